Context: an optimization exercise on an open-source flow, tuned for small area and a short achievable clock period. The choices shown serve that exercise and are no tape-out recipe. Where RTL was checked, it was by simulation tests only, not by an equivalence proof against the original. The runs stand in the order in which they began. Some may have run side by side, so a run need not build on the results above it, and the first need not be the original design. The series may have gaps, and a smaller design here may also do less where the tests do not look. Function not checked in runs 2, 5, 6, 8, 10, 12, 16, 17, 20, 21, 23 to 31 and 38: the RTL went through the layout flow alone. Power is estimated from default activity; no workload was simulated.

File: design/flow/run.sh
#!/bin/bash
# synth_recipe.tcl (not shown) runs the flow's synth.tcl, then flattens the netlist and writes it again
# the make line also repeats each setting of config.mk as NAME=value (left out here)
make -C /OpenROAD-flow-scripts/flow DESIGN_CONFIG=/design/flow/config.mk WORK_HOME=/design/flow/orfs CLKGATE_MAP_FILE= SYNTH_SCRIPT=/design/flow/synth_recipe.tcl finish
File: design/flow/config.mk
export PLATFORM = sky130hd
export DESIGN_NAME = CS
export DESIGN_NICKNAME = CS
export VERILOG_FILES = /design/flow/design.v
export SDC_FILE = /design/flow/constraint.sdc
export NUM_CORES = 4
export LEC_CHECK = 0
export CAP_MARGIN = 20
export CORE_MARGIN = 2
export CORE_UTILIZATION = 40
export SLEW_MARGIN = 20
File: design/flow/constraint.sdc
create_clock -name core_clock -period 23.0 [get_ports {clk}]
set_input_delay 4.6000 -clock core_clock [delete_from_list [all_inputs] [get_ports {clk}]]
set_output_delay 4.6000 -clock core_clock [all_outputs]
set_load 0.01 [all_outputs]
File: design/flow/design.v
`timescale 1ns/10ps
module CS(Y, X, reset, clk);
input clk, reset; 
input [7:0] X;
output reg [9:0] Y;
reg [3:0]count;
reg [7:0]buffer[8:0];
wire [10:0]avg;
wire [7:0]smaller0, smaller1, smaller2, smaller3, smaller4, smaller5, smaller6, smaller7, smaller8, 
          com01, com23, com45, com67, 
          com03, com47,
          com07, com8;        
integer i;
assign avg = (buffer[0] + buffer[1] + buffer[2] + buffer[3] + buffer[4] + buffer[5] + buffer[6] + buffer[7] + buffer[8])/9; 
assign smaller0 = (buffer[0] <= avg)?buffer[0]:8'd0;
assign smaller1 = (buffer[1] <= avg)?buffer[1]:8'd0;
assign smaller2 = (buffer[2] <= avg)?buffer[2]:8'd0;
assign smaller3 = (buffer[3] <= avg)?buffer[3]:8'd0;
assign smaller4 = (buffer[4] <= avg)?buffer[4]:8'd0;
assign smaller5 = (buffer[5] <= avg)?buffer[5]:8'd0;
assign smaller6 = (buffer[6] <= avg)?buffer[6]:8'd0;
assign smaller7 = (buffer[7] <= avg)?buffer[7]:8'd0;
assign smaller8 = (buffer[8] <= avg)?buffer[8]:8'd0;
assign com01 = (smaller0 > smaller1)?smaller0:smaller1;
assign com23 = (smaller2 > smaller3)?smaller2:smaller3;
assign com45 = (smaller4 > smaller5)?smaller4:smaller5;
assign com67 = (smaller6 > smaller7)?smaller6:smaller7;
assign com03 = (com01 > com23)?com01:com23;
assign com47 = (com45 > com67)?com45:com67;
assign com07 = (com03 > com47)?com03:com47;
assign com8 = (com07 > smaller8)?com07:smaller8;
always@(posedge clk)
begin
  if(reset)
    begin
      for(i = 0; i < 9; i = i + 1)
        buffer[i] <= 8'd0;    
  end  
  else
    begin
      for(i = 0; i < 8; i = i + 1)
          buffer[i+1] <= buffer[i]; 
      buffer[0] <= X;
  end
end
always@(posedge clk)
begin
  if(reset)
    begin
      count <= 4'd0; 
      Y <= 10'd0; 
  end  
  else
    begin
      if(count != 4'd9)
        begin     
          Y <= 10'd0;  
          count <= count + 4'd1;  
      end
      else
        begin
          count <= count;
                Y <= (buffer[0] + buffer[1] + buffer[2] + buffer[3] + buffer[4] + buffer[5] + buffer[6] + buffer[7] + buffer[8] + (com8 * 9)) >> 3;
      end
  end
end
endmodule
==> results of run 1 <==
[power by group through the flow]
stage	registers (W)	clock network, W	logic (W)
finish	0.000155	0.000162	0.000992
global route	0.000156	0.000170	0.00111
CTS	0.000155	0.000165	0.000953
detailed placement	0.000159	0	0.000943
global placement	0.000159	0	0.000941
floorplan	0.000157	0	0.000735
[cells in the final DEF (no fill, tap or decap), drive strengths merged, types with 6 or more instances in the layout]
cell and count:
a211oi 16, a21o 28, a21oi 60, a31oi 8
and2 9, and3 11, buf 32, clkbuf 9
clkdlybuf4s50 18, dfxtp 86, fa 59, ha 171
inv 163, maj3 6, mux2i 24, nand2 117
nand2b 24, nand3 48, nand4 21, nor2 88
nor2b 70, nor3 19, o211ai 10, o21a 43
o21ai 67, o221ai 8, o31ai 15, or2 8
or3 8, xnor2 22, xor2 6
[metrics by stage]
step                util [%]  setup TNS (ps)
finish                 44.71               0
global route           44.71          -72.07
CTS                    44.13               0
detailed placement     42.97               0
global placement       42.97               0
floorplan                  -               0
[per-layer routing]
layer	wire (um)	part of all wire, %
met1	14910	49
met2	13630	45
met3	1368	4.5
met4	600	2.0
met5	0	0
[area by class of cell]
| cell class | instances | area [um^2] |
|---|---|---|
| Inverter | 159 | 601.8 |
| Sequential cell | 86 | 1722 |
| Clock inverter | 7 | 85.08 |
| Timing Repair Buffer | 50 | 421.7 |
| Fill cell | 2621 | 14780 |
| Multi-Input combinational cell | 1043 | 8466 |
| Tap cell | 341 | 426.7 |
| Clock buffer | 9 | 225.2 |
[worst max path at each step]
stage,from,end
final,buffer[0][5],Y[8]
after CTS,buffer[0][2],Y[8]
after global placement,buffer[0][2],Y[8]
after global routing,buffer[0][2],Y[8]
after detailed placement,buffer[0][2],Y[8]
after floorplan,buffer[0][2],Y[8]
[cells by family (layout without fill, tap and decap cells)]
kind of cell             Yosys count  in the layout  share of synthesized area [%]
XOR/XNOR                          28             28                          2.345
AO/OA/AOI/OAI                    314            314                          20.65
flip-flops                        86             86                          15.97
adder cells (fa/ha/maj)          236            236                          31.40
buffers and inverters            189            225                          6.709
AND/OR/NAND/NOR                  437            437                          20.28
multiplexers                      28             28                          2.647
[critical path: cells and delay by family, from the launching register on]
family,cells,cell delay (ps)
AND/OR/NAND/NOR,23,3820
XOR/XNOR,1,210
buffers and inverters,14,1730
AO/OA/AOI/OAI,43,8240
adder cells (fa/ha/maj),17,6050
flip-flops,1,480
multiplexers,3,930
[flip-flops by register name (all words and copies together) (netlist names)]
signal,cells
count,4
Y,10
buffer,72
[repair_timing]
item	CTS	global route
buffers inserted	0	3
gates resized for setup	0	30
setup endpoints to repair	0	9
==> qor.csv, run 1 <==
metric;value;unit
status;finished clean;
worst_r2r_path_depth;101;
tightest_slew;778.6;ps
stdcell_area;0.01195;mm^2
synth_cell_types;91;
cpMaxStageDelayCell;fa_1;
pwr-share-seq;11.9;%
path_clk_slew;70;ps
dpl_cell_area;0.01148;mm^2
finalNetCount;1589;
crit_required;23250;ps
total_power;0.001309;W
htree_num_levels;3;
max_slew_margin;48.09;%
yosysMostFrequentCell;ha_1;
netlist.area_leader.share;19.85;%
finalSetupViolCount;0;
drt-initial-drc-count;785;
period_needed;21660;ps
antenna_cells;0;
p_sw;0.0006561;W
async_flop_share;0;%
place_ws;111.0;ps
holdCritStartpoint;count[2];
regToRegEndpoint;Y[8];
synth_seq_area_share;15.97;%
slew_violations;0;
yosysWarnings;2;
grt_pass1_wl;49140;um
hold_depth;2;
syn_inst;1318;
internal-power;0.0006529;W
critPathArrivalTime;21910;ps
ir_drop;0.08048;mV
numCtsBuffers;9;
clock_tree.buffer_depth;2;
p_clk_share;12.4;%
power_density;109.6;mW/mm^2
grt_overflow;0;
antenna_found_initial;0;
cellLeakagePower;5.757;nW
cts_tree;done;
end_kind;flop;
hold_end;count[2];
rows;60;
max_stage_delay;560;ps
fin_cells;1695;
hold_path.class;flop to flop;
ios;20;
track_usage;22.17;%
io_buffers;19;
synth_top_flop_cell;dfxtp_1;
dieWidth;168.2;um
p_comb_share;75.8;%
drcViolationCount;0;
swShare;50.12;%
hold_viol_final;0;
reg2reg_slack;1340;ps
routed_wl;30510;um
syn-cell-area;0.01078;mm^2
ys_seq_elements;86;
die_h;168.2;um
setup.worst_path.start_class;flop;
use_met3;2.821;%
fin_crit_sh;94.17;%
maxCapViolations;0;
ctsHoldBuffers;0;
grt_pass1_vias;9211;
critPathKind;flop to flop;
core-area;0.02673;mm^2
grt_start_max_net_pins;53;
holdWs;506.8;ps
fin_ws;1342;ps
synthTopCellsByCount;ha_1, inv_1, nand2_1;
clock-sinks;86;
synthTopCellsByArea;ha_1, dfxtp_1, fa_1;
cts_root_buf;clkbuf_16;
clock-skew-final;11.00;ps
fmax;46.17;MHz
die_area;0.02828;mm^2
drtPass1Iterations;5;
synth_edf_count;0;
drive_gt1_share;8.124;%
path_max_fanout;18;
num_vias;9442;
viasPerCell;5.571;
wl_per_cell;18.00;um
syn_to_final_growth;10.84;%
syn_area_per_cell;8.178;um^2
start_util;40.33;%
ant_nets;0;
gp_congestion;0.8885;
yosysTopAreaCell;ha_1;
place_inst;1676;
met2_usage;35.47;%
rr_startpoint;buffer[0][5];
use_met1;31.69;%
clock_latency;360;ps
hpwlAfterDp;24510;um
grt-busiest-layer;met2;
==> inputs of run 2 (changes only) <==
==> design/flow/design.v (replaced) <==
`timescale 1ns/10ps
module CS(Y, X, reset, clk);
input clk, reset;
input [7:0] X;
output reg [9:0] Y;
reg [3:0] count;
reg [7:0] w [0:8];
reg [7:0] q;       
reg [3:0] r;       
integer i, k;
wire full = (count == 4'd9);
always @(posedge clk) begin
  w[0] <= X;
  for (i = 1; i < 9; i = i + 1) w[i] <= w[i-1];
end
always @(posedge clk) begin
  if (reset) count <= 4'd0;
  else if (!full) count <= count + 4'd1;
end
wire [9:0] u = {2'b00, X} - {2'b00, (full ? w[8] : 8'd0)};
wire signed [5:0] s = $signed({2'b00, r}) + $signed({3'b000, u[2:0]}) + $signed({3'b000, u[8:6]})
                    + $signed({5'b00000, u[9]}) - $signed({3'b000, u[5:3]});    
wire signed [5:0] s1 = s < 0 ? s + 6'sd9 : (s >= 18 ? s - 6'sd18 : (s >= 9 ? s - 6'sd9 : s));
wire [3:0] rn = s1[3:0];
wire [7:0] v = {4'd0, r} + u[7:0] - {4'd0, rn};
wire [7:0] qn = q + (v << 6) - (v << 3) + v;
always @(posedge clk) begin
  if (reset) begin q <= 8'd0; r <= 4'd0; end
  else begin q <= qn; r <= rn; end
end
function gt8;
  input [7:0] a; input [7:0] b;
  reg [7:0] g, l; reg [3:0] g1, l1; reg [1:0] g2, l2;
  integer k;
  begin
    g = a & ~b; l = ~a & b;
    for (k = 0; k < 4; k = k + 1) begin
      g1[k] = g[2*k+1] | (~l[2*k+1] & g[2*k]);
      l1[k] = l[2*k+1] | (~g[2*k+1] & l[2*k]);
    end
    for (k = 0; k < 2; k = k + 1) begin
      g2[k] = g1[2*k+1] | (~l1[2*k+1] & g1[2*k]);
      l2[k] = l1[2*k+1] | (~g1[2*k+1] & l1[2*k]);
    end
    gt8 = g2[1] | (~l2[1] & g2[0]);
  end
endfunction
reg [8:0] c;
reg [7:0] xa;
reg any;
always @(*) begin
  for (i = 0; i < 9; i = i + 1) c[i] = !gt8(w[i], q);
  for (k = 7; k >= 0; k = k - 1) begin
    any = 1'b0;
    for (i = 0; i < 9; i = i + 1) any = any | (c[i] & w[i][k]);
    xa[k] = any;
    for (i = 0; i < 9; i = i + 1) c[i] = c[i] & (w[i][k] | !any);
  end
end
wire [8:0] T = q + xa;
wire [12:0] tot = {T, 3'b000} + T + r;
always @(posedge clk) begin
  if (reset || !full) Y <= 10'd0;
  else Y <= tot[12:3];
end
endmodule
==> run 2 against run 1 <==
Still clean. Register-to-register slack better by 11000 ps. Highest routed layer unchanged. Final cell count decreased by 28%. Critical endpoint is now q[7]. Non-clock buffer count down 27.
==> qor.csv, run 2 <==
metric;value;unit
status;finished clean;
critPathKind;input pin to flop;
gp_congestion;0.9578;
use_met1;32.84;%
drcViolationCount;0;
syn_inst;945;
largest_reg_flops;72;
mostFrequentLayoutCells;dfxtp_1, inv_1, ha_1;
end_kind;flop;
tightest_slew;734.7;ps
hpwlAfterDp;19460;um
grt_pass1_vias;7003;
ys_seq_elements;98;
clock_latency;360;ps
finalNetCount;1042;
ios;20;
netlist.area_leader.share;24.47;%
drt-initial-drc-count;785;
path_max_fanout;8;
hold_path.class;flop to flop;
ctsHoldBuffers;0;
io_buffers;19;
synthTopCellsByCount;dfxtp_1, inv_1, ha_1;
syn-cell-area;0.008018;mm^2
core-area;0.01959;mm^2
die_area;0.02119;mm^2
grt_start_max_net_pins;19;
synth_seq_area_share;24.47;%
setup_tns;0;ps
antenna_cells;0;
period_needed;13290;ps
routed_wl;25280;um
yosysTopAreaCell;dfxtp_1;
crit_required;23230;ps
clock_tree.buffer_depth;2;
top_register;w;
num_vias;7478;
cts_tree;done;
reg2reg_slack;11970;ps
grt-busiest-layer;met2;
grt_overflow;0;
max_slew_margin;49.76;%
critPathArrivalTime;13520;ps
path_clk_slew;70;ps
yosysWarnings;2;
synth_edf_count;0;
rows;51;
post_cts_buffers;0;
cts_resized;0;
track_usage;23.78;%
setup.worst_path.start_class;input pin;
start_util;40.93;%
cpMaxStageDelayCell;fa_1;
async_flop_share;0;%
use_met3;4.326;%
crit_buf_inv;5;
htree_num_levels;3;
numCtsBuffers;9;
crit_top_cell;ha_1;
rsz0062_at_grt;no;
cts_root_buf;clkbuf_16;
clock-skew-final;8.294;ps
hold_viol_final;0;
maxCapViolations;0;
slew_violations;0;
layout_commonest_cell;dfxtp_1;
syn_area_per_cell;8.484;um^2
synthTopCellsByArea;dfxtp_1, ha_1, fa_1;
max_stage_delay;650;ps
crit_family;adder cells;
grt_pass1_wl;39770;um
die_h;145.6;um
finalSetupViolCount;0;
drive_gt1_share;5.579;%
drtPass1Iterations;6;
viasPerCell;6.155;
antenna_found_initial;0;
met2_usage;37.56;%
syn_to_final_growth;8.833;%
synth_top_flop_cell;dfxtp_1;
yosysMostFrequentCell;dfxtp_1;
clock-sinks;98;
reg_top3;w: 72 flops, Y: 10 flops, q: 8 flops;
synth_cell_types;88;
dieWidth;145.6;um
ant_nets;0;
fmax;75.22;MHz
fin_crit_sh;57.80;%
wl_per_cell;20.81;um
## run 2: changes by cell type in the layout (fill, tap and decap cells not counted), sizes merged, moves of 28 or more
cell | before | now
ha | 171 | 68
nand2 | 117 | 44
inv | 163 | 91
nor2 | 88 | 46
fa | 59 | 19
nor2b | 70 | 39
buf | 32 | 4
## run 2: worst paths after layout
check | from | end | cells past startpoint
setup / recovery | X[0] | q[7] | 41
hold / removal | w[1][0] | w[2][0] | 0
setup reg to reg | q[3] | Y[8] | 41
hold reg to reg | w[1][0] | w[2][0] | 0
## run 2: cell families (layout without fill, tap and decap cells)
group	after synthesis	count (layout)	synth area share, %
buffers and inverters	123	128	6.149
adder cells (fa/ha/maj)	101	101	17.13
XOR/XNOR	42	42	4.588
AND/OR/NAND/NOR	266	266	18.31
flip-flops	98	98	24.47
AO/OA/AOI/OAI	315	315	29.35
## run 2: final cells by class
class / instances / area (um^2)
Timing Repair Buffer: 23 / 220.2
Clock buffer: 10 / 239.0
Fill cell: 1954 / 10860
Multi-Input combinational cell: 724 / 5563
Tap cell: 265 / 331.6
Inverter: 89 / 336.6
Clock inverter: 6 / 73.82
Sequential cell: 98 / 1962
## run 2: stage by stage
step	instance area (um^2)	instances	hold slack (ps)	setup slack, ps	utilization, %
floorplan	8018	945	325.8	10450	-
global placement	8413	1199	338.5	9550	42.95
detailed placement	8413	1199	345.0	9357	42.95
CTS	8726	1215	357.9	9738	44.54
global route	8726	1215	366.6	9027	44.54
finish	8726	1215	358.7	9705	44.54
## run 2: routing by layer
layer  share of wire, %  wire (um)  vias to the layer above
li1                   -          -                     3515
met1                 45      11340                     3528
met2                 44      11200                      389
met3                8.6       2163                       46
met4                2.3        575                        0
met5                  0          0                        -
Power of run 2 is not shown: default switching activity piles up to over one toggle a cycle in this logic, so the estimate is an artifact.
==> inputs of run 3 (changes only) <==
==> design/flow/design.v (replaced) <==
`timescale 1ns/10ps
module cs_fa(input a, input b, input c, output s, output co);
  assign s = a ^ b ^ c;
  assign co = (a & b) | (a & c) | (b & c);
endmodule
module cs_ha(input a, input b, output s, output co);
  assign s = a ^ b;
  assign co = a & b;
endmodule
module cs_hb(input a, input b, output s, output co);
  assign s = ~(a ^ b);
  assign co = a | b;
endmodule
module cs_xor(input a, input b, output y);
  assign y = a ^ b;
endmodule
module cs_xnor(input a, input b, output y);
  assign y = ~(a ^ b);
endmodule
module cs_maj(input a, input b, input c, output y);
  assign y = (a & b) | (a & c) | (b & c);
endmodule
module cs_and(input a, input b, output y);
  assign y = a & b;
endmodule
module cs_or(input a, input b, output y);
  assign y = a | b;
endmodule
module cs_inv(input a, output y);
  assign y = ~a;
endmodule
module cs_nand(input a, input b, output y);
  assign y = ~(a & b);
endmodule
module cs_orn(input a, input b, output y);
  assign y = a | ~b;
endmodule
module cs_o21a(input a, input b, input c, output y);
  assign y = (a | b) & c;
endmodule
module cs_nand3(input a, input b, input c, output y);
  assign y = ~(a & b & c);
endmodule
module cs_nor3(input a, input b, input c, output y);
  assign y = ~(a | b | c);
endmodule
module cs_or3(input a, input b, input c, output y);
  assign y = a | b | c;
endmodule
module cs_and9(input [8:0] a, output y, output ny);
  assign y = &a;
  assign ny = ~(&a);
endmodule
module cs_mux(input s, input a, input b, output y);
  assign y = s ? b : a;
endmodule
module cs_ge(input [4:0] h, output g1, output g2);
  assign g1 = h[4] | (h[3] & (h[2] | h[1] | h[0]));
  assign g2 = h[4] & (h[3] | h[2] | h[1]);
endmodule
module CS(Y, X, reset, clk);
input clk, reset;
input [7:0] X;
output reg [9:0] Y;
reg [3:0] count;                  
reg [7:0] w0, w1, w2, w3, w4, w5, w6, w7, w8;    
reg [7:0] q;                      
reg [3:0] r;                      
wire full = (count == 4'd9);
wire en = full & ~reset;
wire [7:0] qn;
wire [3:0] rn;
wire [9:0] Yd;
always @(posedge clk) begin
  w0 <= X; w1 <= w0; w2 <= w1; w3 <= w2; w4 <= w3;
  w5 <= w4; w6 <= w5; w7 <= w6; w8 <= w7;
end
always @(posedge clk) begin
  if (reset) count <= 4'd0;
  else if (!full) count <= count + 4'd1;
end
always @(posedge clk) begin
  if (reset) begin q <= 8'd0; r <= 4'd0; end
  else begin q <= qn; r <= rn; end
end
always @(posedge clk) Y <= Yd;
wire n1, n2, n3, n4, n5, n6, n7, n8, n9, n10, n11, n12, n13, n14, n15, n16, n17, n18, n19, n20, n21, n22, n23, n24, n25, n26, n27, n28, n29, n30, n31, n32, n33, n34, n35, n36, n37, n38, n39, n40, n41, n42, n43, n44, n45, n46, n47, n48, n49, n50, n51, n52, n53, n54, n55, n56, n57, n58, n59, n60, n61, n62, n63, n64, n65, n66, n67, n68, n69, n70, n71, n72, n73, n74, n75, n76, n77, n78, n79, n80, n81, n82, n83, n84, n85, n86, n87, n88, n89, n90, n91, n92, n93, n94, n95, n96, n97, n98, n99, n100, n101, n102, n103, n104, n105, n106, n107, n108, n109, n110, n111, n112, n113, n114, n115, n116, n117, n118, n119, n120, n121, n122, n123, n124, n125, n126, n127, n128, n129, n130, n131, n132, n133, n134, n135, n136, n137, n138, n139, n140, n141, n142, n143, n144, n145, n146, n147, n148, n149, n150, n151, n152, n153, n154, n155, n156, n157, n158, n159, n160, n161, n162, n163, n164, n165, n166, n167, n168, n169, n170, n171, n172, n173, n174, n175, n176, n177, n178, n179, n180, n181, n182, n183, n184, n185, n186, n187, n188, n189, n190, n191, n192, n193, n194, n195, n196, n197, n198, n199, n200, n201, n202, n203, n204, n205, n206, n207, n208, n209, n210, n211, n212, n213, n214, n215, n216, n217, n218, n219, n220, n221, n222, n223, n224, n225, n226, n227, n228, n229, n230, n231, n232, n233, n234, n235, n236, n237, n238, n239, n240, n241, n242, n243, n244, n245, n246, n247, n248, n249, n250, n251, n252, n253, n254, n255, n256, n257, n258, n259, n260, n261, n262, n263, n264, n265, n266, n267, n268, n269, n270, n271, n272, n273, n274, n275, n276, n277, n278, n279, n280, n281, n282, n283, n284, n285, n286, n287, n288, n289, n290, n291, n292, n293, n294, n295, n296, n297, n298, n299, n300, n301, n302, n303, n304, n305, n306, n307, n308, n309, n310, n311, n312, n313, n314, n315, n316, n317, n318, n319, n320, n321, n322, n323, n324, n325, n326, n327, n328, n329, n330, n331, n332, n333, n334, n335, n336, n337, n338, n339, n340, n341, n342, n343, n344, n345, n346, n347, n348, n349, n350, n351, n352, n353, n354, n355, n356, n357, n358, n359, n360, n361, n362, n363, n364, n365, n366, n367, n368, n369, n370, n371, n372, n373, n374, n375, n376, n377, n378, n379, n380, n381, n382, n383, n384, n385, n386, n387, n388, n389, n390, n391, n392, n393, n394, n395, n396, n397, n398, n399, n400, n401, n402, n403, n404, n405, n406, n407, n408, n409, n410, n411, n412, n413, n414, n415, n416, n417, n418, n419, n420, n421, n422, n423, n424, n425, n426, n427, n428, n429, n430, n431, n432, n433, n434, n435, n436, n437, n438, n439, n440, n441, n442, n443, n444, n445, n446, n447, n448, n449, n450, n451, n452, n453, n454, n455, n456, n457, n458, n459, n460, n461, n462, n463, n464, n465, n466, n467, n468, n469, n470, n471, n472, n473, n474, n475, n476, n477, n478, n479, n480, n481, n482, n483, n484, n485, n486, n487, n488, n489, n490, n491, n492, n493, n494, n495, n496, n497, n498, n499, n500;
cs_and u0 (.a(w8[0]), .b(full), .y(n1));
cs_and u1 (.a(w8[1]), .b(full), .y(n2));
cs_and u2 (.a(w8[2]), .b(full), .y(n3));
cs_and u3 (.a(w8[3]), .b(full), .y(n4));
cs_and u4 (.a(w8[4]), .b(full), .y(n5));
cs_and u5 (.a(w8[5]), .b(full), .y(n6));
cs_and u6 (.a(w8[6]), .b(full), .y(n7));
cs_and u7 (.a(w8[7]), .b(full), .y(n8));
cs_inv u8 (.a(n1), .y(n9));
cs_inv u9 (.a(n2), .y(n10));
cs_inv u10 (.a(n3), .y(n11));
cs_inv u11 (.a(n7), .y(n12));
cs_inv u12 (.a(n8), .y(n13));
cs_inv u13 (.a(r[0]), .y(n14));
cs_fa u14 (.a(n14), .b(n4), .c(n9), .s(n15), .co(n16));
cs_fa u15 (.a(r[1]), .b(r[0]), .c(n5), .s(n17), .co(n18));
cs_fa u16 (.a(n10), .b(n13), .c(n17), .s(n19), .co(n20));
cs_fa u17 (.a(r[2]), .b(n6), .c(n11), .s(n21), .co(n22));
cs_fa u18 (.a(n18), .b(n21), .c(n20), .s(n23), .co(n24));
cs_fa u19 (.a(r[3]), .b(n22), .c(n24), .s(n25), .co(n26));
cs_ha u20 (.a(n12), .b(n15), .s(n27), .co(n28));
cs_fa u21 (.a(n16), .b(n19), .c(n28), .s(n29), .co(n30));
cs_ha u22 (.a(n23), .b(n30), .s(n31), .co(n32));
cs_ha u23 (.a(n25), .b(n32), .s(n33), .co(n34));
cs_xor u24 (.a(n26), .b(n34), .y(n35));
cs_ge u25 (.h({n35, n33, n31, n29, n27}), .g1(n36), .g2(n37));
cs_fa u26 (.a(n27), .b(n36), .c(n37), .s(n38), .co(n39));
cs_fa u27 (.a(n29), .b(n36), .c(n37), .s(n40), .co(n41));
cs_fa u28 (.a(n31), .b(n36), .c(n37), .s(n42), .co(n43));
cs_ha u29 (.a(n39), .b(n40), .s(n44), .co(n45));
cs_fa u30 (.a(n41), .b(n42), .c(n45), .s(n46), .co(n47));
cs_fa u31 (.a(n33), .b(n43), .c(n47), .s(n48), .co(n49));
cs_inv u32 (.a(X[3]), .y(n50));
cs_inv u33 (.a(X[4]), .y(n51));
cs_inv u34 (.a(X[5]), .y(n52));
cs_fa u35 (.a(n38), .b(X[0]), .c(X[6]), .s(n53), .co(n54));
cs_fa u36 (.a(X[1]), .b(X[7]), .c(n51), .s(n55), .co(n56));
cs_fa u37 (.a(n44), .b(n54), .c(n55), .s(n57), .co(n58));
cs_fa u38 (.a(X[2]), .b(n52), .c(n56), .s(n59), .co(n60));
cs_fa u39 (.a(n46), .b(n58), .c(n59), .s(n61), .co(n62));
cs_fa u40 (.a(n60), .b(n48), .c(n62), .s(n63), .co(n64));
cs_ha u41 (.a(n50), .b(n53), .s(n65), .co(n66));
cs_ha u42 (.a(n57), .b(n66), .s(n67), .co(n68));
cs_ha u43 (.a(n61), .b(n68), .s(n69), .co(n70));
cs_ha u44 (.a(n63), .b(n70), .s(n71), .co(n72));
cs_xor u45 (.a(n64), .b(n72), .y(n73));
cs_ge u46 (.h({n73, n71, n69, n67, n65}), .g1(n74), .g2(n75));
cs_fa u47 (.a(n65), .b(n74), .c(n75), .s(n76), .co(n77));
cs_fa u48 (.a(n67), .b(n74), .c(n75), .s(n78), .co(n79));
cs_fa u49 (.a(n69), .b(n74), .c(n75), .s(n80), .co(n81));
cs_ha u50 (.a(n77), .b(n78), .s(n82), .co(n83));
cs_fa u51 (.a(n79), .b(n80), .c(n83), .s(n84), .co(n85));
cs_fa u52 (.a(n71), .b(n81), .c(n85), .s(n86), .co(n87));
cs_inv u53 (.a(n4), .y(n88));
cs_inv u54 (.a(n5), .y(n89));
cs_inv u55 (.a(n6), .y(n90));
cs_inv u56 (.a(q[1]), .y(n91));
cs_inv u57 (.a(q[5]), .y(n92));
cs_inv u58 (.a(q[6]), .y(n93));
cs_inv u59 (.a(q[7]), .y(n94));
cs_fa u60 (.a(q[0]), .b(n88), .c(n12), .s(n95), .co(n96));
cs_fa u61 (.a(n95), .b(n36), .c(n37), .s(n97), .co(n98));
cs_fa u62 (.a(n97), .b(X[3]), .c(X[6]), .s(n99), .co(n100));
cs_fa u63 (.a(n99), .b(n74), .c(n75), .s(n101), .co(n102));
cs_fa u64 (.a(n91), .b(n89), .c(n12), .s(n103), .co(n104));
cs_fa u65 (.a(n13), .b(n96), .c(n103), .s(n105), .co(n106));
cs_fa u66 (.a(n105), .b(n98), .c(X[4]), .s(n107), .co(n108));
cs_fa u67 (.a(X[6]), .b(X[7]), .c(n100), .s(n109), .co(n110));
cs_fa u68 (.a(n107), .b(n109), .c(n102), .s(n111), .co(n112));
cs_fa u69 (.a(q[2]), .b(q[1]), .c(n90), .s(n113), .co(n114));
cs_fa u70 (.a(n12), .b(n13), .c(n104), .s(n115), .co(n116));
cs_fa u71 (.a(n113), .b(n106), .c(n115), .s(n117), .co(n118));
cs_fa u72 (.a(n117), .b(X[5]), .c(X[6]), .s(n119), .co(n120));
cs_fa u73 (.a(X[7]), .b(n108), .c(n119), .s(n121), .co(n122));
cs_fa u74 (.a(n110), .b(n121), .c(n112), .s(n123), .co(n124));
cs_fa u75 (.a(q[3]), .b(n13), .c(n114), .s(n125), .co(n126));
cs_fa u76 (.a(n116), .b(n125), .c(n118), .s(n127), .co(n128));
cs_fa u77 (.a(n127), .b(X[7]), .c(n120), .s(n129), .co(n130));
cs_fa u78 (.a(n122), .b(n129), .c(n124), .s(n131), .co(n132));
cs_fa u79 (.a(q[4]), .b(n126), .c(n128), .s(n133), .co(n134));
cs_fa u80 (.a(n133), .b(n130), .c(n132), .s(n135), .co(n136));
cs_fa u81 (.a(n92), .b(n134), .c(n136), .s(n137), .co(n138));
cs_fa u82 (.a(q[5]), .b(n93), .c(n138), .s(n139), .co(n140));
cs_fa u83 (.a(q[6]), .b(n94), .c(n140), .s(n141), .co(n142));
cs_inv u84 (.a(q[0]), .y(n143));
cs_inv u85 (.a(q[2]), .y(n144));
cs_inv u86 (.a(q[3]), .y(n145));
cs_inv u87 (.a(q[4]), .y(n146));
cs_and u88 (.a(w0[0]), .b(n143), .y(n147));
cs_maj u89 (.a(w0[1]), .b(n91), .c(n147), .y(n148));
cs_maj u90 (.a(w0[2]), .b(n144), .c(n148), .y(n149));
cs_maj u91 (.a(w0[3]), .b(n145), .c(n149), .y(n150));
cs_maj u92 (.a(w0[4]), .b(n146), .c(n150), .y(n151));
cs_maj u93 (.a(w0[5]), .b(n92), .c(n151), .y(n152));
cs_maj u94 (.a(w0[6]), .b(n93), .c(n152), .y(n153));
cs_maj u95 (.a(w0[7]), .b(n94), .c(n153), .y(n154));
cs_and u96 (.a(w1[0]), .b(n143), .y(n155));
cs_maj u97 (.a(w1[1]), .b(n91), .c(n155), .y(n156));
cs_maj u98 (.a(w1[2]), .b(n144), .c(n156), .y(n157));
cs_maj u99 (.a(w1[3]), .b(n145), .c(n157), .y(n158));
cs_maj u100 (.a(w1[4]), .b(n146), .c(n158), .y(n159));
cs_maj u101 (.a(w1[5]), .b(n92), .c(n159), .y(n160));
cs_maj u102 (.a(w1[6]), .b(n93), .c(n160), .y(n161));
cs_maj u103 (.a(w1[7]), .b(n94), .c(n161), .y(n162));
cs_and u104 (.a(w2[0]), .b(n143), .y(n163));
cs_maj u105 (.a(w2[1]), .b(n91), .c(n163), .y(n164));
cs_maj u106 (.a(w2[2]), .b(n144), .c(n164), .y(n165));
cs_maj u107 (.a(w2[3]), .b(n145), .c(n165), .y(n166));
cs_maj u108 (.a(w2[4]), .b(n146), .c(n166), .y(n167));
cs_maj u109 (.a(w2[5]), .b(n92), .c(n167), .y(n168));
cs_maj u110 (.a(w2[6]), .b(n93), .c(n168), .y(n169));
cs_maj u111 (.a(w2[7]), .b(n94), .c(n169), .y(n170));
cs_and u112 (.a(w3[0]), .b(n143), .y(n171));
cs_maj u113 (.a(w3[1]), .b(n91), .c(n171), .y(n172));
cs_maj u114 (.a(w3[2]), .b(n144), .c(n172), .y(n173));
cs_maj u115 (.a(w3[3]), .b(n145), .c(n173), .y(n174));
cs_maj u116 (.a(w3[4]), .b(n146), .c(n174), .y(n175));
cs_maj u117 (.a(w3[5]), .b(n92), .c(n175), .y(n176));
cs_maj u118 (.a(w3[6]), .b(n93), .c(n176), .y(n177));
cs_maj u119 (.a(w3[7]), .b(n94), .c(n177), .y(n178));
cs_and u120 (.a(w4[0]), .b(n143), .y(n179));
cs_maj u121 (.a(w4[1]), .b(n91), .c(n179), .y(n180));
cs_maj u122 (.a(w4[2]), .b(n144), .c(n180), .y(n181));
cs_maj u123 (.a(w4[3]), .b(n145), .c(n181), .y(n182));
cs_maj u124 (.a(w4[4]), .b(n146), .c(n182), .y(n183));
cs_maj u125 (.a(w4[5]), .b(n92), .c(n183), .y(n184));
cs_maj u126 (.a(w4[6]), .b(n93), .c(n184), .y(n185));
cs_maj u127 (.a(w4[7]), .b(n94), .c(n185), .y(n186));
cs_and u128 (.a(w5[0]), .b(n143), .y(n187));
cs_maj u129 (.a(w5[1]), .b(n91), .c(n187), .y(n188));
cs_maj u130 (.a(w5[2]), .b(n144), .c(n188), .y(n189));
cs_maj u131 (.a(w5[3]), .b(n145), .c(n189), .y(n190));
cs_maj u132 (.a(w5[4]), .b(n146), .c(n190), .y(n191));
cs_maj u133 (.a(w5[5]), .b(n92), .c(n191), .y(n192));
cs_maj u134 (.a(w5[6]), .b(n93), .c(n192), .y(n193));
cs_maj u135 (.a(w5[7]), .b(n94), .c(n193), .y(n194));
cs_and u136 (.a(w6[0]), .b(n143), .y(n195));
cs_maj u137 (.a(w6[1]), .b(n91), .c(n195), .y(n196));
cs_maj u138 (.a(w6[2]), .b(n144), .c(n196), .y(n197));
cs_maj u139 (.a(w6[3]), .b(n145), .c(n197), .y(n198));
cs_maj u140 (.a(w6[4]), .b(n146), .c(n198), .y(n199));
cs_maj u141 (.a(w6[5]), .b(n92), .c(n199), .y(n200));
cs_maj u142 (.a(w6[6]), .b(n93), .c(n200), .y(n201));
cs_maj u143 (.a(w6[7]), .b(n94), .c(n201), .y(n202));
cs_and u144 (.a(w7[0]), .b(n143), .y(n203));
cs_maj u145 (.a(w7[1]), .b(n91), .c(n203), .y(n204));
cs_maj u146 (.a(w7[2]), .b(n144), .c(n204), .y(n205));
cs_maj u147 (.a(w7[3]), .b(n145), .c(n205), .y(n206));
cs_maj u148 (.a(w7[4]), .b(n146), .c(n206), .y(n207));
cs_maj u149 (.a(w7[5]), .b(n92), .c(n207), .y(n208));
cs_maj u150 (.a(w7[6]), .b(n93), .c(n208), .y(n209));
cs_maj u151 (.a(w7[7]), .b(n94), .c(n209), .y(n210));
cs_and u152 (.a(w8[0]), .b(n143), .y(n211));
cs_maj u153 (.a(w8[1]), .b(n91), .c(n211), .y(n212));
cs_maj u154 (.a(w8[2]), .b(n144), .c(n212), .y(n213));
cs_maj u155 (.a(w8[3]), .b(n145), .c(n213), .y(n214));
cs_maj u156 (.a(w8[4]), .b(n146), .c(n214), .y(n215));
cs_maj u157 (.a(w8[5]), .b(n92), .c(n215), .y(n216));
cs_maj u158 (.a(w8[6]), .b(n93), .c(n216), .y(n217));
cs_maj u159 (.a(w8[7]), .b(n94), .c(n217), .y(n218));
cs_orn u160 (.a(n154), .b(w0[7]), .y(n219));
cs_orn u161 (.a(n162), .b(w1[7]), .y(n220));
cs_orn u162 (.a(n170), .b(w2[7]), .y(n221));
cs_orn u163 (.a(n178), .b(w3[7]), .y(n222));
cs_orn u164 (.a(n186), .b(w4[7]), .y(n223));
cs_orn u165 (.a(n194), .b(w5[7]), .y(n224));
cs_orn u166 (.a(n202), .b(w6[7]), .y(n225));
cs_orn u167 (.a(n210), .b(w7[7]), .y(n226));
cs_orn u168 (.a(n218), .b(w8[7]), .y(n227));
cs_nand3 u169 (.a(n219), .b(n220), .c(n221), .y(n228));
cs_nand3 u170 (.a(n222), .b(n223), .c(n224), .y(n229));
cs_nand3 u171 (.a(n225), .b(n226), .c(n227), .y(n230));
cs_nor3 u172 (.a(n228), .b(n229), .c(n230), .y(n231));
cs_or3 u173 (.a(n228), .b(n229), .c(n230), .y(n232));
cs_inv u174 (.a(n154), .y(n233));
cs_o21a u175 (.a(w0[7]), .b(n231), .c(n233), .y(n234));
cs_inv u176 (.a(n162), .y(n235));
cs_o21a u177 (.a(w1[7]), .b(n231), .c(n235), .y(n236));
cs_inv u178 (.a(n170), .y(n237));
cs_o21a u179 (.a(w2[7]), .b(n231), .c(n237), .y(n238));
cs_inv u180 (.a(n178), .y(n239));
cs_o21a u181 (.a(w3[7]), .b(n231), .c(n239), .y(n240));
cs_inv u182 (.a(n186), .y(n241));
cs_o21a u183 (.a(w4[7]), .b(n231), .c(n241), .y(n242));
cs_inv u184 (.a(n194), .y(n243));
cs_o21a u185 (.a(w5[7]), .b(n231), .c(n243), .y(n244));
cs_inv u186 (.a(n202), .y(n245));
cs_o21a u187 (.a(w6[7]), .b(n231), .c(n245), .y(n246));
cs_inv u188 (.a(n210), .y(n247));
cs_o21a u189 (.a(w7[7]), .b(n231), .c(n247), .y(n248));
cs_inv u190 (.a(n218), .y(n249));
cs_o21a u191 (.a(w8[7]), .b(n231), .c(n249), .y(n250));
cs_nand u192 (.a(n234), .b(w0[6]), .y(n251));
cs_nand u193 (.a(n236), .b(w1[6]), .y(n252));
cs_nand u194 (.a(n238), .b(w2[6]), .y(n253));
cs_nand u195 (.a(n240), .b(w3[6]), .y(n254));
cs_nand u196 (.a(n242), .b(w4[6]), .y(n255));
cs_nand u197 (.a(n244), .b(w5[6]), .y(n256));
cs_nand u198 (.a(n246), .b(w6[6]), .y(n257));
cs_nand u199 (.a(n248), .b(w7[6]), .y(n258));
cs_nand u200 (.a(n250), .b(w8[6]), .y(n259));
cs_nand3 u201 (.a(n251), .b(n252), .c(n253), .y(n260));
cs_nand3 u202 (.a(n254), .b(n255), .c(n256), .y(n261));
cs_nand3 u203 (.a(n257), .b(n258), .c(n259), .y(n262));
cs_nor3 u204 (.a(n260), .b(n261), .c(n262), .y(n263));
cs_or3 u205 (.a(n260), .b(n261), .c(n262), .y(n264));
cs_o21a u206 (.a(w0[6]), .b(n263), .c(n234), .y(n265));
cs_o21a u207 (.a(w1[6]), .b(n263), .c(n236), .y(n266));
cs_o21a u208 (.a(w2[6]), .b(n263), .c(n238), .y(n267));
cs_o21a u209 (.a(w3[6]), .b(n263), .c(n240), .y(n268));
cs_o21a u210 (.a(w4[6]), .b(n263), .c(n242), .y(n269));
cs_o21a u211 (.a(w5[6]), .b(n263), .c(n244), .y(n270));
cs_o21a u212 (.a(w6[6]), .b(n263), .c(n246), .y(n271));
cs_o21a u213 (.a(w7[6]), .b(n263), .c(n248), .y(n272));
cs_o21a u214 (.a(w8[6]), .b(n263), .c(n250), .y(n273));
cs_nand u215 (.a(n265), .b(w0[5]), .y(n274));
cs_nand u216 (.a(n266), .b(w1[5]), .y(n275));
cs_nand u217 (.a(n267), .b(w2[5]), .y(n276));
cs_nand u218 (.a(n268), .b(w3[5]), .y(n277));
cs_nand u219 (.a(n269), .b(w4[5]), .y(n278));
cs_nand u220 (.a(n270), .b(w5[5]), .y(n279));
cs_nand u221 (.a(n271), .b(w6[5]), .y(n280));
cs_nand u222 (.a(n272), .b(w7[5]), .y(n281));
cs_nand u223 (.a(n273), .b(w8[5]), .y(n282));
cs_nand3 u224 (.a(n274), .b(n275), .c(n276), .y(n283));
cs_nand3 u225 (.a(n277), .b(n278), .c(n279), .y(n284));
cs_nand3 u226 (.a(n280), .b(n281), .c(n282), .y(n285));
cs_nor3 u227 (.a(n283), .b(n284), .c(n285), .y(n286));
cs_or3 u228 (.a(n283), .b(n284), .c(n285), .y(n287));
cs_o21a u229 (.a(w0[5]), .b(n286), .c(n265), .y(n288));
cs_o21a u230 (.a(w1[5]), .b(n286), .c(n266), .y(n289));
cs_o21a u231 (.a(w2[5]), .b(n286), .c(n267), .y(n290));
cs_o21a u232 (.a(w3[5]), .b(n286), .c(n268), .y(n291));
cs_o21a u233 (.a(w4[5]), .b(n286), .c(n269), .y(n292));
cs_o21a u234 (.a(w5[5]), .b(n286), .c(n270), .y(n293));
cs_o21a u235 (.a(w6[5]), .b(n286), .c(n271), .y(n294));
cs_o21a u236 (.a(w7[5]), .b(n286), .c(n272), .y(n295));
cs_o21a u237 (.a(w8[5]), .b(n286), .c(n273), .y(n296));
cs_nand u238 (.a(n288), .b(w0[4]), .y(n297));
cs_nand u239 (.a(n289), .b(w1[4]), .y(n298));
cs_nand u240 (.a(n290), .b(w2[4]), .y(n299));
cs_nand u241 (.a(n291), .b(w3[4]), .y(n300));
cs_nand u242 (.a(n292), .b(w4[4]), .y(n301));
cs_nand u243 (.a(n293), .b(w5[4]), .y(n302));
cs_nand u244 (.a(n294), .b(w6[4]), .y(n303));
cs_nand u245 (.a(n295), .b(w7[4]), .y(n304));
cs_nand u246 (.a(n296), .b(w8[4]), .y(n305));
cs_nand3 u247 (.a(n297), .b(n298), .c(n299), .y(n306));
cs_nand3 u248 (.a(n300), .b(n301), .c(n302), .y(n307));
cs_nand3 u249 (.a(n303), .b(n304), .c(n305), .y(n308));
cs_nor3 u250 (.a(n306), .b(n307), .c(n308), .y(n309));
cs_or3 u251 (.a(n306), .b(n307), .c(n308), .y(n310));
cs_o21a u252 (.a(w0[4]), .b(n309), .c(n288), .y(n311));
cs_o21a u253 (.a(w1[4]), .b(n309), .c(n289), .y(n312));
cs_o21a u254 (.a(w2[4]), .b(n309), .c(n290), .y(n313));
cs_o21a u255 (.a(w3[4]), .b(n309), .c(n291), .y(n314));
cs_o21a u256 (.a(w4[4]), .b(n309), .c(n292), .y(n315));
cs_o21a u257 (.a(w5[4]), .b(n309), .c(n293), .y(n316));
cs_o21a u258 (.a(w6[4]), .b(n309), .c(n294), .y(n317));
cs_o21a u259 (.a(w7[4]), .b(n309), .c(n295), .y(n318));
cs_o21a u260 (.a(w8[4]), .b(n309), .c(n296), .y(n319));
cs_nand u261 (.a(n311), .b(w0[3]), .y(n320));
cs_nand u262 (.a(n312), .b(w1[3]), .y(n321));
cs_nand u263 (.a(n313), .b(w2[3]), .y(n322));
cs_nand u264 (.a(n314), .b(w3[3]), .y(n323));
cs_nand u265 (.a(n315), .b(w4[3]), .y(n324));
cs_nand u266 (.a(n316), .b(w5[3]), .y(n325));
cs_nand u267 (.a(n317), .b(w6[3]), .y(n326));
cs_nand u268 (.a(n318), .b(w7[3]), .y(n327));
cs_nand u269 (.a(n319), .b(w8[3]), .y(n328));
cs_nand3 u270 (.a(n320), .b(n321), .c(n322), .y(n329));
cs_nand3 u271 (.a(n323), .b(n324), .c(n325), .y(n330));
cs_nand3 u272 (.a(n326), .b(n327), .c(n328), .y(n331));
cs_nor3 u273 (.a(n329), .b(n330), .c(n331), .y(n332));
cs_or3 u274 (.a(n329), .b(n330), .c(n331), .y(n333));
cs_o21a u275 (.a(w0[3]), .b(n332), .c(n311), .y(n334));
cs_o21a u276 (.a(w1[3]), .b(n332), .c(n312), .y(n335));
cs_o21a u277 (.a(w2[3]), .b(n332), .c(n313), .y(n336));
cs_o21a u278 (.a(w3[3]), .b(n332), .c(n314), .y(n337));
cs_o21a u279 (.a(w4[3]), .b(n332), .c(n315), .y(n338));
cs_o21a u280 (.a(w5[3]), .b(n332), .c(n316), .y(n339));
cs_o21a u281 (.a(w6[3]), .b(n332), .c(n317), .y(n340));
cs_o21a u282 (.a(w7[3]), .b(n332), .c(n318), .y(n341));
cs_o21a u283 (.a(w8[3]), .b(n332), .c(n319), .y(n342));
cs_nand u284 (.a(n334), .b(w0[2]), .y(n343));
cs_nand u285 (.a(n335), .b(w1[2]), .y(n344));
cs_nand u286 (.a(n336), .b(w2[2]), .y(n345));
cs_nand u287 (.a(n337), .b(w3[2]), .y(n346));
cs_nand u288 (.a(n338), .b(w4[2]), .y(n347));
cs_nand u289 (.a(n339), .b(w5[2]), .y(n348));
cs_nand u290 (.a(n340), .b(w6[2]), .y(n349));
cs_nand u291 (.a(n341), .b(w7[2]), .y(n350));
cs_nand u292 (.a(n342), .b(w8[2]), .y(n351));
cs_nand3 u293 (.a(n343), .b(n344), .c(n345), .y(n352));
cs_nand3 u294 (.a(n346), .b(n347), .c(n348), .y(n353));
cs_nand3 u295 (.a(n349), .b(n350), .c(n351), .y(n354));
cs_nor3 u296 (.a(n352), .b(n353), .c(n354), .y(n355));
cs_or3 u297 (.a(n352), .b(n353), .c(n354), .y(n356));
cs_o21a u298 (.a(w0[2]), .b(n355), .c(n334), .y(n357));
cs_o21a u299 (.a(w1[2]), .b(n355), .c(n335), .y(n358));
cs_o21a u300 (.a(w2[2]), .b(n355), .c(n336), .y(n359));
cs_o21a u301 (.a(w3[2]), .b(n355), .c(n337), .y(n360));
cs_o21a u302 (.a(w4[2]), .b(n355), .c(n338), .y(n361));
cs_o21a u303 (.a(w5[2]), .b(n355), .c(n339), .y(n362));
cs_o21a u304 (.a(w6[2]), .b(n355), .c(n340), .y(n363));
cs_o21a u305 (.a(w7[2]), .b(n355), .c(n341), .y(n364));
cs_o21a u306 (.a(w8[2]), .b(n355), .c(n342), .y(n365));
cs_nand u307 (.a(n357), .b(w0[1]), .y(n366));
cs_nand u308 (.a(n358), .b(w1[1]), .y(n367));
cs_nand u309 (.a(n359), .b(w2[1]), .y(n368));
cs_nand u310 (.a(n360), .b(w3[1]), .y(n369));
cs_nand u311 (.a(n361), .b(w4[1]), .y(n370));
cs_nand u312 (.a(n362), .b(w5[1]), .y(n371));
cs_nand u313 (.a(n363), .b(w6[1]), .y(n372));
cs_nand u314 (.a(n364), .b(w7[1]), .y(n373));
cs_nand u315 (.a(n365), .b(w8[1]), .y(n374));
cs_nand3 u316 (.a(n366), .b(n367), .c(n368), .y(n375));
cs_nand3 u317 (.a(n369), .b(n370), .c(n371), .y(n376));
cs_nand3 u318 (.a(n372), .b(n373), .c(n374), .y(n377));
cs_nor3 u319 (.a(n375), .b(n376), .c(n377), .y(n378));
cs_or3 u320 (.a(n375), .b(n376), .c(n377), .y(n379));
cs_o21a u321 (.a(w0[1]), .b(n378), .c(n357), .y(n380));
cs_o21a u322 (.a(w1[1]), .b(n378), .c(n358), .y(n381));
cs_o21a u323 (.a(w2[1]), .b(n378), .c(n359), .y(n382));
cs_o21a u324 (.a(w3[1]), .b(n378), .c(n360), .y(n383));
cs_o21a u325 (.a(w4[1]), .b(n378), .c(n361), .y(n384));
cs_o21a u326 (.a(w5[1]), .b(n378), .c(n362), .y(n385));
cs_o21a u327 (.a(w6[1]), .b(n378), .c(n363), .y(n386));
cs_o21a u328 (.a(w7[1]), .b(n378), .c(n364), .y(n387));
cs_o21a u329 (.a(w8[1]), .b(n378), .c(n365), .y(n388));
cs_nand u330 (.a(n380), .b(w0[0]), .y(n389));
cs_nand u331 (.a(n381), .b(w1[0]), .y(n390));
cs_nand u332 (.a(n382), .b(w2[0]), .y(n391));
cs_nand u333 (.a(n383), .b(w3[0]), .y(n392));
cs_nand u334 (.a(n384), .b(w4[0]), .y(n393));
cs_nand u335 (.a(n385), .b(w5[0]), .y(n394));
cs_nand u336 (.a(n386), .b(w6[0]), .y(n395));
cs_nand u337 (.a(n387), .b(w7[0]), .y(n396));
cs_nand u338 (.a(n388), .b(w8[0]), .y(n397));
cs_nand3 u339 (.a(n389), .b(n390), .c(n391), .y(n398));
cs_nand3 u340 (.a(n392), .b(n393), .c(n394), .y(n399));
cs_nand3 u341 (.a(n395), .b(n396), .c(n397), .y(n400));
cs_nor3 u342 (.a(n398), .b(n399), .c(n400), .y(n401));
cs_or3 u343 (.a(n398), .b(n399), .c(n400), .y(n402));
cs_fa u344 (.a(q[0]), .b(q[3]), .c(r[3]), .s(n403), .co(n404));
cs_fa u345 (.a(q[1]), .b(q[4]), .c(n404), .s(n405), .co(n406));
cs_fa u346 (.a(q[2]), .b(q[5]), .c(n406), .s(n407), .co(n408));
cs_fa u347 (.a(q[3]), .b(q[6]), .c(n408), .s(n409), .co(n410));
cs_fa u348 (.a(q[4]), .b(q[7]), .c(n410), .s(n411), .co(n412));
cs_ha u349 (.a(q[0]), .b(r[0]), .s(n413), .co(n414));
cs_fa u350 (.a(q[1]), .b(r[1]), .c(n414), .s(n415), .co(n416));
cs_fa u351 (.a(q[2]), .b(r[2]), .c(n416), .s(n417), .co(n418));
cs_ha u352 (.a(n403), .b(n418), .s(n419), .co(n420));
cs_ha u353 (.a(n405), .b(n420), .s(n421), .co(n422));
cs_ha u354 (.a(n407), .b(n422), .s(n423), .co(n424));
cs_ha u355 (.a(n409), .b(n424), .s(n425), .co(n426));
cs_ha u356 (.a(n411), .b(n426), .s(n427), .co(n428));
cs_fa u357 (.a(q[5]), .b(n412), .c(n428), .s(n429), .co(n430));
cs_ha u358 (.a(q[6]), .b(n430), .s(n431), .co(n432));
cs_ha u359 (.a(q[7]), .b(n432), .s(n433), .co(n434));
cs_fa u360 (.a(n419), .b(n333), .c(n402), .s(n435), .co(n436));
cs_fa u361 (.a(n421), .b(n310), .c(n379), .s(n437), .co(n438));
cs_fa u362 (.a(n423), .b(n287), .c(n356), .s(n439), .co(n440));
cs_fa u363 (.a(n425), .b(n264), .c(n333), .s(n441), .co(n442));
cs_fa u364 (.a(n427), .b(n232), .c(n310), .s(n443), .co(n444));
cs_fa u365 (.a(n429), .b(n287), .c(n444), .s(n445), .co(n446));
cs_fa u366 (.a(n431), .b(n264), .c(n446), .s(n447), .co(n448));
cs_fa u367 (.a(n232), .b(n433), .c(n448), .s(n449), .co(n450));
cs_ha u368 (.a(n413), .b(n402), .s(n451), .co(n452));
cs_fa u369 (.a(n415), .b(n379), .c(n452), .s(n453), .co(n454));
cs_fa u370 (.a(n417), .b(n356), .c(n454), .s(n455), .co(n456));
cs_ha u371 (.a(n435), .b(n456), .s(n457), .co(n458));
cs_fa u372 (.a(n437), .b(n436), .c(n458), .s(n459), .co(n460));
cs_fa u373 (.a(n439), .b(n438), .c(n460), .s(n461), .co(n462));
cs_fa u374 (.a(n441), .b(n440), .c(n462), .s(n463), .co(n464));
cs_ha u375 (.a(n443), .b(n442), .s(n465), .co(n466));
cs_ha u376 (.a(n445), .b(n466), .s(n467), .co(n468));
cs_ha u377 (.a(n447), .b(n468), .s(n469), .co(n470));
cs_ha u378 (.a(n449), .b(n470), .s(n471), .co(n472));
cs_fa u379 (.a(n434), .b(n450), .c(n472), .s(n473), .co(n474));
cs_hb u380 (.a(n443), .b(n442), .s(n475), .co(n476));
cs_ha u381 (.a(n445), .b(n476), .s(n477), .co(n478));
cs_ha u382 (.a(n447), .b(n478), .s(n479), .co(n480));
cs_ha u383 (.a(n449), .b(n480), .s(n481), .co(n482));
cs_fa u384 (.a(n434), .b(n450), .c(n482), .s(n483), .co(n484));
cs_mux u385 (.s(n464), .a(n465), .b(n475), .y(n485));
cs_mux u386 (.s(n464), .a(n467), .b(n477), .y(n486));
cs_mux u387 (.s(n464), .a(n469), .b(n479), .y(n487));
cs_mux u388 (.s(n464), .a(n471), .b(n481), .y(n488));
cs_mux u389 (.s(n464), .a(n473), .b(n483), .y(n489));
cs_mux u390 (.s(n464), .a(n474), .b(n484), .y(n490));
cs_and u391 (.a(n457), .b(en), .y(n491));
cs_and u392 (.a(n459), .b(en), .y(n492));
cs_and u393 (.a(n461), .b(en), .y(n493));
cs_and u394 (.a(n463), .b(en), .y(n494));
cs_and u395 (.a(n485), .b(en), .y(n495));
cs_and u396 (.a(n486), .b(en), .y(n496));
cs_and u397 (.a(n487), .b(en), .y(n497));
cs_and u398 (.a(n488), .b(en), .y(n498));
cs_and u399 (.a(n489), .b(en), .y(n499));
cs_and u400 (.a(n490), .b(en), .y(n500));
assign qn[0] = n101;
assign qn[1] = n111;
assign qn[2] = n123;
assign qn[3] = n131;
assign qn[4] = n135;
assign qn[5] = n137;
assign qn[6] = n139;
assign qn[7] = n141;
assign rn[0] = n76;
assign rn[1] = n82;
assign rn[2] = n84;
assign rn[3] = n86;
assign Yd[0] = n491;
assign Yd[1] = n492;
assign Yd[2] = n493;
assign Yd[3] = n494;
assign Yd[4] = n495;
assign Yd[5] = n496;
assign Yd[6] = n497;
assign Yd[7] = n498;
assign Yd[8] = n499;
assign Yd[9] = n500;
endmodule
--- a/design/flow/config.mk
+++ b/design/flow/config.mk
@@ -9,3 +9,5 @@
 export CORE_MARGIN = 2
 export CORE_UTILIZATION = 40
 export SLEW_MARGIN = 20
+export SYNTH_HIERARCHICAL = 1
+export SYNTH_MINIMUM_KEEP_SIZE = 0
==> run 3 against run 2 <==
Final cell count fell by 37%. Critical path depth rose by 7. Wire length fell by 51%. First-iteration DRC count fell by 84%. Register-to-register slack got worse by 600 ps. Area after synthesis fell by 24%. Count of clock-buffer cells in the layout fell by 1. Worst hold slack improved by 9.4 ps. Fmax rose by 14%. Sequential cell count did not move. Worst setup slack improved by 1700 ps.
==> qor.csv, run 3 <==
metric;value;unit
grt_overflow;0;
yosysWarnings;7;
clock_latency;360;ps
post_cts_buffers;0;
clock_tree.buffer_depth;2;
core-area;0.01503;mm^2
final_core_util;45.09;%
num_vias;3782;
largest_reg_flops;10;
drtPass1Iterations;4;
synth_cell_types;25;
critPathArrivalTime;11880;ps
rsz0062_at_grt;no;
ctsHoldBuffers;0;
ant_nets;0;
dieWidth;127.2;um
period_needed;11630;ps
rows;45;
ios;20;
mostFrequentLayoutCells;dfxtp_1, fa_1, nand2_1;
status;finished clean;
place_ws;11410;ps
cpMaxStageDelayCell;fa_1;
syn-cell-area;0.006075;mm^2
start_util;40.41;%
critPathKind;flop to flop;
fmax;86.01;MHz
hold_viol_final;0;
crit_family;adder cells;
crit_buf_inv;1;
top_register;Y;
track_usage;16.46;%
cts_tree;done;
yosysTopAreaCell;dfxtp_1;
drt-initial-drc-count;128;
yosysMostFrequentCell;dfxtp_1;
antenna_cells;0;
crit_required;23250;ps
tightest_slew;617.4;ps
layout_commonest_cell;dfxtp_1;
grt_pass1_wl;20840;um
die_area;0.01619;mm^2
path_max_fanout;10;
setup_tns;0;ps
hold_path.class;flop to flop;
routed_wl;12280;um
die_h;127.2;um
antenna_found_initial;0;
setup.worst_path.start_class;flop;
synthTopCellsByCount;dfxtp_1, fa_1, nand2_1;
fin_ws;11370;ps
slew_violations;0;
synth_edf_count;0;
fin_crit_sh;50.55;%
finalNetCount;676;
syn_area_per_cell;11.29;um^2
cts_resized;0;
synth_top_flop_cell;dfxtp_1;
gp_congestion;0.8209;
cts_root_buf;clkbuf_16;
grt_pass1_vias;4113;
io_buffers;19;
htree_num_levels;3;
viasPerCell;4.976;
crit_top_cell;nand3_1;
end_kind;flop;
clock-sinks;98;
wl_per_cell;16.16;um
path_clk_slew;70;ps
drcViolationCount;0;
netlist.area_leader.share;32.30;%
syn_inst;538;
hpwlAfterDp;10240;um
syn_to_final_growth;11.58;%
synthTopCellsByArea;dfxtp_1, fa_1, maj3_2;
drive_gt1_share;16.96;%
ys_seq_elements;98;
max_slew_margin;58.71;%
maxCapViolations;0;
async_flop_share;0;%
clock-skew-final;8.081;ps
grt_start_max_net_pins;19;
max_stage_delay;570;ps
numCtsBuffers;9;
finalSetupViolCount;0;
synth_seq_area_share;32.30;%
-- run 3: changes by cell type after synthesis, moves of 23 or more --
cell      delta
o211ai_1    -23
xnor2_1     -28
inv_1       -45
nor2_1      -38
a21oi_1     -51
nor2b_1     -27
fa_1        +51
o21ai_0     -37
ha_1        -39
o21a_1      +46
maj3_2      +61
-- run 3: worst reg2reg max path, delay by kind of cell, from the launching register on --
family | cells | cell delay [ps]
compound gates | 7 | 1590
flops | 1 | 490
fa+ha+maj | 14 | 4870
simple gates | 25 | 3900
buf+inv | 1 | 300
mux | 1 | 360
-- run 3: per-module statistics from Yosys, one instance, submodules excluded, a selection --
| module | flip-flops and latches | copies in the design | cells inside | cell area, um^2 |
|---|---|---|---|---|
| cs_and | 0 | 27 | 1 | 6.256 |
| cs_fa | 0 | 70 | 1 | 20.02 |
| cs_hb | 0 | 1 | 5 | 27.53 |
| cs_maj | 0 | 63 | 1 | 11.26 |
| cs_mux | 0 | 6 | 1 | 15.01 |
| cs_nand3 | 0 | 24 | 1 | 5.005 |
| cs_or3 | 0 | 8 | 1 | 6.256 |
| cs_orn | 0 | 9 | 1 | 6.256 |
-- run 3: path summary, 6_finish.rpt --
kind	start	to	slack [ps]	depth (start not counted)
min	w0[0]	w1[0]	370	0
max	q[1]	Y[4]	11370	48
min reg2reg	w0[0]	w1[0]	370	0
max reg2reg	q[1]	Y[4]	11370	48
-- run 3: routing by layer --
layer  vias up  share of wire (%)  global-route usage (%)
li1       1864                  -                       -
met1      1850                 47                   21.43
met2        52                 48                   27.20
met3        16                3.0                   2.889
met4         0                1.6                   6.981
met5         -                  0                       0
-- run 3: cell families (layout without fill, tap and decap cells) --
family	Yosys count	in the layout	synth area share, %
DFF	98	98	32.30
buffers and inverters	36	70	2.286
muxes	6	6	1.483
and+or+nand+nor	165	165	14.23
AOI/OAI and AO/OA	67	67	8.404
adders and majority gates	162	162	40.72
xor gates and xnor gates	4	4	0.5768
-- run 3: area by class of cell --
| type | count | area [um^2] |
|---|---|---|
| multi-input cells | 404 | 3974 |
| repair buffers | 19 | 190.2 |
| well taps | 188 | 235.2 |
| clock buffers | 9 | 225.2 |
| clock inverters | 7 | 60.06 |
| flip-flops and latches | 98 | 1962 |
| fillers | 1391 | 8255 |
| inverters | 35 | 131.4 |
-- run 3: stage by stage --
stage          cells  hold WS [ps]  instance area, um^2
4_1_cts          760         367.3                 6778
3_5_place_dp     744         357.9                 6492
3_3_place_gp     744         365.7                 6492
6_report         760         368.1                 6778
5_1_grt          760         372.3                 6778
2_1_floorplan    538         343.8                 6075
Power of run 3 is left out for the same reason.
==> inputs of run 4 (changes only) <==
==> design/flow/design.v (replaced) <==
`timescale 1ns/10ps
module cs_fa(input a, input b, input c, output s, output co);
  assign s = a ^ b ^ c;
  assign co = (a & b) | (a & c) | (b & c);
endmodule
module cs_ha(input a, input b, output s, output co);
  assign s = a ^ b;
  assign co = a & b;
endmodule
module cs_hb(input a, input b, output s, output co);
  assign s = ~(a ^ b);
  assign co = a | b;
endmodule
module cs_xor(input a, input b, output y);
  assign y = a ^ b;
endmodule
module cs_xnor(input a, input b, output y);
  assign y = ~(a ^ b);
endmodule
module cs_maj(input a, input b, input c, output y);
  assign y = (a & b) | (a & c) | (b & c);
endmodule
module cs_and(input a, input b, output y);
  assign y = a & b;
endmodule
module cs_or(input a, input b, output y);
  assign y = a | b;
endmodule
module cs_inv(input a, output y);
  assign y = ~a;
endmodule
module cs_nand(input a, input b, output y);
  assign y = ~(a & b);
endmodule
module cs_orn(input a, input b, output y);
  assign y = a | ~b;
endmodule
module cs_o21a(input a, input b, input c, output y);
  assign y = (a | b) & c;
endmodule
module cs_nand3(input a, input b, input c, output y);
  assign y = ~(a & b & c);
endmodule
module cs_nor3(input a, input b, input c, output y);
  assign y = ~(a | b | c);
endmodule
module cs_or3(input a, input b, input c, output y);
  assign y = a | b | c;
endmodule
module cs_and9(input [8:0] a, output y, output ny);
  assign y = &a;
  assign ny = ~(&a);
endmodule
module cs_mux(input s, input a, input b, output y);
  assign y = s ? b : a;
endmodule
module cs_ge(input [4:0] h, output g1, output g2);
  assign g1 = h[4] | (h[3] & (h[2] | h[1] | h[0]));
  assign g2 = h[4] & (h[3] | h[2] | h[1]);
endmodule
module cs_add8(input [7:0] a, input [7:0] b, output [7:0] s);
  assign s = a + b;
endmodule
module cs_add13(input [12:0] a, input [12:0] b, output [12:0] s);
  assign s = a + b;
endmodule
module CS(Y, X, reset, clk);
input clk, reset;
input [7:0] X;
output reg [9:0] Y;
reg [3:0] count;                  
reg [7:0] w0, w1, w2, w3, w4, w5, w6, w7, w8;    
reg [7:0] q;                      
reg [3:0] r;                      
wire full = (count == 4'd9);
wire en = full & ~reset;
wire [7:0] qn;
wire [3:0] rn;
wire [9:0] Yd;
always @(posedge clk) begin
  w0 <= X; w1 <= w0; w2 <= w1; w3 <= w2; w4 <= w3;
  w5 <= w4; w6 <= w5; w7 <= w6; w8 <= w7;
end
always @(posedge clk) begin
  if (reset) count <= 4'd0;
  else if (!full) count <= count + 4'd1;
end
always @(posedge clk) begin
  if (reset) begin q <= 8'd0; r <= 4'd0; end
  else begin q <= qn; r <= rn; end
end
always @(posedge clk) Y <= Yd;
wire n1, n2, n3, n4, n5, n6, n7, n8, n9, n10, n11, n12, n13, n14, n15, n16, n17, n18, n19, n20, n21, n22, n23, n24, n25, n26, n27, n28, n29, n30, n31, n32, n33, n34, n35, n36, n37, n38, n39, n40, n41, n42, n43, n44, n45, n46, n47, n48, n49, n50, n51, n52, n53, n54, n55, n56, n57, n58, n59, n60, n61, n62, n63, n64, n65, n66, n67, n68, n69, n70, n71, n72, n73, n74, n75, n76, n77, n78, n79, n80, n81, n82, n83, n84, n85, n86, n87, n88, n89, n90, n91, n92, n93, n94, n95, n96, n97, n98, n99, n100, n101, n102, n103, n104, n105, n106, n107, n108, n109, n110, n111, n112, n113, n114, n115, n116, n117, n118, n119, n120, n121, n122, n123, n124, n125, n126, n127, n128, n129, n130, n131, n132, n133, n134, n135, n136, n137, n138, n139, n140, n141, n142, n143, n144, n145, n146, n147, n148, n149, n150, n151, n152, n153, n154, n155, n156, n157, n158, n159, n160, n161, n162, n163, n164, n165, n166, n167, n168, n169, n170, n171, n172, n173, n174, n175, n176, n177, n178, n179, n180, n181, n182, n183, n184, n185, n186, n187, n188, n189, n190, n191, n192, n193, n194, n195, n196, n197, n198, n199, n200, n201, n202, n203, n204, n205, n206, n207, n208, n209, n210, n211, n212, n213, n214, n215, n216, n217, n218, n219, n220, n221, n222, n223, n224, n225, n226, n227, n228, n229, n230, n231, n232, n233, n234, n235, n236, n237, n238, n239, n240, n241, n242, n243, n244, n245, n246, n247, n248, n249, n250, n251, n252, n253, n254, n255, n256, n257, n258, n259, n260, n261, n262, n263, n264, n265, n266, n267, n268, n269, n270, n271, n272, n273, n274, n275, n276, n277, n278, n279, n280, n281, n282, n283, n284, n285, n286, n287, n288, n289, n290, n291, n292, n293, n294, n295, n296, n297, n298, n299, n300, n301, n302, n303, n304, n305, n306, n307, n308, n309, n310, n311, n312, n313, n314, n315, n316, n317, n318, n319, n320, n321, n322, n323, n324, n325, n326, n327, n328, n329, n330, n331, n332, n333, n334, n335, n336, n337, n338, n339, n340, n341, n342, n343, n344, n345, n346, n347, n348, n349, n350, n351, n352, n353, n354, n355, n356, n357, n358, n359, n360, n361, n362, n363, n364, n365, n366, n367, n368, n369, n370, n371, n372, n373, n374, n375, n376, n377, n378, n379, n380, n381, n382, n383, n384, n385, n386, n387, n388, n389, n390, n391, n392, n393, n394, n395, n396, n397, n398, n399, n400, n401, n402, n403, n404, n405, n406, n407, n408, n409, n410, n411, n412, n413, n414, n415, n416, n417, n418, n419, n420, n421, n422, n423, n424, n425, n426, n427, n428, n429, n430, n431, n432, n433, n434, n435, n436, n437, n438, n439, n440, n441, n442, n443, n444, n445, n446, n447, n448, n449, n450, n451, n452, n453, n454, n455, n456, n457, n458, n459, n460, n461, n462, n463, n464, n465, n466, n467, n468, n469, n470, n471, n472, n473, n474, n475, n476, n477, n478, n479, n480, n481, n482, n483, n484, n485;
cs_and u0 (.a(w8[0]), .b(full), .y(n1));
cs_and u1 (.a(w8[1]), .b(full), .y(n2));
cs_and u2 (.a(w8[2]), .b(full), .y(n3));
cs_and u3 (.a(w8[3]), .b(full), .y(n4));
cs_and u4 (.a(w8[4]), .b(full), .y(n5));
cs_and u5 (.a(w8[5]), .b(full), .y(n6));
cs_and u6 (.a(w8[6]), .b(full), .y(n7));
cs_and u7 (.a(w8[7]), .b(full), .y(n8));
cs_inv u8 (.a(n1), .y(n9));
cs_inv u9 (.a(n2), .y(n10));
cs_inv u10 (.a(n3), .y(n11));
cs_inv u11 (.a(n7), .y(n12));
cs_inv u12 (.a(n8), .y(n13));
cs_inv u13 (.a(r[0]), .y(n14));
cs_fa u14 (.a(n14), .b(n4), .c(n9), .s(n15), .co(n16));
cs_fa u15 (.a(r[1]), .b(r[0]), .c(n5), .s(n17), .co(n18));
cs_fa u16 (.a(n10), .b(n13), .c(n17), .s(n19), .co(n20));
cs_fa u17 (.a(r[2]), .b(n6), .c(n11), .s(n21), .co(n22));
cs_fa u18 (.a(n18), .b(n21), .c(n20), .s(n23), .co(n24));
cs_fa u19 (.a(r[3]), .b(n22), .c(n24), .s(n25), .co(n26));
cs_ha u20 (.a(n12), .b(n15), .s(n27), .co(n28));
cs_fa u21 (.a(n16), .b(n19), .c(n28), .s(n29), .co(n30));
cs_ha u22 (.a(n23), .b(n30), .s(n31), .co(n32));
cs_ha u23 (.a(n25), .b(n32), .s(n33), .co(n34));
cs_xor u24 (.a(n26), .b(n34), .y(n35));
cs_ge u25 (.h({n35, n33, n31, n29, n27}), .g1(n36), .g2(n37));
cs_fa u26 (.a(n27), .b(n36), .c(n37), .s(n38), .co(n39));
cs_fa u27 (.a(n29), .b(n36), .c(n37), .s(n40), .co(n41));
cs_fa u28 (.a(n31), .b(n36), .c(n37), .s(n42), .co(n43));
cs_ha u29 (.a(n39), .b(n40), .s(n44), .co(n45));
cs_fa u30 (.a(n41), .b(n42), .c(n45), .s(n46), .co(n47));
cs_fa u31 (.a(n33), .b(n43), .c(n47), .s(n48), .co(n49));
cs_inv u32 (.a(X[3]), .y(n50));
cs_inv u33 (.a(X[4]), .y(n51));
cs_inv u34 (.a(X[5]), .y(n52));
cs_fa u35 (.a(n38), .b(X[0]), .c(X[6]), .s(n53), .co(n54));
cs_fa u36 (.a(X[1]), .b(X[7]), .c(n51), .s(n55), .co(n56));
cs_fa u37 (.a(n44), .b(n54), .c(n55), .s(n57), .co(n58));
cs_fa u38 (.a(X[2]), .b(n52), .c(n56), .s(n59), .co(n60));
cs_fa u39 (.a(n46), .b(n58), .c(n59), .s(n61), .co(n62));
cs_fa u40 (.a(n60), .b(n48), .c(n62), .s(n63), .co(n64));
cs_ha u41 (.a(n50), .b(n53), .s(n65), .co(n66));
cs_ha u42 (.a(n57), .b(n66), .s(n67), .co(n68));
cs_ha u43 (.a(n61), .b(n68), .s(n69), .co(n70));
cs_ha u44 (.a(n63), .b(n70), .s(n71), .co(n72));
cs_xor u45 (.a(n64), .b(n72), .y(n73));
cs_ge u46 (.h({n73, n71, n69, n67, n65}), .g1(n74), .g2(n75));
cs_fa u47 (.a(n65), .b(n74), .c(n75), .s(n76), .co(n77));
cs_fa u48 (.a(n67), .b(n74), .c(n75), .s(n78), .co(n79));
cs_fa u49 (.a(n69), .b(n74), .c(n75), .s(n80), .co(n81));
cs_ha u50 (.a(n77), .b(n78), .s(n82), .co(n83));
cs_fa u51 (.a(n79), .b(n80), .c(n83), .s(n84), .co(n85));
cs_fa u52 (.a(n71), .b(n81), .c(n85), .s(n86), .co(n87));
cs_inv u53 (.a(n4), .y(n88));
cs_inv u54 (.a(n5), .y(n89));
cs_inv u55 (.a(n6), .y(n90));
cs_inv u56 (.a(q[1]), .y(n91));
cs_inv u57 (.a(q[5]), .y(n92));
cs_inv u58 (.a(q[6]), .y(n93));
cs_inv u59 (.a(q[7]), .y(n94));
cs_fa u60 (.a(q[0]), .b(n88), .c(n12), .s(n95), .co(n96));
cs_ha u61 (.a(n36), .b(n37), .s(n97), .co(n98));
cs_fa u62 (.a(n91), .b(n89), .c(n12), .s(n99), .co(n100));
cs_ha u63 (.a(n13), .b(X[4]), .s(n101), .co(n102));
cs_fa u64 (.a(q[2]), .b(q[1]), .c(n90), .s(n103), .co(n104));
cs_fa u65 (.a(n12), .b(n13), .c(X[5]), .s(n105), .co(n106));
cs_fa u66 (.a(n95), .b(n97), .c(X[3]), .s(n107), .co(n108));
cs_fa u67 (.a(n99), .b(n96), .c(n98), .s(n109), .co(n110));
cs_ha u68 (.a(X[6]), .b(X[7]), .s(n111), .co(n112));
cs_fa u69 (.a(n103), .b(n100), .c(X[6]), .s(n113), .co(n114));
cs_fa u70 (.a(X[7]), .b(n102), .c(n105), .s(n115), .co(n116));
cs_fa u71 (.a(q[3]), .b(n13), .c(n104), .s(n117), .co(n118));
cs_ha u72 (.a(X[7]), .b(n106), .s(n119), .co(n120));
cs_ha u73 (.a(X[6]), .b(n107), .s(n121), .co(n122));
cs_fa u74 (.a(n109), .b(n101), .c(n111), .s(n123), .co(n124));
cs_fa u75 (.a(n110), .b(n112), .c(n113), .s(n125), .co(n126));
cs_fa u76 (.a(n117), .b(n114), .c(n119), .s(n127), .co(n128));
cs_ha u77 (.a(q[4]), .b(n118), .s(n129), .co(n130));
cs_ha u78 (.a(n121), .b(n74), .s(n131), .co(n132));
cs_fa u79 (.a(n108), .b(n123), .c(n122), .s(n133), .co(n134));
cs_fa u80 (.a(n124), .b(n115), .c(n125), .s(n135), .co(n136));
cs_fa u81 (.a(n116), .b(n126), .c(n127), .s(n137), .co(n138));
cs_fa u82 (.a(n129), .b(n120), .c(n128), .s(n139), .co(n140));
cs_ha u83 (.a(n92), .b(n130), .s(n141), .co(n142));
cs_ha u84 (.a(q[5]), .b(n93), .s(n143), .co(n144));
cs_ha u85 (.a(q[6]), .b(n94), .s(n145), .co(n146));
cs_add8 u86 (.a({n145, n143, n141, n139, n137, n135, n133, n75}), .b({n144, n142, n140, n138, n136, n134, n132, n131}), .s({n154, n153, n152, n151, n150, n149, n148, n147}));
cs_inv u87 (.a(q[0]), .y(n155));
cs_inv u88 (.a(q[2]), .y(n156));
cs_inv u89 (.a(q[3]), .y(n157));
cs_inv u90 (.a(q[4]), .y(n158));
cs_and u91 (.a(w0[0]), .b(n155), .y(n159));
cs_maj u92 (.a(w0[1]), .b(n91), .c(n159), .y(n160));
cs_maj u93 (.a(w0[2]), .b(n156), .c(n160), .y(n161));
cs_maj u94 (.a(w0[3]), .b(n157), .c(n161), .y(n162));
cs_maj u95 (.a(w0[4]), .b(n158), .c(n162), .y(n163));
cs_maj u96 (.a(w0[5]), .b(n92), .c(n163), .y(n164));
cs_maj u97 (.a(w0[6]), .b(n93), .c(n164), .y(n165));
cs_maj u98 (.a(w0[7]), .b(n94), .c(n165), .y(n166));
cs_and u99 (.a(w1[0]), .b(n155), .y(n167));
cs_maj u100 (.a(w1[1]), .b(n91), .c(n167), .y(n168));
cs_maj u101 (.a(w1[2]), .b(n156), .c(n168), .y(n169));
cs_maj u102 (.a(w1[3]), .b(n157), .c(n169), .y(n170));
cs_maj u103 (.a(w1[4]), .b(n158), .c(n170), .y(n171));
cs_maj u104 (.a(w1[5]), .b(n92), .c(n171), .y(n172));
cs_maj u105 (.a(w1[6]), .b(n93), .c(n172), .y(n173));
cs_maj u106 (.a(w1[7]), .b(n94), .c(n173), .y(n174));
cs_and u107 (.a(w2[0]), .b(n155), .y(n175));
cs_maj u108 (.a(w2[1]), .b(n91), .c(n175), .y(n176));
cs_maj u109 (.a(w2[2]), .b(n156), .c(n176), .y(n177));
cs_maj u110 (.a(w2[3]), .b(n157), .c(n177), .y(n178));
cs_maj u111 (.a(w2[4]), .b(n158), .c(n178), .y(n179));
cs_maj u112 (.a(w2[5]), .b(n92), .c(n179), .y(n180));
cs_maj u113 (.a(w2[6]), .b(n93), .c(n180), .y(n181));
cs_maj u114 (.a(w2[7]), .b(n94), .c(n181), .y(n182));
cs_and u115 (.a(w3[0]), .b(n155), .y(n183));
cs_maj u116 (.a(w3[1]), .b(n91), .c(n183), .y(n184));
cs_maj u117 (.a(w3[2]), .b(n156), .c(n184), .y(n185));
cs_maj u118 (.a(w3[3]), .b(n157), .c(n185), .y(n186));
cs_maj u119 (.a(w3[4]), .b(n158), .c(n186), .y(n187));
cs_maj u120 (.a(w3[5]), .b(n92), .c(n187), .y(n188));
cs_maj u121 (.a(w3[6]), .b(n93), .c(n188), .y(n189));
cs_maj u122 (.a(w3[7]), .b(n94), .c(n189), .y(n190));
cs_and u123 (.a(w4[0]), .b(n155), .y(n191));
cs_maj u124 (.a(w4[1]), .b(n91), .c(n191), .y(n192));
cs_maj u125 (.a(w4[2]), .b(n156), .c(n192), .y(n193));
cs_maj u126 (.a(w4[3]), .b(n157), .c(n193), .y(n194));
cs_maj u127 (.a(w4[4]), .b(n158), .c(n194), .y(n195));
cs_maj u128 (.a(w4[5]), .b(n92), .c(n195), .y(n196));
cs_maj u129 (.a(w4[6]), .b(n93), .c(n196), .y(n197));
cs_maj u130 (.a(w4[7]), .b(n94), .c(n197), .y(n198));
cs_and u131 (.a(w5[0]), .b(n155), .y(n199));
cs_maj u132 (.a(w5[1]), .b(n91), .c(n199), .y(n200));
cs_maj u133 (.a(w5[2]), .b(n156), .c(n200), .y(n201));
cs_maj u134 (.a(w5[3]), .b(n157), .c(n201), .y(n202));
cs_maj u135 (.a(w5[4]), .b(n158), .c(n202), .y(n203));
cs_maj u136 (.a(w5[5]), .b(n92), .c(n203), .y(n204));
cs_maj u137 (.a(w5[6]), .b(n93), .c(n204), .y(n205));
cs_maj u138 (.a(w5[7]), .b(n94), .c(n205), .y(n206));
cs_and u139 (.a(w6[0]), .b(n155), .y(n207));
cs_maj u140 (.a(w6[1]), .b(n91), .c(n207), .y(n208));
cs_maj u141 (.a(w6[2]), .b(n156), .c(n208), .y(n209));
cs_maj u142 (.a(w6[3]), .b(n157), .c(n209), .y(n210));
cs_maj u143 (.a(w6[4]), .b(n158), .c(n210), .y(n211));
cs_maj u144 (.a(w6[5]), .b(n92), .c(n211), .y(n212));
cs_maj u145 (.a(w6[6]), .b(n93), .c(n212), .y(n213));
cs_maj u146 (.a(w6[7]), .b(n94), .c(n213), .y(n214));
cs_and u147 (.a(w7[0]), .b(n155), .y(n215));
cs_maj u148 (.a(w7[1]), .b(n91), .c(n215), .y(n216));
cs_maj u149 (.a(w7[2]), .b(n156), .c(n216), .y(n217));
cs_maj u150 (.a(w7[3]), .b(n157), .c(n217), .y(n218));
cs_maj u151 (.a(w7[4]), .b(n158), .c(n218), .y(n219));
cs_maj u152 (.a(w7[5]), .b(n92), .c(n219), .y(n220));
cs_maj u153 (.a(w7[6]), .b(n93), .c(n220), .y(n221));
cs_maj u154 (.a(w7[7]), .b(n94), .c(n221), .y(n222));
cs_and u155 (.a(w8[0]), .b(n155), .y(n223));
cs_maj u156 (.a(w8[1]), .b(n91), .c(n223), .y(n224));
cs_maj u157 (.a(w8[2]), .b(n156), .c(n224), .y(n225));
cs_maj u158 (.a(w8[3]), .b(n157), .c(n225), .y(n226));
cs_maj u159 (.a(w8[4]), .b(n158), .c(n226), .y(n227));
cs_maj u160 (.a(w8[5]), .b(n92), .c(n227), .y(n228));
cs_maj u161 (.a(w8[6]), .b(n93), .c(n228), .y(n229));
cs_maj u162 (.a(w8[7]), .b(n94), .c(n229), .y(n230));
cs_orn u163 (.a(n166), .b(w0[7]), .y(n231));
cs_orn u164 (.a(n174), .b(w1[7]), .y(n232));
cs_orn u165 (.a(n182), .b(w2[7]), .y(n233));
cs_orn u166 (.a(n190), .b(w3[7]), .y(n234));
cs_orn u167 (.a(n198), .b(w4[7]), .y(n235));
cs_orn u168 (.a(n206), .b(w5[7]), .y(n236));
cs_orn u169 (.a(n214), .b(w6[7]), .y(n237));
cs_orn u170 (.a(n222), .b(w7[7]), .y(n238));
cs_orn u171 (.a(n230), .b(w8[7]), .y(n239));
cs_nand3 u172 (.a(n231), .b(n232), .c(n233), .y(n240));
cs_nand3 u173 (.a(n234), .b(n235), .c(n236), .y(n241));
cs_nand3 u174 (.a(n237), .b(n238), .c(n239), .y(n242));
cs_nor3 u175 (.a(n240), .b(n241), .c(n242), .y(n243));
cs_or3 u176 (.a(n240), .b(n241), .c(n242), .y(n244));
cs_inv u177 (.a(n166), .y(n245));
cs_o21a u178 (.a(w0[7]), .b(n243), .c(n245), .y(n246));
cs_inv u179 (.a(n174), .y(n247));
cs_o21a u180 (.a(w1[7]), .b(n243), .c(n247), .y(n248));
cs_inv u181 (.a(n182), .y(n249));
cs_o21a u182 (.a(w2[7]), .b(n243), .c(n249), .y(n250));
cs_inv u183 (.a(n190), .y(n251));
cs_o21a u184 (.a(w3[7]), .b(n243), .c(n251), .y(n252));
cs_inv u185 (.a(n198), .y(n253));
cs_o21a u186 (.a(w4[7]), .b(n243), .c(n253), .y(n254));
cs_inv u187 (.a(n206), .y(n255));
cs_o21a u188 (.a(w5[7]), .b(n243), .c(n255), .y(n256));
cs_inv u189 (.a(n214), .y(n257));
cs_o21a u190 (.a(w6[7]), .b(n243), .c(n257), .y(n258));
cs_inv u191 (.a(n222), .y(n259));
cs_o21a u192 (.a(w7[7]), .b(n243), .c(n259), .y(n260));
cs_inv u193 (.a(n230), .y(n261));
cs_o21a u194 (.a(w8[7]), .b(n243), .c(n261), .y(n262));
cs_nand u195 (.a(n246), .b(w0[6]), .y(n263));
cs_nand u196 (.a(n248), .b(w1[6]), .y(n264));
cs_nand u197 (.a(n250), .b(w2[6]), .y(n265));
cs_nand u198 (.a(n252), .b(w3[6]), .y(n266));
cs_nand u199 (.a(n254), .b(w4[6]), .y(n267));
cs_nand u200 (.a(n256), .b(w5[6]), .y(n268));
cs_nand u201 (.a(n258), .b(w6[6]), .y(n269));
cs_nand u202 (.a(n260), .b(w7[6]), .y(n270));
cs_nand u203 (.a(n262), .b(w8[6]), .y(n271));
cs_nand3 u204 (.a(n263), .b(n264), .c(n265), .y(n272));
cs_nand3 u205 (.a(n266), .b(n267), .c(n268), .y(n273));
cs_nand3 u206 (.a(n269), .b(n270), .c(n271), .y(n274));
cs_nor3 u207 (.a(n272), .b(n273), .c(n274), .y(n275));
cs_or3 u208 (.a(n272), .b(n273), .c(n274), .y(n276));
cs_o21a u209 (.a(w0[6]), .b(n275), .c(n246), .y(n277));
cs_o21a u210 (.a(w1[6]), .b(n275), .c(n248), .y(n278));
cs_o21a u211 (.a(w2[6]), .b(n275), .c(n250), .y(n279));
cs_o21a u212 (.a(w3[6]), .b(n275), .c(n252), .y(n280));
cs_o21a u213 (.a(w4[6]), .b(n275), .c(n254), .y(n281));
cs_o21a u214 (.a(w5[6]), .b(n275), .c(n256), .y(n282));
cs_o21a u215 (.a(w6[6]), .b(n275), .c(n258), .y(n283));
cs_o21a u216 (.a(w7[6]), .b(n275), .c(n260), .y(n284));
cs_o21a u217 (.a(w8[6]), .b(n275), .c(n262), .y(n285));
cs_nand u218 (.a(n277), .b(w0[5]), .y(n286));
cs_nand u219 (.a(n278), .b(w1[5]), .y(n287));
cs_nand u220 (.a(n279), .b(w2[5]), .y(n288));
cs_nand u221 (.a(n280), .b(w3[5]), .y(n289));
cs_nand u222 (.a(n281), .b(w4[5]), .y(n290));
cs_nand u223 (.a(n282), .b(w5[5]), .y(n291));
cs_nand u224 (.a(n283), .b(w6[5]), .y(n292));
cs_nand u225 (.a(n284), .b(w7[5]), .y(n293));
cs_nand u226 (.a(n285), .b(w8[5]), .y(n294));
cs_nand3 u227 (.a(n286), .b(n287), .c(n288), .y(n295));
cs_nand3 u228 (.a(n289), .b(n290), .c(n291), .y(n296));
cs_nand3 u229 (.a(n292), .b(n293), .c(n294), .y(n297));
cs_nor3 u230 (.a(n295), .b(n296), .c(n297), .y(n298));
cs_or3 u231 (.a(n295), .b(n296), .c(n297), .y(n299));
cs_o21a u232 (.a(w0[5]), .b(n298), .c(n277), .y(n300));
cs_o21a u233 (.a(w1[5]), .b(n298), .c(n278), .y(n301));
cs_o21a u234 (.a(w2[5]), .b(n298), .c(n279), .y(n302));
cs_o21a u235 (.a(w3[5]), .b(n298), .c(n280), .y(n303));
cs_o21a u236 (.a(w4[5]), .b(n298), .c(n281), .y(n304));
cs_o21a u237 (.a(w5[5]), .b(n298), .c(n282), .y(n305));
cs_o21a u238 (.a(w6[5]), .b(n298), .c(n283), .y(n306));
cs_o21a u239 (.a(w7[5]), .b(n298), .c(n284), .y(n307));
cs_o21a u240 (.a(w8[5]), .b(n298), .c(n285), .y(n308));
cs_nand u241 (.a(n300), .b(w0[4]), .y(n309));
cs_nand u242 (.a(n301), .b(w1[4]), .y(n310));
cs_nand u243 (.a(n302), .b(w2[4]), .y(n311));
cs_nand u244 (.a(n303), .b(w3[4]), .y(n312));
cs_nand u245 (.a(n304), .b(w4[4]), .y(n313));
cs_nand u246 (.a(n305), .b(w5[4]), .y(n314));
cs_nand u247 (.a(n306), .b(w6[4]), .y(n315));
cs_nand u248 (.a(n307), .b(w7[4]), .y(n316));
cs_nand u249 (.a(n308), .b(w8[4]), .y(n317));
cs_nand3 u250 (.a(n309), .b(n310), .c(n311), .y(n318));
cs_nand3 u251 (.a(n312), .b(n313), .c(n314), .y(n319));
cs_nand3 u252 (.a(n315), .b(n316), .c(n317), .y(n320));
cs_nor3 u253 (.a(n318), .b(n319), .c(n320), .y(n321));
cs_or3 u254 (.a(n318), .b(n319), .c(n320), .y(n322));
cs_o21a u255 (.a(w0[4]), .b(n321), .c(n300), .y(n323));
cs_o21a u256 (.a(w1[4]), .b(n321), .c(n301), .y(n324));
cs_o21a u257 (.a(w2[4]), .b(n321), .c(n302), .y(n325));
cs_o21a u258 (.a(w3[4]), .b(n321), .c(n303), .y(n326));
cs_o21a u259 (.a(w4[4]), .b(n321), .c(n304), .y(n327));
cs_o21a u260 (.a(w5[4]), .b(n321), .c(n305), .y(n328));
cs_o21a u261 (.a(w6[4]), .b(n321), .c(n306), .y(n329));
cs_o21a u262 (.a(w7[4]), .b(n321), .c(n307), .y(n330));
cs_o21a u263 (.a(w8[4]), .b(n321), .c(n308), .y(n331));
cs_nand u264 (.a(n323), .b(w0[3]), .y(n332));
cs_nand u265 (.a(n324), .b(w1[3]), .y(n333));
cs_nand u266 (.a(n325), .b(w2[3]), .y(n334));
cs_nand u267 (.a(n326), .b(w3[3]), .y(n335));
cs_nand u268 (.a(n327), .b(w4[3]), .y(n336));
cs_nand u269 (.a(n328), .b(w5[3]), .y(n337));
cs_nand u270 (.a(n329), .b(w6[3]), .y(n338));
cs_nand u271 (.a(n330), .b(w7[3]), .y(n339));
cs_nand u272 (.a(n331), .b(w8[3]), .y(n340));
cs_nand3 u273 (.a(n332), .b(n333), .c(n334), .y(n341));
cs_nand3 u274 (.a(n335), .b(n336), .c(n337), .y(n342));
cs_nand3 u275 (.a(n338), .b(n339), .c(n340), .y(n343));
cs_nor3 u276 (.a(n341), .b(n342), .c(n343), .y(n344));
cs_or3 u277 (.a(n341), .b(n342), .c(n343), .y(n345));
cs_o21a u278 (.a(w0[3]), .b(n344), .c(n323), .y(n346));
cs_o21a u279 (.a(w1[3]), .b(n344), .c(n324), .y(n347));
cs_o21a u280 (.a(w2[3]), .b(n344), .c(n325), .y(n348));
cs_o21a u281 (.a(w3[3]), .b(n344), .c(n326), .y(n349));
cs_o21a u282 (.a(w4[3]), .b(n344), .c(n327), .y(n350));
cs_o21a u283 (.a(w5[3]), .b(n344), .c(n328), .y(n351));
cs_o21a u284 (.a(w6[3]), .b(n344), .c(n329), .y(n352));
cs_o21a u285 (.a(w7[3]), .b(n344), .c(n330), .y(n353));
cs_o21a u286 (.a(w8[3]), .b(n344), .c(n331), .y(n354));
cs_nand u287 (.a(n346), .b(w0[2]), .y(n355));
cs_nand u288 (.a(n347), .b(w1[2]), .y(n356));
cs_nand u289 (.a(n348), .b(w2[2]), .y(n357));
cs_nand u290 (.a(n349), .b(w3[2]), .y(n358));
cs_nand u291 (.a(n350), .b(w4[2]), .y(n359));
cs_nand u292 (.a(n351), .b(w5[2]), .y(n360));
cs_nand u293 (.a(n352), .b(w6[2]), .y(n361));
cs_nand u294 (.a(n353), .b(w7[2]), .y(n362));
cs_nand u295 (.a(n354), .b(w8[2]), .y(n363));
cs_nand3 u296 (.a(n355), .b(n356), .c(n357), .y(n364));
cs_nand3 u297 (.a(n358), .b(n359), .c(n360), .y(n365));
cs_nand3 u298 (.a(n361), .b(n362), .c(n363), .y(n366));
cs_nor3 u299 (.a(n364), .b(n365), .c(n366), .y(n367));
cs_or3 u300 (.a(n364), .b(n365), .c(n366), .y(n368));
cs_o21a u301 (.a(w0[2]), .b(n367), .c(n346), .y(n369));
cs_o21a u302 (.a(w1[2]), .b(n367), .c(n347), .y(n370));
cs_o21a u303 (.a(w2[2]), .b(n367), .c(n348), .y(n371));
cs_o21a u304 (.a(w3[2]), .b(n367), .c(n349), .y(n372));
cs_o21a u305 (.a(w4[2]), .b(n367), .c(n350), .y(n373));
cs_o21a u306 (.a(w5[2]), .b(n367), .c(n351), .y(n374));
cs_o21a u307 (.a(w6[2]), .b(n367), .c(n352), .y(n375));
cs_o21a u308 (.a(w7[2]), .b(n367), .c(n353), .y(n376));
cs_o21a u309 (.a(w8[2]), .b(n367), .c(n354), .y(n377));
cs_nand u310 (.a(n369), .b(w0[1]), .y(n378));
cs_nand u311 (.a(n370), .b(w1[1]), .y(n379));
cs_nand u312 (.a(n371), .b(w2[1]), .y(n380));
cs_nand u313 (.a(n372), .b(w3[1]), .y(n381));
cs_nand u314 (.a(n373), .b(w4[1]), .y(n382));
cs_nand u315 (.a(n374), .b(w5[1]), .y(n383));
cs_nand u316 (.a(n375), .b(w6[1]), .y(n384));
cs_nand u317 (.a(n376), .b(w7[1]), .y(n385));
cs_nand u318 (.a(n377), .b(w8[1]), .y(n386));
cs_nand3 u319 (.a(n378), .b(n379), .c(n380), .y(n387));
cs_nand3 u320 (.a(n381), .b(n382), .c(n383), .y(n388));
cs_nand3 u321 (.a(n384), .b(n385), .c(n386), .y(n389));
cs_nor3 u322 (.a(n387), .b(n388), .c(n389), .y(n390));
cs_or3 u323 (.a(n387), .b(n388), .c(n389), .y(n391));
cs_o21a u324 (.a(w0[1]), .b(n390), .c(n369), .y(n392));
cs_o21a u325 (.a(w1[1]), .b(n390), .c(n370), .y(n393));
cs_o21a u326 (.a(w2[1]), .b(n390), .c(n371), .y(n394));
cs_o21a u327 (.a(w3[1]), .b(n390), .c(n372), .y(n395));
cs_o21a u328 (.a(w4[1]), .b(n390), .c(n373), .y(n396));
cs_o21a u329 (.a(w5[1]), .b(n390), .c(n374), .y(n397));
cs_o21a u330 (.a(w6[1]), .b(n390), .c(n375), .y(n398));
cs_o21a u331 (.a(w7[1]), .b(n390), .c(n376), .y(n399));
cs_o21a u332 (.a(w8[1]), .b(n390), .c(n377), .y(n400));
cs_nand u333 (.a(n392), .b(w0[0]), .y(n401));
cs_nand u334 (.a(n393), .b(w1[0]), .y(n402));
cs_nand u335 (.a(n394), .b(w2[0]), .y(n403));
cs_nand u336 (.a(n395), .b(w3[0]), .y(n404));
cs_nand u337 (.a(n396), .b(w4[0]), .y(n405));
cs_nand u338 (.a(n397), .b(w5[0]), .y(n406));
cs_nand u339 (.a(n398), .b(w6[0]), .y(n407));
cs_nand u340 (.a(n399), .b(w7[0]), .y(n408));
cs_nand u341 (.a(n400), .b(w8[0]), .y(n409));
cs_nand3 u342 (.a(n401), .b(n402), .c(n403), .y(n410));
cs_nand3 u343 (.a(n404), .b(n405), .c(n406), .y(n411));
cs_nand3 u344 (.a(n407), .b(n408), .c(n409), .y(n412));
cs_nor3 u345 (.a(n410), .b(n411), .c(n412), .y(n413));
cs_or3 u346 (.a(n410), .b(n411), .c(n412), .y(n414));
cs_fa u347 (.a(q[0]), .b(q[3]), .c(r[3]), .s(n415), .co(n416));
cs_fa u348 (.a(q[1]), .b(q[4]), .c(n416), .s(n417), .co(n418));
cs_fa u349 (.a(q[2]), .b(q[5]), .c(n418), .s(n419), .co(n420));
cs_fa u350 (.a(q[3]), .b(q[6]), .c(n420), .s(n421), .co(n422));
cs_fa u351 (.a(q[4]), .b(q[7]), .c(n422), .s(n423), .co(n424));
cs_ha u352 (.a(q[0]), .b(r[0]), .s(n425), .co(n426));
cs_fa u353 (.a(q[1]), .b(r[1]), .c(n426), .s(n427), .co(n428));
cs_fa u354 (.a(q[2]), .b(r[2]), .c(n428), .s(n429), .co(n430));
cs_ha u355 (.a(n415), .b(n430), .s(n431), .co(n432));
cs_ha u356 (.a(n417), .b(n432), .s(n433), .co(n434));
cs_ha u357 (.a(n419), .b(n434), .s(n435), .co(n436));
cs_ha u358 (.a(n421), .b(n436), .s(n437), .co(n438));
cs_ha u359 (.a(n423), .b(n438), .s(n439), .co(n440));
cs_fa u360 (.a(q[5]), .b(n424), .c(n440), .s(n441), .co(n442));
cs_ha u361 (.a(q[6]), .b(n442), .s(n443), .co(n444));
cs_ha u362 (.a(q[7]), .b(n444), .s(n445), .co(n446));
cs_ha u363 (.a(n431), .b(n345), .s(n447), .co(n448));
cs_fa u364 (.a(n433), .b(n322), .c(n391), .s(n449), .co(n450));
cs_fa u365 (.a(n435), .b(n299), .c(n368), .s(n451), .co(n452));
cs_fa u366 (.a(n437), .b(n276), .c(n345), .s(n453), .co(n454));
cs_fa u367 (.a(n439), .b(n244), .c(n322), .s(n455), .co(n456));
cs_ha u368 (.a(n441), .b(n299), .s(n457), .co(n458));
cs_ha u369 (.a(n443), .b(n276), .s(n459), .co(n460));
cs_ha u370 (.a(n244), .b(n445), .s(n461), .co(n462));
cs_add13 u371 (.a({1'b0, n446, n461, n459, n457, n455, n453, n451, n449, n414, n429, n427, n425}), .b({1'b0, n462, n460, n458, n456, n454, n452, n450, n448, n447, n368, n391, n414}), .s({n475, n474, n473, n472, n471, n470, n469, n468, n467, n466, n465, n464, n463}));
cs_and u372 (.a(n466), .b(en), .y(n476));
cs_and u373 (.a(n467), .b(en), .y(n477));
cs_and u374 (.a(n468), .b(en), .y(n478));
cs_and u375 (.a(n469), .b(en), .y(n479));
cs_and u376 (.a(n470), .b(en), .y(n480));
cs_and u377 (.a(n471), .b(en), .y(n481));
cs_and u378 (.a(n472), .b(en), .y(n482));
cs_and u379 (.a(n473), .b(en), .y(n483));
cs_and u380 (.a(n474), .b(en), .y(n484));
cs_and u381 (.a(n475), .b(en), .y(n485));
assign qn[0] = n147;
assign qn[1] = n148;
assign qn[2] = n149;
assign qn[3] = n150;
assign qn[4] = n151;
assign qn[5] = n152;
assign qn[6] = n153;
assign qn[7] = n154;
assign rn[0] = n76;
assign rn[1] = n82;
assign rn[2] = n84;
assign rn[3] = n86;
assign Yd[0] = n476;
assign Yd[1] = n477;
assign Yd[2] = n478;
assign Yd[3] = n479;
assign Yd[4] = n480;
assign Yd[5] = n481;
assign Yd[6] = n482;
assign Yd[7] = n483;
assign Yd[8] = n484;
assign Yd[9] = n485;
endmodule
==> run 4 against run 3 <==
Via count up 21%. Non-clock buffer count is the same. Final cell count grew 15%. Area after synthesis grew 7.4%. Core utilization is 0.66 points higher. Cell area is 7.2% higher.
==> qor.csv, run 4 <==
metric;value;unit
setup.worst_path.start_class;flop;
path_max_fanout;9;
yosysWarnings;7;
numCtsBuffers;9;
fin_crit_sh;45.21;%
slew_violations;0;
hold_viol_final;0;
holdCritStartpoint;w7[0];
viasPerCell;5.210;
rsz0062_at_grt;no;
cpMaxStageDelayCell;nor3_2;
place_ws;12690;ps
end_kind;flop;
ant_nets;0;
crit_top_cell;nand3_1;
cts_root_buf;clkbuf_16;
dpl_cell_area;0.006980;mm^2
reg2reg_slack;12600;ps
hold_depth;0;
worst_r2r_path_depth;47;
die_h;131.7;um
fin_ws;12600;ps
status;finished clean;
syn-cell-area;0.006524;mm^2
clock-skew-final;10.13;ps
start_util;41.07;%
dieWidth;131.7;um
rr_startpoint;q[0];
fmax;96.17;MHz
regToRegEndpoint;Y[8];
crit_buf_inv;1;
holdWs;379.0;ps
rows;46;
max_slew_margin;57.61;%
max_stage_delay;490;ps
finalNetCount;771;
drcViolationCount;0;
ctsHoldBuffers;0;
grt_pass1_vias;4656;
die_area;0.01735;mm^2
gp_congestion;0.9330;
post_cts_buffers;0;
syn_to_final_growth;11.39;%
hold_path.class;flop to flop;
layout_commonest_cell;dfxtp_1;
clock_latency;360;ps
largest_reg_flops;10;
grt_overflow;0;
num_vias;4569;
drtPass1Iterations;4;
syn_area_per_cell;10.42;um^2
seq_area;0.001962;mm^2
routed_wl;14130;um
stdcell_area;0.007267;mm^2
setup_tns;0;ps
track_usage;17.21;%
finalSetupViolCount;0;
fillers;1526;
critPathArrivalTime;10650;ps
drt-initial-drc-count;231;
hpwlAfterDp;11910;um
clock_tree.buffer_depth;2;
antenna_cells;0;
grt_pass1_wl;23800;um
mostFrequentLayoutCells;dfxtp_1, nand2_1, o21a_1;
antenna_found_initial;0;
maxCapViolations;0;
cts_tree;done;
syn_inst;626;
hold_end;w8[0];
core-area;0.01589;mm^2
crit_family;simple AND/OR/NAND/NOR gates;
grt_start_max_net_pins;18;
period_needed;10400;ps
top_register;Y;
crit_required;23250;ps
multi_input_area;0.004419;mm^2
io_buffers;19;
wl_per_cell;16.11;um
htree_num_levels;3;
clock-sinks;98;
path_clk_slew;70;ps
drive_gt1_share;14.67;%
ios;20;
tightest_slew;633.9;ps
cts_resized;0;
critPathKind;flop to flop;
==> run 4: routing by layer <==
layer  global-route usage (%)  vias to the layer above  part of all wire, %
li1                         -                     2246                    -
met1                    22.80                     2207                   47
met2                    27.49                       88                   47
met3                    2.392                       28                  3.1
met4                    8.877                        0                  3.0
met5                        0                        -                    0
==> run 4: layout make-up <==
class                           instances  share of cell area, %
Inverter                               37                  1.911
Sequential cell                        98                  27.00
Tap cell                              216                  3.719
Clock buffer                           10                  3.289
Timing Repair Buffer                   19                  2.617
Multi-Input combinational cell        491                  60.81
Clock inverter                          6                 0.6543
==> run 4: metrics by stage <==
step	cells	utilization, %
final	877	45.75
after global routing	877	45.75
after CTS	877	45.75
after detailed placement	861	43.94
after global placement	861	43.94
after floorplan	627	-
==> run 4: how the worst max path moves through the flow <==
stage                     start  endpoint  slack [ps]  cells past startpoint
after global placement     q[1]      Y[8]       12870                     46
after global routing       q[1]      Y[8]       11710                     46
after floorplan            q[1]      Y[9]       14010                     47
final                      q[0]      Y[8]       12600                     47
after CTS                  q[1]      Y[8]       12680                     46
after detailed placement   q[1]      Y[9]       12690                     47
==> run 4: worst register-to-register path, delay by kind of cell, from the launching register on <==
kind / cells / cell delay (ps)
compound gates: 11 / 2690
fa+ha+maj: 8 / 2660
buf+inv: 1 / 160
flops: 1 / 460
simple gates: 27 / 4340
Power of run 4 is left out for the same reason.
## Run 5: large edit since run 4, in outline
design/flow/design.v: 498 -> 524 lines; modules unchanged: 20
  CS: edited, 432 -> 458 lines, shown in part
==> module CS as of run 5, first 26 of 458 lines <==
module CS(Y, X, reset, clk);
input clk, reset;
input [7:0] X;
output reg [9:0] Y;
reg [3:0] count;                  
reg [7:0] w0, w1, w2, w3, w4, w5, w6, w7, w8;    
reg [7:0] q;                      
reg [3:0] r;                      
wire full = (count == 4'd9);
wire en = full & ~reset;
wire [7:0] qn;
wire [3:0] rn;
wire [9:0] Yd;
always @(posedge clk) begin
  w0 <= X; w1 <= w0; w2 <= w1; w3 <= w2; w4 <= w3;
  w5 <= w4; w6 <= w5; w7 <= w6; w8 <= w7;
end
always @(posedge clk) begin
  if (reset) count <= 4'd0;
  else if (!full) count <= count + 4'd1;
end
always @(posedge clk) begin
  if (reset) begin q <= 8'd0; r <= 4'd0; end
  else begin q <= qn; r <= rn; end
end
always @(posedge clk) Y <= Yd;
==> run 5 against run 4 <==
Worst hold slack worse by 13 ps. Global-route usage decreased by 0.52 points. Die area rose by 1.9%. Still clean.
==> qor.csv, run 5 <==
metric;value;unit
regToRegEndpoint;Y[8];
die_h;133.0;um
cts_tree;done;
gp_congestion;0.8498;
track_usage;16.69;%
tightest_slew;667.1;ps
syn_inst;651;
grt_start_max_net_pins;19;
drt-initial-drc-count;280;
setup_tns;0;ps
numCtsBuffers;9;
layout_commonest_cell;dfxtp_1;
viasPerCell;5.007;
ant_nets;0;
slew_violations;0;
place_inst;891;
hold_viol_final;0;
yosysWarnings;7;
grt_overflow;0;
cpMaxStageDelayCell;dfxtp_1;
start_util;40.54;%
cts_resized;0;
drtPass1Iterations;4;
clock_tree.buffer_depth;2;
syn-cell-area;0.006651;mm^2
holdCritStartpoint;w7[0];
dieWidth;133.0;um
finalSetupViolCount;0;
path_clk_slew;70;ps
mostFrequentLayoutCells;dfxtp_1, nand2_1, o21a_1;
drcViolationCount;0;
clock_latency;360;ps
stdcell_area;0.007423;mm^2
critical_path.startpoint;q[0];
use_met1;21.89;%
worst_r2r_path_depth;48;
hold_path.class;flop to flop;
max_stage_delay;550;ps
fin_crit_sh;45.69;%
dpl_cell_area;0.007117;mm^2
htree_num_levels;3;
crit_required;23250;ps
wl_per_cell;15.38;um
grt_pass1_vias;4626;
hold_depth;0;
fin_ws;12490;ps
io_buffers;19;
maxCapViolations;0;
critPathKind;flop to flop;
syn_area_per_cell;10.22;um^2
path_max_fanout;7;
end_kind;flop;
num_vias;4541;
max_slew_margin;55.38;%
grt-busiest-layer;met2;
ctsHoldBuffers;0;
use_met3;4.368;%
rsz0062_at_grt;no;
reg2reg_slack;12490;ps
drive_gt1_share;15.14;%
hpwlAfterDp;11420;um
antenna_cells;0;
crit_top_cell;nand3_1;
grt_pass1_wl;23290;um
top_register;Y;
setup.worst_path.start_class;flop;
status;finished clean;
core-area;0.01641;mm^2
met2_usage;27.55;%
fin_cells;907;
finalNetCount;795;
routed_wl;13950;um
critPathArrivalTime;10760;ps
hold_end;w8[0];
place_ws;12500;ps
die_area;0.01768;mm^2
largest_reg_flops;10;
ios;20;
antenna_found_initial;0;
post_cts_buffers;0;
clock-skew-final;7.765;ps
period_needed;10510;ps
cts_root_buf;clkbuf_16;
rows;47;
clock-sinks;98;
syn_to_final_growth;11.61;%
fmax;95.16;MHz
rr_startpoint;q[0];
==> run 5: worst max-delay path, delay by kind of cell, from the launching register on <==
family          cells  cell delay (ps)
buf+inv             1              110
simple gates       27             4330
compound gates     11             2360
fa+ha+maj           9             3070
flops               1              550
==> run 5: per-layer routing <==
layer,vias to the layer above,wire [um]
met5,-,0
met4,0,200
met3,15,481
met2,67,6542
met1,2167,6727
li1,2292,-
==> run 5: worst max path at each step <==
| stage | end | slack, ps | cells after the start |
|---|---|---|---|
| global route | Y[8] | 11680 | 48 |
| finish | Y[8] | 12490 | 48 |
| floorplan | Y[8] | 13890 | 48 |
| global placement | Y[8] | 12610 | 48 |
| detailed placement | Y[8] | 12500 | 48 |
| CTS | Y[8] | 12470 | 48 |
==> run 5: stage by stage <==
step	hold slack [ps]	util, %
6_report	366.1	45.25
5_1_grt	378.7	45.25
4_1_cts	368.1	45.25
3_5_place_dp	358.2	43.38
3_3_place_gp	363.9	43.38
2_1_floorplan	343.8	-
==> run 5: final cells by class <==
type,count,area (um^2)
Timing Repair Buffer,19,190.2
Fill cell,1554,8984
Multi-Input combinational cell,497,4476
Clock buffer,9,225.2
Tap cell,220,275.3
Inverter,57,214.0
Sequential cell,98,1962
Clock inverter,7,81.33
Power of run 5 is left out for the same reason.
==> inputs of run 6 (changes only) <==
--- a/design/flow/config.mk
+++ b/design/flow/config.mk
@@ -7,7 +7,9 @@
 export LEC_CHECK = 0
 export CAP_MARGIN = 20
 export CORE_MARGIN = 2
-export CORE_UTILIZATION = 40
+export CORE_UTILIZATION = 65
+export CTS_BUF_LIST = sky130_fd_sc_hd__clkbuf_4 sky130_fd_sc_hd__clkbuf_8
+export PLACE_DENSITY = 0.75
 export SLEW_MARGIN = 20
 export SYNTH_HIERARCHICAL = 1
 export SYNTH_MINIMUM_KEEP_SIZE = 0
==> run 6 against run 5 <==
Cell area down 2.3%. Via count grew 2.7%. Fmax decreased by 0.95%. Sequential cell count unchanged. Final cell count decreased by 9.5%. Synthesized cell count unchanged. Critical path type unchanged. Die area fell by 37%. Highest routed layer unchanged. Critical path depth unchanged. Still clean. Count of clock-buffer cells in the layout rose by 1. Clock skew increased by 4.9 ps.
==> qor.csv, run 6 <==
metric;value;unit
drcViolationCount;0;
syn_inst;651;
cts_resized;0;
maxCapViolations;0;
routed_wl;14020;um
clock-sinks;98;
max_slew_margin;66.36;%
cts_tree;done;
hold_end;w8[0];
rr_startpoint;q[0];
finalSetupViolCount;0;
grt_pass1_wl;24020;um
crit_required;23280;ps
finalNetCount;796;
path_max_fanout;7;
track_usage;27.59;%
antenna_cells;0;
largest_reg_flops;10;
drt-initial-drc-count;198;
period_needed;10610;ps
syn-cell-area;0.006651;mm^2
status;finished clean;
hold_path.class;flop to flop;
layout_commonest_cell;dfxtp_1;
clock-skew-final;12.71;ps
ctsHoldBuffers;0;
crit_top_cell;nand3_1;
hold_viol_final;0;
ios;20;
regToRegEndpoint;Y[8];
max_stage_delay;590;ps
die_area;0.01106;mm^2
yosysWarnings;7;
fmax;94.26;MHz
slew_violations;0;
syn_to_final_growth;8.992;%
setup.worst_path.start_class;flop;
clock_tree.buffer_depth;2;
ant_nets;0;
crit_family;simple AND/OR/NAND/NOR gates;
viasPerCell;5.681;
setup_tns;0;ps
post_cts_buffers;0;
rows;36;
worst_r2r_path_depth;48;
end_kind;flop;
path_clk_slew;90;ps
holdCritStartpoint;w7[0];
cpMaxStageDelayCell;dfxtp_1;
fin_crit_sh;46.13;%
grt_pass1_vias;4882;
antenna_found_initial;0;
multi_input_area;0.004476;mm^2
num_vias;4664;
drive_gt1_share;15.26;%
reg2reg_slack;12390;ps
grt_overflow;0;
tightest_slew;502.8;ps
seq_area;0.001962;mm^2
rsz0062_at_grt;no;
die_h;105.2;um
hpwlAfterDp;11410;um
grt_start_max_net_pins;18;
dieWidth;105.2;um
top_register;Y;
start_util;67.43;%
cts_root_buf;clkbuf_8;
syn_area_per_cell;10.22;um^2
numCtsBuffers;9;
clock_latency;390;ps
wl_per_cell;17.07;um
gp_congestion;0.8981;
crit_buf_inv;1;
io_buffers;19;
mostFrequentLayoutCells;dfxtp_1, nand2_1, o21a_1;
hold_depth;0;
drtPass1Iterations;4;
core-area;0.009864;mm^2
htree_num_levels;3;
critPathKind;flop to flop;
critPathArrivalTime;10890;ps
fillers;712;
[run 6: per-layer routing]
layer  share of wire [%]  track usage (%)  vias to the layer above
met1                  44            34.66                     2232
met2                  50            46.75                      113
met4                 1.5            8.000                        0
met5                   0                0                        -
li1                    -                -                     2298
met3                 4.8            7.299                       21
[run 6: stage by stage]
step / instance area [um^2] / util [%] / setup WS (ps) / std cells / hold WS (ps)
CTS: 7249 / 73.49 / 12440 / 821 / 375.1
global placement: 7015 / 71.12 / 12780 / 805 / 359.6
detailed placement: 7015 / 71.12 / 12580 / 805 / 361.1
finish: 7249 / 73.49 / 12390 / 821 / 374.0
floorplan: 6659 / - / 13890 / 653 / 343.8
global route: 7249 / 73.49 / 11720 / 821 / 383.2
[run 6: how the worst max path moves through the flow]
stage	from	end	slack, ps	cells after the start
after global placement	q[0]	Y[8]	12780	48
final	q[0]	Y[8]	12390	48
after CTS	q[0]	Y[8]	12440	48
after floorplan	q[0]	Y[8]	13890	48
after detailed placement	q[0]	Y[8]	12580	48
after global routing	q[0]	Y[8]	11720	48
[run 6: cell type report]
type,count,share of cell area (%)
multi-input cells,497,61.74
flip-flops and latches,98,27.06
inverters,57,2.951
repair buffers,20,2.727
well taps,133,2.295
clock buffers,10,1.899
clock inverters,6,1.329
Power of run 6 is left out for the same reason.
==> inputs of run 7 (changes only) <==
==> design/flow/design.v (replaced) <==
`timescale 1ns/10ps
module cs_fa(input a, input b, input c, output s, output co);
  assign s = a ^ b ^ c;
  assign co = (a & b) | (a & c) | (b & c);
endmodule
module cs_ha(input a, input b, output s, output co);
  assign s = a ^ b;
  assign co = a & b;
endmodule
module cs_hb(input a, input b, output s, output co);
  assign s = ~(a ^ b);
  assign co = a | b;
endmodule
module cs_xor(input a, input b, output y);
  assign y = a ^ b;
endmodule
module cs_xnor(input a, input b, output y);
  assign y = ~(a ^ b);
endmodule
module cs_maj(input a, input b, input c, output y);
  assign y = (a & b) | (a & c) | (b & c);
endmodule
module cs_and(input a, input b, output y);
  assign y = a & b;
endmodule
module cs_or(input a, input b, output y);
  assign y = a | b;
endmodule
module cs_inv(input a, output y);
  assign y = ~a;
endmodule
module cs_nand(input a, input b, output y);
  assign y = ~(a & b);
endmodule
module cs_orn(input a, input b, output y);
  assign y = a | ~b;
endmodule
module cs_o21a(input a, input b, input c, output y);
  assign y = (a | b) & c;
endmodule
module cs_nand3(input a, input b, input c, output y);
  assign y = ~(a & b & c);
endmodule
module cs_nor3(input a, input b, input c, output y);
  assign y = ~(a | b | c);
endmodule
module cs_or3(input a, input b, input c, output y);
  assign y = a | b | c;
endmodule
module cs_and9(input [8:0] a, output y, output ny);
  assign y = &a;
  assign ny = ~(&a);
endmodule
module cs_ao222i(input a0, input b0, input a1, input b1, input a2, input b2, output y);
  assign y = ~((a0 & b0) | (a1 & b1) | (a2 & b2));
endmodule
module cs_and3(input a, input b, input c, output y);
  assign y = a & b & c;
endmodule
module cs_mux(input s, input a, input b, output y);
  assign y = s ? b : a;
endmodule
module cs_ge(input [4:0] h, output g1, output g2);
  assign g1 = h[4] | (h[3] & (h[2] | h[1] | h[0]));
  assign g2 = h[4] & (h[3] | h[2] | h[1]);
endmodule
module cs_add8(input [7:0] a, input [7:0] b, output [7:0] s);
  assign s = a + b;
endmodule
module cs_add13(input [12:0] a, input [12:0] b, output [12:0] s);
  assign s = a + b;
endmodule
module CS(Y, X, reset, clk);
input clk, reset;
input [7:0] X;
output reg [9:0] Y;
reg [3:0] count;                  
reg [7:0] w0, w1, w2, w3, w4, w5, w6, w7, w8;    
reg [7:0] q;                      
reg [3:0] r;                      
wire full = (count == 4'd9);
wire en = full & ~reset;
wire [7:0] qn;
wire [3:0] rn;
wire [9:0] Yd;
always @(posedge clk) begin
  w0 <= X; w1 <= w0; w2 <= w1; w3 <= w2; w4 <= w3;
  w5 <= w4; w6 <= w5; w7 <= w6; w8 <= w7;
end
always @(posedge clk) begin
  if (reset) count <= 4'd0;
  else if (!full) count <= count + 4'd1;
end
always @(posedge clk) begin
  if (reset) begin q <= 8'd0; r <= 4'd0; end
  else begin q <= qn; r <= rn; end
end
always @(posedge clk) Y <= Yd;
wire n1, n2, n3, n4, n5, n6, n7, n8, n9, n10, n11, n12, n13, n14, n15, n16, n17, n18, n19, n20, n21, n22, n23, n24, n25, n26, n27, n28, n29, n30, n31, n32, n33, n34, n35, n36, n37, n38, n39, n40, n41, n42, n43, n44, n45, n46, n47, n48, n49, n50, n51, n52, n53, n54, n55, n56, n57, n58, n59, n60, n61, n62, n63, n64, n65, n66, n67, n68, n69, n70, n71, n72, n73, n74, n75, n76, n77, n78, n79, n80, n81, n82, n83, n84, n85, n86, n87, n88, n89, n90, n91, n92, n93, n94, n95, n96, n97, n98, n99, n100, n101, n102, n103, n104, n105, n106, n107, n108, n109, n110, n111, n112, n113, n114, n115, n116, n117, n118, n119, n120, n121, n122, n123, n124, n125, n126, n127, n128, n129, n130, n131, n132, n133, n134, n135, n136, n137, n138, n139, n140, n141, n142, n143, n144, n145, n146, n147, n148, n149, n150, n151, n152, n153, n154, n155, n156, n157, n158, n159, n160, n161, n162, n163, n164, n165, n166, n167, n168, n169, n170, n171, n172, n173, n174, n175, n176, n177, n178, n179, n180, n181, n182, n183, n184, n185, n186, n187, n188, n189, n190, n191, n192, n193, n194, n195, n196, n197, n198, n199, n200, n201, n202, n203, n204, n205, n206, n207, n208, n209, n210, n211, n212, n213, n214, n215, n216, n217, n218, n219, n220, n221, n222, n223, n224, n225, n226, n227, n228, n229, n230, n231, n232, n233, n234, n235, n236, n237, n238, n239, n240, n241, n242, n243, n244, n245, n246, n247, n248, n249, n250, n251, n252, n253, n254, n255, n256, n257, n258, n259, n260, n261, n262, n263, n264, n265, n266, n267, n268, n269, n270, n271, n272, n273, n274, n275, n276, n277, n278, n279, n280, n281, n282, n283, n284, n285, n286, n287, n288, n289, n290, n291, n292, n293, n294, n295, n296, n297, n298, n299, n300, n301, n302, n303, n304, n305, n306, n307, n308, n309, n310, n311, n312, n313, n314, n315, n316, n317, n318, n319, n320, n321, n322, n323, n324, n325, n326, n327, n328, n329, n330, n331, n332, n333, n334, n335, n336, n337, n338, n339, n340, n341, n342, n343, n344, n345, n346, n347, n348, n349, n350, n351, n352, n353, n354, n355, n356, n357, n358, n359, n360, n361, n362, n363, n364, n365, n366, n367, n368, n369, n370, n371, n372, n373, n374, n375, n376, n377, n378, n379, n380, n381, n382, n383, n384, n385, n386, n387, n388, n389, n390, n391, n392, n393, n394, n395, n396, n397, n398, n399, n400, n401, n402, n403, n404, n405, n406, n407, n408, n409, n410, n411, n412, n413, n414, n415, n416, n417, n418, n419, n420, n421, n422, n423, n424, n425, n426, n427, n428, n429, n430, n431, n432, n433, n434, n435, n436, n437;
cs_and u0 (.a(w8[0]), .b(full), .y(n1));
cs_and u1 (.a(w8[1]), .b(full), .y(n2));
cs_and u2 (.a(w8[2]), .b(full), .y(n3));
cs_and u3 (.a(w8[3]), .b(full), .y(n4));
cs_and u4 (.a(w8[4]), .b(full), .y(n5));
cs_and u5 (.a(w8[5]), .b(full), .y(n6));
cs_and u6 (.a(w8[6]), .b(full), .y(n7));
cs_and u7 (.a(w8[7]), .b(full), .y(n8));
cs_inv u8 (.a(n1), .y(n9));
cs_inv u9 (.a(n2), .y(n10));
cs_inv u10 (.a(n3), .y(n11));
cs_inv u11 (.a(n7), .y(n12));
cs_inv u12 (.a(n8), .y(n13));
cs_inv u13 (.a(r[0]), .y(n14));
cs_fa u14 (.a(n14), .b(n4), .c(n9), .s(n15), .co(n16));
cs_fa u15 (.a(r[1]), .b(r[0]), .c(n5), .s(n17), .co(n18));
cs_fa u16 (.a(n10), .b(n13), .c(n17), .s(n19), .co(n20));
cs_fa u17 (.a(r[2]), .b(n6), .c(n11), .s(n21), .co(n22));
cs_fa u18 (.a(n18), .b(n21), .c(n20), .s(n23), .co(n24));
cs_fa u19 (.a(r[3]), .b(n22), .c(n24), .s(n25), .co(n26));
cs_ha u20 (.a(n12), .b(n15), .s(n27), .co(n28));
cs_fa u21 (.a(n16), .b(n19), .c(n28), .s(n29), .co(n30));
cs_ha u22 (.a(n23), .b(n30), .s(n31), .co(n32));
cs_ha u23 (.a(n25), .b(n32), .s(n33), .co(n34));
cs_xor u24 (.a(n26), .b(n34), .y(n35));
cs_ge u25 (.h({n35, n33, n31, n29, n27}), .g1(n36), .g2(n37));
cs_fa u26 (.a(n27), .b(n36), .c(n37), .s(n38), .co(n39));
cs_fa u27 (.a(n29), .b(n36), .c(n37), .s(n40), .co(n41));
cs_fa u28 (.a(n31), .b(n36), .c(n37), .s(n42), .co(n43));
cs_ha u29 (.a(n39), .b(n40), .s(n44), .co(n45));
cs_fa u30 (.a(n41), .b(n42), .c(n45), .s(n46), .co(n47));
cs_fa u31 (.a(n33), .b(n43), .c(n47), .s(n48), .co(n49));
cs_inv u32 (.a(X[3]), .y(n50));
cs_inv u33 (.a(X[4]), .y(n51));
cs_inv u34 (.a(X[5]), .y(n52));
cs_fa u35 (.a(n38), .b(X[0]), .c(X[6]), .s(n53), .co(n54));
cs_fa u36 (.a(X[1]), .b(X[7]), .c(n51), .s(n55), .co(n56));
cs_fa u37 (.a(n44), .b(n54), .c(n55), .s(n57), .co(n58));
cs_fa u38 (.a(X[2]), .b(n52), .c(n56), .s(n59), .co(n60));
cs_fa u39 (.a(n46), .b(n58), .c(n59), .s(n61), .co(n62));
cs_fa u40 (.a(n60), .b(n48), .c(n62), .s(n63), .co(n64));
cs_ha u41 (.a(n50), .b(n53), .s(n65), .co(n66));
cs_ha u42 (.a(n57), .b(n66), .s(n67), .co(n68));
cs_ha u43 (.a(n61), .b(n68), .s(n69), .co(n70));
cs_ha u44 (.a(n63), .b(n70), .s(n71), .co(n72));
cs_xor u45 (.a(n64), .b(n72), .y(n73));
cs_ge u46 (.h({n73, n71, n69, n67, n65}), .g1(n74), .g2(n75));
cs_fa u47 (.a(n65), .b(n74), .c(n75), .s(n76), .co(n77));
cs_fa u48 (.a(n67), .b(n74), .c(n75), .s(n78), .co(n79));
cs_fa u49 (.a(n69), .b(n74), .c(n75), .s(n80), .co(n81));
cs_ha u50 (.a(n77), .b(n78), .s(n82), .co(n83));
cs_fa u51 (.a(n79), .b(n80), .c(n83), .s(n84), .co(n85));
cs_fa u52 (.a(n71), .b(n81), .c(n85), .s(n86), .co(n87));
cs_inv u53 (.a(n4), .y(n88));
cs_inv u54 (.a(n5), .y(n89));
cs_inv u55 (.a(n6), .y(n90));
cs_inv u56 (.a(q[1]), .y(n91));
cs_inv u57 (.a(q[5]), .y(n92));
cs_inv u58 (.a(q[6]), .y(n93));
cs_inv u59 (.a(q[7]), .y(n94));
cs_fa u60 (.a(q[0]), .b(n88), .c(n12), .s(n95), .co(n96));
cs_ha u61 (.a(n36), .b(n37), .s(n97), .co(n98));
cs_fa u62 (.a(n91), .b(n89), .c(n12), .s(n99), .co(n100));
cs_ha u63 (.a(n13), .b(X[4]), .s(n101), .co(n102));
cs_fa u64 (.a(q[2]), .b(q[1]), .c(n90), .s(n103), .co(n104));
cs_fa u65 (.a(n12), .b(n13), .c(X[5]), .s(n105), .co(n106));
cs_fa u66 (.a(n95), .b(n97), .c(X[3]), .s(n107), .co(n108));
cs_fa u67 (.a(n99), .b(n96), .c(n98), .s(n109), .co(n110));
cs_ha u68 (.a(X[6]), .b(X[7]), .s(n111), .co(n112));
cs_fa u69 (.a(n103), .b(n100), .c(X[6]), .s(n113), .co(n114));
cs_fa u70 (.a(X[7]), .b(n102), .c(n105), .s(n115), .co(n116));
cs_fa u71 (.a(q[3]), .b(n13), .c(n104), .s(n117), .co(n118));
cs_ha u72 (.a(X[7]), .b(n106), .s(n119), .co(n120));
cs_ha u73 (.a(X[6]), .b(n107), .s(n121), .co(n122));
cs_fa u74 (.a(n109), .b(n101), .c(n111), .s(n123), .co(n124));
cs_fa u75 (.a(n110), .b(n112), .c(n113), .s(n125), .co(n126));
cs_fa u76 (.a(n117), .b(n114), .c(n119), .s(n127), .co(n128));
cs_ha u77 (.a(q[4]), .b(n118), .s(n129), .co(n130));
cs_ha u78 (.a(n121), .b(n74), .s(n131), .co(n132));
cs_fa u79 (.a(n108), .b(n123), .c(n122), .s(n133), .co(n134));
cs_fa u80 (.a(n124), .b(n115), .c(n125), .s(n135), .co(n136));
cs_fa u81 (.a(n116), .b(n126), .c(n127), .s(n137), .co(n138));
cs_fa u82 (.a(n129), .b(n120), .c(n128), .s(n139), .co(n140));
cs_ha u83 (.a(n92), .b(n130), .s(n141), .co(n142));
cs_ha u84 (.a(q[5]), .b(n93), .s(n143), .co(n144));
cs_ha u85 (.a(q[6]), .b(n94), .s(n145), .co(n146));
cs_add8 u86 (.a({n145, n143, n141, n139, n137, n135, n133, n75}), .b({n144, n142, n140, n138, n136, n134, n132, n131}), .s({n154, n153, n152, n151, n150, n149, n148, n147}));
cs_inv u87 (.a(q[0]), .y(n155));
cs_inv u88 (.a(q[1]), .y(n156));
cs_inv u89 (.a(q[2]), .y(n157));
cs_inv u90 (.a(q[3]), .y(n158));
cs_inv u91 (.a(q[4]), .y(n159));
cs_inv u92 (.a(q[5]), .y(n160));
cs_inv u93 (.a(q[6]), .y(n161));
cs_inv u94 (.a(q[7]), .y(n162));
cs_inv u95 (.a(q[0]), .y(n163));
cs_inv u96 (.a(q[1]), .y(n164));
cs_inv u97 (.a(q[2]), .y(n165));
cs_inv u98 (.a(q[3]), .y(n166));
cs_inv u99 (.a(q[4]), .y(n167));
cs_inv u100 (.a(q[5]), .y(n168));
cs_inv u101 (.a(q[6]), .y(n169));
cs_inv u102 (.a(q[7]), .y(n170));
cs_inv u103 (.a(q[0]), .y(n171));
cs_inv u104 (.a(q[1]), .y(n172));
cs_inv u105 (.a(q[2]), .y(n173));
cs_inv u106 (.a(q[3]), .y(n174));
cs_inv u107 (.a(q[4]), .y(n175));
cs_inv u108 (.a(q[5]), .y(n176));
cs_inv u109 (.a(q[6]), .y(n177));
cs_inv u110 (.a(q[7]), .y(n178));
cs_and u111 (.a(w0[0]), .b(n155), .y(n179));
cs_maj u112 (.a(w0[1]), .b(n156), .c(n179), .y(n180));
cs_maj u113 (.a(w0[2]), .b(n157), .c(n180), .y(n181));
cs_maj u114 (.a(w0[3]), .b(n158), .c(n181), .y(n182));
cs_maj u115 (.a(w0[4]), .b(n159), .c(n182), .y(n183));
cs_maj u116 (.a(w0[5]), .b(n160), .c(n183), .y(n184));
cs_maj u117 (.a(w0[6]), .b(n161), .c(n184), .y(n185));
cs_maj u118 (.a(w0[7]), .b(n162), .c(n185), .y(n186));
cs_and u119 (.a(w1[0]), .b(n155), .y(n187));
cs_maj u120 (.a(w1[1]), .b(n156), .c(n187), .y(n188));
cs_maj u121 (.a(w1[2]), .b(n157), .c(n188), .y(n189));
cs_maj u122 (.a(w1[3]), .b(n158), .c(n189), .y(n190));
cs_maj u123 (.a(w1[4]), .b(n159), .c(n190), .y(n191));
cs_maj u124 (.a(w1[5]), .b(n160), .c(n191), .y(n192));
cs_maj u125 (.a(w1[6]), .b(n161), .c(n192), .y(n193));
cs_maj u126 (.a(w1[7]), .b(n162), .c(n193), .y(n194));
cs_and u127 (.a(w2[0]), .b(n155), .y(n195));
cs_maj u128 (.a(w2[1]), .b(n156), .c(n195), .y(n196));
cs_maj u129 (.a(w2[2]), .b(n157), .c(n196), .y(n197));
cs_maj u130 (.a(w2[3]), .b(n158), .c(n197), .y(n198));
cs_maj u131 (.a(w2[4]), .b(n159), .c(n198), .y(n199));
cs_maj u132 (.a(w2[5]), .b(n160), .c(n199), .y(n200));
cs_maj u133 (.a(w2[6]), .b(n161), .c(n200), .y(n201));
cs_maj u134 (.a(w2[7]), .b(n162), .c(n201), .y(n202));
cs_and u135 (.a(w3[0]), .b(n163), .y(n203));
cs_maj u136 (.a(w3[1]), .b(n164), .c(n203), .y(n204));
cs_maj u137 (.a(w3[2]), .b(n165), .c(n204), .y(n205));
cs_maj u138 (.a(w3[3]), .b(n166), .c(n205), .y(n206));
cs_maj u139 (.a(w3[4]), .b(n167), .c(n206), .y(n207));
cs_maj u140 (.a(w3[5]), .b(n168), .c(n207), .y(n208));
cs_maj u141 (.a(w3[6]), .b(n169), .c(n208), .y(n209));
cs_maj u142 (.a(w3[7]), .b(n170), .c(n209), .y(n210));
cs_and u143 (.a(w4[0]), .b(n163), .y(n211));
cs_maj u144 (.a(w4[1]), .b(n164), .c(n211), .y(n212));
cs_maj u145 (.a(w4[2]), .b(n165), .c(n212), .y(n213));
cs_maj u146 (.a(w4[3]), .b(n166), .c(n213), .y(n214));
cs_maj u147 (.a(w4[4]), .b(n167), .c(n214), .y(n215));
cs_maj u148 (.a(w4[5]), .b(n168), .c(n215), .y(n216));
cs_maj u149 (.a(w4[6]), .b(n169), .c(n216), .y(n217));
cs_maj u150 (.a(w4[7]), .b(n170), .c(n217), .y(n218));
cs_and u151 (.a(w5[0]), .b(n163), .y(n219));
cs_maj u152 (.a(w5[1]), .b(n164), .c(n219), .y(n220));
cs_maj u153 (.a(w5[2]), .b(n165), .c(n220), .y(n221));
cs_maj u154 (.a(w5[3]), .b(n166), .c(n221), .y(n222));
cs_maj u155 (.a(w5[4]), .b(n167), .c(n222), .y(n223));
cs_maj u156 (.a(w5[5]), .b(n168), .c(n223), .y(n224));
cs_maj u157 (.a(w5[6]), .b(n169), .c(n224), .y(n225));
cs_maj u158 (.a(w5[7]), .b(n170), .c(n225), .y(n226));
cs_and u159 (.a(w6[0]), .b(n171), .y(n227));
cs_maj u160 (.a(w6[1]), .b(n172), .c(n227), .y(n228));
cs_maj u161 (.a(w6[2]), .b(n173), .c(n228), .y(n229));
cs_maj u162 (.a(w6[3]), .b(n174), .c(n229), .y(n230));
cs_maj u163 (.a(w6[4]), .b(n175), .c(n230), .y(n231));
cs_maj u164 (.a(w6[5]), .b(n176), .c(n231), .y(n232));
cs_maj u165 (.a(w6[6]), .b(n177), .c(n232), .y(n233));
cs_maj u166 (.a(w6[7]), .b(n178), .c(n233), .y(n234));
cs_and u167 (.a(w7[0]), .b(n171), .y(n235));
cs_maj u168 (.a(w7[1]), .b(n172), .c(n235), .y(n236));
cs_maj u169 (.a(w7[2]), .b(n173), .c(n236), .y(n237));
cs_maj u170 (.a(w7[3]), .b(n174), .c(n237), .y(n238));
cs_maj u171 (.a(w7[4]), .b(n175), .c(n238), .y(n239));
cs_maj u172 (.a(w7[5]), .b(n176), .c(n239), .y(n240));
cs_maj u173 (.a(w7[6]), .b(n177), .c(n240), .y(n241));
cs_maj u174 (.a(w7[7]), .b(n178), .c(n241), .y(n242));
cs_and u175 (.a(w8[0]), .b(n171), .y(n243));
cs_maj u176 (.a(w8[1]), .b(n172), .c(n243), .y(n244));
cs_maj u177 (.a(w8[2]), .b(n173), .c(n244), .y(n245));
cs_maj u178 (.a(w8[3]), .b(n174), .c(n245), .y(n246));
cs_maj u179 (.a(w8[4]), .b(n175), .c(n246), .y(n247));
cs_maj u180 (.a(w8[5]), .b(n176), .c(n247), .y(n248));
cs_maj u181 (.a(w8[6]), .b(n177), .c(n248), .y(n249));
cs_maj u182 (.a(w8[7]), .b(n178), .c(n249), .y(n250));
cs_inv u183 (.a(n186), .y(n251));
cs_inv u184 (.a(n194), .y(n252));
cs_inv u185 (.a(n202), .y(n253));
cs_inv u186 (.a(n210), .y(n254));
cs_inv u187 (.a(n218), .y(n255));
cs_inv u188 (.a(n226), .y(n256));
cs_inv u189 (.a(n234), .y(n257));
cs_inv u190 (.a(n242), .y(n258));
cs_inv u191 (.a(n250), .y(n259));
cs_ao222i u192 (.a0(n251), .b0(w0[7]), .a1(n252), .b1(w1[7]), .a2(n253), .b2(w2[7]), .y(n260));
cs_ao222i u193 (.a0(n254), .b0(w3[7]), .a1(n255), .b1(w4[7]), .a2(n256), .b2(w5[7]), .y(n261));
cs_ao222i u194 (.a0(n257), .b0(w6[7]), .a1(n258), .b1(w7[7]), .a2(n259), .b2(w8[7]), .y(n262));
cs_and3 u195 (.a(n260), .b(n261), .c(n262), .y(n263));
cs_and3 u196 (.a(n260), .b(n261), .c(n262), .y(n264));
cs_nand3 u197 (.a(n260), .b(n261), .c(n262), .y(n265));
cs_o21a u198 (.a(w0[7]), .b(n263), .c(n251), .y(n266));
cs_o21a u199 (.a(w1[7]), .b(n263), .c(n252), .y(n267));
cs_o21a u200 (.a(w2[7]), .b(n263), .c(n253), .y(n268));
cs_o21a u201 (.a(w3[7]), .b(n263), .c(n254), .y(n269));
cs_o21a u202 (.a(w4[7]), .b(n263), .c(n255), .y(n270));
cs_o21a u203 (.a(w5[7]), .b(n264), .c(n256), .y(n271));
cs_o21a u204 (.a(w6[7]), .b(n264), .c(n257), .y(n272));
cs_o21a u205 (.a(w7[7]), .b(n264), .c(n258), .y(n273));
cs_o21a u206 (.a(w8[7]), .b(n264), .c(n259), .y(n274));
cs_ao222i u207 (.a0(n266), .b0(w0[6]), .a1(n267), .b1(w1[6]), .a2(n268), .b2(w2[6]), .y(n275));
cs_ao222i u208 (.a0(n269), .b0(w3[6]), .a1(n270), .b1(w4[6]), .a2(n271), .b2(w5[6]), .y(n276));
cs_ao222i u209 (.a0(n272), .b0(w6[6]), .a1(n273), .b1(w7[6]), .a2(n274), .b2(w8[6]), .y(n277));
cs_and3 u210 (.a(n275), .b(n276), .c(n277), .y(n278));
cs_and3 u211 (.a(n275), .b(n276), .c(n277), .y(n279));
cs_nand3 u212 (.a(n275), .b(n276), .c(n277), .y(n280));
cs_o21a u213 (.a(w0[6]), .b(n278), .c(n266), .y(n281));
cs_o21a u214 (.a(w1[6]), .b(n278), .c(n267), .y(n282));
cs_o21a u215 (.a(w2[6]), .b(n278), .c(n268), .y(n283));
cs_o21a u216 (.a(w3[6]), .b(n278), .c(n269), .y(n284));
cs_o21a u217 (.a(w4[6]), .b(n278), .c(n270), .y(n285));
cs_o21a u218 (.a(w5[6]), .b(n279), .c(n271), .y(n286));
cs_o21a u219 (.a(w6[6]), .b(n279), .c(n272), .y(n287));
cs_o21a u220 (.a(w7[6]), .b(n279), .c(n273), .y(n288));
cs_o21a u221 (.a(w8[6]), .b(n279), .c(n274), .y(n289));
cs_ao222i u222 (.a0(n281), .b0(w0[5]), .a1(n282), .b1(w1[5]), .a2(n283), .b2(w2[5]), .y(n290));
cs_ao222i u223 (.a0(n284), .b0(w3[5]), .a1(n285), .b1(w4[5]), .a2(n286), .b2(w5[5]), .y(n291));
cs_ao222i u224 (.a0(n287), .b0(w6[5]), .a1(n288), .b1(w7[5]), .a2(n289), .b2(w8[5]), .y(n292));
cs_and3 u225 (.a(n290), .b(n291), .c(n292), .y(n293));
cs_and3 u226 (.a(n290), .b(n291), .c(n292), .y(n294));
cs_nand3 u227 (.a(n290), .b(n291), .c(n292), .y(n295));
cs_o21a u228 (.a(w0[5]), .b(n293), .c(n281), .y(n296));
cs_o21a u229 (.a(w1[5]), .b(n293), .c(n282), .y(n297));
cs_o21a u230 (.a(w2[5]), .b(n293), .c(n283), .y(n298));
cs_o21a u231 (.a(w3[5]), .b(n293), .c(n284), .y(n299));
cs_o21a u232 (.a(w4[5]), .b(n293), .c(n285), .y(n300));
cs_o21a u233 (.a(w5[5]), .b(n294), .c(n286), .y(n301));
cs_o21a u234 (.a(w6[5]), .b(n294), .c(n287), .y(n302));
cs_o21a u235 (.a(w7[5]), .b(n294), .c(n288), .y(n303));
cs_o21a u236 (.a(w8[5]), .b(n294), .c(n289), .y(n304));
cs_ao222i u237 (.a0(n296), .b0(w0[4]), .a1(n297), .b1(w1[4]), .a2(n298), .b2(w2[4]), .y(n305));
cs_ao222i u238 (.a0(n299), .b0(w3[4]), .a1(n300), .b1(w4[4]), .a2(n301), .b2(w5[4]), .y(n306));
cs_ao222i u239 (.a0(n302), .b0(w6[4]), .a1(n303), .b1(w7[4]), .a2(n304), .b2(w8[4]), .y(n307));
cs_and3 u240 (.a(n305), .b(n306), .c(n307), .y(n308));
cs_and3 u241 (.a(n305), .b(n306), .c(n307), .y(n309));
cs_nand3 u242 (.a(n305), .b(n306), .c(n307), .y(n310));
cs_o21a u243 (.a(w0[4]), .b(n308), .c(n296), .y(n311));
cs_o21a u244 (.a(w1[4]), .b(n308), .c(n297), .y(n312));
cs_o21a u245 (.a(w2[4]), .b(n308), .c(n298), .y(n313));
cs_o21a u246 (.a(w3[4]), .b(n308), .c(n299), .y(n314));
cs_o21a u247 (.a(w4[4]), .b(n308), .c(n300), .y(n315));
cs_o21a u248 (.a(w5[4]), .b(n309), .c(n301), .y(n316));
cs_o21a u249 (.a(w6[4]), .b(n309), .c(n302), .y(n317));
cs_o21a u250 (.a(w7[4]), .b(n309), .c(n303), .y(n318));
cs_o21a u251 (.a(w8[4]), .b(n309), .c(n304), .y(n319));
cs_ao222i u252 (.a0(n311), .b0(w0[3]), .a1(n312), .b1(w1[3]), .a2(n313), .b2(w2[3]), .y(n320));
cs_ao222i u253 (.a0(n314), .b0(w3[3]), .a1(n315), .b1(w4[3]), .a2(n316), .b2(w5[3]), .y(n321));
cs_ao222i u254 (.a0(n317), .b0(w6[3]), .a1(n318), .b1(w7[3]), .a2(n319), .b2(w8[3]), .y(n322));
cs_and3 u255 (.a(n320), .b(n321), .c(n322), .y(n323));
cs_and3 u256 (.a(n320), .b(n321), .c(n322), .y(n324));
cs_nand3 u257 (.a(n320), .b(n321), .c(n322), .y(n325));
cs_o21a u258 (.a(w0[3]), .b(n323), .c(n311), .y(n326));
cs_o21a u259 (.a(w1[3]), .b(n323), .c(n312), .y(n327));
cs_o21a u260 (.a(w2[3]), .b(n323), .c(n313), .y(n328));
cs_o21a u261 (.a(w3[3]), .b(n323), .c(n314), .y(n329));
cs_o21a u262 (.a(w4[3]), .b(n323), .c(n315), .y(n330));
cs_o21a u263 (.a(w5[3]), .b(n324), .c(n316), .y(n331));
cs_o21a u264 (.a(w6[3]), .b(n324), .c(n317), .y(n332));
cs_o21a u265 (.a(w7[3]), .b(n324), .c(n318), .y(n333));
cs_o21a u266 (.a(w8[3]), .b(n324), .c(n319), .y(n334));
cs_ao222i u267 (.a0(n326), .b0(w0[2]), .a1(n327), .b1(w1[2]), .a2(n328), .b2(w2[2]), .y(n335));
cs_ao222i u268 (.a0(n329), .b0(w3[2]), .a1(n330), .b1(w4[2]), .a2(n331), .b2(w5[2]), .y(n336));
cs_ao222i u269 (.a0(n332), .b0(w6[2]), .a1(n333), .b1(w7[2]), .a2(n334), .b2(w8[2]), .y(n337));
cs_and3 u270 (.a(n335), .b(n336), .c(n337), .y(n338));
cs_and3 u271 (.a(n335), .b(n336), .c(n337), .y(n339));
cs_nand3 u272 (.a(n335), .b(n336), .c(n337), .y(n340));
cs_o21a u273 (.a(w0[2]), .b(n338), .c(n326), .y(n341));
cs_o21a u274 (.a(w1[2]), .b(n338), .c(n327), .y(n342));
cs_o21a u275 (.a(w2[2]), .b(n338), .c(n328), .y(n343));
cs_o21a u276 (.a(w3[2]), .b(n338), .c(n329), .y(n344));
cs_o21a u277 (.a(w4[2]), .b(n338), .c(n330), .y(n345));
cs_o21a u278 (.a(w5[2]), .b(n339), .c(n331), .y(n346));
cs_o21a u279 (.a(w6[2]), .b(n339), .c(n332), .y(n347));
cs_o21a u280 (.a(w7[2]), .b(n339), .c(n333), .y(n348));
cs_o21a u281 (.a(w8[2]), .b(n339), .c(n334), .y(n349));
cs_ao222i u282 (.a0(n341), .b0(w0[1]), .a1(n342), .b1(w1[1]), .a2(n343), .b2(w2[1]), .y(n350));
cs_ao222i u283 (.a0(n344), .b0(w3[1]), .a1(n345), .b1(w4[1]), .a2(n346), .b2(w5[1]), .y(n351));
cs_ao222i u284 (.a0(n347), .b0(w6[1]), .a1(n348), .b1(w7[1]), .a2(n349), .b2(w8[1]), .y(n352));
cs_and3 u285 (.a(n350), .b(n351), .c(n352), .y(n353));
cs_and3 u286 (.a(n350), .b(n351), .c(n352), .y(n354));
cs_nand3 u287 (.a(n350), .b(n351), .c(n352), .y(n355));
cs_o21a u288 (.a(w0[1]), .b(n353), .c(n341), .y(n356));
cs_o21a u289 (.a(w1[1]), .b(n353), .c(n342), .y(n357));
cs_o21a u290 (.a(w2[1]), .b(n353), .c(n343), .y(n358));
cs_o21a u291 (.a(w3[1]), .b(n353), .c(n344), .y(n359));
cs_o21a u292 (.a(w4[1]), .b(n353), .c(n345), .y(n360));
cs_o21a u293 (.a(w5[1]), .b(n354), .c(n346), .y(n361));
cs_o21a u294 (.a(w6[1]), .b(n354), .c(n347), .y(n362));
cs_o21a u295 (.a(w7[1]), .b(n354), .c(n348), .y(n363));
cs_o21a u296 (.a(w8[1]), .b(n354), .c(n349), .y(n364));
cs_ao222i u297 (.a0(n356), .b0(w0[0]), .a1(n357), .b1(w1[0]), .a2(n358), .b2(w2[0]), .y(n365));
cs_ao222i u298 (.a0(n359), .b0(w3[0]), .a1(n360), .b1(w4[0]), .a2(n361), .b2(w5[0]), .y(n366));
cs_ao222i u299 (.a0(n362), .b0(w6[0]), .a1(n363), .b1(w7[0]), .a2(n364), .b2(w8[0]), .y(n367));
cs_and3 u300 (.a(n365), .b(n366), .c(n367), .y(n368));
cs_and3 u301 (.a(n365), .b(n366), .c(n367), .y(n369));
cs_nand3 u302 (.a(n365), .b(n366), .c(n367), .y(n370));
cs_ha u303 (.a(q[0]), .b(q[3]), .s(n371), .co(n372));
cs_ha u304 (.a(q[1]), .b(q[4]), .s(n373), .co(n374));
cs_ha u305 (.a(q[2]), .b(q[5]), .s(n375), .co(n376));
cs_ha u306 (.a(q[3]), .b(q[6]), .s(n377), .co(n378));
cs_ha u307 (.a(q[4]), .b(q[7]), .s(n379), .co(n380));
cs_ha u308 (.a(r[3]), .b(n371), .s(n381), .co(n382));
cs_fa u309 (.a(n373), .b(n372), .c(n310), .s(n383), .co(n384));
cs_fa u310 (.a(n375), .b(n374), .c(n295), .s(n385), .co(n386));
cs_fa u311 (.a(n377), .b(n376), .c(n280), .s(n387), .co(n388));
cs_fa u312 (.a(n379), .b(n378), .c(n265), .s(n389), .co(n390));
cs_ha u313 (.a(q[5]), .b(n380), .s(n391), .co(n392));
cs_ha u314 (.a(q[0]), .b(r[0]), .s(n393), .co(n394));
cs_fa u315 (.a(q[1]), .b(r[1]), .c(n355), .s(n395), .co(n396));
cs_fa u316 (.a(q[2]), .b(r[2]), .c(n340), .s(n397), .co(n398));
cs_fa u317 (.a(n381), .b(n325), .c(n370), .s(n399), .co(n400));
cs_fa u318 (.a(n382), .b(n383), .c(n355), .s(n401), .co(n402));
cs_fa u319 (.a(n385), .b(n384), .c(n340), .s(n403), .co(n404));
cs_fa u320 (.a(n387), .b(n386), .c(n325), .s(n405), .co(n406));
cs_fa u321 (.a(n389), .b(n388), .c(n310), .s(n407), .co(n408));
cs_fa u322 (.a(n391), .b(n390), .c(n295), .s(n409), .co(n410));
cs_fa u323 (.a(q[6]), .b(n392), .c(n280), .s(n411), .co(n412));
cs_ha u324 (.a(q[7]), .b(n265), .s(n413), .co(n414));
cs_add13 u325 (.a({1'b0, n414, n413, n411, n409, n407, n405, n403, n401, n399, n397, n395, n370}), .b({1'b0, 1'b0, n412, n410, n408, n406, n404, n402, n400, n398, n396, n394, n393}), .s({n427, n426, n425, n424, n423, n422, n421, n420, n419, n418, n417, n416, n415}));
cs_and u326 (.a(n418), .b(en), .y(n428));
cs_and u327 (.a(n419), .b(en), .y(n429));
cs_and u328 (.a(n420), .b(en), .y(n430));
cs_and u329 (.a(n421), .b(en), .y(n431));
cs_and u330 (.a(n422), .b(en), .y(n432));
cs_and u331 (.a(n423), .b(en), .y(n433));
cs_and u332 (.a(n424), .b(en), .y(n434));
cs_and u333 (.a(n425), .b(en), .y(n435));
cs_and u334 (.a(n426), .b(en), .y(n436));
cs_and u335 (.a(n427), .b(en), .y(n437));
assign qn[0] = n147;
assign qn[1] = n148;
assign qn[2] = n149;
assign qn[3] = n150;
assign qn[4] = n151;
assign qn[5] = n152;
assign qn[6] = n153;
assign qn[7] = n154;
assign rn[0] = n76;
assign rn[1] = n82;
assign rn[2] = n84;
assign rn[3] = n86;
assign Yd[0] = n428;
assign Yd[1] = n429;
assign Yd[2] = n430;
assign Yd[3] = n431;
assign Yd[4] = n432;
assign Yd[5] = n433;
assign Yd[6] = n434;
assign Yd[7] = n435;
assign Yd[8] = n436;
assign Yd[9] = n437;
endmodule
==> design/flow/config.mk (replaced) <==
export PLATFORM = sky130hd
export DESIGN_NAME = CS
export DESIGN_NICKNAME = CS
export VERILOG_FILES = /design/flow/design.v
export SDC_FILE = /design/flow/constraint.sdc
export NUM_CORES = 4
export LEC_CHECK = 0
export CAP_MARGIN = 20
export CORE_MARGIN = 2
export CORE_UTILIZATION = 40
export SLEW_MARGIN = 20
export SYNTH_HIERARCHICAL = 1
export SYNTH_MINIMUM_KEEP_SIZE = 0
==> run 7 against run 6 <==
Core utilization is 28 points lower. Final cell count up 1.3%. Clock skew down 6.0 ps. Area after synthesis decreased by 3.5%. Via count down 4.9%. Critical path type unchanged. Largest cell class unchanged. Highest routed layer unchanged.
==> qor.csv, run 7 <==
metric;value;unit
path_clk_slew;70;ps
io_buffers;19;
hpwlAfterDp;11160;um
drtPass1Iterations;5;
fin_crit_sh;50.72;%
layout_commonest_cell;dfxtp_1;
num_vias;4437;
critPathArrivalTime;11920;ps
syn_area_per_cell;11.08;um^2
drcViolationCount;0;
gp_congestion;0.8000;
mostFrequentLayoutCells;dfxtp_1, o21a_1, maj3_2;
ctsHoldBuffers;0;
max_slew_margin;65.44;%
syn_to_final_growth;11.76;%
end_kind;flop;
cts_root_buf;clkbuf_16;
place_inst;816;
regToRegEndpoint;Y[8];
hold_depth;0;
place_ws;11340;ps
worst_r2r_path_depth;41;
cpMaxStageDelayCell;a222oi_1;
numCtsBuffers;9;
grt_pass1_vias;4632;
setup.worst_path.start_class;flop;
htree_num_levels;3;
hold_end;w8[0];
slew_violations;0;
routed_wl;13310;um
die_area;0.01707;mm^2
ios;20;
cts_resized;0;
reg2reg_slack;11330;ps
crit_buf_inv;2;
grt_overflow;0;
setup_tns;0;ps
multi_input_area;0.004240;mm^2
fmax;85.72;MHz
start_util;40.69;%
crit_required;23250;ps
clock-skew-final;6.697;ps
track_usage;17.01;%
antenna_cells;0;
dieWidth;130.7;um
drive_gt1_share;14.77;%
core-area;0.01577;mm^2
critPathKind;flop to flop;
cts_tree;done;
hold_viol_final;0;
rows;46;
path_max_fanout;7;
fillers;1485;
top_register;Y;
clock_tree.buffer_depth;2;
holdCritStartpoint;w7[0];
critical_path.startpoint;q[0];
rr_startpoint;q[0];
fin_ws;11330;ps
clock_latency;350;ps
status;finished clean;
max_stage_delay;530;ps
die_h;130.7;um
syn-cell-area;0.006416;mm^2
fin_cells;832;
finalSetupViolCount;0;
grt_start_max_net_pins;18;
hold_path.class;flop to flop;
largest_reg_flops;10;
tightest_slew;518.4;ps
period_needed;11670;ps
ant_nets;0;
post_cts_buffers;0;
yosysWarnings;7;
rsz0062_at_grt;no;
viasPerCell;5.333;
drt-initial-drc-count;268;
syn_inst;579;
seq_area;0.001962;mm^2
clock-sinks;98;
wl_per_cell;16.00;um
finalNetCount;724;
maxCapViolations;0;
grt_pass1_wl;22340;um
crit_family;compound AO/OA/AOI/OAI gates;
antenna_found_initial;0;
[run 7: cell types whose count changed in the layout (fill, tap and decap cells not counted), sizes merged, moves of 8 or more]
cell    change
nand3      -16
or3         -8
and3       +14
nor3       -14
nand2b      -9
a222oi     +24
nand2      -63
[run 7: worst max path at each step]
stage / end / cells after the start
final: Y[8] / 41
after global routing: Y[8] / 41
after CTS: Y[8] / 41
after detailed placement: Y[8] / 41
after global placement: Y[8] / 41
after floorplan: Y[8] / 41
[run 7: cell type report]
type	count	area share, %
multi-input cells	425	59.13
well taps	216	3.769
inverters	57	2.984
flip-flops and latches	98	27.36
clock inverters	6	0.6631
clock buffers	10	3.333
repair buffers	20	2.757
[run 7: routing by layer]
layer	global-route usage (%)	vias to the layer above	wire length [um]
li1	-	2152	-
met1	20.54	2194	5843
met2	29.66	69	6752
met3	3.054	22	370
met4	7.697	0	345
met5	0	-	0
[run 7: per-stage QoR]
stage | instance area (um^2) | util, % | hold slack, ps
CTS | 7171 | 45.47 | 376.6
floorplan | 6424 | - | 342.9
finish | 7171 | 45.47 | 369.7
detailed placement | 6884 | 43.65 | 359.7
global route | 7171 | 45.47 | 383.5
global placement | 6884 | 43.65 | 362.0
Power of run 7 is left out for the same reason.
## Run 8: large edit since run 7, in outline
design/flow/design.v: 458 -> 481 lines; modules unchanged: 22
  cs_o221a: new, 3 lines
  CS: edited, 386 -> 406 lines, shown in part
==> module cs_o221a as of run 8 <==
module cs_o221a(input a1, input a2, input b1, input b2, input c, output y);
  assign y = (a1 | a2) & (b1 | b2) & c;
endmodule
==> module CS as of run 8, first 23 of 406 lines <==
module CS(Y, X, reset, clk);
input clk, reset;
input [7:0] X;
output reg [9:0] Y;
reg [3:0] count;                  
reg [7:0] w0, w1, w2, w3, w4, w5, w6, w7, w8;    
reg [7:0] q;                      
reg [3:0] r;                      
wire full = (count == 4'd9);
wire en = full & ~reset;
wire [7:0] qn;
wire [3:0] rn;
wire [9:0] Yd;
always @(posedge clk) begin
  w0 <= X; w1 <= w0; w2 <= w1; w3 <= w2; w4 <= w3;
  w5 <= w4; w6 <= w5; w7 <= w6; w8 <= w7;
end
always @(posedge clk) begin
  if (reset) count <= 4'd0;
  else if (!full) count <= count + 4'd1;
end
always @(posedge clk) begin
  if (reset) begin q <= 8'd0; r <= 4'd0; end
==> run 8 against run 7 <==
Worst hold slack gained 17 ps. Core utilization rose by 0.64 points. Die area rose by 2.8%. Via count is 7.1% higher. Synthesized cell count is 2.2% higher. Worst setup slack gained 1000 ps.
==> qor.csv, run 8 <==
metric;value;unit
yosysWarnings;7;
crit_top_cell;maj3_2;
clock-sinks;98;
hold_viol_final;0;
holdCritStartpoint;w1[0];
seq_area;0.001962;mm^2
critPathArrivalTime;10880;ps
dpl_cell_area;0.007059;mm^2
ios;20;
hold_end;w2[0];
fin_crit_sh;46.20;%
setup.worst_path.start_class;flop;
cts_tree;done;
track_usage;18.42;%
layout_commonest_cell;dfxtp_1;
regToRegEndpoint;Y[8];
syn_to_final_growth;11.79;%
gp_congestion;0.8689;
dieWidth;132.4;um
syn-cell-area;0.006599;mm^2
top_register;Y;
mostFrequentLayoutCells;dfxtp_1, and2_1, maj3_2;
stdcell_area;0.007377;mm^2
grt_pass1_vias;4872;
die_area;0.01754;mm^2
clock_tree.buffer_depth;2;
fillers;1514;
drive_gt1_share;14.17;%
max_stage_delay;600;ps
syn_inst;592;
finalSetupViolCount;0;
rows;46;
numCtsBuffers;9;
cpMaxStageDelayCell;dfxtp_1;
hpwlAfterDp;12020;um
htree_num_levels;3;
grt_start_max_net_pins;18;
start_util;41.24;%
routed_wl;15260;um
slew_violations;0;
path_clk_slew;70;ps
hold_depth;0;
cts_resized;0;
setup_tns;0;ps
viasPerCell;5.628;
grt_overflow;0;
max_slew_margin;56.03;%
finalNetCount;736;
drt-initial-drc-count;621;
drcViolationCount;0;
die_h;132.4;um
antenna_found_initial;0;
critPathKind;flop to flop;
wl_per_cell;18.07;um
fmax;94.12;MHz
post_cts_buffers;0;
clock_latency;360;ps
num_vias;4750;
reg2reg_slack;12380;ps
rr_startpoint;q[0];
hold_path.class;flop to flop;
rsz0062_at_grt;no;
maxCapViolations;0;
ant_nets;0;
clock-skew-final;5.824;ps
io_buffers;19;
cts_root_buf;clkbuf_16;
syn_area_per_cell;11.15;um^2
drtPass1Iterations;6;
status;finished clean;
largest_reg_flops;10;
multi_input_area;0.004408;mm^2
path_max_fanout;10;
end_kind;flop;
crit_required;23250;ps
tightest_slew;657.5;ps
grt_pass1_wl;25300;um
period_needed;10630;ps
antenna_cells;0;
worst_r2r_path_depth;34;
core-area;0.01600;mm^2
ctsHoldBuffers;0;
## run 8: worst max path at each step
stage          start  endpoint  slack (ps)  depth (start not counted)
2_1_floorplan   X[1]      r[3]       14160                         13
3_3_place_gp    q[1]      Y[8]       12810                         33
3_5_place_dp    q[0]      Y[8]       12590                         34
4_1_cts         q[0]      Y[8]       12530                         34
5_1_grt         q[0]      Y[8]       11840                         34
6_report        q[0]      Y[8]       12380                         34
## run 8: worst max-delay path: cells and delay by family, from the launching register on
| kind | cells | cell delay [ps] |
|---|---|---|
| DFF | 1 | 600 |
| adders and majority gates | 9 | 3020 |
| AOI/OAI and AO/OA | 15 | 4830 |
| and+or+nand+nor | 7 | 1740 |
| buffers and inverters | 3 | 330 |
## run 8: per-layer routing
metal / up-vias / global-route usage, % / wire, um
li1: 2246 / - / -
met1: 2324 / 25.30 / 6857
met2: 158 / 28.87 / 7084
met3: 22 / 2.107 / 838
met4: 0 / 9.080 / 473
met5: - / 0 / 0
## run 8: area by class of cell
class,count,share of cell area [%]
Clock inverter,6,1.204
Inverter,61,3.104
Timing Repair Buffer,19,2.578
Multi-Input combinational cell,434,59.75
Clock buffer,10,3.104
Tap cell,216,3.663
Sequential cell,98,26.59
## run 8: through the flow
stage | hold WS (ps) | setup WS, ps | std cells | util [%]
3_3_place_gp | 375.9 | 12810 | 828 | 44.12
6_report | 386.7 | 12380 | 844 | 46.11
2_1_floorplan | 354.1 | 14160 | 594 | -
3_5_place_dp | 373.7 | 12590 | 828 | 44.12
4_1_cts | 382.1 | 12530 | 844 | 46.11
5_1_grt | 394.7 | 11840 | 844 | 46.11
Power of run 8 is left out for the same reason.
==> run 9: too many edits to list; what changed since run 8 <==
design/flow/design.v: 481 -> 481 lines; modules unchanged: 23
  cs_add5: new, 3 lines
  CS: edited, 406 -> 403 lines, shown in part
==> module cs_add5 as of run 9 <==
module cs_add5(input [4:0] a, input [4:0] b, output [4:0] s);
  assign s = a + b;
endmodule
==> module CS as of run 9, first 24 of 403 lines <==
module CS(Y, X, reset, clk);
input clk, reset;
input [7:0] X;
output reg [9:0] Y;
reg [3:0] count;                  
reg [7:0] w0, w1, w2, w3, w4, w5, w6, w7, w8;    
reg [7:0] q;                      
reg [3:0] r;                      
wire full = (count == 4'd9);
wire en = full & ~reset;
wire [7:0] qn;
wire [3:0] rn;
wire [9:0] Yd;
always @(posedge clk) begin
  w0 <= X; w1 <= w0; w2 <= w1; w3 <= w2; w4 <= w3;
  w5 <= w4; w6 <= w5; w7 <= w6; w8 <= w7;
end
always @(posedge clk) begin
  if (reset) count <= 4'd0;
  else if (!full) count <= count + 4'd1;
end
always @(posedge clk) begin
  if (reset) begin q <= 8'd0; r <= 4'd0; end
  else begin q <= qn; r <= rn; end
==> run 9 against run 8 <==
Non-clock buffer count unchanged. Global-route usage decreased by 0.26 points. Critical path depth decreased by 2. Synthesized cell count increased by 1.0%. Final cell count increased by 1.3%. Register-to-register slack improved by 400 ps. Worst setup slack improved by 400 ps. Cell area increased by 0.66%. Sequential share of layout area decreased by 0.17 points. Largest cell class unchanged. Highest routed layer unchanged.
==> qor.csv, run 9 <==
metric;value;unit
status;finished clean;
finalSetupViolCount;0;
hold_path.class;flop to flop;
rows;47;
grt_pass1_vias;4926;
critPathArrivalTime;10470;ps
path_clk_slew;70;ps
maxCapViolations;0;
seq_area;0.001962;mm^2
grt_start_max_net_pins;18;
slew_violations;0;
wl_per_cell;17.83;um
dieWidth;133.2;um
hold_viol_final;0;
antenna_cells;0;
period_needed;10230;ps
grt_pass1_wl;25070;um
drcViolationCount;0;
ctsHoldBuffers;0;
dpl_cell_area;0.007143;mm^2
routed_wl;15240;um
crit_required;23250;ps
track_usage;18.16;%
yosysWarnings;7;
mostFrequentLayoutCells;dfxtp_1, inv_1, and2_1;
core-area;0.01647;mm^2
crit_top_cell;maj3_2;
cpMaxStageDelayCell;dfxtp_1;
stdcell_area;0.007426;mm^2
multi_input_area;0.004476;mm^2
setup.worst_path.start_class;flop;
crit_family;compound AO/OA/AOI/OAI gates;
rsz0062_at_grt;no;
drtPass1Iterations;6;
clock_tree.buffer_depth;2;
fillers;1581;
fmax;97.79;MHz
fin_crit_sh;44.46;%
cts_resized;0;
clock-sinks;98;
drt-initial-drc-count;465;
setup_tns;0;ps
hpwlAfterDp;12130;um
syn-cell-area;0.006674;mm^2
grt_overflow;0;
start_util;40.53;%
antenna_found_initial;0;
die_area;0.01773;mm^2
max_stage_delay;570;ps
ant_nets;0;
end_kind;flop;
gp_congestion;0.8377;
cts_root_buf;clkbuf_16;
drive_gt1_share;14.33;%
numCtsBuffers;9;
syn_to_final_growth;11.27;%
largest_reg_flops;10;
viasPerCell;5.604;
layout_commonest_cell;dfxtp_1;
path_max_fanout;10;
finalNetCount;745;
syn_area_per_cell;11.16;um^2
post_cts_buffers;0;
htree_num_levels;3;
num_vias;4791;
syn_inst;598;
io_buffers;19;
top_register;Y;
cts_tree;done;
die_h;133.2;um
max_slew_margin;57.20;%
reg2reg_slack;12770;ps
ios;20;
critPathKind;flop to flop;
clock_latency;360;ps
crit_buf_inv;2;
tightest_slew;640.0;ps
clock-skew-final;9.288;ps
## run 9: cell type report
| cell class | instances | area share [%] |
|---|---|---|
| Timing Repair Buffer | 19 | 2.561 |
| Tap cell | 220 | 3.707 |
| Clock inverter | 3 | 0.3033 |
| Multi-Input combinational cell | 438 | 60.27 |
| Clock buffer | 13 | 3.505 |
| Sequential cell | 98 | 26.42 |
| Inverter | 64 | 3.235 |
## run 9: per-stage QoR
stage               utilization (%)  hold slack [ps]  cells  worst slack, ps
global placement              43.38            372.8    839            12930
floorplan                         -            354.1    601            14360
CTS                           45.10            371.6    855            12860
global route                  45.10            393.9    855            12270
detailed placement            43.38            364.4    839            12900
finish                        45.10            371.1    855            12770
## run 9: worst paths after layout
check | start | cells after the start | to
worst max-delay path | q[0] | 32 | Y[7]
worst min register to register | w7[0] | 0 | w8[0]
worst min-delay path | w7[0] | 0 | w8[0]
worst max register to register | q[0] | 32 | Y[7]
## run 9: per-layer routing
metal  wire length [um]  track usage [%]  share of wire (%)  vias to the layer above
met5                  0                0                  0                        -
met4                435            8.156                2.9                        0
met3                583            2.435                3.8                       25
met2               7287            29.82                 48                      120
met1               6936            23.99                 46                     2400
li1                   -                -                  -                     2246
## run 9: worst register-to-register path: cells and delay by family, from the launching register on
family	cells	cell delay, ps
AOI/OAI and AO/OA	14	4530
adders and majority gates	9	3200
and+or+nand+nor	6	1430
DFF	1	570
buffers and inverters	2	230
xor gates and xnor gates	1	140
Power of run 9 is left out for the same reason.
==> inputs of run 10 (changes only) <==
==> design/flow/design.v (replaced) <==
`timescale 1ns/10ps
module cs_fa(input a, input b, input c, output s, output co);
  assign s = a ^ b ^ c;
  assign co = (a & b) | (a & c) | (b & c);
endmodule
module cs_ha(input a, input b, output s, output co);
  assign s = a ^ b;
  assign co = a & b;
endmodule
module cs_hb(input a, input b, output s, output co);
  assign s = ~(a ^ b);
  assign co = a | b;
endmodule
module cs_xor(input a, input b, output y);
  assign y = a ^ b;
endmodule
module cs_xnor(input a, input b, output y);
  assign y = ~(a ^ b);
endmodule
module cs_maj(input a, input b, input c, output y);
  assign y = (a & b) | (a & c) | (b & c);
endmodule
module cs_and(input a, input b, output y);
  assign y = a & b;
endmodule
module cs_or(input a, input b, output y);
  assign y = a | b;
endmodule
module cs_inv(input a, output y);
  assign y = ~a;
endmodule
module cs_nand(input a, input b, output y);
  assign y = ~(a & b);
endmodule
module cs_orn(input a, input b, output y);
  assign y = a | ~b;
endmodule
module cs_o21a(input a, input b, input c, output y);
  assign y = (a | b) & c;
endmodule
module cs_nand3(input a, input b, input c, output y);
  assign y = ~(a & b & c);
endmodule
module cs_nor3(input a, input b, input c, output y);
  assign y = ~(a | b | c);
endmodule
module cs_or3(input a, input b, input c, output y);
  assign y = a | b | c;
endmodule
module cs_and9(input [8:0] a, output y, output ny);
  assign y = &a;
  assign ny = ~(&a);
endmodule
module cs_ao222i(input a0, input b0, input a1, input b1, input a2, input b2, output y);
  assign y = ~((a0 & b0) | (a1 & b1) | (a2 & b2));
endmodule
module cs_and3(input a, input b, input c, output y);
  assign y = a & b & c;
endmodule
module cs_o221a(input a1, input a2, input b1, input b2, input c, output y);
  assign y = (a1 | a2) & (b1 | b2) & c;
endmodule
module cs_mux(input s, input a, input b, output y);
  assign y = s ? b : a;
endmodule
module cs_ge(input [4:0] h, output g1, output g2);
  assign g1 = h[4] | (h[3] & (h[2] | h[1] | h[0]));
  assign g2 = h[4] & (h[3] | h[2] | h[1]);
endmodule
module cs_add8(input [7:0] a, input [7:0] b, output [7:0] s);
  assign s = a + b;
endmodule
module cs_add13(input [12:0] a, input [12:0] b, output [12:0] s);
  assign s = a + b;
endmodule
module CS(Y, X, reset, clk);
input clk, reset;
input [7:0] X;
output reg [9:0] Y;
reg [3:0] count;                  
reg [7:0] w0, w1, w2, w3, w4, w5, w6, w7, w8;    
reg [7:0] q;                      
reg [3:0] r;                      
wire full = (count == 4'd9);
wire en = full & ~reset;
wire [7:0] qn;
wire [3:0] rn;
wire [9:0] Yd;
always @(posedge clk) begin
  w0 <= X; w1 <= w0; w2 <= w1; w3 <= w2; w4 <= w3;
  w5 <= w4; w6 <= w5; w7 <= w6; w8 <= w7;
end
always @(posedge clk) begin
  if (reset) count <= 4'd0;
  else if (!full) count <= count + 4'd1;
end
always @(posedge clk) begin
  if (reset) begin q <= 8'd0; r <= 4'd0; end
  else begin q <= qn; r <= rn; end
end
always @(posedge clk) Y <= Yd;
wire n1, n2, n3, n4, n5, n6, n7, n8, n9, n10, n11, n12, n13, n14, n15, n16, n17, n18, n19, n20, n21, n22, n23, n24, n25, n26, n27, n28, n29, n30, n31, n32, n33, n34, n35, n36, n37, n38, n39, n40, n41, n42, n43, n44, n45, n46, n47, n48, n49, n50, n51, n52, n53, n54, n55, n56, n57, n58, n59, n60, n61, n62, n63, n64, n65, n66, n67, n68, n69, n70, n71, n72, n73, n74, n75, n76, n77, n78, n79, n80, n81, n82, n83, n84, n85, n86, n87, n88, n89, n90, n91, n92, n93, n94, n95, n96, n97, n98, n99, n100, n101, n102, n103, n104, n105, n106, n107, n108, n109, n110, n111, n112, n113, n114, n115, n116, n117, n118, n119, n120, n121, n122, n123, n124, n125, n126, n127, n128, n129, n130, n131, n132, n133, n134, n135, n136, n137, n138, n139, n140, n141, n142, n143, n144, n145, n146, n147, n148, n149, n150, n151, n152, n153, n154, n155, n156, n157, n158, n159, n160, n161, n162, n163, n164, n165, n166, n167, n168, n169, n170, n171, n172, n173, n174, n175, n176, n177, n178, n179, n180, n181, n182, n183, n184, n185, n186, n187, n188, n189, n190, n191, n192, n193, n194, n195, n196, n197, n198, n199, n200, n201, n202, n203, n204, n205, n206, n207, n208, n209, n210, n211, n212, n213, n214, n215, n216, n217, n218, n219, n220, n221, n222, n223, n224, n225, n226, n227, n228, n229, n230, n231, n232, n233, n234, n235, n236, n237, n238, n239, n240, n241, n242, n243, n244, n245, n246, n247, n248, n249, n250, n251, n252, n253, n254, n255, n256, n257, n258, n259, n260, n261, n262, n263, n264, n265, n266, n267, n268, n269, n270, n271, n272, n273, n274, n275, n276, n277, n278, n279, n280, n281, n282, n283, n284, n285, n286, n287, n288, n289, n290, n291, n292, n293, n294, n295, n296, n297, n298, n299, n300, n301, n302, n303, n304, n305, n306, n307, n308, n309, n310, n311, n312, n313, n314, n315, n316, n317, n318, n319, n320, n321, n322, n323, n324, n325, n326, n327, n328, n329, n330, n331, n332, n333, n334, n335, n336, n337, n338, n339, n340, n341, n342, n343, n344, n345, n346, n347, n348, n349, n350, n351, n352, n353, n354, n355, n356, n357, n358, n359, n360, n361, n362, n363, n364, n365, n366, n367, n368, n369, n370, n371, n372, n373, n374, n375, n376, n377, n378, n379, n380, n381, n382, n383, n384, n385, n386, n387, n388, n389, n390, n391, n392, n393, n394, n395, n396, n397, n398, n399, n400, n401, n402, n403, n404, n405, n406, n407, n408, n409, n410, n411, n412, n413, n414, n415, n416, n417, n418, n419, n420, n421, n422, n423, n424, n425, n426, n427, n428, n429;
cs_and u0 (.a(w8[0]), .b(full), .y(n1));
cs_and u1 (.a(w8[1]), .b(full), .y(n2));
cs_and u2 (.a(w8[2]), .b(full), .y(n3));
cs_and u3 (.a(w8[3]), .b(full), .y(n4));
cs_and u4 (.a(w8[4]), .b(full), .y(n5));
cs_and u5 (.a(w8[5]), .b(full), .y(n6));
cs_and u6 (.a(w8[6]), .b(full), .y(n7));
cs_and u7 (.a(w8[7]), .b(full), .y(n8));
cs_inv u8 (.a(n1), .y(n9));
cs_inv u9 (.a(n2), .y(n10));
cs_inv u10 (.a(n3), .y(n11));
cs_inv u11 (.a(n7), .y(n12));
cs_inv u12 (.a(n8), .y(n13));
cs_inv u13 (.a(r[0]), .y(n14));
cs_fa u14 (.a(n14), .b(n4), .c(n9), .s(n15), .co(n16));
cs_fa u15 (.a(r[1]), .b(r[0]), .c(n5), .s(n17), .co(n18));
cs_fa u16 (.a(n10), .b(n13), .c(n17), .s(n19), .co(n20));
cs_fa u17 (.a(r[2]), .b(n6), .c(n11), .s(n21), .co(n22));
cs_fa u18 (.a(n18), .b(n21), .c(n20), .s(n23), .co(n24));
cs_fa u19 (.a(r[3]), .b(n22), .c(n24), .s(n25), .co(n26));
cs_ha u20 (.a(n12), .b(n15), .s(n27), .co(n28));
cs_fa u21 (.a(n16), .b(n19), .c(n28), .s(n29), .co(n30));
cs_ha u22 (.a(n23), .b(n30), .s(n31), .co(n32));
cs_ha u23 (.a(n25), .b(n32), .s(n33), .co(n34));
cs_xor u24 (.a(n26), .b(n34), .y(n35));
cs_ge u25 (.h({n35, n33, n31, n29, n27}), .g1(n36), .g2(n37));
cs_fa u26 (.a(n27), .b(n36), .c(n37), .s(n38), .co(n39));
cs_fa u27 (.a(n29), .b(n36), .c(n37), .s(n40), .co(n41));
cs_fa u28 (.a(n31), .b(n36), .c(n37), .s(n42), .co(n43));
cs_ha u29 (.a(n39), .b(n40), .s(n44), .co(n45));
cs_fa u30 (.a(n41), .b(n42), .c(n45), .s(n46), .co(n47));
cs_fa u31 (.a(n33), .b(n43), .c(n47), .s(n48), .co(n49));
cs_inv u32 (.a(X[3]), .y(n50));
cs_inv u33 (.a(X[4]), .y(n51));
cs_inv u34 (.a(X[5]), .y(n52));
cs_fa u35 (.a(n38), .b(X[0]), .c(X[6]), .s(n53), .co(n54));
cs_fa u36 (.a(X[1]), .b(X[7]), .c(n51), .s(n55), .co(n56));
cs_fa u37 (.a(n44), .b(n54), .c(n55), .s(n57), .co(n58));
cs_fa u38 (.a(X[2]), .b(n52), .c(n56), .s(n59), .co(n60));
cs_fa u39 (.a(n46), .b(n58), .c(n59), .s(n61), .co(n62));
cs_fa u40 (.a(n60), .b(n48), .c(n62), .s(n63), .co(n64));
cs_ha u41 (.a(n50), .b(n53), .s(n65), .co(n66));
cs_ha u42 (.a(n57), .b(n66), .s(n67), .co(n68));
cs_ha u43 (.a(n61), .b(n68), .s(n69), .co(n70));
cs_ha u44 (.a(n63), .b(n70), .s(n71), .co(n72));
cs_xor u45 (.a(n64), .b(n72), .y(n73));
cs_ge u46 (.h({n73, n71, n69, n67, n65}), .g1(n74), .g2(n75));
cs_fa u47 (.a(n65), .b(n74), .c(n75), .s(n76), .co(n77));
cs_fa u48 (.a(n67), .b(n74), .c(n75), .s(n78), .co(n79));
cs_fa u49 (.a(n69), .b(n74), .c(n75), .s(n80), .co(n81));
cs_ha u50 (.a(n77), .b(n78), .s(n82), .co(n83));
cs_fa u51 (.a(n79), .b(n80), .c(n83), .s(n84), .co(n85));
cs_fa u52 (.a(n71), .b(n81), .c(n85), .s(n86), .co(n87));
cs_inv u53 (.a(n4), .y(n88));
cs_inv u54 (.a(n5), .y(n89));
cs_inv u55 (.a(n6), .y(n90));
cs_inv u56 (.a(q[1]), .y(n91));
cs_inv u57 (.a(q[5]), .y(n92));
cs_inv u58 (.a(q[6]), .y(n93));
cs_inv u59 (.a(q[7]), .y(n94));
cs_fa u60 (.a(q[0]), .b(n88), .c(n12), .s(n95), .co(n96));
cs_ha u61 (.a(n36), .b(n37), .s(n97), .co(n98));
cs_fa u62 (.a(n91), .b(n89), .c(n12), .s(n99), .co(n100));
cs_ha u63 (.a(n13), .b(X[4]), .s(n101), .co(n102));
cs_fa u64 (.a(q[2]), .b(q[1]), .c(n90), .s(n103), .co(n104));
cs_fa u65 (.a(n12), .b(n13), .c(X[5]), .s(n105), .co(n106));
cs_fa u66 (.a(n95), .b(n97), .c(X[3]), .s(n107), .co(n108));
cs_fa u67 (.a(n99), .b(n96), .c(n98), .s(n109), .co(n110));
cs_ha u68 (.a(X[6]), .b(X[7]), .s(n111), .co(n112));
cs_fa u69 (.a(n103), .b(n100), .c(X[6]), .s(n113), .co(n114));
cs_fa u70 (.a(X[7]), .b(n102), .c(n105), .s(n115), .co(n116));
cs_fa u71 (.a(q[3]), .b(n13), .c(n104), .s(n117), .co(n118));
cs_ha u72 (.a(X[7]), .b(n106), .s(n119), .co(n120));
cs_ha u73 (.a(X[6]), .b(n107), .s(n121), .co(n122));
cs_fa u74 (.a(n109), .b(n101), .c(n111), .s(n123), .co(n124));
cs_fa u75 (.a(n110), .b(n112), .c(n113), .s(n125), .co(n126));
cs_fa u76 (.a(n117), .b(n114), .c(n119), .s(n127), .co(n128));
cs_ha u77 (.a(q[4]), .b(n118), .s(n129), .co(n130));
cs_ha u78 (.a(n121), .b(n74), .s(n131), .co(n132));
cs_fa u79 (.a(n108), .b(n123), .c(n122), .s(n133), .co(n134));
cs_fa u80 (.a(n124), .b(n115), .c(n125), .s(n135), .co(n136));
cs_fa u81 (.a(n116), .b(n126), .c(n127), .s(n137), .co(n138));
cs_fa u82 (.a(n129), .b(n120), .c(n128), .s(n139), .co(n140));
cs_ha u83 (.a(n92), .b(n130), .s(n141), .co(n142));
cs_ha u84 (.a(q[5]), .b(n93), .s(n143), .co(n144));
cs_ha u85 (.a(q[6]), .b(n94), .s(n145), .co(n146));
cs_add8 u86 (.a({n145, n143, n141, n139, n137, n135, n133, n75}), .b({n144, n142, n140, n138, n136, n134, n132, n131}), .s({n154, n153, n152, n151, n150, n149, n148, n147}));
cs_inv u87 (.a(q[0]), .y(n155));
cs_inv u88 (.a(q[1]), .y(n156));
cs_inv u89 (.a(q[2]), .y(n157));
cs_inv u90 (.a(q[3]), .y(n158));
cs_inv u91 (.a(q[4]), .y(n159));
cs_inv u92 (.a(q[5]), .y(n160));
cs_inv u93 (.a(q[6]), .y(n161));
cs_inv u94 (.a(q[7]), .y(n162));
cs_inv u95 (.a(q[0]), .y(n163));
cs_inv u96 (.a(q[1]), .y(n164));
cs_inv u97 (.a(q[2]), .y(n165));
cs_inv u98 (.a(q[3]), .y(n166));
cs_inv u99 (.a(q[4]), .y(n167));
cs_inv u100 (.a(q[5]), .y(n168));
cs_inv u101 (.a(q[6]), .y(n169));
cs_inv u102 (.a(q[7]), .y(n170));
cs_inv u103 (.a(q[0]), .y(n171));
cs_inv u104 (.a(q[1]), .y(n172));
cs_inv u105 (.a(q[2]), .y(n173));
cs_inv u106 (.a(q[3]), .y(n174));
cs_inv u107 (.a(q[4]), .y(n175));
cs_inv u108 (.a(q[5]), .y(n176));
cs_inv u109 (.a(q[6]), .y(n177));
cs_inv u110 (.a(q[7]), .y(n178));
cs_and u111 (.a(w0[0]), .b(n155), .y(n179));
cs_maj u112 (.a(w0[1]), .b(n156), .c(n179), .y(n180));
cs_maj u113 (.a(w0[2]), .b(n157), .c(n180), .y(n181));
cs_maj u114 (.a(w0[3]), .b(n158), .c(n181), .y(n182));
cs_maj u115 (.a(w0[4]), .b(n159), .c(n182), .y(n183));
cs_maj u116 (.a(w0[5]), .b(n160), .c(n183), .y(n184));
cs_maj u117 (.a(w0[6]), .b(n161), .c(n184), .y(n185));
cs_maj u118 (.a(w0[7]), .b(n162), .c(n185), .y(n186));
cs_and u119 (.a(w1[0]), .b(n155), .y(n187));
cs_maj u120 (.a(w1[1]), .b(n156), .c(n187), .y(n188));
cs_maj u121 (.a(w1[2]), .b(n157), .c(n188), .y(n189));
cs_maj u122 (.a(w1[3]), .b(n158), .c(n189), .y(n190));
cs_maj u123 (.a(w1[4]), .b(n159), .c(n190), .y(n191));
cs_maj u124 (.a(w1[5]), .b(n160), .c(n191), .y(n192));
cs_maj u125 (.a(w1[6]), .b(n161), .c(n192), .y(n193));
cs_maj u126 (.a(w1[7]), .b(n162), .c(n193), .y(n194));
cs_and u127 (.a(w2[0]), .b(n155), .y(n195));
cs_maj u128 (.a(w2[1]), .b(n156), .c(n195), .y(n196));
cs_maj u129 (.a(w2[2]), .b(n157), .c(n196), .y(n197));
cs_maj u130 (.a(w2[3]), .b(n158), .c(n197), .y(n198));
cs_maj u131 (.a(w2[4]), .b(n159), .c(n198), .y(n199));
cs_maj u132 (.a(w2[5]), .b(n160), .c(n199), .y(n200));
cs_maj u133 (.a(w2[6]), .b(n161), .c(n200), .y(n201));
cs_maj u134 (.a(w2[7]), .b(n162), .c(n201), .y(n202));
cs_and u135 (.a(w3[0]), .b(n163), .y(n203));
cs_maj u136 (.a(w3[1]), .b(n164), .c(n203), .y(n204));
cs_maj u137 (.a(w3[2]), .b(n165), .c(n204), .y(n205));
cs_maj u138 (.a(w3[3]), .b(n166), .c(n205), .y(n206));
cs_maj u139 (.a(w3[4]), .b(n167), .c(n206), .y(n207));
cs_maj u140 (.a(w3[5]), .b(n168), .c(n207), .y(n208));
cs_maj u141 (.a(w3[6]), .b(n169), .c(n208), .y(n209));
cs_maj u142 (.a(w3[7]), .b(n170), .c(n209), .y(n210));
cs_and u143 (.a(w4[0]), .b(n163), .y(n211));
cs_maj u144 (.a(w4[1]), .b(n164), .c(n211), .y(n212));
cs_maj u145 (.a(w4[2]), .b(n165), .c(n212), .y(n213));
cs_maj u146 (.a(w4[3]), .b(n166), .c(n213), .y(n214));
cs_maj u147 (.a(w4[4]), .b(n167), .c(n214), .y(n215));
cs_maj u148 (.a(w4[5]), .b(n168), .c(n215), .y(n216));
cs_maj u149 (.a(w4[6]), .b(n169), .c(n216), .y(n217));
cs_maj u150 (.a(w4[7]), .b(n170), .c(n217), .y(n218));
cs_and u151 (.a(w5[0]), .b(n163), .y(n219));
cs_maj u152 (.a(w5[1]), .b(n164), .c(n219), .y(n220));
cs_maj u153 (.a(w5[2]), .b(n165), .c(n220), .y(n221));
cs_maj u154 (.a(w5[3]), .b(n166), .c(n221), .y(n222));
cs_maj u155 (.a(w5[4]), .b(n167), .c(n222), .y(n223));
cs_maj u156 (.a(w5[5]), .b(n168), .c(n223), .y(n224));
cs_maj u157 (.a(w5[6]), .b(n169), .c(n224), .y(n225));
cs_maj u158 (.a(w5[7]), .b(n170), .c(n225), .y(n226));
cs_and u159 (.a(w6[0]), .b(n171), .y(n227));
cs_maj u160 (.a(w6[1]), .b(n172), .c(n227), .y(n228));
cs_maj u161 (.a(w6[2]), .b(n173), .c(n228), .y(n229));
cs_maj u162 (.a(w6[3]), .b(n174), .c(n229), .y(n230));
cs_maj u163 (.a(w6[4]), .b(n175), .c(n230), .y(n231));
cs_maj u164 (.a(w6[5]), .b(n176), .c(n231), .y(n232));
cs_maj u165 (.a(w6[6]), .b(n177), .c(n232), .y(n233));
cs_maj u166 (.a(w6[7]), .b(n178), .c(n233), .y(n234));
cs_and u167 (.a(w7[0]), .b(n171), .y(n235));
cs_maj u168 (.a(w7[1]), .b(n172), .c(n235), .y(n236));
cs_maj u169 (.a(w7[2]), .b(n173), .c(n236), .y(n237));
cs_maj u170 (.a(w7[3]), .b(n174), .c(n237), .y(n238));
cs_maj u171 (.a(w7[4]), .b(n175), .c(n238), .y(n239));
cs_maj u172 (.a(w7[5]), .b(n176), .c(n239), .y(n240));
cs_maj u173 (.a(w7[6]), .b(n177), .c(n240), .y(n241));
cs_maj u174 (.a(w7[7]), .b(n178), .c(n241), .y(n242));
cs_and u175 (.a(w8[0]), .b(n171), .y(n243));
cs_maj u176 (.a(w8[1]), .b(n172), .c(n243), .y(n244));
cs_maj u177 (.a(w8[2]), .b(n173), .c(n244), .y(n245));
cs_maj u178 (.a(w8[3]), .b(n174), .c(n245), .y(n246));
cs_maj u179 (.a(w8[4]), .b(n175), .c(n246), .y(n247));
cs_maj u180 (.a(w8[5]), .b(n176), .c(n247), .y(n248));
cs_maj u181 (.a(w8[6]), .b(n177), .c(n248), .y(n249));
cs_maj u182 (.a(w8[7]), .b(n178), .c(n249), .y(n250));
cs_inv u183 (.a(n186), .y(n251));
cs_inv u184 (.a(n194), .y(n252));
cs_inv u185 (.a(n202), .y(n253));
cs_inv u186 (.a(n210), .y(n254));
cs_inv u187 (.a(n218), .y(n255));
cs_inv u188 (.a(n226), .y(n256));
cs_inv u189 (.a(n234), .y(n257));
cs_inv u190 (.a(n242), .y(n258));
cs_inv u191 (.a(n250), .y(n259));
cs_ao222i u192 (.a0(n251), .b0(w0[7]), .a1(n252), .b1(w1[7]), .a2(n253), .b2(w2[7]), .y(n260));
cs_ao222i u193 (.a0(n254), .b0(w3[7]), .a1(n255), .b1(w4[7]), .a2(n256), .b2(w5[7]), .y(n261));
cs_ao222i u194 (.a0(n257), .b0(w6[7]), .a1(n258), .b1(w7[7]), .a2(n259), .b2(w8[7]), .y(n262));
cs_and3 u195 (.a(n260), .b(n261), .c(n262), .y(n263));
cs_nand3 u196 (.a(n260), .b(n261), .c(n262), .y(n264));
cs_o21a u197 (.a(w0[7]), .b(n263), .c(n251), .y(n265));
cs_o21a u198 (.a(w1[7]), .b(n263), .c(n252), .y(n266));
cs_o21a u199 (.a(w2[7]), .b(n263), .c(n253), .y(n267));
cs_o21a u200 (.a(w3[7]), .b(n263), .c(n254), .y(n268));
cs_o21a u201 (.a(w4[7]), .b(n263), .c(n255), .y(n269));
cs_o21a u202 (.a(w5[7]), .b(n263), .c(n256), .y(n270));
cs_o21a u203 (.a(w6[7]), .b(n263), .c(n257), .y(n271));
cs_o21a u204 (.a(w7[7]), .b(n263), .c(n258), .y(n272));
cs_o21a u205 (.a(w8[7]), .b(n263), .c(n259), .y(n273));
cs_ao222i u206 (.a0(n265), .b0(w0[6]), .a1(n266), .b1(w1[6]), .a2(n267), .b2(w2[6]), .y(n274));
cs_ao222i u207 (.a0(n268), .b0(w3[6]), .a1(n269), .b1(w4[6]), .a2(n270), .b2(w5[6]), .y(n275));
cs_ao222i u208 (.a0(n271), .b0(w6[6]), .a1(n272), .b1(w7[6]), .a2(n273), .b2(w8[6]), .y(n276));
cs_and3 u209 (.a(n274), .b(n275), .c(n276), .y(n277));
cs_nand3 u210 (.a(n274), .b(n275), .c(n276), .y(n278));
cs_o21a u211 (.a(w0[6]), .b(n277), .c(n265), .y(n279));
cs_o21a u212 (.a(w1[6]), .b(n277), .c(n266), .y(n280));
cs_o21a u213 (.a(w2[6]), .b(n277), .c(n267), .y(n281));
cs_o21a u214 (.a(w3[6]), .b(n277), .c(n268), .y(n282));
cs_o21a u215 (.a(w4[6]), .b(n277), .c(n269), .y(n283));
cs_o21a u216 (.a(w5[6]), .b(n277), .c(n270), .y(n284));
cs_o21a u217 (.a(w6[6]), .b(n277), .c(n271), .y(n285));
cs_o21a u218 (.a(w7[6]), .b(n277), .c(n272), .y(n286));
cs_o21a u219 (.a(w8[6]), .b(n277), .c(n273), .y(n287));
cs_ao222i u220 (.a0(n279), .b0(w0[5]), .a1(n280), .b1(w1[5]), .a2(n281), .b2(w2[5]), .y(n288));
cs_ao222i u221 (.a0(n282), .b0(w3[5]), .a1(n283), .b1(w4[5]), .a2(n284), .b2(w5[5]), .y(n289));
cs_ao222i u222 (.a0(n285), .b0(w6[5]), .a1(n286), .b1(w7[5]), .a2(n287), .b2(w8[5]), .y(n290));
cs_and3 u223 (.a(n288), .b(n289), .c(n290), .y(n291));
cs_nand3 u224 (.a(n288), .b(n289), .c(n290), .y(n292));
cs_o21a u225 (.a(w0[5]), .b(n291), .c(n279), .y(n293));
cs_o21a u226 (.a(w1[5]), .b(n291), .c(n280), .y(n294));
cs_o21a u227 (.a(w2[5]), .b(n291), .c(n281), .y(n295));
cs_o21a u228 (.a(w3[5]), .b(n291), .c(n282), .y(n296));
cs_o21a u229 (.a(w4[5]), .b(n291), .c(n283), .y(n297));
cs_o21a u230 (.a(w5[5]), .b(n291), .c(n284), .y(n298));
cs_o21a u231 (.a(w6[5]), .b(n291), .c(n285), .y(n299));
cs_o21a u232 (.a(w7[5]), .b(n291), .c(n286), .y(n300));
cs_o21a u233 (.a(w8[5]), .b(n291), .c(n287), .y(n301));
cs_ao222i u234 (.a0(n293), .b0(w0[4]), .a1(n294), .b1(w1[4]), .a2(n295), .b2(w2[4]), .y(n302));
cs_ao222i u235 (.a0(n296), .b0(w3[4]), .a1(n297), .b1(w4[4]), .a2(n298), .b2(w5[4]), .y(n303));
cs_ao222i u236 (.a0(n299), .b0(w6[4]), .a1(n300), .b1(w7[4]), .a2(n301), .b2(w8[4]), .y(n304));
cs_and3 u237 (.a(n302), .b(n303), .c(n304), .y(n305));
cs_nand3 u238 (.a(n302), .b(n303), .c(n304), .y(n306));
cs_o21a u239 (.a(w0[4]), .b(n305), .c(n293), .y(n307));
cs_o21a u240 (.a(w1[4]), .b(n305), .c(n294), .y(n308));
cs_o21a u241 (.a(w2[4]), .b(n305), .c(n295), .y(n309));
cs_o21a u242 (.a(w3[4]), .b(n305), .c(n296), .y(n310));
cs_o21a u243 (.a(w4[4]), .b(n305), .c(n297), .y(n311));
cs_o21a u244 (.a(w5[4]), .b(n305), .c(n298), .y(n312));
cs_o21a u245 (.a(w6[4]), .b(n305), .c(n299), .y(n313));
cs_o21a u246 (.a(w7[4]), .b(n305), .c(n300), .y(n314));
cs_o21a u247 (.a(w8[4]), .b(n305), .c(n301), .y(n315));
cs_ao222i u248 (.a0(n307), .b0(w0[3]), .a1(n308), .b1(w1[3]), .a2(n309), .b2(w2[3]), .y(n316));
cs_ao222i u249 (.a0(n310), .b0(w3[3]), .a1(n311), .b1(w4[3]), .a2(n312), .b2(w5[3]), .y(n317));
cs_ao222i u250 (.a0(n313), .b0(w6[3]), .a1(n314), .b1(w7[3]), .a2(n315), .b2(w8[3]), .y(n318));
cs_and3 u251 (.a(n316), .b(n317), .c(n318), .y(n319));
cs_nand3 u252 (.a(n316), .b(n317), .c(n318), .y(n320));
cs_o21a u253 (.a(w0[3]), .b(n319), .c(n307), .y(n321));
cs_o21a u254 (.a(w1[3]), .b(n319), .c(n308), .y(n322));
cs_o21a u255 (.a(w2[3]), .b(n319), .c(n309), .y(n323));
cs_o21a u256 (.a(w3[3]), .b(n319), .c(n310), .y(n324));
cs_o21a u257 (.a(w4[3]), .b(n319), .c(n311), .y(n325));
cs_o21a u258 (.a(w5[3]), .b(n319), .c(n312), .y(n326));
cs_o21a u259 (.a(w6[3]), .b(n319), .c(n313), .y(n327));
cs_o21a u260 (.a(w7[3]), .b(n319), .c(n314), .y(n328));
cs_o21a u261 (.a(w8[3]), .b(n319), .c(n315), .y(n329));
cs_ao222i u262 (.a0(n321), .b0(w0[2]), .a1(n322), .b1(w1[2]), .a2(n323), .b2(w2[2]), .y(n330));
cs_ao222i u263 (.a0(n324), .b0(w3[2]), .a1(n325), .b1(w4[2]), .a2(n326), .b2(w5[2]), .y(n331));
cs_ao222i u264 (.a0(n327), .b0(w6[2]), .a1(n328), .b1(w7[2]), .a2(n329), .b2(w8[2]), .y(n332));
cs_and3 u265 (.a(n330), .b(n331), .c(n332), .y(n333));
cs_nand3 u266 (.a(n330), .b(n331), .c(n332), .y(n334));
cs_o21a u267 (.a(w0[2]), .b(n333), .c(n321), .y(n335));
cs_o21a u268 (.a(w1[2]), .b(n333), .c(n322), .y(n336));
cs_o21a u269 (.a(w2[2]), .b(n333), .c(n323), .y(n337));
cs_o21a u270 (.a(w3[2]), .b(n333), .c(n324), .y(n338));
cs_o21a u271 (.a(w4[2]), .b(n333), .c(n325), .y(n339));
cs_o21a u272 (.a(w5[2]), .b(n333), .c(n326), .y(n340));
cs_o21a u273 (.a(w6[2]), .b(n333), .c(n327), .y(n341));
cs_o21a u274 (.a(w7[2]), .b(n333), .c(n328), .y(n342));
cs_o21a u275 (.a(w8[2]), .b(n333), .c(n329), .y(n343));
cs_ao222i u276 (.a0(n335), .b0(w0[1]), .a1(n336), .b1(w1[1]), .a2(n337), .b2(w2[1]), .y(n344));
cs_ao222i u277 (.a0(n338), .b0(w3[1]), .a1(n339), .b1(w4[1]), .a2(n340), .b2(w5[1]), .y(n345));
cs_ao222i u278 (.a0(n341), .b0(w6[1]), .a1(n342), .b1(w7[1]), .a2(n343), .b2(w8[1]), .y(n346));
cs_and3 u279 (.a(n344), .b(n345), .c(n346), .y(n347));
cs_nand3 u280 (.a(n344), .b(n345), .c(n346), .y(n348));
cs_o21a u281 (.a(w0[1]), .b(n347), .c(n335), .y(n349));
cs_o21a u282 (.a(w1[1]), .b(n347), .c(n336), .y(n350));
cs_o21a u283 (.a(w2[1]), .b(n347), .c(n337), .y(n351));
cs_o21a u284 (.a(w3[1]), .b(n347), .c(n338), .y(n352));
cs_o21a u285 (.a(w4[1]), .b(n347), .c(n339), .y(n353));
cs_o21a u286 (.a(w5[1]), .b(n347), .c(n340), .y(n354));
cs_o21a u287 (.a(w6[1]), .b(n347), .c(n341), .y(n355));
cs_o21a u288 (.a(w7[1]), .b(n347), .c(n342), .y(n356));
cs_o21a u289 (.a(w8[1]), .b(n347), .c(n343), .y(n357));
cs_ao222i u290 (.a0(n349), .b0(w0[0]), .a1(n350), .b1(w1[0]), .a2(n351), .b2(w2[0]), .y(n358));
cs_ao222i u291 (.a0(n352), .b0(w3[0]), .a1(n353), .b1(w4[0]), .a2(n354), .b2(w5[0]), .y(n359));
cs_ao222i u292 (.a0(n355), .b0(w6[0]), .a1(n356), .b1(w7[0]), .a2(n357), .b2(w8[0]), .y(n360));
cs_and3 u293 (.a(n358), .b(n359), .c(n360), .y(n361));
cs_nand3 u294 (.a(n358), .b(n359), .c(n360), .y(n362));
cs_ha u295 (.a(q[0]), .b(q[3]), .s(n363), .co(n364));
cs_ha u296 (.a(q[1]), .b(q[4]), .s(n365), .co(n366));
cs_ha u297 (.a(q[2]), .b(q[5]), .s(n367), .co(n368));
cs_ha u298 (.a(q[3]), .b(q[6]), .s(n369), .co(n370));
cs_ha u299 (.a(q[4]), .b(q[7]), .s(n371), .co(n372));
cs_ha u300 (.a(r[3]), .b(n363), .s(n373), .co(n374));
cs_fa u301 (.a(n365), .b(n364), .c(n306), .s(n375), .co(n376));
cs_fa u302 (.a(n367), .b(n366), .c(n292), .s(n377), .co(n378));
cs_fa u303 (.a(n369), .b(n368), .c(n278), .s(n379), .co(n380));
cs_fa u304 (.a(n371), .b(n370), .c(n264), .s(n381), .co(n382));
cs_ha u305 (.a(q[5]), .b(n372), .s(n383), .co(n384));
cs_ha u306 (.a(q[0]), .b(r[0]), .s(n385), .co(n386));
cs_fa u307 (.a(q[1]), .b(r[1]), .c(n348), .s(n387), .co(n388));
cs_fa u308 (.a(q[2]), .b(r[2]), .c(n334), .s(n389), .co(n390));
cs_fa u309 (.a(n373), .b(n320), .c(n362), .s(n391), .co(n392));
cs_fa u310 (.a(n374), .b(n375), .c(n348), .s(n393), .co(n394));
cs_fa u311 (.a(n377), .b(n376), .c(n334), .s(n395), .co(n396));
cs_fa u312 (.a(n379), .b(n378), .c(n320), .s(n397), .co(n398));
cs_fa u313 (.a(n381), .b(n380), .c(n306), .s(n399), .co(n400));
cs_fa u314 (.a(n383), .b(n382), .c(n292), .s(n401), .co(n402));
cs_fa u315 (.a(q[6]), .b(n384), .c(n278), .s(n403), .co(n404));
cs_ha u316 (.a(q[7]), .b(n264), .s(n405), .co(n406));
cs_add13 u317 (.a({1'b0, n406, n405, n403, n401, n399, n397, n395, n393, n391, n389, n387, n362}), .b({1'b0, 1'b0, n404, n402, n400, n398, n396, n394, n392, n390, n388, n386, n385}), .s({n419, n418, n417, n416, n415, n414, n413, n412, n411, n410, n409, n408, n407}));
cs_and u318 (.a(n410), .b(en), .y(n420));
cs_and u319 (.a(n411), .b(en), .y(n421));
cs_and u320 (.a(n412), .b(en), .y(n422));
cs_and u321 (.a(n413), .b(en), .y(n423));
cs_and u322 (.a(n414), .b(en), .y(n424));
cs_and u323 (.a(n415), .b(en), .y(n425));
cs_and u324 (.a(n416), .b(en), .y(n426));
cs_and u325 (.a(n417), .b(en), .y(n427));
cs_and u326 (.a(n418), .b(en), .y(n428));
cs_and u327 (.a(n419), .b(en), .y(n429));
assign qn[0] = n147;
assign qn[1] = n148;
assign qn[2] = n149;
assign qn[3] = n150;
assign qn[4] = n151;
assign qn[5] = n152;
assign qn[6] = n153;
assign qn[7] = n154;
assign rn[0] = n76;
assign rn[1] = n82;
assign rn[2] = n84;
assign rn[3] = n86;
assign Yd[0] = n420;
assign Yd[1] = n421;
assign Yd[2] = n422;
assign Yd[3] = n423;
assign Yd[4] = n424;
assign Yd[5] = n425;
assign Yd[6] = n426;
assign Yd[7] = n427;
assign Yd[8] = n428;
assign Yd[9] = n429;
endmodule
==> design/flow/flow/run.sh (new file) <==
#!/bin/bash
# The standard layout (standard.sh), with ORFS's timing repair aimed at a
# setup slack of 13 ns at the design's clock period (SETUP_SLACK_MARGIN),
# so that repair_timing sizes and buffers the critical paths.
set -e
export SETUP_SLACK_MARGIN=13
bash standard.sh > standard.log 2>&1
==> design/flow/standard.sh (new file) <==
#!/bin/bash
# synth_recipe.tcl (not shown) runs the flow's synth.tcl, then flattens the netlist and writes it again
# the make line also repeats each setting of config.mk as NAME=value (left out here)
make -C /OpenROAD-flow-scripts/flow DESIGN_CONFIG=/design/flow/config.mk WORK_HOME=/design/flow/orfs CLKGATE_MAP_FILE= SYNTH_SCRIPT=/design/flow/synth_recipe.tcl "${@:-finish}"
removed: design/flow/run.sh
==> run 10 against run 9 <==
Still clean. Worst hold slack worse by 1.5 ps. Register-to-register slack worse by 250 ps. Die area decreased by 4.4%. Worst setup slack got worse by 250 ps. Critical path depth is 28 higher.
==> qor.csv, run 10 <==
metric;value;unit
top_register;Y;
grt_overflow;0;
clock-sinks;98;
largest_reg_flops;10;
hold_path.class;flop to flop;
ios;20;
antenna_cells;0;
numCtsBuffers;9;
setup_tns;0;ps
grt_pass1_wl;25890;um
maxCapViolations;0;
routed_wl;16110;um
syn-cell-area;0.006372;mm^2
drcViolationCount;0;
fin_ws;12530;ps
clock_latency;360;ps
syn_inst;572;
yosysWarnings;7;
rsz0062_at_grt;yes;
use_met3;4.551;%
cts_tree;done;
seq_area;0.001969;mm^2
holdCritStartpoint;w4[0];
critPathArrivalTime;10770;ps
viasPerCell;5.325;
syn_to_final_growth;26.49;%
finalNetCount;807;
crit_top_cell;buf_4;
critPathKind;flop to flop;
clock-skew-final;9.713;ps
cts_root_buf;clkbuf_16;
setup.worst_path.start_class;flop;
die_area;0.01696;mm^2
worst_r2r_path_depth;60;
fillers;1340;
grt_start_max_net_pins;18;
die_h;130.2;um
max_slew_margin;53.69;%
fin_crit_sh;45.54;%
hpwlAfterDp;11110;um
grt_pass1_vias;5118;
drive_gt1_share;31.33;%
wl_per_cell;17.61;um
cpMaxStageDelayCell;fa_1;
rows;46;
multi_input_area;0.004433;mm^2
core-area;0.01571;mm^2
drtPass1Iterations;8;
finalSetupViolCount;0;
ant_nets;0;
tightest_slew;694.6;ps
period_needed;10470;ps
path_max_fanout;5;
ctsHoldBuffers;0;
hold_end;w5[0];
layout_commonest_cell;dfxtp_1;
num_vias;4872;
end_kind;flop;
use_met1;23.92;%
start_util;40.56;%
track_usage;19.92;%
mostFrequentLayoutCells;dfxtp_1, buf_4, o21a_1;
place_ws;11760;ps
io_buffers;19;
dieWidth;130.2;um
antenna_found_initial;0;
hold_viol_final;0;
syn_area_per_cell;11.14;um^2
crit_required;23300;ps
regToRegEndpoint;Y[7];
status;finished clean;
htree_num_levels;3;
reg2reg_slack;12530;ps
clock_tree.buffer_depth;2;
rr_startpoint;q[0];
max_stage_delay;550;ps
drt-initial-drc-count;342;
path_clk_slew;70;ps
fmax;95.47;MHz
gp_congestion;0.8279;
grt-busiest-layer;met2;
met2_usage;33.69;%
slew_violations;0;
hold_depth;0;
-- run 10: worst max-delay path: cells and delay by family (launching register included) --
| family | cells | cell delay, ps |
|---|---|---|
| DFF | 1 | 400 |
| buffers and inverters | 42 | 5120 |
| adders and majority gates | 10 | 3530 |
| AOI/OAI and AO/OA | 2 | 320 |
| xor gates and xnor gates | 1 | 150 |
| and+or+nand+nor | 5 | 870 |
-- run 10: stage by stage --
stage / area [um^2] / utilization [%] / instances / hold slack (ps)
finish: 8060 / 51.30 / 915 / 369.6
global route: 8060 / 51.30 / 915 / 382.9
CTS: 7860 / 50.02 / 897 / 372.4
detailed placement: 6844 / 43.56 / 809 / 360.1
global placement: 6844 / 43.56 / 809 / 357.5
floorplan: 6384 / - / 574 / 342.9
-- run 10: repair_timing --
| item | CTS | global route |
|---|---|---|
| pin swaps | 52 | 34 |
| setup buffers | 65 | 18 |
| cloned | 7 | 0 |
| resized for setup | 34 | 23 |
| endpoints found under the setup margin | 10 | 10 |
-- run 10: final cells by class --
type	count	share of cell area [%]
Tap cell	216	3.353
Multi-Input combinational cell	425	55.00
Clock inverter	6	1.413
Sequential cell	98	24.43
Timing Repair Buffer	103	10.18
Clock buffer	10	2.965
Inverter	57	2.654
-- run 10: per-layer routing --
metal,wire [um],share of wire (%),vias up
li1,-,-,2323
met1,6998,43,2367
met2,7837,49,134
met3,582,3.6,48
met4,691,4.3,0
met5,0,0,-
-- run 10: worst max-delay path by stage --
stage	startpoint	endpoint	slack, ps	depth (start not counted)
floorplan	q[0]	Y[8]	13030	41
global placement	q[0]	Y[8]	11990	41
detailed placement	q[0]	Y[8]	11760	41
CTS	q[0]	Y[8]	12920	43
global route	q[0]	Y[8]	12210	43
finish	q[0]	Y[7]	12530	60
Power of run 10 is left out for the same reason.
==> inputs of run 11 (changes only) <==
==> design/flow/design.v: back to that of run 9 <==
==> run 11 against run 10 <==
Wire length down 4.6%. Global-route usage down 1.8 points. Sequential cell count unchanged. Register-to-register slack better by 1000 ps. First-iteration DRC count up 54%. Critical path depth down 26. Die area up 4.6%. Core utilization down 5.9 points. Synthesized cell count up 4.5%. Count of clock-buffer cells in the layout up 3. Via count down 0.90%. Sequential share of layout area up 1.9 points. Highest routed layer unchanged.
==> qor.csv, run 11 <==
metric;value;unit
setup.worst_path.start_class;flop;
top_register;Y;
critPathArrivalTime;9720;ps
hold_path.class;flop to flop;
cts_tree;done;
clock-sinks;98;
rr_startpoint;q[0];
largest_reg_flops;10;
dieWidth;133.2;um
syn_to_final_growth;11.90;%
gp_congestion;0.8377;
mostFrequentLayoutCells;dfxtp_1, inv_1, and2_1;
drcViolationCount;0;
hpwlAfterDp;12130;um
track_usage;18.16;%
path_max_fanout;10;
die_h;133.2;um
setup_tns;0;ps
finalSetupViolCount;0;
clock_tree.buffer_depth;2;
finalNetCount;748;
rows;47;
drive_gt1_share;15.83;%
yosysWarnings;7;
crit_required;23250;ps
fin_cells;858;
max_slew_margin;57.15;%
grt_start_max_net_pins;18;
path_clk_slew;60;ps
htree_num_levels;3;
num_vias;4828;
period_needed;9467;ps
slew_violations;0;
drt-initial-drc-count;525;
grt_pass1_wl;25070;um
start_util;40.53;%
layout_commonest_cell;dfxtp_1;
holdWs;369.4;ps
wl_per_cell;17.91;um
rsz0062_at_grt;no;
drtPass1Iterations;8;
maxCapViolations;0;
fin_crit_sh;41.16;%
end_kind;flop;
place_inst;839;
status;finished clean;
crit_top_cell;maj3_2;
fmax;105.6;MHz
io_buffers;19;
cts_root_buf;clkbuf_16;
hold_viol_final;0;
antenna_cells;0;
syn_inst;598;
max_stage_delay;480;ps
clock-skew-final;8.978;ps
grt_pass1_vias;4926;
fillers;1574;
routed_wl;15360;um
numCtsBuffers;9;
cpMaxStageDelayCell;a222oi_1;
critPathKind;flop to flop;
syn_area_per_cell;11.16;um^2
clock_latency;360;ps
die_area;0.01773;mm^2
ant_nets;0;
antenna_found_initial;0;
tightest_slew;640.7;ps
ios;20;
syn-cell-area;0.006674;mm^2
core-area;0.01647;mm^2
critical_path.startpoint;q[0];
final_core_util;45.36;%
viasPerCell;5.627;
holdCritStartpoint;w7[0];
grt_overflow;0;
## run 11: final timing paths
kind                            slack [ps]  endpoint  cells past startpoint
worst max-delay path                 13530      Y[6]                     34
worst min-delay path                   370     w8[0]                      0
worst max register to register       13530      Y[6]                     34
worst min register to register         370     w8[0]                      0
## run 11: repair_timing
action,in CTS,in global routing
pin swaps,0,5
setup endpoints to repair,5,8
gates resized for setup,2,5
setup buffers,0,3
hold buffers,0,0
hold endpoints to repair,0,0
## run 11: critical path, delay by kind of cell (launching register included)
| kind | cells | cell delay, ps |
|---|---|---|
| compound gates | 14 | 4330 |
| buf+inv | 3 | 290 |
| simple gates | 7 | 1240 |
| fa+ha+maj | 9 | 2980 |
| flops | 1 | 460 |
| xor+xnor | 1 | 70 |
## run 11: final cells by class
| class | instances | area (um^2) | share of cell area [%] |
|---|---|---|---|
| clock buffer | 13 | 260.3 | 3.485 |
| clock inverter | 3 | 22.52 | 0.3016 |
| inverter | 64 | 240.2 | 3.217 |
| multi-input combinational | 438 | 4493 | 60.16 |
| sequential | 98 | 1964 | 26.30 |
| timing repair buffer | 22 | 212.7 | 2.848 |
| tap | 220 | 275.3 | 3.686 |
## run 11: layer usage
metal  up-vias  wire [um]  GRT usage (%)
li1       2254          -              -
met1      2429       7001          23.99
met2       121       7414          29.82
met3        24        573          2.435
met4         0        374          8.156
met5         -          0              0
## run 11: stage by stage
step | area [um^2] | setup WS, ps
6_report | 7468 | 13530
3_5_place_dp | 7143 | 12900
4_1_cts | 7428 | 13020
3_3_place_gp | 7143 | 12930
2_1_floorplan | 6685 | 14360
5_1_grt | 7468 | 13110
Power of run 11 is left out for the same reason.
--- run 12: outline of the changes from run 11 ---
design/flow/design.v: 481 -> 533 lines; modules unchanged: 24
  CS: edited, 403 -> 455 lines, shown in part
==> module CS as of run 12, first 21 of 455 lines <==
module CS(Y, X, reset, clk);
input clk, reset;
input [7:0] X;
output reg [9:0] Y;
reg [3:0] count;                  
reg [7:0] w0, w1, w2, w3, w4, w5, w6, w7, w8;    
reg [7:0] q;                      
reg [3:0] r;                      
wire full = (count == 4'd9);
wire en = full & ~reset;
wire [7:0] qn;
wire [3:0] rn;
wire [9:0] Yd;
always @(posedge clk) begin
  w0 <= X; w1 <= w0; w2 <= w1; w3 <= w2; w4 <= w3;
  w5 <= w4; w6 <= w5; w7 <= w6; w8 <= w7;
end
always @(posedge clk) begin
  if (reset) count <= 4'd0;
  else if (!full) count <= count + 4'd1;
end
==> design/flow/flow/run.sh (replaced) <==
#!/bin/bash
# The standard layout (standard.sh), with ORFS's timing repair aimed at a
# setup slack of 13.5 ns at the design's clock period (SETUP_SLACK_MARGIN),
# so that repair_timing sizes and buffers the critical paths.
set -e
export SETUP_SLACK_MARGIN=13.5
bash standard.sh > standard.log 2>&1
==> run 12 against run 11 <==
Worst hold slack better by 1.6 ps. Core utilization up 4.7 points. Cell area up 11%. Synthesized cell count up 9.9%. Worst setup slack better by 230 ps. Clock skew up 1.4 ps. Fmax up 2.5%. Via count down 0.99%. Critical path type unchanged.
==> qor.csv, run 12 <==
metric;value;unit
grt_pass1_vias;5045;
fin_crit_sh;40.14;%
drtPass1Iterations;4;
rsz0062_at_grt;yes;
syn_to_final_growth;22.95;%
cp.depth;48;
grt_start_max_net_pins;19;
largest_reg_flops;10;
top_register;Y;
syn_inst;657;
core-area;0.01652;mm^2
ctsHoldBuffers;0;
worst_r2r_path_depth;48;
critPathArrivalTime;9480;ps
regToRegEndpoint;Y[6];
drcViolationCount;0;
endpoint;Y[6];
setup.worst_path.start_class;flop;
drt-initial-drc-count;240;
reg2reg_slack;13770;ps
tightest_slew;666.8;ps
finalNetCount;834;
htree_num_levels;3;
clock_tree.buffer_depth;2;
grt_overflow;0;
drive_gt1_share;29.97;%
gp_congestion;0.8388;
routed_wl;15120;um
status;finished clean;
critical_path.startpoint;q[0];
hpwlAfterDp;12000;um
fillers;1513;
cpMaxStageDelayCell;fa_1;
start_util;40.71;%
cts_root_buf;clkbuf_16;
holdWs;371.0;ps
path_clk_slew;70;ps
clock_latency;360;ps
crit_family;simple AND/OR/NAND/NOR gates;
rows;47;
io_buffers;19;
fmax;108.3;MHz
viasPerCell;5.064;
numCtsBuffers;9;
antenna_cells;0;
period_needed;9232;ps
dieWidth;133.7;um
slew_violations;0;
path_max_fanout;6;
rr_startpoint;q[0];
place_ws;12830;ps
die_area;0.01787;mm^2
finalSetupViolCount;0;
clock-skew-final;10.38;ps
hold_path.class;flop to flop;
ant_nets;0;
syn-cell-area;0.006726;mm^2
layout_commonest_cell;dfxtp_1;
dpl_cell_area;0.007196;mm^2
end_kind;flop;
setup_tns;0;ps
mostFrequentLayoutCells;dfxtp_1, o21a_1, maj3_2;
hold_viol_final;0;
track_usage;17.76;%
crit_required;23250;ps
cts_tree;done;
ios;20;
syn_area_per_cell;10.24;um^2
wl_per_cell;16.02;um
max_slew_margin;55.40;%
die_h;133.7;um
fin_ws;13770;ps
maxCapViolations;0;
num_vias;4780;
critPathKind;flop to flop;
yosysWarnings;7;
stdcell_area;0.008270;mm^2
grt_pass1_wl;24990;um
max_stage_delay;600;ps
antenna_found_initial;0;
crit_buf_inv;1;
clock-sinks;98;
-- run 12: cell types whose count changed in the layout (fill, tap and decap cells not counted), sizes merged, moves of 20 or more --
cell | previous run | this run
o21a | 5 | 64
buf | 3 | 30
and2 | 64 | 28
nand2 | 4 | 67
nand3 | 6 | 26
o221a | 27 | 0
a222oi | 36 | 0
-- run 12: worst min-delay path by stage --
stage                       end  cells past startpoint  start
after floorplan           w1[0]                      0  w0[0]
after global placement    w2[0]                      0  w1[0]
after detailed placement  w3[0]                      0  w2[0]
after CTS                 w3[0]                      0  w2[0]
after global routing      w7[0]                      0  w6[0]
final                     w2[0]                      0  w1[0]
-- run 12: cell type report --
cell class	instances	area, um^2	share of cell area [%]
multi-input cells	501	5086	61.50
inverters	60	227.7	2.753
clock inverters	6	57.56	0.6959
clock buffers	10	239.0	2.890
repair buffers	49	415.4	5.023
well taps	220	275.3	3.328
flip-flops and latches	98	1969	23.81
-- run 12: through the flow --
stage / cells / util [%]
2_1_floorplan: 660 / -
5_1_grt: 944 / 50.05
3_3_place_gp: 898 / 43.55
6_report: 944 / 50.05
3_5_place_dp: 898 / 43.55
4_1_cts: 915 / 46.25
-- run 12: layer usage --
| layer | up-vias | track usage (%) | share of wire (%) |
|---|---|---|---|
| met1 | 2328 | 23.15 | 46 |
| met2 | 61 | 29.47 | 50 |
| met4 | 0 | 8.333 | 2.5 |
| met3 | 25 | 2.131 | 2.2 |
| li1 | 2366 | - | - |
| met5 | - | 0 | 0 |
-- run 12: worst register-to-register path, delay by kind of cell (launching register included) --
| family | cells | cell delay, ps |
|---|---|---|
| AO/OA/AOI/OAI | 10 | 1960 |
| buffers and inverters | 1 | 50 |
| XOR/XNOR | 1 | 80 |
| adder cells (fa/ha/maj) | 9 | 3030 |
| AND/OR/NAND/NOR | 27 | 3600 |
| flip-flops | 1 | 400 |
-- run 12: what timing repair did --
action | CTS | global route
pin swaps | 10 | 101
buffers inserted | 1 | 29
resized for setup | 27 | 90
endpoints found under the setup margin | 9 | 9
Power of run 12 is left out for the same reason.
==> inputs of run 13 (changes only) <==
==> design/flow/design.v: back to that of run 9 <==
==> design/flow/flow/run.sh (replaced) <==
#!/bin/bash
# The standard layout (standard.sh), with ORFS's timing repair aimed at a
# setup slack of 14 ns at the design's clock period (SETUP_SLACK_MARGIN),
# so that repair_timing sizes and buffers the critical paths.
set -e
export SETUP_SLACK_MARGIN=14
bash standard.sh > standard.log 2>&1
==> run 13 against run 12 <==
Core utilization fell by 2.3 points. Non-clock buffer count decreased by 11. Cell area shrank 4.9%. Sequential share of layout area rose by 1.2 points. Global-route usage increased by 0.69 points. Final cell count is 7.1% lower. Fmax rose by 3.6%. Still clean. Critical endpoint unchanged. Die area down 0.75%. Highest routed layer unchanged. Clock skew decreased by 2.2 ps.
==> qor.csv, run 13 <==
metric;value;unit
antenna_found_initial;0;
routed_wl;16020;um
antenna_cells;0;
setup.worst_path.start_class;flop;
ant_nets;0;
grt_pass1_wl;25540;um
cpMaxStageDelayCell;a222oi_1;
clock_latency;360;ps
viasPerCell;5.652;
layout_commonest_cell;dfxtp_1;
numCtsBuffers;9;
grt_start_max_net_pins;18;
yosysWarnings;7;
rows;47;
grt_pass1_vias;5018;
htree_num_levels;3;
mostFrequentLayoutCells;dfxtp_1, and2_1, maj3_2;
crit_required;23250;ps
die_h;133.2;um
routed.top_layer;met4;
cts_root_buf;clkbuf_16;
max_slew_margin;57.25;%
path_clk_slew;70;ps
syn_inst;598;
ios;20;
setup_tns;0;ps
hold_path.class;flop to flop;
drcViolationCount;0;
finalNetCount;767;
fin_cells;877;
maxCapViolations;0;
critPathArrivalTime;9160;ps
core-area;0.01647;mm^2
path_max_fanout;5;
wl_per_cell;18.26;um
wl_met1;7280;um
rr_startpoint;q[0];
top_register;Y;
tightest_slew;639.3;ps
cts_tree;done;
wl_met2;7642;um
fillers;1534;
place_inst;839;
die_area;0.01773;mm^2
drtPass1Iterations;5;
hpwlAfterDp;12130;um
drive_gt1_share;24.20;%
critical_path.startpoint;q[0];
fmax;112.2;MHz
rsz0062_at_grt;yes;
clock-skew-final;8.194;ps
syn_to_final_growth;17.90;%
gp_congestion;0.8377;
end_kind;flop;
slew_violations;0;
dieWidth;133.2;um
crit_top_cell;maj3_2;
clock_tree.buffer_depth;2;
ctsHoldBuffers;0;
track_usage;18.44;%
syn-cell-area;0.006674;mm^2
drt-initial-drc-count;534;
fin_crit_sh;38.74;%
period_needed;8910;ps
status;finished clean;
clock-sinks;98;
syn_area_per_cell;11.16;um^2
start_util;40.53;%
finalSetupViolCount;0;
max_stage_delay;480;ps
hold_viol_final;0;
wl_met3;631;um
grt_overflow;0;
num_vias;4957;
holdCritStartpoint;w7[0];
io_buffers;19;
largest_reg_flops;10;
critPathKind;flop to flop;
-- run 13: area by class of cell --
cell class | instances | area (um^2) | share of cell area (%)
tap | 220 | 275.3 | 3.498
clock inverter | 3 | 22.52 | 0.2862
timing repair buffer | 38 | 340.3 | 4.325
clock buffer | 13 | 260.3 | 3.307
sequential | 98 | 1969 | 25.03
multi-input combinational | 441 | 4758 | 60.47
inverter | 64 | 242.7 | 3.085
-- run 13: metrics by stage --
step / worst slack (ps) / utilization [%] / area [um^2] / hold slack (ps)
floorplan: 14360 / - / 6685 / 354.1
detailed placement: 12900 / 43.38 / 7143 / 364.4
global placement: 12930 / 43.38 / 7143 / 372.8
CTS: 14010 / 45.84 / 7547 / 371.6
finish: 14090 / 47.79 / 7869 / 370.8
global route: 13830 / 47.79 / 7869 / 393.9
-- run 13: worst max-delay path, delay by kind of cell (launching register included) --
kind	cells	cell delay (ps)
AOI/OAI and AO/OA	14	3720
adders and majority gates	9	2930
and+or+nand+nor	7	1230
buffers and inverters	4	430
DFF	1	390
xor gates and xnor gates	1	70
-- run 13: worst paths after layout --
path / to / slack [ps] / cells past startpoint
setup / recovery: Y[6] / 14090 / 35
hold / removal: w8[0] / 370 / 0
setup reg to reg: Y[6] / 14090 / 35
hold reg to reg: w8[0] / 370 / 0
-- run 13: metal layers --
metal	vias up	global-route usage, %
met5	-	0
met3	26	2.435
met4	0	8.688
met2	144	30.17
li1	2307	-
met1	2480	24.34
-- run 13: timing repair --
item,in CTS,in global routing
setup endpoints to repair,15,12
pin swaps,12,49
endpoints found under the hold margin,0,0
gates resized for setup,20,44
buffers inserted,5,14
cloned,0,3
Power of run 13 is left out for the same reason.
==> inputs of run 14 (changes only) <==
==> design/flow/flow/run.sh (replaced) <==
#!/bin/bash
# The standard layout (standard.sh), with two changes to how it is made:
#  - ORFS's timing repair aims at a setup slack of 13.5 ns at the design's clock
#    period (SETUP_SLACK_MARGIN), so repair_timing sizes and buffers critical paths;
#  - every input and output port still gets a buffer, of cell sky130_fd_sc_hd__buf_2.
set -e
export SETUP_SLACK_MARGIN=13.5
export BUFFER_PORTS_ARGS="-buffer_cell sky130_fd_sc_hd__buf_2"
bash standard.sh > standard.log 2>&1
==> run 14 against run 13 <==
Still clean on timing, DRC and antenna. Wire length fell by 0.26%. Core utilization is 2.1 points lower. Count of clock-buffer cells in the layout decreased by 3. Via count shrank 2.2%. Worst hold slack gained 11 ps. Critical path depth is 1 lower. Sequential cell count did not move. Fmax fell by 2.3%. Register-to-register slack worse by 210 ps. Global-route usage barely moved. Sequential share of layout area grew 1.1 points.
==> qor.csv, run 14 <==
metric;value;unit
status;finished clean;
ctsHoldBuffers;0;
ant_nets;0;
core-area;0.01647;mm^2
fillers;1554;
setup.worst_path.start_class;flop;
cts_tree;done;
routed_wl;15980;um
top_register;Y;
die_h;133.2;um
path_clk_slew;70;ps
critPathArrivalTime;9370;ps
yosysWarnings;7;
track_usage;18.47;%
setup_tns;0;ps
multi_input_area;0.004582;mm^2
holdWs;382.3;ps
crit_required;23250;ps
clock_latency;360;ps
ios;20;
rsz0062_at_grt;no;
max_stage_delay;500;ps
layout_commonest_cell;dfxtp_1;
syn_inst;598;
path_max_fanout;10;
hold_path.class;flop to flop;
crit_top_cell;maj3_2;
antenna_cells;0;
seq_area;0.001967;mm^2
slew_violations;0;
grt_pass1_vias;4979;
syn_to_final_growth;12.75;%
grt_pass1_wl;25660;um
critPathKind;flop to flop;
largest_reg_flops;10;
io_buffers;19;
maxCapViolations;0;
clock_tree.buffer_depth;2;
drcViolationCount;0;
drive_gt1_share;21.31;%
clock-skew-final;12.38;ps
htree_num_levels;3;
drtPass1Iterations;8;
fin_crit_sh;39.65;%
num_vias;4850;
cts_root_buf;clkbuf_16;
wl_per_cell;18.51;um
syn-cell-area;0.006674;mm^2
finalNetCount;753;
start_util;40.53;%
mostFrequentLayoutCells;dfxtp_1, and2_1, maj3_2;
period_needed;9121;ps
cpMaxStageDelayCell;fa_1;
end_kind;flop;
antenna_found_initial;0;
hold_viol_final;0;
gp_congestion;0.8922;
finalSetupViolCount;0;
die_area;0.01773;mm^2
hpwlAfterDp;12780;um
drt-initial-drc-count;546;
syn_area_per_cell;11.16;um^2
grt_overflow;0;
dieWidth;133.2;um
rows;47;
numCtsBuffers;9;
viasPerCell;5.620;
fmax;109.6;MHz
grt_start_max_net_pins;18;
clock-sinks;98;
run 14: layout make-up:
cell class                      count  share of cell area [%]
Clock buffer                       10                   3.176
Clock inverter                      6                  0.8813
Inverter                           64                   3.193
Multi-Input combinational cell    438                   60.89
Sequential cell                    98                   26.14
Tap cell                          220                   3.658
Timing Repair Buffer               27                   2.062
run 14: worst max-delay path, delay by kind of cell, from the launching register on:
kind                       cells  cell delay [ps]
DFF                            1              390
buffers and inverters          4              580
xor gates and xnor gates       1              140
AOI/OAI and AO/OA             14             3790
and+or+nand+nor                6              930
adders and majority gates      9             3170
run 14: metal layers:
layer	up-vias	share of wire, %	global-route usage (%)
met3	28	4.6	2.511
li1	2271	-	-
met5	-	0	0
met2	144	49	30.97
met4	0	2.3	7.624
met1	2407	44	24.17
run 14: stage by stage:
stage	setup WS, ps	std cells	utilization [%]	cell area [um^2]
after global placement	13080	839	42.80	7048
final	13880	863	45.70	7525
after global routing	13470	863	45.70	7525
after floorplan	14360	601	-	6685
after CTS	13570	858	44.86	7386
after detailed placement	13000	839	42.80	7048
run 14: timing repair:
action,4_1_cts,5_1_grt
setup buffers,3,5
cloned,0,0
resized for setup,5,17
endpoints found under the setup margin,8,8
pin swaps,6,10
run 14: final timing paths:
check             startpoint    end  slack [ps]  cells after the start
hold reg to reg        w2[0]  w3[0]         380                      0
setup reg to reg        q[0]   Y[7]       13880                     34
setup / recovery        q[0]   Y[7]       13880                     34
hold / removal         w2[0]  w3[0]         380                      0
Power of run 14 is left out for the same reason.
==> inputs of run 15 (changes only) <==
--- a/design/flow/config.mk
+++ b/design/flow/config.mk
@@ -8,6 +8,7 @@
 export CAP_MARGIN = 20
 export CORE_MARGIN = 2
 export CORE_UTILIZATION = 40
+export CTS_BUF_LIST = sky130_fd_sc_hd__clkbuf_8
 export SLEW_MARGIN = 20
 export SYNTH_HIERARCHICAL = 1
 export SYNTH_MINIMUM_KEEP_SIZE = 0
==> run 15 against run 14 <==
Non-clock buffer count unchanged. Cell area decreased by 0.95%. Sequential share of layout area up 0.25 points. Wire length shrank 0.45%. Die area unchanged. Worst hold slack worse by 0.80 ps. Highest routed layer unchanged.
==> qor.csv, run 15 <==
metric;value;unit
status;finished clean;
mostFrequentLayoutCells;dfxtp_1, and2_1, maj3_2;
dieWidth;133.2;um
core-area;0.01647;mm^2
viasPerCell;5.581;
die_area;0.01773;mm^2
grt_start_max_net_pins;18;
finalNetCount;754;
period_needed;9149;ps
antenna_cells;0;
setup_tns;0;ps
syn_area_per_cell;11.16;um^2
place_inst;839;
path_max_fanout;10;
num_vias;4822;
ant_nets;0;
cpMaxStageDelayCell;fa_1;
finalSetupViolCount;0;
rsz0062_at_grt;yes;
drcViolationCount;0;
io_buffers;19;
syn-cell-area;0.006674;mm^2
yosysWarnings;7;
grt_pass1_wl;25460;um
clock-skew-final;15.24;ps
drt-initial-drc-count;486;
grt_pass1_vias;4956;
htree_num_levels;3;
syn_to_final_growth;11.68;%
crit_required;23290;ps
hold_path.class;flop to flop;
wl_per_cell;18.41;um
fmax;109.3;MHz
clock_tree.buffer_depth;2;
drtPass1Iterations;6;
end_kind;flop;
ios;20;
layout_commonest_cell;dfxtp_1;
clock-sinks;98;
hold_viol_final;0;
antenna_found_initial;0;
start_util;40.53;%
fin_crit_sh;39.78;%
crit_top_cell;maj3_2;
track_usage;18.35;%
cts_root_buf;clkbuf_8;
slew_violations;0;
clock_latency;400;ps
rows;47;
critPathKind;flop to flop;
numCtsBuffers;9;
crit_buf_inv;4;
cts_tree;done;
hpwlAfterDp;12780;um
setup.worst_path.start_class;flop;
routed_wl;15900;um
drive_gt1_share;22.05;%
gp_congestion;0.8922;
top_register;Y;
largest_reg_flops;10;
maxCapViolations;0;
fin_cells;864;
critPathArrivalTime;9440;ps
die_h;133.2;um
syn_inst;598;
max_stage_delay;500;ps
grt_overflow;0;
crit_family;compound AO/OA/AOI/OAI gates;
path_clk_slew;100;ps
[run 15: worst paths after layout]
check	start	to	slack, ps	depth (start not counted)
worst max-delay path	q[0]	Y[7]	13850	34
worst min-delay path	w1[0]	w2[0]	380	0
worst max register to register	q[0]	Y[7]	13850	34
worst min register to register	w1[0]	w2[0]	380	0
[run 15: cell type report]
| type | instances | area (um^2) |
|---|---|---|
| fill | 1555 | 9012 |
| multi-input combinational | 439 | 4612 |
| sequential | 98 | 1967 |
| tap | 220 | 275.3 |
| inverter | 64 | 240.2 |
| timing repair buffer | 27 | 155.1 |
| clock buffer | 10 | 137.6 |
| clock inverter | 6 | 66.31 |
[run 15: per-stage QoR]
stage | hold WS, ps | instance area, um^2 | worst slack, ps | utilization [%]
floorplan | 354.1 | 6685 | 14360 | -
global placement | 367.7 | 7048 | 13080 | 42.80
detailed placement | 363.6 | 7048 | 13000 | 42.80
CTS | 380.7 | 7284 | 13570 | 44.24
global route | 391.0 | 7453 | 13460 | 45.27
finish | 381.5 | 7453 | 13850 | 45.27
[run 15: routing by layer]
metal,global-route usage [%],share of wire (%),vias up
li1,-,-,2276
met1,24.18,45,2375
met2,30.60,49,148
met3,2.664,4.5,23
met4,7.210,2.0,0
met5,0,0,-
[run 15: worst register-to-register path, delay by kind of cell (launching register included)]
family | cells | cell delay [ps]
fa+ha+maj | 9 | 3110
simple gates | 6 | 980
flops | 1 | 400
compound gates | 14 | 3830
buf+inv | 4 | 580
xor+xnor | 1 | 150
[run 15: what timing repair did]
item,in CTS,in global routing
buffers inserted,3,5
gates resized for setup,5,21
gates cloned,0,1
setup endpoints to repair,8,8
pin swaps,6,12
hold buffers,0,0
hold endpoints to repair,0,0
Power of run 15 is left out for the same reason.
==> inputs of run 16 (changes only) <==
--- a/design/flow/design.v
+++ b/design/flow/design.v
@@ -84,6 +84,12 @@
 reg [7:0] w0, w1, w2, w3, w4, w5, w6, w7, w8;    
 reg [7:0] q;                      
 reg [3:0] r;                      
+wire nz = (count != 4'd0);
+wire [7:0] qz = q & {8{nz}};
+wire [3:0] rz = r & {4{nz}};
+always @(posedge clk) begin
+  q <= qn; r <= rn;
+end
 wire full = (count == 4'd9);
 wire en = full & ~reset;
 wire [7:0] qn;
@@ -97,10 +103,6 @@
   if (reset) count <= 4'd0;
   else if (!full) count <= count + 4'd1;
 end
-always @(posedge clk) begin
-  if (reset) begin q <= 8'd0; r <= 4'd0; end
-  else begin q <= qn; r <= rn; end
-end
 always @(posedge clk) Y <= Yd;
 wire n1, n2, n3, n4, n5, n6, n7, n8, n9, n10, n11, n12, n13, n14, n15, n16, n17, n18, n19, n20, n21, n22, n23, n24, n25, n26, n27, n28, n29, n30, n31, n32, n33, n34, n35, n36, n37, n38, n39, n40, n41, n42, n43, n44, n45, n46, n47, n48, n49, n50, n51, n52, n53, n54, n55, n56, n57, n58, n59, n60, n61, n62, n63, n64, n65, n66, n67, n68, n69, n70, n71, n72, n73, n74, n75, n76, n77, n78, n79, n80, n81, n82, n83, n84, n85, n86, n87, n88, n89, n90, n91, n92, n93, n94, n95, n96, n97, n98, n99, n100, n101, n102, n103, n104, n105, n106, n107, n108, n109, n110, n111, n112, n113, n114, n115, n116, n117, n118, n119, n120, n121, n122, n123, n124, n125, n126, n127, n128, n129, n130, n131, n132, n133, n134, n135, n136, n137, n138, n139, n140, n141, n142, n143, n144, n145, n146, n147, n148, n149, n150, n151, n152, n153, n154, n155, n156, n157, n158, n159, n160, n161, n162, n163, n164, n165, n166, n167, n168, n169, n170, n171, n172, n173, n174, n175, n176, n177, n178, n179, n180, n181, n182, n183, n184, n185, n186, n187, n188, n189, n190, n191, n192, n193, n194, n195, n196, n197, n198, n199, n200, n201, n202, n203, n204, n205, n206, n207, n208, n209, n210, n211, n212, n213, n214, n215, n216, n217, n218, n219, n220, n221, n222, n223, n224, n225, n226, n227, n228, n229, n230, n231, n232, n233, n234, n235, n236, n237, n238, n239, n240, n241, n242, n243, n244, n245, n246, n247, n248, n249, n250, n251, n252, n253, n254, n255, n256, n257, n258, n259, n260, n261, n262, n263, n264, n265, n266, n267, n268, n269, n270, n271, n272, n273, n274, n275, n276, n277, n278, n279, n280, n281, n282, n283, n284, n285, n286, n287, n288, n289, n290, n291, n292, n293, n294, n295, n296, n297, n298, n299, n300, n301, n302, n303, n304, n305, n306, n307, n308, n309, n310, n311, n312, n313, n314, n315, n316, n317, n318, n319, n320, n321, n322, n323, n324, n325, n326, n327, n328, n329, n330, n331, n332, n333, n334, n335, n336, n337, n338, n339, n340, n341, n342, n343, n344, n345, n346, n347, n348, n349, n350, n351, n352, n353, n354, n355, n356, n357, n358, n359, n360, n361, n362, n363, n364, n365, n366, n367, n368, n369, n370, n371, n372, n373, n374, n375, n376, n377, n378, n379, n380, n381, n382, n383, n384, n385, n386, n387, n388, n389, n390, n391, n392, n393, n394, n395, n396, n397, n398, n399, n400, n401, n402, n403, n404, n405, n406, n407, n408, n409, n410, n411, n412, n413, n414, n415, n416, n417, n418, n419, n420, n421, n422, n423, n424, n425, n426, n427, n428, n429, n430, n431, n432, n433, n434, n435, n436, n437, n438, n439, n440, n441, n442, n443, n444, n445, n446, n447, n448, n449, n450, n451, n452, n453, n454, n455;
 cs_and u0 (.a(w8[0]), .b(full), .y(n1));
@@ -116,13 +118,13 @@
 cs_inv u10 (.a(n3), .y(n11));
 cs_inv u11 (.a(n7), .y(n12));
 cs_inv u12 (.a(n8), .y(n13));
-cs_inv u13 (.a(r[0]), .y(n14));
+cs_inv u13 (.a(rz[0]), .y(n14));
 cs_fa u14 (.a(n14), .b(n4), .c(n9), .s(n15), .co(n16));
-cs_fa u15 (.a(r[1]), .b(r[0]), .c(n5), .s(n17), .co(n18));
+cs_fa u15 (.a(rz[1]), .b(rz[0]), .c(n5), .s(n17), .co(n18));
 cs_fa u16 (.a(n10), .b(n13), .c(n17), .s(n19), .co(n20));
-cs_fa u17 (.a(r[2]), .b(n6), .c(n11), .s(n21), .co(n22));
+cs_fa u17 (.a(rz[2]), .b(n6), .c(n11), .s(n21), .co(n22));
 cs_fa u18 (.a(n18), .b(n21), .c(n20), .s(n23), .co(n24));
-cs_fa u19 (.a(r[3]), .b(n22), .c(n24), .s(n25), .co(n26));
+cs_fa u19 (.a(rz[3]), .b(n22), .c(n24), .s(n25), .co(n26));
 cs_ha u20 (.a(n12), .b(n15), .s(n27), .co(n28));
 cs_fa u21 (.a(n16), .b(n19), .c(n28), .s(n29), .co(n30));
 cs_ha u22 (.a(n23), .b(n30), .s(n31), .co(n32));
@@ -156,36 +158,36 @@
 cs_inv u50 (.a(n4), .y(n86));
 cs_inv u51 (.a(n5), .y(n87));
 cs_inv u52 (.a(n6), .y(n88));
-cs_inv u53 (.a(q[1]), .y(n89));
-cs_inv u54 (.a(q[5]), .y(n90));
-cs_inv u55 (.a(q[6]), .y(n91));
-cs_inv u56 (.a(q[7]), .y(n92));
-cs_fa u57 (.a(q[0]), .b(n86), .c(n12), .s(n93), .co(n94));
+cs_inv u53 (.a(qz[1]), .y(n89));
+cs_inv u54 (.a(qz[5]), .y(n90));
+cs_inv u55 (.a(qz[6]), .y(n91));
+cs_inv u56 (.a(qz[7]), .y(n92));
+cs_fa u57 (.a(qz[0]), .b(n86), .c(n12), .s(n93), .co(n94));
 cs_ha u58 (.a(n36), .b(n37), .s(n95), .co(n96));
 cs_fa u59 (.a(n89), .b(n87), .c(n12), .s(n97), .co(n98));
 cs_ha u60 (.a(n13), .b(X[4]), .s(n99), .co(n100));
-cs_fa u61 (.a(q[2]), .b(q[1]), .c(n88), .s(n101), .co(n102));
+cs_fa u61 (.a(qz[2]), .b(qz[1]), .c(n88), .s(n101), .co(n102));
 cs_fa u62 (.a(n12), .b(n13), .c(X[5]), .s(n103), .co(n104));
 cs_fa u63 (.a(n93), .b(n95), .c(X[3]), .s(n105), .co(n106));
 cs_fa u64 (.a(n97), .b(n94), .c(n96), .s(n107), .co(n108));
 cs_ha u65 (.a(X[6]), .b(X[7]), .s(n109), .co(n110));
 cs_fa u66 (.a(n101), .b(n98), .c(X[6]), .s(n111), .co(n112));
 cs_fa u67 (.a(X[7]), .b(n100), .c(n103), .s(n113), .co(n114));
-cs_fa u68 (.a(q[3]), .b(n13), .c(n102), .s(n115), .co(n116));
+cs_fa u68 (.a(qz[3]), .b(n13), .c(n102), .s(n115), .co(n116));
 cs_ha u69 (.a(X[7]), .b(n104), .s(n117), .co(n118));
 cs_ha u70 (.a(X[6]), .b(n105), .s(n119), .co(n120));
 cs_fa u71 (.a(n107), .b(n99), .c(n109), .s(n121), .co(n122));
 cs_fa u72 (.a(n108), .b(n110), .c(n111), .s(n123), .co(n124));
 cs_fa u73 (.a(n115), .b(n112), .c(n117), .s(n125), .co(n126));
-cs_ha u74 (.a(q[4]), .b(n116), .s(n127), .co(n128));
+cs_ha u74 (.a(qz[4]), .b(n116), .s(n127), .co(n128));
 cs_ha u75 (.a(n119), .b(n72), .s(n129), .co(n130));
 cs_fa u76 (.a(n106), .b(n121), .c(n120), .s(n131), .co(n132));
 cs_fa u77 (.a(n122), .b(n113), .c(n123), .s(n133), .co(n134));
 cs_fa u78 (.a(n114), .b(n124), .c(n125), .s(n135), .co(n136));
 cs_fa u79 (.a(n127), .b(n118), .c(n126), .s(n137), .co(n138));
 cs_ha u80 (.a(n90), .b(n128), .s(n139), .co(n140));
-cs_ha u81 (.a(q[5]), .b(n91), .s(n141), .co(n142));
-cs_ha u82 (.a(q[6]), .b(n92), .s(n143), .co(n144));
+cs_ha u81 (.a(qz[5]), .b(n91), .s(n141), .co(n142));
+cs_ha u82 (.a(qz[6]), .b(n92), .s(n143), .co(n144));
 cs_add8 u83 (.a({n143, n141, n139, n137, n135, n133, n131, n73}), .b({n142, n140, n138, n136, n134, n132, n130, n129}), .s({n152, n151, n150, n149, n148, n147, n146, n145}));
 cs_inv u84 (.a(q[0]), .y(n153));
 cs_inv u85 (.a(q[1]), .y(n154));
==> run 16 against run 15 <==
Critical path depth is the same. Fmax is 1.2% lower. Highest routed layer is now met5. Count of clock-buffer cells in the layout did not move. Largest cell class unchanged. Still clean on timing, DRC and antenna.
==> qor.csv, run 16 <==
metric;value;unit
status;finished clean;
final_core_util;45.21;%
max_slew_margin;47.89;%
fin_crit_sh;40.26;%
wl_per_cell;18.69;um
end_kind;flop;
clock-sinks;98;
gp_congestion;0.9398;
critPathKind;flop to flop;
drtPass1Iterations;8;
hold_viol_final;0;
die_h;133.5;um
grt_start_max_net_pins;17;
top_register;Y;
reg2reg_slack;13740;ps
dieWidth;133.5;um
stdcell_area;0.007445;mm^2
yosysWarnings;7;
die_area;0.01781;mm^2
crit_top_cell;maj3_2;
critPathArrivalTime;9560;ps
syn_to_final_growth;11.05;%
grt_pass1_wl;26360;um
crit_family;compound AO/OA/AOI/OAI gates;
syn-cell-area;0.006704;mm^2
core-area;0.01647;mm^2
num_vias;4899;
drive_gt1_share;20.49;%
ant_nets;0;
hpwlAfterDp;13040;um
path_max_fanout;10;
cts_tree;done;
setup.worst_path.start_class;flop;
clock_tree.buffer_depth;2;
clock-skew-final;14.35;ps
grt_pass1_vias;5130;
antenna_cells;0;
layout_commonest_cell;dfxtp_1;
clock_latency;400;ps
grt_overflow;0;
period_needed;9259;ps
max_stage_delay;500;ps
finalNetCount;765;
crit_buf_inv;4;
rsz0062_at_grt;no;
crit_required;23300;ps
dpl_cell_area;0.007078;mm^2
syn_inst;610;
numCtsBuffers;9;
ios;20;
routed_wl;16340;um
rows;47;
setup_tns;0;ps
htree_num_levels;3;
drcViolationCount;0;
syn_area_per_cell;10.99;um^2
slew_violations;0;
maxCapViolations;0;
track_usage;18.88;%
path_clk_slew;100;ps
mostFrequentLayoutCells;dfxtp_1, inv_1, and2_1, maj3_2;
ctsHoldBuffers;0;
cpMaxStageDelayCell;fa_1;
tightest_slew;778.2;ps
drt-initial-drc-count;436;
holdWs;382.3;ps
fmax;108.0;MHz
antenna_found_initial;2;
largest_reg_flops;10;
io_buffers;19;
hold_path.class;flop to flop;
cts_root_buf;clkbuf_8;
finalSetupViolCount;0;
start_util;40.71;%
viasPerCell;5.605;
[run 16: metal layers]
metal	GRT usage, %	wire length [um]
met3	4.756	705
met4	4.669	236
met2	31.67	8057
met1	24.49	7327
met5	0	12
[run 16: worst paths after layout]
| kind | start | endpoint | cells past startpoint |
|---|---|---|---|
| max | q[0] | Y[9] | 34 |
| min | w2[0] | w3[0] | 0 |
| max reg2reg | q[0] | Y[9] | 34 |
| min reg2reg | w2[0] | w3[0] | 0 |
[run 16: final cells by class]
type	count	area, um^2
flip-flops and latches	98	1967
multi-input cells	449	4611
repair buffers	25	140.1
inverters	66	247.7
clock buffers	10	137.6
fillers	1548	9021
clock inverters	6	66.31
well taps	220	275.3
[run 16: repair_timing]
action	4_1_cts	5_1_grt
buffers inserted	5	1
pin swaps	7	10
endpoints found under the setup margin	8	7
cloned	0	1
gates resized for setup	5	18
[run 16: worst register-to-register path, delay by kind of cell (launching register included)]
family,cells,cell delay (ps)
AOI/OAI and AO/OA,13,3630
and+or+nand+nor,7,1250
xor gates and xnor gates,1,150
buffers and inverters,4,600
adders and majority gates,9,3150
DFF,1,390
[run 16: per-stage QoR]
stage	instances	setup WS [ps]
global placement	851	13120
finish	874	13740
CTS	872	13540
global route	874	13470
detailed placement	851	12930
floorplan	613	14380
Power of run 16 is left out for the same reason.
==> run 17: too many edits to list; what changed since run 16 <==
design/flow/design.v: 483 -> 530 lines; modules unchanged: 24
  CS: edited, 405 -> 452 lines, shown in part
==> module CS as of run 17, first 28 of 452 lines <==
module CS(Y, X, reset, clk);
input clk, reset;
input [7:0] X;
output reg [9:0] Y;
reg [3:0] count;                  
reg [7:0] w0, w1, w2, w3, w4, w5, w6, w7, w8;    
reg [7:0] q;                      
reg [3:0] r;                      
wire nz = (count != 4'd0);
wire [7:0] qz = q & {8{nz}};
wire [3:0] rz = r & {4{nz}};
always @(posedge clk) begin
  q <= qn; r <= rn;
end
wire full = (count == 4'd9);
wire en = full & ~reset;
wire [7:0] qn;
wire [3:0] rn;
wire [9:0] Yd;
always @(posedge clk) begin
  w0 <= X; w1 <= w0; w2 <= w1; w3 <= w2; w4 <= w3;
  w5 <= w4; w6 <= w5; w7 <= w6; w8 <= w7;
end
always @(posedge clk) begin
  if (reset) count <= 4'd0;
  else if (!full) count <= count + 4'd1;
end
always @(posedge clk) Y <= Yd;
==> run 17 against run 16 <==
Cell area rose by 4.1%. Largest cell class unchanged. Die area is 6.8% higher. Still clean on timing, DRC and antenna. Highest routed layer is now met4. Critical path type unchanged. Core utilization decreased by 0.74 points.
==> qor.csv, run 17 <==
metric;value;unit
crit_top_cell;a222oi_1;
clock-skew-final;16.19;ps
htree_num_levels;3;
rr_startpoint;q[4];
top_register;Y;
hold_depth;0;
cts_root_buf;clkbuf_8;
holdCritStartpoint;w4[0];
num_vias;5180;
track_usage;19.12;%
critPathKind;flop to flop;
use_met1;24.57;%
syn-cell-area;0.007172;mm^2
numCtsBuffers;9;
status;finished clean;
multi_input_area;0.004974;mm^2
grt_pass1_wl;27670;um
mostFrequentLayoutCells;dfxtp_1, maj3_2, and2_1;
yosysWarnings;7;
post_cts_buffers;0;
fillers;1662;
drive_gt1_share;20.17;%
start_util;41.18;%
clock_latency;390;ps
drtPass1Iterations;5;
rows;48;
regToRegEndpoint;Y[9];
place_ws;13850;ps
crit_buf_inv;2;
met2_usage;32.04;%
grt_start_max_net_pins;16;
antenna_cells;0;
syn_area_per_cell;10.92;um^2
end_kind;flop;
rsz0062_at_grt;no;
clock-sinks;98;
fmax;109.9;MHz
path_max_fanout;10;
cts_resized;0;
io_buffers;19;
grt_pass1_vias;5290;
critPathArrivalTime;9390;ps
final_core_util;44.48;%
ant_nets;0;
drcViolationCount;0;
layout_commonest_cell;dfxtp_1;
finalSetupViolCount;0;
wl_per_cell;18.26;um
hold_end;w5[0];
reg2reg_slack;13900;ps
dieWidth;137.9;um
grt_overflow;0;
tightest_slew;795.7;ps
setup_tns;0;ps
setup.worst_path.start_class;flop;
crit_family;compound AO/OA/AOI/OAI gates;
clock_tree.buffer_depth;2;
cts_tree;done;
hold_viol_final;0;
use_met3;4.678;%
worst_r2r_path_depth;29;
ctsHoldBuffers;0;
viasPerCell;5.637;
hold_path.class;flop to flop;
syn_inst;657;
seq_area;0.001962;mm^2
crit_required;23290;ps
antenna_found_initial;0;
cpMaxStageDelayCell;dfxtp_1;
core-area;0.01742;mm^2
routed_wl;16780;um
finalNetCount;807;
die_area;0.01902;mm^2
max_slew_margin;46.76;%
die_h;137.9;um
path_clk_slew;100;ps
largest_reg_flops;10;
fin_crit_sh;39.57;%
max_stage_delay;650;ps
slew_violations;0;
gp_congestion;0.8849;
maxCapViolations;0;
period_needed;9102;ps
drt-initial-drc-count;493;
grt-busiest-layer;met2;
hpwlAfterDp;13620;um
syn_to_final_growth;8.008;%
fin_ws;13900;ps
ios;20;
==> run 17: changes by cell type in the layout (fill, tap and decap cells not counted), moves of 3 or more <==
cell,previous run,this run
and2_1,63,72
clkinvlp_4,3,0
mux2_4,0,9
ha_1,52,57
o221a_4,7,0
maj3_2,63,81
buf_4,6,1
o21a_4,3,0
or2_1,0,9
o221a_1,20,27
==> run 17: final cells by class <==
cell class | instances | share of cell area (%)
multi-input cells | 494 | 64.21
flip-flops and latches | 98 | 25.33
repair buffers | 20 | 1.324
inverters | 66 | 3.198
clock inverters | 5 | 0.3554
well taps | 225 | 3.634
clock buffers | 11 | 1.954
==> run 17: how the worst max path moves through the flow <==
stage,slack (ps),endpoint,startpoint,depth (start not counted)
final,13900,Y[9],q[4],29
after CTS,13820,Y[8],q[0],29
after global placement,14080,r[3],X[7],14
after floorplan,14470,r[3],X[1],13
after detailed placement,13850,Y[8],q[0],29
after global routing,13500,Y[8],q[0],29
==> run 17: through the flow <==
step,instances,hold slack [ps],area (um^2)
after CTS,919,368.1,7735
final,919,371.0,7746
after global routing,919,379.6,7746
after global placement,903,377.1,7556
after detailed placement,903,375.8,7556
after floorplan,659,354.1,7179
==> run 17: per-layer routing <==
layer / part of all wire (%) / vias to the layer above / routed length (um)
met2: 49 / 131 / 8194
met1: 45 / 2565 / 7474
met4: 1.5 / 0 / 248
li1: - / 2464 / -
met5: 0 / - / 0
met3: 5.2 / 20 / 865
Power of run 17 is left out for the same reason.
==> run 18: too many edits to list; what changed since run 17 <==
design/flow/design.v: 530 -> 485 lines; modules unchanged: 24
  CS: edited, 452 -> 407 lines, shown in part
==> module CS as of run 18, first 16 of 407 lines <==
module CS(Y, X, reset, clk);
input clk, reset;
input [7:0] X;
output reg [9:0] Y;
reg [3:0] count;                  
reg [7:0] w0, w1, w2, w3, w4, w5, w6, w7, w8;    
reg [7:0] q;                      
reg [3:0] r;                      
wire nz = (count != 4'd0);
wire [7:0] qz = q & {8{nz}};
wire [3:0] rz = r & {4{nz}};
always @(posedge clk) begin
  q <= qn; r <= rn;
end
wire full = (count == 4'd9);
wire en = full & ~reset;
==> design/flow/flow/run.sh (replaced) <==
#!/bin/bash
# The standard layout (standard.sh), with two changes to how it is made:
#  - ORFS's timing repair aims at a setup slack of 14 ns at the design's clock
#    period (SETUP_SLACK_MARGIN), so repair_timing sizes and buffers critical paths;
#  - every input and output port still gets a buffer, of cell sky130_fd_sc_hd__buf_2.
set -e
export SETUP_SLACK_MARGIN=14
export BUFFER_PORTS_ARGS="-buffer_cell sky130_fd_sc_hd__buf_2"
bash standard.sh > standard.log 2>&1
==> run 18 against run 17 <==
Via count shrank 3.3%. Synthesized cell count is 6.8% lower. First-iteration DRC count shrank 9.5%. Final cell count is 2.8% lower. Fmax up 3.1%. Worst setup slack improved by 270 ps. Sequential cell count did not move. Clock skew increased by 2.1 ps. Worst hold slack better by 16 ps. Largest cell class unchanged.
==> qor.csv, run 18 <==
metric;value;unit
critPathArrivalTime;9120;ps
crit_required;23290;ps
syn_to_final_growth;15.12;%
hpwlAfterDp;12700;um
io_buffers;19;
reg2reg_slack;14170;ps
drcViolationCount;0;
syn_area_per_cell;10.98;um^2
clock-skew-final;18.25;ps
crit_top_cell;maj3_2;
grt_pass1_wl;25740;um
hold_path.class;flop to flop;
rr_startpoint;q[0];
syn_inst;612;
drive_gt1_share;26.15;%
top_register;Y;
critPathKind;flop to flop;
mostFrequentLayoutCells;dfxtp_1, and2_1, maj3_2;
fin_cells;893;
num_vias;5009;
setup.worst_path.start_class;flop;
clock_tree.buffer_depth;2;
endpoint;Y[7];
ctsHoldBuffers;0;
hold_viol_final;0;
period_needed;8832;ps
drtPass1Iterations;5;
syn-cell-area;0.006721;mm^2
cts_root_buf;clkbuf_8;
cp.depth;32;
cts_tree;done;
fillers;1521;
layout_commonest_cell;dfxtp_1;
numCtsBuffers;9;
use_met1;24.31;%
die_area;0.01786;mm^2
rsz0062_at_grt;yes;
path_clk_slew;110;ps
grt_start_max_net_pins;18;
rows;47;
end_kind;flop;
crit_family;compound AO/OA/AOI/OAI gates;
largest_reg_flops;10;
finalSetupViolCount;0;
fin_crit_sh;38.40;%
regToRegEndpoint;Y[7];
track_usage;18.53;%
ios;20;
antenna_found_initial;0;
core-area;0.01652;mm^2
finalNetCount;786;
yosysWarnings;7;
max_stage_delay;560;ps
status;finished clean;
cpMaxStageDelayCell;fa_1;
seq_area;0.001967;mm^2
path_max_fanout;6;
tightest_slew;519.6;ps
slew_violations;0;
worst_r2r_path_depth;32;
grt_overflow;0;
clock_latency;400;ps
use_met3;3.349;%
gp_congestion;0.8771;
maxCapViolations;0;
ant_nets;0;
place_inst;852;
drt-initial-drc-count;446;
met2_usage;29.98;%
critical_path.startpoint;q[0];
routed_wl;16350;um
viasPerCell;5.609;
grt_pass1_vias;4955;
grt-busiest-layer;met2;
crit_buf_inv;2;
fmax;113.2;MHz
setup_tns;0;ps
start_util;40.68;%
clock-sinks;98;
wl_per_cell;18.31;um
die_h;133.6;um
dieWidth;133.6;um
htree_num_levels;3;
max_slew_margin;64.99;%
multi_input_area;0.004795;mm^2
antenna_cells;0;
## run 18: timing repair
action,CTS,global route
gates cloned,0,3
setup buffers,3,19
pin swaps,9,27
gates resized for setup,11,45
setup endpoints to repair,9,13
## run 18: how the worst min path moves through the flow
stage          start  endpoint  slack [ps]  depth (start not counted)
6_report       w7[0]     w8[0]         390                          0
5_1_grt        w7[0]     w8[0]         400                          0
4_1_cts        w1[0]     w2[0]         390                          0
3_5_place_dp   w1[0]     w2[0]         370                          0
3_3_place_gp   w7[0]     w8[0]         370                          0
2_1_floorplan  w1[0]     w2[0]         350                          0
## run 18: routing by layer
layer	wire length, um	vias up
met5	0	-
met4	472	0
met3	832	28
met2	7726	147
met1	7322	2465
li1	-	2369
## run 18: through the flow
stage               hold WS (ps)  utilization (%)  setup WS [ps]  instance area [um^2]
finish                     387.2            46.82          14170                  7737
global route               397.6            46.82          13880                  7737
CTS                        388.6            44.41          14000                  7338
detailed placement         374.1            42.92          13070                  7092
global placement           369.9            42.92          13280                  7092
floorplan                  354.1                -          14470                  6729
## run 18: final cells by class
type | instances | share of cell area, %
clock buffer | 10 | 1.779
clock inverter | 6 | 0.6630
inverter | 66 | 3.202
multi-input combinational | 452 | 61.97
sequential | 98 | 25.42
tap | 220 | 3.558
timing repair buffer | 41 | 3.412
Power of run 18 is left out for the same reason.
==> inputs of run 19 (changes only) <==
==> design/flow/flow/run.sh (replaced) <==
#!/bin/bash
# The standard layout (standard.sh), with two changes to how it is made:
#  - ORFS's timing repair aims at a setup slack of 13.5 ns at the design's clock
#    period (SETUP_SLACK_MARGIN), so repair_timing sizes and buffers critical paths;
#  - every input and output port still gets a buffer, of cell sky130_fd_sc_hd__buf_2.
set -e
export SETUP_SLACK_MARGIN=13.5
export BUFFER_PORTS_ARGS="-buffer_cell sky130_fd_sc_hd__buf_2"
bash standard.sh > standard.log 2>&1
==> run 19 against run 18 <==
Area after synthesis stayed put. Worst setup slack worse by 220 ps. Largest cell class unchanged. Critical path type unchanged. Core utilization fell by 2.3 points. First-iteration DRC count decreased by 5.4%. Worst hold slack about the same. Final cell count shrank 2.4%. Clock skew shrank 3.8 ps.
==> qor.csv, run 19 <==
metric;value;unit
status;finished clean;
antenna_found_initial;0;
clock_tree.buffer_depth;2;
cp.depth;32;
cts_root_buf;clkbuf_8;
htree_num_levels;3;
cts_tree;done;
syn_to_final_growth;9.401;%
drtPass1Iterations;6;
drcViolationCount;0;
clock-sinks;98;
path_max_fanout;10;
fillers;1549;
crit_buf_inv;2;
end_kind;flop;
fin_crit_sh;39.34;%
numCtsBuffers;9;
setup.worst_path.start_class;flop;
drt-initial-drc-count;422;
finalNetCount;765;
top_register;Y;
io_buffers;19;
final_core_util;44.50;%
num_vias;4847;
mostFrequentLayoutCells;dfxtp_1, inv_1, and2_1, maj3_2, ha_1;
syn_inst;612;
critPathArrivalTime;9340;ps
path_clk_slew;110;ps
grt_pass1_vias;4938;
maxCapViolations;0;
dieWidth;133.6;um
syn_area_per_cell;10.98;um^2
period_needed;9049;ps
reg2reg_slack;13950;ps
ant_nets;0;
crit_family;compound AO/OA/AOI/OAI gates;
hold_viol_final;0;
layout_commonest_cell;dfxtp_1;
ctsHoldBuffers;0;
setup_tns;0;ps
ios;20;
tightest_slew;727.5;ps
grt_start_max_net_pins;18;
gp_congestion;0.8771;
routed_wl;15570;um
syn-cell-area;0.006721;mm^2
start_util;40.68;%
crit_top_cell;maj3_2;
core-area;0.01652;mm^2
antenna_cells;0;
critPathKind;flop to flop;
max_slew_margin;51.29;%
rows;47;
wl_per_cell;17.86;um
die_h;133.6;um
yosysWarnings;7;
grt_overflow;0;
hpwlAfterDp;12700;um
grt_pass1_wl;25540;um
track_usage;18.37;%
fmax;110.5;MHz
viasPerCell;5.558;
clock-skew-final;14.49;ps
max_stage_delay;540;ps
crit_required;23290;ps
die_area;0.01786;mm^2
clock_latency;390;ps
largest_reg_flops;10;
finalSetupViolCount;0;
worst_r2r_path_depth;32;
rsz0062_at_grt;no;
slew_violations;0;
hold_path.class;flop to flop;
cpMaxStageDelayCell;fa_1;
drive_gt1_share;19.33;%
hold_depth;0;
## run 19: final cells by class
cell class | instances | area [um^2] | area share [%]
sequential | 98 | 1967 | 26.75
inverter | 66 | 247.7 | 3.369
tap | 220 | 275.3 | 3.743
clock buffer | 10 | 137.6 | 1.872
timing repair buffer | 23 | 125.1 | 1.702
clock inverter | 6 | 51.30 | 0.6976
multi-input combinational | 449 | 4549 | 61.87
## run 19: final timing paths
path / start / to
worst max-delay path: q[0] / Y[9]
worst max register to register: q[0] / Y[9]
worst min-delay path: w7[0] / w8[0]
worst min register to register: w7[0] / w8[0]
## run 19: stage by stage
step	instance area (um^2)	cells	hold slack (ps)	setup slack, ps
floorplan	6729	614	354.1	14470
global placement	7092	852	369.9	13280
detailed placement	7092	852	374.1	13070
CTS	7300	869	388.6	13530
global route	7353	872	397.6	13420
finish	7353	872	387.0	13950
## run 19: what timing repair did
item                                    CTS  global route
resized for setup                         6            11
pin swaps                                 4             5
endpoints found under the setup margin    6             7
setup buffers                             1             3
## run 19: routing by layer
metal	share of wire (%)	up-vias	track usage [%]
li1	-	2308	-
met2	47	141	29.44
met1	45	2373	24.36
met4	2.7	0	8.097
met5	0	-	0
met3	4.7	25	3.234
Power of run 19 is left out for the same reason.
--- run 20: outline of the changes from run 19 ---
design/flow/design.v: 485 -> 484 lines; modules unchanged: 24
  cs_add4: new, 3 lines
  CS: edited, 407 -> 403 lines, shown in part
==> module cs_add4 as of run 20 <==
module cs_add4(input [3:0] a, input [3:0] b, output [3:0] s);
  assign s = a + b;
endmodule
==> module CS as of run 20, first 25 of 403 lines <==
module CS(Y, X, reset, clk);
input clk, reset;
input [7:0] X;
output reg [9:0] Y;
reg [3:0] count;                  
reg [7:0] w0, w1, w2, w3, w4, w5, w6, w7, w8;    
reg [7:0] q;                      
reg [3:0] r;                      
wire nz = (count != 4'd0);
wire [7:0] qz = q & {8{nz}};
wire [3:0] rz = r & {4{nz}};
always @(posedge clk) begin
  q <= qn; r <= rn;
end
wire full = (count == 4'd9);
wire en = full & ~reset;
wire [7:0] qn;
wire [3:0] rn;
wire [9:0] Yd;
always @(posedge clk) begin
  w0 <= X; w1 <= w0; w2 <= w1; w3 <= w2; w4 <= w3;
  w5 <= w4; w6 <= w5; w7 <= w6; w8 <= w7;
end
always @(posedge clk) begin
  if (reset) count <= 4'd0;
==> run 20 against run 19 <==
Synthesized cell count is 2.1% higher. Global-route usage hardly changed. Register-to-register slack worse by 70 ps. Worst setup slack worse by 67 ps. Critical path depth is 3 higher. Cell area is 1.5% higher. Non-clock buffer count stayed put. Worst hold slack worse by 5.1 ps. Count of clock-buffer cells in the layout stayed put. Critical path type unchanged. Critical endpoint is now Y[7].
==> qor.csv, run 20 <==
metric;value;unit
status;finished clean;
antenna_found_initial;0;
path_clk_slew;100;ps
cpMaxStageDelayCell;a222oi_1;
gp_congestion;0.9070;
core-area;0.01664;mm^2
rows;47;
grt_pass1_vias;5013;
clock_tree.buffer_depth;2;
clock-skew-final;19.63;ps
viasPerCell;5.514;
dieWidth;134.9;um
finalNetCount;783;
final_core_util;44.87;%
syn_area_per_cell;10.96;um^2
wl_met2;7693;um
cts_tree;done;
start_util;41.15;%
num_vias;4880;
wl_met3;556;um
critical_path.startpoint;q[0];
cp.depth;35;
fillers;1573;
wl_per_cell;18.02;um
numCtsBuffers;9;
slew_violations;0;
drtPass1Iterations;5;
antenna_cells;0;
clock-sinks;98;
drcViolationCount;0;
reg2reg_slack;13880;ps
seq_area;0.001964;mm^2
mostFrequentLayoutCells;dfxtp_1, inv_1, ha_1;
track_usage;18.36;%
fmax;109.7;MHz
rr_startpoint;q[0];
crit_required;23310;ps
ios;20;
syn-cell-area;0.006849;mm^2
clock_latency;400;ps
htree_num_levels;3;
crit_top_cell;maj3_2;
hold_depth;0;
maxCapViolations;0;
finalSetupViolCount;0;
grt_overflow;0;
crit_buf_inv;4;
rsz0062_at_grt;no;
hpwlAfterDp;13120;um
syn_inst;625;
fin_crit_sh;39.63;%
drt-initial-drc-count;432;
critPathArrivalTime;9420;ps
period_needed;9116;ps
io_buffers;19;
regToRegEndpoint;Y[7];
setup.worst_path.start_class;flop;
syn_to_final_growth;9.024;%
hold_end;w2[0];
max_slew_margin;52.32;%
holdCritStartpoint;w1[0];
multi_input_area;0.004649;mm^2
drive_gt1_share;18.80;%
die_h;134.9;um
setup_tns;0;ps
largest_reg_flops;10;
grt_pass1_wl;26050;um
cts_root_buf;clkbuf_8;
yosysWarnings;7;
routed.top_layer;met4;
tightest_slew;712.1;ps
hold_viol_final;0;
wl_met1;7404;um
ant_nets;0;
layout_commonest_cell;dfxtp_1;
end_kind;flop;
critPathKind;flop to flop;
grt_start_max_net_pins;16;
path_max_fanout;10;
routed_wl;15950;um
die_area;0.01819;mm^2
crit_family;compound AO/OA/AOI/OAI gates;
top_register;Y;
hold_path.class;flop to flop;
worst_r2r_path_depth;35;
max_stage_delay;430;ps
## run 20: area by class of cell
class                           count  area share, %
Clock buffer                       10          1.843
Clock inverter                      5         0.7540
Inverter                           69          3.468
Multi-Input combinational cell    460          62.27
Sequential cell                    98          26.31
Tap cell                          220          3.686
Timing Repair Buffer               23          1.676
## run 20: worst register-to-register path: cells and delay by family (launching register included)
kind / cells / cell delay [ps]
AO/OA/AOI/OAI: 15 / 4220
adder cells (fa/ha/maj): 9 / 2800
XOR/XNOR: 1 / 150
flip-flops: 1 / 400
buffers and inverters: 4 / 480
AND/OR/NAND/NOR: 6 / 970
## run 20: repair_timing
action / 4_1_cts / 5_1_grt
hold buffers: 0 / 0
setup buffers: 2 / 2
endpoints found under the setup margin: 7 / 8
gates resized for setup: 0 / 9
pin swaps: 2 / 5
## run 20: metrics by stage
| stage | hold WS (ps) | std cells | setup slack, ps | instance area, um^2 |
|---|---|---|---|---|
| 2_1_floorplan | 354.1 | 628 | 14440 | 6860 |
| 3_3_place_gp | 374.5 | 866 | 13380 | 7223 |
| 3_5_place_dp | 371.2 | 866 | 13250 | 7223 |
| 4_1_cts | 384.7 | 883 | 13510 | 7432 |
| 5_1_grt | 388.9 | 885 | 13500 | 7467 |
| 6_report | 381.9 | 885 | 13880 | 7467 |
## run 20: worst max-delay path by stage
stage / end / slack (ps)
floorplan: r[3] / 14440
global placement: Y[7] / 13380
detailed placement: Y[7] / 13250
CTS: Y[7] / 13510
global route: Y[7] / 13500
finish: Y[7] / 13880
## run 20: metal layers
layer | GRT usage (%) | vias to the layer above
met4 | 6.257 | 0
li1 | - | 2349
met3 | 2.965 | 21
met2 | 30.34 | 114
met5 | 0 | -
met1 | 24.48 | 2396
Power of run 20 is left out for the same reason.
## Run 21: large edit since run 20, in outline
design/flow/design.v: 484 -> 469 lines; modules unchanged: 24
  CS: edited, 403 -> 391 lines, shown in part
  removed: cs_add4
==> module CS as of run 21, first 28 of 391 lines <==
module CS(Y, X, reset, clk);
input clk, reset;
input [7:0] X;
output reg [9:0] Y;
reg [3:0] count;                  
reg [7:0] w0, w1, w2, w3, w4, w5, w6, w7, w8;    
reg [7:0] q;                      
reg [3:0] r;                      
wire nz = (count != 4'd0);
wire [7:0] qz = q & {8{nz}};
wire [3:0] rz = r & {4{nz}};
always @(posedge clk) begin
  q <= qn; r <= rn;
end
wire full = (count == 4'd9);
wire en = full & ~reset;
wire [7:0] qn;
wire [3:0] rn;
wire [9:0] Yd;
always @(posedge clk) begin
  w0 <= X; w1 <= w0; w2 <= w1; w3 <= w2; w4 <= w3;
  w5 <= w4; w6 <= w5; w7 <= w6; w8 <= w7;
end
always @(posedge clk) begin
  if (reset) count <= 4'd0;
  else if (!full) count <= count + 4'd1;
end
always @(posedge clk) Y <= Yd;
==> run 21 against run 20 <==
Count of clock-buffer cells in the layout down 1. Final cell count down 3.4%. Sequential share of layout area is 0.52 points higher. Critical endpoint is now Y[9]. Core utilization is 0.18 points lower. Area after synthesis down 2.7%. Still clean. Critical path type unchanged. Critical path depth down 3. Clock skew is 12 ps lower. Fmax is 0.55% higher. Via count shrank 0.96%.
==> qor.csv, run 21 <==
metric;value;unit
status;finished clean;
io_buffers;19;
drive_gt1_share;19.84;%
dieWidth;133.1;um
wl_per_cell;17.91;um
path_clk_slew;100;ps
hold_path.class;flop to flop;
top_register;Y;
grt_start_max_net_pins;17;
layout_commonest_cell;dfxtp_1;
max_stage_delay;540;ps
critPathKind;flop to flop;
clock-sinks;98;
fin_crit_sh;39.42;%
viasPerCell;5.653;
fillers;1508;
crit_required;23290;ps
htree_num_levels;3;
grt_overflow;0;
hpwlAfterDp;12150;um
grt_pass1_wl;25270;um
drt-initial-drc-count;494;
crit_top_cell;maj3_2;
mostFrequentLayoutCells;dfxtp_1, and2_1, maj3_2;
numCtsBuffers;9;
setup_tns;0;ps
track_usage;17.83;%
die_area;0.01770;mm^2
clock_latency;390;ps
ctsHoldBuffers;0;
die_h;133.1;um
drtPass1Iterations;5;
finalNetCount;750;
antenna_cells;0;
cpMaxStageDelayCell;fa_1;
critPathArrivalTime;9360;ps
maxCapViolations;0;
syn_inst;596;
fmax;110.3;MHz
slew_violations;0;
num_vias;4833;
yosysWarnings;7;
end_kind;flop;
drcViolationCount;0;
cts_tree;done;
syn_to_final_growth;10.07;%
grt_pass1_vias;4966;
ios;20;
tightest_slew;746.0;ps
ant_nets;0;
antenna_found_initial;0;
hold_viol_final;0;
cts_root_buf;clkbuf_8;
clock_tree.buffer_depth;2;
syn-cell-area;0.006661;mm^2
syn_area_per_cell;11.18;um^2
largest_reg_flops;10;
routed_wl;15310;um
path_max_fanout;10;
rows;47;
core-area;0.01641;mm^2
gp_congestion;0.8881;
clock-skew-final;7.838;ps
period_needed;9066;ps
rsz0062_at_grt;no;
start_util;40.60;%
setup.worst_path.start_class;flop;
max_slew_margin;50.05;%
finalSetupViolCount;0;
run 21: cell types whose count changed in the layout (fill, tap and decap cells not counted), sizes merged, moves of 2 or more:
cell | previous run | this run
inv | 70 | 52
ha | 65 | 57
xnor2 | 20 | 14
nand2 | 4 | 9
fa | 47 | 51
a211oi | 4 | 2
a21o | 8 | 6
a311oi | 0 | 2
nand4 | 0 | 2
nor2 | 16 | 14
or3 | 0 | 2
run 21: worst paths after layout:
check                           startpoint     to  slack, ps  cells past startpoint
worst max register to register        q[0]   Y[9]      13930                     32
worst min-delay path                 w2[0]  w3[0]        380                      0
worst min register to register       w2[0]  w3[0]        380                      0
worst max-delay path                  q[0]   Y[9]      13930                     32
run 21: per-stage QoR:
step / std cells / util [%] / worst slack (ps) / hold slack [ps] / instance area, um^2
2_1_floorplan: 598 / - / 14470 / 354.1 / 6669
3_3_place_gp: 836 / 42.86 / 13320 / 369.4 / 7032
3_5_place_dp: 836 / 42.86 / 13020 / 375.2 / 7032
4_1_cts: 852 / 44.28 / 13520 / 383.7 / 7266
5_1_grt: 855 / 44.69 / 13470 / 397.5 / 7332
6_report: 855 / 44.69 / 13930 / 379.7 / 7332
run 21: routing by layer:
metal | track usage (%) | wire, um
met1 | 23.74 | 6972
met2 | 29.10 | 7348
met3 | 4.483 | 748
met4 | 4.480 | 244
met5 | 0 | 0
run 21: cell type report:
cell class | count | area, um^2 | share of cell area, %
Timing Repair Buffer | 23 | 125.1 | 1.706
Clock inverter | 5 | 86.33 | 1.177
Multi-Input combinational cell | 449 | 4556 | 62.13
Tap cell | 220 | 275.3 | 3.754
Timing Repair inverter | 1 | 7.507 | 0.1024
Inverter | 50 | 191.4 | 2.611
Clock buffer | 9 | 123.9 | 1.689
Sequential cell | 98 | 1967 | 26.83
run 21: what timing repair did:
| item | 4_1_cts | 5_1_grt |
|---|---|---|
| setup buffers | 2 | 2 |
| resized for setup | 4 | 15 |
| cloned | 0 | 1 |
| setup endpoints to repair | 7 | 7 |
| pin swaps | 4 | 6 |
run 21: worst max-delay path, delay by kind of cell, from the launching register on:
kind	cells	cell delay (ps)
AOI/OAI and AO/OA	13	3860
DFF	1	410
adders and majority gates	9	3060
xor gates and xnor gates	1	140
and+or+nand+nor	7	1260
buffers and inverters	2	210
Power of run 21 is left out for the same reason.
==> inputs of run 22 (changes only) <==
==> design/flow/design.v: back to that of run 18 <==
--- a/design/flow/config.mk
+++ b/design/flow/config.mk
@@ -5,6 +5,7 @@
 export SDC_FILE = /design/flow/constraint.sdc
 export NUM_CORES = 4
 export LEC_CHECK = 0
+export ABC_AREA = 1
 export CAP_MARGIN = 20
 export CORE_MARGIN = 2
 export CORE_UTILIZATION = 40
==> run 22 against run 21 <==
Sequential cell count did not move. Sequential share of layout area is 5.1 points lower. Count of clock-buffer cells in the layout unchanged. Worst hold slack better by 9.0 ps. Via count grew 45%. Global-route usage barely moved. Largest cell class unchanged. Highest routed layer unchanged.
==> qor.csv, run 22 <==
metric;value;unit
numCtsBuffers;9;
finalSetupViolCount;0;
worst_r2r_path_depth;28;
drcViolationCount;0;
die_h;149.0;um
rr_startpoint;count[0];
finalNetCount;1407;
antenna_cells;0;
hold_path.class;flop to flop;
drive_gt1_share;12.60;%
critPathKind;flop to flop;
maxCapViolations;0;
max_slew_margin;42.51;%
clock-skew-final;8.301;ps
post_cts_buffers;0;
syn_to_final_growth;7.428;%
path_clk_slew;90;ps
wl_per_cell;11.61;um
syn-cell-area;0.008406;mm^2
period_needed;8494;ps
grt_overflow;0;
grt_pass1_wl;31320;um
regToRegEndpoint;r[3];
largest_reg_flops;10;
grt_pass1_vias;6638;
start_util;40.37;%
htree_num_levels;3;
crit_required;23280;ps
crit_top_cell;fa_1;
ant_nets;0;
hpwlAfterDp;15100;um
cts_root_buf;clkbuf_8;
mostFrequentLayoutCells;nand2_1, inv_1, dfxtp_1;
slew_violations;0;
setup_tns;0;ps
clock-sinks;98;
die_area;0.02219;mm^2
grt_start_max_net_pins;16;
cpMaxStageDelayCell;nor2_2;
critPathArrivalTime;8770;ps
path_max_fanout;12;
gp_congestion;0.8424;
ios;20;
holdCritStartpoint;w4[0];
syn_area_per_cell;6.687;um^2
rows;53;
max_stage_delay;580;ps
viasPerCell;4.477;
rsz0062_at_grt;no;
ctsHoldBuffers;0;
fin_crit_sh;36.93;%
cts_resized;0;
tightest_slew;859.2;ps
top_register;Y;
endpoint;r[3];
hold_viol_final;0;
syn_inst;1257;
cts_tree;done;
antenna_found_initial;0;
setup.worst_path.start_class;flop;
end_kind;flop;
io_buffers;19;
clock_tree.buffer_depth;2;
clock_latency;400;ps
yosysWarnings;7;
fmax;117.7;MHz
status;finished clean;
num_vias;7024;
drt-initial-drc-count;416;
layout_commonest_cell;nand2_1;
core-area;0.02082;mm^2
critical_path.startpoint;count[0];
dieWidth;149.0;um
drtPass1Iterations;5;
track_usage;17.81;%
fillers;2185;
routed_wl;18220;um
reg2reg_slack;14510;ps
run 22: worst min-delay path by stage:
stage / to / depth (start not counted) / slack (ps)
finish: w5[0] / 0 / 390
global route: w1[0] / 0 / 410
CTS: w5[0] / 0 / 390
detailed placement: w5[0] / 0 / 380
global placement: w5[0] / 0 / 380
floorplan: w1[0] / 0 / 360
run 22: critical path, delay by kind of cell (launching register included):
family	cells	cell delay, ps
buffers and inverters	3	200
AND/OR/NAND/NOR	7	1140
adder cells (fa/ha/maj)	16	5900
flip-flops	1	370
AO/OA/AOI/OAI	2	750
run 22: stage by stage:
| stage | std cells | instance area [um^2] | utilization (%) | hold slack (ps) | worst slack, ps |
|---|---|---|---|---|---|
| after CTS | 1569 | 9030 | 43.37 | 392.2 | 14430 |
| after detailed placement | 1553 | 8845 | 42.48 | 378.3 | 14260 |
| final | 1569 | 9030 | 43.37 | 388.7 | 14510 |
| after floorplan | 1260 | 8417 | - | 364.3 | 14650 |
| after global routing | 1569 | 9030 | 43.37 | 405.6 | 13680 |
| after global placement | 1553 | 8845 | 42.48 | 380.5 | 14280 |
run 22: area by class of cell:
| type | count | area, um^2 | area share (%) |
|---|---|---|---|
| clock buffer | 9 | 123.9 | 1.372 |
| multi-input combinational | 919 | 5535 | 61.30 |
| clock inverter | 7 | 61.31 | 0.6790 |
| tap | 275 | 344.1 | 3.810 |
| sequential | 98 | 1962 | 21.73 |
| timing repair buffer | 19 | 95.09 | 1.053 |
| inverter | 242 | 908.4 | 10.06 |
run 22: metal layers:
| layer | global-route usage (%) | vias to the layer above | wire (um) |
|---|---|---|---|
| met1 | 23.51 | 3115 | 8827 |
| met3 | 2.080 | 22 | 439 |
| met4 | 6.810 | 0 | 421 |
| met2 | 29.91 | 84 | 8530 |
| li1 | - | 3803 | - |
| met5 | 0 | - | 0 |
Power of run 22 is left out for the same reason.
==> inputs of run 23 (changes only) <==
==> design/flow/design.v: back to that of run 21 <==
--- a/design/flow/config.mk
+++ b/design/flow/config.mk
@@ -5,10 +5,9 @@
 export SDC_FILE = /design/flow/constraint.sdc
 export NUM_CORES = 4
 export LEC_CHECK = 0
-export ABC_AREA = 1
 export CAP_MARGIN = 20
 export CORE_MARGIN = 2
-export CORE_UTILIZATION = 40
+export CORE_UTILIZATION = 60
 export CTS_BUF_LIST = sky130_fd_sc_hd__clkbuf_8
 export SLEW_MARGIN = 20
 export SYNTH_HIERARCHICAL = 1
==> run 23 against run 22 <==
Synthesized cell count decreased by 53%. Clock skew grew 5.6 ps. Global-route usage grew 9.0 points. Critical path depth grew 5. Die area decreased by 46%. Wire length down 18%. Sequential share of layout area is 5.1 points higher. Via count shrank 31%. Cell area shrank 19%. Fmax shrank 7.5%.
==> qor.csv, run 23 <==
metric;value;unit
die_h;109.4;um
fillers;807;
slew_violations;0;
path_max_fanout;10;
finalSetupViolCount;0;
period_needed;9184;ps
antenna_found_initial;0;
io_buffers;19;
ant_nets;0;
htree_num_levels;3;
antenna_cells;0;
clock-skew-final;13.95;ps
die_area;0.01196;mm^2
num_vias;4821;
cpMaxStageDelayCell;fa_1;
syn_to_final_growth;9.917;%
grt_pass1_vias;4877;
layout_commonest_cell;dfxtp_1;
ios;20;
track_usage;26.84;%
fin_ws;13820;ps
numCtsBuffers;9;
drt-initial-drc-count;475;
cts_tree;done;
hold_path.class;flop to flop;
grt_overflow;0;
status;finished clean;
top_register;Y;
max_stage_delay;630;ps
start_util;61.45;%
setup_tns;0;ps
setup.worst_path.start_class;flop;
gp_congestion;0.9243;
fin_cells;783;
viasPerCell;6.157;
largest_reg_flops;10;
routed_wl;15000;um
clock_tree.buffer_depth;2;
mostFrequentLayoutCells;dfxtp_1, and2_1, maj3_2;
hold_viol_final;0;
clock_latency;380;ps
place_inst;757;
critPathKind;flop to flop;
clock-sinks;98;
syn_area_per_cell;11.18;um^2
fmax;108.9;MHz
core-area;0.01084;mm^2
finalNetCount;757;
wl_per_cell;19.15;um
crit_top_cell;maj3_2;
end_kind;flop;
yosysWarnings;7;
drcViolationCount;0;
grt_pass1_wl;24660;um
critPathArrivalTime;9470;ps
path_clk_slew;90;ps
crit_required;23280;ps
drive_gt1_share;22.40;%
drtPass1Iterations;7;
cts_root_buf;clkbuf_8;
rsz0062_at_grt;no;
dieWidth;109.4;um
fin_crit_sh;39.93;%
hpwlAfterDp;11560;um
syn_inst;596;
place_ws;13110;ps
maxCapViolations;0;
rows;38;
grt_start_max_net_pins;17;
syn-cell-area;0.006661;mm^2
run 23: final cells by class:
class	count	area (um^2)	area share, %
Tap cell	140	175.2	2.392
Clock buffer	9	123.9	1.692
Sequential cell	98	1967	26.86
Timing Repair inverter	1	7.507	0.1025
Inverter	50	195.2	2.666
Clock inverter	6	43.79	0.5981
Timing Repair Buffer	29	167.7	2.290
Multi-Input combinational cell	450	4642	63.40
run 23: timing repair:
action | in CTS | in global routing
endpoints found under the setup margin | 6 | 8
pin swaps | 5 | 14
cloned | 0 | 2
resized for setup | 4 | 28
hold buffers | 0 | 0
setup buffers | 1 | 8
run 23: worst max-delay path, delay by kind of cell (launching register included):
kind | cells | cell delay (ps)
compound gates | 13 | 3660
fa+ha+maj | 9 | 3070
flops | 1 | 420
xor+xnor | 1 | 140
simple gates | 7 | 1380
buf+inv | 3 | 380
run 23: routing by layer:
| metal | GRT usage [%] | vias to the layer above | share of wire, % |
|---|---|---|---|
| met5 | 0 | - | 0 |
| met2 | 44.84 | 129 | 49 |
| met3 | 5.809 | 25 | 4.6 |
| met1 | 35.01 | 2376 | 44 |
| met4 | 7.866 | 0 | 2.2 |
| li1 | - | 2291 | - |
run 23: final timing paths:
path	slack, ps	cells after the start	endpoint	start
worst max register to register	13820	33	Y[9]	q[0]
worst min register to register	390	0	w5[0]	w4[0]
worst min-delay path	390	0	w5[0]	w4[0]
worst max-delay path	13820	33	Y[9]	q[0]
run 23: through the flow:
step / utilization, % / hold slack [ps] / instance area [um^2]
after floorplan: - / 354.1 / 6669
after global placement: 64.01 / 369.7 / 6939
after detailed placement: 64.01 / 368.4 / 6939
after CTS: 65.70 / 385.1 / 7122
after global routing: 67.54 / 395.5 / 7322
final: 67.54 / 389.2 / 7322
Power of run 23 is left out for the same reason.
==> inputs of run 24 (changes only) <==
--- a/design/flow/config.mk
+++ b/design/flow/config.mk
@@ -7,8 +7,10 @@
 export LEC_CHECK = 0
 export CAP_MARGIN = 20
 export CORE_MARGIN = 2
-export CORE_UTILIZATION = 60
+export CORE_UTILIZATION = 40
 export CTS_BUF_LIST = sky130_fd_sc_hd__clkbuf_8
+export CTS_CLUSTER_DIAMETER = 150
+export CTS_CLUSTER_SIZE = 40
 export SLEW_MARGIN = 20
 export SYNTH_HIERARCHICAL = 1
 export SYNTH_MINIMUM_KEEP_SIZE = 0
==> run 24 against run 23 <==
Core utilization fell by 23 points. Largest cell class unchanged. Critical path depth fell by 1. Area after synthesis did not move. Global-route usage fell by 9.0 points. Cell area rose by 0.14%. Wire length rose by 2.1%. Count of clock-buffer cells in the layout did not move. Clock skew fell by 6.1 ps. Non-clock buffer count fell by 6. Die area rose by 48%. Synthesized cell count did not move. Via count rose by 0.25%.
==> qor.csv, run 24 <==
metric;value;unit
dieWidth;133.1;um
drcViolationCount;0;
syn-cell-area;0.006661;mm^2
place_inst;836;
wl_per_cell;17.91;um
mostFrequentLayoutCells;dfxtp_1, and2_1, maj3_2;
worst_r2r_path_depth;32;
dpl_cell_area;0.007032;mm^2
hold_end;w3[0];
htree_num_levels;3;
syn_to_final_growth;10.07;%
grt_overflow;0;
drtPass1Iterations;5;
rr_startpoint;q[0];
critPathKind;flop to flop;
crit_required;23290;ps
regToRegEndpoint;Y[9];
track_usage;17.83;%
reg2reg_slack;13930;ps
status;finished clean;
grt_pass1_vias;4966;
antenna_cells;0;
layout_commonest_cell;dfxtp_1;
numCtsBuffers;9;
setup.worst_path.start_class;flop;
start_util;40.60;%
finalSetupViolCount;0;
crit_top_cell;maj3_2;
fin_cells;855;
clock_tree.buffer_depth;2;
max_slew_margin;50.05;%
drt-initial-drc-count;494;
routed_wl;15310;um
end_kind;flop;
critPathArrivalTime;9360;ps
gp_congestion;0.8881;
setup_tns;0;ps
viasPerCell;5.653;
num_vias;4833;
fmax;110.3;MHz
holdCritStartpoint;w2[0];
top_register;Y;
maxCapViolations;0;
yosysWarnings;7;
largest_reg_flops;10;
hold_depth;0;
grt_start_max_net_pins;17;
clock_latency;390;ps
path_max_fanout;10;
rows;47;
max_stage_delay;540;ps
clock-skew-final;7.838;ps
drive_gt1_share;19.84;%
syn_area_per_cell;11.18;um^2
slew_violations;0;
io_buffers;19;
hold_path.class;flop to flop;
holdWs;379.7;ps
grt_pass1_wl;25270;um
tightest_slew;746.0;ps
cts_root_buf;clkbuf_8;
core-area;0.01641;mm^2
ctsHoldBuffers;0;
ios;20;
cts_tree;done;
ant_nets;0;
syn_inst;596;
cpMaxStageDelayCell;fa_1;
die_h;133.1;um
path_clk_slew;100;ps
stdcell_area;0.007332;mm^2
hpwlAfterDp;12150;um
finalNetCount;750;
rsz0062_at_grt;no;
hold_viol_final;0;
clock-sinks;98;
antenna_found_initial;0;
die_area;0.01770;mm^2
fin_crit_sh;39.42;%
period_needed;9066;ps
[run 24: per-stage QoR]
step / utilization (%) / setup WS (ps)
2_1_floorplan: - / 14470
3_3_place_gp: 42.86 / 13320
3_5_place_dp: 42.86 / 13020
4_1_cts: 44.28 / 13520
5_1_grt: 44.69 / 13470
6_report: 44.69 / 13930
[run 24: worst max path at each step]
| stage | cells after the start | from | end |
|---|---|---|---|
| final | 32 | q[0] | Y[9] |
| after global routing | 32 | q[0] | Y[8] |
| after CTS | 32 | q[0] | Y[8] |
| after detailed placement | 32 | q[0] | Y[8] |
| after global placement | 32 | q[0] | Y[8] |
| after floorplan | 13 | X[1] | r[3] |
[run 24: area by class of cell]
cell class	count	area [um^2]
Fill cell	1508	9075
Clock buffer	9	123.9
Tap cell	220	275.3
Multi-Input combinational cell	449	4556
Clock inverter	5	86.33
Sequential cell	98	1967
Inverter	50	191.4
Timing Repair Buffer	23	125.1
Timing Repair inverter	1	7.507
[run 24: timing repair]
| item | 4_1_cts | 5_1_grt |
|---|---|---|
| pin swaps | 4 | 6 |
| endpoints found under the setup margin | 7 | 7 |
| setup buffers | 2 | 2 |
| cloned | 0 | 1 |
| gates resized for setup | 4 | 15 |
[run 24: worst max-delay path, delay by kind of cell (launching register included)]
kind | cells | cell delay (ps)
xor gates and xnor gates | 1 | 140
adders and majority gates | 9 | 3060
DFF | 1 | 410
AOI/OAI and AO/OA | 13 | 3860
buffers and inverters | 2 | 210
and+or+nand+nor | 7 | 1260
[run 24: metal layers]
layer	global-route usage (%)	part of all wire [%]
met2	29.10	48
met1	23.74	46
met4	4.480	1.6
met3	4.483	4.9
met5	0	0
Power of run 24 is left out for the same reason.
==> run 25: too many edits to list; what changed since run 24 <==
design/flow/design.v: 469 -> 465 lines; modules unchanged: 24
  CS: edited, 391 -> 387 lines, shown in part
==> module CS as of run 25, first 19 of 387 lines <==
module CS(Y, X, reset, clk);
input clk, reset;
input [7:0] X;
output reg [9:0] Y;
reg [3:0] count;                  
reg [7:0] w0, w1, w2, w3, w4, w5, w6, w7, w8;    
reg [7:0] q;                      
reg [3:0] r;                      
wire nz = (count != 4'd0);
wire [7:0] qz = q & {8{nz}};
wire [3:0] rz = r & {4{nz}};
always @(posedge clk) begin
  q <= qn; r <= rn;
end
wire full = (count == 4'd9);
wire en = full & ~reset;
wire [7:0] qn;
wire [3:0] rn;
wire [9:0] Yd;
--- a/design/flow/config.mk
+++ b/design/flow/config.mk
@@ -9,8 +9,6 @@
 export CORE_MARGIN = 2
 export CORE_UTILIZATION = 40
 export CTS_BUF_LIST = sky130_fd_sc_hd__clkbuf_8
-export CTS_CLUSTER_DIAMETER = 150
-export CTS_CLUSTER_SIZE = 40
 export SLEW_MARGIN = 20
 export SYNTH_HIERARCHICAL = 1
 export SYNTH_MINIMUM_KEEP_SIZE = 0
==> run 25 against run 24 <==
Worst hold slack improved by 6.2 ps. Still clean. Via count rose by 1.5%. Fmax fell by 0.94%. Wire length rose by 0.84%.
==> qor.csv, run 25 <==
metric;value;unit
crit_top_cell;maj3_2;
hold_end;w2[0];
grt_overflow;0;
dieWidth;132.2;um
rows;46;
die_area;0.01747;mm^2
clock_tree.buffer_depth;2;
htree_num_levels;3;
critPathArrivalTime;9460;ps
gp_congestion;0.8737;
rr_startpoint;q[0];
crit_buf_inv;2;
die_h;132.2;um
grt_pass1_vias;4978;
setup.worst_path.start_class;flop;
hold_path.class;flop to flop;
crit_required;23300;ps
finalNetCount;755;
end_kind;flop;
hpwlAfterDp;11890;um
antenna_found_initial;0;
layout_commonest_cell;dfxtp_1;
finalSetupViolCount;0;
status;finished clean;
ant_nets;0;
routed_wl;15440;um
mostFrequentLayoutCells;dfxtp_1, maj3_2, ha_1;
fmax;109.3;MHz
grt-busiest-layer;met2;
clock-sinks;98;
period_needed;9152;ps
drtPass1Iterations;9;
top_register;Y;
path_max_fanout;10;
met2_usage;28.53;%
viasPerCell;5.717;
holdCritStartpoint;w1[0];
syn-cell-area;0.006571;mm^2
regToRegEndpoint;Y[7];
drcViolationCount;0;
antenna_cells;0;
critPathKind;flop to flop;
numCtsBuffers;9;
path_clk_slew;100;ps
max_stage_delay;490;ps
use_met3;4.075;%
syn_inst;596;
start_util;41.22;%
rsz0062_at_grt;no;
clock-skew-final;11.46;ps
drt-initial-drc-count;515;
io_buffers;19;
use_met1;23.84;%
grt_start_max_net_pins;17;
syn_to_final_growth;11.81;%
syn_area_per_cell;11.03;um^2
ios;20;
core-area;0.01594;mm^2
fin_crit_sh;39.79;%
track_usage;17.82;%
slew_violations;0;
largest_reg_flops;10;
worst_r2r_path_depth;33;
tightest_slew;731.3;ps
clock_latency;400;ps
cts_root_buf;clkbuf_8;
crit_family;compound AO/OA/AOI/OAI gates;
hold_viol_final;0;
drive_gt1_share;21.34;%
setup_tns;0;ps
num_vias;4905;
max_slew_margin;51.03;%
cpMaxStageDelayCell;a222oi_1;
yosysWarnings;7;
wl_per_cell;18.00;um
hold_depth;0;
cts_tree;done;
reg2reg_slack;13850;ps
grt_pass1_wl;24870;um
maxCapViolations;0;
## run 25: timing repair
action,CTS,global route
pin swaps,6,11
endpoints found under the setup margin,7,7
setup buffers,3,6
resized for setup,5,23
cloned,0,1
hold buffers,0,0
## run 25: cell type report
cell class,instances,area [um^2]
clock buffer,9,123.9
clock inverter,7,92.59
fill,1492,8596
inverter,50,191.4
multi-input combinational,449,4513
sequential,98,1969
tap,216,270.3
timing repair buffer,28,178.9
timing repair inverter,1,7.507
## run 25: metal layers
metal | routed length [um] | part of all wire, %
met5 | 0 | 0
met4 | 376 | 2.4
met3 | 840 | 5.4
met2 | 7269 | 47
met1 | 6955 | 45
## run 25: worst max-delay path by stage
stage               start   end  slack [ps]  cells past startpoint
finish               q[0]  Y[7]       13850                     33
global route         q[0]  Y[9]       13410                     36
CTS                  q[1]  Y[8]       13560                     33
detailed placement   q[0]  Y[8]       12880                     33
global placement     q[0]  Y[8]       13170                     33
floorplan            q[0]  Y[8]       14430                     33
## run 25: worst reg2reg max path, delay by kind of cell (launching register included)
kind	cells	cell delay (ps)
AOI/OAI and AO/OA	12	3510
adders and majority gates	9	3120
and+or+nand+nor	9	1800
DFF	1	390
buffers and inverters	2	200
xor gates and xnor gates	1	80
## run 25: per-stage QoR
step                      hold WS [ps]  area (um^2)  utilization, %  cells  worst slack (ps)
after global routing             403.8         7347           46.08    858             13410
after CTS                        392.9         7189           45.10    851             13560
after detailed placement         378.6         6937           43.51    832             12880
after floorplan                  358.8         6579               -    598             14430
after global placement           373.2         6937           43.51    832             13170
final                            385.9         7347           46.08    858             13850
Power of run 25 is left out for the same reason.
==> inputs of run 26 (changes only) <==
==> design/flow/flow/run.sh (replaced) <==
#!/bin/bash
# The standard layout (standard.sh), with two changes to how it is made:
#  - ORFS's timing repair aims at a setup slack of 14 ns at the design's clock
#    period (SETUP_SLACK_MARGIN), so repair_timing sizes and buffers critical paths;
#  - every input and output port still gets a buffer, of cell sky130_fd_sc_hd__buf_2.
set -e
export SETUP_SLACK_MARGIN=14
export BUFFER_PORTS_ARGS="-buffer_cell sky130_fd_sc_hd__buf_2"
bash standard.sh > standard.log 2>&1
==> run 26 against run 25 <==
Register-to-register slack better by 320 ps. Sequential share of layout area down 1.0 points. Wire length up 1.7%. Count of clock-buffer cells in the layout unchanged. Clock skew up 0.63 ps. Die area unchanged. Core utilization up 1.8 points. Sequential cell count unchanged. Fmax up 3.7%. Largest cell class unchanged. First-iteration DRC count down 3.3%. Final cell count up 1.4%.
==> qor.csv, run 26 <==
metric;value;unit
status;finished clean;
start_util;41.22;%
period_needed;8828;ps
rsz0062_at_grt;yes;
dpl_cell_area;0.006937;mm^2
cts_tree;done;
syn_to_final_growth;16.24;%
antenna_cells;0;
rows;46;
critPathKind;flop to flop;
die_h;132.2;um
wl_per_cell;18.06;um
tightest_slew;564.6;ps
routed_wl;15710;um
wl_met3;1066;um
layout_commonest_cell;dfxtp_1;
grt_pass1_vias;5005;
holdWs;384.2;ps
top_register;Y;
ios;20;
clock_tree.buffer_depth;2;
clock-skew-final;12.09;ps
hpwlAfterDp;11890;um
finalSetupViolCount;0;
grt_pass1_wl;25070;um
critPathArrivalTime;9130;ps
max_stage_delay;630;ps
setup.worst_path.start_class;flop;
cts_root_buf;clkbuf_8;
maxCapViolations;0;
track_usage;17.97;%
drcViolationCount;0;
gp_congestion;0.8737;
num_vias;5052;
core-area;0.01594;mm^2
htree_num_levels;3;
max_slew_margin;62.36;%
fillers;1452;
end_kind;flop;
crit_top_cell;maj3_2;
dieWidth;132.2;um
drtPass1Iterations;5;
ant_nets;0;
cpMaxStageDelayCell;fa_1;
drive_gt1_share;27.52;%
grt_start_max_net_pins;17;
place_ws;12880;ps
mostFrequentLayoutCells;dfxtp_1, maj3_2, ha_1;
path_clk_slew;100;ps
fin_ws;14170;ps
path_max_fanout;6;
clock_latency;400;ps
yosysWarnings;7;
slew_violations;0;
crit_required;23300;ps
hold_viol_final;0;
die_area;0.01747;mm^2
finalNetCount;767;
routed.top_layer;met4;
syn_inst;596;
syn_area_per_cell;11.03;um^2
clock-sinks;98;
syn-cell-area;0.006571;mm^2
ctsHoldBuffers;0;
setup_tns;0;ps
wl_met1;6759;um
numCtsBuffers;9;
fmax;113.3;MHz
antenna_found_initial;0;
reg2reg_slack;14170;ps
hold_path.class;flop to flop;
fin_crit_sh;38.38;%
drt-initial-drc-count;498;
stdcell_area;0.007639;mm^2
grt_overflow;0;
largest_reg_flops;10;
viasPerCell;5.807;
wl_met2;7466;um
io_buffers;19;
[run 26: worst paths after layout]
path	from	endpoint	cells past startpoint
setup reg to reg	q[1]	Y[9]	32
hold reg to reg	w1[0]	w2[0]	0
setup / recovery	q[1]	Y[9]	32
hold / removal	w1[0]	w2[0]	0
[run 26: metal layers]
metal,up-vias,GRT usage (%)
met5,-,0
met4,0,7.049
met3,30,3.614
met2,177,28.65
met1,2506,24.05
li1,2339,-
[run 26: layout make-up]
cell class	count	area, um^2	area share [%]
Inverter	50	193.9	2.539
Clock inverter	7	92.59	1.212
Sequential cell	98	1969	25.78
Timing Repair inverter	1	7.507	0.09828
Timing Repair Buffer	38	254.0	3.325
Multi-Input combinational cell	451	4727	61.88
Tap cell	216	270.3	3.538
Clock buffer	9	123.9	1.622
[run 26: stage by stage]
| step | util [%] | std cells |
|---|---|---|
| 3_5_place_dp | 43.51 | 832 |
| 6_report | 47.91 | 870 |
| 3_3_place_gp | 43.51 | 832 |
| 2_1_floorplan | - | 598 |
| 4_1_cts | 45.49 | 855 |
| 5_1_grt | 47.91 | 870 |
[run 26: repair_timing]
action,4_1_cts,5_1_grt
endpoints found under the setup margin,10,12
gates cloned,1,2
pin swaps,14,80
hold endpoints to repair,0,0
resized for setup,17,53
setup buffers,6,13
[run 26: critical path, delay by kind of cell, from the launching register on]
| family | cells | cell delay (ps) |
|---|---|---|
| and+or+nand+nor | 6 | 1140 |
| adders and majority gates | 9 | 3010 |
| buffers and inverters | 3 | 440 |
| xor gates and xnor gates | 1 | 140 |
| DFF | 1 | 420 |
| AOI/OAI and AO/OA | 13 | 3590 |
Power of run 26 is left out for the same reason.
## Run 27: large edit since run 26, in outline
design/flow/design.v: 465 -> 514 lines; modules unchanged: 24
  CS: edited, 387 -> 436 lines, shown in part
==> module CS as of run 27, first 16 of 436 lines <==
module CS(Y, X, reset, clk);
input clk, reset;
input [7:0] X;
output reg [9:0] Y;
reg [3:0] count;                  
reg [7:0] w0, w1, w2, w3, w4, w5, w6, w7, w8;    
reg [7:0] q;                      
reg [3:0] r;                      
wire nz = (count != 4'd0);
wire [7:0] qz = q & {8{nz}};
wire [3:0] rz = r & {4{nz}};
always @(posedge clk) begin
  q <= qn; r <= rn;
end
wire full = (count == 4'd9);
wire en = full & ~reset;
==> design/flow/flow/run.sh (replaced) <==
#!/bin/bash
# The standard layout (standard.sh), with two changes to how it is made:
#  - ORFS's timing repair aims at a setup slack of 14.5 ns at the design's clock
#    period (SETUP_SLACK_MARGIN), so repair_timing sizes and buffers critical paths;
#  - every input and output port still gets a buffer, of cell sky130_fd_sc_hd__buf_2.
set -e
export SETUP_SLACK_MARGIN=14.5
export BUFFER_PORTS_ARGS="-buffer_cell sky130_fd_sc_hd__buf_2"
bash standard.sh > standard.log 2>&1
==> run 27 against run 26 <==
Still clean. Core utilization decreased by 1.0 points. Clock skew decreased by 1.2 ps. Wire length increased by 9.4%. Die area increased by 8.0%. Critical path depth decreased by 17. Global-route usage increased by 1.1 points. Fmax increased by 6.2%. Largest cell class unchanged. Synthesized cell count increased by 7.6%. Non-clock buffer count decreased by 1.
==> qor.csv, run 27 <==
metric;value;unit
status;finished clean;
holdCritStartpoint;w2[0];
drtPass1Iterations;6;
clock-skew-final;10.91;ps
die_h;137.3;um
ant_nets;0;
rsz0062_at_grt;no;
drt-initial-drc-count;535;
ctsHoldBuffers;0;
antenna_found_initial;0;
rr_startpoint;q[0];
hold_viol_final;0;
clock-sinks;98;
grt_pass1_wl;28000;um
fin_crit_sh;36.12;%
path_clk_slew;100;ps
clock_tree.buffer_depth;2;
grt_overflow;0;
hpwlAfterDp;13190;um
routed_wl;17180;um
drcViolationCount;0;
grt_pass1_vias;5454;
fillers;1572;
core-area;0.01736;mm^2
mostFrequentLayoutCells;dfxtp_1, maj3_2, and2_1;
cts_root_buf;clkbuf_8;
hold_path.class;flop to flop;
largest_reg_flops;10;
critPathKind;input pin to flop;
syn-cell-area;0.007112;mm^2
top_register;Y;
htree_num_levels;3;
syn_inst;641;
finalSetupViolCount;0;
holdWs;387.6;ps
numCtsBuffers;9;
ios;20;
viasPerCell;5.723;
clock_latency;390;ps
slew_violations;0;
setup.worst_path.start_class;input pin;
end_kind;flop;
yosysWarnings;7;
syn_to_final_growth;14.50;%
finalNetCount;811;
fmax;120.4;MHz
track_usage;19.10;%
num_vias;5277;
critPathArrivalTime;8580;ps
tightest_slew;757.4;ps
crit_required;23270;ps
wl_per_cell;18.63;um
die_area;0.01886;mm^2
drive_gt1_share;28.26;%
critical_path.startpoint;X[4];
setup_tns;0;ps
layout_commonest_cell;dfxtp_1;
cts_tree;done;
grt_start_max_net_pins;19;
start_util;40.97;%
rows;48;
antenna_cells;0;
gp_congestion;0.8462;
syn_area_per_cell;11.09;um^2
multi_input_area;0.005224;mm^2
max_slew_margin;49.45;%
path_max_fanout;4;
io_buffers;19;
dieWidth;137.3;um
period_needed;8309;ps
maxCapViolations;0;
seq_area;0.001974;mm^2
==> run 27: changes by cell type in the layout (fill, tap and decap cells not counted), sizes merged, moves of 4 or more <==
cell    before  now
a222oi      24   36
and2        27   72
and3        25   13
inv         53   49
maj3        63   81
mux2         0    9
nand3       43    7
or2          0    9
==> run 27: worst paths after layout <==
kind	to	slack, ps	cells after the start
worst max register to register	Y[9]	14740	30
worst min-delay path	w3[0]	390	0
worst min register to register	w3[0]	390	0
worst max-delay path	r[3]	14690	15
==> run 27: area by class of cell <==
| class | count | area share, % |
|---|---|---|
| timing repair buffer | 37 | 3.073 |
| multi-input combinational | 497 | 64.15 |
| clock inverter | 6 | 1.106 |
| tap | 225 | 3.457 |
| sequential | 98 | 24.25 |
| clock buffer | 9 | 1.521 |
| inverter | 50 | 2.443 |
==> run 27: through the flow <==
step / utilization (%) / cells / setup WS [ps] / cell area [um^2]
floorplan: - / 643 / 14530 / 7122
global route: 46.91 / 922 / 14450 / 8143
finish: 46.91 / 922 / 14690 / 8143
CTS: 44.79 / 907 / 14520 / 7774
detailed placement: 43.16 / 886 / 13630 / 7491
global placement: 43.16 / 886 / 14030 / 7491
==> run 27: what timing repair did <==
item	CTS	global route
setup buffers	6	12
pin swaps	5	44
endpoints found under the setup margin	13	13
resized for setup	11	50
gates cloned	0	3
==> run 27: per-layer routing <==
layer  global-route usage, %  part of all wire (%)  up-vias
li1                        -                     -     2485
met1                   24.25                    44     2613
met2                   33.06                    49      151
met3                   3.311                   4.9       28
met4                   5.899                   1.9        0
met5                       0                     0        -
==> run 27: critical path, cell delays in order <==
cell and delay (ps):
buf_2 130, inv_1 70, fa_1 460, fa_1 590
inv_1 70, fa_2 390, nand2b_1 170, a21oi_2 190
xnor2_2 190, nor2_2 80, nor2_4 180, fa_1 450
ha_1 210, fa_2 340, fa_1 450
Power of run 27 is left out for the same reason.
==> inputs of run 28 (changes only) <==
==> design/flow/flow/run.sh (replaced) <==
#!/bin/bash
# The standard layout (standard.sh), with two changes to how it is made:
#  - ORFS's timing repair aims at a setup slack of 14 ns at the design's clock
#    period (SETUP_SLACK_MARGIN), so repair_timing sizes and buffers critical paths;
#  - every input and output port still gets a buffer, of cell sky130_fd_sc_hd__buf_2.
set -e
export SETUP_SLACK_MARGIN=14
export BUFFER_PORTS_ARGS="-buffer_cell sky130_fd_sc_hd__buf_2"
bash standard.sh > standard.log 2>&1
==> run 28 against run 27 <==
Critical path depth grew 14. Via count decreased by 2.4%. Wire length shrank 3.4%. Worst hold slack better by 6.4 ps. Register-to-register slack got worse by 280 ps. First-iteration DRC count decreased by 0.93%. Worst setup slack worse by 230 ps. Clock skew shrank 2.3 ps.
==> qor.csv, run 28 <==
metric;value;unit
status;finished clean;
gp_congestion;0.9008;
critical_path.startpoint;q[0];
syn-cell-area;0.007112;mm^2
cts_root_buf;clkbuf_8;
wl_met3;678;um
ctsHoldBuffers;0;
cts_tree;done;
rows;48;
hold_path.class;flop to flop;
top_register;Y;
wl_per_cell;18.30;um
start_util;40.97;%
grt_pass1_vias;5328;
htree_num_levels;3;
hold_viol_final;0;
critPathArrivalTime;8820;ps
period_needed;8537;ps
syn_to_final_growth;9.236;%
viasPerCell;5.676;
grt_start_max_net_pins;19;
drtPass1Iterations;6;
fmax;117.1;MHz
num_vias;5148;
syn_area_per_cell;11.09;um^2
track_usage;18.90;%
fin_crit_sh;37.12;%
tightest_slew;753.0;ps
crit_required;23290;ps
drive_gt1_share;22.14;%
setup_tns;0;ps
clock_latency;390;ps
path_max_fanout;10;
max_slew_margin;49.75;%
finalNetCount;795;
regToRegEndpoint;Y[9];
ios;20;
ant_nets;0;
worst_r2r_path_depth;29;
wl_met2;8220;um
slew_violations;0;
routed.top_layer;met4;
mostFrequentLayoutCells;dfxtp_1, maj3_2, and2_1;
clock-skew-final;8.588;ps
numCtsBuffers;9;
crit_top_cell;a222oi_1;
reg2reg_slack;14460;ps
rsz0062_at_grt;no;
drcViolationCount;0;
maxCapViolations;0;
path_clk_slew;100;ps
clock_tree.buffer_depth;2;
layout_commonest_cell;dfxtp_1;
largest_reg_flops;10;
die_area;0.01886;mm^2
endpoint;Y[9];
critPathKind;flop to flop;
max_stage_delay;480;ps
yosysWarnings;7;
drt-initial-drc-count;530;
cpMaxStageDelayCell;fa_1;
clock-sinks;98;
grt_pass1_wl;27560;um
finalSetupViolCount;0;
dieWidth;137.3;um
routed_wl;16600;um
setup.worst_path.start_class;flop;
hpwlAfterDp;13110;um
core-area;0.01736;mm^2
antenna_found_initial;0;
wl_met1;7518;um
end_kind;flop;
die_h;137.3;um
grt_overflow;0;
antenna_cells;0;
rr_startpoint;q[0];
syn_inst;641;
io_buffers;19;
## run 28: metrics by stage
| step | utilization [%] | hold WS, ps | instance area [um^2] | cells | setup WS, ps |
|---|---|---|---|---|---|
| 5_1_grt | 44.76 | 405.3 | 7769 | 907 | 13970 |
| 3_3_place_gp | 43.14 | 377.5 | 7488 | 886 | 13990 |
| 2_1_floorplan | - | 354.1 | 7119 | 643 | 14470 |
| 3_5_place_dp | 43.14 | 379.1 | 7488 | 886 | 13750 |
| 6_report | 44.76 | 393.9 | 7769 | 907 | 14460 |
| 4_1_cts | 44.46 | 386.4 | 7716 | 904 | 14020 |
## run 28: repair_timing
item                                    CTS  global route
endpoints found under the hold margin     0             0
pin swaps                                 2             5
gates resized for setup                   4             8
setup buffers                             2             3
endpoints found under the setup margin    6            14
## run 28: worst min-delay path by stage
stage	from	depth (start not counted)	endpoint	slack, ps
final	w3[0]	0	w4[0]	390
after global routing	w3[0]	0	w4[0]	410
after CTS	w3[0]	0	w4[0]	390
after detailed placement	w3[0]	0	w4[0]	380
after global placement	w4[0]	0	w5[0]	380
after floorplan	w1[0]	0	w2[0]	350
## run 28: layer usage
metal / up-vias / global-route usage (%)
li1: 2448 / -
met1: 2569 / 24.50
met2: 115 / 32.39
met3: 16 / 3.900
met4: 0 / 4.238
met5: - / 0
## run 28: worst max-delay path: cells and delay by family, from the launching register on
kind            cells  cell delay [ps]
xor+xnor            1              150
mux                 1              200
simple gates        7             1270
flops               1              430
compound gates     13             4310
buf+inv             2              240
fa+ha+maj           5             1830
## run 28: cell type report
cell class | count | area (um^2)
clock inverter | 7 | 77.57
multi-input combinational | 494 | 4982
sequential | 98 | 1963
clock buffer | 9 | 123.9
timing repair buffer | 24 | 145.1
tap | 225 | 281.5
inverter | 50 | 195.2
fill | 1616 | 9588
Power of run 28 is left out for the same reason.
==> run 29: too many edits to list; what changed since run 28 <==
design/flow/design.v: 514 -> 469 lines; modules unchanged: 24
  cs_add4: new, 3 lines
  CS: edited, 436 -> 388 lines, shown in part
==> module cs_add4 as of run 29 <==
module cs_add4(input [3:0] a, input [3:0] b, output [3:0] s);
  assign s = a + b;
endmodule
==> module CS as of run 29, first 9 of 388 lines <==
module CS(Y, X, reset, clk);
input clk, reset;
input [7:0] X;
output reg [9:0] Y;
reg [3:0] count;                  
reg [7:0] w0, w1, w2, w3, w4, w5, w6, w7, w8;    
reg [7:0] q;                      
reg [3:0] r;                      
reg nz;                           
==> design/flow/flow/run.sh (replaced) <==
#!/bin/bash
# The standard layout (standard.sh), with two changes to how it is made:
#  - ORFS's timing repair aims at a setup slack of 13.5 ns at the design's clock
#    period (SETUP_SLACK_MARGIN), so repair_timing sizes and buffers critical paths;
#  - every input and output port still gets a buffer, of cell sky130_fd_sc_hd__buf_2.
set -e
export SETUP_SLACK_MARGIN=13.5
export BUFFER_PORTS_ARGS="-buffer_cell sky130_fd_sc_hd__buf_2"
bash standard.sh > standard.log 2>&1
==> run 29 against run 28 <==
Clock skew grew 4.4 ps. Wire length is 7.0% lower. Die area down 4.3%. Area after synthesis down 4.5%. Sequential cell count up 1. Final cell count down 4.2%. Worst setup slack got worse by 550 ps. First-iteration DRC count up 0.75%. Worst hold slack got worse by 8.9 ps. Global-route usage shrank 0.94 points. Via count down 5.0%. Fmax shrank 6.1%.
==> qor.csv, run 29 <==
metric;value;unit
status;finished clean;
crit_required;23290;ps
largest_reg_flops;10;
critPathKind;flop to flop;
place_ws;13490;ps
yosysWarnings;7;
grt_pass1_wl;25920;um
crit_family;compound AO/OA/AOI/OAI gates;
clock-skew-final;13.00;ps
num_vias;4891;
layout_commonest_cell;dfxtp_1;
cpMaxStageDelayCell;a222oi_1;
fin_ws;13910;ps
syn_area_per_cell;11.17;um^2
viasPerCell;5.628;
syn_to_final_growth;9.742;%
regToRegEndpoint;Y[6];
rr_startpoint;q[1];
io_buffers;19;
mostFrequentLayoutCells;dfxtp_1, and2_1, ha_1;
cts_tree;done;
grt_start_max_net_pins;18;
hold_path.class;flop to flop;
drtPass1Iterations;6;
antenna_cells;0;
die_area;0.01804;mm^2
hpwlAfterDp;12410;um
core-area;0.01658;mm^2
path_clk_slew;100;ps
setup_tns;0;ps
syn-cell-area;0.006794;mm^2
wl_per_cell;17.77;um
cts_root_buf;clkbuf_8;
fin_crit_sh;39.51;%
setup.worst_path.start_class;flop;
fmax;110.0;MHz
cp.depth;31;
crit_buf_inv;2;
drcViolationCount;0;
ctsHoldBuffers;0;
track_usage;17.96;%
path_max_fanout;10;
stdcell_area;0.007456;mm^2
max_stage_delay;510;ps
die_h;134.3;um
top_register;Y;
clock_tree.buffer_depth;2;
grt_overflow;0;
drt-initial-drc-count;534;
drive_gt1_share;19.57;%
ant_nets;0;
routed_wl;15440;um
critPathArrivalTime;9380;ps
worst_r2r_path_depth;31;
clock-sinks;99;
syn_inst;608;
start_util;40.97;%
critical_path.startpoint;q[1];
maxCapViolations;0;
htree_num_levels;3;
dieWidth;134.3;um
reg2reg_slack;13910;ps
grt_pass1_vias;5088;
slew_violations;0;
finalSetupViolCount;0;
finalNetCount;765;
numCtsBuffers;9;
gp_congestion;0.9393;
crit_top_cell;maj3_2;
dpl_cell_area;0.007172;mm^2
hold_viol_final;0;
antenna_found_initial;0;
ios;20;
endpoint;Y[6];
rsz0062_at_grt;no;
rows;47;
end_kind;flop;
clock_latency;390;ps
period_needed;9088;ps
==> run 29: worst min-delay path by stage <==
stage	from	endpoint	slack [ps]	depth (start not counted)
3_5_place_dp	w2[0]	w3[0]	380	0
2_1_floorplan	w1[0]	w2[0]	350	0
4_1_cts	w2[0]	w3[0]	390	0
3_3_place_gp	w2[0]	w3[0]	370	0
5_1_grt	w2[0]	w3[0]	390	0
6_report	w2[0]	w3[0]	390	0
==> run 29: routing by layer <==
| metal | vias to the layer above | track usage [%] | routed length, um | share of wire (%) |
|---|---|---|---|---|
| met5 | - | 0 | 0 | 0 |
| met4 | 0 | 5.263 | 221 | 1.4 |
| met3 | 23 | 3.515 | 681 | 4.4 |
| met2 | 111 | 29.68 | 7508 | 49 |
| met1 | 2439 | 23.89 | 7032 | 46 |
| li1 | 2318 | - | - | - |
==> run 29: final cells by class <==
type / instances / area [um^2]
clock buffers: 10 / 137.6
clock inverters: 6 / 95.09
fillers: 1575 / 9128
inverters: 53 / 202.7
multi-input cells: 458 / 4633
flip-flops and latches: 99 / 1987
well taps: 220 / 275.3
repair buffers: 22 / 117.6
repair inverters: 1 / 7.507
==> run 29: repair_timing <==
| action | in CTS | in global routing |
|---|---|---|
| setup endpoints to repair | 1 | 8 |
| buffers inserted | 0 | 3 |
| gates resized for setup | 1 | 10 |
| cloned | 0 | 1 |
| endpoints found under the hold margin | 0 | 0 |
| pin swaps | 1 | 6 |
==> run 29: stage by stage <==
step	cells	hold WS [ps]	util, %
after floorplan	611	354.1	-
after global placement	849	370.7	43.25
after detailed placement	849	375.6	43.25
after CTS	865	387.7	44.68
after global routing	869	393.8	44.96
final	869	385.0	44.96
Power of run 29 is left out for the same reason.
==> run 30: too many edits to list; what changed since run 29 <==
design/flow/design.v: 469 -> 514 lines; modules unchanged: 25
  CS: edited, 388 -> 433 lines, shown in part
==> module CS as of run 30, first 15 of 433 lines <==
module CS(Y, X, reset, clk);
input clk, reset;
input [7:0] X;
output reg [9:0] Y;
reg [3:0] count;                  
reg [7:0] w0, w1, w2, w3, w4, w5, w6, w7, w8;    
reg [7:0] q;                      
reg [3:0] r;                      
reg nz;                           
always @(posedge clk) nz <= ~reset;
wire [7:0] qz = q & {8{nz}};
wire [3:0] rz = r & {4{nz}};
always @(posedge clk) begin
  q <= qn; r <= rn;
end
==> design/flow/flow/run.sh (replaced) <==
#!/bin/bash
# The standard layout (standard.sh), with two changes to how it is made:
#  - ORFS's timing repair aims at a setup slack of 14 ns at the design's clock
#    period (SETUP_SLACK_MARGIN), so repair_timing sizes and buffers critical paths;
#  - every input and output port still gets a buffer, of cell sky130_fd_sc_hd__buf_2.
set -e
export SETUP_SLACK_MARGIN=14
export BUFFER_PORTS_ARGS="-buffer_cell sky130_fd_sc_hd__buf_2"
bash standard.sh > standard.log 2>&1
==> run 30 against run 29 <==
Final cell count is 6.6% higher. Wire length is 6.8% higher. First-iteration DRC count is 1.9% lower. Sequential share of layout area is 1.7 points lower. Non-clock buffer count is 4 higher. Synthesized cell count is 7.4% higher. Worst setup slack better by 460 ps. Critical path depth stayed put. Core utilization is 0.48 points lower.
==> qor.csv, run 30 <==
metric;value;unit
status;finished clean;
cp.depth;31;
period_needed;8631;ps
critPathKind;flop to flop;
rsz0062_at_grt;no;
finalNetCount;813;
syn_inst;653;
htree_num_levels;3;
grt_pass1_vias;5293;
syn_to_final_growth;9.551;%
clock-sinks;99;
yosysWarnings;7;
dpl_cell_area;0.007634;mm^2
layout_commonest_cell;dfxtp_1;
drt-initial-drc-count;524;
setup_tns;0;ps
routed_wl;16500;um
num_vias;5210;
top_register;Y;
max_slew_margin;45.59;%
die_area;0.01920;mm^2
syn_area_per_cell;11.09;um^2
setup.worst_path.start_class;flop;
finalSetupViolCount;0;
end_kind;flop;
grt_pass1_wl;27100;um
core-area;0.01784;mm^2
track_usage;17.54;%
crit_family;compound AO/OA/AOI/OAI gates;
holdCritStartpoint;w2[0];
numCtsBuffers;9;
fmax;115.9;MHz
rows;49;
hpwlAfterDp;13150;um
fin_crit_sh;37.52;%
max_stage_delay;590;ps
path_clk_slew;100;ps
rr_startpoint;q[0];
path_max_fanout;10;
largest_reg_flops;10;
cts_root_buf;clkbuf_8;
regToRegEndpoint;Y[7];
use_met3;2.590;%
syn-cell-area;0.007244;mm^2
wl_per_cell;17.82;um
antenna_found_initial;0;
grt_start_max_net_pins;19;
clock_tree.buffer_depth;2;
grt_overflow;0;
die_h;138.6;um
reg2reg_slack;14370;ps
drcViolationCount;0;
maxCapViolations;0;
slew_violations;0;
crit_buf_inv;3;
met2_usage;29.23;%
hold_viol_final;0;
start_util;40.61;%
hold_depth;0;
cts_tree;done;
antenna_cells;0;
crit_required;23280;ps
io_buffers;19;
stdcell_area;0.007936;mm^2
clock_latency;390;ps
hold_end;w3[0];
dieWidth;138.6;um
drive_gt1_share;22.38;%
grt-busiest-layer;met2;
use_met1;22.95;%
critPathArrivalTime;8910;ps
crit_top_cell;a222oi_1;
tightest_slew;815.2;ps
fillers;1657;
ant_nets;0;
clock-skew-final;15.05;ps
gp_congestion;0.8515;
hold_path.class;flop to flop;
mostFrequentLayoutCells;dfxtp_1, and2_1, maj3_2;
drtPass1Iterations;6;
viasPerCell;5.626;
cpMaxStageDelayCell;a222oi_1;
holdWs;388.9;ps
ios;20;
worst_r2r_path_depth;31;
## run 30: final cells by class
class,instances,area (um^2),area share [%]
clock inverter,4,47.55,0.5991
timing repair buffer,26,160.2,2.018
clock buffer,12,165.2,2.081
tap,229,286.5,3.610
inverter,53,202.7,2.554
multi-input combinational,503,5092,64.17
sequential,99,1982,24.97
## run 30: worst max-delay path by stage
| stage | start | end | slack [ps] |
|---|---|---|---|
| finish | q[0] | Y[7] | 14370 |
| global route | count[1] | q[6] | 14000 |
| CTS | q[0] | Y[6] | 14010 |
| floorplan | X[1] | r[3] | 14440 |
| global placement | X[7] | r[3] | 14060 |
| detailed placement | X[4] | r[3] | 13980 |
## run 30: metal layers
metal / wire (um) / share of wire (%) / vias to the layer above
met3: 865 / 5.2 / 27
met1: 7191 / 44 / 2555
met2: 8099 / 49 / 138
met4: 344 / 2.1 / 0
li1: - / - / 2490
met5: 0 / 0 / -
## run 30: worst register-to-register path, delay by kind of cell, from the launching register on
kind / cells / cell delay, ps
buffers and inverters: 3 / 290
AND/OR/NAND/NOR: 6 / 1100
multiplexers: 1 / 200
flip-flops: 1 / 420
AO/OA/AOI/OAI: 15 / 4850
adder cells (fa/ha/maj): 5 / 1520
XOR/XNOR: 1 / 140
## run 30: timing repair
item,in CTS,in global routing
setup endpoints to repair,3,10
setup buffers,1,6
gates resized for setup,2,6
hold buffers,0,0
pin swaps,1,11
## run 30: stage by stage
stage | utilization [%] | worst slack [ps] | cells
after floorplan | - | 14440 | 656
after global placement | 42.79 | 14060 | 903
after detailed placement | 42.79 | 13980 | 903
after CTS | 44.14 | 14010 | 920
after global routing | 44.48 | 14000 | 926
final | 44.48 | 14370 | 926
Power of run 30 is left out for the same reason.
## Run 31: large edit since run 30, in outline
design/flow/design.v: 514 -> 485 lines; modules unchanged: 24
  CS: edited, 433 -> 407 lines, shown in part
  removed: cs_add4
==> module CS as of run 31, first 16 of 407 lines <==
module CS(Y, X, reset, clk);
input clk, reset;
input [7:0] X;
output reg [9:0] Y;
reg [3:0] count;                  
reg [7:0] w0, w1, w2, w3, w4, w5, w6, w7, w8;    
reg [7:0] q;                      
reg [3:0] r;                      
wire nz = (count != 4'd0);
wire [7:0] qz = q & {8{nz}};
wire [3:0] rz = r & {4{nz}};
always @(posedge clk) begin
  q <= qn; r <= rn;
end
wire full = (count == 4'd9);
wire en = full & ~reset;
==> design/flow/flow/run.sh (replaced) <==
#!/bin/bash
# The standard layout (standard.sh), with two changes to how it is made:
#  - ORFS's timing repair aims at a setup slack of 13.25 ns at the design's clock
#    period (SETUP_SLACK_MARGIN), so repair_timing sizes and buffers critical paths;
#  - every input and output port still gets a buffer, of cell sky130_fd_sc_hd__buf_2.
set -e
export SETUP_SLACK_MARGIN=13.25
export BUFFER_PORTS_ARGS="-buffer_cell sky130_fd_sc_hd__buf_2"
bash standard.sh > standard.log 2>&1
==> run 31 against run 30 <==
Sequential share of layout area up 1.8 points. Die area fell by 7.0%. Core utilization hardly changed. Critical path type unchanged.
==> qor.csv, run 31 <==
metric;value;unit
status;finished clean;
syn_inst;612;
yosysWarnings;7;
mostFrequentLayoutCells;dfxtp_1, inv_1, and2_1, maj3_2, ha_1;
holdCritStartpoint;w1[0];
largest_reg_flops;10;
track_usage;18.47;%
path_clk_slew;110;ps
top_register;Y;
critPathArrivalTime;9660;ps
syn_area_per_cell;10.98;um^2
tightest_slew;758.7;ps
dieWidth;133.6;um
period_needed;9380;ps
hold_path.class;flop to flop;
end_kind;flop;
clock_tree.buffer_depth;2;
critical_path.startpoint;q[0];
max_stage_delay;470;ps
syn_to_final_growth;9.252;%
grt_start_max_net_pins;19;
clock_latency;390;ps
antenna_cells;0;
max_slew_margin;49.20;%
rows;47;
maxCapViolations;0;
cpMaxStageDelayCell;fa_1;
finalNetCount;765;
start_util;40.68;%
viasPerCell;5.608;
layout_commonest_cell;dfxtp_1;
syn-cell-area;0.006721;mm^2
rr_startpoint;q[0];
gp_congestion;0.8761;
drcViolationCount;0;
htree_num_levels;3;
die_h;133.6;um
hold_viol_final;0;
drive_gt1_share;18.40;%
routed_wl;15660;um
io_buffers;19;
cts_tree;done;
ios;20;
drt-initial-drc-count;501;
numCtsBuffers;9;
fin_crit_sh;40.78;%
antenna_found_initial;0;
setup.worst_path.start_class;flop;
slew_violations;0;
finalSetupViolCount;0;
clock-skew-final;14.42;ps
setup_tns;0;ps
grt_overflow;0;
ant_nets;0;
rsz0062_at_grt;no;
path_max_fanout;10;
die_area;0.01786;mm^2
fillers;1538;
drtPass1Iterations;6;
wl_per_cell;17.96;um
cts_root_buf;clkbuf_8;
num_vias;4890;
crit_top_cell;maj3_2;
core-area;0.01652;mm^2
grt_pass1_vias;5065;
clock-sinks;98;
crit_required;23280;ps
hpwlAfterDp;12790;um
fmax;106.6;MHz
grt_pass1_wl;25860;um
critPathKind;flop to flop;
[run 31: changes by cell type in the layout (fill, tap and decap cells not counted), sizes merged, moves of 3 or more]
cell    before  now
or2          9    0
xnor2       20   14
and2        85   63
maj3        81   63
nand2        4    9
a211oi       5    2
mux2         9    0
fa          47   51
buf         26   23
inv         54   70
nor2b        3   14
ha          64   57
clkbuf      12    9
[run 31: final timing paths]
kind	to	depth (start not counted)	slack, ps
hold / removal	w2[0]	0	390
setup / recovery	Y[8]	33	13620
hold reg to reg	w2[0]	0	390
setup reg to reg	Y[8]	33	13620
[run 31: area by class of cell]
type | instances | area [um^2] | share of cell area, %
Tap cell | 220 | 275.3 | 3.749
Inverter | 66 | 247.7 | 3.374
Multi-Input combinational cell | 449 | 4524 | 61.61
Clock buffer | 9 | 123.9 | 1.687
Timing Repair Buffer | 23 | 125.1 | 1.704
Sequential cell | 98 | 1964 | 26.75
Clock inverter | 7 | 82.58 | 1.125
[run 31: stage by stage]
step	utilization, %	cell area, um^2	setup slack, ps	hold slack, ps	std cells
finish	44.44	7343	13620	386.7	872
global route	44.44	7343	13170	387.4	872
CTS	44.20	7305	13280	383.7	868
detailed placement	42.92	7092	13120	368.0	852
global placement	42.92	7092	13280	369.9	852
floorplan	-	6729	14470	354.1	614
[run 31: repair_timing]
item | CTS | global route
endpoints found under the setup margin | 3 | 8
buffers inserted | 0 | 4
endpoints found under the hold margin | 0 | 0
pin swaps | 2 | 8
hold buffers | 0 | 0
gates resized for setup | 3 | 5
[run 31: critical path, delay by kind of cell (launching register included)]
family,cells,cell delay (ps)
AO/OA/AOI/OAI,15,4360
adder cells (fa/ha/maj),9,3070
AND/OR/NAND/NOR,6,1000
buffers and inverters,3,420
flip-flops,1,410
[run 31: per-layer routing]
metal / part of all wire, % / GRT usage (%)
met2: 49 / 30.50
met4: 1.8 / 6.501
met1: 45 / 24.42
met3: 4.9 / 3.234
met5: 0 / 0
Power of run 31 is left out for the same reason.
==> run 32: too many edits to list; what changed since run 31 <==
design/flow/design.v: 485 -> 470 lines; modules unchanged: 23
  CS: edited, 407 -> 395 lines, shown in part
  removed: cs_add5
==> module CS as of run 32, first 15 of 395 lines <==
module CS(Y, X, reset, clk);
input clk, reset;
input [7:0] X;
output reg [9:0] Y;
reg [3:0] count;                  
reg [7:0] w0, w1, w2, w3, w4, w5, w6, w7, w8;    
reg [7:0] q;                      
reg [3:0] r;                      
reg nz;                           
always @(posedge clk) nz <= ~reset;
wire [7:0] qz = q & {8{nz}};
wire [3:0] rz = r & {4{nz}};
always @(posedge clk) begin
  q <= qn; r <= rn;
end
==> design/flow/flow/run.sh (replaced) <==
#!/bin/bash
# The standard layout (standard.sh), with two changes to how it is made:
#  - ORFS's timing repair aims at a setup slack of 13.5 ns at the design's clock
#    period (SETUP_SLACK_MARGIN), so repair_timing sizes and buffers critical paths;
#  - every input and output port still gets a buffer, of cell sky130_fd_sc_hd__buf_2.
set -e
export SETUP_SLACK_MARGIN=13.5
export BUFFER_PORTS_ARGS="-buffer_cell sky130_fd_sc_hd__buf_2"
bash standard.sh > standard.log 2>&1
==> run 32 against run 31 <==
Still clean on timing, DRC and antenna. Sequential share of layout area up 0.58 points. Critical path depth rose by 2. Worst hold slack got worse by 4.1 ps. Fmax up 2.4%. Final cell count shrank 3.9%. Clock skew up 2.4 ps. Core utilization grew 0.93 points. Wire length is 6.3% lower. Cell area decreased by 1.1%. Worst setup slack improved by 220 ps. Area after synthesis is 2.2% lower. Synthesized cell count shrank 5.2%. Critical endpoint is now Y[9]. Largest cell class unchanged. Highest routed layer unchanged.
==> qor.csv, run 32 <==
metric;value;unit
maxCapViolations;0;
clock_latency;400;ps
numCtsBuffers;9;
reg2reg_slack;13840;ps
mostFrequentLayoutCells;dfxtp_1, and2_1, maj3_2;
die_area;0.01748;mm^2
cts_tree;done;
die_h;132.2;um
dpl_cell_area;0.006942;mm^2
finalNetCount;732;
syn_to_final_growth;10.39;%
largest_reg_flops;10;
routed_wl;14670;um
dieWidth;132.2;um
clock_tree.buffer_depth;2;
clock-skew-final;16.79;ps
top_register;Y;
syn-cell-area;0.006576;mm^2
hold_path.class;flop to flop;
start_util;41.10;%
crit_required;23340;ps
slew_violations;0;
stdcell_area;0.007259;mm^2
grt_start_max_net_pins;19;
grt_pass1_vias;4934;
rows;46;
yosysWarnings;7;
multi_input_area;0.004449;mm^2
drcViolationCount;0;
hold_depth;0;
track_usage;17.74;%
path_max_fanout;10;
io_buffers;19;
ant_nets;0;
wl_per_cell;17.51;um
path_clk_slew;110;ps
antenna_cells;0;
hpwlAfterDp;11740;um
antenna_found_initial;0;
num_vias;4778;
layout_commonest_cell;dfxtp_1;
drive_gt1_share;20.26;%
fin_crit_sh;39.82;%
max_stage_delay;500;ps
grt_pass1_wl;24830;um
holdWs;382.7;ps
setup.worst_path.start_class;flop;
htree_num_levels;3;
period_needed;9160;ps
ctsHoldBuffers;0;
status;finished clean;
fmax;109.2;MHz
viasPerCell;5.702;
clock-sinks;99;
end_kind;flop;
ios;20;
drtPass1Iterations;6;
syn_area_per_cell;11.34;um^2
core-area;0.01600;mm^2
cpMaxStageDelayCell;a222oi_1;
rsz0062_at_grt;no;
gp_congestion;0.8490;
worst_r2r_path_depth;35;
grt_overflow;0;
critPathKind;flop to flop;
seq_area;0.001984;mm^2
finalSetupViolCount;0;
setup_tns;0;ps
final_core_util;45.37;%
cts_root_buf;clkbuf_8;
fillers;1559;
syn_inst;580;
critPathArrivalTime;9500;ps
drt-initial-drc-count;487;
hold_viol_final;0;
crit_top_cell;maj3_2;
## run 32: worst max-delay path: cells and delay by family, from the launching register on
kind,cells,cell delay [ps]
buffers and inverters,4,590
AND/OR/NAND/NOR,7,1460
AO/OA/AOI/OAI,14,3910
XOR/XNOR,1,130
flip-flops,1,390
adder cells (fa/ha/maj),9,2590
## run 32: path summary, 6_finish.rpt
kind	to	start
setup reg to reg	Y[9]	q[0]
setup / recovery	Y[9]	q[0]
hold reg to reg	w3[0]	w2[0]
hold / removal	w3[0]	w2[0]
## run 32: cell type report
class / count / share of cell area [%]
inverter: 46 / 2.430
multi-input combinational: 435 / 61.29
tap: 216 / 3.723
clock inverter: 7 / 1.482
sequential: 99 / 27.34
timing repair buffer: 26 / 2.034
clock buffer: 9 / 1.706
## run 32: metrics by stage
step | worst slack (ps) | cells
floorplan | 14270 | 581
global placement | 13240 | 815
detailed placement | 13100 | 815
CTS | 13540 | 833
global route | 13490 | 838
finish | 13840 | 838
## run 32: metal layers
metal	vias up	global-route usage [%]	share of wire, %
met4	0	4.600	1.3
met5	-	0	0
li1	2236	-	-
met2	148	28.79	48
met3	14	4.152	5.6
met1	2380	23.90	46
## run 32: repair_timing
item,4_1_cts,5_1_grt
buffers inserted,2,5
setup endpoints to repair,7,7
gates resized for setup,3,10
pin swaps,3,4
hold endpoints to repair,0,0
cloned,0,0
Power of run 32 is left out for the same reason.
==> inputs of run 33 (changes only) <==
==> design/flow/flow/run.sh (replaced) <==
#!/bin/bash
# The standard layout (standard.sh), with two changes to how it is made:
#  - ORFS's timing repair aims at a setup slack of 13.75 ns at the design's clock
#    period (SETUP_SLACK_MARGIN), so repair_timing sizes and buffers critical paths;
#  - every input and output port still gets a buffer, of cell sky130_fd_sc_hd__buf_2.
set -e
export SETUP_SLACK_MARGIN=13.75
export BUFFER_PORTS_ARGS="-buffer_cell sky130_fd_sc_hd__buf_2"
bash standard.sh > standard.log 2>&1
==> run 33 against run 32 <==
Wire length grew 3.0%. Global-route usage is 0.057 points higher. Cell area rose by 3.2%. Die area stayed put. Fmax increased by 1.5%. Area after synthesis stayed put. Count of clock-buffer cells in the layout unchanged. Sequential cell count stayed put. Critical path depth is 3 lower. Synthesized cell count is the same. Worst hold slack barely moved. Critical path type unchanged. Critical endpoint unchanged.
==> qor.csv, run 33 <==
metric;value;unit
status;finished clean;
drtPass1Iterations;6;
routed_wl;15110;um
yosysWarnings;7;
syn_inst;580;
rsz0062_at_grt;no;
track_usage;17.79;%
num_vias;4810;
wl_per_cell;17.87;um
syn-cell-area;0.006576;mm^2
antenna_found_initial;0;
grt_start_max_net_pins;19;
die_h;132.2;um
clock_tree.buffer_depth;2;
finalNetCount;740;
drcViolationCount;0;
cts_tree;done;
gp_congestion;0.8490;
hold_path.class;flop to flop;
crit_buf_inv;2;
syn_area_per_cell;11.34;um^2
clock-skew-final;17.94;ps
start_util;41.10;%
ant_nets;0;
hold_viol_final;0;
grt_pass1_wl;24890;um
grt_overflow;0;
ios;20;
path_clk_slew;110;ps
dieWidth;132.2;um
fmax;110.9;MHz
finalSetupViolCount;0;
setup.worst_path.start_class;flop;
syn_to_final_growth;13.93;%
drt-initial-drc-count;585;
period_needed;9021;ps
slew_violations;0;
clock-sinks;99;
critPathKind;flop to flop;
cpMaxStageDelayCell;fa_1;
path_max_fanout;7;
cts_root_buf;clkbuf_8;
multi_input_area;0.004637;mm^2
numCtsBuffers;9;
layout_commonest_cell;dfxtp_1;
drive_gt1_share;25.40;%
place_inst;815;
ctsHoldBuffers;0;
io_buffers;19;
crit_required;23290;ps
critPathArrivalTime;9310;ps
die_area;0.01748;mm^2
hpwlAfterDp;11740;um
rows;46;
htree_num_levels;3;
fillers;1525;
max_stage_delay;640;ps
core-area;0.01600;mm^2
crit_family;compound AO/OA/AOI/OAI gates;
antenna_cells;0;
fin_crit_sh;39.22;%
crit_top_cell;maj3_2;
maxCapViolations;0;
fin_cells;846;
clock_latency;400;ps
viasPerCell;5.686;
largest_reg_flops;10;
seq_area;0.001987;mm^2
grt_pass1_vias;4933;
mostFrequentLayoutCells;dfxtp_1, and2_1, maj3_2;
end_kind;flop;
top_register;Y;
setup_tns;0;ps
==> run 33: path summary, 6_finish.rpt <==
| check | startpoint | to | slack [ps] | depth (start not counted) |
|---|---|---|---|---|
| setup / recovery | q[0] | Y[9] | 13980 | 32 |
| hold / removal | w2[0] | w3[0] | 380 | 0 |
| setup reg to reg | q[0] | Y[9] | 13980 | 32 |
| hold reg to reg | w2[0] | w3[0] | 380 | 0 |
==> run 33: layout make-up <==
cell class | instances | area share, %
clock buffer | 9 | 1.653
sequential | 99 | 26.52
multi-input combinational | 438 | 61.89
tap | 216 | 3.607
timing repair inverter | 1 | 0.06680
inverter | 46 | 2.405
clock inverter | 7 | 1.436
timing repair buffer | 30 | 2.422
==> run 33: metrics by stage <==
stage          hold slack [ps]  util (%)  cell area, um^2  setup WS (ps)
2_1_floorplan            354.1         -             6580          14270
3_3_place_gp             366.1     43.38             6942          13240
3_5_place_dp             372.9     43.38             6942          13100
4_1_cts                  384.1     45.03             7204          13810
5_1_grt                  395.5     46.83             7492          13640
6_report                 382.6     46.83             7492          13980
==> run 33: worst reg2reg max path: cells and delay by family (launching register included) <==
kind	cells	cell delay, ps
xor+xnor	1	140
compound gates	13	3670
buf+inv	2	240
simple gates	7	1390
flops	1	420
fa+ha+maj	9	3090
==> run 33: per-layer routing <==
layer  wire length (um)  up-vias  global-route usage (%)
li1                   -     2264                       -
met4                187        0                   4.600
met2               7201      135                   28.96
met1               6948     2394                   23.92
met5                  0        -                       0
met3                777       17                   4.152
==> run 33: what timing repair did <==
action / CTS / global route
setup buffers: 3 / 8
endpoints found under the setup margin: 8 / 7
pin swaps: 6 / 23
cloned: 0 / 4
gates resized for setup: 5 / 42
Power of run 33 is left out for the same reason.
==> inputs of run 34 (changes only) <==
==> design/flow/flow/run.sh (replaced) <==
#!/bin/bash
# The standard layout (standard.sh), with two changes to how it is made:
#  - ORFS's timing repair aims at a setup slack of 13.5 ns at the design's clock
#    period (SETUP_SLACK_MARGIN), so repair_timing sizes and buffers critical paths;
#  - every input and output port still gets a buffer, of cell sky130_fd_sc_hd__buf_2.
set -e
export SETUP_SLACK_MARGIN=13.5
export BUFFER_PORTS_ARGS="-buffer_cell sky130_fd_sc_hd__buf_2"
bash standard.sh > standard.log 2>&1
--- a/design/flow/config.mk
+++ b/design/flow/config.mk
@@ -9,6 +9,7 @@
 export CORE_MARGIN = 2
 export CORE_UTILIZATION = 40
 export CTS_BUF_LIST = sky130_fd_sc_hd__clkbuf_8
+export GPL_TIMING_DRIVEN = 1
 export SLEW_MARGIN = 20
 export SYNTH_HIERARCHICAL = 1
 export SYNTH_MINIMUM_KEEP_SIZE = 0
==> run 34 against run 33 <==
Clock skew is 1.2 ps lower. Wire length is 2.9% lower. Critical endpoint unchanged. Cell area is 3.1% lower. Critical path depth is 3 higher. Critical path type unchanged. Count of clock-buffer cells in the layout stayed put. Global-route usage is 0.057 points lower. Non-clock buffer count is 4 lower. Largest cell class unchanged. First-iteration DRC count is 17% lower. Via count is 0.67% lower. Die area stayed put.
==> qor.csv, run 34 <==
metric;value;unit
cpMaxStageDelayCell;a222oi_1;
max_stage_delay;500;ps
end_kind;flop;
fmax;109.2;MHz
syn_inst;580;
gp_congestion;0.8490;
drcViolationCount;0;
crit_buf_inv;4;
grt_pass1_vias;4934;
grt_start_max_net_pins;19;
setup.worst_path.start_class;flop;
place_inst;815;
io_buffers;19;
num_vias;4778;
hold_viol_final;0;
core-area;0.01600;mm^2
holdWs;382.7;ps
grt_overflow;0;
mostFrequentLayoutCells;dfxtp_1, and2_1, maj3_2;
status;finished clean;
routed_wl;14670;um
critPathKind;flop to flop;
rsz0062_at_grt;no;
wl_per_cell;17.51;um
clock-skew-final;16.79;ps
slew_violations;0;
hpwlAfterDp;11740;um
clock_latency;400;ps
finalSetupViolCount;0;
largest_reg_flops;10;
fin_crit_sh;39.82;%
die_area;0.01748;mm^2
maxCapViolations;0;
rows;46;
syn_to_final_growth;10.39;%
drtPass1Iterations;6;
grt_pass1_wl;24830;um
clock-sinks;99;
ios;20;
critPathArrivalTime;9500;ps
layout_commonest_cell;dfxtp_1;
fillers;1559;
numCtsBuffers;9;
finalNetCount;732;
drt-initial-drc-count;487;
die_h;132.2;um
hold_path.class;flop to flop;
fin_cells;838;
setup_tns;0;ps
path_max_fanout;10;
ant_nets;0;
dieWidth;132.2;um
cts_root_buf;clkbuf_8;
clock_tree.buffer_depth;2;
start_util;41.10;%
syn_area_per_cell;11.34;um^2
antenna_cells;0;
crit_top_cell;maj3_2;
htree_num_levels;3;
syn-cell-area;0.006576;mm^2
yosysWarnings;7;
period_needed;9160;ps
track_usage;17.74;%
ctsHoldBuffers;0;
viasPerCell;5.702;
crit_family;compound AO/OA/AOI/OAI gates;
path_clk_slew;110;ps
crit_required;23340;ps
drive_gt1_share;20.26;%
antenna_found_initial;0;
cts_tree;done;
top_register;Y;
run 34: cell count changes in the layout (fill, tap and decap cells not counted), moves of 3 or more:
cell and delta:
buf_4 -3, inv_1 +8, inv_2 -7, o221a_4 -10
o221a_1 +10
run 34: area by class of cell:
type,instances,area [um^2],share of cell area (%)
Multi-Input combinational cell,435,4449,61.29
Sequential cell,99,1984,27.34
Tap cell,216,270.3,3.723
Inverter,46,176.4,2.430
Timing Repair Buffer,26,147.6,2.034
Clock buffer,9,123.9,1.706
Clock inverter,7,107.6,1.482
run 34: metrics by stage:
step	util, %	setup slack (ps)	area (um^2)
4_1_cts	44.97	13540	7196
3_5_place_dp	43.38	13100	6942
5_1_grt	45.37	13490	7259
6_report	45.37	13840	7259
2_1_floorplan	-	14270	6580
3_3_place_gp	43.38	13240	6942
run 34: repair_timing:
item,CTS,global route
setup buffers,2,5
pin swaps,3,4
gates resized for setup,3,10
setup endpoints to repair,7,7
run 34: metal layers:
layer | routed length (um) | share of wire [%] | up-vias | GRT usage, %
li1 | - | - | 2236 | -
met1 | 6686 | 46 | 2380 | 23.90
met2 | 6969 | 48 | 148 | 28.79
met3 | 828 | 5.6 | 14 | 4.152
met4 | 186 | 1.3 | 0 | 4.600
met5 | 0 | 0 | - | 0
run 34: worst paths after layout:
| path | start | endpoint | slack (ps) | cells after the start |
|---|---|---|---|---|
| setup / recovery | q[0] | Y[9] | 13840 | 35 |
| setup reg to reg | q[0] | Y[9] | 13840 | 35 |
| hold reg to reg | w2[0] | w3[0] | 380 | 0 |
| hold / removal | w2[0] | w3[0] | 380 | 0 |
Power of run 34 is left out for the same reason.
==> inputs of run 35 (changes only) <==
--- a/design/flow/config.mk
+++ b/design/flow/config.mk
@@ -7,9 +7,8 @@
 export LEC_CHECK = 0
 export CAP_MARGIN = 20
 export CORE_MARGIN = 2
-export CORE_UTILIZATION = 40
+export CORE_UTILIZATION = 50
 export CTS_BUF_LIST = sky130_fd_sc_hd__clkbuf_8
-export GPL_TIMING_DRIVEN = 1
 export SLEW_MARGIN = 20
 export SYNTH_HIERARCHICAL = 1
 export SYNTH_MINIMUM_KEEP_SIZE = 0
==> run 35 against run 34 <==
Critical path depth down 3. Fmax up 0.62%. Die area down 19%. Sequential cell count unchanged. Area after synthesis unchanged. Core utilization up 11 points. Count of clock-buffer cells in the layout unchanged. Sequential share of layout area up 0.44 points. Wire length down 0.14%. Via count down 1.9%. Highest routed layer unchanged. Non-clock buffer count down 2. Worst setup slack better by 56 ps.
==> qor.csv, run 35 <==
metric;value;unit
syn-cell-area;0.006576;mm^2
maxCapViolations;0;
drt-initial-drc-count;555;
max_stage_delay;510;ps
fmax;109.8;MHz
cts_root_buf;clkbuf_8;
critPathArrivalTime;9410;ps
gp_congestion;0.8327;
path_clk_slew;100;ps
hpwlAfterDp;11650;um
layout_commonest_cell;dfxtp_1;
status;finished clean;
holdWs;382.2;ps
antenna_found_initial;0;
period_needed;9104;ps
hold_viol_final;0;
cpMaxStageDelayCell;a222oi_1;
drcViolationCount;0;
ant_nets;0;
grt_start_max_net_pins;20;
wl_per_cell;18.50;um
crit_top_cell;maj3_2;
grt-busiest-layer;met2;
path_max_fanout;10;
yosysWarnings;7;
clock-skew-final;9.689;ps
ctsHoldBuffers;0;
grt_pass1_vias;4660;
crit_family;compound AO/OA/AOI/OAI gates;
fillers;1154;
clock_latency;400;ps
rows;41;
ios;20;
place_ws;13190;ps
slew_violations;0;
top_register;Y;
rsz0062_at_grt;no;
syn_to_final_growth;8.657;%
grt_overflow;0;
grt_pass1_wl;24070;um
fin_ws;13900;ps
die_area;0.01409;mm^2
hold_path.class;flop to flop;
viasPerCell;5.918;
htree_num_levels;3;
mostFrequentLayoutCells;dfxtp_1, and2_1, maj3_2;
clock-sinks;99;
dieWidth;118.7;um
setup_tns;0;ps
numCtsBuffers;9;
syn_inst;580;
routed_wl;14650;um
track_usage;21.89;%
use_met3;4.440;%
cts_tree;done;
use_met1;27.46;%
drtPass1Iterations;7;
drive_gt1_share;20.00;%
num_vias;4687;
io_buffers;19;
fin_crit_sh;39.58;%
finalNetCount;730;
die_h;118.7;um
syn_area_per_cell;11.34;um^2
setup.worst_path.start_class;flop;
clock_tree.buffer_depth;2;
finalSetupViolCount;0;
crit_buf_inv;3;
antenna_cells;0;
end_kind;flop;
start_util;51.69;%
largest_reg_flops;10;
core-area;0.01272;mm^2
crit_required;23300;ps
critPathKind;flop to flop;
met2_usage;37.21;%
final_core_util;56.17;%
-- run 35: stage by stage --
step	area, um^2	cells
floorplan	6580	581
global placement	6887	771
detailed placement	6887	771
CTS	7103	789
global route	7146	792
finish	7146	792
-- run 35: area by class of cell --
| cell class | instances | area [um^2] | share of cell area [%] |
|---|---|---|---|
| tap | 172 | 215.2 | 3.012 |
| clock buffer | 9 | 123.9 | 1.734 |
| clock inverter | 7 | 70.07 | 0.9806 |
| sequential | 99 | 1984 | 27.77 |
| multi-input combinational | 435 | 4443 | 62.18 |
| timing repair buffer | 24 | 132.6 | 1.856 |
| inverter | 46 | 176.4 | 2.469 |
-- run 35: worst register-to-register path, delay by kind of cell, from the launching register on --
family	cells	cell delay [ps]
AOI/OAI and AO/OA	13	3940
xor gates and xnor gates	1	140
and+or+nand+nor	6	1030
buffers and inverters	3	400
adders and majority gates	9	3080
DFF	1	420
-- run 35: worst paths after layout --
path	from	end	slack, ps	cells past startpoint
max	q[1]	Y[9]	13900	32
max reg2reg	q[1]	Y[9]	13900	32
min	w1[0]	w2[0]	380	0
min reg2reg	w1[0]	w2[0]	380	0
-- run 35: timing repair --
item / CTS / global route
setup buffers: 2 / 3
pin swaps: 4 / 5
resized for setup: 3 / 9
setup endpoints to repair: 6 / 7
endpoints found under the hold margin: 0 / 0
-- run 35: routing by layer --
layer,part of all wire [%],wire [um]
met4,2.0,299
met2,50,7317
met3,4.2,611
met1,44,6420
met5,0,0
Power of run 35 is left out for the same reason.
==> inputs of run 36 (changes only) <==
--- a/design/flow/config.mk
+++ b/design/flow/config.mk
@@ -7,7 +7,7 @@
 export LEC_CHECK = 0
 export CAP_MARGIN = 20
 export CORE_MARGIN = 2
-export CORE_UTILIZATION = 50
+export CORE_UTILIZATION = 55
 export CTS_BUF_LIST = sky130_fd_sc_hd__clkbuf_8
 export SLEW_MARGIN = 20
 export SYNTH_HIERARCHICAL = 1
==> run 36 against run 35 <==
Still clean. Sequential cell count unchanged. Global-route usage up 2.9 points. First-iteration DRC count down 36%. Worst setup slack better by 37 ps. Critical path type unchanged. Highest routed layer unchanged.
==> qor.csv, run 36 <==
metric;value;unit
drtPass1Iterations;7;
grt_start_max_net_pins;19;
grt_pass1_vias;4767;
core-area;0.01156;mm^2
rows;39;
start_util;56.86;%
ctsHoldBuffers;0;
max_slew_margin;66.75;%
clock_tree.buffer_depth;2;
gp_congestion;0.8656;
drcViolationCount;0;
cts_root_buf;clkbuf_8;
hold_viol_final;0;
period_needed;9067;ps
htree_num_levels;3;
clock_latency;390;ps
critPathKind;flop to flop;
layout_commonest_cell;dfxtp_1;
numCtsBuffers;9;
drt-initial-drc-count;354;
reg2reg_slack;13930;ps
max_stage_delay;530;ps
dieWidth;113.3;um
fmax;110.3;MHz
syn-cell-area;0.006576;mm^2
track_usage;24.75;%
crit_family;compound AO/OA/AOI/OAI gates;
status;finished clean;
rsz0062_at_grt;no;
io_buffers;19;
critPathArrivalTime;9360;ps
viasPerCell;6.098;
finalSetupViolCount;0;
path_max_fanout;10;
antenna_cells;0;
tightest_slew;497.0;ps
ant_nets;0;
crit_top_cell;maj3_2;
clock-skew-final;12.62;ps
hpwlAfterDp;11620;um
setup.worst_path.start_class;flop;
cts_tree;done;
maxCapViolations;0;
syn_to_final_growth;8.428;%
num_vias;4659;
holdWs;366.6;ps
top_register;Y;
syn_inst;580;
path_clk_slew;100;ps
setup_tns;0;ps
yosysWarnings;7;
end_kind;flop;
drive_gt1_share;20.45;%
ios;20;
crit_required;23290;ps
antenna_found_initial;0;
largest_reg_flops;10;
clock-sinks;99;
wl_per_cell;19.42;um
syn_area_per_cell;11.34;um^2
grt_pass1_wl;24600;um
grt_overflow;0;
fin_crit_sh;39.42;%
finalNetCount;731;
slew_violations;0;
routed_wl;14840;um
crit_buf_inv;2;
die_h;113.3;um
hold_path.class;flop to flop;
die_area;0.01285;mm^2
cpMaxStageDelayCell;fa_1;
mostFrequentLayoutCells;dfxtp_1, and2_1, maj3_2;
run 36: final timing paths:
check / to / from / cells past startpoint
setup reg to reg: Y[8] / q[1] / 31
hold / removal: w3[0] / w2[0] / 0
hold reg to reg: w3[0] / w2[0] / 0
setup / recovery: Y[8] / q[1] / 31
run 36: per-layer routing:
layer | wire length [um] | track usage (%) | up-vias | share of wire (%)
li1 | - | - | 2232 | -
met1 | 6537 | 31.04 | 2309 | 44
met2 | 7406 | 41.64 | 95 | 50
met3 | 515 | 5.570 | 23 | 3.5
met4 | 379 | 9.675 | 0 | 2.6
met5 | 0 | 0 | - | 0
run 36: what timing repair did:
action / 4_1_cts / 5_1_grt
pin swaps: 4 / 9
gates resized for setup: 6 / 11
buffers inserted: 1 / 4
hold endpoints to repair: 0 / 0
setup endpoints to repair: 6 / 7
cloned: 0 / 1
run 36: cell type report:
cell class                      instances  area [um^2]
Clock buffer                            9        123.9
Clock inverter                          7        61.31
Fill cell                             984         4434
Inverter                               46        176.4
Multi-Input combinational cell        435         4463
Sequential cell                        99         1987
Tap cell                              143        178.9
Timing Repair Buffer                   24        132.6
Timing Repair inverter                  1        7.507
run 36: through the flow:
| step | worst slack (ps) | instance area (um^2) | utilization [%] | instances |
|---|---|---|---|---|
| after detailed placement | 13120 | 6850 | 59.23 | 742 |
| after CTS | 13590 | 7057 | 61.02 | 759 |
| after global placement | 13440 | 6850 | 59.23 | 742 |
| after floorplan | 14270 | 6580 | - | 581 |
| final | 13930 | 7131 | 61.66 | 764 |
| after global routing | 13530 | 7131 | 61.66 | 764 |
run 36: worst reg2reg max path, delay by kind of cell, from the launching register on:
| kind | cells | cell delay (ps) |
|---|---|---|
| flops | 1 | 430 |
| fa+ha+maj | 9 | 3110 |
| compound gates | 15 | 4310 |
| buf+inv | 2 | 310 |
| simple gates | 5 | 810 |
Power of run 36 is left out for the same reason.
==> inputs of run 37 (changes only) <==
==> design/flow/flow/run.sh (replaced) <==
#!/bin/bash
# The standard layout (standard.sh), with two changes to how it is made:
#  - ORFS's timing repair aims at a setup slack of 14 ns at the design's clock
#    period (SETUP_SLACK_MARGIN), so repair_timing sizes and buffers critical paths;
#  - every input and output port still gets a buffer, of cell sky130_fd_sc_hd__buf_2.
set -e
export SETUP_SLACK_MARGIN=14
export BUFFER_PORTS_ARGS="-buffer_cell sky130_fd_sc_hd__buf_2"
bash standard.sh > standard.log 2>&1
--- a/design/flow/config.mk
+++ b/design/flow/config.mk
@@ -7,7 +7,7 @@
 export LEC_CHECK = 0
 export CAP_MARGIN = 20
 export CORE_MARGIN = 2
-export CORE_UTILIZATION = 55
+export CORE_UTILIZATION = 50
 export CTS_BUF_LIST = sky130_fd_sc_hd__clkbuf_8
 export SLEW_MARGIN = 20
 export SYNTH_HIERARCHICAL = 1
==> run 37 against run 36 <==
Worst setup slack improved by 250 ps. Core utilization fell by 2.6 points. Worst hold slack improved by 17 ps. Sequential cell count did not move. Register-to-register slack improved by 250 ps. Critical path depth rose by 1.
==> qor.csv, run 37 <==
metric;value;unit
fin_crit_sh;38.31;%
max_stage_delay;620;ps
regToRegEndpoint;Y[7];
ctsHoldBuffers;0;
wl_per_cell;19.08;um
fin_cells;811;
rows;41;
period_needed;8812;ps
syn_to_final_growth;14.31;%
track_usage;22.11;%
critPathKind;flop to flop;
routed_wl;15470;um
gp_congestion;0.8327;
dpl_cell_area;0.006887;mm^2
antenna_cells;0;
worst_r2r_path_depth;32;
stdcell_area;0.007517;mm^2
hpwlAfterDp;11650;um
setup.worst_path.start_class;flop;
top_register;Y;
maxCapViolations;0;
finalNetCount;749;
drtPass1Iterations;6;
start_util;51.69;%
antenna_found_initial;0;
yosysWarnings;7;
grt_pass1_wl;24290;um
place_inst;771;
rr_startpoint;q[1];
path_max_fanout;7;
hold_depth;0;
crit_required;23300;ps
drive_gt1_share;27.07;%
layout_commonest_cell;dfxtp_1;
hold_viol_final;0;
grt_start_max_net_pins;20;
htree_num_levels;3;
setup_tns;0;ps
numCtsBuffers;9;
hold_path.class;flop to flop;
cts_root_buf;clkbuf_8;
holdCritStartpoint;w1[0];
syn_inst;580;
reg2reg_slack;14190;ps
cts_tree;done;
drcViolationCount;0;
dieWidth;118.7;um
clock_latency;400;ps
clock-skew-final;10.17;ps
mostFrequentLayoutCells;dfxtp_1, and2_1, maj3_2;
syn_area_per_cell;11.34;um^2
cpMaxStageDelayCell;fa_1;
rsz0062_at_grt;yes;
grt_overflow;0;
largest_reg_flops;10;
fmax;113.5;MHz
critPathArrivalTime;9110;ps
path_clk_slew;100;ps
slew_violations;0;
grt_pass1_vias;4667;
crit_top_cell;maj3_2;
viasPerCell;5.949;
core-area;0.01272;mm^2
io_buffers;19;
clock-sinks;99;
hold_end;w2[0];
die_h;118.7;um
syn-cell-area;0.006576;mm^2
ios;20;
drt-initial-drc-count;551;
status;finished clean;
fillers;1135;
clock_tree.buffer_depth;2;
end_kind;flop;
ant_nets;0;
num_vias;4825;
die_area;0.01409;mm^2
finalSetupViolCount;0;
run 37: metrics by stage:
step | hold slack (ps) | util, % | setup WS (ps)
6_report | 383.4 | 59.09 | 14190
5_1_grt | 395.0 | 59.09 | 13810
4_1_cts | 386.3 | 56.08 | 14020
3_5_place_dp | 372.7 | 54.13 | 13190
3_3_place_gp | 370.5 | 54.13 | 13340
2_1_floorplan | 354.1 | - | 14270
run 37: cell type report:
type	instances	area [um^2]	share of cell area (%)
Timing Repair inverter	1	7.507	0.09987
Timing Repair Buffer	40	260.3	3.462
Tap cell	172	215.2	2.863
Inverter	46	181.4	2.413
Clock inverter	7	70.07	0.9321
Sequential cell	99	1989	26.46
Clock buffer	9	123.9	1.648
Multi-Input combinational cell	437	4669	62.12
run 37: how the worst max path moves through the flow:
stage	slack (ps)	cells past startpoint	startpoint	end
final	14190	32	q[1]	Y[7]
after global routing	13810	33	q[1]	Y[8]
after CTS	14020	31	q[1]	Y[8]
after detailed placement	13190	32	q[0]	Y[8]
after global placement	13340	32	q[0]	Y[8]
after floorplan	14270	12	X[1]	r[3]
run 37: timing repair:
action | CTS | global route
pin swaps | 8 | 47
cloned | 1 | 2
endpoints found under the hold margin | 0 | 0
setup endpoints to repair | 8 | 9
setup buffers | 4 | 17
resized for setup | 10 | 51
run 37: critical path: cells and delay by family, from the launching register on:
family	cells	cell delay, ps
xor gates and xnor gates	1	170
and+or+nand+nor	6	1230
adders and majority gates	9	3080
AOI/OAI and AO/OA	13	3410
DFF	1	420
buffers and inverters	3	410
run 37: per-layer routing:
metal	up-vias	GRT usage [%]	part of all wire [%]
li1	2279	-	-
met1	2402	28.02	43
met2	123	37.39	51
met3	21	4.440	4.0
met4	0	7.887	1.7
met5	-	0	0
Power of run 37 is left out for the same reason.
==> run 38: too many edits to list; what changed since run 37 <==
design/flow/design.v: 470 -> 466 lines; modules unchanged: 23
  CS: edited, 395 -> 391 lines, shown in part
==> module CS as of run 38, first 15 of 391 lines <==
module CS(Y, X, reset, clk);
input clk, reset;
input [7:0] X;
output reg [9:0] Y;
reg [3:0] count;                  
reg [7:0] w0, w1, w2, w3, w4, w5, w6, w7, w8;    
reg [7:0] q;                      
reg [3:0] r;                      
reg nz;                           
always @(posedge clk) nz <= ~reset;
wire [7:0] qz = q & {8{nz}};
wire [3:0] rz = r & {4{nz}};
always @(posedge clk) begin
  q <= qn; r <= rn;
end
==> design/flow/flow/run.sh (replaced) <==
#!/bin/bash
# The standard layout (standard.sh), with two changes to how it is made:
#  - ORFS's timing repair aims at a setup slack of 13.5 ns at the design's clock
#    period (SETUP_SLACK_MARGIN), so repair_timing sizes and buffers critical paths;
#  - every input and output port still gets a buffer, of cell sky130_fd_sc_hd__buf_2.
set -e
export SETUP_SLACK_MARGIN=13.5
export BUFFER_PORTS_ARGS="-buffer_cell sky130_fd_sc_hd__buf_2"
bash standard.sh > standard.log 2>&1
==> run 38 against run 37 <==
Still clean. Fmax down 4.2%. Global-route usage up 0.43 points. Synthesized cell count unchanged. Non-clock buffer count down 13. First-iteration DRC count down 7.8%. Area after synthesis down 1.4%. Critical endpoint is now Y[9].
==> qor.csv, run 38 <==
metric;value;unit
status;finished clean;
seq_area;0.001989;mm^2
finalNetCount;734;
ctsHoldBuffers;0;
crit_buf_inv;5;
crit_top_cell;maj3_2;
numCtsBuffers;9;
slew_violations;0;
routed_wl;15180;um
hpwlAfterDp;11640;um
num_vias;4728;
drt-initial-drc-count;508;
core-area;0.01262;mm^2
holdCritStartpoint;w2[0];
path_max_fanout;10;
crit_family;compound AO/OA/AOI/OAI gates;
path_clk_slew;100;ps
rsz0062_at_grt;no;
dieWidth;117.9;um
track_usage;22.55;%
htree_num_levels;3;
die_area;0.01390;mm^2
grt_start_max_net_pins;17;
ant_nets;0;
cpMaxStageDelayCell;fa_1;
yosysWarnings;7;
hold_path.class;flop to flop;
maxCapViolations;0;
fin_crit_sh;39.98;%
gp_congestion;0.8703;
clock_tree.buffer_depth;2;
fillers;1157;
multi_input_area;0.004487;mm^2
drtPass1Iterations;5;
finalSetupViolCount;0;
grt_pass1_vias;4789;
antenna_cells;0;
hold_viol_final;0;
top_register;Y;
end_kind;flop;
drcViolationCount;0;
ios;20;
wl_per_cell;19.09;um
critPathKind;flop to flop;
fmax;108.8;MHz
clock-sinks;99;
critical_path.startpoint;q[1];
io_buffers;19;
drive_gt1_share;23.43;%
syn_to_final_growth;11.19;%
rows;41;
setup_tns;0;ps
syn-cell-area;0.006486;mm^2
grt_overflow;0;
max_stage_delay;640;ps
period_needed;9195;ps
mostFrequentLayoutCells;dfxtp_1, maj3_2, fa_1;
cts_tree;done;
antenna_found_initial;0;
max_slew_margin;65.64;%
rr_startpoint;q[1];
cts_root_buf;clkbuf_8;
critPathArrivalTime;9490;ps
crit_required;23290;ps
largest_reg_flops;10;
grt_pass1_wl;24630;um
tightest_slew;513.5;ps
start_util;51.40;%
syn_area_per_cell;11.18;um^2
layout_commonest_cell;dfxtp_1;
clock-skew-final;9.404;ps
die_h;117.9;um
syn_inst;580;
setup.worst_path.start_class;flop;
viasPerCell;5.947;
clock_latency;390;ps
==> run 38: final timing paths <==
kind | to | slack, ps | cells after the start
min reg2reg | w3[0] | 390 | 0
min | w3[0] | 390 | 0
max reg2reg | Y[9] | 13810 | 35
max | Y[9] | 13810 | 35
==> run 38: cell type report <==
| cell class | instances | share of cell area, % |
|---|---|---|
| timing repair buffer | 27 | 2.151 |
| sequential | 99 | 27.59 |
| multi-input combinational | 436 | 62.21 |
| tap | 172 | 2.984 |
| clock inverter | 6 | 0.9022 |
| inverter | 46 | 2.446 |
| clock buffer | 9 | 1.718 |
==> run 38: through the flow <==
| stage | hold WS, ps | utilization, % | cell area, um^2 | std cells | worst slack, ps |
|---|---|---|---|---|---|
| after global placement | 374.3 | 53.86 | 6797 | 771 | 13040 |
| final | 386.7 | 57.15 | 7212 | 795 | 13810 |
| after detailed placement | 373.9 | 53.86 | 6797 | 771 | 12860 |
| after CTS | 387.7 | 55.59 | 7015 | 789 | 13500 |
| after floorplan | 358.8 | - | 6490 | 581 | 14270 |
| after global routing | 404.7 | 57.15 | 7212 | 795 | 13470 |
==> run 38: what timing repair did <==
| item | 4_1_cts | 5_1_grt |
|---|---|---|
| setup buffers | 3 | 5 |
| setup endpoints to repair | 8 | 8 |
| cloned | 0 | 1 |
| resized for setup | 4 | 36 |
| pin swaps | 6 | 16 |
==> run 38: worst reg2reg max path: cells and delay by family (launching register included) <==
family                     cells  cell delay, ps
AOI/OAI and AO/OA             12            3420
DFF                            1             390
xor gates and xnor gates       1             150
and+or+nand+nor                8            1340
adders and majority gates      9            3110
buffers and inverters          5             670
==> run 38: metal layers <==
layer | part of all wire (%) | track usage (%) | up-vias
met3 | 3.3 | 4.070 | 26
met4 | 2.2 | 7.380 | 0
met5 | 0 | 0 | -
li1 | - | - | 2243
met1 | 45 | 29.74 | 2361
met2 | 50 | 37.46 | 98
Power of run 38 is left out for the same reason.

## separate check: timing with driven ports
The flow's constraints put no driver on any port. The routed layouts listed below were extracted and timed again, unchanged, in two steps.
Step 1 sets driving cells, clkbuf_16 on the clock port and buf_2 on the other inputs (assumed; they add their load-dependent delay and slew).
Step 2 times the ports against the registers' clock, not the clock port: input delays grow and output delays shrink by t, the midpoint of the rising clock arrivals with the driver on.
Slacks: ideal ports / drivers / drivers and shift; pairs: ideal ports / drivers.
run	t (ns)	setup WS [ns]	latest minus earliest clock arrival (ns)
run 1	0.406	1.342 / 1.342 / 1.342	0.011 / 0.011
run 2	0.402	9.705 / 9.727 / 9.325	0.009 / 0.010
run 3	0.392	11.373 / 11.373 / 11.373	0.008 / 0.008
run 4	0.391	12.602 / 12.602 / 12.602	0.010 / 0.010
run 5	0.395	12.491 / 12.491 / 12.491	0.010 / 0.010
run 6	0.413	12.391 / 12.391 / 12.391	0.013 / 0.013
run 7	0.391	11.334 / 11.334 / 11.334	0.008 / 0.008
run 8	0.400	12.375 / 12.375 / 12.375	0.005 / 0.006
run 9	0.396	12.774 / 12.774 / 12.774	0.009 / 0.009
run 10	0.397	12.526 / 12.526 / 12.526	0.009 / 0.010
run 11	0.396	13.533 / 13.533 / 13.415	0.009 / 0.009
run 12	0.399	13.768 / 13.768 / 13.390	0.010 / 0.010
run 13	0.396	14.090 / 14.090 / 13.889	0.008 / 0.008
run 14	0.391	13.879 / 13.879 / 13.879	0.012 / 0.012
run 15	0.425	13.851 / 13.851 / 13.851	0.016 / 0.015
run 16	0.432	13.741 / 13.741 / 13.741	0.014 / 0.015
run 17	0.417	13.898 / 13.898 / 13.898	0.016 / 0.017
run 18	0.423	14.168 / 14.168 / 14.112	0.018 / 0.019
run 19	0.423	13.951 / 13.951 / 13.951	0.015 / 0.014
run 20	0.425	13.884 / 13.884 / 13.884	0.019 / 0.019
run 21	0.427	13.934 / 13.934 / 13.934	0.011 / 0.011
run 22	0.434	14.506 / 14.506 / 14.321	0.009 / 0.009
run 23	0.411	13.816 / 13.816 / 13.816	0.017 / 0.017
run 24	0.427	13.934 / 13.934 / 13.934	0.011 / 0.011
run 25	0.430	13.848 / 13.848 / 13.848	0.012 / 0.012
run 26	0.425	14.173 / 14.173 / 14.125	0.014 / 0.013
run 27	0.419	14.691 / 14.697 / 14.278	0.013 / 0.012
run 28	0.419	14.463 / 14.463 / 14.164	0.009 / 0.009
run 29	0.424	13.912 / 13.912 / 13.912	0.015 / 0.015
run 30	0.419	14.370 / 14.370 / 14.129	0.015 / 0.015
run 31	0.419	13.620 / 13.620 / 13.620	0.014 / 0.015
run 32	0.428	13.840 / 13.840 / 13.840	0.017 / 0.018
run 33	0.428	13.980 / 13.980 / 13.904	0.019 / 0.019
run 34	0.428	13.840 / 13.840 / 13.840	0.017 / 0.018
run 35	0.435	13.896 / 13.896 / 13.839	0.010 / 0.011
run 36	0.420	13.933 / 13.933 / 13.871	0.013 / 0.013
run 37	0.436	14.188 / 14.188 / 13.927	0.012 / 0.012
run 38	0.424	13.805 / 13.805 / 13.805	0.010 / 0.010
After both steps setup and hold are still met in every run listed. The setup slack of run 27, which loses most, moves by +0.006 ns with the drivers and by -0.413 ns with both steps.
